This design comes from an exercise in tuning for small area on the open sky130 flow, not from production work. At most, simulation tests tie the RTL to the original design; equivalence was not proved. Runs are listed by start time; runs that overlapped did not see each other's results, and the first one shown may already differ from the original design. Not every run is shown, and edits may drop behaviour that the tests do not exercise. Function not checked in runs 14 to 19, 24, 28 and 30: the RTL went through the layout flow alone.

## flow/run.sh

```bash
#!/bin/bash
# synth_recipe.tcl (not shown) runs the flow's synth.tcl, then flattens the netlist and writes it again
# the make line also repeats each setting of config.mk as NAME=value (left out here)
make -C /OpenROAD-flow-scripts/flow DESIGN_CONFIG=/design/flow/config.mk WORK_HOME=/design/flow/orfs CLKGATE_MAP_FILE= SYNTH_SCRIPT=/design/flow/synth_recipe.tcl finish
```

## flow/config.mk

```make
export PLATFORM = sky130hd
export DESIGN_NAME = top_level
export DESIGN_NICKNAME = top_level
export VERILOG_FILES = /design/flow/design.v
export SDC_FILE = /design/flow/constraint.sdc
export NUM_CORES = 4
export LEC_CHECK = 0
export CAP_MARGIN = 20
export CORE_MARGIN = 2
export CORE_UTILIZATION = 50
export SLEW_MARGIN = 20
```

## flow/design.v

```verilog
module top_level (
    input clk, reset,
    input logic signed [10:0] sig_modulated_fixed_real,
    input logic signed [10:0] sig_modulated_fixed_imag,
    input logic signed [10:0] demod_Lo_real,
    input logic signed [10:0] demod_Lo_imag,
    output logic signed [61:0] sig_demod_30_real,
    output logic signed [61:0] sig_demod_30_imag
);
logic signed [21:0] p_re, p_im;
assign p_re = sig_modulated_fixed_real * demod_Lo_real - sig_modulated_fixed_imag * demod_Lo_imag;
assign p_im = sig_modulated_fixed_real * demod_Lo_imag + sig_modulated_fixed_imag * demod_Lo_real;
logic [4:0] cnt;
wire last = (cnt == 5'd29);
logic signed [3:0] h;
always_comb begin
    if (cnt <= 5'd1)       h = 4'sd3;
    else if (cnt <= 5'd5)  h = 4'sd4;
    else if (cnt <= 5'd19) h = 4'sd5;
    else if (cnt <= 5'd23) h = 4'sd4;
    else if (cnt <= 5'd26) h = 4'sd3;
    else if (cnt <= 5'd28) h = 4'sd2;
    else                   h = 4'sd3;
end
logic signed [28:0] acc_re, acc_im, out_re, out_im;
logic signed [22:0] nxt_re, nxt_im;
wire signed [28:0] base_re = last ? {{5{nxt_re[22]}}, nxt_re, 1'b0} : acc_re;
wire signed [28:0] base_im = last ? {{5{nxt_im[22]}}, nxt_im, 1'b0} : acc_im;
always_ff @(posedge clk) begin
    if (reset) begin
        cnt <= 5'd0;
        acc_re <= '0;
        acc_im <= '0;
        out_re <= '0;
        out_im <= '0;
    end else begin
        cnt <= last ? 5'd0 : cnt + 5'd1;
        acc_re <= base_re + h * p_re;
        acc_im <= base_im + h * p_im;
        if (last) begin
            out_re <= acc_re;
            out_im <= acc_im;
        end
    end
end
always_ff @(posedge clk) begin
    if (cnt == 5'd27) begin
        nxt_re <= p_re;
        nxt_im <= p_im;
    end else if (cnt == 5'd28) begin
        nxt_re <= nxt_re + p_re;
        nxt_im <= nxt_im + p_im;
    end
end
assign sig_demod_30_real = {{33{out_re[28]}}, out_re};
assign sig_demod_30_imag = {{33{out_im[28]}}, out_im};
endmodule
```

## flow/constraint.sdc

```tcl
create_clock -name core_clock -period 10.0 [get_ports {clk}]
set_input_delay 2.0000 -clock core_clock [delete_from_list [all_inputs] [get_ports {clk}]]
set_output_delay 2.0000 -clock core_clock [all_outputs]
set_load 0.01 [all_outputs]
```

==> impl_metrics.env, run 1 <==
export IMPL_rows=96
export IMPL_fmax_ghz=0.0969
export IMPL_yosys_top_cells_count="inv_1, fa_1, nand2_1"
export IMPL_hold_viol=0
export IMPL_finalWirelength_um=90100
export IMPL_crit_type="in2reg"
export IMPL_fin_setup_tns_ns=-3.36
export IMPL_reg2reg_slack_ns=4.41
export IMPL_vias=27600
export IMPL_syn_avg_cell_area_sq_um=8.78
export IMPL_die_x_um=267
export IMPL_path_depth=34
export IMPL_wire_per_inst_um=16.4
export IMPL_synthArstFlopShare=0
export IMPL_antenna_found_initial=1
export IMPL_violations="setup timing"
export IMPL_syn_area_sq_um=34500
export IMPL_post_synth_top_count_cell="inv_1"
export IMPL_clock_sinks=167
export IMPL_port_buffers=169
export IMPL_insertedDiodeCount=0
export IMPL_synth_top_area_frac=0.364
export IMPL_clock_latency_ns=0.45
export IMPL_synth_top_cell_by_area="fa_1"
export IMPL_cp_num_buf_inv=7
export IMPL_postRouteAntennaNets=0
export IMPL_initial_core_util=0.504
export IMPL_hpwl_um=70800
export IMPL_dpl_cell_area_sq_um=41000
export IMPL_cpPeakStageDelay_ns=0.57
export IMPL_required_ns=10.36
export IMPL_synth_ff_type="dfxtp_1"
export IMPL_seq_area_sq_um=3800
export IMPL_setup_viol=16
export IMPL_netlist_instances=3930
export IMPL_globalplace_congestion=0.884
export IMPL_critical_path_max_fanout=5
export IMPL_drive_gt1_frac=0.262
export IMPL_overflow=0
export IMPL_grt_pass1_wl_um=147000
export IMPL_setup_worst_path_start="demod_Lo_imag[5]"
export IMPL_dieArea_sq_um=71100
export IMPL_multiInputGateArea_sq_um=28600
export IMPL_drt_pre_antenna_iters=5
export IMPL_r2r_cells=20
export IMPL_layout_setup_ws_ns=-0.316
export IMPL_drv_slew=0
export IMPL_synth_area_leaders="fa_1, ha_1, inv_1, dfxtp_1, nand2_1"
export IMPL_period_needed_ns=10.32
export IMPL_ios=170
export IMPL_cts_buffers=17
export IMPL_htreeDepth=4
export IMPL_fin_nets=5614
export IMPL_slew_headroom=0.404
export IMPL_slowest_stage="fa_1"
export IMPL_drtIter0Drc=1404
export IMPL_final_util=0.661
export IMPL_synth_nets=4930
export IMPL_coreArea_sq_um=68500
export IMPL_cp_arrival_ns=10.68
export IMPL_r2r_end="acc_re[28]$_SDFF_PP0_"
export IMPL_end_kind="register"
export IMPL_fin_worst_skew_ns=0.0183
export IMPL_synth_seq_cells=167
export IMPL_period_share=1.03
export IMPL_worst_pin_slew_ns=0.893
export IMPL_path_delay_family="adder cells"
export IMPL_cts_root_buf="clkbuf_16"
export IMPL_grt_setup_unrepaired="true"
export IMPL_r2r_start="cnt[0]$_SDFF_PP0_"
export IMPL_groute_usage_overall=0.260
export IMPL_synth_seq_area_share=0.110
export IMPL_ys_warn_count=1
export IMPL_status="finished with violations"
export IMPL_crit_top_cell="fa_1"
export IMPL_crit_end="acc_re[28]$_SDFF_PP0_"
export IMPL_hp_class="reg2reg"
export IMPL_vias_per_cell=5.01
export IMPL_clock_path_buffers=2
export IMPL_post_place_cells=5305
export IMPL_die_h_um=267
export IMPL_grt_max_degree=83
export IMPL_fillerInstances=5764
export IMPL_grt_pass1_vias=28300
export IMPL_tritoncts="yes"
export IMPL_drc=0
export IMPL_stdcell_count=5508
export IMPL_synthDistinctLibCells=78
export IMPL_synth_edff_count=46
export IMPL_crit_path_start_kind="input port"
export IMPL_area_growth_pct=31.2
export IMPL_clk_pin_slew_ns=0.07
export IMPL_maxCapViolations=0
export IMPL_final_area_sq_um=45200
[final cells by class]
cell class	count	area share
inverter	826	0.0687
timing repair buffer	881	0.177
clock inverter	13	0.00340
tap	882	0.0244
multi-input combinational	2721	0.632
sequential	167	0.0841
clock buffer	18	0.00996
[sequential cells by signal, indices dropped and copies added (netlist names)]
register and count:
acc_im 29, acc_re 29, cnt 5, nxt_im 23
nxt_re 23, out_im 29, out_re 29
[stage by stage]
stage                     hold WS (ns)  setup WS [ns]
final                            0.451         -0.316
after global routing             0.460         -0.629
after CTS                        0.453         -0.239
after floorplan                  0.427         -0.289
after global placement           0.439          -1.45
after detailed placement         0.444          -1.53
[cell families after synthesis]
logic type	share of synthesized area
XOR/XNOR	0.0410
AO/OA/AOI/OAI	0.0821
flip-flops	0.110
AND/OR/NAND/NOR	0.155
adder cells (fa/ha/maj)	0.483
buffers and inverters	0.121
multiplexers	0.00787
[worst min-delay path: stages (launching register included)]
cell and delay (ns):
dfxtp_1 0.31, nand2_1 0.05, a21oi_1 0.05
[repair_timing]
item / CTS / global route
pin swaps: 211 / 206
setup endpoints to repair: 37 / 32
resized for setup: 474 / 293
gates cloned: 9 / 1
setup buffers: 142 / 42
hold buffers: 0 / 0
[worst min-delay path by stage]
stage | slack [ns] | endpoint | cells after the start | from
3_3_place_gp | 0.44 | out_re[8]$_SDFFE_PP0P_ | 2 | acc_re[8]$_SDFF_PP0_
3_5_place_dp | 0.44 | out_re[4]$_SDFFE_PP0P_ | 2 | acc_re[4]$_SDFF_PP0_
2_1_floorplan | 0.43 | out_im[0]$_SDFFE_PP0P_ | 2 | acc_im[0]$_SDFF_PP0_
4_1_cts | 0.45 | out_re[1]$_SDFFE_PP0P_ | 2 | acc_re[1]$_SDFF_PP0_
6_report | 0.45 | out_im[12]$_SDFFE_PP0P_ | 2 | acc_im[12]$_SDFF_PP0_
5_1_grt | 0.46 | out_im[11]$_SDFFE_PP0P_ | 2 | acc_im[11]$_SDFF_PP0_
[cells in the final DEF (no fill, tap or decap), types with 52 or more instances in the layout]
cell type	synthesis	final
ha_1	326	258
buf_6	0	82
xnor2_1	104	90
fa_1	628	600
a21oi_1	171	141
dfxtp_1	121	121
nand2_1	509	466
inv_1	826	752
clkdlybuf4s50_1	0	124
a21o_1	52	52
nor2_1	195	168
o21ai_0	75	53
ha_4	0	59
and2_1	273	230
inv_2	0	71
buf_4	66	578
[metal layers]
metal | routed length (um) | track usage | part of all wire | up-vias
met1 | 41200 | 0.365 | 0.46 | 13600
met3 | 3910 | 0.0257 | 0.043 | 103
met2 | 42800 | 0.432 | 0.47 | 633
li1 | - | - | - | 13300
met5 | 0 | 0 | 0 | -
met4 | 2180 | 0.0700 | 0.024 | 0
Power of run 1 is left out: the tool's default activity adds up to more than one toggle a clock period on the data nets, which glitch-free logic cannot reach.
==> run 2, diff against run 1 <==
==> flow/design.v (replaced) <==
module top_level (
    input clk, reset,
    input logic signed [10:0] sig_modulated_fixed_real,
    input logic signed [10:0] sig_modulated_fixed_imag,
    input logic signed [10:0] demod_Lo_real,
    input logic signed [10:0] demod_Lo_imag,
    output logic signed [61:0] sig_demod_30_real,
    output logic signed [61:0] sig_demod_30_imag
);
logic [4:0] cnt;
wire last = (cnt == 5'd29);
wire sel4 = (cnt >= 5'd2) && (cnt <= 5'd23);
wire odd = (cnt <= 5'd1) || ((cnt >= 5'd6) && (cnt <= 5'd19)) || (cnt == 5'd24) || (cnt == 5'd25) || (cnt == 5'd26) || last;
wire [21:0] p_re, p_im;
logic [28:0] acc_re, acc_im, out_re, out_im;
logic [22:0] nxt_re, nxt_im;
wire [28:0] base_re = last ? {{5{nxt_re[22]}}, nxt_re, 1'b0} : acc_re;
wire [28:0] base_im = last ? {{5{nxt_im[22]}}, nxt_im, 1'b0} : acc_im;
wire [28:0] acc_next_re, acc_next_im;
wire rs1;
wire rc2;
wire rs3;
wire rc4;
wire rs5;
wire rc6;
wire rs7;
wire rc8;
wire rs9;
wire rc10;
wire rs11;
wire rc12;
wire rs13;
wire rc14;
wire rs15;
wire rc16;
wire rs17;
wire rc18;
wire rs19;
wire rc20;
wire rs21;
wire rc22;
wire rs23;
wire rc24;
wire rs25;
wire rc26;
wire rs27;
wire rc28;
wire rs29;
wire rc30;
wire rs31;
wire rc32;
wire rs33;
wire rc34;
wire rs35;
wire rc36;
wire rs37;
wire rc38;
wire rs39;
wire rc40;
wire rs41;
wire rc42;
wire rs43;
wire rc44;
wire rs45;
wire rc46;
wire rs47;
wire rc48;
wire rs49;
wire rc50;
wire rs51;
wire rc52;
wire rs53;
wire rc54;
wire rs55;
wire rc56;
wire rs57;
wire rc58;
wire rs59;
wire rc60;
wire rs61;
wire rc62;
wire rs63;
wire rc64;
wire rs65;
wire rc66;
wire rs67;
wire rc68;
wire rs69;
wire rc70;
wire rs71;
wire rc72;
wire rs73;
wire rc74;
wire rs75;
wire rc76;
wire rs77;
wire rc78;
wire rs79;
wire rc80;
wire rs81;
wire rc82;
wire rs83;
wire rc84;
wire rs85;
wire rc86;
wire rs87;
wire rc88;
wire rs89;
wire rc90;
wire rs91;
wire rc92;
wire rs93;
wire rc94;
wire rs95;
wire rc96;
wire rs97;
wire rc98;
wire rs99;
wire rc100;
wire rs101;
wire rc102;
wire rs103;
wire rc104;
wire rs105;
wire rc106;
wire rs107;
wire rc108;
wire rs109;
wire rc110;
wire rs111;
wire rc112;
wire rs113;
wire rc114;
wire rs115;
wire rc116;
wire rs117;
wire rc118;
wire rs119;
wire rc120;
wire rs121;
wire rc122;
wire rs123;
wire rc124;
wire rs125;
wire rc126;
wire rs127;
wire rc128;
wire rs129;
wire rc130;
wire rs131;
wire rc132;
wire rs133;
wire rc134;
wire rs135;
wire rc136;
wire rs137;
wire rc138;
wire rs139;
wire rc140;
wire rs141;
wire rc142;
wire rs143;
wire rc144;
wire rs145;
wire rc146;
wire rs147;
wire rc148;
wire rs149;
wire rc150;
wire rs151;
wire rc152;
wire rs153;
wire rc154;
wire rs155;
wire rc156;
wire rs157;
wire rc158;
wire rs159;
wire rc160;
wire rs161;
wire rc162;
wire rs163;
wire rc164;
wire rs165;
wire rc166;
wire rs167;
wire rc168;
wire rs169;
wire rc170;
wire rs171;
wire rc172;
wire rs173;
wire rc174;
wire rs175;
wire rc176;
wire rs177;
wire rc178;
wire rs179;
wire rc180;
wire rs181;
wire rc182;
wire rs183;
wire rc184;
wire rs185;
wire rc186;
wire rs187;
wire rc188;
wire rs189;
wire rc190;
wire rs191;
wire rc192;
wire rs193;
wire rc194;
wire rs195;
wire rc196;
wire rs197;
wire rc198;
wire rs199;
wire rc200;
wire rs201;
wire rc202;
wire rs203;
wire rc204;
wire rs205;
wire rc206;
wire rs207;
wire rc208;
wire rs209;
wire rc210;
wire rs211;
wire rc212;
wire rs213;
wire rc214;
wire rs215;
wire rc216;
wire rs217;
wire rc218;
wire rs219;
wire rc220;
wire rs221;
wire rc222;
wire rs223;
wire rc224;
wire rs225;
wire rc226;
wire rs227;
wire rc228;
wire rs229;
wire rc230;
wire rs231;
wire rc232;
wire rs233;
wire rc234;
wire rs235;
wire rc236;
wire rs237;
wire rc238;
wire rs239;
wire rc240;
wire rs241;
wire rc242;
wire rs243;
wire rc244;
wire rs245;
wire rc246;
wire rs247;
wire rc248;
wire rs249;
wire rc250;
wire rs251;
wire rc252;
wire rs253;
wire rc254;
wire rs255;
wire rc256;
wire rs257;
wire rc258;
wire rs259;
wire rc260;
wire rs261;
wire rc262;
wire rs263;
wire rc264;
wire rs265;
wire rc266;
wire rs267;
wire rc268;
wire rs269;
wire rc270;
wire rs271;
wire rc272;
wire rs273;
wire rc274;
wire rs275;
wire rc276;
wire rs277;
wire rc278;
wire rs279;
wire rc280;
wire rs281;
wire rc282;
wire rs283;
wire rc284;
wire rs285;
wire rc286;
wire rs287;
wire rc288;
wire rs289;
wire rc290;
wire rs291;
wire rc292;
wire rs293;
wire rc294;
wire rs295;
wire rc296;
wire rs297;
wire rc298;
wire rs299;
wire rc300;
wire rs301;
wire rc302;
wire rs303;
wire rc304;
wire rs305;
wire rc306;
wire rs307;
wire rc308;
wire rs309;
wire rc310;
wire rs311;
wire rc312;
wire rs313;
wire rc314;
wire rs315;
wire rc316;
wire rs317;
wire rc318;
wire rs319;
wire rc320;
wire rs321;
wire rc322;
wire rs323;
wire rc324;
wire rs325;
wire rc326;
wire rs327;
wire rc328;
wire rs329;
wire rc330;
wire rs331;
wire rc332;
wire rs333;
wire rc334;
wire rs335;
wire rc336;
wire rs337;
wire rc338;
wire rs339;
wire rc340;
wire rs341;
wire rc342;
wire rs343;
wire rc344;
wire rs345;
wire rc346;
wire rs347;
wire rc348;
wire rs349;
wire rc350;
wire rs351;
wire rc352;
wire rs353;
wire rc354;
wire rs355;
wire rc356;
wire rs357;
wire rc358;
wire rs359;
wire rc360;
wire rs361;
wire rc362;
wire rs363;
wire rc364;
wire rs365;
wire rc366;
wire rs367;
wire rc368;
wire rs369;
wire rc370;
wire rs371;
wire rc372;
wire rs373;
wire rc374;
wire rs375;
wire rc376;
wire rs377;
wire rc378;
wire rs379;
wire rc380;
wire rs381;
wire rc382;
wire rs383;
wire rc384;
wire rs385;
wire rc386;
wire rs387;
wire rc388;
wire rs389;
wire rc390;
wire rs391;
wire rc392;
wire rs393;
wire rc394;
wire rs395;
wire rc396;
wire rs397;
wire rc398;
wire rs399;
wire rc400;
wire rs401;
wire rc402;
wire rs403;
wire rc404;
wire rs405;
wire rc406;
wire rs407;
wire rc408;
wire rs409;
wire rc410;
wire rs411;
wire rc412;
wire rs413;
wire rc414;
wire rs415;
wire rc416;
wire rs417;
wire rc418;
wire rs419;
wire rc420;
wire rs421;
wire rc422;
wire rs423;
wire rc424;
wire rs425;
wire rc426;
wire rs427;
wire rc428;
wire rs429;
wire rc430;
wire rs431;
wire rc432;
wire rs433;
wire rc434;
wire rs435;
wire rc436;
wire rs437;
wire rc438;
wire rs439;
wire rc440;
wire rs441;
wire rc442;
wire rs443;
wire rc444;
wire [21:0] p_re_t;
wire is445;
wire ic446;
wire is447;
wire ic448;
wire is449;
wire ic450;
wire is451;
wire ic452;
wire is453;
wire ic454;
wire is455;
wire ic456;
wire is457;
wire ic458;
wire is459;
wire ic460;
wire is461;
wire ic462;
wire is463;
wire ic464;
wire is465;
wire ic466;
wire is467;
wire ic468;
wire is469;
wire ic470;
wire is471;
wire ic472;
wire is473;
wire ic474;
wire is475;
wire ic476;
wire is477;
wire ic478;
wire is479;
wire ic480;
wire is481;
wire ic482;
wire is483;
wire ic484;
wire is485;
wire ic486;
wire is487;
wire ic488;
wire is489;
wire ic490;
wire is491;
wire ic492;
wire is493;
wire ic494;
wire is495;
wire ic496;
wire is497;
wire ic498;
wire is499;
wire ic500;
wire is501;
wire ic502;
wire is503;
wire ic504;
wire is505;
wire ic506;
wire is507;
wire ic508;
wire is509;
wire ic510;
wire is511;
wire ic512;
wire is513;
wire ic514;
wire is515;
wire ic516;
wire is517;
wire ic518;
wire is519;
wire ic520;
wire is521;
wire ic522;
wire is523;
wire ic524;
wire is525;
wire ic526;
wire is527;
wire ic528;
wire is529;
wire ic530;
wire is531;
wire ic532;
wire is533;
wire ic534;
wire is535;
wire ic536;
wire is537;
wire ic538;
wire is539;
wire ic540;
wire is541;
wire ic542;
wire is543;
wire ic544;
wire is545;
wire ic546;
wire is547;
wire ic548;
wire is549;
wire ic550;
wire is551;
wire ic552;
wire is553;
wire ic554;
wire is555;
wire ic556;
wire is557;
wire ic558;
wire is559;
wire ic560;
wire is561;
wire ic562;
wire is563;
wire ic564;
wire is565;
wire ic566;
wire is567;
wire ic568;
wire is569;
wire ic570;
wire is571;
wire ic572;
wire is573;
wire ic574;
wire is575;
wire ic576;
wire is577;
wire ic578;
wire is579;
wire ic580;
wire is581;
wire ic582;
wire is583;
wire ic584;
wire is585;
wire ic586;
wire is587;
wire ic588;
wire is589;
wire ic590;
wire is591;
wire ic592;
wire is593;
wire ic594;
wire is595;
wire ic596;
wire is597;
wire ic598;
wire is599;
wire ic600;
wire is601;
wire ic602;
wire is603;
wire ic604;
wire is605;
wire ic606;
wire is607;
wire ic608;
wire is609;
wire ic610;
wire is611;
wire ic612;
wire is613;
wire ic614;
wire is615;
wire ic616;
wire is617;
wire ic618;
wire is619;
wire ic620;
wire is621;
wire ic622;
wire is623;
wire ic624;
wire is625;
wire ic626;
wire is627;
wire ic628;
wire is629;
wire ic630;
wire is631;
wire ic632;
wire is633;
wire ic634;
wire is635;
wire ic636;
wire is637;
wire ic638;
wire is639;
wire ic640;
wire is641;
wire ic642;
wire is643;
wire ic644;
wire is645;
wire ic646;
wire is647;
wire ic648;
wire is649;
wire ic650;
wire is651;
wire ic652;
wire is653;
wire ic654;
wire is655;
wire ic656;
wire is657;
wire ic658;
wire is659;
wire ic660;
wire is661;
wire ic662;
wire is663;
wire ic664;
wire is665;
wire ic666;
wire is667;
wire ic668;
wire is669;
wire ic670;
wire is671;
wire ic672;
wire is673;
wire ic674;
wire is675;
wire ic676;
wire is677;
wire ic678;
wire is679;
wire ic680;
wire is681;
wire ic682;
wire is683;
wire ic684;
wire is685;
wire ic686;
wire is687;
wire ic688;
wire is689;
wire ic690;
wire is691;
wire ic692;
wire is693;
wire ic694;
wire is695;
wire ic696;
wire is697;
wire ic698;
wire is699;
wire ic700;
wire is701;
wire ic702;
wire is703;
wire ic704;
wire is705;
wire ic706;
wire is707;
wire ic708;
wire is709;
wire ic710;
wire is711;
wire ic712;
wire is713;
wire ic714;
wire is715;
wire ic716;
wire is717;
wire ic718;
wire is719;
wire ic720;
wire is721;
wire ic722;
wire is723;
wire ic724;
wire is725;
wire ic726;
wire is727;
wire ic728;
wire is729;
wire ic730;
wire is731;
wire ic732;
wire is733;
wire ic734;
wire is735;
wire ic736;
wire is737;
wire ic738;
wire is739;
wire ic740;
wire is741;
wire ic742;
wire is743;
wire ic744;
wire is745;
wire ic746;
wire is747;
wire ic748;
wire is749;
wire ic750;
wire is751;
wire ic752;
wire is753;
wire ic754;
wire is755;
wire ic756;
wire is757;
wire ic758;
wire is759;
wire ic760;
wire is761;
wire ic762;
wire is763;
wire ic764;
wire is765;
wire ic766;
wire is767;
wire ic768;
wire is769;
wire ic770;
wire is771;
wire ic772;
wire is773;
wire ic774;
wire is775;
wire ic776;
wire is777;
wire ic778;
wire is779;
wire ic780;
wire is781;
wire ic782;
wire is783;
wire ic784;
wire is785;
wire ic786;
wire is787;
wire ic788;
wire is789;
wire ic790;
wire is791;
wire ic792;
wire is793;
wire ic794;
wire is795;
wire ic796;
wire is797;
wire ic798;
wire is799;
wire ic800;
wire is801;
wire ic802;
wire is803;
wire ic804;
wire is805;
wire ic806;
wire is807;
wire ic808;
wire is809;
wire ic810;
wire is811;
wire ic812;
wire is813;
wire ic814;
wire is815;
wire ic816;
wire is817;
wire ic818;
wire is819;
wire ic820;
wire is821;
wire ic822;
wire is823;
wire ic824;
wire is825;
wire ic826;
wire is827;
wire ic828;
wire is829;
wire ic830;
wire is831;
wire ic832;
wire is833;
wire ic834;
wire is835;
wire ic836;
wire is837;
wire ic838;
wire is839;
wire ic840;
wire is841;
wire ic842;
wire is843;
wire ic844;
wire is845;
wire ic846;
wire is847;
wire ic848;
wire is849;
wire ic850;
wire is851;
wire ic852;
wire is853;
wire ic854;
wire is855;
wire ic856;
wire is857;
wire ic858;
wire is859;
wire ic860;
wire is861;
wire ic862;
wire is863;
wire ic864;
wire is865;
wire ic866;
wire is867;
wire ic868;
wire is869;
wire ic870;
wire is871;
wire ic872;
wire is873;
wire ic874;
wire is875;
wire ic876;
wire is877;
wire ic878;
wire is879;
wire ic880;
wire is881;
wire ic882;
wire is883;
wire ic884;
wire is885;
wire ic886;
wire [21:0] p_im_t;
wire Rs887;
wire Rc888;
wire Rs889;
wire Rc890;
wire Rs891;
wire Rc892;
wire Rs893;
wire Rc894;
wire Rs895;
wire Rc896;
wire Rs897;
wire Rc898;
wire Rs899;
wire Rc900;
wire Rs901;
wire Rc902;
wire Rs903;
wire Rc904;
wire Rs905;
wire Rc906;
wire Rs907;
wire Rc908;
wire Rs909;
wire Rc910;
wire Rs911;
wire Rc912;
wire Rs913;
wire Rc914;
wire Rs915;
wire Rc916;
wire Rs917;
wire Rc918;
wire Rs919;
wire Rc920;
wire Rs921;
wire Rc922;
wire Rs923;
wire Rc924;
wire Rs925;
wire Rc926;
wire Rs927;
wire Rc928;
wire Rs929;
wire Rc930;
wire Rs931;
wire Rc932;
wire Rs933;
wire Rc934;
wire Rs935;
wire Rc936;
wire Rs937;
wire Rc938;
wire Rs939;
wire Rc940;
wire Rs941;
wire Rc942;
wire Rs943;
wire Rc944;
wire Rs945;
wire Rc946;
wire Is947;
wire Ic948;
wire Is949;
wire Ic950;
wire Is951;
wire Ic952;
wire Is953;
wire Ic954;
wire Is955;
wire Ic956;
wire Is957;
wire Ic958;
wire Is959;
wire Ic960;
wire Is961;
wire Ic962;
wire Is963;
wire Ic964;
wire Is965;
wire Ic966;
wire Is967;
wire Ic968;
wire Is969;
wire Ic970;
wire Is971;
wire Ic972;
wire Is973;
wire Ic974;
wire Is975;
wire Ic976;
wire Is977;
wire Ic978;
wire Is979;
wire Ic980;
wire Is981;
wire Ic982;
wire Is983;
wire Ic984;
wire Is985;
wire Ic986;
wire Is987;
wire Ic988;
wire Is989;
wire Ic990;
wire Is991;
wire Ic992;
wire Is993;
wire Ic994;
wire Is995;
wire Ic996;
wire Is997;
wire Ic998;
wire Is999;
wire Ic1000;
wire Is1001;
wire Ic1002;
wire Is1003;
wire Ic1004;
wire Is1005;
wire Ic1006;
assign rs1 = ~(~(sig_modulated_fixed_real[0] & demod_Lo_real[9]) ^ ~(sig_modulated_fixed_real[1] & demod_Lo_real[8]));
assign rc2 = ~(sig_modulated_fixed_real[0] & demod_Lo_real[9]) | ~(sig_modulated_fixed_real[1] & demod_Lo_real[8]);
assign rs3 = ~((sig_modulated_fixed_real[0] & demod_Lo_real[10]) ^ ~(sig_modulated_fixed_real[1] & demod_Lo_real[9]));
assign rc4 = (sig_modulated_fixed_real[0] & demod_Lo_real[10]) | ~(sig_modulated_fixed_real[1] & demod_Lo_real[9]);
fa u_rs5 (.a(~(sig_modulated_fixed_real[2] & demod_Lo_real[8])), .b(~(sig_modulated_fixed_real[3] & demod_Lo_real[7])), .c(~(sig_modulated_fixed_real[4] & demod_Lo_real[6])), .s(rs5), .co(rc6));
ha u_rs7 (.a(~(sig_modulated_fixed_real[5] & demod_Lo_real[5])), .b(~(sig_modulated_fixed_real[6] & demod_Lo_real[4])), .s(rs7), .co(rc8));
assign rs9 = ~((sig_modulated_fixed_real[1] & demod_Lo_real[10]) ^ ~(sig_modulated_fixed_real[2] & demod_Lo_real[9]));
assign rc10 = (sig_modulated_fixed_real[1] & demod_Lo_real[10]) | ~(sig_modulated_fixed_real[2] & demod_Lo_real[9]);
fa u_rs11 (.a(~(sig_modulated_fixed_real[3] & demod_Lo_real[8])), .b(~(sig_modulated_fixed_real[4] & demod_Lo_real[7])), .c(~(sig_modulated_fixed_real[5] & demod_Lo_real[6])), .s(rs11), .co(rc12));
ha u_rs13 (.a(~(sig_modulated_fixed_real[6] & demod_Lo_real[5])), .b(~(sig_modulated_fixed_real[7] & demod_Lo_real[4])), .s(rs13), .co(rc14));
fa u_rs15 (.a((sig_modulated_fixed_real[2] & demod_Lo_real[10])), .b(~(sig_modulated_fixed_real[3] & demod_Lo_real[9])), .c(~(sig_modulated_fixed_real[4] & demod_Lo_real[8])), .s(rs15), .co(rc16));
assign rs17 = ~(~(sig_modulated_fixed_real[0] & demod_Lo_real[6]) ^ ~(sig_modulated_fixed_real[1] & demod_Lo_real[5]));
assign rc18 = ~(sig_modulated_fixed_real[0] & demod_Lo_real[6]) | ~(sig_modulated_fixed_real[1] & demod_Lo_real[5]);
assign rs19 = ~(~(sig_modulated_fixed_real[0] & demod_Lo_real[7]) ^ ~(sig_modulated_fixed_real[1] & demod_Lo_real[6]));
assign rc20 = ~(sig_modulated_fixed_real[0] & demod_Lo_real[7]) | ~(sig_modulated_fixed_real[1] & demod_Lo_real[6]);
fa u_rs21 (.a(~(sig_modulated_fixed_real[2] & demod_Lo_real[5])), .b(~(sig_modulated_fixed_real[3] & demod_Lo_real[4])), .c(~(sig_modulated_fixed_real[4] & demod_Lo_real[3])), .s(rs21), .co(rc22));
ha u_rs23 (.a(~(sig_modulated_fixed_real[5] & demod_Lo_real[2])), .b(~(sig_modulated_fixed_real[6] & demod_Lo_real[1])), .s(rs23), .co(rc24));
assign rs25 = ~(~(sig_modulated_fixed_real[0] & demod_Lo_real[8]) ^ ~(sig_modulated_fixed_real[1] & demod_Lo_real[7]));
assign rc26 = ~(sig_modulated_fixed_real[0] & demod_Lo_real[8]) | ~(sig_modulated_fixed_real[1] & demod_Lo_real[7]);
fa u_rs27 (.a(~(sig_modulated_fixed_real[2] & demod_Lo_real[6])), .b(~(sig_modulated_fixed_real[3] & demod_Lo_real[5])), .c(~(sig_modulated_fixed_real[4] & demod_Lo_real[4])), .s(rs27), .co(rc28));
fa u_rs29 (.a(~(sig_modulated_fixed_real[5] & demod_Lo_real[3])), .b(~(sig_modulated_fixed_real[6] & demod_Lo_real[2])), .c(~(sig_modulated_fixed_real[7] & demod_Lo_real[1])), .s(rs29), .co(rc30));
fa u_rs31 (.a(~(sig_modulated_fixed_real[8] & demod_Lo_real[0])), .b((sig_modulated_fixed_imag[0] & demod_Lo_imag[8])), .c((sig_modulated_fixed_imag[1] & demod_Lo_imag[7])), .s(rs31), .co(rc32));
ha u_rs33 (.a((sig_modulated_fixed_imag[2] & demod_Lo_imag[6])), .b((sig_modulated_fixed_imag[3] & demod_Lo_imag[5])), .s(rs33), .co(rc34));
fa u_rs35 (.a(~(sig_modulated_fixed_real[2] & demod_Lo_real[7])), .b(~(sig_modulated_fixed_real[3] & demod_Lo_real[6])), .c(~(sig_modulated_fixed_real[4] & demod_Lo_real[5])), .s(rs35), .co(rc36));
fa u_rs37 (.a(~(sig_modulated_fixed_real[5] & demod_Lo_real[4])), .b(~(sig_modulated_fixed_real[6] & demod_Lo_real[3])), .c(~(sig_modulated_fixed_real[7] & demod_Lo_real[2])), .s(rs37), .co(rc38));
fa u_rs39 (.a(~(sig_modulated_fixed_real[8] & demod_Lo_real[1])), .b(~(sig_modulated_fixed_real[9] & demod_Lo_real[0])), .c((sig_modulated_fixed_imag[0] & demod_Lo_imag[9])), .s(rs39), .co(rc40));
fa u_rs41 (.a((sig_modulated_fixed_imag[1] & demod_Lo_imag[8])), .b((sig_modulated_fixed_imag[2] & demod_Lo_imag[7])), .c((sig_modulated_fixed_imag[3] & demod_Lo_imag[6])), .s(rs41), .co(rc42));
fa u_rs43 (.a((sig_modulated_fixed_imag[4] & demod_Lo_imag[5])), .b((sig_modulated_fixed_imag[5] & demod_Lo_imag[4])), .c((sig_modulated_fixed_imag[6] & demod_Lo_imag[3])), .s(rs43), .co(rc44));
ha u_rs45 (.a((sig_modulated_fixed_imag[7] & demod_Lo_imag[2])), .b((sig_modulated_fixed_imag[8] & demod_Lo_imag[1])), .s(rs45), .co(rc46));
fa u_rs47 (.a(~(sig_modulated_fixed_real[7] & demod_Lo_real[3])), .b(~(sig_modulated_fixed_real[8] & demod_Lo_real[2])), .c(~(sig_modulated_fixed_real[9] & demod_Lo_real[1])), .s(rs47), .co(rc48));
fa u_rs49 (.a((sig_modulated_fixed_real[10] & demod_Lo_real[0])), .b(~(sig_modulated_fixed_imag[0] & demod_Lo_imag[10])), .c((sig_modulated_fixed_imag[1] & demod_Lo_imag[9])), .s(rs49), .co(rc50));
fa u_rs51 (.a((sig_modulated_fixed_imag[2] & demod_Lo_imag[8])), .b((sig_modulated_fixed_imag[3] & demod_Lo_imag[7])), .c((sig_modulated_fixed_imag[4] & demod_Lo_imag[6])), .s(rs51), .co(rc52));
fa u_rs53 (.a((sig_modulated_fixed_imag[5] & demod_Lo_imag[5])), .b((sig_modulated_fixed_imag[6] & demod_Lo_imag[4])), .c((sig_modulated_fixed_imag[7] & demod_Lo_imag[3])), .s(rs53), .co(rc54));
fa u_rs55 (.a((sig_modulated_fixed_imag[8] & demod_Lo_imag[2])), .b((sig_modulated_fixed_imag[9] & demod_Lo_imag[1])), .c(~(sig_modulated_fixed_imag[10] & demod_Lo_imag[0])), .s(rs55), .co(rc56));
fa u_rs57 (.a(rs7), .b(rc2), .c(rs3), .s(rs57), .co(rc58));
fa u_rs59 (.a(~(sig_modulated_fixed_real[8] & demod_Lo_real[3])), .b(~(sig_modulated_fixed_real[9] & demod_Lo_real[2])), .c((sig_modulated_fixed_real[10] & demod_Lo_real[1])), .s(rs59), .co(rc60));
fa u_rs61 (.a(~(sig_modulated_fixed_imag[1] & demod_Lo_imag[10])), .b((sig_modulated_fixed_imag[2] & demod_Lo_imag[9])), .c((sig_modulated_fixed_imag[3] & demod_Lo_imag[8])), .s(rs61), .co(rc62));
fa u_rs63 (.a((sig_modulated_fixed_imag[4] & demod_Lo_imag[7])), .b((sig_modulated_fixed_imag[5] & demod_Lo_imag[6])), .c((sig_modulated_fixed_imag[6] & demod_Lo_imag[5])), .s(rs63), .co(rc64));
fa u_rs65 (.a((sig_modulated_fixed_imag[7] & demod_Lo_imag[4])), .b((sig_modulated_fixed_imag[8] & demod_Lo_imag[3])), .c((sig_modulated_fixed_imag[9] & demod_Lo_imag[2])), .s(rs65), .co(rc66));
fa u_rs67 (.a(~(sig_modulated_fixed_imag[10] & demod_Lo_imag[1])), .b(rc8), .c(rs13), .s(rs67), .co(rc68));
fa u_rs69 (.a(rc4), .b(rc6), .c(rs9), .s(rs69), .co(rc70));
fa u_rs71 (.a(~(sig_modulated_fixed_real[5] & demod_Lo_real[7])), .b(~(sig_modulated_fixed_real[6] & demod_Lo_real[6])), .c(~(sig_modulated_fixed_real[7] & demod_Lo_real[5])), .s(rs71), .co(rc72));
fa u_rs73 (.a(~(sig_modulated_fixed_real[8] & demod_Lo_real[4])), .b(~(sig_modulated_fixed_real[9] & demod_Lo_real[3])), .c((sig_modulated_fixed_real[10] & demod_Lo_real[2])), .s(rs73), .co(rc74));
fa u_rs75 (.a(~(sig_modulated_fixed_imag[2] & demod_Lo_imag[10])), .b((sig_modulated_fixed_imag[3] & demod_Lo_imag[9])), .c((sig_modulated_fixed_imag[4] & demod_Lo_imag[8])), .s(rs75), .co(rc76));
fa u_rs77 (.a((sig_modulated_fixed_imag[5] & demod_Lo_imag[7])), .b((sig_modulated_fixed_imag[6] & demod_Lo_imag[6])), .c((sig_modulated_fixed_imag[7] & demod_Lo_imag[5])), .s(rs77), .co(rc78));
fa u_rs79 (.a((sig_modulated_fixed_imag[8] & demod_Lo_imag[4])), .b((sig_modulated_fixed_imag[9] & demod_Lo_imag[3])), .c(~(sig_modulated_fixed_imag[10] & demod_Lo_imag[2])), .s(rs79), .co(rc80));
fa u_rs81 (.a(rc14), .b(rc10), .c(rc12), .s(rs81), .co(rc82));
fa u_rs83 (.a((sig_modulated_fixed_real[3] & demod_Lo_real[10])), .b(~(sig_modulated_fixed_real[4] & demod_Lo_real[9])), .c(~(sig_modulated_fixed_real[5] & demod_Lo_real[8])), .s(rs83), .co(rc84));
fa u_rs85 (.a(~(sig_modulated_fixed_real[6] & demod_Lo_real[7])), .b(~(sig_modulated_fixed_real[7] & demod_Lo_real[6])), .c(~(sig_modulated_fixed_real[8] & demod_Lo_real[5])), .s(rs85), .co(rc86));
fa u_rs87 (.a(~(sig_modulated_fixed_real[9] & demod_Lo_real[4])), .b((sig_modulated_fixed_real[10] & demod_Lo_real[3])), .c(~(sig_modulated_fixed_imag[3] & demod_Lo_imag[10])), .s(rs87), .co(rc88));
fa u_rs89 (.a((sig_modulated_fixed_imag[4] & demod_Lo_imag[9])), .b((sig_modulated_fixed_imag[5] & demod_Lo_imag[8])), .c((sig_modulated_fixed_imag[6] & demod_Lo_imag[7])), .s(rs89), .co(rc90));
fa u_rs91 (.a((sig_modulated_fixed_imag[7] & demod_Lo_imag[6])), .b((sig_modulated_fixed_imag[8] & demod_Lo_imag[5])), .c((sig_modulated_fixed_imag[9] & demod_Lo_imag[4])), .s(rs91), .co(rc92));
fa u_rs93 (.a((sig_modulated_fixed_real[4] & demod_Lo_real[10])), .b(~(sig_modulated_fixed_real[5] & demod_Lo_real[9])), .c(~(sig_modulated_fixed_real[6] & demod_Lo_real[8])), .s(rs93), .co(rc94));
fa u_rs95 (.a(~(sig_modulated_fixed_real[7] & demod_Lo_real[7])), .b(~(sig_modulated_fixed_real[8] & demod_Lo_real[6])), .c(~(sig_modulated_fixed_real[9] & demod_Lo_real[5])), .s(rs95), .co(rc96));
fa u_rs97 (.a((sig_modulated_fixed_real[10] & demod_Lo_real[4])), .b(~(sig_modulated_fixed_imag[4] & demod_Lo_imag[10])), .c((sig_modulated_fixed_imag[5] & demod_Lo_imag[9])), .s(rs97), .co(rc98));
fa u_rs99 (.a((sig_modulated_fixed_real[5] & demod_Lo_real[10])), .b(~(sig_modulated_fixed_real[6] & demod_Lo_real[9])), .c(~(sig_modulated_fixed_real[7] & demod_Lo_real[8])), .s(rs99), .co(rc100));
assign rs101 = ~(~(sig_modulated_fixed_real[0] & demod_Lo_real[4]) ^ ~(sig_modulated_fixed_real[1] & demod_Lo_real[3]));
assign rc102 = ~(sig_modulated_fixed_real[0] & demod_Lo_real[4]) | ~(sig_modulated_fixed_real[1] & demod_Lo_real[3]);
assign rs103 = ~(~(sig_modulated_fixed_real[0] & demod_Lo_real[5]) ^ ~(sig_modulated_fixed_real[1] & demod_Lo_real[4]));
assign rc104 = ~(sig_modulated_fixed_real[0] & demod_Lo_real[5]) | ~(sig_modulated_fixed_real[1] & demod_Lo_real[4]);
fa u_rs105 (.a(~(sig_modulated_fixed_real[2] & demod_Lo_real[3])), .b(~(sig_modulated_fixed_real[3] & demod_Lo_real[2])), .c(~(sig_modulated_fixed_real[4] & demod_Lo_real[1])), .s(rs105), .co(rc106));
ha u_rs107 (.a(~(sig_modulated_fixed_real[5] & demod_Lo_real[0])), .b((sig_modulated_fixed_imag[0] & demod_Lo_imag[5])), .s(rs107), .co(rc108));
fa u_rs109 (.a(~(sig_modulated_fixed_real[2] & demod_Lo_real[4])), .b(~(sig_modulated_fixed_real[3] & demod_Lo_real[3])), .c(~(sig_modulated_fixed_real[4] & demod_Lo_real[2])), .s(rs109), .co(rc110));
fa u_rs111 (.a(~(sig_modulated_fixed_real[5] & demod_Lo_real[1])), .b(~(sig_modulated_fixed_real[6] & demod_Lo_real[0])), .c((sig_modulated_fixed_imag[0] & demod_Lo_imag[6])), .s(rs111), .co(rc112));
fa u_rs113 (.a((sig_modulated_fixed_imag[1] & demod_Lo_imag[5])), .b((sig_modulated_fixed_imag[2] & demod_Lo_imag[4])), .c((sig_modulated_fixed_imag[3] & demod_Lo_imag[3])), .s(rs113), .co(rc114));
ha u_rs115 (.a((sig_modulated_fixed_imag[4] & demod_Lo_imag[2])), .b((sig_modulated_fixed_imag[5] & demod_Lo_imag[1])), .s(rs115), .co(rc116));
fa u_rs117 (.a(~(sig_modulated_fixed_real[7] & demod_Lo_real[0])), .b((sig_modulated_fixed_imag[0] & demod_Lo_imag[7])), .c((sig_modulated_fixed_imag[1] & demod_Lo_imag[6])), .s(rs117), .co(rc118));
fa u_rs119 (.a((sig_modulated_fixed_imag[2] & demod_Lo_imag[5])), .b((sig_modulated_fixed_imag[3] & demod_Lo_imag[4])), .c((sig_modulated_fixed_imag[4] & demod_Lo_imag[3])), .s(rs119), .co(rc120));
fa u_rs121 (.a((sig_modulated_fixed_imag[5] & demod_Lo_imag[2])), .b((sig_modulated_fixed_imag[6] & demod_Lo_imag[1])), .c((sig_modulated_fixed_imag[7] & demod_Lo_imag[0])), .s(rs121), .co(rc122));
fa u_rs123 (.a(rs23), .b(rc18), .c(rs19), .s(rs123), .co(rc124));
fa u_rs125 (.a((sig_modulated_fixed_imag[4] & demod_Lo_imag[4])), .b((sig_modulated_fixed_imag[5] & demod_Lo_imag[3])), .c((sig_modulated_fixed_imag[6] & demod_Lo_imag[2])), .s(rs125), .co(rc126));
fa u_rs127 (.a((sig_modulated_fixed_imag[7] & demod_Lo_imag[1])), .b((sig_modulated_fixed_imag[8] & demod_Lo_imag[0])), .c(rc24), .s(rs127), .co(rc128));
fa u_rs129 (.a(rs33), .b(rc20), .c(rc22), .s(rs129), .co(rc130));
fa u_rs131 (.a(rs25), .b(rs27), .c(rs29), .s(rs131), .co(rc132));
fa u_rs133 (.a((sig_modulated_fixed_imag[9] & demod_Lo_imag[0])), .b(rc34), .c(rs45), .s(rs133), .co(rc134));
fa u_rs135 (.a(rc26), .b(rc28), .c(rc30), .s(rs135), .co(rc136));
fa u_rs137 (.a(rc32), .b(rs35), .c(rs37), .s(rs137), .co(rc138));
fa u_rs139 (.a(rs39), .b(rs41), .c(rs43), .s(rs139), .co(rc140));
fa u_rs141 (.a(rc46), .b(rc36), .c(rc38), .s(rs141), .co(rc142));
fa u_rs143 (.a(rc40), .b(rc42), .c(rc44), .s(rs143), .co(rc144));
fa u_rs145 (.a(rs47), .b(rs49), .c(rs51), .s(rs145), .co(rc146));
fa u_rs147 (.a(rs53), .b(rs55), .c(rs5), .s(rs147), .co(rc148));
fa u_rs149 (.a(rc48), .b(rc50), .c(rc52), .s(rs149), .co(rc150));
fa u_rs151 (.a(rc54), .b(rc56), .c(rs59), .s(rs151), .co(rc152));
fa u_rs153 (.a(rs61), .b(rs63), .c(rs65), .s(rs153), .co(rc154));
fa u_rs155 (.a(rs11), .b(rs67), .c(rc58), .s(rs155), .co(rc156));
fa u_rs157 (.a(rc60), .b(rc62), .c(rc64), .s(rs157), .co(rc158));
fa u_rs159 (.a(rc66), .b(rs71), .c(rs73), .s(rs159), .co(rc160));
fa u_rs161 (.a(rs75), .b(rs77), .c(rs79), .s(rs161), .co(rc162));
fa u_rs163 (.a(rs15), .b(rc68), .c(rc70), .s(rs163), .co(rc164));
fa u_rs165 (.a(~(sig_modulated_fixed_imag[10] & demod_Lo_imag[3])), .b(rc72), .c(rc74), .s(rs165), .co(rc166));
fa u_rs167 (.a(rc76), .b(rc78), .c(rc80), .s(rs167), .co(rc168));
fa u_rs169 (.a(rc16), .b(rs83), .c(rs85), .s(rs169), .co(rc170));
fa u_rs171 (.a(rs87), .b(rs89), .c(rs91), .s(rs171), .co(rc172));
fa u_rs173 (.a((sig_modulated_fixed_imag[6] & demod_Lo_imag[8])), .b((sig_modulated_fixed_imag[7] & demod_Lo_imag[7])), .c((sig_modulated_fixed_imag[8] & demod_Lo_imag[6])), .s(rs173), .co(rc174));
fa u_rs175 (.a((sig_modulated_fixed_imag[9] & demod_Lo_imag[5])), .b(~(sig_modulated_fixed_imag[10] & demod_Lo_imag[4])), .c(rc84), .s(rs175), .co(rc176));
fa u_rs177 (.a(rc86), .b(rc88), .c(rc90), .s(rs177), .co(rc178));
fa u_rs179 (.a(rc92), .b(rs93), .c(rs95), .s(rs179), .co(rc180));
fa u_rs181 (.a(~(sig_modulated_fixed_real[8] & demod_Lo_real[7])), .b(~(sig_modulated_fixed_real[9] & demod_Lo_real[6])), .c((sig_modulated_fixed_real[10] & demod_Lo_real[5])), .s(rs181), .co(rc182));
fa u_rs183 (.a(~(sig_modulated_fixed_imag[5] & demod_Lo_imag[10])), .b((sig_modulated_fixed_imag[6] & demod_Lo_imag[9])), .c((sig_modulated_fixed_imag[7] & demod_Lo_imag[8])), .s(rs183), .co(rc184));
fa u_rs185 (.a((sig_modulated_fixed_imag[8] & demod_Lo_imag[7])), .b((sig_modulated_fixed_imag[9] & demod_Lo_imag[6])), .c(~(sig_modulated_fixed_imag[10] & demod_Lo_imag[5])), .s(rs185), .co(rc186));
fa u_rs187 (.a(rc94), .b(rc96), .c(rc98), .s(rs187), .co(rc188));
fa u_rs189 (.a((sig_modulated_fixed_real[6] & demod_Lo_real[10])), .b(~(sig_modulated_fixed_real[7] & demod_Lo_real[9])), .c(~(sig_modulated_fixed_real[8] & demod_Lo_real[8])), .s(rs189), .co(rc190));
fa u_rs191 (.a(~(sig_modulated_fixed_real[9] & demod_Lo_real[7])), .b((sig_modulated_fixed_real[10] & demod_Lo_real[6])), .c(~(sig_modulated_fixed_imag[6] & demod_Lo_imag[10])), .s(rs191), .co(rc192));
fa u_rs193 (.a((sig_modulated_fixed_imag[7] & demod_Lo_imag[9])), .b((sig_modulated_fixed_imag[8] & demod_Lo_imag[8])), .c((sig_modulated_fixed_imag[9] & demod_Lo_imag[7])), .s(rs193), .co(rc194));
fa u_rs195 (.a((sig_modulated_fixed_real[7] & demod_Lo_real[10])), .b(~(sig_modulated_fixed_real[8] & demod_Lo_real[9])), .c(~(sig_modulated_fixed_real[9] & demod_Lo_real[8])), .s(rs195), .co(rc196));
assign rs197 = ~(~(sig_modulated_fixed_real[0] & demod_Lo_real[2]));
assign rc198 = ~(sig_modulated_fixed_real[0] & demod_Lo_real[2]);
assign rs199 = ~(~(sig_modulated_fixed_real[0] & demod_Lo_real[3]) ^ ~(sig_modulated_fixed_real[1] & demod_Lo_real[2]));
assign rc200 = ~(sig_modulated_fixed_real[0] & demod_Lo_real[3]) | ~(sig_modulated_fixed_real[1] & demod_Lo_real[2]);
fa u_rs201 (.a(~(sig_modulated_fixed_real[2] & demod_Lo_real[1])), .b(~(sig_modulated_fixed_real[3] & demod_Lo_real[0])), .c((sig_modulated_fixed_imag[0] & demod_Lo_imag[3])), .s(rs201), .co(rc202));
fa u_rs203 (.a(~(sig_modulated_fixed_real[2] & demod_Lo_real[2])), .b(~(sig_modulated_fixed_real[3] & demod_Lo_real[1])), .c(~(sig_modulated_fixed_real[4] & demod_Lo_real[0])), .s(rs203), .co(rc204));
fa u_rs205 (.a((sig_modulated_fixed_imag[0] & demod_Lo_imag[4])), .b((sig_modulated_fixed_imag[1] & demod_Lo_imag[3])), .c((sig_modulated_fixed_imag[2] & demod_Lo_imag[2])), .s(rs205), .co(rc206));
ha u_rs207 (.a((sig_modulated_fixed_imag[3] & demod_Lo_imag[1])), .b((sig_modulated_fixed_imag[4] & demod_Lo_imag[0])), .s(rs207), .co(rc208));
fa u_rs209 (.a((sig_modulated_fixed_imag[1] & demod_Lo_imag[4])), .b((sig_modulated_fixed_imag[2] & demod_Lo_imag[3])), .c((sig_modulated_fixed_imag[3] & demod_Lo_imag[2])), .s(rs209), .co(rc210));
fa u_rs211 (.a((sig_modulated_fixed_imag[4] & demod_Lo_imag[1])), .b((sig_modulated_fixed_imag[5] & demod_Lo_imag[0])), .c(rs107), .s(rs211), .co(rc212));
fa u_rs213 (.a(rc102), .b(rs103), .c(rs105), .s(rs213), .co(rc214));
fa u_rs215 (.a((sig_modulated_fixed_imag[6] & demod_Lo_imag[0])), .b(rc108), .c(rs115), .s(rs215), .co(rc216));
fa u_rs217 (.a(rc104), .b(rc106), .c(rs109), .s(rs217), .co(rc218));
fa u_rs219 (.a(rs111), .b(rs113), .c(rs17), .s(rs219), .co(rc220));
fa u_rs221 (.a(rc116), .b(rc110), .c(rc112), .s(rs221), .co(rc222));
fa u_rs223 (.a(rc114), .b(rs117), .c(rs119), .s(rs223), .co(rc224));
fa u_rs225 (.a(rs121), .b(rs21), .c(rs123), .s(rs225), .co(rc226));
fa u_rs227 (.a(rc118), .b(rc120), .c(rc122), .s(rs227), .co(rc228));
fa u_rs229 (.a(rs125), .b(rs31), .c(rs127), .s(rs229), .co(rc230));
fa u_rs231 (.a(rc124), .b(rs129), .c(rs131), .s(rs231), .co(rc232));
fa u_rs233 (.a(rc126), .b(rs1), .c(rc128), .s(rs233), .co(rc234));
fa u_rs235 (.a(rs133), .b(rc130), .c(rc132), .s(rs235), .co(rc236));
fa u_rs237 (.a(rs135), .b(rs137), .c(rs139), .s(rs237), .co(rc238));
fa u_rs239 (.a(rc134), .b(rc136), .c(rc138), .s(rs239), .co(rc240));
fa u_rs241 (.a(rc140), .b(rs141), .c(rs143), .s(rs241), .co(rc242));
fa u_rs243 (.a(rs145), .b(rs147), .c(rs57), .s(rs243), .co(rc244));
fa u_rs245 (.a(rc142), .b(rc144), .c(rc146), .s(rs245), .co(rc246));
fa u_rs247 (.a(rc148), .b(rs149), .c(rs151), .s(rs247), .co(rc248));
fa u_rs249 (.a(rs153), .b(rs69), .c(rs155), .s(rs249), .co(rc250));
fa u_rs251 (.a(rc150), .b(rc152), .c(rc154), .s(rs251), .co(rc252));
fa u_rs253 (.a(rs157), .b(rs81), .c(rs159), .s(rs253), .co(rc254));
fa u_rs255 (.a(rs161), .b(rc156), .c(rs163), .s(rs255), .co(rc256));
fa u_rs257 (.a(rc158), .b(rc82), .c(rc160), .s(rs257), .co(rc258));
fa u_rs259 (.a(rc162), .b(rs165), .c(rs167), .s(rs259), .co(rc260));
fa u_rs261 (.a(rs169), .b(rs171), .c(rc164), .s(rs261), .co(rc262));
fa u_rs263 (.a(rs173), .b(rs97), .c(rc166), .s(rs263), .co(rc264));
fa u_rs265 (.a(rc168), .b(rc170), .c(rc172), .s(rs265), .co(rc266));
fa u_rs267 (.a(rs175), .b(rs177), .c(rs179), .s(rs267), .co(rc268));
fa u_rs269 (.a(rc174), .b(rs181), .c(rs183), .s(rs269), .co(rc270));
fa u_rs271 (.a(rs185), .b(rs99), .c(rc176), .s(rs271), .co(rc272));
fa u_rs273 (.a(rc178), .b(rc180), .c(rs187), .s(rs273), .co(rc274));
fa u_rs275 (.a(~(sig_modulated_fixed_imag[10] & demod_Lo_imag[6])), .b(rc182), .c(rc184), .s(rs275), .co(rc276));
fa u_rs277 (.a(rc186), .b(rc100), .c(rs189), .s(rs277), .co(rc278));
fa u_rs279 (.a(rs191), .b(rs193), .c(rc188), .s(rs279), .co(rc280));
fa u_rs281 (.a((sig_modulated_fixed_real[10] & demod_Lo_real[7])), .b(~(sig_modulated_fixed_imag[7] & demod_Lo_imag[10])), .c((sig_modulated_fixed_imag[8] & demod_Lo_imag[9])), .s(rs281), .co(rc282));
fa u_rs283 (.a((sig_modulated_fixed_imag[9] & demod_Lo_imag[8])), .b(~(sig_modulated_fixed_imag[10] & demod_Lo_imag[7])), .c(rc190), .s(rs283), .co(rc284));
fa u_rs285 (.a(rc192), .b(rc194), .c(rs195), .s(rs285), .co(rc286));
fa u_rs287 (.a((sig_modulated_fixed_real[8] & demod_Lo_real[10])), .b(~(sig_modulated_fixed_real[9] & demod_Lo_real[9])), .c((sig_modulated_fixed_real[10] & demod_Lo_real[8])), .s(rs287), .co(rc288));
fa u_rs289 (.a(~(sig_modulated_fixed_imag[8] & demod_Lo_imag[10])), .b((sig_modulated_fixed_imag[9] & demod_Lo_imag[9])), .c(~(sig_modulated_fixed_imag[10] & demod_Lo_imag[8])), .s(rs289), .co(rc290));
assign rs291 = ~(~(sig_modulated_fixed_real[0] & demod_Lo_real[1]));
assign rc292 = ~(sig_modulated_fixed_real[0] & demod_Lo_real[1]);
fa u_rs293 (.a(~(sig_modulated_fixed_real[1] & demod_Lo_real[1])), .b(~(sig_modulated_fixed_real[2] & demod_Lo_real[0])), .c((sig_modulated_fixed_imag[0] & demod_Lo_imag[2])), .s(rs293), .co(rc294));
ha u_rs295 (.a((sig_modulated_fixed_imag[1] & demod_Lo_imag[1])), .b((sig_modulated_fixed_imag[2] & demod_Lo_imag[0])), .s(rs295), .co(rc296));
fa u_rs297 (.a((sig_modulated_fixed_imag[1] & demod_Lo_imag[2])), .b((sig_modulated_fixed_imag[2] & demod_Lo_imag[1])), .c((sig_modulated_fixed_imag[3] & demod_Lo_imag[0])), .s(rs297), .co(rc298));
fa u_rs299 (.a(rc198), .b(rs199), .c(rs201), .s(rs299), .co(rc300));
fa u_rs301 (.a(rs207), .b(rc200), .c(rc202), .s(rs301), .co(rc302));
fa u_rs303 (.a(rs203), .b(rs205), .c(rs101), .s(rs303), .co(rc304));
fa u_rs305 (.a(rc208), .b(rc204), .c(rc206), .s(rs305), .co(rc306));
fa u_rs307 (.a(rs209), .b(rs211), .c(rs213), .s(rs307), .co(rc308));
fa u_rs309 (.a(rc210), .b(rc212), .c(rs215), .s(rs309), .co(rc310));
fa u_rs311 (.a(rc214), .b(rs217), .c(rs219), .s(rs311), .co(rc312));
fa u_rs313 (.a(rc216), .b(rc218), .c(rc220), .s(rs313), .co(rc314));
fa u_rs315 (.a(rs221), .b(rs223), .c(rs225), .s(rs315), .co(rc316));
fa u_rs317 (.a(rc222), .b(rc224), .c(rs227), .s(rs317), .co(rc318));
fa u_rs319 (.a(rs229), .b(rc226), .c(rs231), .s(rs319), .co(rc320));
fa u_rs321 (.a(rc228), .b(rc230), .c(rs233), .s(rs321), .co(rc322));
fa u_rs323 (.a(rc232), .b(rs235), .c(rs237), .s(rs323), .co(rc324));
fa u_rs325 (.a(rc234), .b(rc236), .c(rc238), .s(rs325), .co(rc326));
fa u_rs327 (.a(rs239), .b(rs241), .c(rs243), .s(rs327), .co(rc328));
fa u_rs329 (.a(rc240), .b(rc242), .c(rc244), .s(rs329), .co(rc330));
fa u_rs331 (.a(rs245), .b(rs247), .c(rs249), .s(rs331), .co(rc332));
fa u_rs333 (.a(rc246), .b(rc248), .c(rs251), .s(rs333), .co(rc334));
fa u_rs335 (.a(rs253), .b(rc250), .c(rs255), .s(rs335), .co(rc336));
fa u_rs337 (.a(rc252), .b(rc254), .c(rs257), .s(rs337), .co(rc338));
fa u_rs339 (.a(rs259), .b(rc256), .c(rs261), .s(rs339), .co(rc340));
fa u_rs341 (.a(rc258), .b(rc260), .c(rs263), .s(rs341), .co(rc342));
fa u_rs343 (.a(rs265), .b(rs267), .c(rc262), .s(rs343), .co(rc344));
fa u_rs345 (.a(rs269), .b(rc264), .c(rc266), .s(rs345), .co(rc346));
fa u_rs347 (.a(rs271), .b(rc268), .c(rs273), .s(rs347), .co(rc348));
fa u_rs349 (.a(rc270), .b(rs275), .c(rs277), .s(rs349), .co(rc350));
fa u_rs351 (.a(rc272), .b(rc274), .c(rs279), .s(rs351), .co(rc352));
fa u_rs353 (.a(rs281), .b(rc276), .c(rc278), .s(rs353), .co(rc354));
fa u_rs355 (.a(rs283), .b(rs285), .c(rc280), .s(rs355), .co(rc356));
fa u_rs357 (.a(rc282), .b(rc196), .c(rs287), .s(rs357), .co(rc358));
fa u_rs359 (.a(rs289), .b(rc284), .c(rc286), .s(rs359), .co(rc360));
fa u_rs361 (.a((sig_modulated_fixed_real[9] & demod_Lo_real[10])), .b((sig_modulated_fixed_real[10] & demod_Lo_real[9])), .c(~(sig_modulated_fixed_imag[9] & demod_Lo_imag[10])), .s(rs361), .co(rc362));
fa u_rs363 (.a(~(sig_modulated_fixed_imag[10] & demod_Lo_imag[9])), .b(rc288), .c(rc290), .s(rs363), .co(rc364));
ha u_rs365 (.a(~(sig_modulated_fixed_real[1] & demod_Lo_real[0])), .b((sig_modulated_fixed_imag[0] & demod_Lo_imag[1])), .s(rs365), .co(rc366));
fa u_rs367 (.a(rc292), .b(rs295), .c(rs197), .s(rs367), .co(rc368));
fa u_rs369 (.a(rc296), .b(rc294), .c(rs297), .s(rs369), .co(rc370));
fa u_rs371 (.a(rc298), .b(rc300), .c(rs301), .s(rs371), .co(rc372));
fa u_rs373 (.a(rc302), .b(rc304), .c(rs305), .s(rs373), .co(rc374));
fa u_rs375 (.a(rc306), .b(rs309), .c(rc308), .s(rs375), .co(rc376));
fa u_rs377 (.a(rc310), .b(rc312), .c(rs313), .s(rs377), .co(rc378));
fa u_rs379 (.a(rc314), .b(rs317), .c(rc316), .s(rs379), .co(rc380));
fa u_rs381 (.a(rc318), .b(rs321), .c(rc320), .s(rs381), .co(rc382));
fa u_rs383 (.a(rc322), .b(rs325), .c(rc324), .s(rs383), .co(rc384));
fa u_rs385 (.a(rc326), .b(rs329), .c(rc328), .s(rs385), .co(rc386));
fa u_rs387 (.a(rc330), .b(rs333), .c(rc332), .s(rs387), .co(rc388));
fa u_rs389 (.a(rc334), .b(rs337), .c(rc336), .s(rs389), .co(rc390));
fa u_rs391 (.a(rc338), .b(rs341), .c(rs343), .s(rs391), .co(rc392));
fa u_rs393 (.a(rc342), .b(rs345), .c(rs347), .s(rs393), .co(rc394));
fa u_rs395 (.a(rs349), .b(rc346), .c(rc348), .s(rs395), .co(rc396));
fa u_rs397 (.a(rc350), .b(rs353), .c(rc352), .s(rs397), .co(rc398));
fa u_rs399 (.a(rs357), .b(rc354), .c(rs359), .s(rs399), .co(rc400));
fa u_rs401 (.a(rs361), .b(rc358), .c(rs363), .s(rs401), .co(rc402));
fa u_rs403 (.a(~(sig_modulated_fixed_real[10] & demod_Lo_real[10])), .b((sig_modulated_fixed_imag[10] & demod_Lo_imag[10])), .c(rc362), .s(rs403), .co(rc404));
ha u_rs405 (.a((sig_modulated_fixed_imag[1] & demod_Lo_imag[0])), .b(rs365), .s(rs405), .co(rc406));
fa u_rs407 (.a(rc366), .b(rs293), .c(rs367), .s(rs407), .co(rc408));
fa u_rs409 (.a(rc368), .b(rs369), .c(rs299), .s(rs409), .co(rc410));
fa u_rs411 (.a(rc370), .b(rs303), .c(rs371), .s(rs411), .co(rc412));
fa u_rs413 (.a(rc372), .b(rs373), .c(rs307), .s(rs413), .co(rc414));
fa u_rs415 (.a(rc374), .b(rs311), .c(rs375), .s(rs415), .co(rc416));
fa u_rs417 (.a(rc376), .b(rs377), .c(rs315), .s(rs417), .co(rc418));
fa u_rs419 (.a(rc378), .b(rs319), .c(rs379), .s(rs419), .co(rc420));
fa u_rs421 (.a(rs323), .b(rc380), .c(rs381), .s(rs421), .co(rc422));
fa u_rs423 (.a(rs327), .b(rc382), .c(rs383), .s(rs423), .co(rc424));
fa u_rs425 (.a(rc384), .b(rs331), .c(rs385), .s(rs425), .co(rc426));
fa u_rs427 (.a(rc386), .b(rs335), .c(rs387), .s(rs427), .co(rc428));
fa u_rs429 (.a(rs339), .b(rc388), .c(rs389), .s(rs429), .co(rc430));
fa u_rs431 (.a(rc340), .b(rs391), .c(rc390), .s(rs431), .co(rc432));
fa u_rs433 (.a(rc344), .b(rs393), .c(rc392), .s(rs433), .co(rc434));
fa u_rs435 (.a(rs351), .b(rc394), .c(rs395), .s(rs435), .co(rc436));
fa u_rs437 (.a(rs355), .b(rs397), .c(rc396), .s(rs437), .co(rc438));
fa u_rs439 (.a(rc356), .b(rs399), .c(rc398), .s(rs439), .co(rc440));
fa u_rs441 (.a(rc360), .b(rs401), .c(rc400), .s(rs441), .co(rc442));
fa u_rs443 (.a(rc364), .b(rs403), .c(rc402), .s(rs443), .co(rc444));
assign p_re_t = {rc444, rc442, rc440, rc438, rc436, rc434, rc432, rc430, rc428, rc426, rc424, rc422, rc420, rc418, rc416, rc414, rc412, rc410, rc408, rc406, rs405, ~(sig_modulated_fixed_real[0] & demod_Lo_real[0])} + {rc404, rs443, rs441, rs439, rs437, rs435, rs433, rs431, rs429, rs427, rs425, rs423, rs421, rs419, rs417, rs415, rs413, rs411, rs409, rs407, rs291, (sig_modulated_fixed_imag[0] & demod_Lo_imag[0])};
assign p_re = ~p_re_t;
assign is445 = ~(~(sig_modulated_fixed_real[0] & demod_Lo_imag[9]) ^ ~(sig_modulated_fixed_real[1] & demod_Lo_imag[8]));
assign ic446 = ~(sig_modulated_fixed_real[0] & demod_Lo_imag[9]) | ~(sig_modulated_fixed_real[1] & demod_Lo_imag[8]);
assign is447 = ~((sig_modulated_fixed_real[0] & demod_Lo_imag[10]) ^ ~(sig_modulated_fixed_real[1] & demod_Lo_imag[9]));
assign ic448 = (sig_modulated_fixed_real[0] & demod_Lo_imag[10]) | ~(sig_modulated_fixed_real[1] & demod_Lo_imag[9]);
fa u_is449 (.a(~(sig_modulated_fixed_real[2] & demod_Lo_imag[8])), .b(~(sig_modulated_fixed_real[3] & demod_Lo_imag[7])), .c(~(sig_modulated_fixed_real[4] & demod_Lo_imag[6])), .s(is449), .co(ic450));
ha u_is451 (.a(~(sig_modulated_fixed_real[5] & demod_Lo_imag[5])), .b(~(sig_modulated_fixed_real[6] & demod_Lo_imag[4])), .s(is451), .co(ic452));
assign is453 = ~((sig_modulated_fixed_real[1] & demod_Lo_imag[10]) ^ ~(sig_modulated_fixed_real[2] & demod_Lo_imag[9]));
assign ic454 = (sig_modulated_fixed_real[1] & demod_Lo_imag[10]) | ~(sig_modulated_fixed_real[2] & demod_Lo_imag[9]);
fa u_is455 (.a(~(sig_modulated_fixed_real[3] & demod_Lo_imag[8])), .b(~(sig_modulated_fixed_real[4] & demod_Lo_imag[7])), .c(~(sig_modulated_fixed_real[5] & demod_Lo_imag[6])), .s(is455), .co(ic456));
ha u_is457 (.a(~(sig_modulated_fixed_real[6] & demod_Lo_imag[5])), .b(~(sig_modulated_fixed_real[7] & demod_Lo_imag[4])), .s(is457), .co(ic458));
fa u_is459 (.a((sig_modulated_fixed_real[2] & demod_Lo_imag[10])), .b(~(sig_modulated_fixed_real[3] & demod_Lo_imag[9])), .c(~(sig_modulated_fixed_real[4] & demod_Lo_imag[8])), .s(is459), .co(ic460));
assign is461 = ~(~(sig_modulated_fixed_real[0] & demod_Lo_imag[6]) ^ ~(sig_modulated_fixed_real[1] & demod_Lo_imag[5]));
assign ic462 = ~(sig_modulated_fixed_real[0] & demod_Lo_imag[6]) | ~(sig_modulated_fixed_real[1] & demod_Lo_imag[5]);
assign is463 = ~(~(sig_modulated_fixed_real[0] & demod_Lo_imag[7]) ^ ~(sig_modulated_fixed_real[1] & demod_Lo_imag[6]));
assign ic464 = ~(sig_modulated_fixed_real[0] & demod_Lo_imag[7]) | ~(sig_modulated_fixed_real[1] & demod_Lo_imag[6]);
fa u_is465 (.a(~(sig_modulated_fixed_real[2] & demod_Lo_imag[5])), .b(~(sig_modulated_fixed_real[3] & demod_Lo_imag[4])), .c(~(sig_modulated_fixed_real[4] & demod_Lo_imag[3])), .s(is465), .co(ic466));
ha u_is467 (.a(~(sig_modulated_fixed_real[5] & demod_Lo_imag[2])), .b(~(sig_modulated_fixed_real[6] & demod_Lo_imag[1])), .s(is467), .co(ic468));
assign is469 = ~(~(sig_modulated_fixed_real[0] & demod_Lo_imag[8]) ^ ~(sig_modulated_fixed_real[1] & demod_Lo_imag[7]));
assign ic470 = ~(sig_modulated_fixed_real[0] & demod_Lo_imag[8]) | ~(sig_modulated_fixed_real[1] & demod_Lo_imag[7]);
fa u_is471 (.a(~(sig_modulated_fixed_real[2] & demod_Lo_imag[6])), .b(~(sig_modulated_fixed_real[3] & demod_Lo_imag[5])), .c(~(sig_modulated_fixed_real[4] & demod_Lo_imag[4])), .s(is471), .co(ic472));
fa u_is473 (.a(~(sig_modulated_fixed_real[5] & demod_Lo_imag[3])), .b(~(sig_modulated_fixed_real[6] & demod_Lo_imag[2])), .c(~(sig_modulated_fixed_real[7] & demod_Lo_imag[1])), .s(is473), .co(ic474));
fa u_is475 (.a(~(sig_modulated_fixed_real[8] & demod_Lo_imag[0])), .b(~(sig_modulated_fixed_imag[0] & demod_Lo_real[8])), .c(~(sig_modulated_fixed_imag[1] & demod_Lo_real[7])), .s(is475), .co(ic476));
ha u_is477 (.a(~(sig_modulated_fixed_imag[2] & demod_Lo_real[6])), .b(~(sig_modulated_fixed_imag[3] & demod_Lo_real[5])), .s(is477), .co(ic478));
fa u_is479 (.a(~(sig_modulated_fixed_real[2] & demod_Lo_imag[7])), .b(~(sig_modulated_fixed_real[3] & demod_Lo_imag[6])), .c(~(sig_modulated_fixed_real[4] & demod_Lo_imag[5])), .s(is479), .co(ic480));
fa u_is481 (.a(~(sig_modulated_fixed_real[5] & demod_Lo_imag[4])), .b(~(sig_modulated_fixed_real[6] & demod_Lo_imag[3])), .c(~(sig_modulated_fixed_real[7] & demod_Lo_imag[2])), .s(is481), .co(ic482));
fa u_is483 (.a(~(sig_modulated_fixed_real[8] & demod_Lo_imag[1])), .b(~(sig_modulated_fixed_real[9] & demod_Lo_imag[0])), .c(~(sig_modulated_fixed_imag[0] & demod_Lo_real[9])), .s(is483), .co(ic484));
fa u_is485 (.a(~(sig_modulated_fixed_imag[1] & demod_Lo_real[8])), .b(~(sig_modulated_fixed_imag[2] & demod_Lo_real[7])), .c(~(sig_modulated_fixed_imag[3] & demod_Lo_real[6])), .s(is485), .co(ic486));
fa u_is487 (.a(~(sig_modulated_fixed_imag[4] & demod_Lo_real[5])), .b(~(sig_modulated_fixed_imag[5] & demod_Lo_real[4])), .c(~(sig_modulated_fixed_imag[6] & demod_Lo_real[3])), .s(is487), .co(ic488));
ha u_is489 (.a(~(sig_modulated_fixed_imag[7] & demod_Lo_real[2])), .b(~(sig_modulated_fixed_imag[8] & demod_Lo_real[1])), .s(is489), .co(ic490));
fa u_is491 (.a(~(sig_modulated_fixed_real[7] & demod_Lo_imag[3])), .b(~(sig_modulated_fixed_real[8] & demod_Lo_imag[2])), .c(~(sig_modulated_fixed_real[9] & demod_Lo_imag[1])), .s(is491), .co(ic492));
fa u_is493 (.a((sig_modulated_fixed_real[10] & demod_Lo_imag[0])), .b((sig_modulated_fixed_imag[0] & demod_Lo_real[10])), .c(~(sig_modulated_fixed_imag[1] & demod_Lo_real[9])), .s(is493), .co(ic494));
fa u_is495 (.a(~(sig_modulated_fixed_imag[2] & demod_Lo_real[8])), .b(~(sig_modulated_fixed_imag[3] & demod_Lo_real[7])), .c(~(sig_modulated_fixed_imag[4] & demod_Lo_real[6])), .s(is495), .co(ic496));
fa u_is497 (.a(~(sig_modulated_fixed_imag[5] & demod_Lo_real[5])), .b(~(sig_modulated_fixed_imag[6] & demod_Lo_real[4])), .c(~(sig_modulated_fixed_imag[7] & demod_Lo_real[3])), .s(is497), .co(ic498));
fa u_is499 (.a(~(sig_modulated_fixed_imag[8] & demod_Lo_real[2])), .b(~(sig_modulated_fixed_imag[9] & demod_Lo_real[1])), .c((sig_modulated_fixed_imag[10] & demod_Lo_real[0])), .s(is499), .co(ic500));
fa u_is501 (.a(is451), .b(ic446), .c(is447), .s(is501), .co(ic502));
fa u_is503 (.a(~(sig_modulated_fixed_real[8] & demod_Lo_imag[3])), .b(~(sig_modulated_fixed_real[9] & demod_Lo_imag[2])), .c((sig_modulated_fixed_real[10] & demod_Lo_imag[1])), .s(is503), .co(ic504));
fa u_is505 (.a((sig_modulated_fixed_imag[1] & demod_Lo_real[10])), .b(~(sig_modulated_fixed_imag[2] & demod_Lo_real[9])), .c(~(sig_modulated_fixed_imag[3] & demod_Lo_real[8])), .s(is505), .co(ic506));
fa u_is507 (.a(~(sig_modulated_fixed_imag[4] & demod_Lo_real[7])), .b(~(sig_modulated_fixed_imag[5] & demod_Lo_real[6])), .c(~(sig_modulated_fixed_imag[6] & demod_Lo_real[5])), .s(is507), .co(ic508));
fa u_is509 (.a(~(sig_modulated_fixed_imag[7] & demod_Lo_real[4])), .b(~(sig_modulated_fixed_imag[8] & demod_Lo_real[3])), .c(~(sig_modulated_fixed_imag[9] & demod_Lo_real[2])), .s(is509), .co(ic510));
fa u_is511 (.a((sig_modulated_fixed_imag[10] & demod_Lo_real[1])), .b(ic452), .c(is457), .s(is511), .co(ic512));
fa u_is513 (.a(ic448), .b(ic450), .c(is453), .s(is513), .co(ic514));
fa u_is515 (.a(~(sig_modulated_fixed_real[5] & demod_Lo_imag[7])), .b(~(sig_modulated_fixed_real[6] & demod_Lo_imag[6])), .c(~(sig_modulated_fixed_real[7] & demod_Lo_imag[5])), .s(is515), .co(ic516));
fa u_is517 (.a(~(sig_modulated_fixed_real[8] & demod_Lo_imag[4])), .b(~(sig_modulated_fixed_real[9] & demod_Lo_imag[3])), .c((sig_modulated_fixed_real[10] & demod_Lo_imag[2])), .s(is517), .co(ic518));
fa u_is519 (.a((sig_modulated_fixed_imag[2] & demod_Lo_real[10])), .b(~(sig_modulated_fixed_imag[3] & demod_Lo_real[9])), .c(~(sig_modulated_fixed_imag[4] & demod_Lo_real[8])), .s(is519), .co(ic520));
fa u_is521 (.a(~(sig_modulated_fixed_imag[5] & demod_Lo_real[7])), .b(~(sig_modulated_fixed_imag[6] & demod_Lo_real[6])), .c(~(sig_modulated_fixed_imag[7] & demod_Lo_real[5])), .s(is521), .co(ic522));
fa u_is523 (.a(~(sig_modulated_fixed_imag[8] & demod_Lo_real[4])), .b(~(sig_modulated_fixed_imag[9] & demod_Lo_real[3])), .c((sig_modulated_fixed_imag[10] & demod_Lo_real[2])), .s(is523), .co(ic524));
fa u_is525 (.a(ic458), .b(ic454), .c(ic456), .s(is525), .co(ic526));
fa u_is527 (.a((sig_modulated_fixed_real[3] & demod_Lo_imag[10])), .b(~(sig_modulated_fixed_real[4] & demod_Lo_imag[9])), .c(~(sig_modulated_fixed_real[5] & demod_Lo_imag[8])), .s(is527), .co(ic528));
fa u_is529 (.a(~(sig_modulated_fixed_real[6] & demod_Lo_imag[7])), .b(~(sig_modulated_fixed_real[7] & demod_Lo_imag[6])), .c(~(sig_modulated_fixed_real[8] & demod_Lo_imag[5])), .s(is529), .co(ic530));
fa u_is531 (.a(~(sig_modulated_fixed_real[9] & demod_Lo_imag[4])), .b((sig_modulated_fixed_real[10] & demod_Lo_imag[3])), .c((sig_modulated_fixed_imag[3] & demod_Lo_real[10])), .s(is531), .co(ic532));
fa u_is533 (.a(~(sig_modulated_fixed_imag[4] & demod_Lo_real[9])), .b(~(sig_modulated_fixed_imag[5] & demod_Lo_real[8])), .c(~(sig_modulated_fixed_imag[6] & demod_Lo_real[7])), .s(is533), .co(ic534));
fa u_is535 (.a(~(sig_modulated_fixed_imag[7] & demod_Lo_real[6])), .b(~(sig_modulated_fixed_imag[8] & demod_Lo_real[5])), .c(~(sig_modulated_fixed_imag[9] & demod_Lo_real[4])), .s(is535), .co(ic536));
fa u_is537 (.a((sig_modulated_fixed_real[4] & demod_Lo_imag[10])), .b(~(sig_modulated_fixed_real[5] & demod_Lo_imag[9])), .c(~(sig_modulated_fixed_real[6] & demod_Lo_imag[8])), .s(is537), .co(ic538));
fa u_is539 (.a(~(sig_modulated_fixed_real[7] & demod_Lo_imag[7])), .b(~(sig_modulated_fixed_real[8] & demod_Lo_imag[6])), .c(~(sig_modulated_fixed_real[9] & demod_Lo_imag[5])), .s(is539), .co(ic540));
fa u_is541 (.a((sig_modulated_fixed_real[10] & demod_Lo_imag[4])), .b((sig_modulated_fixed_imag[4] & demod_Lo_real[10])), .c(~(sig_modulated_fixed_imag[5] & demod_Lo_real[9])), .s(is541), .co(ic542));
fa u_is543 (.a((sig_modulated_fixed_real[5] & demod_Lo_imag[10])), .b(~(sig_modulated_fixed_real[6] & demod_Lo_imag[9])), .c(~(sig_modulated_fixed_real[7] & demod_Lo_imag[8])), .s(is543), .co(ic544));
assign is545 = ~(~(sig_modulated_fixed_real[0] & demod_Lo_imag[4]) ^ ~(sig_modulated_fixed_real[1] & demod_Lo_imag[3]));
assign ic546 = ~(sig_modulated_fixed_real[0] & demod_Lo_imag[4]) | ~(sig_modulated_fixed_real[1] & demod_Lo_imag[3]);
assign is547 = ~(~(sig_modulated_fixed_real[0] & demod_Lo_imag[5]) ^ ~(sig_modulated_fixed_real[1] & demod_Lo_imag[4]));
assign ic548 = ~(sig_modulated_fixed_real[0] & demod_Lo_imag[5]) | ~(sig_modulated_fixed_real[1] & demod_Lo_imag[4]);
fa u_is549 (.a(~(sig_modulated_fixed_real[2] & demod_Lo_imag[3])), .b(~(sig_modulated_fixed_real[3] & demod_Lo_imag[2])), .c(~(sig_modulated_fixed_real[4] & demod_Lo_imag[1])), .s(is549), .co(ic550));
ha u_is551 (.a(~(sig_modulated_fixed_real[5] & demod_Lo_imag[0])), .b(~(sig_modulated_fixed_imag[0] & demod_Lo_real[5])), .s(is551), .co(ic552));
fa u_is553 (.a(~(sig_modulated_fixed_real[2] & demod_Lo_imag[4])), .b(~(sig_modulated_fixed_real[3] & demod_Lo_imag[3])), .c(~(sig_modulated_fixed_real[4] & demod_Lo_imag[2])), .s(is553), .co(ic554));
fa u_is555 (.a(~(sig_modulated_fixed_real[5] & demod_Lo_imag[1])), .b(~(sig_modulated_fixed_real[6] & demod_Lo_imag[0])), .c(~(sig_modulated_fixed_imag[0] & demod_Lo_real[6])), .s(is555), .co(ic556));
fa u_is557 (.a(~(sig_modulated_fixed_imag[1] & demod_Lo_real[5])), .b(~(sig_modulated_fixed_imag[2] & demod_Lo_real[4])), .c(~(sig_modulated_fixed_imag[3] & demod_Lo_real[3])), .s(is557), .co(ic558));
ha u_is559 (.a(~(sig_modulated_fixed_imag[4] & demod_Lo_real[2])), .b(~(sig_modulated_fixed_imag[5] & demod_Lo_real[1])), .s(is559), .co(ic560));
fa u_is561 (.a(~(sig_modulated_fixed_real[7] & demod_Lo_imag[0])), .b(~(sig_modulated_fixed_imag[0] & demod_Lo_real[7])), .c(~(sig_modulated_fixed_imag[1] & demod_Lo_real[6])), .s(is561), .co(ic562));
fa u_is563 (.a(~(sig_modulated_fixed_imag[2] & demod_Lo_real[5])), .b(~(sig_modulated_fixed_imag[3] & demod_Lo_real[4])), .c(~(sig_modulated_fixed_imag[4] & demod_Lo_real[3])), .s(is563), .co(ic564));
fa u_is565 (.a(~(sig_modulated_fixed_imag[5] & demod_Lo_real[2])), .b(~(sig_modulated_fixed_imag[6] & demod_Lo_real[1])), .c(~(sig_modulated_fixed_imag[7] & demod_Lo_real[0])), .s(is565), .co(ic566));
fa u_is567 (.a(is467), .b(ic462), .c(is463), .s(is567), .co(ic568));
fa u_is569 (.a(~(sig_modulated_fixed_imag[4] & demod_Lo_real[4])), .b(~(sig_modulated_fixed_imag[5] & demod_Lo_real[3])), .c(~(sig_modulated_fixed_imag[6] & demod_Lo_real[2])), .s(is569), .co(ic570));
fa u_is571 (.a(~(sig_modulated_fixed_imag[7] & demod_Lo_real[1])), .b(~(sig_modulated_fixed_imag[8] & demod_Lo_real[0])), .c(ic468), .s(is571), .co(ic572));
fa u_is573 (.a(is477), .b(ic464), .c(ic466), .s(is573), .co(ic574));
fa u_is575 (.a(is469), .b(is471), .c(is473), .s(is575), .co(ic576));
fa u_is577 (.a(~(sig_modulated_fixed_imag[9] & demod_Lo_real[0])), .b(ic478), .c(is489), .s(is577), .co(ic578));
fa u_is579 (.a(ic470), .b(ic472), .c(ic474), .s(is579), .co(ic580));
fa u_is581 (.a(ic476), .b(is479), .c(is481), .s(is581), .co(ic582));
fa u_is583 (.a(is483), .b(is485), .c(is487), .s(is583), .co(ic584));
fa u_is585 (.a(ic490), .b(ic480), .c(ic482), .s(is585), .co(ic586));
fa u_is587 (.a(ic484), .b(ic486), .c(ic488), .s(is587), .co(ic588));
fa u_is589 (.a(is491), .b(is493), .c(is495), .s(is589), .co(ic590));
fa u_is591 (.a(is497), .b(is499), .c(is449), .s(is591), .co(ic592));
fa u_is593 (.a(ic492), .b(ic494), .c(ic496), .s(is593), .co(ic594));
fa u_is595 (.a(ic498), .b(ic500), .c(is503), .s(is595), .co(ic596));
fa u_is597 (.a(is505), .b(is507), .c(is509), .s(is597), .co(ic598));
fa u_is599 (.a(is455), .b(is511), .c(ic502), .s(is599), .co(ic600));
fa u_is601 (.a(ic504), .b(ic506), .c(ic508), .s(is601), .co(ic602));
fa u_is603 (.a(ic510), .b(is515), .c(is517), .s(is603), .co(ic604));
fa u_is605 (.a(is519), .b(is521), .c(is523), .s(is605), .co(ic606));
fa u_is607 (.a(is459), .b(ic512), .c(ic514), .s(is607), .co(ic608));
fa u_is609 (.a((sig_modulated_fixed_imag[10] & demod_Lo_real[3])), .b(ic516), .c(ic518), .s(is609), .co(ic610));
fa u_is611 (.a(ic520), .b(ic522), .c(ic524), .s(is611), .co(ic612));
fa u_is613 (.a(ic460), .b(is527), .c(is529), .s(is613), .co(ic614));
fa u_is615 (.a(is531), .b(is533), .c(is535), .s(is615), .co(ic616));
fa u_is617 (.a(~(sig_modulated_fixed_imag[6] & demod_Lo_real[8])), .b(~(sig_modulated_fixed_imag[7] & demod_Lo_real[7])), .c(~(sig_modulated_fixed_imag[8] & demod_Lo_real[6])), .s(is617), .co(ic618));
fa u_is619 (.a(~(sig_modulated_fixed_imag[9] & demod_Lo_real[5])), .b((sig_modulated_fixed_imag[10] & demod_Lo_real[4])), .c(ic528), .s(is619), .co(ic620));
fa u_is621 (.a(ic530), .b(ic532), .c(ic534), .s(is621), .co(ic622));
fa u_is623 (.a(ic536), .b(is537), .c(is539), .s(is623), .co(ic624));
fa u_is625 (.a(~(sig_modulated_fixed_real[8] & demod_Lo_imag[7])), .b(~(sig_modulated_fixed_real[9] & demod_Lo_imag[6])), .c((sig_modulated_fixed_real[10] & demod_Lo_imag[5])), .s(is625), .co(ic626));
fa u_is627 (.a((sig_modulated_fixed_imag[5] & demod_Lo_real[10])), .b(~(sig_modulated_fixed_imag[6] & demod_Lo_real[9])), .c(~(sig_modulated_fixed_imag[7] & demod_Lo_real[8])), .s(is627), .co(ic628));
fa u_is629 (.a(~(sig_modulated_fixed_imag[8] & demod_Lo_real[7])), .b(~(sig_modulated_fixed_imag[9] & demod_Lo_real[6])), .c((sig_modulated_fixed_imag[10] & demod_Lo_real[5])), .s(is629), .co(ic630));
fa u_is631 (.a(ic538), .b(ic540), .c(ic542), .s(is631), .co(ic632));
fa u_is633 (.a((sig_modulated_fixed_real[6] & demod_Lo_imag[10])), .b(~(sig_modulated_fixed_real[7] & demod_Lo_imag[9])), .c(~(sig_modulated_fixed_real[8] & demod_Lo_imag[8])), .s(is633), .co(ic634));
fa u_is635 (.a(~(sig_modulated_fixed_real[9] & demod_Lo_imag[7])), .b((sig_modulated_fixed_real[10] & demod_Lo_imag[6])), .c((sig_modulated_fixed_imag[6] & demod_Lo_real[10])), .s(is635), .co(ic636));
fa u_is637 (.a(~(sig_modulated_fixed_imag[7] & demod_Lo_real[9])), .b(~(sig_modulated_fixed_imag[8] & demod_Lo_real[8])), .c(~(sig_modulated_fixed_imag[9] & demod_Lo_real[7])), .s(is637), .co(ic638));
fa u_is639 (.a((sig_modulated_fixed_real[7] & demod_Lo_imag[10])), .b(~(sig_modulated_fixed_real[8] & demod_Lo_imag[9])), .c(~(sig_modulated_fixed_real[9] & demod_Lo_imag[8])), .s(is639), .co(ic640));
assign is641 = ~(~(sig_modulated_fixed_real[0] & demod_Lo_imag[2]));
assign ic642 = ~(sig_modulated_fixed_real[0] & demod_Lo_imag[2]);
assign is643 = ~(~(sig_modulated_fixed_real[0] & demod_Lo_imag[3]) ^ ~(sig_modulated_fixed_real[1] & demod_Lo_imag[2]));
assign ic644 = ~(sig_modulated_fixed_real[0] & demod_Lo_imag[3]) | ~(sig_modulated_fixed_real[1] & demod_Lo_imag[2]);
fa u_is645 (.a(~(sig_modulated_fixed_real[2] & demod_Lo_imag[1])), .b(~(sig_modulated_fixed_real[3] & demod_Lo_imag[0])), .c(~(sig_modulated_fixed_imag[0] & demod_Lo_real[3])), .s(is645), .co(ic646));
fa u_is647 (.a(~(sig_modulated_fixed_real[2] & demod_Lo_imag[2])), .b(~(sig_modulated_fixed_real[3] & demod_Lo_imag[1])), .c(~(sig_modulated_fixed_real[4] & demod_Lo_imag[0])), .s(is647), .co(ic648));
fa u_is649 (.a(~(sig_modulated_fixed_imag[0] & demod_Lo_real[4])), .b(~(sig_modulated_fixed_imag[1] & demod_Lo_real[3])), .c(~(sig_modulated_fixed_imag[2] & demod_Lo_real[2])), .s(is649), .co(ic650));
ha u_is651 (.a(~(sig_modulated_fixed_imag[3] & demod_Lo_real[1])), .b(~(sig_modulated_fixed_imag[4] & demod_Lo_real[0])), .s(is651), .co(ic652));
fa u_is653 (.a(~(sig_modulated_fixed_imag[1] & demod_Lo_real[4])), .b(~(sig_modulated_fixed_imag[2] & demod_Lo_real[3])), .c(~(sig_modulated_fixed_imag[3] & demod_Lo_real[2])), .s(is653), .co(ic654));
fa u_is655 (.a(~(sig_modulated_fixed_imag[4] & demod_Lo_real[1])), .b(~(sig_modulated_fixed_imag[5] & demod_Lo_real[0])), .c(is551), .s(is655), .co(ic656));
fa u_is657 (.a(ic546), .b(is547), .c(is549), .s(is657), .co(ic658));
fa u_is659 (.a(~(sig_modulated_fixed_imag[6] & demod_Lo_real[0])), .b(ic552), .c(is559), .s(is659), .co(ic660));
fa u_is661 (.a(ic548), .b(ic550), .c(is553), .s(is661), .co(ic662));
fa u_is663 (.a(is555), .b(is557), .c(is461), .s(is663), .co(ic664));
fa u_is665 (.a(ic560), .b(ic554), .c(ic556), .s(is665), .co(ic666));
fa u_is667 (.a(ic558), .b(is561), .c(is563), .s(is667), .co(ic668));
fa u_is669 (.a(is565), .b(is465), .c(is567), .s(is669), .co(ic670));
fa u_is671 (.a(ic562), .b(ic564), .c(ic566), .s(is671), .co(ic672));
fa u_is673 (.a(is569), .b(is475), .c(is571), .s(is673), .co(ic674));
fa u_is675 (.a(ic568), .b(is573), .c(is575), .s(is675), .co(ic676));
fa u_is677 (.a(ic570), .b(is445), .c(ic572), .s(is677), .co(ic678));
fa u_is679 (.a(is577), .b(ic574), .c(ic576), .s(is679), .co(ic680));
fa u_is681 (.a(is579), .b(is581), .c(is583), .s(is681), .co(ic682));
fa u_is683 (.a(ic578), .b(ic580), .c(ic582), .s(is683), .co(ic684));
fa u_is685 (.a(ic584), .b(is585), .c(is587), .s(is685), .co(ic686));
fa u_is687 (.a(is589), .b(is591), .c(is501), .s(is687), .co(ic688));
fa u_is689 (.a(ic586), .b(ic588), .c(ic590), .s(is689), .co(ic690));
fa u_is691 (.a(ic592), .b(is593), .c(is595), .s(is691), .co(ic692));
fa u_is693 (.a(is597), .b(is513), .c(is599), .s(is693), .co(ic694));
fa u_is695 (.a(ic594), .b(ic596), .c(ic598), .s(is695), .co(ic696));
fa u_is697 (.a(is601), .b(is525), .c(is603), .s(is697), .co(ic698));
fa u_is699 (.a(is605), .b(ic600), .c(is607), .s(is699), .co(ic700));
fa u_is701 (.a(ic602), .b(ic526), .c(ic604), .s(is701), .co(ic702));
fa u_is703 (.a(ic606), .b(is609), .c(is611), .s(is703), .co(ic704));
fa u_is705 (.a(is613), .b(is615), .c(ic608), .s(is705), .co(ic706));
fa u_is707 (.a(is617), .b(is541), .c(ic610), .s(is707), .co(ic708));
fa u_is709 (.a(ic612), .b(ic614), .c(ic616), .s(is709), .co(ic710));
fa u_is711 (.a(is619), .b(is621), .c(is623), .s(is711), .co(ic712));
fa u_is713 (.a(ic618), .b(is625), .c(is627), .s(is713), .co(ic714));
fa u_is715 (.a(is629), .b(is543), .c(ic620), .s(is715), .co(ic716));
fa u_is717 (.a(ic622), .b(ic624), .c(is631), .s(is717), .co(ic718));
fa u_is719 (.a((sig_modulated_fixed_imag[10] & demod_Lo_real[6])), .b(ic626), .c(ic628), .s(is719), .co(ic720));
fa u_is721 (.a(ic630), .b(ic544), .c(is633), .s(is721), .co(ic722));
fa u_is723 (.a(is635), .b(is637), .c(ic632), .s(is723), .co(ic724));
fa u_is725 (.a((sig_modulated_fixed_real[10] & demod_Lo_imag[7])), .b((sig_modulated_fixed_imag[7] & demod_Lo_real[10])), .c(~(sig_modulated_fixed_imag[8] & demod_Lo_real[9])), .s(is725), .co(ic726));
fa u_is727 (.a(~(sig_modulated_fixed_imag[9] & demod_Lo_real[8])), .b((sig_modulated_fixed_imag[10] & demod_Lo_real[7])), .c(ic634), .s(is727), .co(ic728));
fa u_is729 (.a(ic636), .b(ic638), .c(is639), .s(is729), .co(ic730));
fa u_is731 (.a((sig_modulated_fixed_real[8] & demod_Lo_imag[10])), .b(~(sig_modulated_fixed_real[9] & demod_Lo_imag[9])), .c((sig_modulated_fixed_real[10] & demod_Lo_imag[8])), .s(is731), .co(ic732));
fa u_is733 (.a((sig_modulated_fixed_imag[8] & demod_Lo_real[10])), .b(~(sig_modulated_fixed_imag[9] & demod_Lo_real[9])), .c((sig_modulated_fixed_imag[10] & demod_Lo_real[8])), .s(is733), .co(ic734));
fa u_is735 (.a(~(sig_modulated_fixed_real[1] & demod_Lo_imag[1])), .b(~(sig_modulated_fixed_real[2] & demod_Lo_imag[0])), .c(~(sig_modulated_fixed_imag[0] & demod_Lo_real[2])), .s(is735), .co(ic736));
fa u_is737 (.a(~(sig_modulated_fixed_imag[1] & demod_Lo_real[2])), .b(~(sig_modulated_fixed_imag[2] & demod_Lo_real[1])), .c(~(sig_modulated_fixed_imag[3] & demod_Lo_real[0])), .s(is737), .co(ic738));
ha u_is739 (.a(ic642), .b(is643), .s(is739), .co(ic740));
fa u_is741 (.a(is651), .b(ic644), .c(ic646), .s(is741), .co(ic742));
fa u_is743 (.a(is647), .b(is649), .c(is545), .s(is743), .co(ic744));
fa u_is745 (.a(ic652), .b(ic648), .c(ic650), .s(is745), .co(ic746));
fa u_is747 (.a(is653), .b(is655), .c(is657), .s(is747), .co(ic748));
fa u_is749 (.a(ic654), .b(ic656), .c(is659), .s(is749), .co(ic750));
fa u_is751 (.a(ic658), .b(is661), .c(is663), .s(is751), .co(ic752));
fa u_is753 (.a(ic660), .b(ic662), .c(ic664), .s(is753), .co(ic754));
fa u_is755 (.a(is665), .b(is667), .c(is669), .s(is755), .co(ic756));
fa u_is757 (.a(ic666), .b(ic668), .c(is671), .s(is757), .co(ic758));
fa u_is759 (.a(is673), .b(ic670), .c(is675), .s(is759), .co(ic760));
fa u_is761 (.a(ic672), .b(ic674), .c(is677), .s(is761), .co(ic762));
fa u_is763 (.a(ic676), .b(is679), .c(is681), .s(is763), .co(ic764));
fa u_is765 (.a(ic678), .b(ic680), .c(ic682), .s(is765), .co(ic766));
fa u_is767 (.a(is683), .b(is685), .c(is687), .s(is767), .co(ic768));
fa u_is769 (.a(ic684), .b(ic686), .c(ic688), .s(is769), .co(ic770));
fa u_is771 (.a(is689), .b(is691), .c(is693), .s(is771), .co(ic772));
fa u_is773 (.a(ic690), .b(ic692), .c(is695), .s(is773), .co(ic774));
fa u_is775 (.a(is697), .b(ic694), .c(is699), .s(is775), .co(ic776));
fa u_is777 (.a(ic696), .b(ic698), .c(is701), .s(is777), .co(ic778));
fa u_is779 (.a(is703), .b(ic700), .c(is705), .s(is779), .co(ic780));
fa u_is781 (.a(ic702), .b(ic704), .c(is707), .s(is781), .co(ic782));
fa u_is783 (.a(is709), .b(is711), .c(ic706), .s(is783), .co(ic784));
fa u_is785 (.a(is713), .b(ic708), .c(ic710), .s(is785), .co(ic786));
fa u_is787 (.a(is715), .b(ic712), .c(is717), .s(is787), .co(ic788));
fa u_is789 (.a(ic714), .b(is719), .c(is721), .s(is789), .co(ic790));
fa u_is791 (.a(ic716), .b(ic718), .c(is723), .s(is791), .co(ic792));
fa u_is793 (.a(is725), .b(ic720), .c(ic722), .s(is793), .co(ic794));
fa u_is795 (.a(is727), .b(is729), .c(ic724), .s(is795), .co(ic796));
fa u_is797 (.a(ic726), .b(ic640), .c(is731), .s(is797), .co(ic798));
fa u_is799 (.a(is733), .b(ic728), .c(ic730), .s(is799), .co(ic800));
fa u_is801 (.a((sig_modulated_fixed_real[9] & demod_Lo_imag[10])), .b((sig_modulated_fixed_real[10] & demod_Lo_imag[9])), .c((sig_modulated_fixed_imag[9] & demod_Lo_real[10])), .s(is801), .co(ic802));
fa u_is803 (.a((sig_modulated_fixed_imag[10] & demod_Lo_real[9])), .b(ic732), .c(ic734), .s(is803), .co(ic804));
ha u_is805 (.a(~(sig_modulated_fixed_real[0] & demod_Lo_imag[1])), .b(~(sig_modulated_fixed_real[1] & demod_Lo_imag[0])), .s(is805), .co(ic806));
fa u_is807 (.a(~(sig_modulated_fixed_imag[1] & demod_Lo_real[1])), .b(~(sig_modulated_fixed_imag[2] & demod_Lo_real[0])), .c(is641), .s(is807), .co(ic808));
fa u_is809 (.a(ic736), .b(is737), .c(is645), .s(is809), .co(ic810));
fa u_is811 (.a(ic738), .b(ic740), .c(is741), .s(is811), .co(ic812));
fa u_is813 (.a(ic742), .b(ic744), .c(is745), .s(is813), .co(ic814));
fa u_is815 (.a(ic746), .b(is749), .c(ic748), .s(is815), .co(ic816));
fa u_is817 (.a(ic750), .b(ic752), .c(is753), .s(is817), .co(ic818));
fa u_is819 (.a(ic754), .b(is757), .c(ic756), .s(is819), .co(ic820));
fa u_is821 (.a(ic758), .b(is761), .c(ic760), .s(is821), .co(ic822));
fa u_is823 (.a(ic762), .b(is765), .c(ic764), .s(is823), .co(ic824));
fa u_is825 (.a(ic766), .b(is769), .c(ic768), .s(is825), .co(ic826));
fa u_is827 (.a(ic770), .b(is773), .c(ic772), .s(is827), .co(ic828));
fa u_is829 (.a(ic774), .b(is777), .c(ic776), .s(is829), .co(ic830));
fa u_is831 (.a(ic778), .b(is781), .c(is783), .s(is831), .co(ic832));
fa u_is833 (.a(ic782), .b(is785), .c(is787), .s(is833), .co(ic834));
fa u_is835 (.a(is789), .b(ic786), .c(ic788), .s(is835), .co(ic836));
fa u_is837 (.a(ic790), .b(is793), .c(ic792), .s(is837), .co(ic838));
fa u_is839 (.a(is797), .b(ic794), .c(is799), .s(is839), .co(ic840));
fa u_is841 (.a(is801), .b(ic798), .c(is803), .s(is841), .co(ic842));
fa u_is843 (.a(~(sig_modulated_fixed_real[10] & demod_Lo_imag[10])), .b(~(sig_modulated_fixed_imag[10] & demod_Lo_real[10])), .c(ic802), .s(is843), .co(ic844));
assign is845 = ~(~(sig_modulated_fixed_real[0] & demod_Lo_imag[0]));
assign ic846 = ~(sig_modulated_fixed_real[0] & demod_Lo_imag[0]);
fa u_is847 (.a(~(sig_modulated_fixed_imag[0] & demod_Lo_real[1])), .b(~(sig_modulated_fixed_imag[1] & demod_Lo_real[0])), .c(is805), .s(is847), .co(ic848));
fa u_is849 (.a(ic806), .b(is735), .c(is807), .s(is849), .co(ic850));
fa u_is851 (.a(ic808), .b(is739), .c(is809), .s(is851), .co(ic852));
fa u_is853 (.a(ic810), .b(is743), .c(is811), .s(is853), .co(ic854));
fa u_is855 (.a(ic812), .b(is813), .c(is747), .s(is855), .co(ic856));
fa u_is857 (.a(ic814), .b(is751), .c(is815), .s(is857), .co(ic858));
fa u_is859 (.a(ic816), .b(is817), .c(is755), .s(is859), .co(ic860));
fa u_is861 (.a(ic818), .b(is759), .c(is819), .s(is861), .co(ic862));
fa u_is863 (.a(is763), .b(ic820), .c(is821), .s(is863), .co(ic864));
fa u_is865 (.a(is767), .b(ic822), .c(is823), .s(is865), .co(ic866));
fa u_is867 (.a(ic824), .b(is771), .c(is825), .s(is867), .co(ic868));
fa u_is869 (.a(ic826), .b(is775), .c(is827), .s(is869), .co(ic870));
fa u_is871 (.a(is779), .b(ic828), .c(is829), .s(is871), .co(ic872));
fa u_is873 (.a(ic780), .b(is831), .c(ic830), .s(is873), .co(ic874));
fa u_is875 (.a(ic784), .b(is833), .c(ic832), .s(is875), .co(ic876));
fa u_is877 (.a(is791), .b(ic834), .c(is835), .s(is877), .co(ic878));
fa u_is879 (.a(is795), .b(is837), .c(ic836), .s(is879), .co(ic880));
fa u_is881 (.a(ic796), .b(is839), .c(ic838), .s(is881), .co(ic882));
fa u_is883 (.a(ic800), .b(is841), .c(ic840), .s(is883), .co(ic884));
fa u_is885 (.a(ic804), .b(is843), .c(ic842), .s(is885), .co(ic886));
assign p_im_t = {ic886, ic884, ic882, ic880, ic878, ic876, ic874, ic872, ic870, ic868, ic866, ic864, ic862, ic860, ic858, ic856, ic854, ic852, ic850, ic848, ic846, is845} + {ic844, is885, is883, is881, is879, is877, is875, is873, is871, is869, is867, is865, is863, is861, is859, is857, is855, is853, is851, is849, is847, ~(sig_modulated_fixed_imag[0] & demod_Lo_real[0])};
assign p_im = ~p_im_t;
assign Rs887 = ~(base_re[21]);
assign Rc888 = base_re[21];
assign Rs889 = ~(base_re[22]);
assign Rc890 = base_re[22];
ha u_Rs891 (.a(base_re[1]), .b((odd & p_re[1])), .s(Rs891), .co(Rc892));
fa u_Rs893 (.a(base_re[2]), .b((odd & p_re[2])), .c((sel4 ? p_re[0] : p_re[1])), .s(Rs893), .co(Rc894));
fa u_Rs895 (.a(base_re[3]), .b((odd & p_re[3])), .c((sel4 ? p_re[1] : p_re[2])), .s(Rs895), .co(Rc896));
fa u_Rs897 (.a(base_re[4]), .b((odd & p_re[4])), .c((sel4 ? p_re[2] : p_re[3])), .s(Rs897), .co(Rc898));
fa u_Rs899 (.a(base_re[5]), .b((odd & p_re[5])), .c((sel4 ? p_re[3] : p_re[4])), .s(Rs899), .co(Rc900));
fa u_Rs901 (.a(base_re[6]), .b((odd & p_re[6])), .c((sel4 ? p_re[4] : p_re[5])), .s(Rs901), .co(Rc902));
fa u_Rs903 (.a(base_re[7]), .b((odd & p_re[7])), .c((sel4 ? p_re[5] : p_re[6])), .s(Rs903), .co(Rc904));
fa u_Rs905 (.a(base_re[8]), .b((odd & p_re[8])), .c((sel4 ? p_re[6] : p_re[7])), .s(Rs905), .co(Rc906));
fa u_Rs907 (.a(base_re[9]), .b((odd & p_re[9])), .c((sel4 ? p_re[7] : p_re[8])), .s(Rs907), .co(Rc908));
fa u_Rs909 (.a(base_re[10]), .b((odd & p_re[10])), .c((sel4 ? p_re[8] : p_re[9])), .s(Rs909), .co(Rc910));
fa u_Rs911 (.a(base_re[11]), .b((odd & p_re[11])), .c((sel4 ? p_re[9] : p_re[10])), .s(Rs911), .co(Rc912));
fa u_Rs913 (.a(base_re[12]), .b((odd & p_re[12])), .c((sel4 ? p_re[10] : p_re[11])), .s(Rs913), .co(Rc914));
fa u_Rs915 (.a(base_re[13]), .b((odd & p_re[13])), .c((sel4 ? p_re[11] : p_re[12])), .s(Rs915), .co(Rc916));
fa u_Rs917 (.a(base_re[14]), .b((odd & p_re[14])), .c((sel4 ? p_re[12] : p_re[13])), .s(Rs917), .co(Rc918));
fa u_Rs919 (.a(base_re[15]), .b((odd & p_re[15])), .c((sel4 ? p_re[13] : p_re[14])), .s(Rs919), .co(Rc920));
fa u_Rs921 (.a(base_re[16]), .b((odd & p_re[16])), .c((sel4 ? p_re[14] : p_re[15])), .s(Rs921), .co(Rc922));
fa u_Rs923 (.a(base_re[17]), .b((odd & p_re[17])), .c((sel4 ? p_re[15] : p_re[16])), .s(Rs923), .co(Rc924));
fa u_Rs925 (.a(base_re[18]), .b((odd & p_re[18])), .c((sel4 ? p_re[16] : p_re[17])), .s(Rs925), .co(Rc926));
fa u_Rs927 (.a(base_re[19]), .b((odd & p_re[19])), .c((sel4 ? p_re[17] : p_re[18])), .s(Rs927), .co(Rc928));
fa u_Rs929 (.a(base_re[20]), .b((odd & p_re[20])), .c((sel4 ? p_re[18] : p_re[19])), .s(Rs929), .co(Rc930));
fa u_Rs931 (.a(Rs887), .b(~(odd & p_re[21])), .c((sel4 ? p_re[19] : p_re[20])), .s(Rs931), .co(Rc932));
fa u_Rs933 (.a(Rc888), .b(Rs889), .c((sel4 ? p_re[20] : p_re[21])), .s(Rs933), .co(Rc934));
fa u_Rs935 (.a(base_re[23]), .b(Rc890), .c(~p_re[21]), .s(Rs935), .co(Rc936));
assign Rs937 = ~(base_re[24]);
assign Rc938 = base_re[24];
assign Rs939 = ~(base_re[25]);
assign Rc940 = base_re[25];
assign Rs941 = ~(base_re[26]);
assign Rc942 = base_re[26];
assign Rs943 = ~(base_re[27]);
assign Rc944 = base_re[27];
assign Rs945 = ~(base_re[28]);
assign Rc946 = base_re[28];
assign acc_next_re = {Rc944, Rc942, Rc940, Rc938, Rc936, Rc934, Rc932, Rc930, Rc928, Rc926, Rc924, Rc922, Rc920, Rc918, Rc916, Rc914, Rc912, Rc910, Rc908, Rc906, Rc904, Rc902, Rc900, Rc898, Rc896, Rc894, Rc892, Rs891, base_re[0]} + {Rs945, Rs943, Rs941, Rs939, Rs937, Rs935, Rs933, Rs931, Rs929, Rs927, Rs925, Rs923, Rs921, Rs919, Rs917, Rs915, Rs913, Rs911, Rs909, Rs907, Rs905, Rs903, Rs901, Rs899, Rs897, Rs895, Rs893, (~sel4 & p_re[0]), (odd & p_re[0])};
assign Is947 = ~(base_im[21]);
assign Ic948 = base_im[21];
assign Is949 = ~(base_im[22]);
assign Ic950 = base_im[22];
ha u_Is951 (.a(base_im[1]), .b((odd & p_im[1])), .s(Is951), .co(Ic952));
fa u_Is953 (.a(base_im[2]), .b((odd & p_im[2])), .c((sel4 ? p_im[0] : p_im[1])), .s(Is953), .co(Ic954));
fa u_Is955 (.a(base_im[3]), .b((odd & p_im[3])), .c((sel4 ? p_im[1] : p_im[2])), .s(Is955), .co(Ic956));
fa u_Is957 (.a(base_im[4]), .b((odd & p_im[4])), .c((sel4 ? p_im[2] : p_im[3])), .s(Is957), .co(Ic958));
fa u_Is959 (.a(base_im[5]), .b((odd & p_im[5])), .c((sel4 ? p_im[3] : p_im[4])), .s(Is959), .co(Ic960));
fa u_Is961 (.a(base_im[6]), .b((odd & p_im[6])), .c((sel4 ? p_im[4] : p_im[5])), .s(Is961), .co(Ic962));
fa u_Is963 (.a(base_im[7]), .b((odd & p_im[7])), .c((sel4 ? p_im[5] : p_im[6])), .s(Is963), .co(Ic964));
fa u_Is965 (.a(base_im[8]), .b((odd & p_im[8])), .c((sel4 ? p_im[6] : p_im[7])), .s(Is965), .co(Ic966));
fa u_Is967 (.a(base_im[9]), .b((odd & p_im[9])), .c((sel4 ? p_im[7] : p_im[8])), .s(Is967), .co(Ic968));
fa u_Is969 (.a(base_im[10]), .b((odd & p_im[10])), .c((sel4 ? p_im[8] : p_im[9])), .s(Is969), .co(Ic970));
fa u_Is971 (.a(base_im[11]), .b((odd & p_im[11])), .c((sel4 ? p_im[9] : p_im[10])), .s(Is971), .co(Ic972));
fa u_Is973 (.a(base_im[12]), .b((odd & p_im[12])), .c((sel4 ? p_im[10] : p_im[11])), .s(Is973), .co(Ic974));
fa u_Is975 (.a(base_im[13]), .b((odd & p_im[13])), .c((sel4 ? p_im[11] : p_im[12])), .s(Is975), .co(Ic976));
fa u_Is977 (.a(base_im[14]), .b((odd & p_im[14])), .c((sel4 ? p_im[12] : p_im[13])), .s(Is977), .co(Ic978));
fa u_Is979 (.a(base_im[15]), .b((odd & p_im[15])), .c((sel4 ? p_im[13] : p_im[14])), .s(Is979), .co(Ic980));
fa u_Is981 (.a(base_im[16]), .b((odd & p_im[16])), .c((sel4 ? p_im[14] : p_im[15])), .s(Is981), .co(Ic982));
fa u_Is983 (.a(base_im[17]), .b((odd & p_im[17])), .c((sel4 ? p_im[15] : p_im[16])), .s(Is983), .co(Ic984));
fa u_Is985 (.a(base_im[18]), .b((odd & p_im[18])), .c((sel4 ? p_im[16] : p_im[17])), .s(Is985), .co(Ic986));
fa u_Is987 (.a(base_im[19]), .b((odd & p_im[19])), .c((sel4 ? p_im[17] : p_im[18])), .s(Is987), .co(Ic988));
fa u_Is989 (.a(base_im[20]), .b((odd & p_im[20])), .c((sel4 ? p_im[18] : p_im[19])), .s(Is989), .co(Ic990));
fa u_Is991 (.a(Is947), .b(~(odd & p_im[21])), .c((sel4 ? p_im[19] : p_im[20])), .s(Is991), .co(Ic992));
fa u_Is993 (.a(Ic948), .b(Is949), .c((sel4 ? p_im[20] : p_im[21])), .s(Is993), .co(Ic994));
fa u_Is995 (.a(base_im[23]), .b(Ic950), .c(~p_im[21]), .s(Is995), .co(Ic996));
assign Is997 = ~(base_im[24]);
assign Ic998 = base_im[24];
assign Is999 = ~(base_im[25]);
assign Ic1000 = base_im[25];
assign Is1001 = ~(base_im[26]);
assign Ic1002 = base_im[26];
assign Is1003 = ~(base_im[27]);
assign Ic1004 = base_im[27];
assign Is1005 = ~(base_im[28]);
assign Ic1006 = base_im[28];
assign acc_next_im = {Ic1004, Ic1002, Ic1000, Ic998, Ic996, Ic994, Ic992, Ic990, Ic988, Ic986, Ic984, Ic982, Ic980, Ic978, Ic976, Ic974, Ic972, Ic970, Ic968, Ic966, Ic964, Ic962, Ic960, Ic958, Ic956, Ic954, Ic952, Is951, base_im[0]} + {Is1005, Is1003, Is1001, Is999, Is997, Is995, Is993, Is991, Is989, Is987, Is985, Is983, Is981, Is979, Is977, Is975, Is973, Is971, Is969, Is967, Is965, Is963, Is961, Is959, Is957, Is955, Is953, (~sel4 & p_im[0]), (odd & p_im[0])};
always_ff @(posedge clk) begin
    if (reset) begin
        cnt <= 5'd0;
        acc_re <= '0;
        acc_im <= '0;
        out_re <= '0;
        out_im <= '0;
    end else begin
        cnt <= last ? 5'd0 : cnt + 5'd1;
        acc_re <= acc_next_re;
        acc_im <= acc_next_im;
        if (last) begin
            out_re <= acc_re;
            out_im <= acc_im;
        end
    end
end
always_ff @(posedge clk) begin
    if (cnt == 5'd27) begin
        nxt_re <= {p_re[21], p_re};
        nxt_im <= {p_im[21], p_im};
    end else if (cnt == 5'd28) begin
        nxt_re <= nxt_re + {p_re[21], p_re};
        nxt_im <= nxt_im + {p_im[21], p_im};
    end
end
assign sig_demod_30_real = {{33{out_re[28]}}, out_re};
assign sig_demod_30_imag = {{33{out_im[28]}}, out_im};
endmodule
module fa (input a, b, c, output s, co);
assign s = a ^ b ^ c;
assign co = (a & b) | (a & c) | (b & c);
endmodule
module ha (input a, b, output s, co);
assign s = a ^ b;
assign co = a & b;
endmodule
--- a/flow/config.mk
+++ b/flow/config.mk
@@ -9,3 +9,5 @@
 export CORE_MARGIN = 2
 export CORE_UTILIZATION = 50
 export SLEW_MARGIN = 20
+export SYNTH_HIERARCHICAL = 1
+export SYNTH_MINIMUM_KEEP_SIZE = 0
==> impl_metrics.env, run 2 <==
export IMPL_post_synth_top_count_cell="nand2_1"
export IMPL_fillerInstances=4536
export IMPL_finalWirelength_um=73900
export IMPL_hp_class="reg2reg"
export IMPL_synth_top_area_frac=0.342
export IMPL_synth_area_leaders="fa_1, dfxtp_1, ha_1, nand2_1, edfxtp_1"
export IMPL_multiInputGateArea_sq_um=21100
export IMPL_grt_setup_unrepaired="false"
export IMPL_fmax_ghz=0.104
export IMPL_clock_path_buffers=2
export IMPL_reg2reg_slack_ns=4.72
export IMPL_insertedDiodeCount=0
export IMPL_r2r_end="acc_re[24]$_SDFF_PP0_"
export IMPL_crit_top_cell="fa_1"
export IMPL_hold_viol=0
export IMPL_netlist_instances=2943
export IMPL_critical_path_max_fanout=7
export IMPL_fin_worst_skew_ns=0.0213
export IMPL_drive_gt1_frac=0.111
export IMPL_tritoncts="yes"
export IMPL_grt_max_degree=71
export IMPL_status="complete, no violations"
export IMPL_initial_core_util=0.509
export IMPL_r2r_start="cnt[1]$_SDFF_PP0_"
export IMPL_globalplace_congestion=0.919
export IMPL_min_delay_worst_endpoint="out_re[0]$_SDFFE_PP0P_"
export IMPL_slowest_stage="clkdlybuf4s50_1"
export IMPL_ios=170
export IMPL_worst_pin_slew_ns=0.972
export IMPL_grt_pass1_vias=22400
export IMPL_slew_headroom=0.352
export IMPL_synthDistinctLibCells=71
export IMPL_cts_buffers=17
export IMPL_antenna_found_initial=0
export IMPL_final_util=0.597
export IMPL_synth_nets=3625
export IMPL_clock_sinks=167
export IMPL_synth_top_cell_by_area="fa_1"
export IMPL_final_common_cell="nand2_1"
export IMPL_min_delay_start="acc_re[0]$_SDFF_PP0_"
export IMPL_fin_nets=3875
export IMPL_overflow=0
export IMPL_synth_seq_cells=167
export IMPL_clk_pin_slew_ns=0.07
export IMPL_vias=21500
export IMPL_hpwl_um=59800
export IMPL_dpl_cell_area_sq_um=30100
export IMPL_postRouteAntennaNets=0
export IMPL_syn_avg_cell_area_sq_um=8.92
export IMPL_die_x_um=233
export IMPL_port_buffers=169
export IMPL_setup_viol=0
export IMPL_yosys_top_cells_count="nand2_1, fa_1, a21oi_1"
export IMPL_end_kind="register"
export IMPL_drtIter0Drc=1318
export IMPL_fin_setup_tns_ns=0
export IMPL_die_h_um=233
export IMPL_drv_slew=0
export IMPL_maxCapViolations=0
export IMPL_rows=83
export IMPL_drt_pre_antenna_iters=5
export IMPL_hold_depth=2
export IMPL_drc=0
export IMPL_synthArstFlopShare=0
export IMPL_cpPeakStageDelay_ns=0.54
export IMPL_synth_edff_count=46
export IMPL_required_ns=10.33
export IMPL_period_needed_ns=9.62
export IMPL_wire_per_inst_um=19.0
export IMPL_layout_common_cells="nand2_1, fa_1, buf_4, a21oi_1, and2_1"
export IMPL_htreeDepth=4
export IMPL_clock_latency_ns=0.46
export IMPL_groute_usage_overall=0.282
export IMPL_grt_pass1_wl_um=120000
export IMPL_synth_seq_area_share=0.145
export IMPL_syn_area_sq_um=26300
export IMPL_vias_per_cell=5.54
export IMPL_period_share=0.962
export IMPL_synth_ff_type="dfxtp_1"
export IMPL_area_growth_pct=17.3
export IMPL_crit_type="in2reg"
export IMPL_r2r_cells=17
export IMPL_seq_area_sq_um=3800
export IMPL_coreArea_sq_um=51600
export IMPL_crit_path_start_kind="input port"
export IMPL_ys_warn_count=7
export IMPL_dieArea_sq_um=54400
export IMPL_final_area_sq_um=30800
export IMPL_cp_arrival_ns=9.95
export IMPL_cts_root_buf="clkbuf_16"
==> run 2: cell types whose count changed after synthesis, sizes merged, moves of 12 or more <==
cell | before | now
inv | 826 | 118
fa | 628 | 449
ha | 326 | 187
nand2 | 509 | 619
and2 | 274 | 206
a21oi | 172 | 230
xnor2 | 106 | 78
nand2b | 30 | 11
o21a | 34 | 16
a21o | 52 | 64
nand3 | 27 | 15
==> run 2: cell families (layout without fill, tap and decap cells) <==
group,Yosys count,after routing,synth area share
xor+xnor,127,127,0.0439
fa+ha+maj,636,636,0.431
compound gates,510,510,0.120
buf+inv,340,601,0.0580
simple gates,1142,1142,0.194
mux,21,21,0.00800
flops,167,167,0.145
==> run 2: worst max-delay path, delay by kind of cell <==
family / cells / cell delay [ns]
fa+ha+maj: 9 / 3.90
compound gates: 11 / 2.12
simple gates: 4 / 0.56
buf+inv: 4 / 1.06
xor+xnor: 1 / 0.28
==> run 2: worst max-delay path by stage <==
stage | from | endpoint | slack (ns)
2_1_floorplan | demod_Lo_imag[7] | acc_im[28]$_SDFF_PP0_ | 0.65
3_3_place_gp | demod_Lo_real[5] | acc_re[24]$_SDFF_PP0_ | -0.15
3_5_place_dp | demod_Lo_real[10] | acc_re[26]$_SDFF_PP0_ | -0.14
4_1_cts | demod_Lo_real[10] | acc_re[26]$_SDFF_PP0_ | 0.30
5_1_grt | demod_Lo_real[5] | acc_re[22]$_SDFF_PP0_ | 0.03
6_report | demod_Lo_real[5] | acc_re[27]$_SDFF_PP0_ | 0.38
==> run 2: per-module statistics from Yosys (local to each module, per instance) <==
module     cells  flops+latches  area, sq um
fa             1              0         20.0
ha             1              0         12.5
top_level   2476            167        17100
==> run 2: through the flow <==
stage / worst slack, ns / hold slack, ns / std cells
floorplan: 0.645 / 0.427 / 2943
CTS: 0.304 / 0.453 / 3883
detailed placement: -0.143 / 0.445 / 3853
global route: 0.0252 / 0.470 / 3884
finish: 0.382 / 0.449 / 3884
global placement: -0.146 / 0.441 / 3853
==> run 2: area by class of cell <==
type / count / area share
Multi-Input combinational cell: 2436 / 0.684
Timing Repair Buffer: 453 / 0.133
Sequential cell: 167 / 0.123
Tap cell: 680 / 0.0276
Inverter: 118 / 0.0144
Clock buffer: 18 / 0.0143
Clock inverter: 12 / 0.00394
==> run 2: layer usage <==
layer / up-vias / track usage / share of wire
met4: 0 / 0.0758 / 0.023
li1: 10000 / - / -
met2: 752 / 0.463 / 0.46
met5: - / 0 / 0
met1: 10600 / 0.400 / 0.45
met3: 98 / 0.0280 / 0.059
==> run 2: repair_timing <==
action	4_1_cts	5_1_grt
buffers inserted	0	1
endpoints found under the setup margin	0	12
hold buffers	0	0
gates resized for setup	0	18
Power of run 2 is left out for the same reason.
==> run 3, diff against run 2 <==
--- a/flow/config.mk
+++ b/flow/config.mk
@@ -5,9 +5,9 @@
 export SDC_FILE = /design/flow/constraint.sdc
 export NUM_CORES = 4
 export LEC_CHECK = 0
-export CAP_MARGIN = 20
+export CAP_MARGIN = 0
 export CORE_MARGIN = 2
 export CORE_UTILIZATION = 50
-export SLEW_MARGIN = 20
+export SLEW_MARGIN = 0
 export SYNTH_HIERARCHICAL = 1
 export SYNTH_MINIMUM_KEEP_SIZE = 0
==> impl_metrics.env, run 3 <==
export IMPL_dpl_cell_area_sq_um=30100
export IMPL_final_area_sq_um=30800
export IMPL_status="complete, no violations"
export IMPL_hpwl_um=59800
export IMPL_wire_per_inst_um=19.0
export IMPL_worst_pin_slew_ns=0.972
export IMPL_multiInputGateArea_sq_um=21100
export IMPL_area_growth_pct=17.3
export IMPL_dieArea_sq_um=54400
export IMPL_tritoncts="yes"
export IMPL_insertedDiodeCount=0
export IMPL_synth_area_leaders="fa_1, dfxtp_1, ha_1, nand2_1, edfxtp_1"
export IMPL_netlist_instances=2943
export IMPL_seq_area_sq_um=3800
export IMPL_synth_nets=3625
export IMPL_critical_path_max_fanout=7
export IMPL_crit_path_start_kind="input port"
export IMPL_cpPeakStageDelay_ns=0.54
export IMPL_r2r_start="cnt[1]$_SDFF_PP0_"
export IMPL_r2r_end="acc_re[24]$_SDFF_PP0_"
export IMPL_clock_latency_ns=0.46
export IMPL_required_ns=10.33
export IMPL_synth_ff_type="dfxtp_1"
export IMPL_path_delay_family="adder cells"
export IMPL_initial_core_util=0.509
export IMPL_synth_edff_count=46
export IMPL_period_share=0.962
export IMPL_clock_path_buffers=2
export IMPL_vias=21500
export IMPL_hp_class="reg2reg"
export IMPL_setup_viol=0
export IMPL_synth_seq_area_share=0.145
export IMPL_cts_root_buf="clkbuf_16"
export IMPL_fin_worst_skew_ns=0.0213
export IMPL_path_depth=29
export IMPL_end_kind="register"
export IMPL_postRouteAntennaNets=0
export IMPL_reg2reg_slack_ns=4.72
export IMPL_maxCapViolations=0
export IMPL_overflow=0
export IMPL_crit_top_cell="fa_1"
export IMPL_htreeDepth=4
export IMPL_fin_nets=3875
export IMPL_fillerInstances=4536
export IMPL_holdWs_ns=0.449
export IMPL_drive_gt1_frac=0.111
export IMPL_die_x_um=233
export IMPL_crit_end="acc_re[27]$_SDFF_PP0_"
export IMPL_layout_common_cells="nand2_1, fa_1, buf_4, a21oi_1, and2_1"
export IMPL_grt_pass1_wl_um=120000
export IMPL_cp_arrival_ns=9.95
export IMPL_drc=0
export IMPL_ios=170
export IMPL_crit_type="in2reg"
export IMPL_grt_max_degree=71
export IMPL_holdBufCountCts=0
export IMPL_r2r_cells=17
export IMPL_slowest_stage="clkdlybuf4s50_1"
export IMPL_coreArea_sq_um=51600
export IMPL_die_h_um=233
export IMPL_synth_seq_cells=167
export IMPL_rows=83
export IMPL_groute_usage_overall=0.282
export IMPL_ys_warn_count=7
export IMPL_globalplace_congestion=0.919
export IMPL_grt_pass1_vias=22400
export IMPL_final_common_cell="nand2_1"
export IMPL_syn_area_sq_um=26300
export IMPL_period_needed_ns=9.62
export IMPL_clock_sinks=167
export IMPL_syn_avg_cell_area_sq_um=8.92
export IMPL_synthArstFlopShare=0
export IMPL_cts_buffers=17
export IMPL_port_buffers=169
export IMPL_synthDistinctLibCells=71
export IMPL_drtIter0Drc=1318
export IMPL_setup_worst_path_start="demod_Lo_real[5]"
export IMPL_finalWirelength_um=73900
export IMPL_post_synth_top_count_cell="nand2_1"
export IMPL_vias_per_cell=5.54
export IMPL_slew_headroom=0.352
export IMPL_clk_pin_slew_ns=0.07
export IMPL_synth_top_cell_by_area="fa_1"
export IMPL_grt_setup_unrepaired="false"
export IMPL_yosys_top_cells_count="nand2_1, fa_1, a21oi_1"
export IMPL_drt_pre_antenna_iters=5
export IMPL_drv_slew=0
export IMPL_synth_top_area_frac=0.342
export IMPL_hold_viol=0
export IMPL_antenna_found_initial=0
export IMPL_fin_setup_tns_ns=0
export IMPL_cp_num_buf_inv=4
export IMPL_fmax_ghz=0.104
==> run 3: per-layer routing <==
| layer | GRT usage | vias up | wire length, um |
|---|---|---|---|
| li1 | - | 10000 | - |
| met1 | 0.400 | 10600 | 33600 |
| met2 | 0.463 | 752 | 34300 |
| met3 | 0.0280 | 98 | 4370 |
| met4 | 0.0758 | 0 | 1670 |
| met5 | 0 | - | 0 |
==> run 3: timing repair <==
item / CTS / global route
setup buffers: 0 / 1
endpoints found under the setup margin: 0 / 12
gates resized for setup: 0 / 18
hold endpoints to repair: 0 / 0
==> run 3: layout make-up <==
class	instances	area share
multi-input combinational	2436	0.684
timing repair buffer	453	0.133
sequential	167	0.123
tap	680	0.0276
inverter	118	0.0144
clock buffer	18	0.0143
clock inverter	12	0.00394
==> run 3: worst min-delay path: cells and delay by family (launching register included) <==
| family | cells | cell delay (ns) |
|---|---|---|
| AO/OA/AOI/OAI | 1 | 0.05 |
| flip-flops | 1 | 0.31 |
| AND/OR/NAND/NOR | 1 | 0.05 |
==> run 3: worst min-delay path by stage <==
stage	endpoint	start	slack [ns]	depth (start not counted)
3_3_place_gp	out_re[3]$_SDFFE_PP0P_	acc_re[3]$_SDFF_PP0_	0.44	2
5_1_grt	out_re[7]$_SDFFE_PP0P_	acc_re[7]$_SDFF_PP0_	0.47	2
4_1_cts	out_re[21]$_SDFFE_PP0P_	acc_re[21]$_SDFF_PP0_	0.45	2
2_1_floorplan	out_im[0]$_SDFFE_PP0P_	acc_im[0]$_SDFF_PP0_	0.43	2
6_report	out_re[0]$_SDFFE_PP0P_	acc_re[0]$_SDFF_PP0_	0.45	2
3_5_place_dp	out_re[21]$_SDFFE_PP0P_	acc_re[21]$_SDFF_PP0_	0.44	2
==> run 3: Yosys stat by module, one instance, submodules excluded <==
module	flip-flops and latches	times used	cell area [sq um]
top_level	167	1	17100
ha	0	23	12.5
fa	0	444	20.0
==> run 3: stage by stage <==
stage / utilization / setup WS (ns) / std cells
after floorplan: - / 0.645 / 2943
after global placement: 0.584 / -0.146 / 3853
after detailed placement: 0.584 / -0.143 / 3853
after CTS: 0.595 / 0.304 / 3883
after global routing: 0.597 / 0.0252 / 3884
final: 0.597 / 0.382 / 3884
==> run 3: logic make-up after synthesis <==
group / count (synthesis) / share of synthesized area
buffers and inverters: 340 / 0.0580
AOI/OAI and AO/OA: 510 / 0.120
muxes: 21 / 0.00800
and+or+nand+nor: 1142 / 0.194
xor gates and xnor gates: 127 / 0.0439
adders and majority gates: 636 / 0.431
DFF: 167 / 0.145
Power of run 3 is left out for the same reason.
==> run 4, diff against run 3 <==
--- a/flow/config.mk
+++ b/flow/config.mk
@@ -8,6 +8,7 @@
 export CAP_MARGIN = 0
 export CORE_MARGIN = 2
 export CORE_UTILIZATION = 50
+export GPL_TIMING_DRIVEN = 0
 export SLEW_MARGIN = 0
 export SYNTH_HIERARCHICAL = 1
 export SYNTH_MINIMUM_KEEP_SIZE = 0
==> impl_metrics.env, run 4 <==
export IMPL_globalplace_congestion=0.979
export IMPL_worst_pin_slew_ns=1.02
export IMPL_status="complete, no violations"
export IMPL_highest_layer="met4"
export IMPL_layout_setup_ws_ns=0.221
export IMPL_yosys_top_cells_count="nand2_1, fa_1, a21oi_1"
export IMPL_syn_avg_cell_area_sq_um=8.92
export IMPL_pre_cts_slack_ns=-1.51
export IMPL_r2r_cells=17
export IMPL_slowest_stage="or4b_1"
export IMPL_htreeDepth=4
export IMPL_die_h_um=233
export IMPL_drv_slew=0
export IMPL_synth_area_leaders="fa_1, dfxtp_1, ha_1, nand2_1, edfxtp_1"
export IMPL_cp_arrival_ns=10.10
export IMPL_holdBufCountCts=0
export IMPL_synth_top_area_frac=0.342
export IMPL_slew_headroom=0.318
export IMPL_netlist_instances=2943
export IMPL_cts_buffers=17
export IMPL_port_buffers=168
export IMPL_drtIter0Drc=1447
export IMPL_drc=0
export IMPL_reg2reg_slack_ns=4.11
export IMPL_wl_met2_um=40800
export IMPL_path_delay_family="adder cells"
export IMPL_drt_met1_wl_um=34200
export IMPL_maxCapViolations=0
export IMPL_post_synth_top_count_cell="nand2_1"
export IMPL_holdWs_ns=0.450
export IMPL_hold_viol=0
export IMPL_r2r_end="acc_re[27]$_SDFF_PP0_"
export IMPL_fillerInstances=4672
export IMPL_hp_class="reg2reg"
export IMPL_ios=170
export IMPL_seq_area_sq_um=3800
export IMPL_insertedDiodeCount=0
export IMPL_vias_per_cell=5.68
export IMPL_synthArstFlopShare=0
export IMPL_grt_max_degree=36
export IMPL_clock_path_buffers=2
export IMPL_period_share=0.978
export IMPL_multiInputGateArea_sq_um=21200
export IMPL_dieArea_sq_um=54400
export IMPL_initial_core_util=0.509
export IMPL_crit_end="acc_im[27]$_SDFF_PP0_"
export IMPL_postRouteAntennaNets=0
export IMPL_clock_sinks=167
export IMPL_fmax_ghz=0.102
export IMPL_final_area_sq_um=30300
export IMPL_layout_common_cells="nand2_1, fa_1, a21oi_1, and2_1, nor2_1"
export IMPL_path_depth=30
export IMPL_synth_edff_count=46
export IMPL_final_common_cell="nand2_1"
export IMPL_synth_top_cell_by_area="fa_1"
export IMPL_cp_num_buf_inv=3
export IMPL_crit_path_start_kind="input port"
export IMPL_met3WireLength_um=4830
export IMPL_synth_seq_area_share=0.145
export IMPL_grt_setup_unrepaired="false"
export IMPL_clk_pin_slew_ns=0.08
export IMPL_vias=21800
export IMPL_end_kind="register"
export IMPL_rows=83
export IMPL_drive_gt1_frac=0.0868
export IMPL_grt_pass1_vias=22800
export IMPL_dpl_cell_area_sq_um=28800
export IMPL_cts_root_buf="clkbuf_16"
export IMPL_drt_pre_antenna_iters=5
export IMPL_tritoncts="yes"
export IMPL_r2r_start="cnt[3]$_SDFF_PP0_"
export IMPL_setup_viol=0
export IMPL_coreArea_sq_um=51600
export IMPL_crit_top_cell="fa_1"
export IMPL_stdcell_count=3836
export IMPL_synth_seq_cells=167
export IMPL_syn_area_sq_um=26300
export IMPL_synth_ff_type="dfxtp_1"
export IMPL_setup_worst_path_start="demod_Lo_imag[9]"
export IMPL_groute_usage_overall=0.311
export IMPL_crit_type="in2reg"
export IMPL_post_place_cells=3793
export IMPL_wire_per_inst_um=21.7
export IMPL_antenna_found_initial=0
export IMPL_synthDistinctLibCells=71
export IMPL_fin_nets=3825
export IMPL_critical_path_max_fanout=10
export IMPL_fin_worst_skew_ns=0.0175
export IMPL_overflow=0
export IMPL_required_ns=10.32
export IMPL_die_x_um=233
export IMPL_clock_latency_ns=0.46
export IMPL_cpPeakStageDelay_ns=0.59
export IMPL_ys_warn_count=7
export IMPL_finalWirelength_um=83200
export IMPL_grt_pass1_wl_um=128000
export IMPL_synth_nets=3625
export IMPL_hpwl_um=67200
export IMPL_period_needed_ns=9.78
export IMPL_area_growth_pct=15.5
run 4: metrics by stage:
step | TNS [ns] | utilization
finish | 0 | 0.588
global route | 0 | 0.588
CTS | 0 | 0.583
detailed placement | -33.26 | 0.559
global placement | -29.73 | 0.558
floorplan | 0 | -
run 4: worst min-delay path by stage:
stage	start	endpoint	cells past startpoint	slack, ns
5_1_grt	out_im[25]$_SDFFE_PP0P_	out_im[25]$_SDFFE_PP0P_	2	0.47
3_3_place_gp	acc_re[15]$_SDFF_PP0_	out_re[15]$_SDFFE_PP0P_	2	0.44
3_5_place_dp	acc_im[0]$_SDFF_PP0_	out_im[0]$_SDFFE_PP0P_	2	0.44
6_report	acc_re[14]$_SDFF_PP0_	out_re[14]$_SDFFE_PP0P_	2	0.45
4_1_cts	acc_im[0]$_SDFF_PP0_	out_im[0]$_SDFFE_PP0P_	2	0.45
2_1_floorplan	acc_im[0]$_SDFF_PP0_	out_im[0]$_SDFFE_PP0P_	2	0.43
run 4: per-layer routing:
layer / vias up / track usage
met1: 10800 / 0.393
met2: 810 / 0.543
met3: 189 / 0.0342
met5: - / 0
met4: 0 / 0.128
li1: 9954 / -
run 4: worst reg2reg max path: cells and delay by family, from the launching register on:
kind | cells | cell delay (ns)
AOI/OAI and AO/OA | 6 | 1.93
buffers and inverters | 4 | 1.45
and+or+nand+nor | 5 | 1.37
adders and majority gates | 2 | 0.70
DFF | 1 | 0.35
run 4: timing repair:
action / 4_1_cts / 5_1_grt
pin swaps: 3 / 6
resized for setup: 206 / 149
endpoints found under the setup margin: 29 / 22
setup buffers: 13 / 2
run 4: cell type report:
class                   count  area share
plain buffers             218      0.0523
clock buffers              18      0.0149
clock inverters            14     0.00516
inverters                 118      0.0146
multi-input cells        2436       0.700
flip-flops and latches    167       0.125
well taps                 680      0.0281
repair buffers            185      0.0600
run 4: kinds of logic (layout without fill, tap and decap cells):
kind of cell / after synthesis / after routing / synth area share
and+or+nand+nor: 1142 / 1142 / 0.194
adders and majority gates: 636 / 636 / 0.431
AOI/OAI and AO/OA: 510 / 510 / 0.120
buffers and inverters: 340 / 553 / 0.0580
DFF: 167 / 167 / 0.145
xor gates and xnor gates: 127 / 127 / 0.0439
muxes: 21 / 21 / 0.00800
run 4: modules after synthesis, one instance, submodules excluded:
module     copies in the design  flops+latches  cells
fa                          444              0      1
ha                           23              0      1
top_level                     1            167   2476
Power of run 4 is left out for the same reason.
--- run 5: outline of the changes from run 4 ---
flow/design.v: 1609 -> 3404 lines; modules unchanged: 2
  top_level: edited, 1601 -> 3396 lines, shown in part
==> module top_level, changes in run 5, first 123 of 2962 lines <==
@@ -17,6 +17,8 @@
 wire [28:0] base_re = last ? {{5{nxt_re[22]}}, nxt_re, 1'b0} : acc_re;
 wire [28:0] base_im = last ? {{5{nxt_im[22]}}, nxt_im, 1'b0} : acc_im;
 wire [28:0] acc_next_re, acc_next_im;
+wire first2 = (cnt == 5'd27);
+wire [22:0] nxt_next_re, nxt_next_im;
 wire rs1;
 wire rc2;
 wire rs3;
@@ -461,135 +463,135 @@
 wire rc442;
 wire rs443;
 wire rc444;
+wire rp445;
+wire rg446;
+wire rp447;
+wire rg448;
+wire rp449;
+wire rg450;
+wire rp451;
+wire rg452;
+wire rp453;
+wire rg454;
+wire rp455;
+wire rg456;
+wire rp457;
+wire rg458;
+wire rp459;
+wire rg460;
+wire rp461;
+wire rg462;
+wire rp463;
+wire rg464;
+wire rp465;
+wire rg466;
+wire rp467;
+wire rg468;
+wire rp469;
+wire rg470;
+wire rp471;
+wire rg472;
+wire rp473;
+wire rg474;
+wire rp475;
+wire rg476;
+wire rp477;
+wire rg478;
+wire rp479;
+wire rg480;
+wire rp481;
+wire rg482;
+wire rp483;
+wire rg484;
+wire rp485;
+wire rg486;
+wire rp487;
+wire rg488;
+wire rG489;
+wire rP490;
+wire rG491;
+wire rP492;
+wire rG493;
+wire rP494;
+wire rG495;
+wire rP496;
+wire rG497;
+wire rP498;
+wire rG499;
+wire rP500;
+wire rG501;
+wire rP502;
+wire rG503;
+wire rP504;
+wire rG505;
+wire rP506;
+wire rG507;
+wire rP508;
+wire rG509;
+wire rP510;
+wire rG511;
+wire rP512;
+wire rG513;
+wire rP514;
+wire rG515;
+wire rP516;
+wire rG517;
+wire rP518;
+wire rG519;
+wire rP520;
+wire rG521;
+wire rP522;
+wire rG523;
+wire rP524;
+wire rG525;
+wire rP526;
+wire rG527;
+wire rP528;
+wire rG529;
+wire rP530;
+wire rG531;
+wire rP532;
+wire rG533;
+wire rP534;
+wire rG535;
+wire rP536;
+wire rG537;
+wire rP538;
+wire rG539;
+wire rP540;
+wire rG541;
+wire rP542;
+wire rG543;
+wire rP544;
+wire rG545;
+wire rP546;
+wire rG547;
+wire rP548;
+wire rG549;
+wire rP550;
+wire rG551;
+wire rP552;
+wire rG553;
+wire rP554;
--- a/flow/config.mk
+++ b/flow/config.mk
@@ -5,10 +5,10 @@
 export SDC_FILE = /design/flow/constraint.sdc
 export NUM_CORES = 4
 export LEC_CHECK = 0
-export CAP_MARGIN = 0
+export CAP_MARGIN = 20
 export CORE_MARGIN = 2
 export CORE_UTILIZATION = 50
 export GPL_TIMING_DRIVEN = 0
-export SLEW_MARGIN = 0
+export SLEW_MARGIN = 20
 export SYNTH_HIERARCHICAL = 1
 export SYNTH_MINIMUM_KEEP_SIZE = 0
==> impl_metrics.env, run 5 <==
export IMPL_antenna_found_initial=3
export IMPL_initial_core_util=0.508
export IMPL_syn_avg_cell_area_sq_um=9.29
export IMPL_crit_top_cell="fa_1"
export IMPL_path_delay_family="adder cells"
export IMPL_dpl_cell_area_sq_um=27500
export IMPL_drive_gt1_frac=0.113
export IMPL_post_synth_top_count_cell="nand2_1"
export IMPL_ys_warn_count=7
export IMPL_coreArea_sq_um=49200
export IMPL_period_share=0.979
export IMPL_end_kind="register"
export IMPL_hold_viol=0
export IMPL_drt_pre_antenna_iters=5
export IMPL_slew_headroom=0.338
export IMPL_cp_num_buf_inv=2
export IMPL_cpPeakStageDelay_ns=0.60
export IMPL_port_buffers=169
export IMPL_cts_root_buf="clkbuf_16"
export IMPL_required_ns=10.34
export IMPL_synth_seq_cells=167
export IMPL_overflow=0
export IMPL_postRouteAntennaNets=0
export IMPL_synthArstFlopShare=0
export IMPL_crit_path_start_kind="input port"
export IMPL_hpwl_um=63600
export IMPL_setup_viol=0
export IMPL_layout_common_cells="nand2_1, fa_1, and2_1, ha_1, nor2_1"
export IMPL_reg2reg_slack_ns=3.25
export IMPL_synth_seq_area_share=0.152
export IMPL_drv_slew=0
export IMPL_tritoncts="yes"
export IMPL_die_h_um=227
export IMPL_fmax_ghz=0.102
export IMPL_groute_usage_overall=0.316
export IMPL_area_growth_pct=17.9
export IMPL_netlist_instances=2688
export IMPL_rows=81
export IMPL_dieArea_sq_um=51700
export IMPL_slowest_stage="fa_1"
export IMPL_clock_path_buffers=2
export IMPL_synth_edff_count=46
export IMPL_vias=20000
export IMPL_synth_top_area_frac=0.356
export IMPL_clock_latency_ns=0.45
export IMPL_cts_buffers=17
export IMPL_synth_area_leaders="fa_1, ha_1, dfxtp_1, nand2_1, and2_1"
export IMPL_clk_pin_slew_ns=0.07
export IMPL_synth_ff_type="dfxtp_1"
export IMPL_grt_pass1_vias=20800
export IMPL_grt_pass1_wl_um=121000
export IMPL_clock_sinks=167
export IMPL_period_needed_ns=9.79
export IMPL_grt_max_degree=36
export IMPL_final_area_sq_um=29400
export IMPL_final_common_cell="nand2_1"
export IMPL_fin_worst_skew_ns=0.0158
export IMPL_synthDistinctLibCells=62
export IMPL_fin_setup_tns_ns=0
export IMPL_cp_arrival_ns=10.13
export IMPL_vias_per_cell=5.57
export IMPL_drc=0
export IMPL_worst_pin_slew_ns=0.993
export IMPL_die_x_um=227
export IMPL_ios=170
export IMPL_maxCapViolations=0
export IMPL_fin_nets=3631
export IMPL_syn_area_sq_um=25000
export IMPL_wire_per_inst_um=22.2
export IMPL_yosys_top_cells_count="nand2_1, fa_1, and2_1"
export IMPL_critical_path_max_fanout=10
export IMPL_fillerInstances=4345
export IMPL_drtIter0Drc=1465
export IMPL_globalplace_congestion=0.982
export IMPL_status="complete, no violations"
export IMPL_htreeDepth=4
export IMPL_hp_class="reg2reg"
export IMPL_synth_top_cell_by_area="fa_1"
export IMPL_finalWirelength_um=79800
export IMPL_synth_nets=3401
export IMPL_crit_type="in2reg"
==> run 5: path summary, 6_finish.rpt <==
check / start / to / cells past startpoint
setup reg to reg: cnt[0]$_SDFF_PP0_ / acc_re[28]$_SDFF_PP0_ / 18
hold / removal: acc_im[25]$_SDFF_PP0_ / out_im[25]$_SDFFE_PP0P_ / 2
hold reg to reg: acc_im[25]$_SDFF_PP0_ / out_im[25]$_SDFFE_PP0P_ / 2
setup / recovery: sig_modulated_fixed_real[9] / acc_re[28]$_SDFF_PP0_ / 27
==> run 5: Yosys stat by module (local to each module, per instance) <==
| module | times used | area (sq um) | cells inside | flip-flops and latches |
|---|---|---|---|---|
| fa | 444 | 20.0 | 1 | 0 |
| ha | 171 | 12.5 | 1 | 0 |
| top_level | 1 | 13900 | 2073 | 167 |
==> run 5: area by class of cell <==
cell class                 count  area (sq um)  area share
multi-input combinational   2197         20100       0.682
sequential                   167          3810       0.129
timing repair buffer         211          1940      0.0659
buffer                       210          1730      0.0589
tap                          664           831      0.0282
clock buffer                  18           450      0.0153
inverter                     114           428      0.0145
clock inverter                14           159     0.00540
antenna                        2          5.00    0.000170
==> run 5: logic make-up (layout without fill, tap and decap cells) <==
| group | Yosys count | after routing | synth area share |
|---|---|---|---|
| compound gates | 293 | 293 | 0.0732 |
| xor+xnor | 106 | 106 | 0.0372 |
| fa+ha+maj | 667 | 667 | 0.468 |
| buf+inv | 324 | 567 | 0.0586 |
| flops | 167 | 167 | 0.152 |
| mux | 22 | 22 | 0.00892 |
| other cells | 0 | 2 | 0 |
| simple gates | 1109 | 1109 | 0.202 |
==> run 5: worst register-to-register path: cells and delay by family (launching register included) <==
family	cells	cell delay, ns
mux	2	0.64
fa+ha+maj	3	1.11
flops	1	0.53
compound gates	10	2.71
simple gates	1	0.07
buf+inv	2	1.59
==> run 5: layer usage <==
metal,GRT usage,share of wire
met5,0,0
met4,0.0907,0.028
met3,0.0639,0.074
met2,0.512,0.47
met1,0.432,0.42
==> run 5: timing repair <==
item,CTS,global route
hold buffers,0,0
gates cloned,1,0
endpoints found under the setup margin,30,13
resized for setup,306,124
pin swaps,8,10
setup buffers,33,6
==> run 5: per-stage QoR <==
step	utilization	std cells	hold WS, ns	setup WS, ns
global route	0.599	3595	0.468	-0.0100
global placement	0.559	3521	0.442	-1.90
finish	0.599	3597	0.447	0.210
CTS	0.595	3589	0.455	0.000210
detailed placement	0.560	3523	0.447	-1.98
floorplan	-	2688	0.427	0.327
Power of run 5 is left out for the same reason.
==> run 6, diff against run 5 <==
--- a/flow/config.mk
+++ b/flow/config.mk
@@ -8,7 +8,6 @@
 export CAP_MARGIN = 20
 export CORE_MARGIN = 2
 export CORE_UTILIZATION = 50
-export GPL_TIMING_DRIVEN = 0
 export SLEW_MARGIN = 20
 export SYNTH_HIERARCHICAL = 1
 export SYNTH_MINIMUM_KEEP_SIZE = 0
==> impl_metrics.env, run 6 <==
export IMPL_status="complete, no violations"
export IMPL_worst_pin_slew_ns=1.01
export IMPL_dieArea_sq_um=51700
export IMPL_slowest_stage="fa_1"
export IMPL_hp_class="reg2reg"
export IMPL_synth_top_cell_by_area="fa_1"
export IMPL_synth_ff_type="dfxtp_1"
export IMPL_vias_per_cell=5.40
export IMPL_synthArstFlopShare=0
export IMPL_grt_pass1_wl_um=111000
export IMPL_end_kind="register"
export IMPL_drv_slew=0
export IMPL_finalWirelength_um=70000
export IMPL_r2r_cells=18
export IMPL_groute_usage_overall=0.278
export IMPL_synth_area_leaders="fa_1, ha_1, dfxtp_1, nand2_1, and2_1"
export IMPL_period_needed_ns=9.70
export IMPL_crit_path_start_kind="input port"
export IMPL_fin_setup_tns_ns=0
export IMPL_grt_max_degree=95
export IMPL_clock_latency_ns=0.45
export IMPL_crit_top_cell="fa_1"
export IMPL_drt_pre_antenna_iters=5
export IMPL_drtIter0Drc=1009
export IMPL_ios=170
export IMPL_slew_headroom=0.325
export IMPL_die_h_um=227
export IMPL_synthDistinctLibCells=62
export IMPL_cts_root_buf="clkbuf_16"
export IMPL_post_synth_top_count_cell="nand2_1"
export IMPL_clock_path_buffers=2
export IMPL_crit_type="in2reg"
export IMPL_fin_nets=3680
export IMPL_htreeDepth=4
export IMPL_cts_buffers=17
export IMPL_synth_edff_count=46
export IMPL_hold_viol=0
export IMPL_ys_warn_count=7
export IMPL_globalplace_congestion=0.926
export IMPL_grt_pass1_vias=20800
export IMPL_vias=19700
export IMPL_hpwl_um=55700
export IMPL_coreArea_sq_um=49200
export IMPL_synth_top_area_frac=0.356
export IMPL_maxCapViolations=0
export IMPL_wire_per_inst_um=19.2
export IMPL_drc=0
export IMPL_netlist_instances=2688
export IMPL_synth_seq_area_share=0.152
export IMPL_postRouteAntennaNets=0
export IMPL_die_x_um=227
export IMPL_clk_pin_slew_ns=0.07
export IMPL_synth_seq_cells=167
export IMPL_syn_area_sq_um=25000
export IMPL_fmax_ghz=0.103
export IMPL_syn_avg_cell_area_sq_um=9.29
export IMPL_setup_viol=0
export IMPL_period_share=0.970
export IMPL_rows=81
export IMPL_cpPeakStageDelay_ns=0.57
export IMPL_hold_depth=2
export IMPL_synth_nets=3401
export IMPL_final_common_cell="nand2_1"
export IMPL_insertedDiodeCount=0
export IMPL_cp_arrival_ns=10.03
export IMPL_critical_path_max_fanout=14
export IMPL_clock_sinks=167
export IMPL_required_ns=10.34
export IMPL_antenna_found_initial=1
export IMPL_layout_common_cells="nand2_1, fa_1, buf_4, and2_1, ha_1"
export IMPL_reg2reg_slack_ns=4.80
export IMPL_yosys_top_cells_count="nand2_1, fa_1, and2_1"
export IMPL_overflow=0
export IMPL_holdBufCountCts=0
export IMPL_fin_worst_skew_ns=0.00877
export IMPL_area_growth_pct=19.6
export IMPL_tritoncts="yes"
export IMPL_port_buffers=169
export IMPL_drive_gt1_frac=0.130
export IMPL_initial_core_util=0.508
-- run 6: cell counts after synthesis --
No cell type changed its count.
-- run 6: cell families after synthesis --
group / share of synthesized area
and+or+nand+nor: 0.202
AOI/OAI and AO/OA: 0.0732
muxes: 0.00892
adders and majority gates: 0.468
buffers and inverters: 0.0586
xor gates and xnor gates: 0.0372
DFF: 0.152
-- run 6: per-stage QoR --
stage | util | hold slack (ns) | cell area, sq um | setup slack [ns] | cells
6_report | 0.607 | 0.455 | 29800 | 0.304 | 3644
5_1_grt | 0.607 | 0.478 | 29800 | -0.0127 | 3644
4_1_cts | 0.602 | 0.458 | 29600 | 0.00181 | 3637
3_5_place_dp | 0.591 | 0.448 | 29000 | -0.445 | 3605
3_3_place_gp | 0.591 | 0.441 | 29000 | -0.474 | 3605
2_1_floorplan | - | 0.427 | 25000 | 0.327 | 2688
-- run 6: layout make-up --
type | count | area, sq um
Clock buffer | 17 | 425
Clock inverter | 15 | 158
Inverter | 114 | 428
Timing Repair Buffer | 470 | 4320
Sequential cell | 167 | 3800
Fill cell | 4307 | 19300
Tap cell | 664 | 831
Multi-Input combinational cell | 2197 | 19900
-- run 6: path summary, 6_finish.rpt --
check | startpoint | end
max | sig_modulated_fixed_real[5] | acc_re[28]$_SDFF_PP0_
min | out_re[22]$_SDFFE_PP0P_ | out_re[22]$_SDFFE_PP0P_
max reg2reg | cnt[1]$_SDFF_PP0_ | acc_re[28]$_SDFF_PP0_
min reg2reg | out_re[22]$_SDFFE_PP0P_ | out_re[22]$_SDFFE_PP0P_
-- run 6: modules after synthesis, one instance, submodules excluded --
module     copies in the design  flip-flops and latches  cell area [sq um]  cells
top_level                     1                     167              13900   2073
fa                          444                       0               20.0      1
ha                          171                       0               12.5      1
-- run 6: critical path, delay by kind of cell --
| family | cells | cell delay (ns) |
|---|---|---|
| AND/OR/NAND/NOR | 3 | 0.34 |
| AO/OA/AOI/OAI | 12 | 2.50 |
| buffers and inverters | 3 | 0.84 |
| adder cells (fa/ha/maj) | 9 | 3.88 |
| multiplexers | 1 | 0.32 |
| XOR/XNOR | 1 | 0.15 |
-- run 6: metal layers --
layer  vias to the layer above  routed length (um)  GRT usage
met5                         -                   0          0
met4                         0                1530     0.0706
met3                       109                3330     0.0416
met2                       506               36100      0.493
met1                      9984               29100      0.357
li1                       9093                   -          -
-- run 6: repair_timing --
action / CTS / global route
gates cloned: 0 / 0
setup endpoints to repair: 1 / 19
buffers inserted: 0 / 7
gates resized for setup: 1 / 39
pin swaps: 0 / 4
Power of run 6 is left out for the same reason.
==> run 7, diff against run 6 <==
==> flow/flow/run.sh (new file) <==
#!/bin/bash
# The standard layout, with smaller port buffers: buffer_ports otherwise picks
# clkdlybuf4s50_1 for every port.
set -euo pipefail
export BUFFER_PORTS_ARGS="-buffer_cell sky130_fd_sc_hd__buf_2"
bash standard.sh > standard.log 2>&1
==> flow/standard.sh (new file) <==
#!/bin/bash
# synth_recipe.tcl (not shown) runs the flow's synth.tcl, then flattens the netlist and writes it again
# the make line also repeats each setting of config.mk as NAME=value (left out here)
make -C /OpenROAD-flow-scripts/flow DESIGN_CONFIG=/design/flow/config.mk WORK_HOME=/design/flow/orfs CLKGATE_MAP_FILE= SYNTH_SCRIPT=/design/flow/synth_recipe.tcl "${@:-finish}"
--- a/flow/config.mk
+++ b/flow/config.mk
@@ -8,6 +8,8 @@
 export CAP_MARGIN = 20
 export CORE_MARGIN = 2
 export CORE_UTILIZATION = 50
+export GPL_TIMING_DRIVEN = 0
+export SETUP_SLACK_MARGIN = 0.2
 export SLEW_MARGIN = 20
 export SYNTH_HIERARCHICAL = 1
 export SYNTH_MINIMUM_KEEP_SIZE = 0
removed: flow/run.sh
==> impl_metrics.env, run 7 <==
export IMPL_post_place_cells=3524
export IMPL_r2r_end="acc_re[28]$_SDFF_PP0_"
export IMPL_insertedDiodeCount=0
export IMPL_synth_seq_area_share=0.152
export IMPL_postRouteAntennaNets=0
export IMPL_final_common_cell="nand2_1"
export IMPL_worst_pin_slew_ns=0.991
export IMPL_status="complete, no violations"
export IMPL_slowest_stage="fa_1"
export IMPL_seq_area_sq_um=3800
export IMPL_cts_buffers=17
export IMPL_clock_sinks=167
export IMPL_grt_max_degree=36
export IMPL_syn_avg_cell_area_sq_um=9.29
export IMPL_area_growth_pct=13.4
export IMPL_hp_class="reg2reg"
export IMPL_fillerInstances=4423
export IMPL_grt_pass1_wl_um=118000
export IMPL_r2r_cells=18
export IMPL_hold_depth=2
export IMPL_die_h_um=227
export IMPL_globalplace_congestion=0.975
export IMPL_synth_seq_cells=167
export IMPL_dieArea_sq_um=51700
export IMPL_fin_nets=3612
export IMPL_port_buffers=169
export IMPL_ios=170
export IMPL_period_needed_ns=9.60
export IMPL_path_delay_family="adder cells"
export IMPL_synth_top_cell_by_area="fa_1"
export IMPL_min_delay_worst_endpoint="out_re[0]$_SDFFE_PP0P_"
export IMPL_required_ns=10.32
export IMPL_fin_worst_skew_ns=0.0113
export IMPL_antenna_found_initial=1
export IMPL_min_delay_start="acc_re[0]$_SDFF_PP0_"
export IMPL_netlist_instances=2688
export IMPL_clock_path_buffers=2
export IMPL_synth_nets=3401
export IMPL_overflow=0
export IMPL_end_kind="register"
export IMPL_synthArstFlopShare=0
export IMPL_synth_ff_type="dfxtp_1"
export IMPL_clock_latency_ns=0.45
export IMPL_initial_core_util=0.508
export IMPL_cp_num_buf_inv=3
export IMPL_syn_area_sq_um=25000
export IMPL_period_share=0.960
export IMPL_htreeDepth=4
export IMPL_hold_viol=0
export IMPL_die_x_um=227
export IMPL_vias=19800
export IMPL_clk_pin_slew_ns=0.07
export IMPL_reg2reg_slack_ns=3.35
export IMPL_drv_slew=0
export IMPL_fmax_ghz=0.104
export IMPL_final_area_sq_um=28300
export IMPL_yosys_top_cells_count="nand2_1, fa_1, and2_1"
export IMPL_wire_per_inst_um=21.5
export IMPL_holdBufCountCts=0
export IMPL_drtIter0Drc=1418
export IMPL_synth_top_area_frac=0.356
export IMPL_setup_viol=0
export IMPL_vias_per_cell=5.53
export IMPL_drive_gt1_frac=0.156
export IMPL_cpPeakStageDelay_ns=0.56
export IMPL_stdcell_count=3576
export IMPL_finalWirelength_um=77000
export IMPL_hpwl_um=62000
export IMPL_drt_pre_antenna_iters=5
export IMPL_critical_path_max_fanout=10
export IMPL_synthDistinctLibCells=62
export IMPL_cts_root_buf="clkbuf_16"
export IMPL_grt_setup_unrepaired="true"
export IMPL_rows=81
export IMPL_dpl_cell_area_sq_um=26700
export IMPL_synth_edff_count=46
export IMPL_drc=0
export IMPL_crit_path_start_kind="input port"
export IMPL_r2r_start="cnt[0]$_SDFF_PP0_"
export IMPL_synth_area_leaders="fa_1, ha_1, dfxtp_1, nand2_1, and2_1"
export IMPL_maxCapViolations=0
export IMPL_groute_usage_overall=0.306
export IMPL_multiInputGateArea_sq_um=20100
export IMPL_tritoncts="yes"
export IMPL_coreArea_sq_um=49200
export IMPL_grt_pass1_vias=20500
export IMPL_cp_arrival_ns=9.92
export IMPL_crit_top_cell="fa_1"
export IMPL_layout_common_cells="nand2_1, fa_1, and2_1, ha_1, buf_2"
export IMPL_post_synth_top_count_cell="nand2_1"
export IMPL_slew_headroom=0.338
export IMPL_ys_warn_count=7
export IMPL_crit_type="in2reg"
run 7: cell counts after synthesis:
No cell type changed its count.
run 7: kinds of logic (layout without fill, tap and decap cells):
family | Yosys count | after routing | share of synthesized area
simple gates | 1109 | 1109 | 0.202
fa+ha+maj | 667 | 667 | 0.468
buf+inv | 324 | 548 | 0.0586
compound gates | 293 | 293 | 0.0732
flops | 167 | 167 | 0.152
xor+xnor | 106 | 106 | 0.0372
mux | 22 | 22 | 0.00892
run 7: worst max-delay path by stage:
| stage | from | endpoint | depth (start not counted) |
|---|---|---|---|
| after floorplan | demod_Lo_real[8] | acc_re[28]$_SDFF_PP0_ | 29 |
| after global placement | sig_modulated_fixed_real[2] | acc_im[28]$_SDFF_PP0_ | 27 |
| after detailed placement | sig_modulated_fixed_real[2] | acc_im[28]$_SDFF_PP0_ | 27 |
| after CTS | demod_Lo_imag[7] | acc_im[28]$_SDFF_PP0_ | 31 |
| after global routing | demod_Lo_imag[0] | acc_im[27]$_SDFF_PP0_ | 31 |
| final | sig_modulated_fixed_real[6] | acc_im[27]$_SDFF_PP0_ | 32 |
run 7: area by class of cell:
cell class / count / area share
buffer: 210 / 0.0529
clock buffer: 22 / 0.0172
clock inverter: 10 / 0.00371
inverter: 114 / 0.0151
multi-input combinational: 2197 / 0.709
sequential: 167 / 0.134
tap: 664 / 0.0294
timing repair buffer: 192 / 0.0378
run 7: timing repair:
| item | in CTS | in global routing |
|---|---|---|
| setup buffers | 7 | 13 |
| pin swaps | 6 | 14 |
| gates resized for setup | 153 | 186 |
| setup endpoints to repair | 25 | 17 |
run 7: metal layers:
layer	track usage	wire length, um	vias to the layer above
met5	0	11	-
met4	0.0816	2120	2
met3	0.0680	6230	124
met2	0.491	36300	715
met1	0.419	32400	9989
li1	-	-	8963
run 7: metrics by stage:
step | setup WS (ns) | utilization | hold slack [ns] | setup TNS, ns
detailed placement | -1.86 | 0.543 | 0.443 | -22.51
finish | 0.396 | 0.576 | 0.448 | 0
global route | 0.179 | 0.576 | 0.474 | 0
floorplan | 0.327 | - | 0.427 | 0
CTS | 0.173 | 0.566 | 0.453 | 0
global placement | -1.68 | 0.542 | 0.439 | -18.73
run 7: Yosys stat by module (local to each module, per instance):
module / times used / flops+latches / cell area, sq um
fa: 444 / 0 / 20.0
ha: 171 / 0 / 12.5
top_level: 1 / 167 / 13900
run 7: tightest hold or removal path, cell delays in order (launching register included):
cell and delay (ns):
dfxtp_1 0.31, nand2_1 0.05, a21oi_1 0.05
Power of run 7 is left out for the same reason.
==> run 8, diff against run 7 <==
==> flow/flow/run.sh (replaced) <==
#!/bin/bash
# The standard layout, with smaller port buffers: buffer_ports otherwise picks
# clkdlybuf4s50_1 for every port.
set -euo pipefail
export BUFFER_PORTS_ARGS="-buffer_cell sky130_fd_sc_hd__buf_1"
bash standard.sh > standard.log 2>&1
==> impl_metrics.env, run 8 <==
export IMPL_status="complete, no violations"
export IMPL_hold_viol=0
export IMPL_fin_worst_skew_ns=0.0164
export IMPL_postRouteAntennaNets=0
export IMPL_tritoncts="yes"
export IMPL_coreArea_sq_um=49200
export IMPL_overflow=0
export IMPL_synthArstFlopShare=0
export IMPL_syn_area_sq_um=25000
export IMPL_synth_seq_area_share=0.152
export IMPL_port_buffers=169
export IMPL_dieArea_sq_um=51700
export IMPL_finalWirelength_um=76800
export IMPL_rows=81
export IMPL_critical_path_max_fanout=10
export IMPL_synth_top_area_frac=0.356
export IMPL_synth_edff_count=46
export IMPL_layout_common_cells="nand2_1, fa_1, and2_1, ha_1, nor2_1"
export IMPL_hp_class="reg2reg"
export IMPL_setup_viol=0
export IMPL_pre_cts_slack_ns=-1.82
export IMPL_hpwl_um=61900
export IMPL_synth_top_cell_by_area="fa_1"
export IMPL_die_x_um=227
export IMPL_ios=170
export IMPL_ys_warn_count=7
export IMPL_slew_headroom=0.279
export IMPL_crit_type="in2reg"
export IMPL_clock_path_buffers=2
export IMPL_crit_path_start_kind="input port"
export IMPL_area_growth_pct=13.5
export IMPL_fillerInstances=4437
export IMPL_htreeDepth=4
export IMPL_synth_ff_type="dfxtp_1"
export IMPL_drtIter0Drc=1313
export IMPL_initial_core_util=0.508
export IMPL_slowest_stage="fa_1"
export IMPL_drive_gt1_frac=0.111
export IMPL_syn_avg_cell_area_sq_um=9.29
export IMPL_fin_nets=3614
export IMPL_end_kind="register"
export IMPL_drc=0
export IMPL_fmax_ghz=0.104
export IMPL_worst_pin_slew_ns=1.08
export IMPL_vias=19900
export IMPL_crit_top_cell="fa_1"
export IMPL_die_h_um=227
export IMPL_maxCapViolations=0
export IMPL_grt_setup_unrepaired="true"
export IMPL_drt_pre_antenna_iters=5
export IMPL_antenna_found_initial=0
export IMPL_fin_setup_tns_ns=0
export IMPL_clk_pin_slew_ns=0.07
export IMPL_synth_seq_cells=167
export IMPL_setup_worst_path_start="sig_modulated_fixed_imag[5]"
export IMPL_required_ns=10.33
export IMPL_clock_latency_ns=0.46
export IMPL_synth_nets=3401
export IMPL_groute_usage_overall=0.303
export IMPL_drv_slew=0
export IMPL_grt_pass1_wl_um=117000
export IMPL_grt_pass1_vias=20600
export IMPL_cts_buffers=17
export IMPL_yosys_top_cells_count="nand2_1, fa_1, and2_1"
export IMPL_synth_area_leaders="fa_1, ha_1, dfxtp_1, nand2_1, and2_1"
export IMPL_cp_arrival_ns=9.91
export IMPL_clock_sinks=167
export IMPL_holdBufCountCts=0
export IMPL_min_delay_start="acc_re[28]$_SDFF_PP0_"
export IMPL_cpPeakStageDelay_ns=0.58
export IMPL_synthDistinctLibCells=62
export IMPL_period_share=0.958
export IMPL_vias_per_cell=5.56
export IMPL_netlist_instances=2688
export IMPL_period_needed_ns=9.58
export IMPL_globalplace_congestion=0.970
export IMPL_final_common_cell="nand2_1"
export IMPL_wire_per_inst_um=21.5
export IMPL_grt_max_degree=36
export IMPL_post_synth_top_count_cell="nand2_1"
export IMPL_cts_root_buf="clkbuf_16"
export IMPL_layout_setup_ws_ns=0.423
export IMPL_r2r_start="cnt[0]$_SDFF_PP0_"
run 8: critical path, delay by kind of cell:
| family | cells | cell delay, ns |
|---|---|---|
| muxes | 1 | 0.32 |
| and+or+nand+nor | 4 | 0.73 |
| adders and majority gates | 9 | 4.11 |
| buffers and inverters | 2 | 0.39 |
| AOI/OAI and AO/OA | 13 | 2.35 |
run 8: cell families after synthesis:
logic type               count (synthesis)  synth area share
XOR/XNOR                               106            0.0372
multiplexers                            22           0.00892
adder cells (fa/ha/maj)                667             0.468
AO/OA/AOI/OAI                          293            0.0732
flip-flops                             167             0.152
AND/OR/NAND/NOR                       1109             0.202
buffers and inverters                  324            0.0586
run 8: final timing paths:
check / to / slack [ns] / cells after the start
max: acc_re[28]$_SDFF_PP0_ / 0.42 / 29
min: out_re[28]$_SDFFE_PP0P_ / 0.45 / 2
max reg2reg: acc_re[28]$_SDFF_PP0_ / 3.16 / 18
min reg2reg: out_re[28]$_SDFFE_PP0P_ / 0.45 / 2
run 8: layer usage:
metal / up-vias / GRT usage / routed length [um]
met5: - / 0 / 0
met4: 0 / 0.105 / 2400
met3: 157 / 0.0609 / 5460
met2: 734 / 0.488 / 36600
met1: 10100 / 0.409 / 32300
li1: 8970 / - / -
run 8: area by class of cell:
cell class                      instances  area, sq um  area share
Multi-Input combinational cell       2197        20100       0.709
Sequential cell                       167         3800       0.134
Buffer                                210         1660      0.0585
Timing Repair Buffer                  194          945      0.0333
Tap cell                              664          831      0.0293
Clock buffer                           21          462      0.0163
Inverter                              114          428      0.0151
Clock inverter                         11          123     0.00433
Antenna cell                            2         5.00    0.000177
run 8: per-module statistics from Yosys (local to each module, per instance):
module / cells / copies in the design / flip-flops and latches
fa: 1 / 444 / 0
top_level: 2073 / 1 / 167
ha: 1 / 171 / 0
run 8: what timing repair did:
action	in CTS	in global routing
resized for setup	231	178
endpoints found under the setup margin	28	15
pin swaps	4	22
setup buffers	8	14
run 8: metrics by stage:
step,area [sq um],util,cells,hold WS (ns)
6_report,28300,0.577,3580,0.451
5_1_grt,28300,0.576,3578,0.468
4_1_cts,27800,0.566,3564,0.449
3_5_place_dp,26500,0.539,3524,0.443
3_3_place_gp,26400,0.538,3521,0.442
2_1_floorplan,25000,-,2688,0.427
Power of run 8 is left out for the same reason.
==> run 9, diff against run 8 <==
==> flow/flow/run.sh (replaced) <==
#!/bin/bash
# The standard layout, with smaller port buffers: buffer_ports otherwise picks
# clkdlybuf4s50_1 for every port.
set -euo pipefail
export BUFFER_PORTS_ARGS="-buffer_cell sky130_fd_sc_hd__buf_2"
bash standard.sh > standard.log 2>&1
--- a/flow/config.mk
+++ b/flow/config.mk
@@ -8,8 +8,9 @@
 export CAP_MARGIN = 20
 export CORE_MARGIN = 2
 export CORE_UTILIZATION = 50
+export CTS_BUF_LIST = sky130_fd_sc_hd__clkbuf_8
 export GPL_TIMING_DRIVEN = 0
-export SETUP_SLACK_MARGIN = 0.2
+export SETUP_SLACK_MARGIN = 0.1
 export SLEW_MARGIN = 20
 export SYNTH_HIERARCHICAL = 1
 export SYNTH_MINIMUM_KEEP_SIZE = 0
==> impl_metrics.env, run 9 <==
export IMPL_status="complete, no violations"
export IMPL_maxCapViolations=0
export IMPL_synth_top_cell_by_area="fa_1"
export IMPL_layout_setup_ws_ns=0.244
export IMPL_clock_path_buffers=2
export IMPL_synthArstFlopShare=0
export IMPL_clock_sinks=167
export IMPL_coreArea_sq_um=49200
export IMPL_postRouteAntennaNets=0
export IMPL_yosys_top_cells_count="nand2_1, fa_1, and2_1"
export IMPL_fin_nets=3605
export IMPL_hp_class="reg2reg"
export IMPL_critical_path_max_fanout=10
export IMPL_min_delay_start="acc_re[0]$_SDFF_PP0_"
export IMPL_synth_seq_area_share=0.152
export IMPL_grt_setup_unrepaired="false"
export IMPL_fin_worst_skew_ns=0.0144
export IMPL_fmax_ghz=0.103
export IMPL_final_common_cell="nand2_1"
export IMPL_post_place_cells=3524
export IMPL_required_ns=10.39
export IMPL_cp_arrival_ns=10.15
export IMPL_layout_common_cells="nand2_1, fa_1, and2_1, ha_1, buf_2"
export IMPL_stdcell_count=3569
export IMPL_cts_root_buf="clkbuf_8"
export IMPL_pre_cts_slack_ns=-1.86
export IMPL_synth_seq_cells=167
export IMPL_tritoncts="yes"
export IMPL_globalplace_congestion=0.975
export IMPL_drtIter0Drc=1385
export IMPL_setup_worst_path_start="sig_modulated_fixed_real[6]"
export IMPL_groute_usage_overall=0.305
export IMPL_grt_pass1_vias=20300
export IMPL_ys_warn_count=7
export IMPL_hpwl_um=62000
export IMPL_clock_latency_ns=0.50
export IMPL_worst_pin_slew_ns=1.06
export IMPL_synth_top_area_frac=0.356
export IMPL_post_synth_top_count_cell="nand2_1"
export IMPL_crit_path_start_kind="input port"
export IMPL_die_x_um=227
export IMPL_htreeDepth=4
export IMPL_overflow=0
export IMPL_ios=170
export IMPL_cts_buffers=17
export IMPL_holdBufCountCts=0
export IMPL_grt_max_degree=36
export IMPL_cpPeakStageDelay_ns=0.54
export IMPL_dieArea_sq_um=51700
export IMPL_initial_core_util=0.508
export IMPL_synth_nets=3401
export IMPL_slew_headroom=0.289
export IMPL_insertedDiodeCount=0
export IMPL_synthDistinctLibCells=62
export IMPL_antenna_found_initial=2
export IMPL_end_kind="register"
export IMPL_drc=0
export IMPL_grt_pass1_wl_um=117000
export IMPL_drive_gt1_frac=0.148
export IMPL_slowest_stage="fa_1"
export IMPL_drv_slew=0
export IMPL_netlist_instances=2688
export IMPL_vias=19700
export IMPL_vias_per_cell=5.53
export IMPL_syn_avg_cell_area_sq_um=9.29
export IMPL_crit_top_cell="fa_1"
export IMPL_drt_pre_antenna_iters=5
export IMPL_setup_viol=0
export IMPL_port_buffers=169
export IMPL_area_growth_pct=11.4
export IMPL_period_needed_ns=9.76
export IMPL_die_h_um=227
export IMPL_rows=81
export IMPL_clk_pin_slew_ns=0.09
export IMPL_hold_viol=0
export IMPL_synth_edff_count=46
export IMPL_final_util=0.566
export IMPL_synth_ff_type="dfxtp_1"
export IMPL_period_share=0.976
export IMPL_finalWirelength_um=76600
export IMPL_synth_area_leaders="fa_1, ha_1, dfxtp_1, nand2_1, and2_1"
export IMPL_crit_type="in2reg"
export IMPL_r2r_start="cnt[0]$_SDFF_PP0_"
export IMPL_wire_per_inst_um=21.5
export IMPL_syn_area_sq_um=25000
==> run 9: worst paths after layout <==
| kind | end | slack, ns | cells past startpoint |
|---|---|---|---|
| min | out_re[0]$_SDFFE_PP0P_ | 0.45 | 2 |
| min reg2reg | out_re[0]$_SDFFE_PP0P_ | 0.45 | 2 |
| max | acc_im[28]$_SDFF_PP0_ | 0.24 | 31 |
| max reg2reg | acc_re[28]$_SDFF_PP0_ | 3.23 | 18 |
==> run 9: cell type report <==
| class | count | area, sq um |
|---|---|---|
| Clock buffer | 19 | 262 |
| Buffer | 210 | 1340 |
| Fill cell | 4489 | 21400 |
| Sequential cell | 167 | 3800 |
| Timing Repair Buffer | 185 | 1000 |
| Clock inverter | 13 | 143 |
| Tap cell | 664 | 831 |
| Inverter | 114 | 428 |
| Multi-Input combinational cell | 2197 | 20000 |
==> run 9: through the flow <==
step	TNS [ns]	instance area, sq um	hold slack, ns
after floorplan	0	25000	0.427
after global placement	-18.73	26600	0.439
after detailed placement	-22.51	26700	0.443
after CTS	0	27400	0.455
after global routing	0	27800	0.477
final	0	27800	0.452
==> run 9: per-module statistics from Yosys (local to each module, per instance) <==
| module | cells | area, sq um |
|---|---|---|
| top_level | 2073 | 13900 |
| fa | 1 | 20.0 |
| ha | 1 | 12.5 |
==> run 9: metal layers <==
layer	global-route usage	wire length, um	part of all wire	vias up
li1	-	-	-	8943
met1	0.418	32200	0.42	9891
met2	0.487	35900	0.47	741
met3	0.0694	6140	0.080	140
met4	0.0862	2270	0.030	4
met5	0	28	0.00037	-
==> run 9: logic make-up (layout without fill, tap and decap cells) <==
family,Yosys count,after routing,synth area share
mux,22,22,0.00892
fa+ha+maj,667,667,0.468
compound gates,293,293,0.0732
xor+xnor,106,106,0.0372
buf+inv,324,541,0.0586
simple gates,1109,1109,0.202
flops,167,167,0.152
==> run 9: repair_timing <==
item                                    4_1_cts  5_1_grt
pin swaps                                     2       10
setup buffers                                 2       11
resized for setup                           113      159
endpoints found under the setup margin       22       13
cloned                                        0        0
==> run 9: critical path, delay by kind of cell <==
family	cells	cell delay, ns
fa+ha+maj	10	4.16
compound gates	12	2.02
simple gates	5	0.95
buf+inv	2	0.44
mux	1	0.34
xor+xnor	1	0.20
Power of run 9 is left out for the same reason.
==> run 10, diff against run 9 <==
--- a/flow/config.mk
+++ b/flow/config.mk
@@ -8,7 +8,7 @@
 export CAP_MARGIN = 20
 export CORE_MARGIN = 2
 export CORE_UTILIZATION = 50
-export CTS_BUF_LIST = sky130_fd_sc_hd__clkbuf_8
+export CTS_BUF_LIST = sky130_fd_sc_hd__clkbuf_2 sky130_fd_sc_hd__clkbuf_4 sky130_fd_sc_hd__clkbuf_8
 export GPL_TIMING_DRIVEN = 0
 export SETUP_SLACK_MARGIN = 0.1
 export SLEW_MARGIN = 20
==> impl_metrics.env, run 10 <==
export IMPL_status="complete, no violations"
export IMPL_clock_path_buffers=2
export IMPL_port_buffers=169
export IMPL_grt_max_degree=36
export IMPL_grt_setup_unrepaired="false"
export IMPL_period_share=0.973
export IMPL_synth_top_family_by_area="adder cells"
export IMPL_min_delay_start="acc_re[0]$_SDFF_PP0_"
export IMPL_multiInputGateArea_sq_um=20000
export IMPL_vias=19700
export IMPL_synth_ff_type="dfxtp_1"
export IMPL_grt_pass1_wl_um=117000
export IMPL_clock_latency_ns=0.50
export IMPL_reg2reg_slack_ns=3.23
export IMPL_crit_type="in2reg"
export IMPL_crit_top_cell="fa_1"
export IMPL_synth_nets=3401
export IMPL_maxCapViolations=0
export IMPL_synth_area_mux_share=0.00892
export IMPL_seq_area_sq_um=3800
export IMPL_post_synth_top_count_cell="nand2_1"
export IMPL_period_needed_ns=9.73
export IMPL_antenna_found_initial=2
export IMPL_cts_buffers=17
export IMPL_initial_core_util=0.508
export IMPL_wire_per_inst_um=21.4
export IMPL_required_ns=10.39
export IMPL_ios=170
export IMPL_slowest_stage="fa_1"
export IMPL_syn_area_sq_um=25000
export IMPL_final_common_cell="nand2_1"
export IMPL_rows=81
export IMPL_pre_cts_slack_ns=-1.86
export IMPL_cts_root_buf="clkbuf_8"
export IMPL_r2r_cells=18
export IMPL_area_growth_pct=11.4
export IMPL_cp_arrival_ns=10.12
export IMPL_ys_warn_count=7
export IMPL_hold_viol=0
export IMPL_synth_xor_area_frac=0.0372
export IMPL_dieArea_sq_um=51700
export IMPL_synthDistinctLibCells=62
export IMPL_worst_pin_slew_ns=1.06
export IMPL_end_kind="register"
export IMPL_die_h_um=227
export IMPL_drt_pre_antenna_iters=5
export IMPL_groute_usage_overall=0.305
export IMPL_r2r_start="cnt[0]$_SDFF_PP0_"
export IMPL_coreArea_sq_um=49200
export IMPL_tritoncts="yes"
export IMPL_layout_common_cells="nand2_1, fa_1, and2_1, ha_1, buf_2"
export IMPL_r2r_end="acc_re[28]$_SDFF_PP0_"
export IMPL_fmax_ghz=0.103
export IMPL_slew_headroom=0.289
export IMPL_min_delay_worst_endpoint="out_re[0]$_SDFFE_PP0P_"
export IMPL_synthArstFlopShare=0
export IMPL_drv_slew=0
export IMPL_syn_avg_cell_area_sq_um=9.29
export IMPL_drive_gt1_frac=0.149
export IMPL_grt_pass1_vias=20300
export IMPL_synth_seq_area_share=0.152
export IMPL_setup_viol=0
export IMPL_synth_seq_cells=167
export IMPL_vias_per_cell=5.52
export IMPL_hpwl_um=62000
export IMPL_yosys_top_cells_count="nand2_1, fa_1, and2_1"
export IMPL_overflow=0
export IMPL_die_x_um=227
export IMPL_critical_path_max_fanout=10
export IMPL_final_util=0.566
export IMPL_fin_worst_skew_ns=0.0144
export IMPL_htreeDepth=4
export IMPL_synth_simple_area_share=0.202
export IMPL_hp_class="reg2reg"
export IMPL_synth_area_leaders="fa_1, ha_1, dfxtp_1, nand2_1, and2_1"
export IMPL_cpPeakStageDelay_ns=0.54
export IMPL_clk_pin_slew_ns=0.09
export IMPL_layout_setup_ws_ns=0.273
export IMPL_drtIter0Drc=1392
export IMPL_synth_edff_count=46
export IMPL_clock_sinks=167
export IMPL_synth_compound_area_frac=0.0732
export IMPL_hold_depth=2
export IMPL_insertedDiodeCount=0
export IMPL_finalWirelength_um=76500
export IMPL_synth_top_cell_by_area="fa_1"
export IMPL_fin_setup_tns_ns=0
export IMPL_postRouteAntennaNets=0
export IMPL_synth_top_area_frac=0.356
export IMPL_fillerInstances=4486
export IMPL_fin_nets=3605
export IMPL_globalplace_congestion=0.975
export IMPL_netlist_instances=2688
export IMPL_crit_path_start_kind="input port"
export IMPL_drc=0
export IMPL_synth_fa_ha_area_frac=0.468
==> run 10: critical path, delay by kind of cell <==
kind | cells | cell delay [ns]
adder cells (fa/ha/maj) | 10 | 4.16
AND/OR/NAND/NOR | 5 | 0.95
multiplexers | 1 | 0.34
AO/OA/AOI/OAI | 12 | 2.02
XOR/XNOR | 1 | 0.21
buffers and inverters | 2 | 0.43
==> run 10: worst max-delay path by stage <==
stage,start,endpoint,slack [ns],cells after the start
detailed placement,sig_modulated_fixed_real[2],acc_im[28]$_SDFF_PP0_,-1.86,27
finish,sig_modulated_fixed_real[6],acc_im[28]$_SDFF_PP0_,0.27,31
CTS,sig_modulated_fixed_real[3],acc_im[28]$_SDFF_PP0_,0.10,31
floorplan,demod_Lo_real[8],acc_re[28]$_SDFF_PP0_,0.33,29
global placement,sig_modulated_fixed_real[2],acc_im[28]$_SDFF_PP0_,-1.68,27
global route,sig_modulated_fixed_real[6],acc_im[28]$_SDFF_PP0_,0.08,31
==> run 10: area by class of cell <==
type / count / share of cell area
buffer: 210 / 0.0481
clock buffer: 21 / 0.00994
clock inverter: 11 / 0.00486
inverter: 114 / 0.0154
multi-input combinational: 2197 / 0.719
sequential: 167 / 0.137
tap: 664 / 0.0299
timing repair buffer: 185 / 0.0361
==> run 10: kinds of logic (layout without fill, tap and decap cells) <==
kind of cell,after synthesis,count (layout)
AND/OR/NAND/NOR,1109,1109
adder cells (fa/ha/maj),667,667
buffers and inverters,324,541
AO/OA/AOI/OAI,293,293
flip-flops,167,167
XOR/XNOR,106,106
multiplexers,22,22
==> run 10: through the flow <==
step           cell area, sq um  std cells  hold slack, ns
2_1_floorplan             25000       2688           0.427
3_3_place_gp              26600       3521           0.439
3_5_place_dp              26700       3524           0.443
4_1_cts                   27400       3558           0.455
5_1_grt                   27800       3569           0.477
6_report                  27800       3569           0.452
==> run 10: timing repair <==
| item | CTS | global route |
|---|---|---|
| endpoints found under the setup margin | 22 | 13 |
| pin swaps | 2 | 10 |
| hold buffers | 0 | 0 |
| resized for setup | 113 | 159 |
| buffers inserted | 2 | 11 |
==> run 10: routing by layer <==
| layer | part of all wire | global-route usage |
|---|---|---|
| met5 | 0.00037 | 0 |
| met4 | 0.030 | 0.0862 |
| met3 | 0.079 | 0.0694 |
| met2 | 0.47 | 0.487 |
| met1 | 0.42 | 0.418 |
==> run 10: modules after synthesis, one instance, submodules excluded <==
module	flip-flops and latches	cells inside
top_level	167	2073
fa	0	1
ha	0	1
Power of run 10 is left out for the same reason.
==> run 11: too many edits to list; what changed since run 10 <==
flow/design.v: 3404 -> 3024 lines; modules unchanged: 2
  top_level: edited, 3396 -> 3016 lines, shown in part
==> module top_level, changes in run 11, first 90 of 4545 lines <==
@@ -9,16 +9,20 @@
 );
 logic [4:0] cnt;
 wire last = (cnt == 5'd29);
+wire is27 = (cnt == 5'd27);
+wire fold = (cnt == 5'd28);
 wire sel4 = (cnt >= 5'd2) && (cnt <= 5'd23);
+wire sel2 = ~sel4 & ~is27;
+wire xon = ~is27;
 wire odd = (cnt <= 5'd1) || ((cnt >= 5'd6) && (cnt <= 5'd19)) || (cnt == 5'd24) || (cnt == 5'd25) || (cnt == 5'd26) || last;
-wire [21:0] p_re, p_im;
+wire wrap22 = (sig_modulated_fixed_real == 11'h400) && (sig_modulated_fixed_imag == 11'h400)
+           && (demod_Lo_real == 11'h400) && (demod_Lo_imag == 11'h400);
+wire [22:0] p_re, p_im;
 logic [28:0] acc_re, acc_im, out_re, out_im;
 logic [22:0] nxt_re, nxt_im;
 wire [28:0] base_re = last ? {{5{nxt_re[22]}}, nxt_re, 1'b0} : acc_re;
 wire [28:0] base_im = last ? {{5{nxt_im[22]}}, nxt_im, 1'b0} : acc_im;
 wire [28:0] acc_next_re, acc_next_im;
-wire first2 = (cnt == 5'd27);
-wire [22:0] nxt_next_re, nxt_next_im;
 wire rs1;
 wire rc2;
 wire rs3;
@@ -463,96 +467,96 @@
 wire rc442;
 wire rs443;
 wire rc444;
-wire rp445;
-wire rg446;
-wire rp447;
-wire rg448;
-wire rp449;
-wire rg450;
-wire rp451;
-wire rg452;
-wire rp453;
-wire rg454;
-wire rp455;
-wire rg456;
-wire rp457;
-wire rg458;
-wire rp459;
-wire rg460;
-wire rp461;
-wire rg462;
-wire rp463;
-wire rg464;
-wire rp465;
-wire rg466;
-wire rp467;
-wire rg468;
-wire rp469;
-wire rg470;
-wire rp471;
-wire rg472;
-wire rp473;
-wire rg474;
-wire rp475;
-wire rg476;
-wire rp477;
-wire rg478;
-wire rp479;
-wire rg480;
-wire rp481;
-wire rg482;
-wire rp483;
-wire rg484;
-wire rp485;
-wire rg486;
-wire rp487;
-wire rg488;
-wire rG489;
-wire rP490;
-wire rG491;
-wire rP492;
-wire rG493;
-wire rP494;
-wire rG495;
-wire rP496;
-wire rG497;
-wire rP498;
-wire rG499;
-wire rP500;
-wire rG501;
-wire rP502;
-wire rG503;
-wire rP504;
-wire rG505;
-wire rP506;
--- a/flow/config.mk
+++ b/flow/config.mk
@@ -8,7 +8,7 @@
 export CAP_MARGIN = 20
 export CORE_MARGIN = 2
 export CORE_UTILIZATION = 50
-export CTS_BUF_LIST = sky130_fd_sc_hd__clkbuf_2 sky130_fd_sc_hd__clkbuf_4 sky130_fd_sc_hd__clkbuf_8
+export CTS_BUF_LIST = sky130_fd_sc_hd__clkbuf_8
 export GPL_TIMING_DRIVEN = 0
 export SETUP_SLACK_MARGIN = 0.1
 export SLEW_MARGIN = 20
==> impl_metrics.env, run 11 <==
export IMPL_synthDistinctLibCells=67
export IMPL_rows=81
export IMPL_htreeDepth=4
export IMPL_setup_viol=0
export IMPL_syn_avg_cell_area_sq_um=9.43
export IMPL_path_delay_family="adder cells"
export IMPL_required_ns=10.40
export IMPL_coreArea_sq_um=48600
export IMPL_cts_buffers=17
export IMPL_drtIter0Drc=1555
export IMPL_synth_seq_cells=167
export IMPL_setup_worst_path_start="sig_modulated_fixed_real[1]"
export IMPL_met2_usage=0.522
export IMPL_post_place_cells=3390
export IMPL_vias_per_cell=5.69
export IMPL_crit_top_cell="fa_1"
export IMPL_vias=19500
export IMPL_reg2reg_slack_ns=0.35
export IMPL_synth_top_cell_by_area="fa_1"
export IMPL_final_util=0.555
export IMPL_finalWirelength_um=81000
export IMPL_grt_pass1_wl_um=124000
export IMPL_slowest_stage="fa_2"
export IMPL_overflow=0
export IMPL_die_x_um=225
export IMPL_crit_type="in2reg"
export IMPL_antenna_found_initial=4
export IMPL_status="complete, no violations"
export IMPL_grt_setup_unrepaired="true"
export IMPL_tritoncts="yes"
export IMPL_globalplace_congestion=0.961
export IMPL_final_area_sq_um=27000
export IMPL_grt_max_degree=36
export IMPL_cpPeakStageDelay_ns=0.62
export IMPL_ios=170
export IMPL_synth_edff_count=46
export IMPL_drt_pre_antenna_iters=5
export IMPL_layout_common_cells="nand2_1, fa_1, and2_1, buf_2, ha_1"
export IMPL_r2r_end="acc_im[28]$_SDFF_PP0_"
export IMPL_netlist_instances=2599
export IMPL_holdBufCountCts=0
export IMPL_synth_top_area_frac=0.401
export IMPL_syn_area_sq_um=24500
export IMPL_worst_pin_slew_ns=0.775
export IMPL_clock_sinks=167
export IMPL_cts_root_buf="clkbuf_8"
export IMPL_use_met1=0.453
export IMPL_period_needed_ns=9.79
export IMPL_hpwl_um=66600
export IMPL_r2r_cells=32
export IMPL_synth_area_leaders="fa_1, dfxtp_1, nand2_1, ha_1, edfxtp_1"
export IMPL_cp_num_buf_inv=2
export IMPL_postRouteAntennaNets=0
export IMPL_r2r_start="cnt[2]$_SDFF_PP0_"
export IMPL_maxCapViolations=0
export IMPL_port_buffers=168
export IMPL_cp_arrival_ns=10.19
export IMPL_met3_usage=0.0622
export IMPL_period_share=0.979
export IMPL_hold_viol=0
export IMPL_synthArstFlopShare=0
export IMPL_die_h_um=225
export IMPL_synth_nets=3300
export IMPL_clock_path_buffers=2
export IMPL_fin_worst_skew_ns=0.0111
export IMPL_drv_slew=0
export IMPL_clock_latency_ns=0.51
export IMPL_ys_warn_count=7
export IMPL_slew_headroom=0.483
export IMPL_dpl_cell_area_sq_um=26200
export IMPL_synth_seq_area_share=0.155
export IMPL_drive_gt1_frac=0.148
export IMPL_fin_nets=3496
export IMPL_area_growth_pct=10.2
export IMPL_dieArea_sq_um=50800
export IMPL_post_synth_top_count_cell="nand2_1"
export IMPL_stdcell_count=3430
export IMPL_grt_busiest_layer="met2"
export IMPL_wire_per_inst_um=23.6
export IMPL_grt_pass1_vias=20500
export IMPL_groute_usage_overall=0.330
export IMPL_path_depth=27
export IMPL_fmax_ghz=0.102
export IMPL_drc=0
export IMPL_crit_path_start_kind="input port"
export IMPL_critical_path_max_fanout=10
export IMPL_synth_ff_type="dfxtp_1"
export IMPL_initial_core_util=0.504
export IMPL_hp_class="reg2reg"
export IMPL_yosys_top_cells_count="nand2_1, fa_1, and2_1"
export IMPL_final_common_cell="nand2_1"
export IMPL_end_kind="register"
export IMPL_crit_end="acc_im[28]$_SDFF_PP0_"
export IMPL_insertedDiodeCount=0
export IMPL_clk_pin_slew_ns=0.10
## run 11: how the worst min path moves through the flow
| stage | startpoint | endpoint | slack [ns] | cells after the start |
|---|---|---|---|---|
| finish | acc_re[21]$_SDFF_PP0_ | out_re[21]$_SDFFE_PP0P_ | 0.46 | 2 |
| global route | acc_re[19]$_SDFF_PP0_ | out_re[19]$_SDFFE_PP0P_ | 0.46 | 2 |
| CTS | acc_re[19]$_SDFF_PP0_ | out_re[19]$_SDFFE_PP0P_ | 0.46 | 2 |
| detailed placement | out_im[4]$_SDFFE_PP0P_ | out_im[4]$_SDFFE_PP0P_ | 0.45 | 2 |
| global placement | out_im[13]$_SDFFE_PP0P_ | out_im[13]$_SDFFE_PP0P_ | 0.44 | 2 |
| floorplan | acc_im[0]$_SDFF_PP0_ | out_im[0]$_SDFFE_PP0P_ | 0.43 | 2 |
## run 11: area by class of cell
| type | count | area [sq um] |
|---|---|---|
| clock buffers | 18 | 248 |
| inverters | 106 | 398 |
| well taps | 622 | 778 |
| clock inverters | 14 | 121 |
| flip-flops and latches | 167 | 3800 |
| fillers | 4510 | 21600 |
| plain buffers | 219 | 1320 |
| multi-input cells | 2107 | 19400 |
| repair buffers | 177 | 941 |
## run 11: metrics by stage
step / setup slack, ns / setup TNS [ns] / hold slack [ns]
3_5_place_dp: -0.929 / -9.88 / 0.445
5_1_grt: 0.0287 / 0 / 0.464
3_3_place_gp: -0.845 / -9.03 / 0.443
4_1_cts: 0.108 / 0 / 0.461
6_report: 0.210 / 0 / 0.460
2_1_floorplan: 0.447 / 0 / 0.427
## run 11: repair_timing
item | in CTS | in global routing
resized for setup | 79 | 167
buffers inserted | 0 | 7
endpoints found under the hold margin | 0 | 0
pin swaps | 0 | 5
setup endpoints to repair | 13 | 21
## run 11: worst register-to-register path, delay by kind of cell (launching register included)
| kind | cells | cell delay, ns |
|---|---|---|
| and+or+nand+nor | 9 | 1.91 |
| muxes | 1 | 0.36 |
| adders and majority gates | 10 | 4.55 |
| DFF | 1 | 0.35 |
| buffers and inverters | 5 | 1.21 |
| AOI/OAI and AO/OA | 7 | 1.16 |
## run 11: logic make-up (layout without fill, tap and decap cells)
family                     Yosys count  after routing  share of synthesized area
adders and majority gates          655            655                      0.485
DFF                                167            167                      0.155
muxes                                7              7                    0.00306
buffers and inverters              325            534                     0.0599
AOI/OAI and AO/OA                  300            300                     0.0781
and+or+nand+nor                   1093           1093                      0.201
xor gates and xnor gates            52             52                     0.0186
## run 11: Yosys stat by module, one instance, submodules excluded
| module | cell area, sq um | copies in the design | flops+latches | cells inside |
|---|---|---|---|---|
| ha | 12.5 | 124 | 0 | 1 |
| top_level | 13100 | 1 | 167 | 1984 |
| fa | 20.0 | 491 | 0 | 1 |
## run 11: metal layers
layer / wire length [um] / up-vias
li1: - / 8676
met1: 34700 / 9757
met2: 36500 / 887
met3: 6380 / 191
met4: 3380 / 6
met5: 41 / -
Power of run 11 is left out for the same reason.
==> run 12, diff against run 11 <==
--- a/flow/design.v
+++ b/flow/design.v
@@ -3006,10 +3006,8 @@
     end
 end
 always_ff @(posedge clk) begin
-    if (is27 || fold) begin
-        nxt_re <= p_re;
-        nxt_im <= p_im;
-    end
+    nxt_re <= p_re;
+    nxt_im <= p_im;
 end
 assign sig_demod_30_real = {{33{out_re[28]}}, out_re};
 assign sig_demod_30_imag = {{33{out_im[28]}}, out_im};
==> impl_metrics.env, run 12 <==
export IMPL_finalWirelength_um=79700
export IMPL_initial_core_util=0.504
export IMPL_cts_root_buf="clkbuf_8"
export IMPL_cts_buffers=17
export IMPL_ios=170
export IMPL_synth_area_leaders="fa_1, dfxtp_1, nand2_1, ha_1, and2_1"
export IMPL_synth_nets=3290
export IMPL_drtIter0Drc=1466
export IMPL_grt_pass1_wl_um=122000
export IMPL_groute_usage_overall=0.332
export IMPL_synth_top_area_frac=0.410
export IMPL_tritoncts="yes"
export IMPL_grt_setup_unrepaired="true"
export IMPL_ys_warn_count=7
export IMPL_final_common_cell="nand2_1"
export IMPL_synth_seq_cells=167
export IMPL_syn_area_sq_um=24000
export IMPL_synth_ff_type="dfxtp_1"
export IMPL_fmax_ghz=0.103
export IMPL_clock_sinks=167
export IMPL_area_growth_pct=9.65
export IMPL_yosys_top_cells_count="nand2_1, fa_1, and2_1"
export IMPL_holdWs_ns=0.462
export IMPL_drc=0
export IMPL_post_synth_top_count_cell="nand2_1"
export IMPL_fin_worst_skew_ns=0.0157
export IMPL_clock_path_buffers=2
export IMPL_synth_top_cell_by_area="fa_1"
export IMPL_clk_pin_slew_ns=0.09
export IMPL_synth_edff_count=0
export IMPL_rows=80
export IMPL_synthDistinctLibCells=65
export IMPL_drt_pre_antenna_iters=6
export IMPL_fillerInstances=4419
export IMPL_period_share=0.967
export IMPL_drv_slew=0
export IMPL_critical_path_max_fanout=10
export IMPL_clock_latency_ns=0.50
export IMPL_htreeDepth=4
export IMPL_synthArstFlopShare=0
export IMPL_crit_type="in2reg"
export IMPL_cp_arrival_ns=10.05
export IMPL_worst_pin_slew_ns=1.03
export IMPL_grt_max_degree=36
export IMPL_synth_seq_area_share=0.140
export IMPL_globalplace_congestion=0.964
export IMPL_wire_per_inst_um=23.4
export IMPL_required_ns=10.39
export IMPL_netlist_instances=2589
export IMPL_period_needed_ns=9.67
export IMPL_drive_gt1_frac=0.141
export IMPL_syn_avg_cell_area_sq_um=9.26
export IMPL_postRouteAntennaNets=0
export IMPL_port_buffers=168
export IMPL_layout_common_cells="nand2_1, fa_1, and2_1, buf_2, dfxtp_1"
export IMPL_end_kind="register"
export IMPL_hpwl_um=65100
export IMPL_die_h_um=223
export IMPL_seq_area_sq_um=3340
export IMPL_antenna_found_initial=1
export IMPL_hp_class="reg2reg"
export IMPL_slew_headroom=0.313
export IMPL_crit_path_start_kind="input port"
export IMPL_vias=19400
export IMPL_coreArea_sq_um=47500
export IMPL_grt_pass1_vias=20400
export IMPL_multiInputGateArea_sq_um=19200
export IMPL_status="complete, no violations"
export IMPL_hold_viol=0
export IMPL_vias_per_cell=5.69
export IMPL_maxCapViolations=0
export IMPL_overflow=0
export IMPL_fin_setup_tns_ns=0
export IMPL_die_x_um=223
export IMPL_holdBufCountCts=0
export IMPL_dieArea_sq_um=49700
export IMPL_setup_viol=0
export IMPL_fin_nets=3478
-- run 12: per-module statistics from Yosys, one instance, submodules excluded --
module     copies in the design  cells inside  flops+latches  cell area, sq um
ha                          124             1              0              12.5
top_level                     1          1974            167             12600
fa                          491             1              0              20.0
-- run 12: worst max-delay path, stage by stage --
cell	delay, ns
buf_2	0.20
clkbuf_2	0.40
nand2_1	0.13
fa_1	0.53
fa_1	0.43
fa_1	0.46
fa_1	0.41
fa_1	0.51
fa_1	0.50
ha_1	0.39
nand2_1	0.06
o21a_1	0.19
o21a_1	0.25
a21boi_4	0.22
o21ai_1	0.13
nor2b_2	0.19
xnor2_2	0.27
nor2_1	0.10
fa_1	0.49
ha_1	0.34
and3_1	0.24
and2_1	0.18
a221oi_2	0.26
nand2_2	0.17
a31oi_4	0.28
o211ai_4	0.16
o31ai_4	0.19
mux2_1	0.33
-- run 12: metrics by stage --
step / instance area, sq um / setup WS, ns / instances / util
global route: 26300 / 0.0617 / 3405 / 0.553
floorplan: 24000 / 0.570 / 2589 / -
CTS: 26000 / 0.0990 / 3403 / 0.547
finish: 26300 / 0.331 / 3405 / 0.553
global placement: 25600 / -0.761 / 3372 / 0.538
detailed placement: 25600 / -0.860 / 3372 / 0.538
-- run 12: layout make-up --
type	count	area share
Clock buffer	19	0.00995
Clock inverter	12	0.00476
Multi-Input combinational cell	2091	0.732
Sequential cell	167	0.127
Inverter	116	0.0166
Buffer	214	0.0470
Timing Repair Buffer	170	0.0327
Antenna cell	1	0.0000952
Tap cell	615	0.0293
-- run 12: cell families after synthesis --
group                    Yosys count  share of synthesized area
AO/OA/AOI/OAI                    277                     0.0740
XOR/XNOR                          68                     0.0249
adder cells (fa/ha/maj)          655                      0.496
buffers and inverters            331                     0.0623
flip-flops                       167                      0.140
multiplexers                       3                    0.00136
AND/OR/NAND/NOR                 1088                      0.202
-- run 12: timing repair --
| action | 4_1_cts | 5_1_grt |
|---|---|---|
| cloned | 0 | 0 |
| gates resized for setup | 40 | 181 |
| setup endpoints to repair | 10 | 22 |
| pin swaps | 1 | 3 |
| buffers inserted | 1 | 1 |
-- run 12: layer usage --
| metal | GRT usage | part of all wire | vias up |
|---|---|---|---|
| met3 | 0.0740 | 0.084 | 179 |
| li1 | - | - | 8535 |
| met5 | 0 | 0 | - |
| met2 | 0.518 | 0.45 | 964 |
| met4 | 0.132 | 0.040 | 0 |
| met1 | 0.450 | 0.43 | 9689 |
-- run 12: worst paths after layout --
path,start,to,slack (ns),cells after the start
setup / recovery,demod_Lo_real[7],acc_im[28]$_SDFF_PP0_,0.33,28
hold reg to reg,out_re[26]$_SDFFE_PP0P_,out_re[26]$_SDFFE_PP0P_,0.46,2
setup reg to reg,cnt[2]$_SDFF_PP0_,acc_im[28]$_SDFF_PP0_,0.63,31
hold / removal,out_re[26]$_SDFFE_PP0P_,out_re[26]$_SDFFE_PP0P_,0.46,2
Power of run 12 is left out for the same reason.
==> run 13, diff against run 12 <==
--- a/flow/config.mk
+++ b/flow/config.mk
@@ -10,7 +10,7 @@
 export CORE_UTILIZATION = 50
 export CTS_BUF_LIST = sky130_fd_sc_hd__clkbuf_8
 export GPL_TIMING_DRIVEN = 0
-export SETUP_SLACK_MARGIN = 0.1
+export SETUP_SLACK_MARGIN = 0.2
 export SLEW_MARGIN = 20
 export SYNTH_HIERARCHICAL = 1
 export SYNTH_MINIMUM_KEEP_SIZE = 0
==> impl_metrics.env, run 13 <==
export IMPL_rows=80
export IMPL_status="complete, no violations"
export IMPL_vias_per_cell=5.71
export IMPL_drv_slew=0
export IMPL_crit_path_start_kind="input port"
export IMPL_slew_headroom=0.313
export IMPL_path_depth=28
export IMPL_drt_pre_antenna_iters=6
export IMPL_coreArea_sq_um=47500
export IMPL_crit_type="in2reg"
export IMPL_synth_seq_cells=167
export IMPL_crit_top_cell="fa_1"
export IMPL_hold_viol=0
export IMPL_ys_warn_count=7
export IMPL_cp_arrival_ns=10.01
export IMPL_period_needed_ns=9.63
export IMPL_fin_setup_tns_ns=0
export IMPL_die_x_um=223
export IMPL_drtIter0Drc=1509
export IMPL_reg2reg_slack_ns=0.70
export IMPL_synth_top_cell_by_area="fa_1"
export IMPL_worst_pin_slew_ns=1.03
export IMPL_fin_nets=3483
export IMPL_grt_pass1_vias=20500
export IMPL_synth_nets=3290
export IMPL_overflow=0
export IMPL_cp_num_buf_inv=2
export IMPL_final_common_cell="nand2_1"
export IMPL_tritoncts="yes"
export IMPL_yosys_top_cells_count="nand2_1, fa_1, and2_1"
export IMPL_vias=19500
export IMPL_setup_worst_path_start="sig_modulated_fixed_imag[4]"
export IMPL_clock_path_buffers=2
export IMPL_synth_seq_area_share=0.140
export IMPL_hpwl_um=65100
export IMPL_layout_common_cells="nand2_1, fa_1, and2_1, buf_2, dfxtp_1"
export IMPL_cpPeakStageDelay_ns=0.53
export IMPL_initial_core_util=0.504
export IMPL_drc=0
export IMPL_syn_avg_cell_area_sq_um=9.26
export IMPL_globalplace_congestion=0.964
export IMPL_maxCapViolations=0
export IMPL_synth_top_area_frac=0.410
export IMPL_grt_max_degree=36
export IMPL_clock_latency_ns=0.50
export IMPL_dieArea_sq_um=49700
export IMPL_synthDistinctLibCells=65
export IMPL_critical_path_max_fanout=10
export IMPL_r2r_start="cnt[3]$_SDFF_PP0_"
export IMPL_grt_pass1_wl_um=123000
export IMPL_drive_gt1_frac=0.146
export IMPL_die_h_um=223
export IMPL_synth_area_leaders="fa_1, dfxtp_1, nand2_1, ha_1, and2_1"
export IMPL_synth_ff_type="dfxtp_1"
export IMPL_antenna_found_initial=1
export IMPL_r2r_cells=31
export IMPL_ios=170
export IMPL_slowest_stage="fa_1"
export IMPL_port_buffers=168
export IMPL_setup_viol=0
export IMPL_end_kind="register"
export IMPL_r2r_end="acc_im[28]$_SDFF_PP0_"
export IMPL_hp_class="reg2reg"
export IMPL_grt_setup_unrepaired="false"
export IMPL_netlist_instances=2589
export IMPL_htreeDepth=4
export IMPL_synth_edff_count=0
export IMPL_crit_end="acc_im[28]$_SDFF_PP0_"
export IMPL_path_delay_family="adder cells"
export IMPL_cts_buffers=17
export IMPL_clk_pin_slew_ns=0.09
export IMPL_required_ns=10.39
export IMPL_groute_usage_overall=0.332
export IMPL_finalWirelength_um=80200
export IMPL_holdWs_ns=0.461
export IMPL_fin_worst_skew_ns=0.0169
export IMPL_clock_sinks=167
export IMPL_min_delay_start="out_re[26]$_SDFFE_PP0P_"
export IMPL_post_synth_top_count_cell="nand2_1"
export IMPL_syn_area_sq_um=24000
export IMPL_period_share=0.963
export IMPL_cts_root_buf="clkbuf_8"
export IMPL_holdBufCountCts=0
export IMPL_fmax_ghz=0.104
export IMPL_wire_per_inst_um=23.5
export IMPL_synthArstFlopShare=0
export IMPL_area_growth_pct=10.2
export IMPL_postRouteAntennaNets=0
[run 13: worst min-delay path by stage]
stage,cells past startpoint,end,slack (ns)
final,2,out_re[26]$_SDFFE_PP0P_,0.46
after global routing,2,out_re[2]$_SDFFE_PP0P_,0.48
after CTS,2,out_re[2]$_SDFFE_PP0P_,0.46
after detailed placement,2,out_re[2]$_SDFFE_PP0P_,0.45
after global placement,2,out_re[2]$_SDFFE_PP0P_,0.44
after floorplan,2,out_im[0]$_SDFFE_PP0P_,0.43
[run 13: tightest hold or removal path, delay by kind of cell (launching register included)]
family	cells	cell delay, ns
simple gates	1	0.05
compound gates	1	0.05
flops	1	0.32
[run 13: per-stage QoR]
stage / setup slack (ns) / util / area (sq um) / cells
after global routing: 0.196 / 0.556 / 26400 / 3410
after CTS: 0.215 / 0.549 / 26100 / 3405
after floorplan: 0.570 / - / 24000 / 2589
after detailed placement: -0.860 / 0.538 / 25600 / 3372
final: 0.374 / 0.556 / 26400 / 3410
after global placement: -0.761 / 0.538 / 25600 / 3372
[run 13: what timing repair did]
action / 4_1_cts / 5_1_grt
pin swaps: 2 / 5
setup endpoints to repair: 13 / 20
resized for setup: 68 / 200
buffers inserted: 2 / 4
endpoints found under the hold margin: 0 / 0
[run 13: kinds of logic after synthesis]
kind of cell | count (synthesis) | share of synthesized area
XOR/XNOR | 68 | 0.0249
multiplexers | 3 | 0.00136
AND/OR/NAND/NOR | 1088 | 0.202
adder cells (fa/ha/maj) | 655 | 0.496
buffers and inverters | 331 | 0.0623
flip-flops | 167 | 0.140
AO/OA/AOI/OAI | 277 | 0.0740
[run 13: layer usage]
metal,part of all wire,track usage,vias to the layer above
li1,-,-,8543
met1,0.42,0.451,9742
met2,0.45,0.519,988
met3,0.089,0.0744,188
met4,0.041,0.131,0
met5,0,0,-
[run 13: cell type report]
class,count,area [sq um]
well taps,615,769
clock inverters,12,125
clock buffers,19,262
multi-input cells,2091,19200
fillers,4389,21100
flip-flops and latches,167,3340
repair buffers,174,901
diodes,1,2.50
inverters,116,435
plain buffers,215,1330
[run 13: per-module statistics from Yosys, one instance, submodules excluded]
| module | times used | flops+latches | cell area (sq um) | cells inside |
|---|---|---|---|---|
| top_level | 1 | 167 | 12600 | 1974 |
| ha | 124 | 0 | 12.5 | 1 |
| fa | 491 | 0 | 20.0 | 1 |
Power of run 13 is left out for the same reason.
--- run 14: outline of the changes from run 13 ---
flow/design.v: 3022 -> 4006 lines; modules unchanged: 2
  top_level: edited, 3014 -> 3986 lines, shown in part
  pn: new, 3 lines
  pr: new, 3 lines
  xr: new, 3 lines
  xn: new, 3 lines
==> module top_level, changes in run 14, first 95 of 6428 lines <==
@@ -17,254 +17,258 @@
 wire odd = (cnt <= 5'd1) || ((cnt >= 5'd6) && (cnt <= 5'd19)) || (cnt == 5'd24) || (cnt == 5'd25) || (cnt == 5'd26) || last;
 wire wrap22 = (sig_modulated_fixed_real == 11'h400) && (sig_modulated_fixed_imag == 11'h400)
            && (demod_Lo_real == 11'h400) && (demod_Lo_imag == 11'h400);
+wire [10:0] n_sig_modulated_fixed_real = ~sig_modulated_fixed_real;
+wire [10:0] n_sig_modulated_fixed_imag = ~sig_modulated_fixed_imag;
+wire [10:0] n_demod_Lo_real = ~demod_Lo_real;
+wire [10:0] n_demod_Lo_imag = ~demod_Lo_imag;
 wire [22:0] p_re, p_im;
 logic [28:0] acc_re, acc_im, out_re, out_im;
 logic [22:0] nxt_re, nxt_im;
 wire [28:0] base_re = last ? {{5{nxt_re[22]}}, nxt_re, 1'b0} : acc_re;
 wire [28:0] base_im = last ? {{5{nxt_im[22]}}, nxt_im, 1'b0} : acc_im;
 wire [28:0] acc_next_re, acc_next_im;
-wire rs1;
-wire rc2;
-wire rs3;
-wire rc4;
-wire rs5;
-wire rc6;
-wire rs7;
-wire rc8;
-wire rs9;
-wire rc10;
-wire rs11;
-wire rc12;
-wire rs13;
-wire rc14;
-wire rs15;
-wire rc16;
-wire rs17;
-wire rc18;
-wire rs19;
-wire rc20;
-wire rs21;
-wire rc22;
-wire rs23;
-wire rc24;
-wire rs25;
-wire rc26;
-wire rs27;
-wire rc28;
-wire rs29;
-wire rc30;
-wire rs31;
-wire rc32;
-wire rs33;
-wire rc34;
-wire rs35;
-wire rc36;
-wire rs37;
-wire rc38;
-wire rs39;
-wire rc40;
-wire rs41;
-wire rc42;
-wire rs43;
-wire rc44;
-wire rs45;
-wire rc46;
-wire rs47;
-wire rc48;
-wire rs49;
-wire rc50;
-wire rs51;
-wire rc52;
-wire rs53;
-wire rc54;
-wire rs55;
-wire rc56;
-wire rs57;
-wire rc58;
-wire rs59;
-wire rc60;
-wire rs61;
-wire rc62;
-wire rs63;
-wire rc64;
-wire rs65;
-wire rc66;
-wire rs67;
-wire rc68;
-wire rs69;
-wire rc70;
-wire rs71;
-wire rc72;
-wire rs73;
-wire rc74;
-wire rs75;
-wire rc76;
-wire rs77;
-wire rc78;
-wire rs79;
-wire rc80;
-wire rs81;
==> module pn as of run 14 <==
module pn (input a, b, output y);
assign y = ~(a & b);
endmodule
==> module pr as of run 14 <==
module pr (input a, b, output y);
assign y = ~(a | b);
endmodule
==> module xr as of run 14 <==
module xr (input a, b, output y);
assign y = a ^ b;
endmodule
==> module xn as of run 14 <==
module xn (input a, b, output y);
assign y = ~(a ^ b);
endmodule
--- a/flow/config.mk
+++ b/flow/config.mk
@@ -10,7 +10,7 @@
 export CORE_UTILIZATION = 50
 export CTS_BUF_LIST = sky130_fd_sc_hd__clkbuf_8
 export GPL_TIMING_DRIVEN = 0
-export SETUP_SLACK_MARGIN = 0.2
+export SETUP_SLACK_MARGIN = 0.1
 export SLEW_MARGIN = 20
 export SYNTH_HIERARCHICAL = 1
 export SYNTH_MINIMUM_KEEP_SIZE = 0
==> impl_metrics.env, run 14 <==
export IMPL_hold_viol=0
export IMPL_period_needed_ns=9.70
export IMPL_grt_pass1_wl_um=115000
export IMPL_hp_class="reg2reg"
export IMPL_clk_pin_slew_ns=0.09
export IMPL_netlist_instances=2540
export IMPL_drive_gt1_frac=0.144
export IMPL_port_buffers=168
export IMPL_end_kind="register"
export IMPL_grt_setup_unrepaired="true"
export IMPL_antenna_found_initial=0
export IMPL_synth_seq_cells=167
export IMPL_required_ns=10.42
export IMPL_wire_per_inst_um=21.8
export IMPL_r2r_start="cnt[3]$_SDFF_PP0_"
export IMPL_dieArea_sq_um=48600
export IMPL_finalWirelength_um=74200
export IMPL_drv_slew=0
export IMPL_crit_type="in2reg"
export IMPL_syn_avg_cell_area_sq_um=9.23
export IMPL_synthArstFlopShare=0
export IMPL_synth_top_area_frac=0.419
export IMPL_status="complete, no violations"
export IMPL_synth_top_cell_by_area="fa_1"
export IMPL_insertedDiodeCount=0
export IMPL_synth_nets=3221
export IMPL_tritoncts="yes"
export IMPL_crit_end="acc_im[28]$_SDFF_PP0_"
export IMPL_maxCapViolations=0
export IMPL_synth_seq_area_share=0.143
export IMPL_syn_area_sq_um=23400
export IMPL_holdBufCountCts=0
export IMPL_rows=79
export IMPL_die_h_um=221
export IMPL_yosys_top_cells_count="nand2_1, fa_1, nor2_1"
export IMPL_synth_area_leaders="fa_1, dfxtp_1, nand2_1, ha_1, nor2_1"
export IMPL_fin_nets=3464
export IMPL_postRouteAntennaNets=0
export IMPL_die_x_um=221
export IMPL_critical_path_max_fanout=13
export IMPL_initial_core_util=0.505
export IMPL_fin_setup_tns_ns=0
export IMPL_cts_root_buf="clkbuf_8"
export IMPL_crit_path_start_kind="input port"
export IMPL_drt_pre_antenna_iters=8
export IMPL_worst_pin_slew_ns=0.759
export IMPL_r2r_cells=33
export IMPL_fillerInstances=4246
export IMPL_ys_warn_count=7
export IMPL_vias_per_cell=5.63
export IMPL_layout_common_cells="nand2_1, fa_1, nor2_1, dfxtp_1, buf_2"
export IMPL_fin_worst_skew_ns=0.0153
export IMPL_r2r_end="acc_im[28]$_SDFF_PP0_"
export IMPL_slew_headroom=0.494
export IMPL_htreeDepth=4
export IMPL_overflow=0
export IMPL_vias=19100
export IMPL_hpwl_um=56200
export IMPL_clock_latency_ns=0.49
export IMPL_area_growth_pct=11.8
export IMPL_ios=170
export IMPL_period_share=0.970
export IMPL_setup_viol=0
export IMPL_grt_pass1_vias=19800
export IMPL_synth_edff_count=0
export IMPL_groute_usage_overall=0.312
export IMPL_globalplace_congestion=0.913
export IMPL_clock_sinks=167
export IMPL_drc=0
export IMPL_cp_arrival_ns=10.12
export IMPL_final_common_cell="nand2_1"
export IMPL_setup_worst_path_start="sig_modulated_fixed_imag[0]"
export IMPL_cts_buffers=17
export IMPL_grt_max_degree=36
export IMPL_fmax_ghz=0.103
export IMPL_synth_ff_type="dfxtp_1"
export IMPL_drtIter0Drc=1497
export IMPL_post_synth_top_count_cell="nand2_1"
export IMPL_reg2reg_slack_ns=0.55
export IMPL_synthDistinctLibCells=46
export IMPL_coreArea_sq_um=46500
export IMPL_clock_path_buffers=2
-- run 14: what timing repair did --
action                     CTS  global route
buffers inserted             0            52
cloned                       1             3
setup endpoints to repair    7            25
gates resized for setup     16           104
pin swaps                    0             9
-- run 14: worst min-delay path by stage --
stage                             from                      end  slack [ns]  cells after the start
2_1_floorplan     acc_im[0]$_SDFF_PP0_   out_im[0]$_SDFFE_PP0P_        0.43                      2
3_3_place_gp    out_im[6]$_SDFFE_PP0P_   out_im[6]$_SDFFE_PP0P_        0.44                      2
3_5_place_dp   out_im[13]$_SDFFE_PP0P_  out_im[13]$_SDFFE_PP0P_        0.45                      2
4_1_cts         out_re[3]$_SDFFE_PP0P_   out_re[3]$_SDFFE_PP0P_        0.46                      2
5_1_grt         out_im[5]$_SDFFE_PP0P_   out_im[5]$_SDFFE_PP0P_        0.48                      2
6_report       out_re[16]$_SDFFE_PP0P_  out_re[16]$_SDFFE_PP0P_        0.46                      2
-- run 14: cells by family (layout without fill, tap and decap cells) --
logic type | after synthesis | in the layout | synth area share
compound gates | 292 | 292 | 0.0764
mux | 4 | 4 | 0.00171
fa+ha+maj | 635 | 635 | 0.496
buf+inv | 259 | 513 | 0.0529
xor+xnor | 102 | 102 | 0.0381
flops | 167 | 167 | 0.143
simple gates | 1081 | 1081 | 0.192
-- run 14: Yosys stat by module, one instance, submodules excluded --
module	flip-flops and latches	copies in the design
xr	0	56
fa	0	491
pr	0	161
pn	0	323
ha	0	124
top_level	167	1
xn	0	44
-- run 14: critical path, stage by stage --
cell and delay, ns:
buf_2 0.38, clkinvlp_4 0.24, nor2_1 0.17, fa_1 0.47, fa_1 0.54, fa_1 0.53
fa_1 0.42, fa_1 0.52, fa_1 0.44, ha_1 0.35, a21oi_1 0.15, o21ai_0 0.12
a21oi_1 0.20, o21ai_1 0.12, xnor2_1 0.55, nand2_1 0.09, o21ai_0 0.27, fa_1 0.48
ha_1 0.36, nand4_1 0.22, nor4_2 0.28, a22oi_1 0.17, a211o_1 0.33, a31oi_2 0.23
a31o_1 0.20, xor2_1 0.13, nor2b_1 0.13
-- run 14: final cells by class --
| class | count | area [sq um] | share of cell area |
|---|---|---|---|
| timing repair buffer | 220 | 1360 | 0.0518 |
| buffer | 129 | 756 | 0.0288 |
| sequential | 167 | 3350 | 0.128 |
| multi-input combinational | 2114 | 19100 | 0.727 |
| tap | 607 | 759 | 0.0290 |
| clock buffer | 18 | 248 | 0.00945 |
| timing repair inverter | 4 | 22.5 | 0.000859 |
| clock inverter | 12 | 93.8 | 0.00358 |
| inverter | 130 | 574 | 0.0219 |
-- run 14: metal layers --
layer	wire length (um)	global-route usage
met5	0	0
met4	1890	0.0856
met3	6670	0.0625
met2	33200	0.486
met1	32400	0.445
-- run 14: per-stage QoR --
stage / instance area, sq um / hold WS, ns / cells / setup WS (ns) / utilization
2_1_floorplan: 23400 / 0.427 / 2540 / 0.698 / -
5_1_grt: 26200 / 0.476 / 3401 / 0.0562 / 0.564
3_5_place_dp: 25000 / 0.447 / 3315 / -0.628 / 0.539
3_3_place_gp: 25000 / 0.439 / 3315 / -0.527 / 0.539
6_report: 26200 / 0.457 / 3401 / 0.300 / 0.564
4_1_cts: 25400 / 0.461 / 3346 / 0.100 / 0.548
Power of run 14 is left out for the same reason.
==> run 15: too many edits to list; what changed since run 14 <==
flow/design.v: 4006 -> 3806 lines; modules unchanged: 6
  top_level: edited, 3986 -> 3786 lines, shown in part
==> module top_level, changes in run 15, first 129 of 3103 lines <==
@@ -875,24 +875,24 @@
 wire rP846;
 wire rG847;
 wire rP848;
-wire rG849;
-wire rP850;
-wire rG851;
-wire rP852;
-wire rG853;
-wire rP854;
-wire rG855;
-wire rP856;
-wire rG857;
-wire rP858;
-wire rG859;
-wire rP860;
-wire rG861;
-wire rP862;
-wire rG863;
-wire rP864;
-wire rG865;
-wire rP866;
+wire pp849;
+wire pp850;
+wire pp851;
+wire pp852;
+wire pp853;
+wire pp854;
+wire pp855;
+wire pp856;
+wire pp857;
+wire pp858;
+wire pp859;
+wire pp860;
+wire pp861;
+wire pp862;
+wire pp863;
+wire pp864;
+wire pp865;
+wire pp866;
 wire pp867;
 wire pp868;
 wire pp869;
@@ -1117,24 +1117,24 @@
 wire pp1088;
 wire pp1089;
 wire pp1090;
-wire pp1091;
-wire pp1092;
-wire pp1093;
-wire pp1094;
-wire pp1095;
-wire pp1096;
-wire pp1097;
-wire pp1098;
-wire pp1099;
-wire pp1100;
-wire pp1101;
-wire pp1102;
-wire pp1103;
-wire pp1104;
-wire pp1105;
-wire pp1106;
-wire pp1107;
-wire pp1108;
+wire is1091;
+wire ic1092;
+wire is1093;
+wire ic1094;
+wire is1095;
+wire ic1096;
+wire is1097;
+wire ic1098;
+wire is1099;
+wire ic1100;
+wire is1101;
+wire ic1102;
+wire is1103;
+wire ic1104;
+wire is1105;
+wire ic1106;
+wire is1107;
+wire ic1108;
 wire is1109;
 wire ic1110;
 wire is1111;
@@ -1603,24 +1603,24 @@
 wire ic1574;
 wire is1575;
 wire ic1576;
-wire is1577;
-wire ic1578;
-wire is1579;
-wire ic1580;
-wire is1581;
-wire ic1582;
-wire is1583;
-wire ic1584;
-wire is1585;
-wire ic1586;
-wire is1587;
-wire ic1588;
-wire is1589;
-wire ic1590;
-wire is1591;
-wire ic1592;
-wire is1593;
-wire ic1594;
+wire ip1577;
+wire ig1578;
+wire ip1579;
+wire ig1580;
+wire ip1581;
+wire ig1582;
+wire ip1583;
+wire ig1584;
+wire ip1585;
+wire ig1586;
+wire ip1587;
+wire ig1588;
+wire ip1589;
+wire ig1590;
+wire ip1591;
+wire ig1592;
+wire ip1593;
+wire ig1594;
 wire ip1595;
 wire ig1596;
 wire ip1597;
==> impl_metrics.env, run 15 <==
export IMPL_status="complete, no violations"
export IMPL_cts_root_buf="clkbuf_8"
export IMPL_period_needed_ns=9.67
export IMPL_wire_per_inst_um=21.5
export IMPL_netlist_instances=2508
export IMPL_drc=0
export IMPL_insertedDiodeCount=0
export IMPL_clk_pin_slew_ns=0.09
export IMPL_crit_top_cell="fa_1"
export IMPL_final_common_cell="nand2_1"
export IMPL_setup_viol=0
export IMPL_r2r_cells=35
export IMPL_crit_path_start_kind="input port"
export IMPL_required_ns=10.37
export IMPL_post_synth_top_count_cell="nand2_1"
export IMPL_coreArea_sq_um=46300
export IMPL_fmax_ghz=0.103
export IMPL_synth_nets=3189
export IMPL_overflow=0
export IMPL_stdcell_count=3371
export IMPL_globalplace_congestion=0.912
export IMPL_drtIter0Drc=1342
export IMPL_drive_gt1_frac=0.144
export IMPL_synth_top_area_frac=0.422
export IMPL_worst_pin_slew_ns=1.00
export IMPL_clock_path_buffers=2
export IMPL_maxCapViolations=0
export IMPL_drt_pre_antenna_iters=7
export IMPL_end_kind="register"
export IMPL_clock_sinks=167
export IMPL_grt_max_degree=36
export IMPL_synth_seq_cells=167
export IMPL_grt_pass1_wl_um=113000
export IMPL_htreeDepth=4
export IMPL_initial_core_util=0.504
export IMPL_finalWirelength_um=72600
export IMPL_synthDistinctLibCells=48
export IMPL_layout_common_cells="nand2_1, fa_1, nor2_1, dfxtp_1, ha_1"
export IMPL_tritoncts="yes"
export IMPL_ios=170
export IMPL_synth_top_cell_by_area="fa_1"
export IMPL_hpwl_um=55400
export IMPL_yosys_top_cells_count="nand2_1, fa_1, nor2_1"
export IMPL_synthArstFlopShare=0
export IMPL_vias_per_cell=5.63
export IMPL_synth_edff_count=0
export IMPL_slew_headroom=0.330
export IMPL_groute_usage_overall=0.313
export IMPL_postRouteAntennaNets=0
export IMPL_slowest_stage="fa_1"
export IMPL_synth_area_mux_share=0.000859
export IMPL_fin_worst_skew_ns=0.0197
export IMPL_area_growth_pct=12.6
export IMPL_synth_ff_type="dfxtp_1"
export IMPL_synth_top_family_by_area="adder cells"
export IMPL_drv_slew=0
export IMPL_synth_compound_area_frac=0.0636
export IMPL_port_buffers=168
export IMPL_synth_area_leaders="fa_1, dfxtp_1, nand2_1, ha_1, nor2_1"
export IMPL_syn_avg_cell_area_sq_um=9.29
export IMPL_cts_buffers=17
export IMPL_vias=19000
export IMPL_hold_depth=2
export IMPL_grt_setup_unrepaired="true"
export IMPL_syn_area_sq_um=23300
export IMPL_clock_latency_ns=0.50
export IMPL_synth_seq_area_share=0.143
export IMPL_critical_path_max_fanout=8
export IMPL_fin_nets=3432
export IMPL_cpPeakStageDelay_ns=0.55
export IMPL_antenna_found_initial=0
export IMPL_synth_fa_ha_area_frac=0.499
export IMPL_hp_class="reg2reg"
export IMPL_die_x_um=220
export IMPL_synth_xor_area_frac=0.0383
export IMPL_die_h_um=220
export IMPL_synth_simple_area_share=0.203
export IMPL_post_place_cells=3283
export IMPL_dieArea_sq_um=48300
export IMPL_period_share=0.967
export IMPL_ys_warn_count=7
export IMPL_hold_viol=0
export IMPL_crit_type="in2reg"
export IMPL_grt_pass1_vias=20700
export IMPL_rows=79
export IMPL_cp_arrival_ns=10.04
-- run 15: cell count changes after synthesis, moves of 6 or more --
cell / change
a21o_1: +7
a21oi_1: -13
buf_2: -17
clkbuf_1: +20
nand2_1: -14
nand2b_1: +6
nand3_1: +33
nor2_1: +7
o21ai_0: -40
-- run 15: stage by stage --
| stage | utilization | cell area [sq um] | hold WS (ns) | setup TNS, ns | setup slack, ns |
|---|---|---|---|---|---|
| after floorplan | - | 23300 | 0.427 | 0 | 0.546 |
| after global placement | 0.538 | 24900 | 0.441 | -10.26 | -0.725 |
| after detailed placement | 0.538 | 24900 | 0.443 | -11.50 | -0.831 |
| after CTS | 0.558 | 25800 | 0.456 | 0 | 0.103 |
| after global routing | 0.567 | 26200 | 0.470 | 0 | 0.0505 |
| final | 0.567 | 26200 | 0.457 | 0 | 0.328 |
-- run 15: path summary, 6_finish.rpt --
path	slack, ns	endpoint	from
hold / removal	0.46	out_re[3]$_SDFFE_PP0P_	out_re[3]$_SDFFE_PP0P_
hold reg to reg	0.46	out_re[3]$_SDFFE_PP0P_	out_re[3]$_SDFFE_PP0P_
setup / recovery	0.33	acc_im[28]$_SDFF_PP0_	sig_modulated_fixed_real[10]
setup reg to reg	0.56	acc_im[28]$_SDFF_PP0_	cnt[2]$_SDFF_PP0_
-- run 15: per-module statistics from Yosys (local to each module, per instance) --
module | cell area [sq um] | flip-flops and latches | cells inside | times used
ha | 12.5 | 0 | 1 | 124
xr | 8.76 | 0 | 1 | 56
xn | 8.76 | 0 | 1 | 44
top_level | 9230 | 167 | 1309 | 1
fa | 20.0 | 0 | 1 | 491
pr | 3.75 | 0 | 1 | 161
pn | 3.75 | 0 | 1 | 323
-- run 15: routing by layer --
layer,share of wire,wire length [um],vias to the layer above,track usage
li1,-,-,8355,-
met1,0.40,28800,9675,0.392
met2,0.49,35800,734,0.536
met3,0.071,5130,200,0.0638
met4,0.040,2890,2,0.115
met5,0.00066,48,-,0
-- run 15: cells by family after synthesis --
kind of cell             count (synthesis)
AO/OA/AOI/OAI                          232
adder cells (fa/ha/maj)                635
flip-flops                             167
AND/OR/NAND/NOR                       1116
XOR/XNOR                               102
multiplexers                             2
buffers and inverters                  254
-- run 15: what timing repair did --
item	in CTS	in global routing
hold buffers	0	0
setup endpoints to repair	24	19
resized for setup	66	76
pin swaps	0	9
cloned	2	0
setup buffers	39	15
-- run 15: final cells by class --
cell class | instances | area (sq um)
fillers | 4286 | 20000
multi-input cells | 2087 | 19000
flip-flops and latches | 167 | 3340
repair buffers | 222 | 1450
well taps | 607 | 759
plain buffers | 129 | 747
inverters | 125 | 559
clock buffers | 17 | 234
clock inverters | 15 | 155
repair inverters | 2 | 10.0
-- run 15: critical path, delay by kind of cell --
family                     cells  cell delay, ns
and+or+nand+nor                7            0.89
buffers and inverters          3            0.64
xor gates and xnor gates       2            0.38
AOI/OAI and AO/OA              9            2.12
adders and majority gates      9            4.03
Power of run 15 is left out for the same reason.
==> run 16: too many edits to list; what changed since run 15 <==
flow/design.v: 3806 -> 2828 lines; modules unchanged: 4
  top_level: edited, 3786 -> 2814 lines, shown in part
  removed: pn, pr
==> module top_level as of run 16, first 89 of 2814 lines <==
module top_level (
    input clk, reset,
    input logic signed [10:0] sig_modulated_fixed_real,
    input logic signed [10:0] sig_modulated_fixed_imag,
    input logic signed [10:0] demod_Lo_real,
    input logic signed [10:0] demod_Lo_imag,
    output logic signed [61:0] sig_demod_30_real,
    output logic signed [61:0] sig_demod_30_imag
);
logic [4:0] cnt;
wire last = (cnt == 5'd29);
wire is27 = (cnt == 5'd27);
wire fold = (cnt == 5'd28);
wire sel4 = (cnt >= 5'd2) && (cnt <= 5'd23);
wire sel2 = ~sel4 & ~is27;
wire xon = ~is27;
wire odd = (cnt <= 5'd1) || ((cnt >= 5'd6) && (cnt <= 5'd19)) || (cnt == 5'd24) || (cnt == 5'd25) || (cnt == 5'd26) || last;
wire wrap22 = (sig_modulated_fixed_real == 11'h400) && (sig_modulated_fixed_imag == 11'h400)
           && (demod_Lo_real == 11'h400) && (demod_Lo_imag == 11'h400);
wire [22:0] p_re, p_im;
logic [28:0] acc_re, acc_im, out_re, out_im;
logic [22:0] nxt_re, nxt_im;
wire [28:0] base_re = last ? {{5{nxt_re[22]}}, nxt_re, 1'b0} : acc_re;
wire [28:0] base_im = last ? {{5{nxt_im[22]}}, nxt_im, 1'b0} : acc_im;
wire [28:0] acc_next_re, acc_next_im;
wire rs1;
wire rc2;
wire rs3;
wire rc4;
wire rs5;
wire rc6;
wire rs7;
wire rc8;
wire rs9;
wire rc10;
wire rs11;
wire rc12;
wire rs13;
wire rc14;
wire rs15;
wire rc16;
wire rs17;
wire rc18;
wire rs19;
wire rc20;
wire rs21;
wire rc22;
wire rs23;
wire rc24;
wire rs25;
wire rc26;
wire rs27;
wire rc28;
wire rs29;
wire rc30;
wire rs31;
wire rc32;
wire rs33;
wire rc34;
wire rs35;
wire rc36;
wire rs37;
wire rc38;
wire rs39;
wire rc40;
wire rs41;
wire rc42;
wire rs43;
wire rc44;
wire rs45;
wire rc46;
wire rs47;
wire rc48;
wire rs49;
wire rc50;
wire rs51;
wire rc52;
wire rs53;
wire rc54;
wire rs55;
wire rc56;
wire rs57;
wire rc58;
wire rs59;
wire rc60;
wire rs61;
wire rc62;
wire rs63;
wire rc64;
==> impl_metrics.env, run 16 <==
export IMPL_status="complete, no violations"
export IMPL_slowest_stage="fa_2"
export IMPL_post_synth_top_count_cell="nand2_1"
export IMPL_layout_common_cells="nand2_1, fa_1, and2_1, dfxtp_1, buf_2"
export IMPL_end_kind="register"
export IMPL_grt_setup_unrepaired="true"
export IMPL_required_ns=10.42
export IMPL_synth_edff_count=0
export IMPL_synthDistinctLibCells=52
export IMPL_dieArea_sq_um=49500
export IMPL_synth_ff_type="dfxtp_1"
export IMPL_coreArea_sq_um=47400
export IMPL_die_x_um=222
export IMPL_cts_buffers=17
export IMPL_clk_pin_slew_ns=0.10
export IMPL_postRouteAntennaNets=0
export IMPL_synth_seq_area_share=0.140
export IMPL_maxCapViolations=0
export IMPL_fin_nets=3424
export IMPL_port_buffers=168
export IMPL_drv_slew=0
export IMPL_synth_nets=3218
export IMPL_cpPeakStageDelay_ns=0.64
export IMPL_layout_setup_ws_ns=0.236
export IMPL_wire_per_inst_um=23.2
export IMPL_crit_path_start_kind="input port"
export IMPL_cts_root_buf="clkbuf_8"
export IMPL_pre_cts_slack_ns=-1.15
export IMPL_netlist_instances=2537
export IMPL_ys_warn_count=7
export IMPL_grt_pass1_vias=20400
export IMPL_synthArstFlopShare=0
export IMPL_finalWirelength_um=78300
export IMPL_area_growth_pct=13.1
export IMPL_clock_sinks=167
export IMPL_seq_area_sq_um=3340
export IMPL_tritoncts="yes"
export IMPL_groute_usage_overall=0.325
export IMPL_drive_gt1_frac=0.154
export IMPL_critical_path_max_fanout=10
export IMPL_slew_headroom=0.331
export IMPL_rows=80
export IMPL_antenna_found_initial=11
export IMPL_crit_type="in2reg"
export IMPL_cp_arrival_ns=10.19
export IMPL_crit_top_cell="fa_1"
export IMPL_drt_pre_antenna_iters=7
export IMPL_final_common_cell="nand2_1"
export IMPL_ios=170
export IMPL_clock_latency_ns=0.49
export IMPL_fin_worst_skew_ns=0.0136
export IMPL_drc=0
export IMPL_period_share=0.976
export IMPL_worst_pin_slew_ns=1.00
export IMPL_initial_core_util=0.503
export IMPL_synth_top_cell_by_area="fa_1"
export IMPL_synth_seq_cells=167
export IMPL_setup_viol=0
export IMPL_fillerInstances=4320
export IMPL_globalplace_congestion=1.01
export IMPL_synth_top_area_frac=0.412
export IMPL_clock_path_buffers=2
export IMPL_grt_pass1_wl_um=120000
export IMPL_fmax_ghz=0.102
export IMPL_vias=18900
export IMPL_htreeDepth=4
export IMPL_hpwl_um=64200
export IMPL_synth_area_leaders="fa_1, dfxtp_1, nand2_1, ha_1, and2_1"
export IMPL_die_h_um=222
export IMPL_drtIter0Drc=1299
export IMPL_overflow=0
export IMPL_hold_viol=0
export IMPL_yosys_top_cells_count="nand2_1, fa_1, and2_1"
export IMPL_multiInputGateArea_sq_um=19500
export IMPL_hp_class="reg2reg"
export IMPL_period_needed_ns=9.76
export IMPL_syn_area_sq_um=23900
export IMPL_vias_per_cell=5.62
export IMPL_syn_avg_cell_area_sq_um=9.40
export IMPL_grt_max_degree=36
run 16: cell count changes after synthesis, moves of 2 or more:
| cell | change |
|---|---|
| a21o_1 | -2 |
| and2_1 | +169 |
| buf_2 | +2 |
| clkbuf_1 | +85 |
| inv_1 | -60 |
| nand2_1 | -6 |
| nor2_1 | -162 |
| nor4_1 | -3 |
| o21ai_0 | +2 |
run 16: layout make-up:
cell class              count  share of cell area
plain buffers             217              0.0620
clock buffers              18             0.00918
repair buffers            187              0.0393
flip-flops and latches    167               0.124
inverters                  65             0.00904
clock inverters            13             0.00622
well taps                 615              0.0285
multi-input cells        2088               0.721
diodes                      3            0.000278
run 16: stage by stage:
stage | instance area (sq um) | utilization | hold slack (ns) | TNS, ns | cells
after floorplan | 23900 | - | 0.427 | 0 | 2537
final | 27000 | 0.569 | 0.457 | 0 | 3373
after global routing | 27000 | 0.568 | 0.477 | 0 | 3371
after CTS | 26300 | 0.555 | 0.459 | 0 | 3352
after global placement | 25500 | 0.537 | 0.443 | -18.07 | 3320
after detailed placement | 25500 | 0.537 | 0.445 | -19.91 | 3320
run 16: final timing paths:
check | end | cells past startpoint | start | slack, ns
max | acc_re[28]$_SDFF_PP0_ | 31 | demod_Lo_imag[1] | 0.24
min | out_im[26]$_SDFFE_PP0P_ | 2 | out_im[26]$_SDFFE_PP0P_ | 0.46
max reg2reg | acc_re[28]$_SDFF_PP0_ | 37 | cnt[3]$_SDFF_PP0_ | 0.48
min reg2reg | out_im[26]$_SDFFE_PP0P_ | 2 | out_im[26]$_SDFFE_PP0P_ | 0.46
run 16: cell families (layout without fill, tap and decap cells):
group                      after synthesis  count (layout)  share of synthesized area
and+or+nand+nor                       1115            1115                      0.216
adders and majority gates              635             635                      0.488
buffers and inverters                  282             500                     0.0549
AOI/OAI and AO/OA                      234             234                     0.0631
DFF                                    167             167                      0.140
xor gates and xnor gates               102             102                     0.0375
muxes                                    2               2                   0.000839
other                                    0               3                          0
run 16: metal layers:
| metal | routed length, um | vias up | GRT usage |
|---|---|---|---|
| met5 | 96 | - | 0 |
| met4 | 3670 | 12 | 0.137 |
| met3 | 5950 | 196 | 0.0718 |
| met2 | 36600 | 771 | 0.518 |
| met1 | 32000 | 9621 | 0.431 |
| li1 | - | 8344 | - |
run 16: modules after synthesis, one instance, submodules excluded:
module,cell area [sq um],cells
top_level,11600,1822
fa,20.0,1
ha,12.5,1
xn,8.76,1
xr,8.76,1
run 16: critical path: cells and delay by family:
kind / cells / cell delay (ns)
AO/OA/AOI/OAI: 11 / 2.06
XOR/XNOR: 2 / 0.36
adder cells (fa/ha/maj): 9 / 4.04
buffers and inverters: 2 / 0.54
AND/OR/NAND/NOR: 7 / 1.16
run 16: timing repair:
action                                  CTS  global route
setup buffers                             1            18
endpoints found under the setup margin   23            17
pin swaps                                 3            30
hold buffers                              0             0
resized for setup                       167           213
Power of run 16 is left out for the same reason.
==> run 17, diff against run 16 <==
==> flow/design.v: back to that of run 14 <==
==> flow/flow/run.sh (replaced) <==
#!/bin/bash
# The standard layout with smaller port buffers: buffer_ports otherwise picks
# clkdlybuf4s50_1 for every port. Outputs get buf_1 (from a hook run before
# global placement), inputs buf_2.
set -euo pipefail
export PRE_GLOBAL_PLACE_TCL="$(pwd)/flow/hook_out.tcl"
export BUFFER_PORTS_ARGS="-inputs -buffer_cell sky130_fd_sc_hd__buf_2"
bash standard.sh > standard.log 2>&1
==> flow/flow/hook_out.tcl (new file) <==
# buffer the outputs with the smallest buffer; global_place.tcl then buffers the inputs
buffer_ports -outputs -buffer_cell sky130_fd_sc_hd__buf_1
==> impl_metrics.env, run 17 <==
export IMPL_synthDistinctLibCells=46
export IMPL_final_area_sq_um=26100
export IMPL_drc=0
export IMPL_cts_buffers=17
export IMPL_rows=79
export IMPL_min_delay_start="out_im[11]$_SDFFE_PP0P_"
export IMPL_setup_viol=0
export IMPL_die_x_um=221
export IMPL_setup_worst_path_start="sig_modulated_fixed_real[5]"
export IMPL_post_synth_top_count_cell="nand2_1"
export IMPL_antenna_found_initial=0
export IMPL_groute_usage_overall=0.309
export IMPL_period_needed_ns=9.62
export IMPL_grt_setup_unrepaired="true"
export IMPL_htreeDepth=4
export IMPL_slew_headroom=0.285
export IMPL_required_ns=10.37
export IMPL_tritoncts="yes"
export IMPL_critical_path_max_fanout=22
export IMPL_fin_nets=3466
export IMPL_drive_gt1_frac=0.101
export IMPL_slowest_stage="fa_1"
export IMPL_crit_type="in2reg"
export IMPL_port_buffers=168
export IMPL_dieArea_sq_um=48600
export IMPL_synth_top_cell_by_area="fa_1"
export IMPL_overflow=0
export IMPL_clk_pin_slew_ns=0.09
export IMPL_synthArstFlopShare=0
export IMPL_vias=19000
export IMPL_clock_sinks=167
export IMPL_finalWirelength_um=72900
export IMPL_dpl_cell_area_sq_um=24900
export IMPL_path_delay_family="adder cells"
export IMPL_end_kind="register"
export IMPL_drtIter0Drc=1647
export IMPL_crit_path_start_kind="input port"
export IMPL_cp_num_buf_inv=2
export IMPL_pre_cts_slack_ns=-0.590
export IMPL_fin_setup_tns_ns=0
export IMPL_layout_common_cells="nand2_1, fa_1, nor2_1, dfxtp_1, ha_1"
export IMPL_cts_root_buf="clkbuf_8"
export IMPL_yosys_top_cells_count="nand2_1, fa_1, nor2_1"
export IMPL_cp_arrival_ns=9.99
export IMPL_clock_path_buffers=2
export IMPL_hold_viol=0
export IMPL_vias_per_cell=5.59
export IMPL_ys_warn_count=7
export IMPL_hpwl_um=55600
export IMPL_grt_pass1_wl_um=113000
export IMPL_grt_pass1_vias=19900
export IMPL_syn_area_sq_um=23400
export IMPL_synth_edff_count=0
export IMPL_netlist_instances=2540
export IMPL_holdBufCountCts=0
export IMPL_die_h_um=221
export IMPL_layout_setup_ws_ns=0.383
export IMPL_ios=170
export IMPL_synth_seq_cells=167
export IMPL_status="complete, no violations"
export IMPL_drv_slew=0
export IMPL_postRouteAntennaNets=0
export IMPL_synth_top_area_frac=0.419
export IMPL_period_share=0.962
export IMPL_hp_class="reg2reg"
export IMPL_final_util=0.563
export IMPL_grt_max_degree=36
export IMPL_maxCapViolations=0
export IMPL_fmax_ghz=0.104
export IMPL_worst_pin_slew_ns=1.07
export IMPL_crit_top_cell="fa_1"
export IMPL_synth_ff_type="dfxtp_1"
export IMPL_final_common_cell="nand2_1"
export IMPL_synth_area_leaders="fa_1, dfxtp_1, nand2_1, ha_1, nor2_1"
export IMPL_syn_avg_cell_area_sq_um=9.23
export IMPL_wire_per_inst_um=21.4
export IMPL_insertedDiodeCount=0
export IMPL_synth_seq_area_share=0.143
export IMPL_fillerInstances=4266
export IMPL_clock_latency_ns=0.51
export IMPL_drt_pre_antenna_iters=5
export IMPL_fin_worst_skew_ns=0.0165
export IMPL_initial_core_util=0.505
export IMPL_synth_nets=3221
export IMPL_r2r_start="cnt[2]$_SDFF_PP0_"
export IMPL_area_growth_pct=11.5
export IMPL_globalplace_congestion=0.905
export IMPL_cpPeakStageDelay_ns=0.58
export IMPL_coreArea_sq_um=46500
[run 17: cell count changes in the layout (fill, tap and decap cells not counted), sizes merged, moves of 16 or more]
cell,delta
buf,-16
and2,-169
nand2,+18
inv,+40
nor2,+155
o21ai,+43
clkinvlp,+25
nand3,-34
clkbuf,-34
[run 17: per-module statistics from Yosys (local to each module, per instance)]
module / flops+latches / cells / area, sq um
top_level: 167 / 1341 / 9370
fa: 0 / 1 / 20.0
ha: 0 / 1 / 12.5
xn: 0 / 1 / 8.76
xr: 0 / 1 / 8.76
pn: 0 / 1 / 3.75
pr: 0 / 1 / 3.75
[run 17: cells by family after synthesis]
family	synth area share
simple gates	0.192
fa+ha+maj	0.496
compound gates	0.0764
buf+inv	0.0529
flops	0.143
xor+xnor	0.0381
mux	0.00171
[run 17: repair_timing]
item | 4_1_cts | 5_1_grt
pin swaps | 0 | 10
buffers inserted | 2 | 53
gates cloned | 1 | 2
resized for setup | 16 | 106
endpoints found under the setup margin | 6 | 24
[run 17: path summary, 6_finish.rpt]
| check | endpoint | cells past startpoint | slack, ns |
|---|---|---|---|
| hold reg to reg | out_im[11]$_SDFFE_PP0P_ | 2 | 0.46 |
| setup / recovery | acc_re[28]$_SDFF_PP0_ | 29 | 0.38 |
| setup reg to reg | acc_re[28]$_SDFF_PP0_ | 35 | 0.58 |
| hold / removal | out_im[11]$_SDFFE_PP0P_ | 2 | 0.46 |
[run 17: final cells by class]
type	count	area, sq um	share of cell area
clock buffer	20	275	0.0105
timing repair inverter	3	17.5	0.000670
inverter	130	574	0.0220
clock inverter	11	146	0.00560
multi-input combinational	2114	19000	0.728
sequential	167	3340	0.128
tap	607	759	0.0290
timing repair buffer	223	1230	0.0471
buffer	129	761	0.0291
[run 17: metal layers]
layer / vias up / wire length [um] / GRT usage
met5: - / 0 / 0
met4: 0 / 1860 / 0.0851
met3: 149 / 6520 / 0.0605
met2: 955 / 32800 / 0.486
met1: 9424 / 31800 / 0.439
li1: 8493 / - / -
[run 17: through the flow]
step	hold WS, ns	std cells
final	0.458	3404
after global routing	0.479	3404
after CTS	0.461	3349
after detailed placement	0.447	3315
after global placement	0.442	3315
after floorplan	0.427	2540
[run 17: worst register-to-register path: cells and delay by family, from the launching register on]
kind                       cells  cell delay, ns
AOI/OAI and AO/OA             11            2.14
xor gates and xnor gates       2            0.41
adders and majority gates     10            4.16
buffers and inverters          6            1.13
DFF                            1            0.32
and+or+nand+nor                6            1.10
Power of run 17 is left out for the same reason.
==> run 18, diff against run 17 <==
==> flow/flow/run.sh (replaced) <==
#!/bin/bash
# The standard layout with smaller port buffers: buffer_ports otherwise picks
# clkdlybuf4s50_1 for every port. Outputs get buf_1 (from a hook run before
# global placement), inputs buf_4.
set -euo pipefail
export PRE_GLOBAL_PLACE_TCL="$(pwd)/flow/hook_out.tcl"
export BUFFER_PORTS_ARGS="-inputs -buffer_cell sky130_fd_sc_hd__buf_4"
bash standard.sh > standard.log 2>&1
==> impl_metrics.env, run 18 <==
export IMPL_status="complete, no violations"
export IMPL_overflow=0
export IMPL_holdBufCountCts=0
export IMPL_end_kind="register"
export IMPL_stdcell_count=3405
export IMPL_required_ns=10.39
export IMPL_critical_path_max_fanout=14
export IMPL_fillerInstances=4277
export IMPL_final_common_cell="nand2_1"
export IMPL_hpwl_um=55800
export IMPL_worst_pin_slew_ns=0.729
export IMPL_dieArea_sq_um=48600
export IMPL_synth_area_mux_share=0.00171
export IMPL_layout_setup_ws_ns=0.369
export IMPL_drt_pre_antenna_iters=6
export IMPL_drtIter0Drc=1670
export IMPL_clock_sinks=167
export IMPL_crit_type="in2reg"
export IMPL_slew_headroom=0.514
export IMPL_wire_per_inst_um=21.5
export IMPL_post_synth_top_count_cell="nand2_1"
export IMPL_port_buffers=168
export IMPL_synth_fa_ha_area_frac=0.496
export IMPL_synth_seq_area_share=0.143
export IMPL_hold_viol=0
export IMPL_maxCapViolations=0
export IMPL_crit_path_start_kind="input port"
export IMPL_cpPeakStageDelay_ns=0.52
export IMPL_die_x_um=221
export IMPL_drc=0
export IMPL_hp_class="reg2reg"
export IMPL_antenna_found_initial=0
export IMPL_synth_area_leaders="fa_1, dfxtp_1, nand2_1, ha_1, nor2_1"
export IMPL_clock_path_buffers=2
export IMPL_post_place_cells=3315
export IMPL_setup_viol=0
export IMPL_crit_top_cell="fa_1"
export IMPL_period_share=0.963
export IMPL_synth_top_cell_by_area="fa_1"
export IMPL_synth_edff_count=0
export IMPL_grt_max_degree=36
export IMPL_ios=170
export IMPL_period_needed_ns=9.63
export IMPL_area_growth_pct=11.4
export IMPL_synth_top_family_by_area="adder cells"
export IMPL_layout_common_cells="nand2_1, fa_1, nor2_1, dfxtp_1, buf_4"
export IMPL_drv_slew=0
export IMPL_cts_buffers=17
export IMPL_synth_simple_area_share=0.192
export IMPL_syn_area_sq_um=23400
export IMPL_ys_warn_count=7
export IMPL_dpl_cell_area_sq_um=25000
export IMPL_globalplace_congestion=0.912
export IMPL_synth_nets=3221
export IMPL_cts_root_buf="clkbuf_8"
export IMPL_synth_ff_type="dfxtp_1"
export IMPL_syn_avg_cell_area_sq_um=9.23
export IMPL_holdWs_ns=0.456
export IMPL_postRouteAntennaNets=0
export IMPL_htreeDepth=4
export IMPL_finalWirelength_um=73200
export IMPL_synth_xor_area_frac=0.0381
export IMPL_synthArstFlopShare=0
export IMPL_clk_pin_slew_ns=0.10
export IMPL_netlist_instances=2540
export IMPL_drive_gt1_frac=0.0987
export IMPL_grt_pass1_wl_um=114000
export IMPL_fin_nets=3465
export IMPL_tritoncts="yes"
export IMPL_clock_latency_ns=0.51
export IMPL_fmax_ghz=0.104
export IMPL_vias=19100
export IMPL_rows=79
export IMPL_synth_seq_cells=167
export IMPL_yosys_top_cells_count="nand2_1, fa_1, nor2_1"
export IMPL_synth_top_area_frac=0.419
export IMPL_initial_core_util=0.505
export IMPL_die_h_um=221
export IMPL_synth_compound_area_frac=0.0764
export IMPL_grt_setup_unrepaired="true"
export IMPL_pre_cts_slack_ns=-0.568
export IMPL_final_area_sq_um=26100
export IMPL_slowest_stage="fa_1"
export IMPL_groute_usage_overall=0.310
export IMPL_synthDistinctLibCells=46
export IMPL_fin_worst_skew_ns=0.0192
export IMPL_coreArea_sq_um=46500
export IMPL_cp_arrival_ns=10.02
export IMPL_grt_pass1_vias=19700
export IMPL_vias_per_cell=5.60
[run 18: area by class of cell]
cell class	instances	area, sq um	area share
Buffer	129	762	0.0292
Sequential cell	167	3340	0.128
Timing Repair inverter	5	27.5	0.00105
Clock inverter	14	144	0.00551
Antenna cell	1	2.50	0.0000958
Inverter	130	567	0.0217
Multi-Input combinational cell	2114	19000	0.727
Clock buffer	18	248	0.00948
Tap cell	607	759	0.0291
Timing Repair Buffer	220	1270	0.0488
[run 18: cells by family after synthesis]
family                     Yosys count
and+or+nand+nor                   1081
adders and majority gates          635
AOI/OAI and AO/OA                  292
buffers and inverters              259
DFF                                167
xor gates and xnor gates           102
muxes                                4
[run 18: per-module statistics from Yosys (local to each module, per instance)]
module / copies in the design / flops+latches
xn: 44 / 0
pn: 323 / 0
ha: 124 / 0
top_level: 1 / 167
pr: 161 / 0
xr: 56 / 0
fa: 491 / 0
[run 18: per-layer routing]
layer  share of wire  vias to the layer above  track usage
met1            0.43                     9446        0.440
met2            0.45                      974        0.491
met4           0.025                        0       0.0780
li1                -                     8489            -
met5               0                        -            0
met3           0.088                      153       0.0631
[run 18: path summary, 6_finish.rpt]
check,slack (ns),cells after the start,start,endpoint
hold / removal,0.46,2,out_im[5]$_SDFFE_PP0P_,out_im[5]$_SDFFE_PP0P_
setup reg to reg,0.63,35,cnt[3]$_SDFF_PP0_,acc_re[28]$_SDFF_PP0_
hold reg to reg,0.46,2,out_im[5]$_SDFFE_PP0P_,out_im[5]$_SDFFE_PP0P_
setup / recovery,0.37,30,demod_Lo_imag[7],acc_re[28]$_SDFF_PP0_
[run 18: critical path: cells and delay by family]
family | cells | cell delay (ns)
fa+ha+maj | 9 | 4.10
buf+inv | 3 | 0.75
simple gates | 6 | 0.74
compound gates | 10 | 1.99
xor+xnor | 2 | 0.43
[run 18: what timing repair did]
action,CTS,global route
resized for setup,1,76
setup buffers,0,51
hold endpoints to repair,0,0
pin swaps,0,3
setup endpoints to repair,3,25
cloned,1,4
[run 18: stage by stage]
stage	utilization	setup TNS, ns
after floorplan	-	0
after global placement	0.538	-2.95
after detailed placement	0.538	-4.00
after CTS	0.547	0
after global routing	0.562	0
final	0.562	0
Power of run 18 is left out for the same reason.
==> run 19, diff against run 18 <==
--- a/flow/config.mk
+++ b/flow/config.mk
@@ -10,7 +10,7 @@
 export CORE_UTILIZATION = 50
 export CTS_BUF_LIST = sky130_fd_sc_hd__clkbuf_8
 export GPL_TIMING_DRIVEN = 0
-export SETUP_SLACK_MARGIN = 0.1
+export SETUP_SLACK_MARGIN = 0.03
 export SLEW_MARGIN = 20
 export SYNTH_HIERARCHICAL = 1
 export SYNTH_MINIMUM_KEEP_SIZE = 0
==> impl_metrics.env, run 19 <==
export IMPL_path_delay_family="adder cells"
export IMPL_drive_gt1_frac=0.0959
export IMPL_vias=19100
export IMPL_cts_root_buf="clkbuf_8"
export IMPL_synth_nets=3221
export IMPL_groute_usage_overall=0.310
export IMPL_rows=79
export IMPL_fmax_ghz=0.103
export IMPL_layout_common_cells="nand2_1, fa_1, nor2_1, dfxtp_1, ha_1"
export IMPL_fin_worst_skew_ns=0.0197
export IMPL_hold_viol=0
export IMPL_hpwl_um=55800
export IMPL_cp_num_buf_inv=4
export IMPL_yosys_top_cells_count="nand2_1, fa_1, nor2_1"
export IMPL_maxCapViolations=0
export IMPL_synth_ff_type="dfxtp_1"
export IMPL_grt_pass1_wl_um=114000
export IMPL_slew_headroom=0.515
export IMPL_drc=0
export IMPL_synth_edff_count=0
export IMPL_grt_setup_unrepaired="true"
export IMPL_min_delay_start="out_im[5]$_SDFFE_PP0P_"
export IMPL_wire_per_inst_um=21.6
export IMPL_required_ns=10.39
export IMPL_vias_per_cell=5.62
export IMPL_crit_type="in2reg"
export IMPL_postRouteAntennaNets=0
export IMPL_netlist_instances=2540
export IMPL_synth_seq_area_share=0.143
export IMPL_grt_pass1_vias=19700
export IMPL_cts_buffers=17
export IMPL_ios=170
export IMPL_overflow=0
export IMPL_synth_top_cell_by_area="fa_1"
export IMPL_critical_path_max_fanout=14
export IMPL_syn_area_sq_um=23400
export IMPL_hp_class="reg2reg"
export IMPL_drt_pre_antenna_iters=8
export IMPL_die_x_um=221
export IMPL_final_area_sq_um=26100
export IMPL_synth_area_leaders="fa_1, dfxtp_1, nand2_1, ha_1, nor2_1"
export IMPL_port_buffers=168
export IMPL_r2r_start="cnt[3]$_SDFF_PP0_"
export IMPL_crit_top_cell="fa_1"
export IMPL_globalplace_congestion=0.912
export IMPL_clk_pin_slew_ns=0.10
export IMPL_htreeDepth=4
export IMPL_clock_sinks=167
export IMPL_setup_worst_path_start="demod_Lo_imag[7]"
export IMPL_fin_nets=3462
export IMPL_setup_viol=0
export IMPL_finalWirelength_um=73300
export IMPL_synth_seq_cells=167
export IMPL_clock_path_buffers=2
export IMPL_end_kind="register"
export IMPL_synthArstFlopShare=0
export IMPL_clock_latency_ns=0.51
export IMPL_synthDistinctLibCells=46
export IMPL_status="complete, no violations"
export IMPL_worst_pin_slew_ns=0.728
export IMPL_tritoncts="yes"
export IMPL_fillerInstances=4282
export IMPL_grt_max_degree=36
export IMPL_area_growth_pct=11.2
export IMPL_cp_arrival_ns=10.14
export IMPL_period_needed_ns=9.74
export IMPL_antenna_found_initial=0
export IMPL_dpl_cell_area_sq_um=25000
export IMPL_holdBufCountCts=0
export IMPL_post_synth_top_count_cell="nand2_1"
export IMPL_crit_path_start_kind="input port"
export IMPL_initial_core_util=0.505
export IMPL_synth_top_area_frac=0.419
export IMPL_final_common_cell="nand2_1"
export IMPL_syn_avg_cell_area_sq_um=9.23
export IMPL_dieArea_sq_um=48600
export IMPL_period_share=0.974
export IMPL_drv_slew=0
export IMPL_slowest_stage="fa_1"
export IMPL_die_h_um=221
export IMPL_coreArea_sq_um=46500
export IMPL_insertedDiodeCount=0
export IMPL_cpPeakStageDelay_ns=0.57
export IMPL_drtIter0Drc=1742
export IMPL_ys_warn_count=7
-- run 19: final cells by class --
type	count	area [sq um]	area share
timing repair inverter	4	20.0	0.000767
tap	607	759	0.0291
sequential	167	3340	0.128
buffer	127	752	0.0288
inverter	130	567	0.0217
multi-input combinational	2114	19000	0.727
timing repair buffer	220	1280	0.0490
clock inverter	14	144	0.00552
clock buffer	18	248	0.00950
-- run 19: logic make-up after synthesis --
| logic type | Yosys count | share of synthesized area |
|---|---|---|
| AO/OA/AOI/OAI | 292 | 0.0764 |
| XOR/XNOR | 102 | 0.0381 |
| adder cells (fa/ha/maj) | 635 | 0.496 |
| buffers and inverters | 259 | 0.0529 |
| flip-flops | 167 | 0.143 |
| multiplexers | 4 | 0.00171 |
| AND/OR/NAND/NOR | 1081 | 0.192 |
-- run 19: metal layers --
metal  routed length [um]  GRT usage  up-vias
met4                 1840     0.0809        0
met1                31700      0.440     9490
li1                     -          -     8487
met3                 6540     0.0612      144
met2                33200      0.490      978
met5                    0          0        -
-- run 19: path summary, 6_finish.rpt --
| check | endpoint | slack (ns) | cells after the start |
|---|---|---|---|
| max | acc_re[28]$_SDFF_PP0_ | 0.26 | 30 |
| min | out_im[5]$_SDFFE_PP0P_ | 0.46 | 2 |
| max reg2reg | acc_re[28]$_SDFF_PP0_ | 0.53 | 34 |
| min reg2reg | out_im[5]$_SDFFE_PP0P_ | 0.46 | 2 |
-- run 19: timing repair --
action | in CTS | in global routing
gates resized for setup | 1 | 62
setup endpoints to repair | 2 | 24
buffers inserted | 0 | 51
cloned | 0 | 4
-- run 19: worst register-to-register path, delay by kind of cell (launching register included) --
kind | cells | cell delay [ns]
AOI/OAI and AO/OA | 11 | 2.26
xor gates and xnor gates | 2 | 0.43
adders and majority gates | 10 | 4.21
buffers and inverters | 5 | 0.84
DFF | 1 | 0.51
and+or+nand+nor | 6 | 1.12
-- run 19: Yosys stat by module (local to each module, per instance) --
module	flops+latches	times used	cell area [sq um]
top_level	167	1	9370
fa	0	491	20.0
ha	0	124	12.5
xn	0	44	8.76
xr	0	56	8.76
pn	0	323	3.75
pr	0	161	3.75
-- run 19: through the flow --
step | utilization | hold WS, ns | TNS, ns | std cells | worst slack [ns]
2_1_floorplan | - | 0.427 | 0 | 2540 | 0.698
6_report | 0.561 | 0.456 | 0 | 3401 | 0.258
5_1_grt | 0.561 | 0.477 | -0.0178 | 3401 | -0.0178
3_3_place_gp | 0.538 | 0.442 | -2.95 | 3315 | -0.446
3_5_place_dp | 0.538 | 0.450 | -4.00 | 3315 | -0.568
4_1_cts | 0.547 | 0.462 | 0 | 3347 | 0.0548
Power of run 19 is left out for the same reason.
==> run 20, diff against run 19 <==
--- a/flow/design.v
+++ b/flow/design.v
@@ -26,7 +26,7 @@
 logic [22:0] nxt_re, nxt_im;
 wire [28:0] base_re = last ? {{5{nxt_re[22]}}, nxt_re, 1'b0} : acc_re;
 wire [28:0] base_im = last ? {{5{nxt_im[22]}}, nxt_im, 1'b0} : acc_im;
-wire [28:0] acc_next_re, acc_next_im;
+wire [28:0] acc_next_re, acc_next_im, acc_nextn_re, acc_nextn_im;
 wire pp1;
 wire pp2;
 wire pp3;
@@ -3709,35 +3709,36 @@
 assign RP1974 = RP1950 & RP1944;
 assign RG1975 = RG1951 | (RP1952 & RG1943);
 assign RP1976 = RP1952 & RP1944;
-assign acc_next_re[0] = Rp1791;
-xr u_acc_next_re_1 (.a(Rp1793), .b(Rg1792), .y(acc_next_re[1]));
-xr u_acc_next_re_2 (.a(Rp1795), .b(RG1849), .y(acc_next_re[2]));
-xr u_acc_next_re_3 (.a(Rp1797), .b(RG1877), .y(acc_next_re[3]));
-xr u_acc_next_re_4 (.a(Rp1799), .b(RG1879), .y(acc_next_re[4]));
-xr u_acc_next_re_5 (.a(Rp1801), .b(RG1905), .y(acc_next_re[5]));
-xr u_acc_next_re_6 (.a(Rp1803), .b(RG1907), .y(acc_next_re[6]));
-xr u_acc_next_re_7 (.a(Rp1805), .b(RG1909), .y(acc_next_re[7]));
-xr u_acc_next_re_8 (.a(Rp1807), .b(RG1911), .y(acc_next_re[8]));
-xr u_acc_next_re_9 (.a(Rp1809), .b(RG1929), .y(acc_next_re[9]));
-xr u_acc_next_re_10 (.a(Rp1811), .b(RG1931), .y(acc_next_re[10]));
-xr u_acc_next_re_11 (.a(Rp1813), .b(RG1933), .y(acc_next_re[11]));
-xr u_acc_next_re_12 (.a(Rp1815), .b(RG1935), .y(acc_next_re[12]));
-xr u_acc_next_re_13 (.a(Rp1817), .b(RG1937), .y(acc_next_re[13]));
-xr u_acc_next_re_14 (.a(Rp1819), .b(RG1939), .y(acc_next_re[14]));
-xr u_acc_next_re_15 (.a(Rp1821), .b(RG1941), .y(acc_next_re[15]));
-xr u_acc_next_re_16 (.a(Rp1823), .b(RG1943), .y(acc_next_re[16]));
-xr u_acc_next_re_17 (.a(Rp1825), .b(RG1953), .y(acc_next_re[17]));
-xr u_acc_next_re_18 (.a(Rp1827), .b(RG1955), .y(acc_next_re[18]));
-xr u_acc_next_re_19 (.a(Rp1829), .b(RG1957), .y(acc_next_re[19]));
-xr u_acc_next_re_20 (.a(Rp1831), .b(RG1959), .y(acc_next_re[20]));
-xr u_acc_next_re_21 (.a(Rp1833), .b(RG1961), .y(acc_next_re[21]));
-xr u_acc_next_re_22 (.a(Rp1835), .b(RG1963), .y(acc_next_re[22]));
-xr u_acc_next_re_23 (.a(Rp1837), .b(RG1965), .y(acc_next_re[23]));
-xr u_acc_next_re_24 (.a(Rp1839), .b(RG1967), .y(acc_next_re[24]));
-xr u_acc_next_re_25 (.a(Rp1841), .b(RG1969), .y(acc_next_re[25]));
-xr u_acc_next_re_26 (.a(Rp1843), .b(RG1971), .y(acc_next_re[26]));
-xr u_acc_next_re_27 (.a(Rp1845), .b(RG1973), .y(acc_next_re[27]));
-xr u_acc_next_re_28 (.a(Rp1847), .b(RG1975), .y(acc_next_re[28]));
+assign acc_nextn_re[0] = ~Rp1791;
+xn u_acc_nextn_re_1 (.a(Rp1793), .b(Rg1792), .y(acc_nextn_re[1]));
+xn u_acc_nextn_re_2 (.a(Rp1795), .b(RG1849), .y(acc_nextn_re[2]));
+xn u_acc_nextn_re_3 (.a(Rp1797), .b(RG1877), .y(acc_nextn_re[3]));
+xn u_acc_nextn_re_4 (.a(Rp1799), .b(RG1879), .y(acc_nextn_re[4]));
+xn u_acc_nextn_re_5 (.a(Rp1801), .b(RG1905), .y(acc_nextn_re[5]));
+xn u_acc_nextn_re_6 (.a(Rp1803), .b(RG1907), .y(acc_nextn_re[6]));
+xn u_acc_nextn_re_7 (.a(Rp1805), .b(RG1909), .y(acc_nextn_re[7]));
+xn u_acc_nextn_re_8 (.a(Rp1807), .b(RG1911), .y(acc_nextn_re[8]));
+xn u_acc_nextn_re_9 (.a(Rp1809), .b(RG1929), .y(acc_nextn_re[9]));
+xn u_acc_nextn_re_10 (.a(Rp1811), .b(RG1931), .y(acc_nextn_re[10]));
+xn u_acc_nextn_re_11 (.a(Rp1813), .b(RG1933), .y(acc_nextn_re[11]));
+xn u_acc_nextn_re_12 (.a(Rp1815), .b(RG1935), .y(acc_nextn_re[12]));
+xn u_acc_nextn_re_13 (.a(Rp1817), .b(RG1937), .y(acc_nextn_re[13]));
+xn u_acc_nextn_re_14 (.a(Rp1819), .b(RG1939), .y(acc_nextn_re[14]));
+xn u_acc_nextn_re_15 (.a(Rp1821), .b(RG1941), .y(acc_nextn_re[15]));
+xn u_acc_nextn_re_16 (.a(Rp1823), .b(RG1943), .y(acc_nextn_re[16]));
+xn u_acc_nextn_re_17 (.a(Rp1825), .b(RG1953), .y(acc_nextn_re[17]));
+xn u_acc_nextn_re_18 (.a(Rp1827), .b(RG1955), .y(acc_nextn_re[18]));
+xn u_acc_nextn_re_19 (.a(Rp1829), .b(RG1957), .y(acc_nextn_re[19]));
+xn u_acc_nextn_re_20 (.a(Rp1831), .b(RG1959), .y(acc_nextn_re[20]));
+xn u_acc_nextn_re_21 (.a(Rp1833), .b(RG1961), .y(acc_nextn_re[21]));
+xn u_acc_nextn_re_22 (.a(Rp1835), .b(RG1963), .y(acc_nextn_re[22]));
+xn u_acc_nextn_re_23 (.a(Rp1837), .b(RG1965), .y(acc_nextn_re[23]));
+xn u_acc_nextn_re_24 (.a(Rp1839), .b(RG1967), .y(acc_nextn_re[24]));
+xn u_acc_nextn_re_25 (.a(Rp1841), .b(RG1969), .y(acc_nextn_re[25]));
+xn u_acc_nextn_re_26 (.a(Rp1843), .b(RG1971), .y(acc_nextn_re[26]));
+xn u_acc_nextn_re_27 (.a(Rp1845), .b(RG1973), .y(acc_nextn_re[27]));
+xn u_acc_nextn_re_28 (.a(Rp1847), .b(RG1975), .y(acc_nextn_re[28]));
+assign acc_next_re = ~acc_nextn_re;
 assign Is1977 = ~(base_im[22]);
 assign Ic1978 = base_im[22];
 assign Is1979 = ~(base_im[23]);
@@ -3931,35 +3932,36 @@
 assign IP2220 = IP2196 & IP2190;
 assign IG2221 = IG2197 | (IP2198 & IG2189);
 assign IP2222 = IP2198 & IP2190;
-assign acc_next_im[0] = Ip2037;
-xr u_acc_next_im_1 (.a(Ip2039), .b(Ig2038), .y(acc_next_im[1]));
-xr u_acc_next_im_2 (.a(Ip2041), .b(IG2095), .y(acc_next_im[2]));
-xr u_acc_next_im_3 (.a(Ip2043), .b(IG2123), .y(acc_next_im[3]));
-xr u_acc_next_im_4 (.a(Ip2045), .b(IG2125), .y(acc_next_im[4]));
-xr u_acc_next_im_5 (.a(Ip2047), .b(IG2151), .y(acc_next_im[5]));
-xr u_acc_next_im_6 (.a(Ip2049), .b(IG2153), .y(acc_next_im[6]));
-xr u_acc_next_im_7 (.a(Ip2051), .b(IG2155), .y(acc_next_im[7]));
-xr u_acc_next_im_8 (.a(Ip2053), .b(IG2157), .y(acc_next_im[8]));
-xr u_acc_next_im_9 (.a(Ip2055), .b(IG2175), .y(acc_next_im[9]));
-xr u_acc_next_im_10 (.a(Ip2057), .b(IG2177), .y(acc_next_im[10]));
-xr u_acc_next_im_11 (.a(Ip2059), .b(IG2179), .y(acc_next_im[11]));
-xr u_acc_next_im_12 (.a(Ip2061), .b(IG2181), .y(acc_next_im[12]));
-xr u_acc_next_im_13 (.a(Ip2063), .b(IG2183), .y(acc_next_im[13]));
-xr u_acc_next_im_14 (.a(Ip2065), .b(IG2185), .y(acc_next_im[14]));
-xr u_acc_next_im_15 (.a(Ip2067), .b(IG2187), .y(acc_next_im[15]));
-xr u_acc_next_im_16 (.a(Ip2069), .b(IG2189), .y(acc_next_im[16]));
-xr u_acc_next_im_17 (.a(Ip2071), .b(IG2199), .y(acc_next_im[17]));
-xr u_acc_next_im_18 (.a(Ip2073), .b(IG2201), .y(acc_next_im[18]));
-xr u_acc_next_im_19 (.a(Ip2075), .b(IG2203), .y(acc_next_im[19]));
-xr u_acc_next_im_20 (.a(Ip2077), .b(IG2205), .y(acc_next_im[20]));
-xr u_acc_next_im_21 (.a(Ip2079), .b(IG2207), .y(acc_next_im[21]));
-xr u_acc_next_im_22 (.a(Ip2081), .b(IG2209), .y(acc_next_im[22]));
-xr u_acc_next_im_23 (.a(Ip2083), .b(IG2211), .y(acc_next_im[23]));
-xr u_acc_next_im_24 (.a(Ip2085), .b(IG2213), .y(acc_next_im[24]));
-xr u_acc_next_im_25 (.a(Ip2087), .b(IG2215), .y(acc_next_im[25]));
-xr u_acc_next_im_26 (.a(Ip2089), .b(IG2217), .y(acc_next_im[26]));
-xr u_acc_next_im_27 (.a(Ip2091), .b(IG2219), .y(acc_next_im[27]));
-xr u_acc_next_im_28 (.a(Ip2093), .b(IG2221), .y(acc_next_im[28]));
+assign acc_nextn_im[0] = ~Ip2037;
+xn u_acc_nextn_im_1 (.a(Ip2039), .b(Ig2038), .y(acc_nextn_im[1]));
+xn u_acc_nextn_im_2 (.a(Ip2041), .b(IG2095), .y(acc_nextn_im[2]));
+xn u_acc_nextn_im_3 (.a(Ip2043), .b(IG2123), .y(acc_nextn_im[3]));
+xn u_acc_nextn_im_4 (.a(Ip2045), .b(IG2125), .y(acc_nextn_im[4]));
+xn u_acc_nextn_im_5 (.a(Ip2047), .b(IG2151), .y(acc_nextn_im[5]));
+xn u_acc_nextn_im_6 (.a(Ip2049), .b(IG2153), .y(acc_nextn_im[6]));
+xn u_acc_nextn_im_7 (.a(Ip2051), .b(IG2155), .y(acc_nextn_im[7]));
+xn u_acc_nextn_im_8 (.a(Ip2053), .b(IG2157), .y(acc_nextn_im[8]));
+xn u_acc_nextn_im_9 (.a(Ip2055), .b(IG2175), .y(acc_nextn_im[9]));
+xn u_acc_nextn_im_10 (.a(Ip2057), .b(IG2177), .y(acc_nextn_im[10]));
+xn u_acc_nextn_im_11 (.a(Ip2059), .b(IG2179), .y(acc_nextn_im[11]));
+xn u_acc_nextn_im_12 (.a(Ip2061), .b(IG2181), .y(acc_nextn_im[12]));
+xn u_acc_nextn_im_13 (.a(Ip2063), .b(IG2183), .y(acc_nextn_im[13]));
+xn u_acc_nextn_im_14 (.a(Ip2065), .b(IG2185), .y(acc_nextn_im[14]));
+xn u_acc_nextn_im_15 (.a(Ip2067), .b(IG2187), .y(acc_nextn_im[15]));
+xn u_acc_nextn_im_16 (.a(Ip2069), .b(IG2189), .y(acc_nextn_im[16]));
+xn u_acc_nextn_im_17 (.a(Ip2071), .b(IG2199), .y(acc_nextn_im[17]));
+xn u_acc_nextn_im_18 (.a(Ip2073), .b(IG2201), .y(acc_nextn_im[18]));
+xn u_acc_nextn_im_19 (.a(Ip2075), .b(IG2203), .y(acc_nextn_im[19]));
+xn u_acc_nextn_im_20 (.a(Ip2077), .b(IG2205), .y(acc_nextn_im[20]));
+xn u_acc_nextn_im_21 (.a(Ip2079), .b(IG2207), .y(acc_nextn_im[21]));
+xn u_acc_nextn_im_22 (.a(Ip2081), .b(IG2209), .y(acc_nextn_im[22]));
+xn u_acc_nextn_im_23 (.a(Ip2083), .b(IG2211), .y(acc_nextn_im[23]));
+xn u_acc_nextn_im_24 (.a(Ip2085), .b(IG2213), .y(acc_nextn_im[24]));
+xn u_acc_nextn_im_25 (.a(Ip2087), .b(IG2215), .y(acc_nextn_im[25]));
+xn u_acc_nextn_im_26 (.a(Ip2089), .b(IG2217), .y(acc_nextn_im[26]));
+xn u_acc_nextn_im_27 (.a(Ip2091), .b(IG2219), .y(acc_nextn_im[27]));
+xn u_acc_nextn_im_28 (.a(Ip2093), .b(IG2221), .y(acc_nextn_im[28]));
+assign acc_next_im = ~acc_nextn_im;
 always_ff @(posedge clk) begin
     if (reset) begin
         cnt <= 5'd0;
--- a/flow/config.mk
+++ b/flow/config.mk
@@ -10,7 +10,7 @@
 export CORE_UTILIZATION = 50
 export CTS_BUF_LIST = sky130_fd_sc_hd__clkbuf_8
 export GPL_TIMING_DRIVEN = 0
-export SETUP_SLACK_MARGIN = 0.03
+export SETUP_SLACK_MARGIN = 0.1
 export SLEW_MARGIN = 20
 export SYNTH_HIERARCHICAL = 1
 export SYNTH_MINIMUM_KEEP_SIZE = 0
==> impl_metrics.env, run 20 <==
export IMPL_grt_pass1_vias=19900
export IMPL_clk_pin_slew_ns=0.09
export IMPL_period_needed_ns=9.63
export IMPL_required_ns=10.37
export IMPL_vias=19000
export IMPL_syn_area_sq_um=23300
export IMPL_area_growth_pct=11.2
export IMPL_antenna_found_initial=0
export IMPL_yosys_top_cells_count="nand2_1, fa_1, nor2_1"
export IMPL_synthArstFlopShare=0
export IMPL_synth_edff_count=0
export IMPL_groute_usage_overall=0.306
export IMPL_coreArea_sq_um=46300
export IMPL_layout_setup_ws_ns=0.369
export IMPL_hp_class="reg2reg"
export IMPL_rows=79
export IMPL_drc=0
export IMPL_synth_area_leaders="fa_1, dfxtp_1, nand2_1, ha_1, xnor2_1"
export IMPL_clock_latency_ns=0.50
export IMPL_slowest_stage="fa_1"
export IMPL_clock_sinks=167
export IMPL_die_h_um=220
export IMPL_cp_arrival_ns=10.00
export IMPL_ys_warn_count=7
export IMPL_slew_headroom=0.327
export IMPL_period_share=0.963
export IMPL_post_synth_top_count_cell="nand2_1"
export IMPL_layout_common_cells="nand2_1, fa_1, nor2_1, dfxtp_1, ha_1"
export IMPL_netlist_instances=2527
export IMPL_postRouteAntennaNets=0
export IMPL_vias_per_cell=5.62
export IMPL_die_x_um=220
export IMPL_pre_cts_slack_ns=-0.576
export IMPL_critical_path_max_fanout=5
export IMPL_insertedDiodeCount=0
export IMPL_synth_top_cell_by_area="fa_1"
export IMPL_finalWirelength_um=71400
export IMPL_crit_type="in2reg"
export IMPL_drive_gt1_frac=0.0930
export IMPL_final_common_cell="nand2_1"
export IMPL_fmax_ghz=0.104
export IMPL_synth_top_area_frac=0.422
export IMPL_maxCapViolations=0
export IMPL_worst_pin_slew_ns=1.01
export IMPL_initial_core_util=0.503
export IMPL_tritoncts="yes"
export IMPL_synth_seq_area_share=0.144
export IMPL_drt_pre_antenna_iters=6
export IMPL_crit_path_start_kind="input port"
export IMPL_drv_slew=0
export IMPL_cts_root_buf="clkbuf_8"
export IMPL_ios=170
export IMPL_overflow=0
export IMPL_htreeDepth=4
export IMPL_hpwl_um=54600
export IMPL_end_kind="register"
export IMPL_synth_ff_type="dfxtp_1"
export IMPL_setup_viol=0
export IMPL_synth_seq_cells=167
export IMPL_grt_pass1_wl_um=112000
export IMPL_fin_worst_skew_ns=0.0176
export IMPL_cpPeakStageDelay_ns=0.51
export IMPL_status="complete, no violations"
export IMPL_wire_per_inst_um=21.1
export IMPL_synthDistinctLibCells=43
export IMPL_syn_avg_cell_area_sq_um=9.21
export IMPL_synth_nets=3208
export IMPL_globalplace_congestion=0.916
export IMPL_cts_buffers=17
export IMPL_fin_nets=3443
export IMPL_hold_viol=0
export IMPL_grt_max_degree=36
export IMPL_drtIter0Drc=1567
export IMPL_port_buffers=168
export IMPL_dieArea_sq_um=48300
export IMPL_crit_top_cell="fa_1"
export IMPL_grt_setup_unrepaired="true"
export IMPL_clock_path_buffers=2
-- run 20: cell count changes after synthesis, moves of 3 or more --
cell and change:
buf_2 -5, xor2_1 -56, o21ai_1 -6, a21o_1 +8, xnor2_1 +56, nand2_1 -4
inv_1 -3, clkbuf_1 +6, nor2_1 +55, nor2b_1 -56
-- run 20: layout make-up --
type	count	area, sq um
inverter	126	544
fill	4229	20400
clock buffer	18	248
multi-input combinational	2105	18900
timing repair inverter	4	20.0
tap	607	759
sequential	167	3340
clock inverter	13	133
timing repair buffer	212	1200
buffer	129	757
-- run 20: logic make-up (layout without fill, tap and decap cells) --
kind of cell / Yosys count / in the layout / share of synthesized area
compound gates: 292 / 292 / 0.0783
xor+xnor: 102 / 102 / 0.0384
fa+ha+maj: 635 / 635 / 0.500
buf+inv: 255 / 502 / 0.0524
flops: 167 / 167 / 0.144
mux: 4 / 4 / 0.00172
simple gates: 1072 / 1072 / 0.186
-- run 20: Yosys stat by module, one instance, submodules excluded --
module	cell area, sq um	copies in the design	flip-flops and latches	cells inside
top_level	9200	1	167	1328
ha	12.5	124	0	1
xn	8.76	100	0	1
pn	3.75	323	0	1
fa	20.0	491	0	1
pr	3.75	161	0	1
-- run 20: timing repair --
item | 4_1_cts | 5_1_grt
hold buffers | 0 | 0
gates resized for setup | 15 | 55
buffers inserted | 0 | 44
gates cloned | 1 | 3
pin swaps | 0 | 1
endpoints found under the setup margin | 7 | 20
-- run 20: worst paths after layout --
check | startpoint | end | slack [ns] | depth (start not counted)
max | demod_Lo_real[10] | acc_re[28]$_SDFF_PP0_ | 0.37 | 30
min | out_im[5]$_SDFFE_PP0P_ | out_im[5]$_SDFFE_PP0P_ | 0.45 | 2
max reg2reg | cnt[3]$_SDFF_PP0_ | acc_re[28]$_SDFF_PP0_ | 0.59 | 35
min reg2reg | out_im[5]$_SDFFE_PP0P_ | out_im[5]$_SDFFE_PP0P_ | 0.45 | 2
-- run 20: metal layers --
layer,up-vias,part of all wire,GRT usage
li1,8454,-,-
met1,9484,0.43,0.424
met2,935,0.46,0.485
met3,136,0.092,0.0650
met4,0,0.025,0.0899
met5,-,0,0
-- run 20: worst max-delay path, delay by kind of cell --
family,cells,cell delay [ns]
adders and majority gates,10,4.16
AOI/OAI and AO/OA,11,2.39
and+or+nand+nor,4,0.56
buffers and inverters,3,0.48
xor gates and xnor gates,2,0.37
-- run 20: stage by stage --
step	setup TNS (ns)	std cells	utilization	hold slack (ns)	instance area, sq um
after floorplan	0	2527	-	0.427	23300
after global placement	-2.67	3302	0.537	0.441	24800
after detailed placement	-3.28	3302	0.537	0.447	24800
after CTS	0	3334	0.546	0.459	25300
after global routing	0	3381	0.559	0.477	25900
final	0	3381	0.559	0.455	25900
Power of run 20 is left out for the same reason.
==> run 21, diff against run 20 <==
--- a/flow/config.mk
+++ b/flow/config.mk
@@ -9,8 +9,8 @@
 export CORE_MARGIN = 2
 export CORE_UTILIZATION = 50
 export CTS_BUF_LIST = sky130_fd_sc_hd__clkbuf_8
-export GPL_TIMING_DRIVEN = 0
-export SETUP_SLACK_MARGIN = 0.1
+export GPL_TIMING_DRIVEN = 1
+export SETUP_SLACK_MARGIN = 0.03
 export SLEW_MARGIN = 20
 export SYNTH_HIERARCHICAL = 1
 export SYNTH_MINIMUM_KEEP_SIZE = 0
==> impl_metrics.env, run 21 <==
export IMPL_coreArea_sq_um=46300
export IMPL_crit_path_start_kind="input port"
export IMPL_synth_area_leaders="fa_1, dfxtp_1, nand2_1, ha_1, xnor2_1"
export IMPL_fin_setup_tns_ns=0
export IMPL_vias=18100
export IMPL_insertedDiodeCount=0
export IMPL_drtIter0Drc=1310
export IMPL_drive_gt1_frac=0.0964
export IMPL_final_common_cell="nand2_1"
export IMPL_grt_max_degree=89
export IMPL_synth_nets=3208
export IMPL_htreeDepth=4
export IMPL_fin_worst_skew_ns=0.0153
export IMPL_setup_viol=0
export IMPL_dieArea_sq_um=48300
export IMPL_tritoncts="yes"
export IMPL_clock_latency_ns=0.51
export IMPL_period_needed_ns=9.55
export IMPL_holdWs_ns=0.453
export IMPL_area_growth_pct=9.22
export IMPL_crit_type="in2reg"
export IMPL_drc=0
export IMPL_globalplace_congestion=0.942
export IMPL_synth_top_cell_by_area="fa_1"
export IMPL_synth_top_area_frac=0.422
export IMPL_clock_path_buffers=2
export IMPL_port_buffers=169
export IMPL_synth_ff_type="dfxtp_1"
export IMPL_finalWirelength_um=66800
export IMPL_vias_per_cell=5.57
export IMPL_hold_viol=0
export IMPL_cts_root_buf="clkbuf_8"
export IMPL_path_delay_family="adder cells"
export IMPL_holdBufCountCts=0
export IMPL_synth_edff_count=0
export IMPL_cp_arrival_ns=9.91
export IMPL_synthArstFlopShare=0
export IMPL_grt_setup_unrepaired="false"
export IMPL_cp_num_buf_inv=3
export IMPL_final_util=0.550
export IMPL_clock_sinks=167
export IMPL_hp_class="reg2reg"
export IMPL_fin_nets=3304
export IMPL_rows=79
export IMPL_overflow=0
export IMPL_groute_usage_overall=0.297
export IMPL_initial_core_util=0.503
export IMPL_drv_slew=0
export IMPL_syn_area_sq_um=23300
export IMPL_synth_seq_cells=167
export IMPL_post_synth_top_count_cell="nand2_1"
export IMPL_status="complete, no violations"
export IMPL_required_ns=10.36
export IMPL_ios=170
export IMPL_period_share=0.955
export IMPL_postRouteAntennaNets=0
export IMPL_clk_pin_slew_ns=0.08
export IMPL_grt_pass1_wl_um=110000
export IMPL_critical_path_max_fanout=8
export IMPL_ys_warn_count=7
export IMPL_netlist_instances=2527
export IMPL_layout_common_cells="nand2_1, fa_1, nor2_1, buf_4, dfxtp_1"
export IMPL_die_h_um=220
export IMPL_cpPeakStageDelay_ns=0.52
export IMPL_synthDistinctLibCells=43
export IMPL_die_x_um=220
export IMPL_cts_buffers=17
export IMPL_antenna_found_initial=0
export IMPL_syn_avg_cell_area_sq_um=9.21
export IMPL_synth_seq_area_share=0.144
export IMPL_drt_pre_antenna_iters=5
export IMPL_maxCapViolations=0
export IMPL_yosys_top_cells_count="nand2_1, fa_1, nor2_1"
export IMPL_worst_pin_slew_ns=0.973
export IMPL_slew_headroom=0.351
export IMPL_fmax_ghz=0.105
export IMPL_end_kind="register"
export IMPL_wire_per_inst_um=20.6
export IMPL_crit_top_cell="fa_1"
export IMPL_hpwl_um=54800
export IMPL_slowest_stage="fa_1"
export IMPL_grt_pass1_vias=19600
-- run 21: cell counts after synthesis --
No cell type changed its count.
-- run 21: area by class of cell --
cell class / count / area (sq um)
Fill cell: 4317 / 20800
Clock inverter: 13 / 180
Sequential cell: 167 / 3350
Multi-Input combinational cell: 2105 / 18700
Inverter: 126 / 477
Clock buffer: 19 / 262
Timing Repair Buffer: 206 / 1650
Tap cell: 607 / 759
-- run 21: tightest hold or removal path: stages, from the launching register on --
cell,delay (ns)
dfxtp_1,0.32
nand2_1,0.05
a21oi_1,0.05
-- run 21: metrics by stage --
| step | worst slack, ns | cell area, sq um | instances |
|---|---|---|---|
| finish | 0.452 | 25400 | 3243 |
| global route | 0.0544 | 25400 | 3243 |
| detailed placement | -0.0356 | 25000 | 3211 |
| global placement | 0.0274 | 25000 | 3211 |
| CTS | 0.501 | 25400 | 3243 |
| floorplan | 0.465 | 23300 | 2527 |
-- run 21: cell families (layout without fill, tap and decap cells) --
group,count (synthesis),count (layout),synth area share
and+or+nand+nor,1072,1072,0.186
adders and majority gates,635,635,0.500
muxes,4,4,0.00172
xor gates and xnor gates,102,102,0.0384
buffers and inverters,255,364,0.0524
AOI/OAI and AO/OA,292,292,0.0783
DFF,167,167,0.144
-- run 21: worst paths after layout --
path,start,to,slack [ns],cells after the start
setup reg to reg,cnt[3]$_SDFF_PP0_,acc_im[28]$_SDFF_PP0_,0.96,31
hold reg to reg,acc_re[28]$_SDFF_PP0_,out_re[28]$_SDFFE_PP0P_,0.45,2
setup / recovery,demod_Lo_real[10],acc_re[28]$_SDFF_PP0_,0.45,30
hold / removal,acc_re[28]$_SDFF_PP0_,out_re[28]$_SDFFE_PP0P_,0.45,2
-- run 21: layer usage --
metal	global-route usage	vias up	wire [um]
met2	0.457	724	29900
li1	-	8148	-
met1	0.434	9092	29900
met5	0	-	0
met3	0.0541	96	5480
met4	0.0801	0	1570
-- run 21: repair_timing --
action / CTS / global route
setup endpoints to repair: 0 / 1
resized for setup: 0 / 1
setup buffers: 0 / 0
-- run 21: per-module statistics from Yosys (local to each module, per instance) --
| module | cells inside | times used | area [sq um] | flops+latches |
|---|---|---|---|---|
| top_level | 1328 | 1 | 9200 | 167 |
| pn | 1 | 323 | 3.75 | 0 |
| pr | 1 | 161 | 3.75 | 0 |
| fa | 1 | 491 | 20.0 | 0 |
| ha | 1 | 124 | 12.5 | 0 |
| xn | 1 | 100 | 8.76 | 0 |
Power of run 21 is left out for the same reason.
==> run 22, diff against run 21 <==
--- a/flow/config.mk
+++ b/flow/config.mk
@@ -10,7 +10,7 @@
 export CORE_UTILIZATION = 50
 export CTS_BUF_LIST = sky130_fd_sc_hd__clkbuf_8
 export GPL_TIMING_DRIVEN = 1
-export SETUP_SLACK_MARGIN = 0.03
+export SETUP_SLACK_MARGIN = 0.1
 export SLEW_MARGIN = 20
 export SYNTH_HIERARCHICAL = 1
 export SYNTH_MINIMUM_KEEP_SIZE = 0
==> impl_metrics.env, run 22 <==
export IMPL_die_h_um=220
export IMPL_drc=0
export IMPL_crit_path_start_kind="input port"
export IMPL_end_kind="register"
export IMPL_final_util=0.550
export IMPL_crit_type="in2reg"
export IMPL_syn_area_sq_um=23300
export IMPL_grt_setup_unrepaired="true"
export IMPL_synth_ff_type="dfxtp_1"
export IMPL_cpPeakStageDelay_ns=0.53
export IMPL_hp_class="reg2reg"
export IMPL_slowest_stage="fa_1"
export IMPL_hpwl_um=54800
export IMPL_ys_warn_count=7
export IMPL_syn_avg_cell_area_sq_um=9.21
export IMPL_period_share=0.950
export IMPL_grt_pass1_wl_um=110000
export IMPL_synth_seq_cells=167
export IMPL_period_needed_ns=9.50
export IMPL_final_common_cell="nand2_1"
export IMPL_cts_buffers=17
export IMPL_synth_seq_area_share=0.144
export IMPL_yosys_top_cells_count="nand2_1, fa_1, nor2_1"
export IMPL_fin_worst_skew_ns=0.0160
export IMPL_clk_pin_slew_ns=0.08
export IMPL_globalplace_congestion=0.942
export IMPL_port_buffers=169
export IMPL_synth_nets=3208
export IMPL_layout_common_cells="nand2_1, fa_1, nor2_1, buf_4, dfxtp_1"
export IMPL_groute_usage_overall=0.297
export IMPL_clock_sinks=167
export IMPL_drv_slew=0
export IMPL_cts_root_buf="clkbuf_8"
export IMPL_vias=18000
export IMPL_postRouteAntennaNets=0
export IMPL_seq_area_sq_um=3350
export IMPL_multiInputGateArea_sq_um=18800
export IMPL_synth_edff_count=0
export IMPL_cp_arrival_ns=9.86
export IMPL_status="complete, no violations"
export IMPL_fmax_ghz=0.105
export IMPL_synth_area_leaders="fa_1, dfxtp_1, nand2_1, ha_1, xnor2_1"
export IMPL_fillerInstances=4316
export IMPL_htreeDepth=4
export IMPL_synth_top_cell_by_area="fa_1"
export IMPL_coreArea_sq_um=46300
export IMPL_antenna_found_initial=0
export IMPL_worst_pin_slew_ns=0.974
export IMPL_grt_max_degree=89
export IMPL_hold_viol=0
export IMPL_die_x_um=220
export IMPL_netlist_instances=2527
export IMPL_synthDistinctLibCells=43
export IMPL_insertedDiodeCount=0
export IMPL_drt_pre_antenna_iters=6
export IMPL_layout_setup_ws_ns=0.498
export IMPL_grt_pass1_vias=19600
export IMPL_crit_top_cell="fa_1"
export IMPL_vias_per_cell=5.55
export IMPL_post_synth_top_count_cell="nand2_1"
export IMPL_setup_viol=0
export IMPL_clock_latency_ns=0.51
export IMPL_initial_core_util=0.503
export IMPL_slew_headroom=0.351
export IMPL_stdcell_count=3243
export IMPL_clock_path_buffers=2
export IMPL_critical_path_max_fanout=8
export IMPL_rows=79
export IMPL_pre_cts_slack_ns=-0.0356
export IMPL_drtIter0Drc=1311
export IMPL_maxCapViolations=0
export IMPL_wire_per_inst_um=20.6
export IMPL_area_growth_pct=9.30
export IMPL_dieArea_sq_um=48300
export IMPL_drive_gt1_frac=0.0975
export IMPL_required_ns=10.36
export IMPL_fin_nets=3304
export IMPL_synth_top_area_frac=0.422
export IMPL_overflow=0
export IMPL_synthArstFlopShare=0
export IMPL_finalWirelength_um=66900
export IMPL_ios=170
export IMPL_post_place_cells=3211
export IMPL_tritoncts="yes"
[run 22: cell counts after synthesis]
No cell type changed its count.
[run 22: cells by family (layout without fill, tap and decap cells)]
logic type,count (synthesis),in the layout,synth area share
fa+ha+maj,635,635,0.500
xor+xnor,102,102,0.0384
flops,167,167,0.144
simple gates,1072,1072,0.186
compound gates,292,292,0.0783
buf+inv,255,364,0.0524
mux,4,4,0.00172
[run 22: worst paths after layout]
check                             start  depth (start not counted)                 endpoint  slack [ns]
hold / removal    acc_re[28]$_SDFF_PP0_                          2  out_re[28]$_SDFFE_PP0P_        0.45
setup reg to reg      cnt[3]$_SDFF_PP0_                         31    acc_im[28]$_SDFF_PP0_        0.99
setup / recovery      demod_Lo_real[10]                         30    acc_re[28]$_SDFF_PP0_        0.50
hold reg to reg   acc_re[28]$_SDFF_PP0_                          2  out_re[28]$_SDFFE_PP0P_        0.45
[run 22: layout make-up]
type,count,area share
Clock buffer,19,0.0103
Sequential cell,167,0.132
Timing Repair Buffer,206,0.0647
Multi-Input combinational cell,2105,0.737
Clock inverter,13,0.00708
Inverter,126,0.0189
Tap cell,607,0.0299
[run 22: critical path: cells and delay by family]
kind            cells  cell delay [ns]
fa+ha+maj           9             3.91
compound gates     11             2.51
buf+inv             4             0.59
simple gates        4             0.49
xor+xnor            2             0.35
[run 22: modules after synthesis (local to each module, per instance)]
module,area (sq um),flops+latches,times used,cells
pn,3.75,0,323,1
fa,20.0,0,491,1
ha,12.5,0,124,1
top_level,9200,167,1,1328
xn,8.76,0,100,1
pr,3.75,0,161,1
[run 22: per-stage QoR]
step	area [sq um]	hold WS, ns	setup TNS (ns)
global placement	25000	0.441	0
floorplan	23300	0.427	0
global route	25400	0.477	0
detailed placement	25000	0.445	-0.0510
CTS	25400	0.459	0
finish	25400	0.453	0
[run 22: what timing repair did]
action                     CTS  global route
resized for setup            0             4
setup buffers                0             0
hold buffers                 0             0
setup endpoints to repair    0             4
[run 22: layer usage]
layer | vias up | GRT usage | routed length, um
li1 | 8146 | - | -
met1 | 9082 | 0.434 | 30200
met2 | 671 | 0.457 | 29900
met3 | 96 | 0.0541 | 5310
met4 | 0 | 0.0801 | 1560
met5 | - | 0 | 0
Power of run 22 is left out for the same reason.
==> run 23, diff against run 22 <==
--- a/flow/config.mk
+++ b/flow/config.mk
@@ -9,6 +9,8 @@
 export CORE_MARGIN = 2
 export CORE_UTILIZATION = 50
 export CTS_BUF_LIST = sky130_fd_sc_hd__clkbuf_8
+export CTS_CLUSTER_DIAMETER = 100
+export CTS_CLUSTER_SIZE = 30
 export GPL_TIMING_DRIVEN = 1
 export SETUP_SLACK_MARGIN = 0.1
 export SLEW_MARGIN = 20
==> impl_metrics.env, run 23 <==
export IMPL_path_delay_family="adder cells"
export IMPL_grt_setup_unrepaired="true"
export IMPL_synth_seq_area_share=0.144
export IMPL_worst_pin_slew_ns=0.974
export IMPL_fillerInstances=4316
export IMPL_syn_avg_cell_area_sq_um=9.21
export IMPL_drive_gt1_frac=0.0975
export IMPL_postRouteAntennaNets=0
export IMPL_highest_layer="met4"
export IMPL_synth_nets=3208
export IMPL_postCtsSetupBuffers=0
export IMPL_period_needed_ns=9.50
export IMPL_layout_common_cells="nand2_1, fa_1, nor2_1, buf_4, dfxtp_1"
export IMPL_status="complete, no violations"
export IMPL_drv_slew=0
export IMPL_synth_top_cell_by_area="fa_1"
export IMPL_vias_per_cell=5.55
export IMPL_slowest_stage="fa_1"
export IMPL_final_common_cell="nand2_1"
export IMPL_antenna_found_initial=0
export IMPL_grt_pass1_wl_um=110000
export IMPL_cts_buffers=17
export IMPL_synth_seq_cells=167
export IMPL_overflow=0
export IMPL_drtIter0Drc=1311
export IMPL_dpl_cell_area_sq_um=25000
export IMPL_met3WireLength_um=5310
export IMPL_clock_sinks=167
export IMPL_drt_pre_antenna_iters=6
export IMPL_initial_core_util=0.503
export IMPL_yosys_top_cells_count="nand2_1, fa_1, nor2_1"
export IMPL_setup_viol=0
export IMPL_synth_area_leaders="fa_1, dfxtp_1, nand2_1, ha_1, xnor2_1"
export IMPL_wl_met2_um=29900
export IMPL_netlist_instances=2527
export IMPL_cp_num_buf_inv=4
export IMPL_die_h_um=220
export IMPL_clock_path_buffers=2
export IMPL_wire_per_inst_um=20.6
export IMPL_slew_headroom=0.351
export IMPL_port_buffers=169
export IMPL_drt_met1_wl_um=30200
export IMPL_hpwl_um=54800
export IMPL_seq_area_sq_um=3350
export IMPL_dieArea_sq_um=48300
export IMPL_synth_top_area_frac=0.422
export IMPL_hp_class="reg2reg"
export IMPL_final_area_sq_um=25400
export IMPL_grt_pass1_vias=19600
export IMPL_cpPeakStageDelay_ns=0.53
export IMPL_insertedDiodeCount=0
export IMPL_coreArea_sq_um=46300
export IMPL_area_growth_pct=9.30
export IMPL_required_ns=10.36
export IMPL_die_x_um=220
export IMPL_drc=0
export IMPL_finalWirelength_um=66900
export IMPL_synth_ff_type="dfxtp_1"
export IMPL_ios=170
export IMPL_grt_max_degree=89
export IMPL_globalplace_congestion=0.942
export IMPL_fin_nets=3304
export IMPL_clock_latency_ns=0.51
export IMPL_tritoncts="yes"
export IMPL_synthDistinctLibCells=43
export IMPL_critical_path_max_fanout=8
export IMPL_crit_path_start_kind="input port"
export IMPL_fin_worst_skew_ns=0.0160
export IMPL_post_place_cells=3211
export IMPL_period_share=0.950
export IMPL_stdcell_count=3243
export IMPL_multiInputGateArea_sq_um=18800
export IMPL_htreeDepth=4
export IMPL_cp_arrival_ns=9.86
export IMPL_clk_pin_slew_ns=0.08
export IMPL_synthArstFlopShare=0
export IMPL_rows=79
export IMPL_cts_root_buf="clkbuf_8"
export IMPL_vias=18000
export IMPL_crit_top_cell="fa_1"
export IMPL_groute_usage_overall=0.297
export IMPL_maxCapViolations=0
export IMPL_end_kind="register"
export IMPL_synth_edff_count=0
export IMPL_syn_area_sq_um=23300
export IMPL_fmax_ghz=0.105
export IMPL_crit_type="in2reg"
export IMPL_post_synth_top_count_cell="nand2_1"
export IMPL_ys_warn_count=7
export IMPL_hold_viol=0
## run 23: cell counts after synthesis
Identical to the previous run, type by type.
## run 23: cell families after synthesis
family / synth area share
buffers and inverters: 0.0524
muxes: 0.00172
and+or+nand+nor: 0.186
adders and majority gates: 0.500
xor gates and xnor gates: 0.0384
DFF: 0.144
AOI/OAI and AO/OA: 0.0783
## run 23: per-stage QoR
step / worst slack, ns / TNS (ns) / hold WS (ns) / util
after floorplan: 0.465 / 0 / 0.427 / -
after global placement: 0.0274 / 0 / 0.441 / 0.540
after detailed placement: -0.0356 / -0.0510 / 0.445 / 0.540
after CTS: 0.501 / 0 / 0.459 / 0.550
after global routing: 0.0831 / 0 / 0.477 / 0.550
final: 0.498 / 0 / 0.453 / 0.550
## run 23: area by class of cell
cell class | count | share of cell area
clock buffers | 19 | 0.0103
clock inverters | 13 | 0.00708
inverters | 126 | 0.0189
multi-input cells | 2105 | 0.737
flip-flops and latches | 167 | 0.132
well taps | 607 | 0.0299
repair buffers | 206 | 0.0647
## run 23: routing by layer
metal | GRT usage | up-vias
met2 | 0.457 | 671
li1 | - | 8146
met5 | 0 | -
met3 | 0.0541 | 96
met4 | 0.0801 | 0
met1 | 0.434 | 9082
## run 23: what timing repair did
action,4_1_cts,5_1_grt
setup endpoints to repair,0,4
hold buffers,0,0
resized for setup,0,4
## run 23: worst min-delay path, cell delays in order (launching register included)
cell and delay (ns):
dfxtp_1 0.32, nand2_1 0.05, a21oi_1 0.05
## run 23: final timing paths
check	cells past startpoint	to	slack [ns]	from
worst max-delay path	30	acc_re[28]$_SDFF_PP0_	0.50	demod_Lo_real[10]
worst min-delay path	2	out_re[28]$_SDFFE_PP0P_	0.45	acc_re[28]$_SDFF_PP0_
worst max register to register	31	acc_im[28]$_SDFF_PP0_	0.99	cnt[3]$_SDFF_PP0_
worst min register to register	2	out_re[28]$_SDFFE_PP0P_	0.45	acc_re[28]$_SDFF_PP0_
## run 23: Yosys stat by module (local to each module, per instance)
module | times used | area [sq um]
ha | 124 | 12.5
fa | 491 | 20.0
pr | 161 | 3.75
top_level | 1 | 9200
xn | 100 | 8.76
pn | 323 | 3.75
Power of run 23 is left out for the same reason.
## Run 24: large edit since run 23, in outline
flow/design.v: 4008 -> 3806 lines; modules unchanged: 6
  top_level: edited, 3988 -> 3786 lines, shown in part
==> module top_level, changes in run 24, first 102 of 3131 lines <==
@@ -24,8 +24,9 @@
 wire [22:0] p_re, p_im;
 logic [28:0] acc_re, acc_im, out_re, out_im;
 logic [22:0] nxt_re, nxt_im;
-wire [28:0] base_re = last ? {{5{nxt_re[22]}}, nxt_re, 1'b0} : acc_re;
-wire [28:0] base_im = last ? {{5{nxt_im[22]}}, nxt_im, 1'b0} : acc_im;
+logic fresh;
+wire [28:0] base_re = last ? {{5{nxt_re[22]}}, nxt_re, 1'b0} : fresh ? 29'd0 : acc_re;
+wire [28:0] base_im = last ? {{5{nxt_im[22]}}, nxt_im, 1'b0} : fresh ? 29'd0 : acc_im;
 wire [28:0] acc_next_re, acc_next_im, acc_nextn_re, acc_nextn_im;
 wire pp1;
 wire pp2;
@@ -875,24 +876,24 @@
 wire rP846;
 wire rG847;
 wire rP848;
-wire rG849;
-wire rP850;
-wire rG851;
-wire rP852;
-wire rG853;
-wire rP854;
-wire rG855;
-wire rP856;
-wire rG857;
-wire rP858;
-wire rG859;
-wire rP860;
-wire rG861;
-wire rP862;
-wire rG863;
-wire rP864;
-wire rG865;
-wire rP866;
+wire pp849;
+wire pp850;
+wire pp851;
+wire pp852;
+wire pp853;
+wire pp854;
+wire pp855;
+wire pp856;
+wire pp857;
+wire pp858;
+wire pp859;
+wire pp860;
+wire pp861;
+wire pp862;
+wire pp863;
+wire pp864;
+wire pp865;
+wire pp866;
 wire pp867;
 wire pp868;
 wire pp869;
@@ -1117,24 +1118,24 @@
 wire pp1088;
 wire pp1089;
 wire pp1090;
-wire pp1091;
-wire pp1092;
-wire pp1093;
-wire pp1094;
-wire pp1095;
-wire pp1096;
-wire pp1097;
-wire pp1098;
-wire pp1099;
-wire pp1100;
-wire pp1101;
-wire pp1102;
-wire pp1103;
-wire pp1104;
-wire pp1105;
-wire pp1106;
-wire pp1107;
-wire pp1108;
+wire is1091;
+wire ic1092;
+wire is1093;
+wire ic1094;
+wire is1095;
+wire ic1096;
+wire is1097;
+wire ic1098;
+wire is1099;
+wire ic1100;
+wire is1101;
+wire ic1102;
+wire is1103;
+wire ic1104;
+wire is1105;
+wire ic1106;
+wire is1107;
+wire ic1108;
 wire is1109;
 wire ic1110;
 wire is1111;
@@ -1603,24 +1604,24 @@
 wire ic1574;
 wire is1575;
 wire ic1576;
--- a/flow/config.mk
+++ b/flow/config.mk
@@ -9,8 +9,6 @@
 export CORE_MARGIN = 2
 export CORE_UTILIZATION = 50
 export CTS_BUF_LIST = sky130_fd_sc_hd__clkbuf_8
-export CTS_CLUSTER_DIAMETER = 100
-export CTS_CLUSTER_SIZE = 30
 export GPL_TIMING_DRIVEN = 1
 export SETUP_SLACK_MARGIN = 0.1
 export SLEW_MARGIN = 20
==> impl_metrics.env, run 24 <==
export IMPL_groute_usage_overall=0.291
export IMPL_synth_edff_count=0
export IMPL_r2r_start="cnt[3]$_SDFF_PP0_"
export IMPL_globalplace_congestion=0.940
export IMPL_insertedDiodeCount=0
export IMPL_drc=0
export IMPL_vias=17700
export IMPL_overflow=0
export IMPL_hp_class="reg2reg"
export IMPL_drtIter0Drc=1638
export IMPL_postRouteAntennaNets=0
export IMPL_synth_top_area_frac=0.425
export IMPL_cpPeakStageDelay_ns=0.56
export IMPL_r2r_cells=33
export IMPL_fmax_ghz=0.103
export IMPL_required_ns=10.39
export IMPL_fin_nets=3181
export IMPL_min_delay_start="acc_re[24]$_DFF_P_"
export IMPL_grt_pass1_vias=19200
export IMPL_final_common_cell="nand2_1"
export IMPL_holdBufCountCts=0
export IMPL_synthArstFlopShare=0
export IMPL_initial_core_util=0.508
export IMPL_seq_area_sq_um=3370
export IMPL_synth_ff_type="dfxtp_1"
export IMPL_fillerInstances=4228
export IMPL_grt_pass1_wl_um=107000
export IMPL_period_share=0.968
export IMPL_crit_top_cell="fa_1"
export IMPL_post_synth_top_count_cell="nand2_1"
export IMPL_synth_top_cell_by_area="fa_1"
export IMPL_slew_headroom=0.351
export IMPL_tritoncts="yes"
export IMPL_reg2reg_slack_ns=0.63
export IMPL_r2r_end="acc_im[23]$_DFF_P_"
export IMPL_die_h_um=219
export IMPL_synth_nets=3134
export IMPL_grt_max_degree=65
export IMPL_coreArea_sq_um=45500
export IMPL_grt_setup_unrepaired="false"
export IMPL_htreeDepth=4
export IMPL_synthDistinctLibCells=49
export IMPL_antenna_found_initial=0
export IMPL_syn_area_sq_um=23100
export IMPL_clk_pin_slew_ns=0.10
export IMPL_cts_root_buf="clkbuf_8"
export IMPL_hold_depth=2
export IMPL_cp_num_buf_inv=2
export IMPL_pre_cts_slack_ns=-0.260
export IMPL_layout_common_cells="nand2_1, fa_1, nor2_1, dfxtp_1, buf_4"
export IMPL_yosys_top_cells_count="nand2_1, fa_1, nor2_1"
export IMPL_crit_path_start_kind="input port"
export IMPL_critical_path_max_fanout=13
export IMPL_cts_buffers=17
export IMPL_end_kind="register"
export IMPL_path_delay_family="adder cells"
export IMPL_setup_viol=0
export IMPL_syn_avg_cell_area_sq_um=9.43
export IMPL_period_needed_ns=9.68
export IMPL_hpwl_um=52900
export IMPL_worst_pin_slew_ns=0.973
export IMPL_fin_worst_skew_ns=0.0162
export IMPL_drive_gt1_frac=0.0844
export IMPL_crit_type="in2reg"
export IMPL_synth_seq_area_share=0.145
export IMPL_netlist_instances=2453
export IMPL_status="complete, no violations"
export IMPL_layout_setup_ws_ns=0.325
export IMPL_fin_setup_tns_ns=0
export IMPL_vias_per_cell=5.70
export IMPL_maxCapViolations=0
export IMPL_ys_warn_count=7
export IMPL_min_delay_worst_endpoint="out_re[24]$_SDFFE_PP0P_"
export IMPL_wire_per_inst_um=21.3
export IMPL_clock_path_buffers=2
export IMPL_clock_sinks=168
export IMPL_area_growth_pct=7.30
export IMPL_cp_arrival_ns=10.06
export IMPL_finalWirelength_um=66300
export IMPL_drt_pre_antenna_iters=7
export IMPL_die_x_um=219
export IMPL_slowest_stage="fa_1"
export IMPL_multiInputGateArea_sq_um=18600
export IMPL_dieArea_sq_um=48000
export IMPL_clock_latency_ns=0.50
export IMPL_rows=78
export IMPL_synth_area_leaders="fa_1, dfxtp_1, nand2_1, ha_1, nor2_1"
export IMPL_synth_seq_cells=168
export IMPL_drv_slew=0
export IMPL_port_buffers=169
export IMPL_hold_viol=0
export IMPL_ios=170
## run 24: cell families after synthesis
| family | share of synthesized area |
|---|---|
| AO/OA/AOI/OAI | 0.0650 |
| XOR/XNOR | 0.0386 |
| adder cells (fa/ha/maj) | 0.503 |
| buffers and inverters | 0.0512 |
| flip-flops | 0.145 |
| AND/OR/NAND/NOR | 0.197 |
## run 24: worst max-delay path by stage
| stage | from | end | slack, ns | depth (start not counted) |
|---|---|---|---|---|
| after floorplan | sig_modulated_fixed_real[10] | acc_re[23]$_DFF_P_ | 0.59 | 30 |
| after global placement | sig_modulated_fixed_real[2] | acc_im[23]$_DFF_P_ | -0.11 | 29 |
| after detailed placement | sig_modulated_fixed_real[2] | acc_im[23]$_DFF_P_ | -0.26 | 29 |
| after CTS | sig_modulated_fixed_real[2] | acc_im[23]$_DFF_P_ | 0.28 | 29 |
| after global routing | sig_modulated_fixed_real[2] | acc_im[28]$_DFF_P_ | 0.11 | 28 |
| final | demod_Lo_imag[5] | acc_re[23]$_DFF_P_ | 0.32 | 31 |
## run 24: worst register-to-register path, delay by kind of cell (launching register included)
| kind | cells | cell delay, ns |
|---|---|---|
| fa+ha+maj | 10 | 3.98 |
| compound gates | 12 | 2.36 |
| simple gates | 7 | 1.56 |
| flops | 1 | 0.51 |
| xor+xnor | 2 | 0.51 |
| buf+inv | 2 | 0.32 |
## run 24: what timing repair did
action,4_1_cts,5_1_grt
setup buffers,0,5
gates resized for setup,0,6
endpoints found under the hold margin,0,0
endpoints found under the setup margin,0,8
## run 24: area by class of cell
class / instances / share of cell area
timing repair buffer: 155 / 0.0474
sequential: 168 / 0.136
clock inverter: 15 / 0.00741
inverter: 122 / 0.0188
tap: 600 / 0.0303
clock buffer: 17 / 0.00943
multi-input combinational: 2036 / 0.751
## run 24: Yosys stat by module (local to each module, per instance)
module	area (sq um)	times used
pn	3.75	323
xn	8.76	44
xr	8.76	56
pr	3.75	161
fa	20.0	491
top_level	9050	1
ha	12.5	124
## run 24: metal layers
layer | vias to the layer above | share of wire | GRT usage
li1 | 7825 | - | -
met1 | 8922 | 0.43 | 0.413
met2 | 860 | 0.45 | 0.456
met3 | 131 | 0.088 | 0.0649
met4 | 0 | 0.024 | 0.0680
met5 | - | 0 | 0
## run 24: per-stage QoR
step / hold WS, ns / std cells / utilization / cell area, sq um
after floorplan: 0.427 / 2453 / - / 23100
after global placement: 0.449 / 3076 / 0.535 / 24300
after detailed placement: 0.453 / 3076 / 0.535 / 24300
after CTS: 0.469 / 3108 / 0.544 / 24700
after global routing: 0.487 / 3113 / 0.546 / 24800
final: 0.459 / 3113 / 0.546 / 24800
Power of run 24 is left out for the same reason.
## Run 25: large edit since run 24, in outline
flow/design.v: 3806 -> 4006 lines; modules unchanged: 6
  top_level: edited, 3786 -> 3986 lines, shown in part
==> module top_level, changes in run 25, first 129 of 3103 lines <==
@@ -876,24 +876,24 @@
 wire rP846;
 wire rG847;
 wire rP848;
-wire pp849;
-wire pp850;
-wire pp851;
-wire pp852;
-wire pp853;
-wire pp854;
-wire pp855;
-wire pp856;
-wire pp857;
-wire pp858;
-wire pp859;
-wire pp860;
-wire pp861;
-wire pp862;
-wire pp863;
-wire pp864;
-wire pp865;
-wire pp866;
+wire rG849;
+wire rP850;
+wire rG851;
+wire rP852;
+wire rG853;
+wire rP854;
+wire rG855;
+wire rP856;
+wire rG857;
+wire rP858;
+wire rG859;
+wire rP860;
+wire rG861;
+wire rP862;
+wire rG863;
+wire rP864;
+wire rG865;
+wire rP866;
 wire pp867;
 wire pp868;
 wire pp869;
@@ -1118,24 +1118,24 @@
 wire pp1088;
 wire pp1089;
 wire pp1090;
-wire is1091;
-wire ic1092;
-wire is1093;
-wire ic1094;
-wire is1095;
-wire ic1096;
-wire is1097;
-wire ic1098;
-wire is1099;
-wire ic1100;
-wire is1101;
-wire ic1102;
-wire is1103;
-wire ic1104;
-wire is1105;
-wire ic1106;
-wire is1107;
-wire ic1108;
+wire pp1091;
+wire pp1092;
+wire pp1093;
+wire pp1094;
+wire pp1095;
+wire pp1096;
+wire pp1097;
+wire pp1098;
+wire pp1099;
+wire pp1100;
+wire pp1101;
+wire pp1102;
+wire pp1103;
+wire pp1104;
+wire pp1105;
+wire pp1106;
+wire pp1107;
+wire pp1108;
 wire is1109;
 wire ic1110;
 wire is1111;
@@ -1604,24 +1604,24 @@
 wire ic1574;
 wire is1575;
 wire ic1576;
-wire ip1577;
-wire ig1578;
-wire ip1579;
-wire ig1580;
-wire ip1581;
-wire ig1582;
-wire ip1583;
-wire ig1584;
-wire ip1585;
-wire ig1586;
-wire ip1587;
-wire ig1588;
-wire ip1589;
-wire ig1590;
-wire ip1591;
-wire ig1592;
-wire ip1593;
-wire ig1594;
+wire is1577;
+wire ic1578;
+wire is1579;
+wire ic1580;
+wire is1581;
+wire ic1582;
+wire is1583;
+wire ic1584;
+wire is1585;
+wire ic1586;
+wire is1587;
+wire ic1588;
+wire is1589;
+wire ic1590;
+wire is1591;
+wire ic1592;
+wire is1593;
+wire ic1594;
 wire ip1595;
 wire ig1596;
 wire ip1597;
==> impl_metrics.env, run 25 <==
export IMPL_finalWirelength_um=65900
export IMPL_drc=0
export IMPL_clk_pin_slew_ns=0.09
export IMPL_cts_buffers=17
export IMPL_cp_arrival_ns=9.78
export IMPL_hp_class="reg2reg"
export IMPL_synth_ff_type="dfxtp_1"
export IMPL_final_area_sq_um=24400
export IMPL_fin_worst_skew_ns=0.0194
export IMPL_wire_per_inst_um=21.4
export IMPL_fin_nets=3149
export IMPL_crit_top_cell="fa_1"
export IMPL_setup_worst_path_start="sig_modulated_fixed_imag[6]"
export IMPL_vias_per_cell=5.71
export IMPL_drt_pre_antenna_iters=5
export IMPL_port_buffers=169
export IMPL_synthArstFlopShare=0
export IMPL_coreArea_sq_um=45600
export IMPL_synth_seq_cells=168
export IMPL_final_common_cell="nand2_1"
export IMPL_path_depth=28
export IMPL_postRouteAntennaNets=0
export IMPL_drive_gt1_frac=0.0605
export IMPL_synthDistinctLibCells=53
export IMPL_vias=17600
export IMPL_clock_latency_ns=0.50
export IMPL_r2r_start="cnt[3]$_SDFF_PP0_"
export IMPL_slew_headroom=0.356
export IMPL_htreeDepth=4
export IMPL_layout_common_cells="nand2_1, fa_1, nor2_1, dfxtp_1, ha_1"
export IMPL_cts_root_buf="clkbuf_8"
export IMPL_required_ns=10.38
export IMPL_status="complete, no violations"
export IMPL_area_growth_pct=5.28
export IMPL_fin_setup_tns_ns=0
export IMPL_antenna_found_initial=0
export IMPL_die_x_um=219
export IMPL_syn_area_sq_um=23200
export IMPL_final_util=0.536
export IMPL_groute_usage_overall=0.293
export IMPL_grt_pass1_vias=19300
export IMPL_period_share=0.940
export IMPL_grt_setup_unrepaired="false"
export IMPL_setup_viol=0
export IMPL_drv_slew=0
export IMPL_rows=78
export IMPL_overflow=0
export IMPL_r2r_end="acc_im[28]$_DFF_P_"
export IMPL_maxCapViolations=0
export IMPL_synth_top_cell_by_area="fa_1"
export IMPL_synth_nets=3155
export IMPL_path_delay_family="adder cells"
export IMPL_r2r_cells=28
export IMPL_cpPeakStageDelay_ns=0.55
export IMPL_clock_path_buffers=2
export IMPL_crit_type="in2reg"
export IMPL_fmax_ghz=0.106
export IMPL_slowest_stage="fa_1"
export IMPL_synth_top_area_frac=0.424
export IMPL_hold_viol=0
export IMPL_reg2reg_slack_ns=1.02
export IMPL_critical_path_max_fanout=11
export IMPL_die_h_um=219
export IMPL_end_kind="register"
export IMPL_clock_sinks=168
export IMPL_dpl_cell_area_sq_um=24000
export IMPL_synth_seq_area_share=0.145
export IMPL_grt_max_degree=65
export IMPL_synth_area_leaders="fa_1, dfxtp_1, nand2_1, ha_1, nor2_1"
export IMPL_post_synth_top_count_cell="nand2_1"
export IMPL_initial_core_util=0.509
export IMPL_worst_pin_slew_ns=0.967
export IMPL_crit_end="acc_re[23]$_DFF_P_"
export IMPL_tritoncts="yes"
export IMPL_drtIter0Drc=1428
export IMPL_holdBufCountCts=0
export IMPL_insertedDiodeCount=0
export IMPL_period_needed_ns=9.40
export IMPL_hpwl_um=51000
export IMPL_synth_edff_count=0
export IMPL_globalplace_congestion=0.910
export IMPL_yosys_top_cells_count="nand2_1, fa_1, nor2_1"
export IMPL_ios=170
export IMPL_cp_num_buf_inv=2
export IMPL_syn_avg_cell_area_sq_um=9.38
export IMPL_crit_path_start_kind="input port"
export IMPL_grt_pass1_wl_um=108000
export IMPL_dieArea_sq_um=48100
export IMPL_ys_warn_count=7
export IMPL_netlist_instances=2474
## run 25: tightest hold or removal path: cells and delay by family (launching register included)
kind	cells	cell delay, ns
compound gates	1	0.05
flops	1	0.32
simple gates	1	0.05
## run 25: how the worst min path moves through the flow
stage                                  start                 endpoint  slack [ns]  depth (start not counted)
after detailed placement  acc_re[22]$_DFF_P_  out_re[22]$_SDFFE_PP0P_        0.45                          2
final                     acc_re[26]$_DFF_P_  out_re[26]$_SDFFE_PP0P_        0.47                          2
after global routing      acc_im[21]$_DFF_P_  out_im[21]$_SDFFE_PP0P_        0.49                          2
after CTS                 acc_re[22]$_DFF_P_  out_re[22]$_SDFFE_PP0P_        0.46                          2
after global placement     acc_im[0]$_DFF_P_   out_im[0]$_SDFFE_PP0P_        0.44                          2
after floorplan            acc_im[0]$_DFF_P_   out_im[0]$_SDFFE_PP0P_        0.43                          2
## run 25: Yosys stat by module, one instance, submodules excluded
| module | area [sq um] | flops+latches | times used |
|---|---|---|---|
| top_level | 9130 | 168 | 1 |
| ha | 12.5 | 0 | 124 |
| xr | 8.76 | 0 | 56 |
| pn | 3.75 | 0 | 323 |
| fa | 20.0 | 0 | 491 |
| xn | 8.76 | 0 | 44 |
| pr | 3.75 | 0 | 161 |
## run 25: cell type report
cell class / instances / area [sq um]
Inverter: 127 / 480
Sequential cell: 168 / 3370
Timing Repair Buffer: 103 / 786
Tap cell: 600 / 751
Clock buffer: 21 / 289
Clock inverter: 11 / 123
Multi-Input combinational cell: 2051 / 18600
Fill cell: 4164 / 21200
## run 25: through the flow
step | setup slack [ns] | hold slack, ns | instances
after floorplan | 0.813 | 0.427 | 2474
after global placement | 0.233 | 0.444 | 3046
after detailed placement | 0.164 | 0.455 | 3046
after CTS | 0.660 | 0.465 | 3078
after global routing | 0.120 | 0.494 | 3081
final | 0.602 | 0.465 | 3081
## run 25: repair_timing
| item | CTS | global route |
|---|---|---|
| gates resized for setup | 0 | 2 |
| setup endpoints to repair | 0 | 2 |
| setup buffers | 0 | 3 |
## run 25: layer usage
layer	up-vias	part of all wire	track usage
met5	-	0	0
met4	0	0.016	0.0550
met3	93	0.088	0.0636
met2	776	0.45	0.453
met1	8927	0.44	0.426
li1	7787	-	-
## run 25: kinds of logic after synthesis
family,share of synthesized area
xor+xnor,0.0385
flops,0.145
fa+ha+maj,0.501
buf+inv,0.0530
compound gates,0.0645
simple gates,0.198
Power of run 25 is left out for the same reason.
==> run 26, diff against run 25 <==
==> flow/flow/run.sh (replaced) <==
#!/bin/bash
# The standard layout with smaller port buffers: buffer_ports otherwise picks
# clkdlybuf4s50_1 for every port. Outputs get buf_1 (from a hook run before
# global placement), inputs buf_2.
set -euo pipefail
export PRE_GLOBAL_PLACE_TCL="$(pwd)/flow/hook_out.tcl"
export BUFFER_PORTS_ARGS="-inputs -buffer_cell sky130_fd_sc_hd__buf_2"
bash standard.sh > standard.log 2>&1
==> impl_metrics.env, run 26 <==
export IMPL_status="complete, no violations"
export IMPL_drt_pre_antenna_iters=6
export IMPL_clock_path_buffers=2
export IMPL_r2r_cells=30
export IMPL_grt_setup_unrepaired="false"
export IMPL_final_util=0.541
export IMPL_setup_viol=0
export IMPL_syn_avg_cell_area_sq_um=9.38
export IMPL_area_growth_pct=6.35
export IMPL_synth_nets=3155
export IMPL_synthDistinctLibCells=53
export IMPL_hold_viol=0
export IMPL_layout_common_cells="nand2_1, fa_1, nor2_1, dfxtp_1, ha_1"
export IMPL_cpPeakStageDelay_ns=0.54
export IMPL_grt_pass1_wl_um=108000
export IMPL_critical_path_max_fanout=17
export IMPL_coreArea_sq_um=45600
export IMPL_drive_gt1_frac=0.0791
export IMPL_ys_warn_count=7
export IMPL_crit_top_cell="fa_1"
export IMPL_crit_path_start_kind="input port"
export IMPL_period_needed_ns=9.46
export IMPL_antenna_found_initial=1
export IMPL_fillerInstances=4221
export IMPL_syn_area_sq_um=23200
export IMPL_postRouteAntennaNets=0
export IMPL_dieArea_sq_um=48100
export IMPL_synth_seq_cells=168
export IMPL_die_x_um=219
export IMPL_hold_depth=2
export IMPL_synth_seq_area_share=0.145
export IMPL_maxCapViolations=0
export IMPL_synth_simple_area_share=0.198
export IMPL_ios=170
export IMPL_groute_usage_overall=0.295
export IMPL_slew_headroom=0.356
export IMPL_tritoncts="yes"
export IMPL_port_buffers=169
export IMPL_htreeDepth=4
export IMPL_cts_buffers=17
export IMPL_slowest_stage="fa_1"
export IMPL_period_share=0.946
export IMPL_holdBufCountCts=0
export IMPL_netlist_instances=2474
export IMPL_grt_pass1_vias=19400
export IMPL_stdcell_count=3128
export IMPL_synth_area_leaders="fa_1, dfxtp_1, nand2_1, ha_1, nor2_1"
export IMPL_post_place_cells=3077
export IMPL_worst_pin_slew_ns=0.966
export IMPL_synth_top_cell_by_area="fa_1"
export IMPL_final_common_cell="nand2_1"
export IMPL_synth_top_family_by_area="adder cells"
export IMPL_die_h_um=219
export IMPL_fmax_ghz=0.106
export IMPL_overflow=0
export IMPL_drc=0
export IMPL_clk_pin_slew_ns=0.09
export IMPL_vias_per_cell=5.75
export IMPL_fin_worst_skew_ns=0.0148
export IMPL_drv_slew=0
export IMPL_synth_compound_area_frac=0.0645
export IMPL_vias=18000
export IMPL_yosys_top_cells_count="nand2_1, fa_1, nor2_1"
export IMPL_synth_edff_count=0
export IMPL_cts_root_buf="clkbuf_8"
export IMPL_synthArstFlopShare=0
export IMPL_finalWirelength_um=66900
export IMPL_final_area_sq_um=24700
export IMPL_grt_max_degree=65
export IMPL_drtIter0Drc=1651
export IMPL_clock_sinks=168
export IMPL_crit_type="in2reg"
export IMPL_synth_fa_ha_area_frac=0.501
export IMPL_wire_per_inst_um=21.4
export IMPL_synth_area_mux_share=0
export IMPL_dpl_cell_area_sq_um=24100
export IMPL_end_kind="register"
export IMPL_synth_ff_type="dfxtp_1"
export IMPL_clock_latency_ns=0.49
export IMPL_hp_class="reg2reg"
export IMPL_post_synth_top_count_cell="nand2_1"
export IMPL_initial_core_util=0.509
export IMPL_synth_xor_area_frac=0.0385
export IMPL_cp_arrival_ns=9.85
export IMPL_rows=78
export IMPL_globalplace_congestion=0.936
export IMPL_hpwl_um=53200
export IMPL_synth_top_area_frac=0.424
export IMPL_required_ns=10.39
export IMPL_layout_setup_ws_ns=0.539
export IMPL_pre_cts_slack_ns=-0.0126
export IMPL_fin_nets=3196
==> run 26: worst max-delay path, delay by kind of cell <==
| kind | cells | cell delay (ns) |
|---|---|---|
| adders and majority gates | 10 | 4.24 |
| AOI/OAI and AO/OA | 9 | 1.57 |
| buffers and inverters | 3 | 0.80 |
| and+or+nand+nor | 6 | 0.70 |
| xor gates and xnor gates | 2 | 0.52 |
==> run 26: through the flow <==
step	TNS, ns	hold WS [ns]
floorplan	0	0.427
global placement	0	0.448
detailed placement	-0.0141	0.454
CTS	0	0.459
global route	0	0.477
finish	0	0.463
==> run 26: metal layers <==
metal | vias up | share of wire | global-route usage
li1 | 7891 | - | -
met1 | 9111 | 0.44 | 0.422
met2 | 842 | 0.44 | 0.447
met3 | 131 | 0.086 | 0.0675
met4 | 0 | 0.030 | 0.0917
met5 | - | 0 | 0
==> run 26: layout make-up <==
| class | instances | area [sq um] | area share |
|---|---|---|---|
| multi-input cells | 2051 | 18600 | 0.755 |
| flip-flops and latches | 168 | 3370 | 0.137 |
| repair buffers | 150 | 1050 | 0.0424 |
| well taps | 600 | 751 | 0.0304 |
| inverters | 127 | 499 | 0.0202 |
| clock buffers | 20 | 275 | 0.0112 |
| clock inverters | 11 | 100 | 0.00406 |
| diodes | 1 | 2.50 | 0.000101 |
==> run 26: kinds of logic after synthesis <==
logic type,count (synthesis)
AOI/OAI and AO/OA,234
xor gates and xnor gates,102
buffers and inverters,255
and+or+nand+nor,1080
DFF,168
adders and majority gates,635
==> run 26: Yosys stat by module, one instance, submodules excluded <==
module     times used  flops+latches
pr                161              0
top_level           1            168
xn                 44              0
xr                 56              0
pn                323              0
fa                491              0
ha                124              0
==> run 26: final timing paths <==
check | slack (ns) | end | start
setup / recovery | 0.54 | acc_im[28]$_DFF_P_ | sig_modulated_fixed_real[4]
hold / removal | 0.46 | out_re[25]$_SDFFE_PP0P_ | acc_re[25]$_DFF_P_
setup reg to reg | 0.83 | acc_re[27]$_DFF_P_ | cnt[2]$_SDFF_PP0_
hold reg to reg | 0.46 | out_re[25]$_SDFFE_PP0P_ | acc_re[25]$_DFF_P_
==> run 26: timing repair <==
item,in CTS,in global routing
setup endpoints to repair,0,2
buffers inserted,0,19
gates resized for setup,0,9
Power of run 26 is left out for the same reason.
==> run 27, diff against run 26 <==
==> flow/flow/run.sh (replaced) <==
#!/bin/bash
# The standard layout with smaller port buffers: buffer_ports otherwise picks
# clkdlybuf4s50_1 for every port. Outputs get buf_1 (from a hook run before
# global placement), inputs buf_4.
set -euo pipefail
export PRE_GLOBAL_PLACE_TCL="$(pwd)/flow/hook_out.tcl"
export BUFFER_PORTS_ARGS="-inputs -buffer_cell sky130_fd_sc_hd__buf_4"
bash standard.sh > standard.log 2>&1
--- a/flow/config.mk
+++ b/flow/config.mk
@@ -7,7 +7,7 @@
 export LEC_CHECK = 0
 export CAP_MARGIN = 20
 export CORE_MARGIN = 2
-export CORE_UTILIZATION = 50
+export CORE_UTILIZATION = 60
 export CTS_BUF_LIST = sky130_fd_sc_hd__clkbuf_8
 export GPL_TIMING_DRIVEN = 1
 export SETUP_SLACK_MARGIN = 0.1
==> impl_metrics.env, run 27 <==
export IMPL_crit_top_cell="fa_1"
export IMPL_fin_worst_skew_ns=0.0223
export IMPL_final_common_cell="nand2_1"
export IMPL_clock_latency_ns=0.50
export IMPL_slew_headroom=0.332
export IMPL_die_h_um=201
export IMPL_drv_slew=0
export IMPL_rows=72
export IMPL_setup_viol=0
export IMPL_dieArea_sq_um=40300
export IMPL_syn_avg_cell_area_sq_um=9.38
export IMPL_cts_buffers=17
export IMPL_netlist_instances=2474
export IMPL_synth_top_cell_by_area="fa_1"
export IMPL_wire_per_inst_um=21.7
export IMPL_fin_setup_tns_ns=0
export IMPL_synth_edff_count=0
export IMPL_drt_pre_antenna_iters=6
export IMPL_critical_path_max_fanout=13
export IMPL_hold_depth=2
export IMPL_synth_seq_area_share=0.145
export IMPL_port_buffers=169
export IMPL_antenna_found_initial=2
export IMPL_hpwl_um=51800
export IMPL_clk_pin_slew_ns=0.11
export IMPL_synth_nets=3155
export IMPL_fin_nets=3161
export IMPL_globalplace_congestion=0.937
export IMPL_postRouteAntennaNets=0
export IMPL_die_x_um=201
export IMPL_final_area_sq_um=24500
export IMPL_syn_area_sq_um=23200
export IMPL_synth_top_area_frac=0.424
export IMPL_cpPeakStageDelay_ns=0.54
export IMPL_drive_gt1_frac=0.0666
export IMPL_dpl_cell_area_sq_um=24000
export IMPL_cts_root_buf="clkbuf_8"
export IMPL_area_growth_pct=5.47
export IMPL_clock_sinks=168
export IMPL_synthDistinctLibCells=53
export IMPL_r2r_cells=29
export IMPL_post_synth_top_count_cell="nand2_1"
export IMPL_synthArstFlopShare=0
export IMPL_vias_per_cell=5.95
export IMPL_tritoncts="yes"
export IMPL_overflow=0
export IMPL_status="complete, no violations"
export IMPL_crit_type="in2reg"
export IMPL_ys_warn_count=7
export IMPL_drc=0
export IMPL_hp_class="reg2reg"
export IMPL_fmax_ghz=0.106
export IMPL_htreeDepth=4
export IMPL_grt_setup_unrepaired="true"
export IMPL_grt_pass1_wl_um=108000
export IMPL_synth_area_leaders="fa_1, dfxtp_1, nand2_1, ha_1, nor2_1"
export IMPL_coreArea_sq_um=38400
export IMPL_pre_cts_slack_ns=0.0389
export IMPL_fillerInstances=3319
export IMPL_yosys_top_cells_count="nand2_1, fa_1, nor2_1"
export IMPL_vias=17900
export IMPL_groute_usage_overall=0.345
export IMPL_r2r_end="acc_im[28]$_DFF_P_"
export IMPL_period_share=0.945
export IMPL_period_needed_ns=9.45
export IMPL_hold_viol=0
export IMPL_synth_seq_cells=168
export IMPL_synth_ff_type="dfxtp_1"
export IMPL_reg2reg_slack_ns=0.83
export IMPL_crit_path_start_kind="input port"
export IMPL_stdcell_count=3012
export IMPL_grt_pass1_vias=19600
export IMPL_maxCapViolations=0
export IMPL_layout_common_cells="nand2_1, fa_1, nor2_1, dfxtp_1, ha_1"
export IMPL_post_place_cells=2978
export IMPL_worst_pin_slew_ns=1.00
export IMPL_finalWirelength_um=65400
export IMPL_ios=170
export IMPL_clock_path_buffers=2
export IMPL_cp_arrival_ns=9.85
export IMPL_min_delay_start="acc_re[28]$_DFF_P_"
export IMPL_drtIter0Drc=1651
export IMPL_slowest_stage="fa_1"
export IMPL_initial_core_util=0.604
export IMPL_r2r_start="cnt[3]$_SDFF_PP0_"
export IMPL_min_delay_worst_endpoint="out_re[28]$_SDFFE_PP0P_"
export IMPL_required_ns=10.40
export IMPL_end_kind="register"
export IMPL_grt_max_degree=74
export IMPL_layout_setup_ws_ns=0.546
-- run 27: layout make-up --
type	count	area (sq um)	area share
Multi-Input combinational cell	2051	18600	0.761
Sequential cell	168	3370	0.138
Timing Repair Buffer	115	876	0.0358
Tap cell	518	648	0.0265
Inverter	127	484	0.0198
Clock buffer	17	234	0.00956
Clock inverter	15	220	0.00900
Antenna cell	1	2.50	0.000102
-- run 27: layer usage --
layer  vias to the layer above  global-route usage  wire length [um]
li1                       7813                   -                 -
met2                       868               0.538             29700
met1                      9077               0.490             27600
met4                         0               0.113              2200
met5                         -                   0                 0
met3                       150              0.0683              5990
-- run 27: Yosys stat by module, one instance, submodules excluded --
module | copies in the design | flops+latches | area [sq um]
xn | 44 | 0 | 8.76
top_level | 1 | 168 | 9130
xr | 56 | 0 | 8.76
pn | 323 | 0 | 3.75
ha | 124 | 0 | 12.5
fa | 491 | 0 | 20.0
pr | 161 | 0 | 3.75
-- run 27: worst max-delay path by stage --
stage                                start                  to  slack (ns)  cells after the start
2_1_floorplan            demod_Lo_real[10]  acc_re[27]$_DFF_P_        0.81                     28
3_3_place_gp              demod_Lo_imag[5]  acc_re[27]$_DFF_P_        0.21                     30
3_5_place_dp              demod_Lo_imag[5]  acc_re[27]$_DFF_P_        0.04                     30
4_1_cts        sig_modulated_fixed_imag[2]  acc_re[27]$_DFF_P_        0.58                     30
5_1_grt        sig_modulated_fixed_real[4]  acc_im[28]$_DFF_P_        0.08                     29
6_report       sig_modulated_fixed_real[4]  acc_im[28]$_DFF_P_        0.55                     29
-- run 27: logic make-up (layout without fill, tap and decap cells) --
family | count (synthesis) | count (layout) | share of synthesized area
AOI/OAI and AO/OA | 234 | 234 | 0.0645
DFF | 168 | 168 | 0.145
adders and majority gates | 635 | 635 | 0.501
other | 0 | 1 | 0
xor gates and xnor gates | 102 | 102 | 0.0385
buffers and inverters | 255 | 274 | 0.0530
and+or+nand+nor | 1080 | 1080 | 0.198
-- run 27: what timing repair did --
| item | 4_1_cts | 5_1_grt |
|---|---|---|
| buffers inserted | 0 | 1 |
| gates resized for setup | 0 | 4 |
| hold buffers | 0 | 0 |
| setup endpoints to repair | 0 | 4 |
-- run 27: worst max-delay path, delay by kind of cell --
| family | cells | cell delay [ns] |
|---|---|---|
| AND/OR/NAND/NOR | 6 | 0.80 |
| buffers and inverters | 2 | 0.49 |
| adder cells (fa/ha/maj) | 10 | 4.36 |
| AO/OA/AOI/OAI | 9 | 1.68 |
| XOR/XNOR | 2 | 0.51 |
-- run 27: per-stage QoR --
step	util	hold WS, ns
global route	0.637	0.487
floorplan	-	0.427
finish	0.638	0.463
detailed placement	0.625	0.445
global placement	0.625	0.442
CTS	0.637	0.464
Power of run 27 is left out for the same reason.
--- run 28: outline of the changes from run 27 ---
flow/design.v: 4006 -> 3934 lines; modules unchanged: 6
  top_level: edited, 3986 -> 3914 lines, shown in part
==> module top_level, changes in run 28, first 129 of 2950 lines <==
@@ -876,24 +876,24 @@
 wire rP846;
 wire rG847;
 wire rP848;
-wire rG849;
-wire rP850;
-wire rG851;
-wire rP852;
-wire rG853;
-wire rP854;
-wire rG855;
-wire rP856;
-wire rG857;
-wire rP858;
-wire rG859;
-wire rP860;
-wire rG861;
-wire rP862;
-wire rG863;
-wire rP864;
-wire rG865;
-wire rP866;
+wire pp849;
+wire pp850;
+wire pp851;
+wire pp852;
+wire pp853;
+wire pp854;
+wire pp855;
+wire pp856;
+wire pp857;
+wire pp858;
+wire pp859;
+wire pp860;
+wire pp861;
+wire pp862;
+wire pp863;
+wire pp864;
+wire pp865;
+wire pp866;
 wire pp867;
 wire pp868;
 wire pp869;
@@ -1118,24 +1118,24 @@
 wire pp1088;
 wire pp1089;
 wire pp1090;
-wire pp1091;
-wire pp1092;
-wire pp1093;
-wire pp1094;
-wire pp1095;
-wire pp1096;
-wire pp1097;
-wire pp1098;
-wire pp1099;
-wire pp1100;
-wire pp1101;
-wire pp1102;
-wire pp1103;
-wire pp1104;
-wire pp1105;
-wire pp1106;
-wire pp1107;
-wire pp1108;
+wire is1091;
+wire ic1092;
+wire is1093;
+wire ic1094;
+wire is1095;
+wire ic1096;
+wire is1097;
+wire ic1098;
+wire is1099;
+wire ic1100;
+wire is1101;
+wire ic1102;
+wire is1103;
+wire ic1104;
+wire is1105;
+wire ic1106;
+wire is1107;
+wire ic1108;
 wire is1109;
 wire ic1110;
 wire is1111;
@@ -1604,24 +1604,24 @@
 wire ic1574;
 wire is1575;
 wire ic1576;
-wire is1577;
-wire ic1578;
-wire is1579;
-wire ic1580;
-wire is1581;
-wire ic1582;
-wire is1583;
-wire ic1584;
-wire is1585;
-wire ic1586;
-wire is1587;
-wire ic1588;
-wire is1589;
-wire ic1590;
-wire is1591;
-wire ic1592;
-wire is1593;
-wire ic1594;
+wire ip1577;
+wire ig1578;
+wire ip1579;
+wire ig1580;
+wire ip1581;
+wire ig1582;
+wire ip1583;
+wire ig1584;
+wire ip1585;
+wire ig1586;
+wire ip1587;
+wire ig1588;
+wire ip1589;
+wire ig1590;
+wire ip1591;
+wire ig1592;
+wire ip1593;
+wire ig1594;
 wire ip1595;
 wire ig1596;
 wire ip1597;
--- a/flow/config.mk
+++ b/flow/config.mk
@@ -7,7 +7,7 @@
 export LEC_CHECK = 0
 export CAP_MARGIN = 20
 export CORE_MARGIN = 2
-export CORE_UTILIZATION = 60
+export CORE_UTILIZATION = 50
 export CTS_BUF_LIST = sky130_fd_sc_hd__clkbuf_8
 export GPL_TIMING_DRIVEN = 1
 export SETUP_SLACK_MARGIN = 0.1
==> impl_metrics.env, run 28 <==
export IMPL_status="complete, no violations"
export IMPL_clock_path_buffers=2
export IMPL_hp_class="reg2reg"
export IMPL_synth_ff_type="dfxtp_1"
export IMPL_clk_pin_slew_ns=0.10
export IMPL_layout_common_cells="nand2_1, fa_1, buf_4, nor2_1, dfxtp_1"
export IMPL_groute_usage_overall=0.296
export IMPL_synthArstFlopShare=0
export IMPL_maxCapViolations=0
export IMPL_dieArea_sq_um=48000
export IMPL_holdBufCountCts=0
export IMPL_critical_path_max_fanout=5
export IMPL_syn_avg_cell_area_sq_um=9.46
export IMPL_synth_edff_count=0
export IMPL_ios=170
export IMPL_postRouteAntennaNets=0
export IMPL_drv_slew=0
export IMPL_drt_met1_wl_um=29300
export IMPL_globalplace_congestion=0.931
export IMPL_worst_pin_slew_ns=0.972
export IMPL_ys_warn_count=7
export IMPL_coreArea_sq_um=45500
export IMPL_wl_met2_um=30500
export IMPL_met3WireLength_um=5670
export IMPL_rows=78
export IMPL_fin_worst_skew_ns=0.0189
export IMPL_initial_core_util=0.508
export IMPL_grt_max_degree=65
export IMPL_yosys_top_cells_count="nand2_1, fa_1, nor2_1"
export IMPL_synth_seq_cells=168
export IMPL_setup_worst_path_start="demod_Lo_real[10]"
export IMPL_fmax_ghz=0.104
export IMPL_drt_pre_antenna_iters=5
export IMPL_overflow=0
export IMPL_vias=17800
export IMPL_drtIter0Drc=1296
export IMPL_final_common_cell="nand2_1"
export IMPL_tritoncts="yes"
export IMPL_setup_viol=0
export IMPL_antenna_found_initial=1
export IMPL_finalWirelength_um=67000
export IMPL_final_area_sq_um=25600
export IMPL_vias_per_cell=5.58
export IMPL_crit_top_cell="fa_1"
export IMPL_port_buffers=169
export IMPL_clock_sinks=168
export IMPL_die_h_um=219
export IMPL_synth_top_cell_by_area="fa_1"
export IMPL_cp_arrival_ns=9.99
export IMPL_slew_headroom=0.352
export IMPL_synthDistinctLibCells=45
export IMPL_crit_path_start_kind="input port"
export IMPL_required_ns=10.41
export IMPL_syn_area_sq_um=23100
export IMPL_r2r_start="cnt[3]$_SDFF_PP0_"
export IMPL_fin_nets=3257
export IMPL_grt_setup_unrepaired="false"
export IMPL_period_share=0.957
export IMPL_htreeDepth=4
export IMPL_slowest_stage="fa_1"
export IMPL_synth_top_area_frac=0.425
export IMPL_drc=0
export IMPL_highest_layer="met4"
export IMPL_synth_nets=3125
export IMPL_grt_pass1_vias=19400
export IMPL_hpwl_um=55100
export IMPL_cpPeakStageDelay_ns=0.56
export IMPL_netlist_instances=2444
export IMPL_drive_gt1_frac=0.117
export IMPL_die_x_um=219
export IMPL_cts_root_buf="clkbuf_8"
export IMPL_hold_viol=0
export IMPL_crit_type="in2reg"
export IMPL_synth_seq_area_share=0.146
export IMPL_area_growth_pct=10.6
export IMPL_min_delay_start="acc_re[16]$_DFF_P_"
export IMPL_synth_area_leaders="fa_1, dfxtp_1, nand2_1, ha_1, nor2_1"
export IMPL_clock_latency_ns=0.52
export IMPL_final_util=0.562
export IMPL_post_synth_top_count_cell="nand2_1"
export IMPL_wire_per_inst_um=21.0
export IMPL_dpl_cell_area_sq_um=25100
export IMPL_cts_buffers=17
export IMPL_grt_pass1_wl_um=108000
export IMPL_period_needed_ns=9.57
export IMPL_end_kind="register"
## run 28: cell count changes in the layout (fill, tap and decap cells not counted), moves of 9 or more
cell | before | now
a21o_1 | 68 | 85
buf_12 | 1 | 10
a21oi_1 | 102 | 93
buf_4 | 114 | 228
nor2_1 | 192 | 171
## run 28: cell type report
class	instances	area, sq um
multi-input combinational	2030	18700
timing repair buffer	240	1930
inverter	119	450
clock buffer	18	248
tap	600	751
fill	4225	19900
antenna	1	2.50
clock inverter	14	126
sequential	168	3370
## run 28: routing by layer
metal  track usage  vias up
met5             0        -
met4        0.0770        0
met3        0.0638      114
met2         0.460      737
met1         0.423     8991
li1              -     7973
## run 28: worst paths after layout
check,to,slack [ns],cells after the start
max,acc_re[28]$_DFF_P_,0.43,32
min,out_re[16]$_SDFFE_PP0P_,0.45,2
max reg2reg,acc_im[28]$_DFF_P_,0.71,31
min reg2reg,out_re[16]$_SDFFE_PP0P_,0.45,2
## run 28: cell families after synthesis
family,after synthesis,share of synthesized area
flip-flops,168,0.146
XOR/XNOR,102,0.0387
AO/OA/AOI/OAI,237,0.0672
buffers and inverters,246,0.0507
adder cells (fa/ha/maj),635,0.503
AND/OR/NAND/NOR,1056,0.195
## run 28: Yosys stat by module (local to each module, per instance)
| module | cells | times used |
|---|---|---|
| fa | 1 | 491 |
| ha | 1 | 124 |
| pn | 1 | 323 |
| pr | 1 | 161 |
| top_level | 1245 | 1 |
| xn | 1 | 44 |
| xr | 1 | 56 |
## run 28: repair_timing
| item | in CTS | in global routing |
|---|---|---|
| buffers inserted | 0 | 1 |
| resized for setup | 0 | 17 |
| setup endpoints to repair | 0 | 6 |
## run 28: worst max-delay path, delay by kind of cell
family                   cells  cell delay (ns)
AO/OA/AOI/OAI               12             2.36
adder cells (fa/ha/maj)     10             4.10
XOR/XNOR                     2             0.37
buffers and inverters        5             0.49
AND/OR/NAND/NOR              3             0.67
## run 28: per-stage QoR
step	setup slack (ns)	setup TNS (ns)	instances	hold slack (ns)
floorplan	0.360	0	2444	0.427
global placement	-0.142	-0.432	3156	0.446
detailed placement	-0.202	-0.773	3156	0.448
CTS	0.343	0	3188	0.456
global route	0.0988	0	3190	0.465
finish	0.426	0	3190	0.451
Power of run 28 is left out for the same reason.
==> run 29, diff against run 28 <==
==> flow/design.v: back to that of run 25 <==
--- a/flow/config.mk
+++ b/flow/config.mk
@@ -7,7 +7,7 @@
 export LEC_CHECK = 0
 export CAP_MARGIN = 20
 export CORE_MARGIN = 2
-export CORE_UTILIZATION = 50
+export CORE_UTILIZATION = 45
 export CTS_BUF_LIST = sky130_fd_sc_hd__clkbuf_8
 export GPL_TIMING_DRIVEN = 1
 export SETUP_SLACK_MARGIN = 0.1
==> impl_metrics.env, run 29 <==
export IMPL_status="complete, no violations"
export IMPL_overflow=0
export IMPL_tritoncts="yes"
export IMPL_grt_max_degree=65
export IMPL_ios=170
export IMPL_hold_viol=0
export IMPL_synth_seq_area_share=0.145
export IMPL_crit_type="in2reg"
export IMPL_initial_core_util=0.454
export IMPL_antenna_found_initial=1
export IMPL_drc=0
export IMPL_port_buffers=169
export IMPL_rows=83
export IMPL_synth_seq_cells=168
export IMPL_synth_nets=3155
export IMPL_crit_top_cell="fa_1"
export IMPL_drv_slew=0
export IMPL_die_h_um=231
export IMPL_synthArstFlopShare=0
export IMPL_fin_nets=3158
export IMPL_globalplace_congestion=0.891
export IMPL_netlist_instances=2474
export IMPL_finalWirelength_um=68000
export IMPL_cts_root_buf="clkbuf_8"
export IMPL_holdBufCountCts=0
export IMPL_wire_per_inst_um=21.4
export IMPL_fmax_ghz=0.105
export IMPL_slowest_stage="fa_1"
export IMPL_end_kind="register"
export IMPL_worst_pin_slew_ns=0.966
export IMPL_clock_path_buffers=2
export IMPL_fin_worst_skew_ns=0.0214
export IMPL_drive_gt1_frac=0.0655
export IMPL_grt_setup_unrepaired="true"
export IMPL_area_growth_pct=6.36
export IMPL_htreeDepth=4
export IMPL_layout_common_cells="nand2_1, fa_1, nor2_1, dfxtp_1, ha_1"
export IMPL_syn_avg_cell_area_sq_um=9.38
export IMPL_drtIter0Drc=1547
export IMPL_slew_headroom=0.356
export IMPL_yosys_top_cells_count="nand2_1, fa_1, nor2_1"
export IMPL_post_place_cells=3132
export IMPL_grt_pass1_wl_um=109000
export IMPL_fillerInstances=4913
export IMPL_vias_per_cell=5.64
export IMPL_crit_path_start_kind="input port"
export IMPL_cp_arrival_ns=9.99
export IMPL_clock_sinks=168
export IMPL_groute_usage_overall=0.265
export IMPL_synth_top_cell_by_area="fa_1"
export IMPL_stdcell_count=3172
export IMPL_synth_top_area_frac=0.424
export IMPL_maxCapViolations=0
export IMPL_required_ns=10.44
export IMPL_dieArea_sq_um=53400
export IMPL_synth_edff_count=0
export IMPL_final_common_cell="nand2_1"
export IMPL_ys_warn_count=7
export IMPL_vias=17900
export IMPL_fin_setup_tns_ns=0
export IMPL_hpwl_um=52900
export IMPL_coreArea_sq_um=51100
export IMPL_die_x_um=231
export IMPL_synth_ff_type="dfxtp_1"
export IMPL_postRouteAntennaNets=0
export IMPL_synth_area_leaders="fa_1, dfxtp_1, nand2_1, ha_1, nor2_1"
export IMPL_period_needed_ns=9.55
export IMPL_period_share=0.955
export IMPL_drt_pre_antenna_iters=6
export IMPL_grt_pass1_vias=19400
export IMPL_post_synth_top_count_cell="nand2_1"
export IMPL_cpPeakStageDelay_ns=0.59
export IMPL_synthDistinctLibCells=53
export IMPL_clk_pin_slew_ns=0.10
export IMPL_clock_latency_ns=0.51
export IMPL_cts_buffers=17
export IMPL_critical_path_max_fanout=13
export IMPL_setup_viol=0
export IMPL_syn_area_sq_um=23200
export IMPL_final_util=0.483
export IMPL_hp_class="reg2reg"
run 29: cell count changes after synthesis, moves of 8 or more:
| cell | before | now |
|---|---|---|
| a21o_1 | 85 | 68 |
| buf_2 | 0 | 20 |
| clkbuf_1 | 60 | 41 |
| nand2_1 | 667 | 675 |
| nor2_1 | 172 | 192 |
run 29: area by class of cell:
type                            count  area, sq um  area share
Inverter                          127          495      0.0201
Timing Repair Buffer              112          916      0.0371
Tap cell                          680          851      0.0345
Clock inverter                     13          144     0.00583
Antenna cell                        2         5.00    0.000203
Clock buffer                       19          262      0.0106
Multi-Input combinational cell   2051        18600       0.755
Sequential cell                   168         3370       0.137
run 29: routing by layer:
metal  part of all wire  wire length [um]  vias up  global-route usage
li1                   -                 -     7813                   -
met1               0.43             29000     9091               0.372
met2               0.46             31300      842               0.420
met3              0.087              5930      134              0.0518
met4              0.026              1760        0              0.0764
met5                  0                 0        -                   0
run 29: path summary, 6_finish.rpt:
kind / from / end / slack (ns) / cells after the start
hold reg to reg: acc_im[19]$_DFF_P_ / out_im[19]$_SDFFE_PP0P_ / 0.46 / 2
hold / removal: acc_im[19]$_DFF_P_ / out_im[19]$_SDFFE_PP0P_ / 0.46 / 2
setup reg to reg: cnt[2]$_SDFF_PP0_ / acc_re[28]$_DFF_P_ / 1.02 / 31
setup / recovery: sig_modulated_fixed_imag[1] / acc_re[28]$_DFF_P_ / 0.45 / 28
run 29: stage by stage:
step / hold WS [ns] / worst slack (ns) / instance area (sq um)
2_1_floorplan: 0.427 / 0.813 / 23200
3_3_place_gp: 0.445 / 0.0503 / 24200
3_5_place_dp: 0.451 / 0.0348 / 24200
5_1_grt: 0.492 / 0.0950 / 24700
6_report: 0.458 / 0.453 / 24700
4_1_cts: 0.464 / 0.517 / 24600
run 29: modules after synthesis (local to each module, per instance):
module / cell area [sq um] / cells / times used / flip-flops and latches
xr: 8.76 / 1 / 56 / 0
fa: 20.0 / 1 / 491 / 0
pr: 3.75 / 1 / 161 / 0
xn: 8.76 / 1 / 44 / 0
top_level: 9130 / 1275 / 1 / 168
ha: 12.5 / 1 / 124 / 0
pn: 3.75 / 1 / 323 / 0
run 29: timing repair:
action | 4_1_cts | 5_1_grt
setup buffers | 0 | 6
endpoints found under the hold margin | 0 | 0
setup endpoints to repair | 0 | 3
gates resized for setup | 0 | 6
run 29: cell families after synthesis:
family                     count (synthesis)  share of synthesized area
xor gates and xnor gates                 102                     0.0385
buffers and inverters                    255                     0.0530
DFF                                      168                      0.145
and+or+nand+nor                         1080                      0.198
AOI/OAI and AO/OA                        234                     0.0645
adders and majority gates                635                      0.501
run 29: worst max-delay path, delay by kind of cell:
| kind | cells | cell delay (ns) |
|---|---|---|
| adders and majority gates | 9 | 4.04 |
| AOI/OAI and AO/OA | 10 | 2.07 |
| and+or+nand+nor | 4 | 0.60 |
| xor gates and xnor gates | 2 | 0.54 |
| buffers and inverters | 3 | 0.74 |
Power of run 29 is left out for the same reason.
==> run 30, diff against run 29 <==
--- a/flow/design.v
+++ b/flow/design.v
@@ -2863,28 +2863,28 @@
 assign rG865 = rG837 | (rP838 & rG853);
 assign rP866 = rP838 & rP854;
 assign p_re[0] = ~rp731;
-xn u_p_re_1 (.a(rp733), .b(rg732), .y(p_re[1]));
-xn u_p_re_2 (.a(rp735), .b(rG777), .y(p_re[2]));
-xn u_p_re_3 (.a(rp737), .b(rG799), .y(p_re[3]));
-xn u_p_re_4 (.a(rp739), .b(rG801), .y(p_re[4]));
-xn u_p_re_5 (.a(rp741), .b(rG819), .y(p_re[5]));
-xn u_p_re_6 (.a(rp743), .b(rG821), .y(p_re[6]));
-xn u_p_re_7 (.a(rp745), .b(rG823), .y(p_re[7]));
-xn u_p_re_8 (.a(rp747), .b(rG825), .y(p_re[8]));
-xn u_p_re_9 (.a(rp749), .b(rG839), .y(p_re[9]));
-xn u_p_re_10 (.a(rp751), .b(rG841), .y(p_re[10]));
-xn u_p_re_11 (.a(rp753), .b(rG843), .y(p_re[11]));
-xn u_p_re_12 (.a(rp755), .b(rG845), .y(p_re[12]));
-xn u_p_re_13 (.a(rp757), .b(rG847), .y(p_re[13]));
-xn u_p_re_14 (.a(rp759), .b(rG849), .y(p_re[14]));
-xn u_p_re_15 (.a(rp761), .b(rG851), .y(p_re[15]));
-xn u_p_re_16 (.a(rp763), .b(rG853), .y(p_re[16]));
-xn u_p_re_17 (.a(rp765), .b(rG855), .y(p_re[17]));
-xn u_p_re_18 (.a(rp767), .b(rG857), .y(p_re[18]));
-xn u_p_re_19 (.a(rp769), .b(rG859), .y(p_re[19]));
-xn u_p_re_20 (.a(rp771), .b(rG861), .y(p_re[20]));
-xn u_p_re_21 (.a(rp773), .b(rG863), .y(p_re[21]));
-xn u_p_re_22 (.a(rp775), .b(rG865), .y(p_re[22]));
+assign p_re[1] = ~(rp733 ^ rg732);
+assign p_re[2] = ~(rp735 ^ rG777);
+assign p_re[3] = ~(rp737 ^ rG799);
+assign p_re[4] = ~(rp739 ^ rG801);
+assign p_re[5] = ~(rp741 ^ rG819);
+assign p_re[6] = ~(rp743 ^ rG821);
+assign p_re[7] = ~(rp745 ^ rG823);
+assign p_re[8] = ~(rp747 ^ rG825);
+assign p_re[9] = ~(rp749 ^ rG839);
+assign p_re[10] = ~(rp751 ^ rG841);
+assign p_re[11] = ~(rp753 ^ rG843);
+assign p_re[12] = ~(rp755 ^ rG845);
+assign p_re[13] = ~(rp757 ^ rG847);
+assign p_re[14] = ~(rp759 ^ rG849);
+assign p_re[15] = ~(rp761 ^ rG851);
+assign p_re[16] = ~(rp763 ^ rG853);
+assign p_re[17] = ~(rp765 ^ rG855);
+assign p_re[18] = ~(rp767 ^ rG857);
+assign p_re[19] = ~(rp769 ^ rG859);
+assign p_re[20] = ~(rp771 ^ rG861);
+assign p_re[21] = ~(rp773 ^ rG863);
+assign p_re[22] = ~(rp775 ^ rG865);
 pn u_pp867 (.a(sig_modulated_fixed_real[0]), .b(demod_Lo_imag[0]), .y(pp867));
 pn u_pp868 (.a(sig_modulated_fixed_real[0]), .b(demod_Lo_imag[1]), .y(pp868));
 pn u_pp869 (.a(sig_modulated_fixed_real[0]), .b(demod_Lo_imag[2]), .y(pp869));
@@ -3495,28 +3495,28 @@
 assign iG1729 = iG1701 | (iP1702 & iG1717);
 assign iP1730 = iP1702 & iP1718;
 assign p_im[0] = ~ip1595;
-xn u_p_im_1 (.a(ip1597), .b(ig1596), .y(p_im[1]));
-xn u_p_im_2 (.a(ip1599), .b(iG1641), .y(p_im[2]));
-xn u_p_im_3 (.a(ip1601), .b(iG1663), .y(p_im[3]));
-xn u_p_im_4 (.a(ip1603), .b(iG1665), .y(p_im[4]));
-xn u_p_im_5 (.a(ip1605), .b(iG1683), .y(p_im[5]));
-xn u_p_im_6 (.a(ip1607), .b(iG1685), .y(p_im[6]));
-xn u_p_im_7 (.a(ip1609), .b(iG1687), .y(p_im[7]));
-xn u_p_im_8 (.a(ip1611), .b(iG1689), .y(p_im[8]));
-xn u_p_im_9 (.a(ip1613), .b(iG1703), .y(p_im[9]));
-xn u_p_im_10 (.a(ip1615), .b(iG1705), .y(p_im[10]));
-xn u_p_im_11 (.a(ip1617), .b(iG1707), .y(p_im[11]));
-xn u_p_im_12 (.a(ip1619), .b(iG1709), .y(p_im[12]));
-xn u_p_im_13 (.a(ip1621), .b(iG1711), .y(p_im[13]));
-xn u_p_im_14 (.a(ip1623), .b(iG1713), .y(p_im[14]));
-xn u_p_im_15 (.a(ip1625), .b(iG1715), .y(p_im[15]));
-xn u_p_im_16 (.a(ip1627), .b(iG1717), .y(p_im[16]));
-xn u_p_im_17 (.a(ip1629), .b(iG1719), .y(p_im[17]));
-xn u_p_im_18 (.a(ip1631), .b(iG1721), .y(p_im[18]));
-xn u_p_im_19 (.a(ip1633), .b(iG1723), .y(p_im[19]));
-xn u_p_im_20 (.a(ip1635), .b(iG1725), .y(p_im[20]));
-xn u_p_im_21 (.a(ip1637), .b(iG1727), .y(p_im[21]));
-xn u_p_im_22 (.a(ip1639), .b(iG1729), .y(p_im[22]));
+assign p_im[1] = ~(ip1597 ^ ig1596);
+assign p_im[2] = ~(ip1599 ^ iG1641);
+assign p_im[3] = ~(ip1601 ^ iG1663);
+assign p_im[4] = ~(ip1603 ^ iG1665);
+assign p_im[5] = ~(ip1605 ^ iG1683);
+assign p_im[6] = ~(ip1607 ^ iG1685);
+assign p_im[7] = ~(ip1609 ^ iG1687);
+assign p_im[8] = ~(ip1611 ^ iG1689);
+assign p_im[9] = ~(ip1613 ^ iG1703);
+assign p_im[10] = ~(ip1615 ^ iG1705);
+assign p_im[11] = ~(ip1617 ^ iG1707);
+assign p_im[12] = ~(ip1619 ^ iG1709);
+assign p_im[13] = ~(ip1621 ^ iG1711);
+assign p_im[14] = ~(ip1623 ^ iG1713);
+assign p_im[15] = ~(ip1625 ^ iG1715);
+assign p_im[16] = ~(ip1627 ^ iG1717);
+assign p_im[17] = ~(ip1629 ^ iG1719);
+assign p_im[18] = ~(ip1631 ^ iG1721);
+assign p_im[19] = ~(ip1633 ^ iG1723);
+assign p_im[20] = ~(ip1635 ^ iG1725);
+assign p_im[21] = ~(ip1637 ^ iG1727);
+assign p_im[22] = ~(ip1639 ^ iG1729);
 assign Rs1731 = ~(base_re[22]);
 assign Rc1732 = base_re[22];
 assign Rs1733 = ~(base_re[23]);
@@ -3711,34 +3711,34 @@
 assign RG1975 = RG1951 | (RP1952 & RG1943);
 assign RP1976 = RP1952 & RP1944;
 assign acc_next_re[0] = Rp1791;
-xr u_acc_next_re_1 (.a(Rp1793), .b(Rg1792), .y(acc_next_re[1]));
-xr u_acc_next_re_2 (.a(Rp1795), .b(RG1849), .y(acc_next_re[2]));
-xr u_acc_next_re_3 (.a(Rp1797), .b(RG1877), .y(acc_next_re[3]));
-xr u_acc_next_re_4 (.a(Rp1799), .b(RG1879), .y(acc_next_re[4]));
-xr u_acc_next_re_5 (.a(Rp1801), .b(RG1905), .y(acc_next_re[5]));
-xr u_acc_next_re_6 (.a(Rp1803), .b(RG1907), .y(acc_next_re[6]));
-xr u_acc_next_re_7 (.a(Rp1805), .b(RG1909), .y(acc_next_re[7]));
-xr u_acc_next_re_8 (.a(Rp1807), .b(RG1911), .y(acc_next_re[8]));
-xr u_acc_next_re_9 (.a(Rp1809), .b(RG1929), .y(acc_next_re[9]));
-xr u_acc_next_re_10 (.a(Rp1811), .b(RG1931), .y(acc_next_re[10]));
-xr u_acc_next_re_11 (.a(Rp1813), .b(RG1933), .y(acc_next_re[11]));
-xr u_acc_next_re_12 (.a(Rp1815), .b(RG1935), .y(acc_next_re[12]));
-xr u_acc_next_re_13 (.a(Rp1817), .b(RG1937), .y(acc_next_re[13]));
-xr u_acc_next_re_14 (.a(Rp1819), .b(RG1939), .y(acc_next_re[14]));
-xr u_acc_next_re_15 (.a(Rp1821), .b(RG1941), .y(acc_next_re[15]));
-xr u_acc_next_re_16 (.a(Rp1823), .b(RG1943), .y(acc_next_re[16]));
-xr u_acc_next_re_17 (.a(Rp1825), .b(RG1953), .y(acc_next_re[17]));
-xr u_acc_next_re_18 (.a(Rp1827), .b(RG1955), .y(acc_next_re[18]));
-xr u_acc_next_re_19 (.a(Rp1829), .b(RG1957), .y(acc_next_re[19]));
-xr u_acc_next_re_20 (.a(Rp1831), .b(RG1959), .y(acc_next_re[20]));
-xr u_acc_next_re_21 (.a(Rp1833), .b(RG1961), .y(acc_next_re[21]));
-xr u_acc_next_re_22 (.a(Rp1835), .b(RG1963), .y(acc_next_re[22]));
-xr u_acc_next_re_23 (.a(Rp1837), .b(RG1965), .y(acc_next_re[23]));
-xr u_acc_next_re_24 (.a(Rp1839), .b(RG1967), .y(acc_next_re[24]));
-xr u_acc_next_re_25 (.a(Rp1841), .b(RG1969), .y(acc_next_re[25]));
-xr u_acc_next_re_26 (.a(Rp1843), .b(RG1971), .y(acc_next_re[26]));
-xr u_acc_next_re_27 (.a(Rp1845), .b(RG1973), .y(acc_next_re[27]));
-xr u_acc_next_re_28 (.a(Rp1847), .b(RG1975), .y(acc_next_re[28]));
+assign acc_next_re[1] = (Rp1793 ^ Rg1792);
+assign acc_next_re[2] = (Rp1795 ^ RG1849);
+assign acc_next_re[3] = (Rp1797 ^ RG1877);
+assign acc_next_re[4] = (Rp1799 ^ RG1879);
+assign acc_next_re[5] = (Rp1801 ^ RG1905);
+assign acc_next_re[6] = (Rp1803 ^ RG1907);
+assign acc_next_re[7] = (Rp1805 ^ RG1909);
+assign acc_next_re[8] = (Rp1807 ^ RG1911);
+assign acc_next_re[9] = (Rp1809 ^ RG1929);
+assign acc_next_re[10] = (Rp1811 ^ RG1931);
+assign acc_next_re[11] = (Rp1813 ^ RG1933);
+assign acc_next_re[12] = (Rp1815 ^ RG1935);
+assign acc_next_re[13] = (Rp1817 ^ RG1937);
+assign acc_next_re[14] = (Rp1819 ^ RG1939);
+assign acc_next_re[15] = (Rp1821 ^ RG1941);
+assign acc_next_re[16] = (Rp1823 ^ RG1943);
+assign acc_next_re[17] = (Rp1825 ^ RG1953);
+assign acc_next_re[18] = (Rp1827 ^ RG1955);
+assign acc_next_re[19] = (Rp1829 ^ RG1957);
+assign acc_next_re[20] = (Rp1831 ^ RG1959);
+assign acc_next_re[21] = (Rp1833 ^ RG1961);
+assign acc_next_re[22] = (Rp1835 ^ RG1963);
+assign acc_next_re[23] = (Rp1837 ^ RG1965);
+assign acc_next_re[24] = (Rp1839 ^ RG1967);
+assign acc_next_re[25] = (Rp1841 ^ RG1969);
+assign acc_next_re[26] = (Rp1843 ^ RG1971);
+assign acc_next_re[27] = (Rp1845 ^ RG1973);
+assign acc_next_re[28] = (Rp1847 ^ RG1975);
 assign Is1977 = ~(base_im[22]);
 assign Ic1978 = base_im[22];
 assign Is1979 = ~(base_im[23]);
@@ -3933,34 +3933,34 @@
 assign IG2221 = IG2197 | (IP2198 & IG2189);
 assign IP2222 = IP2198 & IP2190;
 assign acc_next_im[0] = Ip2037;
-xr u_acc_next_im_1 (.a(Ip2039), .b(Ig2038), .y(acc_next_im[1]));
-xr u_acc_next_im_2 (.a(Ip2041), .b(IG2095), .y(acc_next_im[2]));
-xr u_acc_next_im_3 (.a(Ip2043), .b(IG2123), .y(acc_next_im[3]));
-xr u_acc_next_im_4 (.a(Ip2045), .b(IG2125), .y(acc_next_im[4]));
-xr u_acc_next_im_5 (.a(Ip2047), .b(IG2151), .y(acc_next_im[5]));
-xr u_acc_next_im_6 (.a(Ip2049), .b(IG2153), .y(acc_next_im[6]));
-xr u_acc_next_im_7 (.a(Ip2051), .b(IG2155), .y(acc_next_im[7]));
-xr u_acc_next_im_8 (.a(Ip2053), .b(IG2157), .y(acc_next_im[8]));
-xr u_acc_next_im_9 (.a(Ip2055), .b(IG2175), .y(acc_next_im[9]));
-xr u_acc_next_im_10 (.a(Ip2057), .b(IG2177), .y(acc_next_im[10]));
-xr u_acc_next_im_11 (.a(Ip2059), .b(IG2179), .y(acc_next_im[11]));
-xr u_acc_next_im_12 (.a(Ip2061), .b(IG2181), .y(acc_next_im[12]));
-xr u_acc_next_im_13 (.a(Ip2063), .b(IG2183), .y(acc_next_im[13]));
-xr u_acc_next_im_14 (.a(Ip2065), .b(IG2185), .y(acc_next_im[14]));
-xr u_acc_next_im_15 (.a(Ip2067), .b(IG2187), .y(acc_next_im[15]));
-xr u_acc_next_im_16 (.a(Ip2069), .b(IG2189), .y(acc_next_im[16]));
-xr u_acc_next_im_17 (.a(Ip2071), .b(IG2199), .y(acc_next_im[17]));
-xr u_acc_next_im_18 (.a(Ip2073), .b(IG2201), .y(acc_next_im[18]));
-xr u_acc_next_im_19 (.a(Ip2075), .b(IG2203), .y(acc_next_im[19]));
-xr u_acc_next_im_20 (.a(Ip2077), .b(IG2205), .y(acc_next_im[20]));
-xr u_acc_next_im_21 (.a(Ip2079), .b(IG2207), .y(acc_next_im[21]));
-xr u_acc_next_im_22 (.a(Ip2081), .b(IG2209), .y(acc_next_im[22]));
-xr u_acc_next_im_23 (.a(Ip2083), .b(IG2211), .y(acc_next_im[23]));
-xr u_acc_next_im_24 (.a(Ip2085), .b(IG2213), .y(acc_next_im[24]));
-xr u_acc_next_im_25 (.a(Ip2087), .b(IG2215), .y(acc_next_im[25]));
-xr u_acc_next_im_26 (.a(Ip2089), .b(IG2217), .y(acc_next_im[26]));
-xr u_acc_next_im_27 (.a(Ip2091), .b(IG2219), .y(acc_next_im[27]));
-xr u_acc_next_im_28 (.a(Ip2093), .b(IG2221), .y(acc_next_im[28]));
+assign acc_next_im[1] = (Ip2039 ^ Ig2038);
+assign acc_next_im[2] = (Ip2041 ^ IG2095);
+assign acc_next_im[3] = (Ip2043 ^ IG2123);
+assign acc_next_im[4] = (Ip2045 ^ IG2125);
+assign acc_next_im[5] = (Ip2047 ^ IG2151);
+assign acc_next_im[6] = (Ip2049 ^ IG2153);
+assign acc_next_im[7] = (Ip2051 ^ IG2155);
+assign acc_next_im[8] = (Ip2053 ^ IG2157);
+assign acc_next_im[9] = (Ip2055 ^ IG2175);
+assign acc_next_im[10] = (Ip2057 ^ IG2177);
+assign acc_next_im[11] = (Ip2059 ^ IG2179);
+assign acc_next_im[12] = (Ip2061 ^ IG2181);
+assign acc_next_im[13] = (Ip2063 ^ IG2183);
+assign acc_next_im[14] = (Ip2065 ^ IG2185);
+assign acc_next_im[15] = (Ip2067 ^ IG2187);
+assign acc_next_im[16] = (Ip2069 ^ IG2189);
+assign acc_next_im[17] = (Ip2071 ^ IG2199);
+assign acc_next_im[18] = (Ip2073 ^ IG2201);
+assign acc_next_im[19] = (Ip2075 ^ IG2203);
+assign acc_next_im[20] = (Ip2077 ^ IG2205);
+assign acc_next_im[21] = (Ip2079 ^ IG2207);
+assign acc_next_im[22] = (Ip2081 ^ IG2209);
+assign acc_next_im[23] = (Ip2083 ^ IG2211);
+assign acc_next_im[24] = (Ip2085 ^ IG2213);
+assign acc_next_im[25] = (Ip2087 ^ IG2215);
+assign acc_next_im[26] = (Ip2089 ^ IG2217);
+assign acc_next_im[27] = (Ip2091 ^ IG2219);
+assign acc_next_im[28] = (Ip2093 ^ IG2221);
 always_ff @(posedge clk) begin
     fresh <= reset;
     acc_re <= acc_next_re;
@@ -3998,9 +3998,3 @@
 module pr (input a, b, output y);
 assign y = ~(a | b);
 endmodule
-module xr (input a, b, output y);
-assign y = a ^ b;
-endmodule
-module xn (input a, b, output y);
-assign y = ~(a ^ b);
-endmodule
--- a/flow/config.mk
+++ b/flow/config.mk
@@ -7,7 +7,7 @@
 export LEC_CHECK = 0
 export CAP_MARGIN = 20
 export CORE_MARGIN = 2
-export CORE_UTILIZATION = 45
+export CORE_UTILIZATION = 50
 export CTS_BUF_LIST = sky130_fd_sc_hd__clkbuf_8
 export GPL_TIMING_DRIVEN = 1
 export SETUP_SLACK_MARGIN = 0.1
==> impl_metrics.env, run 30 <==
export IMPL_postRouteAntennaNets=0
export IMPL_crit_top_cell="fa_1"
export IMPL_rows=78
export IMPL_antenna_found_initial=0
export IMPL_synthDistinctLibCells=52
export IMPL_synth_top_area_frac=0.423
export IMPL_htreeDepth=4
export IMPL_seq_area_sq_um=3370
export IMPL_globalplace_congestion=0.949
export IMPL_coreArea_sq_um=45600
export IMPL_cts_buffers=17
export IMPL_clock_latency_ns=0.51
export IMPL_stdcell_count=3130
export IMPL_synth_nets=3192
export IMPL_synth_seq_area_share=0.145
export IMPL_crit_path_start_kind="input port"
export IMPL_yosys_top_cells_count="nand2_1, fa_1, nor2_1"
export IMPL_synth_edff_count=0
export IMPL_post_synth_top_count_cell="nand2_1"
export IMPL_drive_gt1_frac=0.0739
export IMPL_groute_usage_overall=0.296
export IMPL_setup_viol=0
export IMPL_grt_setup_unrepaired="false"
export IMPL_hpwl_um=53500
export IMPL_dieArea_sq_um=48200
export IMPL_overflow=0
export IMPL_port_buffers=169
export IMPL_r2r_cells=33
export IMPL_required_ns=10.43
export IMPL_holdBufCountCts=0
export IMPL_slowest_stage="fa_1"
export IMPL_ios=170
export IMPL_maxCapViolations=0
export IMPL_min_delay_worst_endpoint="out_re[0]$_SDFFE_PP0P_"
export IMPL_syn_area_sq_um=23200
export IMPL_fin_nets=3218
export IMPL_synth_area_leaders="fa_1, dfxtp_1, nand2_1, ha_1, nor2_1"
export IMPL_syn_avg_cell_area_sq_um=9.32
export IMPL_drtIter0Drc=1582
export IMPL_min_delay_start="acc_re[0]$_DFF_P_"
export IMPL_synth_top_cell_by_area="fa_1"
export IMPL_hp_class="reg2reg"
export IMPL_netlist_instances=2491
export IMPL_insertedDiodeCount=0
export IMPL_hold_viol=0
export IMPL_clk_pin_slew_ns=0.09
export IMPL_tritoncts="yes"
export IMPL_die_x_um=219
export IMPL_fillerInstances=4212
export IMPL_end_kind="register"
export IMPL_area_growth_pct=6.59
export IMPL_met2_usage=0.459
export IMPL_wire_per_inst_um=21.5
export IMPL_die_h_um=219
export IMPL_clock_sinks=168
export IMPL_fin_worst_skew_ns=0.0163
export IMPL_final_common_cell="nand2_1"
export IMPL_grt_pass1_vias=19500
export IMPL_worst_pin_slew_ns=0.976
export IMPL_clock_path_buffers=2
export IMPL_synthArstFlopShare=0
export IMPL_initial_core_util=0.509
export IMPL_grt_busiest_layer="met2"
export IMPL_hold_depth=2
export IMPL_cpPeakStageDelay_ns=0.53
export IMPL_crit_type="in2reg"
export IMPL_reg2reg_slack_ns=0.96
export IMPL_r2r_end="acc_re[28]$_DFF_P_"
export IMPL_post_place_cells=3096
export IMPL_ys_warn_count=7
export IMPL_status="complete, no violations"
export IMPL_layout_common_cells="nand2_1, fa_1, nor2_1, dfxtp_1, ha_1"
export IMPL_cts_root_buf="clkbuf_8"
export IMPL_grt_max_degree=70
export IMPL_critical_path_max_fanout=13
export IMPL_synth_ff_type="dfxtp_1"
export IMPL_grt_pass1_wl_um=108000
export IMPL_slew_headroom=0.349
export IMPL_synth_seq_cells=168
export IMPL_drt_pre_antenna_iters=6
export IMPL_multiInputGateArea_sq_um=18500
export IMPL_vias=18000
export IMPL_drc=0
export IMPL_fmax_ghz=0.105
export IMPL_finalWirelength_um=67200
export IMPL_cp_arrival_ns=9.94
export IMPL_r2r_start="cnt[1]$_SDFF_PP0_"
export IMPL_period_share=0.951
export IMPL_period_needed_ns=9.51
export IMPL_met3_usage=0.0613
export IMPL_use_met1=0.420
export IMPL_vias_per_cell=5.74
export IMPL_drv_slew=0
run 30: logic make-up after synthesis:
kind of cell | count (synthesis) | share of synthesized area
DFF | 168 | 0.145
xor gates and xnor gates | 75 | 0.0283
AOI/OAI and AO/OA | 258 | 0.0672
adders and majority gates | 655 | 0.512
and+or+nand+nor | 1042 | 0.190
buffers and inverters | 293 | 0.0581
run 30: final cells by class:
cell class | instances | share of cell area
Sequential cell | 168 | 0.136
Tap cell | 600 | 0.0303
Inverter | 164 | 0.0250
Timing Repair Buffer | 136 | 0.0434
Clock buffer | 19 | 0.0106
Multi-Input combinational cell | 2030 | 0.749
Clock inverter | 13 | 0.00582
run 30: worst max-delay path by stage:
stage,startpoint,endpoint,slack [ns],cells past startpoint
2_1_floorplan,sig_modulated_fixed_real[10],acc_im[28]$_DFF_P_,0.69,27
6_report,demod_Lo_imag[6],acc_re[28]$_DFF_P_,0.49,30
3_3_place_gp,sig_modulated_fixed_real[4],acc_re[26]$_DFF_P_,0.08,30
4_1_cts,sig_modulated_fixed_real[4],acc_re[28]$_DFF_P_,0.46,30
3_5_place_dp,sig_modulated_fixed_real[4],acc_re[26]$_DFF_P_,-0.04,30
5_1_grt,demod_Lo_imag[6],acc_re[28]$_DFF_P_,0.11,30
run 30: metrics by stage:
step	setup slack, ns	area (sq um)	hold slack, ns	TNS (ns)	utilization
after floorplan	0.693	23200	0.427	0	-
after global placement	0.0815	24300	0.447	0	0.533
after detailed placement	-0.0405	24300	0.448	-0.0728	0.533
after CTS	0.460	24700	0.462	0	0.542
after global routing	0.114	24700	0.485	0	0.543
final	0.490	24700	0.459	0	0.543
run 30: layer usage:
layer,part of all wire,up-vias,routed length (um)
met1,0.43,9038,29000
met4,0.031,0,2060
met2,0.45,830,30100
li1,-,7944,-
met5,0,-,0
met3,0.090,151,6030
run 30: timing repair:
action,4_1_cts,5_1_grt
setup buffers,0,2
endpoints found under the setup margin,0,5
resized for setup,0,6
run 30: worst max-delay path, delay by kind of cell:
family	cells	cell delay, ns
xor+xnor	2	0.37
fa+ha+maj	9	3.94
simple gates	7	0.86
compound gates	8	1.85
buf+inv	4	0.91
run 30: modules after synthesis (local to each module, per instance):
module | cells | times used | cell area (sq um)
fa | 1 | 491 | 20.0
top_level | 1392 | 1 | 10000
pr | 1 | 161 | 3.75
ha | 1 | 124 | 12.5
pn | 1 | 323 | 3.75
Power of run 30 is left out for the same reason.

[re-timing with driven ports]
In the flow no input, the clock included, has a driving cell. The finished layouts below were timed again as built, in two steps. Step 1 sets driving cells, clkbuf_16 on the clock port and buf_2 on the other inputs (assumed; they add their load-dependent delay and slew). Step 2, shift: input delay + t, output delay - t, t = (earliest + latest rising clock arrival at the registers) / 2. This alone moves slack from input paths to output paths. Three values: no drivers, after step 1, after step 2; two values: the first two.
| run | shift t [ns] | slack for setup (ns) | hold slack, ns |
|---|---|---|---|
| run 1 | 0.495 | -0.316 / -0.299 / -0.794 | 0.451 / 0.451 / 0.451 |
| run 2 | 0.498 | 0.382 / 0.402 / -0.096 | 0.449 / 0.449 / 0.449 |
| run 3 | 0.498 | 0.382 / 0.402 / -0.096 | 0.449 / 0.449 / 0.449 |
| run 4 | 0.509 | 0.221 / 0.248 / -0.261 | 0.450 / 0.450 / 0.450 |
| run 5 | 0.501 | 0.210 / 0.242 / -0.259 | 0.447 / 0.447 / 0.447 |
| run 6 | 0.502 | 0.304 / 0.320 / -0.182 | 0.455 / 0.455 / 0.455 |
| run 7 | 0.495 | 0.396 / 0.408 / -0.088 | 0.448 / 0.448 / 0.448 |
| run 8 | 0.499 | 0.423 / 0.455 / -0.044 | 0.451 / 0.451 / 0.451 |
| run 9 | 0.542 | 0.244 / 0.268 / -0.274 | 0.452 / 0.452 / 0.452 |
| run 10 | 0.542 | 0.273 / 0.296 / -0.246 | 0.452 / 0.452 / 0.452 |
| run 11 | 0.545 | 0.210 / 0.230 / -0.315 | 0.460 / 0.460 / 0.460 |
| run 12 | 0.534 | 0.331 / 0.349 / -0.185 | 0.462 / 0.462 / 0.462 |
| run 13 | 0.536 | 0.374 / 0.392 / -0.144 | 0.461 / 0.461 / 0.461 |
| run 14 | 0.526 | 0.300 / 0.319 / -0.207 | 0.457 / 0.457 / 0.457 |
| run 15 | 0.537 | 0.328 / 0.320 / -0.217 | 0.457 / 0.457 / 0.457 |
| run 16 | 0.541 | 0.236 / 0.237 / -0.304 | 0.457 / 0.457 / 0.457 |
| run 17 | 0.546 | 0.383 / 0.407 / -0.139 | 0.458 / 0.458 / 0.458 |
| run 18 | 0.550 | 0.369 / 0.379 / -0.171 | 0.456 / 0.456 / 0.456 |
| run 19 | 0.551 | 0.258 / 0.268 / -0.283 | 0.456 / 0.456 / 0.456 |
| run 20 | 0.538 | 0.369 / 0.391 / -0.147 | 0.455 / 0.455 / 0.455 |
| run 21 | 0.549 | 0.452 / 0.468 / -0.081 | 0.453 / 0.453 / 0.453 |
| run 22 | 0.548 | 0.498 / 0.512 / -0.036 | 0.453 / 0.453 / 0.453 |
| run 23 | 0.548 | 0.498 / 0.512 / -0.036 | 0.453 / 0.453 / 0.453 |
| run 24 | 0.532 | 0.325 / 0.332 / -0.200 | 0.459 / 0.459 / 0.459 |
| run 25 | 0.529 | 0.602 / 0.617 / 0.088 | 0.465 / 0.465 / 0.465 |
| run 26 | 0.526 | 0.539 / 0.556 / 0.030 | 0.463 / 0.463 / 0.463 |
| run 27 | 0.540 | 0.546 / 0.564 / 0.023 | 0.463 / 0.463 / 0.463 |
| run 28 | 0.564 | 0.426 / 0.449 / -0.115 | 0.451 / 0.451 / 0.451 |
| run 29 | 0.546 | 0.453 / 0.481 / -0.066 | 0.458 / 0.458 / 0.458 |
| run 30 | 0.548 | 0.490 / 0.505 / -0.043 | 0.459 / 0.459 / 0.459 |
With both steps, setup timing fails in 26 of these runs, where it was met with ideal ports. For run 15, which loses most, drivers alone change the setup slack by -0.008 ns; drivers and shift together by -0.545 ns.
